Source: an optimization exercise on an open RTL-to-GDS flow (aim: small area). Production flows keep margins and buffers that such runs may drop. At most, simulation tests tie the RTL to the original design; equivalence was not proved. Order is by start time. A run may have started before the one above it ended, and the first run may already hold edits. Not every run is shown, and edits may drop behaviour that the tests do not exercise. Only the layout flow was run in runs 6 and 22 to 24; the RTL was not checked for function there. The flow treats the clock pin as an ideal source, which a real chip does not have.

**flow/config.mk**
```make
export PLATFORM = sky130hd
export DESIGN_NAME = uart_ip_top
export DESIGN_NICKNAME = uart_ip_top
export VERILOG_FILES = /design/flow/design.v
export SDC_FILE = /design/flow/constraint.sdc
export NUM_CORES = 4
export LEC_CHECK = 0
export CAP_MARGIN = 20
export CORE_MARGIN = 2
export CORE_UTILIZATION = 40
export SLEW_MARGIN = 20
```
**flow/constraint.sdc**
```tcl
create_clock -name core_clock -period 20.0 [get_ports {sys_clk}]
set_input_delay 4.0000 -clock core_clock [delete_from_list [all_inputs] [get_ports {sys_clk}]]
set_output_delay 4.0000 -clock core_clock [all_outputs]
set_load 0.01 [all_outputs]
```
**flow/design.v**
```verilog
 `timescale 1ns/1ps
 module async_fifo #(
     parameter  DEPTH   =   128,
     parameter  WIDTH   =   8
 )
 (
     clk,
     reset,
     r_ce,
     r_en,
     r_dout,
     r_depth,
     r_empty,
     w_ce,
     w_en, 
     w_din,
     w_depth,
     w_full
 );
    localparam  PTR_WIDTH   =   $clog2(DEPTH) + 1;   
    input                       clk;         
    input                       reset;
    input                       r_ce;        
    input                       r_en;
    output  [0:WIDTH - 1]       r_dout;
    output  [0:PTR_WIDTH - 1]   r_depth;
    output  r_empty;
    input                       w_ce;        
    input                       w_en;
    input   [0:WIDTH - 1]       w_din;
    output  [0:PTR_WIDTH - 1]   w_depth;
    output                      w_full;
    reg     [0:PTR_WIDTH - 1]   r_ptr;
    wire    [0:PTR_WIDTH - 1]   r_ptr_g;         
    reg     [0:PTR_WIDTH - 1]   r_ptr_g_s;       
    reg     [0:PTR_WIDTH - 1]   r_ptr_g_ss;      
    reg     [0:PTR_WIDTH - 1]   r_ptr_g_ss_b;    
    reg     [0:PTR_WIDTH - 1]   w_ptr;
    wire    [0:PTR_WIDTH - 1]   w_ptr_g;         
    reg     [0:PTR_WIDTH - 1]   w_ptr_g_s;       
    reg     [0:PTR_WIDTH - 1]   w_ptr_g_ss;      
    reg     [0:PTR_WIDTH - 1]   w_ptr_g_ss_b;    
    wire    [0:PTR_WIDTH - 1]   diff_r;
    wire    [0:PTR_WIDTH - 1]   diff_w;
    reg [0:WIDTH - 1]   mem [0:DEPTH - 1];
    assign  r_ptr_g         =   ((r_ptr >> 1) ^ r_ptr);
    assign  w_ptr_g         =   ((w_ptr >> 1) ^ w_ptr);
    always @(*) begin : grey_to_binary
        integer i;
        for(i = 0; i < PTR_WIDTH; i = i + 1) begin
            if(i == 0) begin
                r_ptr_g_ss_b[i] = r_ptr_g_ss[i];
                w_ptr_g_ss_b[i] = w_ptr_g_ss[i];
            end
            else begin
                r_ptr_g_ss_b[i] = r_ptr_g_ss[i] ^ r_ptr_g_ss_b[i - 1];
                w_ptr_g_ss_b[i] = w_ptr_g_ss[i] ^ w_ptr_g_ss_b[i - 1];
            end
        end
    end
    always @(posedge clk, posedge reset) begin
        if(reset) begin
            r_ptr_g_s <= 0;
            r_ptr_g_ss <= 0;
        end
        else if(w_ce) begin
            r_ptr_g_s <= r_ptr_g;
            r_ptr_g_ss <= r_ptr_g_s;
        end
    end
    always @(posedge clk, posedge reset) begin
        if(reset) begin
            w_ptr_g_s <= 0;
            w_ptr_g_ss <= 0;
        end
        else if(r_ce) begin
            w_ptr_g_s <= w_ptr_g;
            w_ptr_g_ss <= w_ptr_g_s;
        end
    end
    assign  diff_r  =   w_ptr_g_ss_b - r_ptr;
    assign  diff_w  =   w_ptr - r_ptr_g_ss_b;
    assign  r_empty =   (diff_r == 0);
    assign  r_depth =   diff_r;
    assign  w_full  =   (diff_w == DEPTH);
    assign  w_depth =   diff_w;
    assign  r_dout  =   mem[r_ptr[1:PTR_WIDTH - 1]];
    always @(posedge clk, posedge reset) begin
        if(reset) r_ptr <= 0;
        else if(r_ce && r_en)
            r_ptr <= r_ptr + 1;
    end
    always @(posedge clk) begin
        if(w_ce && w_en)
            mem[w_ptr[1:PTR_WIDTH - 1]] <= w_din;
    end
    always @(posedge clk, posedge reset) begin
        if(reset) w_ptr <= 0;
        else if(w_ce && w_en)
            w_ptr <= w_ptr + 1;
    end
 endmodule
 `timescale 1ns/1ps
 module uart_tx_clk_gen #(
     parameter  SYS_CLK_FREQ    =   200_000_000,     
     parameter  BAUD_RATE       =   19200            
 )
 (
     sys_clk, 
     reset,
     bit_clk
 );
    input   sys_clk;         
    input   reset;           
    output  bit_clk;
    localparam  COUNT_VALUE =   SYS_CLK_FREQ / BAUD_RATE;    
    reg                             sample_dff;      
    reg [0:$clog2(COUNT_VALUE) - 1] counter;         
    wire                            find_count;      
    assign  bit_clk =   sample_dff;
    assign  find_count  =   (counter == COUNT_VALUE - 1);
    always @(posedge sys_clk, posedge reset) begin
        if(reset) begin
            counter <= 0;
            sample_dff <= 0;
        end
        else begin
            if(find_count) counter <= 0;
            else counter <= counter + 1;
            sample_dff <= find_count;
        end
    end
 endmodule
 `timescale 1ns/1ps
 module uart_tx_send_logic #(
     parameter  FRAME_WIDTH    =   8    
 )
 (
     sys_clk,
     bit_clk,
     reset,
     uart_tx_en,
     uart_tx_din,  
     uart_tx_dout,  
     uart_tx_done
 );
    input                           sys_clk;         
    input                           bit_clk;         
    input                           reset;           
    input                           uart_tx_en;      
    input   [0:FRAME_WIDTH - 1]     uart_tx_din;     
    output                          uart_tx_dout;    
    output                          uart_tx_done;    
    localparam  IDLE    =   2'b00,  
                INIT    =   2'b01,  
                ACTIVE  =   2'b10,  
                STOP    =   2'b11;  
    reg [0:1]                               state;       
    reg [0:$clog2(FRAME_WIDTH + 1) - 1]     counter;     
    reg [0:FRAME_WIDTH]                     shift_reg;   
    reg [0:FRAME_WIDTH - 1]                 din_temp;    
    reg                                     parity_bit;  
    always @(*) begin : parity_generator
        integer i;
        parity_bit = 0;
        for(i = 0; i < FRAME_WIDTH; i = i + 1)
            parity_bit = (parity_bit ^ din_temp[i]);
    end
    always @(posedge sys_clk, posedge reset) begin
        if(reset) begin
            state <= IDLE;
            counter <= 0;
            shift_reg <= 1;  
            din_temp <= 0;
        end
        else if(bit_clk)
            case(state)
                IDLE : begin
                    if(uart_tx_en) begin
                        shift_reg[FRAME_WIDTH] <= 0;  
                        din_temp <= uart_tx_din;
                        state <= INIT;  
                    end
                end
                INIT : begin
                    shift_reg <= {parity_bit, din_temp};  
                    counter <= 0;
                    state <= ACTIVE;  
                end
                ACTIVE : begin
                    if(counter < FRAME_WIDTH) begin : shift_loop
                        integer i;
                        for(i = 1; i <= FRAME_WIDTH; i = i + 1) 
                            shift_reg[i] <= shift_reg[i - 1];  
                        counter <= counter + 1;
                    end
                    else begin
                        shift_reg[FRAME_WIDTH] <= 1;  
                        counter <= 0;
                        state <= STOP;  
                    end
                end
                STOP : begin   
                    if(counter == 1) state <= IDLE;  
                    else counter <= counter + 1;
                end
            endcase
    end
    assign  uart_tx_dout    =   shift_reg[FRAME_WIDTH];      
    assign  uart_tx_done    =   (state == IDLE);             
 endmodule
 `timescale 1ns/1ps
 module uart_tx_top #(
     parameter  SYS_CLK_FREQ    =   200_000_000,
     parameter  BAUD_RATE       =   19200,       
     parameter  FRAME_WIDTH     =   8
 )
 (
     sys_clk,
     reset,
     uart_tx_en,
     uart_tx_din,
     uart_tx_dout,
     uart_tx_done,
     uart_tx_bit_clk
 );
    input                       sys_clk;
    input                       reset;
    input                       uart_tx_en;
    input   [0:FRAME_WIDTH - 1] uart_tx_din;
    output                      uart_tx_dout;
    output                      uart_tx_done;
    output                      uart_tx_bit_clk;     
    wire                        bit_clk_i;
    assign  uart_tx_bit_clk =   bit_clk_i;
    uart_tx_send_logic #(
        .FRAME_WIDTH    (FRAME_WIDTH)
    )
    uart_tx_send_logic_inst
    (
        .sys_clk        (sys_clk),
        .bit_clk        (bit_clk_i),
        .reset          (reset),
        .uart_tx_en     (uart_tx_en),
        .uart_tx_din    (uart_tx_din),
        .uart_tx_dout   (uart_tx_dout),
        .uart_tx_done   (uart_tx_done)
    );
    uart_tx_clk_gen #(
        .SYS_CLK_FREQ   (SYS_CLK_FREQ),
        .BAUD_RATE      (BAUD_RATE)
    )
    uart_tx_clk_gen_inst
    (
        .sys_clk        (sys_clk),
        .reset          (reset),
        .bit_clk        (bit_clk_i)
    );
 endmodule
 `timescale 1ns/1ps
 module uart_rx_clk_gen #(
     parameter  SYS_CLK_FREQ    =   200_000_000,     
     parameter  BAUD_RATE       =   19200            
 )
 (
     sys_clk, 
     reset,
     sample_clk
 );
    input   sys_clk;         
    input   reset;           
    output  sample_clk;
    localparam  COUNT_VALUE =   SYS_CLK_FREQ / (BAUD_RATE * 16);    
    reg                             sample_dff;      
    reg [0:$clog2(COUNT_VALUE) - 1] counter;         
    wire                            find_count;      
    assign  sample_clk =   sample_dff;
    assign  find_count  =   (counter == COUNT_VALUE - 1);
    always @(posedge sys_clk, posedge reset) begin
        if(reset) begin
            counter <= 0;
            sample_dff <= 0;
        end
        else begin
            if(find_count) counter <= 0;
            else counter <= counter + 1;
            sample_dff <= find_count;
        end
    end
 endmodule
 `timescale 1ns/1ps
 module uart_rx_receive_logic #(
     parameter  FRAME_WIDTH =   8
 )
 (
     sys_clk,
     sample_clk,
     reset,
     uart_rx_din,
     uart_rx_dout,
     uart_rx_done,
     uart_rx_data_error,
     uart_rx_frame_error
 );
    input                       sys_clk;                 
    input                       sample_clk;              
    input                       reset;                   
    input                       uart_rx_din;
    output  [0:FRAME_WIDTH - 1] uart_rx_dout;            
    output                      uart_rx_done;
    output                      uart_rx_data_error;      
    output                      uart_rx_frame_error;     
    localparam  IDLE    =   2'b00,
                INIT    =   2'b01,
                SAMPLE  =   2'b10,
                DONE    =   2'b11;
    reg [0:4]               clk_counter;         
    reg [0:FRAME_WIDTH]     bit_counter;         
    reg [0:FRAME_WIDTH - 1] shift_reg;           
    reg                     parity_check_flag;   
    reg                     frame_check_flag;    
    reg [0:1]               state;               
    reg                     din_delay1;          
    reg                     din_delay2;          
    reg                     din_delay3;          
    wire                    negedge_detect;      
    reg                     parity_cur;          
    always @(*) begin : parity_generator_loop
        integer i;
        parity_cur = 0;
        for(i = 0; i < FRAME_WIDTH; i = i + 1)
            parity_cur = parity_cur ^ shift_reg[i];
    end
    always @(posedge sys_clk, posedge reset) begin
        if(reset) begin
            din_delay1 <= 0;
            din_delay2 <= 0;
            din_delay3 <= 0;
        end
        else if(sample_clk) begin
            din_delay1 <= uart_rx_din;
            din_delay2 <= din_delay1;    
            din_delay3 <= din_delay2;
        end
    end
    assign  negedge_detect  =   (~din_delay2) & din_delay3;
    always @(posedge sys_clk, posedge reset) begin
        if(reset) begin
            clk_counter <= 0;
            bit_counter <= 0;
            shift_reg <= 0;
            parity_check_flag <= 0;
            frame_check_flag <= 0;
            state <= IDLE;
        end
        else if(sample_clk)
            case(state)
                IDLE : 
                    if(negedge_detect) begin
                        clk_counter <= 0;
                        state <= INIT;
                    end
                INIT : begin
                    if(clk_counter == 6) begin
                        clk_counter <= 0;
                        bit_counter <= 0;
                        state <= SAMPLE;
                    end
                    else 
                        clk_counter <= clk_counter + 1;
                end
                SAMPLE : begin : shift_loop
                    integer i;
                    if(clk_counter == 15) begin
                        bit_counter <= bit_counter + 1;
                        clk_counter <= 0;
                        if(bit_counter < FRAME_WIDTH) begin  
                            shift_reg[0] <= uart_rx_din;
                            for(i = 1; i < FRAME_WIDTH; i = i + 1)
                                shift_reg[i] <= shift_reg[i - 1];
                        end
                        else if(bit_counter == FRAME_WIDTH) begin  
                            if(uart_rx_din == parity_cur)
                                parity_check_flag <= 0;
                            else 
                                parity_check_flag <= 1;  
                        end
                        else begin  
                            state <= DONE;
                            if(uart_rx_din == 1)
                                frame_check_flag <= 0;
                            else
                                frame_check_flag <= 1;
                        end
                    end
                    else 
                        clk_counter <= clk_counter + 1;
                end
                DONE : state <= IDLE;
            endcase
    end
    assign  uart_rx_done        =   (state == DONE);
    assign  uart_rx_data_error  =   parity_check_flag;
    assign  uart_rx_frame_error =   frame_check_flag;
    assign  uart_rx_dout        =   shift_reg;
 endmodule  
 `timescale 1ns/1ps
 module uart_rx_top #(
     parameter  SYS_CLK_FREQ    =   200_000_000,
     parameter  BAUD_RATE       =   19200,   
     parameter  FRAME_WIDTH     =   8
 )
 (
     sys_clk,
     reset,
     uart_rx_din,
     uart_rx_dout,
     uart_rx_done,
     uart_rx_data_error,
     uart_rx_frame_error,
     uart_rx_sample_clk
 );
    input                       sys_clk;
    input                       reset;
    input                       uart_rx_din;
    output  [0:FRAME_WIDTH - 1] uart_rx_dout;
    output                      uart_rx_done;
    output                      uart_rx_data_error;
    output                      uart_rx_frame_error;
    output                      uart_rx_sample_clk;  
    wire                        sample_clk_i;
    assign  uart_rx_sample_clk  =   sample_clk_i;   
    uart_rx_receive_logic #(
        .FRAME_WIDTH            (FRAME_WIDTH)
    )
    uart_rx_receive_logic_inst
    (
        .sys_clk                (sys_clk),
        .sample_clk             (sample_clk_i),
        .reset                  (reset),
        .uart_rx_din            (uart_rx_din),
        .uart_rx_dout           (uart_rx_dout),
        .uart_rx_done           (uart_rx_done),
        .uart_rx_data_error     (uart_rx_data_error),
        .uart_rx_frame_error    (uart_rx_frame_error)
    );
    uart_rx_clk_gen #(
        .SYS_CLK_FREQ           (SYS_CLK_FREQ),
        .BAUD_RATE              (BAUD_RATE)
    )
    uart_rx_clk_gen_inst
    (
        .sys_clk                (sys_clk),
        .reset                  (reset),
        .sample_clk             (sample_clk_i)
    );
 endmodule
 `timescale 1ns/1ps
 module uart_ip_top #(
     parameter  FRAME_WIDTH     =   8,
     parameter  FIFO_DEPTH      =   16,
     parameter  BAUD_RATE       =   115_200,
     parameter  SYS_CLK_FREQ    =   50_000_000
 )
 (
     sys_clk,
     reset,
     din,
     ri,
     si,
     tx,
     dout,
     ro, 
     so,
     rx
 );
    input                       sys_clk;     
    input                       reset;       
    input   [0:FRAME_WIDTH - 1] din;
    input                       si;          
    output                      ri;          
    output                      tx;          
    output  [0:FRAME_WIDTH - 1] dout;
    input                       ro;          
    output                      so;          
    input                       rx;          
    wire                        in_buf_full;
    wire                        in_buf_w_en;
    wire    [0:FRAME_WIDTH - 1] in_buf_w_din;
    wire                        in_buf_empty;
    wire                        in_buf_r_en;
    wire    [0:FRAME_WIDTH - 1] in_buf_r_dout;
    wire                        out_buf_full;
    wire                        out_buf_w_en;
    wire    [0:FRAME_WIDTH - 1] out_buf_w_din;
    wire                        out_buf_empty;
    wire                        out_buf_r_en;
    wire    [0:FRAME_WIDTH - 1] out_buf_r_dout;
    wire                        bit_clk;
    wire                        uart_tx_en;
    wire    [0:FRAME_WIDTH - 1] uart_tx_din;
    wire                        uart_tx_dout;
    wire                        uart_tx_done;
    wire                        sample_clk;
    wire                        uart_rx_din;
    wire    [0:FRAME_WIDTH - 1] uart_rx_dout;
    wire                        uart_rx_done;
    wire                        uart_rx_data_error;
    wire                        uart_rx_frame_error;
    async_fifo #(
        .DEPTH              (FIFO_DEPTH),
        .WIDTH              (FRAME_WIDTH)
    )
    in_buf
    (
        .clk                (sys_clk),
        .reset              (reset),
        .r_ce               (bit_clk),
        .r_en               (in_buf_r_en),
        .r_dout             (in_buf_r_dout),
        .r_depth            (),
        .r_empty            (in_buf_empty),
        .w_ce               (1'b1),
        .w_en               (in_buf_w_en),
        .w_din              (in_buf_w_din),
        .w_depth            (),
        .w_full             (in_buf_full)
    );
    uart_tx_top #(
        .SYS_CLK_FREQ       (SYS_CLK_FREQ),
        .BAUD_RATE          (BAUD_RATE),
        .FRAME_WIDTH        (FRAME_WIDTH)
    )
    tx_inst
    (
        .sys_clk            (sys_clk),
        .reset              (reset),
        .uart_tx_en         (uart_tx_en),
        .uart_tx_din        (uart_tx_din),
        .uart_tx_dout       (uart_tx_dout),
        .uart_tx_done       (uart_tx_done),
        .uart_tx_bit_clk    (bit_clk)
    );
    async_fifo #(
        .DEPTH              (FIFO_DEPTH),
        .WIDTH              (FRAME_WIDTH)
    )
    out_buf
    (
        .clk                (sys_clk),
        .reset              (reset),
        .r_ce               (1'b1),
        .r_en               (out_buf_r_en),
        .r_dout             (out_buf_r_dout),
        .r_depth            (),
        .r_empty            (out_buf_empty),
        .w_ce               (sample_clk),
        .w_en               (out_buf_w_en),
        .w_din              (out_buf_w_din),
        .w_depth            (),
        .w_full             (out_buf_full)
    );
    uart_rx_top #(
        .SYS_CLK_FREQ           (SYS_CLK_FREQ),
        .BAUD_RATE              (BAUD_RATE),
        .FRAME_WIDTH            (FRAME_WIDTH)
    )
    rx_inst
    (
        .sys_clk                (sys_clk),
        .reset                  (reset),
        .uart_rx_din            (uart_rx_din),
        .uart_rx_dout           (uart_rx_dout),
        .uart_rx_done           (uart_rx_done),
        .uart_rx_data_error     (uart_rx_data_error),
        .uart_rx_frame_error    (uart_rx_frame_error),
        .uart_rx_sample_clk     (sample_clk)
    );
    assign  ri              =   si & (!in_buf_full);
    assign  in_buf_w_en     =   ri;
    assign  in_buf_w_din    =   (in_buf_w_en) ? din : 0;
    assign  in_buf_r_en     =   uart_tx_done & (!in_buf_empty);
    assign  uart_tx_en      =   uart_tx_done & (!in_buf_empty);
    assign  uart_tx_din     =   in_buf_r_dout;
    assign  tx              =   uart_tx_dout;
    assign  so              =   (!out_buf_empty);
    assign  out_buf_r_en    =   so & ro;
    assign  dout            =   (out_buf_r_en) ? out_buf_r_dout : 0;
    assign  out_buf_w_en    =  uart_rx_done & (!out_buf_full);
    assign  out_buf_w_din   =  (out_buf_w_en) ? uart_rx_dout : 0;
    assign  uart_rx_din     =   rx;
 endmodule      
```
**flow/run.sh**
```bash
#!/bin/bash
# synth_recipe.tcl (not shown) runs the flow's synth.tcl, then flattens the netlist and writes it again
# the make line also repeats each setting of config.mk as NAME=value (left out here)
make -C /OpenROAD-flow-scripts/flow DESIGN_CONFIG=/design/flow/config.mk WORK_HOME=/design/flow/orfs CLKGATE_MAP_FILE= SYNTH_SCRIPT=/design/flow/synth_recipe.tcl finish
```
==> summary.txt, run 1 <==
# TYPE chip_impl_metric gauge
chip_impl_info{name="synthDominantAreaCellType",value="sky130_fd_sc_hd__edfxtp_1"} 1
chip_impl_metric{name="syn_area_per_cell",unit="um2"} 16.82
chip_impl_metric{name="hold-path-cell-count",unit=""} 0
chip_impl_info{name="critical_path.reg2reg.endpoint",value="in_buf.mem[11][4]$_DFFE_PP_"} 1
chip_impl_metric{name="crit_path_max_fanout",unit=""} 18
chip_impl_info{name="worst_path_dominant_cell_family",value="buffers and inverters"} 1
chip_impl_metric{name="yosys.area.top_type_share",unit="%"} 47.16
chip_impl_info{name="critical-path-slowest-cell",value="sky130_fd_sc_hd__clkdlybuf4s50_1"} 1
chip_impl_metric{name="skew",unit="ns"} 0.009867
chip_impl_info{name="hold_end",value="out_buf.w_ptr_g_ss[3]$_DFF_PP0_"} 1
chip_impl_metric{name="core_area",unit="mm2"} 0.04001
chip_impl_info{name="min-delay-start",value="out_buf.w_ptr_g_s[3]$_DFF_PP0_"} 1
chip_impl_info{name="worst_path_most_repeated_cell",value="sky130_fd_sc_hd__clkdlybuf4s50_1"} 1
chip_impl_metric{name="diodes",unit=""} 0
chip_impl_metric{name="postSynthNetCount",unit=""} 1043
chip_impl_metric{name="cts_hold_buffers",unit=""} 0
chip_impl_metric{name="clock_tree.buffer_depth",unit=""} 3
chip_impl_metric{name="slew_headroom",unit="%"} 35.08
chip_impl_metric{name="synth_seq_cells",unit=""} 382
chip_impl_metric{name="cts_inserted_buffers",unit=""} 41
chip_impl_metric{name="detailroute.via_count",unit=""} 7901
chip_impl_info{name="timing.critical_path.from_type",value="primary input"} 1
chip_impl_metric{name="totalWireLength",unit="um"} 27960
chip_impl_metric{name="syn_area",unit="mm2"} 0.01630
chip_impl_metric{name="clkLatencyLatePin",unit="ns"} 0.54
chip_impl_metric{name="first_global_vias",unit=""} 8487
chip_impl_metric{name="first_pass_iters",unit=""} 4
chip_impl_info{name="critPathCaptureType",value="primary output"} 1
chip_impl_metric{name="max_slew.worst_pin.slew",unit="ns"} 0.9649
chip_impl_metric{name="globalRouteOverflowTotal",unit=""} 0
chip_impl_metric{name="wl_per_cell",unit="um"} 17.90
chip_impl_metric{name="hold_violations",unit=""} 0
chip_impl_metric{name="x_dimension_of_the_die",unit="um"} 205.9
chip_impl_metric{name="crit_required",unit="ns"} 16.00
chip_impl_metric{name="fin_crit_sh",unit="%"} 48.18
chip_impl_metric{name="setup_slack",unit="ns"} 10.36
chip_impl_metric{name="drtIter0Drc",unit=""} 496
chip_impl_metric{name="preCtsSetupSlack",unit="ns"} 10.39
chip_impl_metric{name="rows",unit=""} 73
chip_impl_metric{name="min_period",unit="ns"} 9.636
chip_impl_metric{name="final.hold.worst_slack",unit="ns"} 0.3490
chip_impl_metric{name="worst-path-buf-inv",unit=""} 2
chip_impl_info{name="hold_path_class",value="flop to flop"} 1
chip_impl_metric{name="drt.antenna.violating_nets",unit=""} 0
chip_impl_metric{name="floorplan.initialDensity",unit="%"} 40.74
chip_impl_metric{name="synth-edff-count",unit=""} 256
chip_impl_metric{name="initial_antenna_violation_count",unit=""} 0
chip_impl_metric{name="layout-drive-gt1-share",unit="%"} 19.38
chip_impl_metric{name="async_reset_ff_share",unit="%"} 32.98
chip_impl_metric{name="synth_cell_types",unit=""} 54
chip_impl_info{name="rsz0062_at_grt",value="no"} 1
chip_impl_metric{name="max_cap_violations",unit=""} 0
chip_impl_metric{name="grt_start_max_net_pins",unit=""} 82
chip_impl_metric{name="cts_htree_levels",unit=""} 2
chip_impl_info{name="rr_startpoint",value="in_buf.r_ptr_g_ss[0]$_DFF_PP0_"} 1
chip_impl_info{name="timing.critical_path.cells",value="clkdlybuf4s50_1, and2_1, clkdlybuf4s50_1"} 1
chip_impl_info{name="yosysMostFrequentCell",value="sky130_fd_sc_hd__edfxtp_1"} 1
chip_impl_metric{name="final_util",unit="%"} 46.16
chip_impl_info{name="most_used_standard_cells_in_the_synthesized_netlist",value="256 x sky130_fd_sc_hd__edfxtp_1, 125 x sky130_fd_sc_hd__dfrtp_1, 80 x sky130_fd_sc_hd__mux4_2"} 1
chip_impl_info{name="clock_tree_root_buffer_cell",value="sky130_fd_sc_hd__clkbuf_16"} 1
chip_impl_metric{name="timing.final.max_slew_violations",unit=""} 0
chip_impl_metric{name="critical_path.max_stage_delay",unit="ns"} 0.63
chip_impl_metric{name="via_per_inst",unit=""} 5.058
chip_impl_metric{name="die-area",unit="mm2"} 0.04238
chip_impl_metric{name="report.final.setup_viol",unit=""} 0
chip_impl_info{name="synth_area_leaders",value="sky130_fd_sc_hd__edfxtp_1 47%, sky130_fd_sc_hd__dfrtp_1 19%, sky130_fd_sc_hd__mux4_2 11%"} 1
chip_impl_metric{name="io_pins",unit=""} 24
chip_impl_metric{name="global_route_wire_length_before_repair",unit="um"} 46020
chip_impl_metric{name="gp_congestion",unit=""} 0.7559
chip_impl_metric{name="postCtsResizedCells",unit=""} 0
chip_impl_metric{name="final_net_count",unit=""} 1081
chip_impl_metric{name="synth_cells",unit=""} 969
chip_impl_metric{name="post_cts.repair.setup_buffers",unit=""} 0
chip_impl_metric{name="gr-usage-all-layers",unit="%"} 13.87
chip_impl_metric{name="setup.reg_to_reg.worst_slack",unit="ns"} 16.40
chip_impl_metric{name="r2r_cells",unit=""} 11
chip_impl_info{name="synth_flop_cell",value="sky130_fd_sc_hd__edfxtp_1"} 1
chip_impl_info{name="status",value="complete, no violations"} 1
chip_impl_metric{name="worst_setup_hold_path_clk_slew",unit="ns"} 0.06
chip_impl_metric{name="synthesis_to_finish_area_growth",unit="%"} 13.29
chip_impl_metric{name="drc",unit=""} 0
chip_impl_metric{name="synth.yosys.warnings",unit=""} 5
chip_impl_info{name="tritoncts",value="done"} 1
chip_impl_metric{name="place.detailed.hpwl",unit="um"} 18540
chip_impl_metric{name="achievable-frequency",unit="MHz"} 103.8
chip_impl_metric{name="yosysSeqAreaShare",unit="%"} 66.52
chip_impl_info{name="setup.worst_path.class",value="primary input to primary output"} 1
chip_impl_metric{name="die_height",unit="um"} 205.9
chip_impl_metric{name="cts.sink_count",unit=""} 382
chip_impl_metric{name="total_negative_setup_slack",unit="ns"} 0
chip_impl_metric{name="port-buffer-count",unit=""} 23
chip_impl_metric{name="worstPathArrival",unit="ns"} 5.64
stage by stage:
stage | cells | cell area, um2
detailed placement | 1489 | 17090
CTS | 1562 | 18460
floorplan | 969 | 16300
finish | 1562 | 18470
global placement | 1489 | 17090
global route | 1562 | 18470
cell type report:
cell class              count  area, um2
inverters                  45      173.9
clock buffers              48       1115
multi-input cells         507       5136
repair buffers             30      282.8
clock inverters            25      256.5
flip-flops and latches    382      10840
fillers                  3456      21540
well taps                 525      656.9
logic make-up (layout without fill, tap and decap cells):
kind of cell	count (synthesis)	after routing	share of synthesized area [%]
adder cells (fa/ha/maj)	61	61	4.683
multiplexers	130	130	14.52
buffers and inverters	80	148	1.981
AO/OA/AOI/OAI	72	72	2.717
flip-flops	382	382	66.52
AND/OR/NAND/NOR	175	175	5.788
XOR/XNOR	69	69	3.792
worst max-delay path by stage:
stage / startpoint / end / slack (ns) / depth (start not counted)
2_1_floorplan: si / ri / 11.59 / 3
3_3_place_gp: si / ri / 10.43 / 3
3_5_place_dp: si / ri / 10.39 / 3
4_1_cts: si / ri / 10.39 / 3
5_1_grt: si / ri / 10.28 / 3
6_report: si / ri / 10.36 / 3
layout by cell type (no fill, tap or decap), types with 11 or more instances in the layout:
cell type | Yosys | layout
sky130_fd_sc_hd__edfxtp_1 | 256 | 256
sky130_fd_sc_hd__dfrtp_1 | 125 | 123
sky130_fd_sc_hd__mux4_2 | 80 | 80
sky130_fd_sc_hd__ha_1 | 61 | 61
sky130_fd_sc_hd__clkbuf_16 | 0 | 43
sky130_fd_sc_hd__inv_1 | 43 | 42
sky130_fd_sc_hd__xnor2_1 | 41 | 41
sky130_fd_sc_hd__and3_1 | 41 | 41
sky130_fd_sc_hd__o21ai_0 | 39 | 39
sky130_fd_sc_hd__mux2_2 | 36 | 36
sky130_fd_sc_hd__nand2_1 | 34 | 34
sky130_fd_sc_hd__nor2_1 | 32 | 32
sky130_fd_sc_hd__xor2_1 | 27 | 27
sky130_fd_sc_hd__clkdlybuf4s50_1 | 0 | 23
sky130_fd_sc_hd__nand3_1 | 19 | 19
sky130_fd_sc_hd__a21oi_1 | 11 | 11
sky130_fd_sc_hd__and2_1 | 11 | 11
routing by layer:
layer  part of all wire, %  up-vias  track usage [%]
met2                    50       90            23.70
li1                      -     3766                -
met5                     0        -                0
met1                    46     4008            18.19
met4                   1.7        0            3.776
met3                   3.1       37            2.681
Power of run 1 is not shown: the default activity estimate is doubtful for this run.
==> inputs of run 2 (changes only) <==
--- a/flow/config.mk
+++ b/flow/config.mk
@@ -9,3 +9,4 @@
 export CORE_MARGIN = 2
 export CORE_UTILIZATION = 40
+export CTS_BUF_LIST = sky130_fd_sc_hd__clkbuf_4
 export SLEW_MARGIN = 20
==> summary.txt, run 2 <==
# TYPE chip_impl_metric gauge
chip_impl_metric{name="x_dimension_of_the_die",unit="um"} 205.9
chip_impl_metric{name="post_cts.repair.setup_buffers",unit=""} 0
chip_impl_metric{name="crit_required",unit="ns"} 16.00
chip_impl_info{name="synth_area_leaders",value="sky130_fd_sc_hd__edfxtp_1 47%, sky130_fd_sc_hd__dfrtp_1 19%, sky130_fd_sc_hd__mux4_2 11%"} 1
chip_impl_info{name="hold_end",value="out_buf.w_ptr_g_ss[3]$_DFF_PP0_"} 1
chip_impl_metric{name="syn_area_per_cell",unit="um2"} 16.82
chip_impl_metric{name="io_pins",unit=""} 24
chip_impl_metric{name="yosysSeqAreaShare",unit="%"} 66.52
chip_impl_metric{name="core_area",unit="mm2"} 0.04001
chip_impl_metric{name="layout-drive-gt1-share",unit="%"} 26.54
chip_impl_metric{name="postSynthNetCount",unit=""} 1043
chip_impl_info{name="clock_tree_root_buffer_cell",value="sky130_fd_sc_hd__clkbuf_4"} 1
chip_impl_info{name="critical_path.reg2reg.endpoint",value="in_buf.mem[11][6]$_DFFE_PP_"} 1
chip_impl_metric{name="worst_setup_hold_path_clk_slew",unit="ns"} 0.06
chip_impl_metric{name="synth-edff-count",unit=""} 256
chip_impl_metric{name="max_cap_violations",unit=""} 0
chip_impl_metric{name="clock_tree.buffer_depth",unit=""} 3
chip_impl_info{name="synthDominantAreaCellType",value="sky130_fd_sc_hd__edfxtp_1"} 1
chip_impl_metric{name="rows",unit=""} 73
chip_impl_metric{name="synthesis_to_finish_area_growth",unit="%"} 12.74
chip_impl_metric{name="place.detailed.hpwl",unit="um"} 18540
chip_impl_metric{name="postCtsResizedCells",unit=""} 0
chip_impl_metric{name="skew",unit="ns"} 0.04454
chip_impl_metric{name="final.hold.worst_slack",unit="ns"} 0.3459
chip_impl_metric{name="totalWireLength",unit="um"} 28430
chip_impl_metric{name="cts_htree_levels",unit=""} 3
chip_impl_metric{name="fin_crit_sh",unit="%"} 48.13
chip_impl_info{name="synth_flop_cell",value="sky130_fd_sc_hd__edfxtp_1"} 1
chip_impl_metric{name="gr-usage-all-layers",unit="%"} 14.34
chip_impl_metric{name="cts.sink_count",unit=""} 382
chip_impl_metric{name="synth.yosys.warnings",unit=""} 5
chip_impl_metric{name="synth_cells",unit=""} 969
chip_impl_metric{name="crit_path_max_fanout",unit=""} 18
chip_impl_metric{name="global_route_wire_length_before_repair",unit="um"} 47000
chip_impl_metric{name="r2r_cells",unit=""} 11
chip_impl_metric{name="total_negative_setup_slack",unit="ns"} 0
chip_impl_info{name="rsz0062_at_grt",value="no"} 1
chip_impl_metric{name="via_per_inst",unit=""} 4.942
chip_impl_metric{name="hold_violations",unit=""} 0
chip_impl_metric{name="die-area",unit="mm2"} 0.04238
chip_impl_metric{name="detailroute.via_count",unit=""} 8203
chip_impl_metric{name="timing.final.max_slew_violations",unit=""} 0
chip_impl_metric{name="yosys.area.top_type_share",unit="%"} 47.16
chip_impl_metric{name="max_slew.worst_pin.slew",unit="ns"} 0.9699
chip_impl_metric{name="port-buffer-count",unit=""} 23
chip_impl_metric{name="drt.antenna.violating_nets",unit=""} 0
chip_impl_metric{name="setup_slack",unit="ns"} 10.37
chip_impl_metric{name="setup.reg_to_reg.worst_slack",unit="ns"} 16.43
chip_impl_info{name="critPathCaptureType",value="primary output"} 1
chip_impl_metric{name="synth_seq_cells",unit=""} 382
chip_impl_metric{name="final_net_count",unit=""} 1137
chip_impl_metric{name="synth_cell_types",unit=""} 54
chip_impl_metric{name="syn_area",unit="mm2"} 0.01630
chip_impl_info{name="hold_path_class",value="flop to flop"} 1
chip_impl_metric{name="preCtsSetupSlack",unit="ns"} 10.39
chip_impl_metric{name="report.final.setup_viol",unit=""} 0
chip_impl_metric{name="worstPathArrival",unit="ns"} 5.63
chip_impl_metric{name="fill_cells",unit=""} 3558
chip_impl_metric{name="achievable-frequency",unit="MHz"} 103.9
chip_impl_metric{name="drtIter0Drc",unit=""} 490
chip_impl_metric{name="min_period",unit="ns"} 9.626
chip_impl_info{name="tritoncts",value="done"} 1
chip_impl_metric{name="async_reset_ff_share",unit="%"} 32.98
chip_impl_metric{name="hold-path-cell-count",unit=""} 0
chip_impl_info{name="yosysMostFrequentCell",value="sky130_fd_sc_hd__edfxtp_1"} 1
chip_impl_metric{name="clkLatencyLatePin",unit="ns"} 0.77
chip_impl_metric{name="first_pass_iters",unit=""} 5
chip_impl_info{name="most-common-layout-cells",value="256 x sky130_fd_sc_hd__edfxtp_1, 156 x sky130_fd_sc_hd__clkbuf_4, 123 x sky130_fd_sc_hd__dfrtp_1"} 1
chip_impl_metric{name="cts_inserted_buffers",unit=""} 97
chip_impl_metric{name="die_height",unit="um"} 205.9
chip_impl_metric{name="layout.area.seq",unit="mm2"} 0.01084
chip_impl_metric{name="grt_start_max_net_pins",unit=""} 82
chip_impl_metric{name="gp_congestion",unit=""} 0.7559
chip_impl_metric{name="wl_per_cell",unit="um"} 17.12
chip_impl_metric{name="initial_antenna_violation_count",unit=""} 1
chip_impl_info{name="setup.worst_path.class",value="primary input to primary output"} 1
chip_impl_metric{name="drc",unit=""} 0
chip_impl_metric{name="first_global_vias",unit=""} 8974
chip_impl_metric{name="placedCellCount",unit=""} 1489
chip_impl_info{name="most_used_standard_cells_in_the_synthesized_netlist",value="256 x sky130_fd_sc_hd__edfxtp_1, 125 x sky130_fd_sc_hd__dfrtp_1, 80 x sky130_fd_sc_hd__mux4_2"} 1
chip_impl_info{name="rr_startpoint",value="in_buf.r_ptr_g_ss[0]$_DFF_PP0_"} 1
chip_impl_info{name="min-delay-start",value="out_buf.w_ptr_g_s[3]$_DFF_PP0_"} 1
chip_impl_metric{name="final-instance-count-excl-fill",unit=""} 1660
chip_impl_metric{name="multi_input_comb_area",unit="mm2"} 0.005135
chip_impl_info{name="status",value="complete, no violations"} 1
chip_impl_info{name="layout.cells.most_common",value="sky130_fd_sc_hd__edfxtp_1"} 1
chip_impl_info{name="timing.critical_path.from_type",value="primary input"} 1
chip_impl_metric{name="slew_headroom",unit="%"} 34.74
chip_impl_metric{name="globalRouteOverflowTotal",unit=""} 0
chip_impl_metric{name="floorplan.initialDensity",unit="%"} 40.74
chip_impl_metric{name="cts_hold_buffers",unit=""} 0
-- run 2: cell count changes in the layout (fill, tap and decap cells not counted), moves of 2 or more --
cell / before / now
sky130_fd_sc_hd__bufinv_16: 5 / 2
sky130_fd_sc_hd__clkbuf_1: 3 / 0
sky130_fd_sc_hd__clkbuf_16: 43 / 0
sky130_fd_sc_hd__clkbuf_8: 2 / 0
sky130_fd_sc_hd__clkinv_2: 7 / 1
sky130_fd_sc_hd__inv_2: 2 / 4
sky130_fd_sc_hd__clkbuf_4: 0 / 156
sky130_fd_sc_hd__clkinv_4: 2 / 0
-- run 2: per-layer routing --
metal / global-route usage, % / wire, um / up-vias
met4: 6.658 / 627 / 0
met2: 23.64 / 14000 / 124
met1: 18.02 / 12830 / 4095
met3: 3.343 / 961 / 44
met5: 0 / 0 / -
li1: - / - / 3940
-- run 2: area by class of cell --
class | count | share of cell area [%]
flip-flops and latches | 382 | 59.01
multi-input cells | 507 | 27.94
clock buffers | 156 | 6.373
well taps | 525 | 3.575
repair buffers | 30 | 1.539
inverters | 45 | 0.9464
clock inverters | 14 | 0.5992
diodes | 1 | 0.01362
-- run 2: critical path, cell delays in order --
cell and delay (ns):
sky130_fd_sc_hd__clkdlybuf4s50_1 0.53, sky130_fd_sc_hd__and2_1 0.46, sky130_fd_sc_hd__clkdlybuf4s50_1 0.63
-- run 2: cells by family (layout without fill, tap and decap cells) --
family                   Yosys count  count (layout)  synth area share [%]
AND/OR/NAND/NOR                  175             175                 5.788
other                              0               1                     0
multiplexers                     130             130                 14.52
adder cells (fa/ha/maj)           61              61                 4.683
XOR/XNOR                          69              69                 3.792
flip-flops                       382             382                 66.52
buffers and inverters             80             245                 1.981
AO/OA/AOI/OAI                     72              72                 2.717
-- run 2: how the worst max path moves through the flow --
stage | startpoint | to
after CTS | si | ri
after global placement | si | ri
final | si | ri
after floorplan | si | ri
after global routing | si | ri
after detailed placement | si | ri
-- run 2: metrics by stage --
step | util, % | cell area (um2)
after floorplan | - | 16300
after global placement | 42.72 | 17090
after detailed placement | 42.72 | 17090
after CTS | 45.92 | 18370
after global routing | 45.93 | 18380
final | 45.93 | 18380
Power of run 2 is not shown: the default activity estimate is doubtful for this run.
==> inputs of run 3 (changes only) <==
==> flow/design.v (replaced) <==
`timescale 1ns/1ps
module uart_ip_top (
    sys_clk,
    reset,
    din,
    ri,
    si,
    tx,
    dout,
    ro,
    so,
    rx
);
    input           sys_clk;
    input           reset;
    input   [0:7]   din;
    input           si;
    output          ri;
    output          tx;
    output  [0:7]   dout;
    input           ro;
    output          so;
    input           rx;
    reg     [8:0]   tc;
    wire            bit_tick = (tc == 9'd434);
    wire            tc_two   = (tc == 9'd2);
    always @(posedge sys_clk, posedge reset)
        if (reset)          tc <= 9'd0;
        else if (bit_tick)  tc <= 9'd1;
        else                tc <= tc + 9'd1;
    reg     [0:7]   tmem [0:15];
    reg     [4:0]   twp;             
    reg     [4:0]   trp;             
    wire    [4:0]   tdx    = twp ^ trp;
    wire            t_full = (tdx == 5'b10000);
    wire            t_ne   = |tdx;
    assign ri = si & ~t_full;
    always @(posedge sys_clk)
        if (ri) tmem[twp[3:0]] <= din;
    always @(posedge sys_clk, posedge reset)
        if (reset)      twp <= 5'd0;
        else if (ri)    twp <= twp + 5'd1;
    reg     [3:0]   tp;
    reg             e_s, e_ss;       
    wire            t_idle = (tp == 4'd3);
    always @(posedge sys_clk, posedge reset)
        if (reset) begin
            tp   <= 4'd3;
            e_s  <= 1'b0;
            e_ss <= 1'b0;
        end
        else if (bit_tick) begin
            e_s  <= t_ne;
            e_ss <= e_s;
            if (t_idle) begin
                if (e_ss) tp <= 4'd7;
            end
            else tp <= tp + 4'd1;
        end
    always @(posedge sys_clk, posedge reset)
        if (reset)                      trp <= 5'd0;
        else if (tc_two && tp == 4'd7)  trp <= trp + 5'd1;
    reg     [0:7]   dt;
    always @(posedge sys_clk)
        if (bit_tick && t_idle && e_ss) dt <= tmem[trp[3:0]];
    wire            dbit = dt[~tp[2:0]];
    reg             par;
    always @(posedge sys_clk)
        if (bit_tick) par <= tp[3] & (par ^ dbit);
    assign tx = tp[3] ? dbit : (tp[2] ? 1'b0 : ((tp[1] | tp[0]) ? 1'b1 : par));
    reg     [4:0]   rc;
    wire            s_tick = (rc == 5'd27);
    wire            rc_two = (rc == 5'd2);
    always @(posedge sys_clk, posedge reset)
        if (reset)          rc <= 5'd0;
        else if (s_tick)    rc <= 5'd1;
        else                rc <= rc + 5'd1;
    reg             d1, d2, d3;
    always @(posedge sys_clk, posedge reset)
        if (reset) begin
            d1 <= 1'b0;
            d2 <= 1'b0;
            d3 <= 1'b0;
        end
        else if (s_tick) begin
            d1 <= rx;
            d2 <= d1;
            d3 <= d2;
        end
    reg             ridle;
    reg     [7:0]   k;
    wire            r_done = ~ridle & (k == 8'd167);
    always @(posedge sys_clk, posedge reset)
        if (reset) ridle <= 1'b1;
        else if (s_tick) begin
            if (ridle) begin
                if (~d2 & d3) ridle <= 1'b0;
            end
            else if (k == 8'd167) ridle <= 1'b1;
        end
    always @(posedge sys_clk)
        if (s_tick) begin
            if (ridle) k <= 8'd0;
            else       k <= k + 8'd1;
        end
    reg     [0:7]   sr;
    wire            shift = ~ridle && k[3:0] == 4'd6 && k[7:4] >= 4'd1 && k[7:4] <= 4'd8;
    always @(posedge sys_clk)
        if (s_tick && shift) sr <= {rx, sr[0:6]};
    reg     [0:7]   rmem [0:15];
    reg     [4:0]   rwp;             
    reg     [4:0]   rrp;
    reg             f_s, f_ss;       
    reg             wp;              
    wire    [4:0]   rdx    = rwp ^ rrp;
    wire            r_full = (rdx == 5'b10000);
    wire            wgo    = wp & rc_two;
    always @(posedge sys_clk, posedge reset)
        if (reset) begin
            f_s  <= 1'b0;
            f_ss <= 1'b0;
            wp   <= 1'b0;
        end
        else begin
            if (s_tick) begin
                f_s  <= r_full;
                f_ss <= f_s;
            end
            if (s_tick && r_done) wp <= ~f_ss;
            else if (rc_two)      wp <= 1'b0;
        end
    always @(posedge sys_clk)
        if (wgo) rmem[rwp[3:0]] <= sr;
    always @(posedge sys_clk, posedge reset)
        if (reset)      rwp <= 5'd0;
        else if (wgo)   rwp <= rwp + 5'd1;
    assign so = |rdx;
    wire rd = so & ro;
    assign dout = rd ? rmem[rrp[3:0]] : 8'd0;
    always @(posedge sys_clk, posedge reset)
        if (reset)      rrp <= 5'd0;
        else if (rd)    rrp <= rrp + 5'd1;
endmodule
--- a/flow/config.mk
+++ b/flow/config.mk
@@ -9,4 +9,3 @@
 export CORE_MARGIN = 2
 export CORE_UTILIZATION = 40
-export CTS_BUF_LIST = sky130_fd_sc_hd__clkbuf_4
 export SLEW_MARGIN = 20
==> summary.txt, run 3 <==
# TYPE chip_impl_metric gauge
chip_impl_metric{name="slew_headroom",unit="%"} 32.43
chip_impl_metric{name="via_per_inst",unit=""} 5.311
chip_impl_info{name="most-common-layout-cells",value="281 x sky130_fd_sc_hd__edfxtp_1, 57 x sky130_fd_sc_hd__mux4_2, 41 x sky130_fd_sc_hd__dfrtp_1"} 1
chip_impl_metric{name="layout-drive-gt1-share",unit="%"} 16.79
chip_impl_metric{name="critical_path.max_stage_delay",unit="ns"} 0.62
chip_impl_metric{name="totalWireLength",unit="um"} 25300
chip_impl_metric{name="wl_per_cell",unit="um"} 20.50
chip_impl_metric{name="place.detailed.hpwl",unit="um"} 15940
chip_impl_info{name="critPathCaptureType",value="primary output"} 1
chip_impl_info{name="synthDominantAreaCellType",value="sky130_fd_sc_hd__edfxtp_1"} 1
chip_impl_metric{name="fin_crit_sh",unit="%"} 47.83
chip_impl_info{name="critical-path-slowest-cell",value="sky130_fd_sc_hd__clkdlybuf4s50_1"} 1
chip_impl_metric{name="layout.area.seq",unit="mm2"} 0.009622
chip_impl_metric{name="first_global_vias",unit=""} 6862
chip_impl_metric{name="report.final.setup_viol",unit=""} 0
chip_impl_metric{name="clkLatencyLatePin",unit="ns"} 0.53
chip_impl_metric{name="fill_cells",unit=""} 2821
chip_impl_info{name="worst_path_most_repeated_cell",value="sky130_fd_sc_hd__clkdlybuf4s50_1"} 1
chip_impl_metric{name="core_area",unit="mm2"} 0.03270
chip_impl_metric{name="drt.antenna.violating_nets",unit=""} 0
chip_impl_metric{name="multi_input_comb_area",unit="mm2"} 0.003453
chip_impl_metric{name="post_cts.repair.setup_buffers",unit=""} 0
chip_impl_metric{name="crit_path_max_fanout",unit=""} 15
chip_impl_metric{name="drc",unit=""} 0
chip_impl_info{name="worst_path_dominant_cell_family",value="buffers and inverters"} 1
chip_impl_metric{name="cts.sink_count",unit=""} 328
chip_impl_metric{name="diodes",unit=""} 0
chip_impl_metric{name="x_dimension_of_the_die",unit="um"} 186.7
chip_impl_info{name="hold_path_class",value="flop to flop"} 1
chip_impl_metric{name="synth-edff-count",unit=""} 281
chip_impl_metric{name="rows",unit=""} 66
chip_impl_metric{name="clock_tree.buffer_depth",unit=""} 3
chip_impl_metric{name="max_cap_violations",unit=""} 0
chip_impl_metric{name="yosys.area.top_type_share",unit="%"} 63.20
chip_impl_metric{name="initial_antenna_violation_count",unit=""} 0
chip_impl_info{name="synth_flop_cell",value="sky130_fd_sc_hd__edfxtp_1"} 1
chip_impl_info{name="tritoncts",value="done"} 1
chip_impl_metric{name="die-area",unit="mm2"} 0.03486
chip_impl_metric{name="synthesis_to_finish_area_growth",unit="%"} 13.33
chip_impl_metric{name="total_negative_setup_slack",unit="ns"} 0
chip_impl_metric{name="die_height",unit="um"} 186.7
chip_impl_metric{name="syn_area_per_cell",unit="um2"} 18.24
chip_impl_metric{name="crit_cells",unit=""} 3
chip_impl_metric{name="drtIter0Drc",unit=""} 451
chip_impl_metric{name="postCtsResizedCells",unit=""} 0
chip_impl_metric{name="min_period",unit="ns"} 9.565
chip_impl_info{name="setup.worst_path.class",value="primary input to primary output"} 1
chip_impl_info{name="most_used_standard_cells_in_the_synthesized_netlist",value="281 x sky130_fd_sc_hd__edfxtp_1, 57 x sky130_fd_sc_hd__mux4_2, 44 x sky130_fd_sc_hd__dfrtp_1"} 1
chip_impl_metric{name="gp_congestion",unit=""} 0.7663
chip_impl_metric{name="achievable-frequency",unit="MHz"} 104.5
chip_impl_metric{name="detailroute.via_count",unit=""} 6554
chip_impl_info{name="timing.critical_path.from_type",value="primary input"} 1
chip_impl_metric{name="synth.yosys.warnings",unit=""} 1
chip_impl_info{name="rsz0062_at_grt",value="no"} 1
chip_impl_info{name="synth_area_leaders",value="sky130_fd_sc_hd__edfxtp_1 63%, sky130_fd_sc_hd__mux4_2 9.6%, sky130_fd_sc_hd__dfrtp_1 8.2%"} 1
chip_impl_metric{name="synth_cell_types",unit=""} 51
chip_impl_metric{name="synth_cells",unit=""} 732
chip_impl_metric{name="cts_htree_levels",unit=""} 2
chip_impl_metric{name="cts_hold_buffers",unit=""} 0
chip_impl_metric{name="postSynthNetCount",unit=""} 763
chip_impl_metric{name="global_route_wire_length_before_repair",unit="um"} 39610
chip_impl_metric{name="floorplan.initialDensity",unit="%"} 40.83
chip_impl_metric{name="skew",unit="ns"} 0.02300
chip_impl_metric{name="r2r_cells",unit=""} 5
chip_impl_metric{name="io_pins",unit=""} 24
chip_impl_metric{name="hold_violations",unit=""} 0
chip_impl_metric{name="async_reset_ff_share",unit="%"} 14.33
chip_impl_metric{name="synth_seq_cells",unit=""} 328
chip_impl_info{name="timing.critical_path.cells",value="clkdlybuf4s50_1, o21a_1, clkdlybuf4s50_1"} 1
chip_impl_metric{name="syn_area",unit="mm2"} 0.01335
chip_impl_info{name="clock_tree_root_buffer_cell",value="sky130_fd_sc_hd__clkbuf_16"} 1
chip_impl_metric{name="first_pass_iters",unit=""} 4
chip_impl_metric{name="globalRouteOverflowTotal",unit=""} 0
chip_impl_metric{name="hold-path-cell-count",unit=""} 1
chip_impl_metric{name="crit_required",unit="ns"} 16.00
chip_impl_info{name="layout.cells.most_common",value="sky130_fd_sc_hd__edfxtp_1"} 1
chip_impl_metric{name="gr-usage-all-layers",unit="%"} 14.67
chip_impl_metric{name="yosysSeqAreaShare",unit="%"} 72.04
chip_impl_metric{name="max_slew.worst_pin.slew",unit="ns"} 1.012
chip_impl_metric{name="grt_start_max_net_pins",unit=""} 48
chip_impl_info{name="yosysMostFrequentCell",value="sky130_fd_sc_hd__edfxtp_1"} 1
chip_impl_metric{name="cts_inserted_buffers",unit=""} 36
chip_impl_metric{name="port-buffer-count",unit=""} 23
chip_impl_metric{name="final_net_count",unit=""} 797
chip_impl_metric{name="timing.final.max_slew_violations",unit=""} 0
chip_impl_info{name="status",value="complete, no violations"} 1
chip_impl_metric{name="worstPathArrival",unit="ns"} 5.57
chip_impl_metric{name="worst_setup_hold_path_clk_slew",unit="ns"} 0.06
chip_impl_metric{name="worst-path-buf-inv",unit=""} 2
==> run 3: worst paths after layout <==
kind / slack (ns) / start / end
hold reg to reg: 0.46 / f_ss$_DFFE_PP0N_ / wp$_DFFE_PP0P_
setup / recovery: 10.43 / si / ri
min in group asynchronous: 3.96 / reset / rrp[3]$_DFFE_PP0P_
max in group asynchronous: 15.48 / reset / trp[0]$_DFFE_PP0P_
hold / removal: 0.46 / f_ss$_DFFE_PP0N_ / wp$_DFFE_PP0P_
setup reg to reg: 17.25 / trp[0]$_DFFE_PP0P_ / tmem[11][2]$_DFFE_PP_
==> run 3: final cells by class <==
| cell class | count | area share [%] |
|---|---|---|
| multi-input cells | 350 | 22.82 |
| flip-flops and latches | 328 | 63.59 |
| clock buffers | 45 | 6.318 |
| well taps | 442 | 3.655 |
| inverters | 18 | 0.4548 |
| repair buffers | 32 | 1.968 |
| clock inverters | 19 | 1.191 |
==> run 3: logic make-up (layout without fill, tap and decap cells) <==
logic type / after synthesis / count (layout) / share of synthesized area [%]
xor+xnor: 41 / 41 / 2.689
mux: 81 / 81 / 12.59
compound gates: 68 / 68 / 3.449
buf+inv: 54 / 114 / 2.099
simple gates: 142 / 142 / 5.454
fa+ha+maj: 18 / 18 / 1.687
flops: 328 / 328 / 72.04
==> run 3: worst register-to-register path, cell delays in order (launching register included) <==
cell and delay [ns]:
sky130_fd_sc_hd__dfrtp_2 0.34, sky130_fd_sc_hd__buf_4 0.56, sky130_fd_sc_hd__xnor2_1 0.17, sky130_fd_sc_hd__nand4_1 0.23, sky130_fd_sc_hd__o211ai_1 0.22, sky130_fd_sc_hd__nor2b_1 0.84
==> run 3: per-stage QoR <==
stage / util (%) / worst slack, ns / area, um2 / hold WS (ns) / std cells
final: 46.27 / 10.43 / 15130 / 0.4634 / 1234
after global placement: 42.79 / 10.49 / 13990 / 0.4374 / 1170
after detailed placement: 42.79 / 10.46 / 13990 / 0.4527 / 1170
after global routing: 46.27 / 10.39 / 15130 / 0.4876 / 1234
after floorplan: - / 11.65 / 13350 / 0.4229 / 732
after CTS: 46.27 / 10.46 / 15130 / 0.4682 / 1234
==> run 3: layer usage <==
metal | GRT usage (%) | up-vias | share of wire (%)
met4 | 4.426 | 0 | 2.3
met5 | 0 | - | 0
met2 | 24.65 | 138 | 50
met1 | 19.41 | 3416 | 43
li1 | - | 2955 | -
met3 | 2.878 | 45 | 4.5
Power of run 3 is not shown: the default activity estimate is doubtful for this run.
==> inputs of run 4 (changes only) <==
--- a/flow/config.mk
+++ b/flow/config.mk
@@ -9,3 +9,6 @@
 export CORE_MARGIN = 2
 export CORE_UTILIZATION = 40
+export CTS_BUF_LIST = sky130_fd_sc_hd__clkbuf_8
+export CTS_CLUSTER_DIAMETER = 60
+export CTS_CLUSTER_SIZE = 16
 export SLEW_MARGIN = 20
==> summary.txt, run 4 <==
# TYPE chip_impl_metric gauge
chip_impl_metric{name="cts_inserted_buffers",unit=""} 28
chip_impl_metric{name="critical_path.max_stage_delay",unit="ns"} 0.62
chip_impl_metric{name="yosys.area.top_type_share",unit="%"} 63.20
chip_impl_info{name="status",value="complete, no violations"} 1
chip_impl_metric{name="floorplan.initialDensity",unit="%"} 40.83
chip_impl_metric{name="gr-usage-all-layers",unit="%"} 14.41
chip_impl_metric{name="synth_cells",unit=""} 732
chip_impl_info{name="worst_path_dominant_cell_family",value="buffers and inverters"} 1
chip_impl_info{name="timing.critical_path.from_type",value="primary input"} 1
chip_impl_metric{name="syn_area_per_cell",unit="um2"} 18.24
chip_impl_info{name="synth_area_leaders",value="sky130_fd_sc_hd__edfxtp_1 63%, sky130_fd_sc_hd__mux4_2 9.6%, sky130_fd_sc_hd__dfrtp_1 8.2%"} 1
chip_impl_metric{name="crit_path_max_fanout",unit=""} 15
chip_impl_metric{name="cts_hold_buffers",unit=""} 0
chip_impl_metric{name="synth_xor_area_share",unit="%"} 2.690
chip_impl_info{name="most-common-layout-cells",value="281 x sky130_fd_sc_hd__edfxtp_1, 57 x sky130_fd_sc_hd__mux4_2, 41 x sky130_fd_sc_hd__dfrtp_1"} 1
chip_impl_metric{name="postCtsResizedCells",unit=""} 0
chip_impl_metric{name="place.detailed.hpwl",unit="um"} 15940
chip_impl_metric{name="timing.final.max_slew_violations",unit=""} 0
chip_impl_info{name="clock_tree_root_buffer_cell",value="sky130_fd_sc_hd__clkbuf_8"} 1
chip_impl_metric{name="cts_htree_levels",unit=""} 1
chip_impl_metric{name="max_cap_violations",unit=""} 0
chip_impl_info{name="synthDominantAreaCellType",value="sky130_fd_sc_hd__edfxtp_1"} 1
chip_impl_info{name="synth_flop_cell",value="sky130_fd_sc_hd__edfxtp_1"} 1
chip_impl_metric{name="hold_violations",unit=""} 0
chip_impl_metric{name="worstPathArrival",unit="ns"} 5.56
chip_impl_metric{name="post_cts.repair.setup_buffers",unit=""} 0
chip_impl_metric{name="via_per_inst",unit=""} 5.329
chip_impl_metric{name="worst_setup_hold_path_clk_slew",unit="ns"} 0.09
chip_impl_metric{name="post_synthesis_adder_cell_area_fraction",unit="%"} 1.687
chip_impl_info{name="most_used_standard_cells_in_the_synthesized_netlist",value="281 x sky130_fd_sc_hd__edfxtp_1, 57 x sky130_fd_sc_hd__mux4_2, 44 x sky130_fd_sc_hd__dfrtp_1"} 1
chip_impl_metric{name="postSynthNetCount",unit=""} 763
chip_impl_metric{name="clkLatencyLatePin",unit="ns"} 0.58
chip_impl_metric{name="synth-edff-count",unit=""} 281
chip_impl_info{name="rsz0062_at_grt",value="no"} 1
chip_impl_metric{name="synth-compound-area-share",unit="%"} 3.449
chip_impl_metric{name="die_height",unit="um"} 186.7
chip_impl_metric{name="globalRouteOverflowTotal",unit=""} 0
chip_impl_info{name="tritoncts",value="done"} 1
chip_impl_metric{name="worst-path-buf-inv",unit=""} 2
chip_impl_metric{name="port-buffer-count",unit=""} 23
chip_impl_info{name="layout.cells.most_common",value="sky130_fd_sc_hd__edfxtp_1"} 1
chip_impl_metric{name="gp_congestion",unit=""} 0.7663
chip_impl_metric{name="first_global_vias",unit=""} 6740
chip_impl_metric{name="min_period",unit="ns"} 9.562
chip_impl_metric{name="final_net_count",unit=""} 789
chip_impl_metric{name="drc",unit=""} 0
chip_impl_info{name="hold_path_class",value="flop to flop"} 1
chip_impl_metric{name="synthesis_to_finish_area_growth",unit="%"} 9.315
chip_impl_metric{name="layout-drive-gt1-share",unit="%"} 15.87
chip_impl_metric{name="fin_crit_sh",unit="%"} 47.81
chip_impl_metric{name="cts.sink_count",unit=""} 328
chip_impl_metric{name="synth_simple_gate_area_share",unit="%"} 5.454
chip_impl_metric{name="yosysSeqAreaShare",unit="%"} 72.04
chip_impl_metric{name="x_dimension_of_the_die",unit="um"} 186.7
chip_impl_metric{name="clock_tree.buffer_depth",unit=""} 3
chip_impl_metric{name="detailroute.via_count",unit=""} 6491
chip_impl_metric{name="global_route_wire_length_before_repair",unit="um"} 39110
chip_impl_metric{name="skew",unit="ns"} 0.02554
chip_impl_metric{name="totalWireLength",unit="um"} 24980
chip_impl_info{name="combinational_family_with_the_most_area_after_synthesis",value="multiplexers"} 1
chip_impl_info{name="timing.critical_path.cells",value="clkdlybuf4s50_1, o21a_1, clkdlybuf4s50_1"} 1
chip_impl_info{name="critPathCaptureType",value="primary output"} 1
chip_impl_info{name="yosysMostFrequentCell",value="sky130_fd_sc_hd__edfxtp_1"} 1
chip_impl_metric{name="report.final.setup_viol",unit=""} 0
chip_impl_metric{name="drt.antenna.violating_nets",unit=""} 0
chip_impl_metric{name="portion_of_netlist_area_occupied_by_mux_cells",unit="%"} 12.59
chip_impl_metric{name="max_slew.worst_pin.slew",unit="ns"} 1.061
chip_impl_metric{name="crit_required",unit="ns"} 16.00
chip_impl_metric{name="die-area",unit="mm2"} 0.03486
chip_impl_metric{name="rows",unit=""} 66
chip_impl_metric{name="initial_antenna_violation_count",unit=""} 0
chip_impl_info{name="critical-path-slowest-cell",value="sky130_fd_sc_hd__clkdlybuf4s50_1"} 1
chip_impl_metric{name="synth_cell_types",unit=""} 51
chip_impl_metric{name="synth_seq_cells",unit=""} 328
chip_impl_metric{name="async_reset_ff_share",unit="%"} 14.33
chip_impl_metric{name="drtIter0Drc",unit=""} 508
chip_impl_metric{name="syn_area",unit="mm2"} 0.01335
chip_impl_metric{name="achievable-frequency",unit="MHz"} 104.6
chip_impl_metric{name="core_area",unit="mm2"} 0.03270
chip_impl_metric{name="synth.yosys.warnings",unit=""} 1
chip_impl_info{name="setup.worst_path.class",value="primary input to primary output"} 1
chip_impl_metric{name="wl_per_cell",unit="um"} 20.51
chip_impl_metric{name="first_pass_iters",unit=""} 4
chip_impl_metric{name="slew_headroom",unit="%"} 29.12
chip_impl_metric{name="total_negative_setup_slack",unit="ns"} 0
chip_impl_info{name="worst_path_most_repeated_cell",value="sky130_fd_sc_hd__clkdlybuf4s50_1"} 1
chip_impl_metric{name="grt_start_max_net_pins",unit=""} 48
chip_impl_metric{name="io_pins",unit=""} 24
chip_impl_metric{name="final.hold.worst_slack",unit="ns"} 0.4656
-- run 4: cell counts after synthesis --
Identical to the previous run, type by type.
-- run 4: worst paths after layout --
path | cells past startpoint | end | slack [ns] | from
hold / removal | 1 | wp$_DFFE_PP0P_ | 0.47 | f_ss$_DFFE_PP0N_
max in group asynchronous | 2 | rrp[0]$_DFFE_PP0P_ | 15.55 | reset
setup reg to reg | 5 | tmem[11][2]$_DFFE_PP_ | 17.17 | trp[0]$_DFFE_PP0P_
hold reg to reg | 1 | wp$_DFFE_PP0P_ | 0.47 | f_ss$_DFFE_PP0N_
min in group asynchronous | 2 | rwp[2]$_DFFE_PP0P_ | 3.91 | reset
setup / recovery | 3 | ri | 10.44 | si
-- run 4: kinds of logic after synthesis --
logic type               after synthesis
AO/OA/AOI/OAI                         68
XOR/XNOR                              41
adder cells (fa/ha/maj)               18
buffers and inverters                 54
flip-flops                           328
multiplexers                          81
AND/OR/NAND/NOR                      142
-- run 4: through the flow --
stage / util (%) / cells / cell area, um2 / setup slack [ns]
after floorplan: - / 732 / 13350 / 11.65
after global placement: 42.79 / 1170 / 13990 / 10.49
after detailed placement: 42.79 / 1170 / 13990 / 10.46
after CTS: 44.62 / 1217 / 14590 / 10.46
after global routing: 44.62 / 1217 / 14590 / 10.39
final: 44.63 / 1218 / 14600 / 10.44
-- run 4: final cells by class --
type	count	area (um2)
repair buffers	32	297.8
fillers	2846	18110
inverters	18	68.82
clock inverters	18	198.9
flip-flops and latches	328	9622
clock buffers	29	399.1
well taps	442	553.0
diodes	1	2.502
multi-input cells	350	3453
-- run 4: layer usage --
metal | part of all wire, % | vias up | global-route usage, %
met3 | 4.4 | 38 | 2.295
li1 | - | 2918 | -
met5 | 0 | - | 0
met2 | 50 | 139 | 24.29
met1 | 44 | 3396 | 19.60
met4 | 1.9 | 0 | 3.755
Power of run 4 is not shown: the default activity estimate is doubtful for this run.
==> inputs of run 5 (changes only) <==
--- a/flow/config.mk
+++ b/flow/config.mk
@@ -8,7 +8,7 @@
 export CAP_MARGIN = 20
 export CORE_MARGIN = 2
-export CORE_UTILIZATION = 40
-export CTS_BUF_LIST = sky130_fd_sc_hd__clkbuf_8
-export CTS_CLUSTER_DIAMETER = 60
-export CTS_CLUSTER_SIZE = 16
+export CORE_UTILIZATION = 60
+export CTS_BUF_LIST = sky130_fd_sc_hd__clkbuf_16
+export CTS_CLUSTER_DIAMETER = 80
+export CTS_CLUSTER_SIZE = 30
 export SLEW_MARGIN = 20
==> summary.txt, run 5 <==
# TYPE chip_impl_metric gauge
chip_impl_metric{name="postCtsResizedCells",unit=""} 0
chip_impl_metric{name="gp_congestion",unit=""} 0.7877
chip_impl_metric{name="syn_area",unit="mm2"} 0.01335
chip_impl_info{name="tritoncts",value="done"} 1
chip_impl_metric{name="die_height",unit="um"} 153.2
chip_impl_metric{name="drt.antenna.violating_nets",unit=""} 0
chip_impl_metric{name="first_global_vias",unit=""} 6420
chip_impl_metric{name="initial_antenna_violation_count",unit=""} 0
chip_impl_metric{name="yosys.area.top_type_share",unit="%"} 63.20
chip_impl_metric{name="slew_headroom",unit="%"} 41.39
chip_impl_info{name="yosysMostFrequentCell",value="sky130_fd_sc_hd__edfxtp_1"} 1
chip_impl_metric{name="detailed_place.area",unit="mm2"} 0.01380
chip_impl_metric{name="die-area",unit="mm2"} 0.02346
chip_impl_metric{name="total_negative_setup_slack",unit="ns"} 0
chip_impl_info{name="synthDominantAreaCellType",value="sky130_fd_sc_hd__edfxtp_1"} 1
chip_impl_metric{name="synth-edff-count",unit=""} 281
chip_impl_metric{name="layout-drive-gt1-share",unit="%"} 13.96
chip_impl_metric{name="critical_path.max_stage_delay",unit="ns"} 0.62
chip_impl_metric{name="skew",unit="ns"} 0.01695
chip_impl_metric{name="fin_crit_sh",unit="%"} 47.84
chip_impl_metric{name="fill_cells",unit=""} 1467
chip_impl_metric{name="rows",unit=""} 54
chip_impl_metric{name="totalWireLength",unit="um"} 23900
chip_impl_metric{name="global_route_wire_length_before_repair",unit="um"} 37610
chip_impl_metric{name="drtIter0Drc",unit=""} 432
chip_impl_info{name="setup.worst_path.class",value="primary input to primary output"} 1
chip_impl_metric{name="synth_cells",unit=""} 732
chip_impl_metric{name="cts_htree_levels",unit=""} 1
chip_impl_metric{name="postLayoutCellArea",unit="mm2"} 0.01423
chip_impl_metric{name="globalRouteOverflowTotal",unit=""} 0
chip_impl_metric{name="worst_setup_hold_path_clk_slew",unit="ns"} 0.12
chip_impl_metric{name="async_reset_ff_share",unit="%"} 14.33
chip_impl_metric{name="port-buffer-count",unit=""} 23
chip_impl_info{name="synth_flop_cell",value="sky130_fd_sc_hd__edfxtp_1"} 1
chip_impl_metric{name="clkLatencyLatePin",unit="ns"} 0.51
chip_impl_info{name="most-common-layout-cells",value="281 x sky130_fd_sc_hd__edfxtp_1, 57 x sky130_fd_sc_hd__mux4_2, 42 x sky130_fd_sc_hd__dfrtp_1"} 1
chip_impl_metric{name="crit_path_max_fanout",unit=""} 15
chip_impl_metric{name="cts_hold_buffers",unit=""} 0
chip_impl_metric{name="diodes",unit=""} 0
chip_impl_info{name="most_used_standard_cells_in_the_synthesized_netlist",value="281 x sky130_fd_sc_hd__edfxtp_1, 57 x sky130_fd_sc_hd__mux4_2, 44 x sky130_fd_sc_hd__dfrtp_1"} 1
chip_impl_metric{name="timing.final.max_slew_violations",unit=""} 0
chip_impl_info{name="rsz0062_at_grt",value="no"} 1
chip_impl_metric{name="achievable-frequency",unit="MHz"} 104.5
chip_impl_metric{name="first_pass_iters",unit=""} 5
chip_impl_metric{name="max_cap_violations",unit=""} 0
chip_impl_metric{name="core_area",unit="mm2"} 0.02182
chip_impl_info{name="layout.cells.most_common",value="sky130_fd_sc_hd__edfxtp_1"} 1
chip_impl_metric{name="syn_area_per_cell",unit="um2"} 18.24
chip_impl_metric{name="max_slew.worst_pin.slew",unit="ns"} 0.8773
chip_impl_metric{name="grt_start_max_net_pins",unit=""} 48
chip_impl_metric{name="detailroute.via_count",unit=""} 6354
chip_impl_metric{name="synth.yosys.warnings",unit=""} 1
chip_impl_metric{name="x_dimension_of_the_die",unit="um"} 153.2
chip_impl_metric{name="report.final.setup_viol",unit=""} 0
chip_impl_metric{name="post_cts.repair.setup_buffers",unit=""} 0
chip_impl_metric{name="cts_inserted_buffers",unit=""} 15
chip_impl_metric{name="hold_violations",unit=""} 0
chip_impl_metric{name="place.detailed.hpwl",unit="um"} 15200
chip_impl_info{name="status",value="complete, no violations"} 1
chip_impl_info{name="timing.critical_path.cells",value="clkdlybuf4s50_1, o21a_1, clkdlybuf4s50_1"} 1
chip_impl_metric{name="synth_cell_types",unit=""} 51
chip_impl_info{name="worst_path_most_repeated_cell",value="sky130_fd_sc_hd__clkdlybuf4s50_1"} 1
chip_impl_info{name="critPathCaptureType",value="primary output"} 1
chip_impl_metric{name="cts.sink_count",unit=""} 328
chip_impl_metric{name="final_net_count",unit=""} 777
chip_impl_metric{name="gr-usage-all-layers",unit="%"} 21.04
chip_impl_metric{name="via_per_inst",unit=""} 6.157
chip_impl_info{name="synth_area_leaders",value="sky130_fd_sc_hd__edfxtp_1 63%, sky130_fd_sc_hd__mux4_2 9.6%, sky130_fd_sc_hd__dfrtp_1 8.2%"} 1
chip_impl_metric{name="yosysSeqAreaShare",unit="%"} 72.04
chip_impl_info{name="hold_path_class",value="flop to flop"} 1
chip_impl_metric{name="drc",unit=""} 0
chip_impl_metric{name="worstPathArrival",unit="ns"} 5.57
chip_impl_metric{name="io_pins",unit=""} 24
chip_impl_info{name="timing.critical_path.from_type",value="primary input"} 1
chip_impl_metric{name="synth_seq_cells",unit=""} 328
chip_impl_metric{name="wl_per_cell",unit="um"} 23.16
chip_impl_metric{name="clock_tree.buffer_depth",unit=""} 3
chip_impl_metric{name="min_period",unit="ns"} 9.568
chip_impl_info{name="clock_tree_root_buffer_cell",value="sky130_fd_sc_hd__clkbuf_16"} 1
chip_impl_metric{name="floorplan.initialDensity",unit="%"} 61.18
chip_impl_info{name="critical-path-slowest-cell",value="sky130_fd_sc_hd__clkdlybuf4s50_1"} 1
chip_impl_metric{name="synthesis_to_finish_area_growth",unit="%"} 6.597
chip_impl_metric{name="postSynthNetCount",unit=""} 763
chip_impl_metric{name="crit_required",unit="ns"} 16.00
==> run 5: cell counts after synthesis <==
No cell type changed its count.
==> run 5: worst paths after layout <==
| kind | from | end | slack, ns | cells after the start |
|---|---|---|---|---|
| max in group asynchronous | reset | trp[0]$_DFFE_PP0P_ | 15.49 | 2 |
| min in group asynchronous | reset | f_ss$_DFFE_PP0N_ | 3.95 | 2 |
| setup / recovery | si | ri | 10.43 | 3 |
| setup reg to reg | trp[3]$_DFFE_PP0P_ | tmem[2][7]$_DFFE_PP_ | 17.31 | 4 |
| hold reg to reg | f_ss$_DFFE_PP0N_ | wp$_DFFE_PP0P_ | 0.47 | 1 |
| hold / removal | f_ss$_DFFE_PP0N_ | wp$_DFFE_PP0P_ | 0.47 | 1 |
==> run 5: logic make-up (layout without fill, tap and decap cells) <==
logic type                 Yosys count  after routing  synth area share (%)
DFF                                328            328                 72.04
and+or+nand+nor                    142            142                 5.454
buffers and inverters               54             74                 2.099
xor gates and xnor gates            41             41                 2.689
AOI/OAI and AO/OA                   68             68                 3.449
adders and majority gates           18             18                 1.687
muxes                               81             81                 12.59
==> run 5: layout make-up <==
type | instances | area [um2] | area share [%]
clock buffer | 15 | 375.4 | 2.637
clock inverter | 8 | 58.81 | 0.4132
inverter | 18 | 68.82 | 0.4835
multi-input combinational | 350 | 3453 | 24.26
sequential | 328 | 9620 | 67.60
tap | 280 | 350.3 | 2.462
timing repair buffer | 33 | 305.3 | 2.145
==> run 5: worst max-delay path, delay by kind of cell <==
kind | cells | cell delay [ns]
compound gates | 1 | 0.41
buf+inv | 2 | 1.16
==> run 5: stage by stage <==
step	hold slack [ns]	util (%)	instances	setup slack, ns
after floorplan	0.4229	-	732	11.65
after detailed placement	0.4385	63.22	1009	10.48
after global placement	0.4478	63.22	1009	10.53
after global routing	0.5057	65.22	1032	10.37
after CTS	0.4772	65.21	1032	10.46
final	0.4749	65.22	1032	10.43
==> run 5: layer usage <==
| metal | wire length (um) | global-route usage [%] | vias to the layer above |
|---|---|---|---|
| met1 | 10170 | 30.25 | 3291 |
| met4 | 431 | 4.497 | 0 |
| met2 | 12240 | 35.99 | 147 |
| met5 | 0 | 0 | - |
| met3 | 1053 | 1.956 | 24 |
| li1 | - | - | 2892 |
Power of run 5 is not shown: the default activity estimate is doubtful for this run.
==> inputs of run 6 (changes only) <==
--- a/flow/design.v
+++ b/flow/design.v
@@ -23,22 +23,21 @@
     input           rx;
     reg     [8:0]   tc;
-    wire            bit_tick = (tc == 9'd434);
-    wire            tc_two   = (tc == 9'd2);
+    wire            bit_tick = tc[8] & ~tc[7] & tc[6] & ~tc[5] & tc[4] & ~tc[3] & tc[2] & ~tc[0];
+    wire            tc_two   = tc[8] & ~tc[7] & ~tc[5] & tc[4] & ~tc[3] & ~tc[2] & ~tc[1] & tc[0];
     always @(posedge sys_clk, posedge reset)
-        if (reset)          tc <= 9'd0;
-        else if (bit_tick)  tc <= 9'd1;
-        else                tc <= tc + 9'd1;
+        if (reset)  tc <= 9'b001010100;
+        else        tc <= {tc[7:0], tc[8] ^ tc[3] ^ bit_tick};
     reg     [0:7]   tmem [0:15];
-    reg     [4:0]   twp;             
-    reg     [4:0]   trp;             
-    wire    [4:0]   tdx    = twp ^ trp;
-    wire            t_full = (tdx == 5'b10000);
-    wire            t_ne   = |tdx;
+    reg     [4:0]   tcnt;
+    wire            t_full = tcnt[4];
+    wire            t_ne   = |tcnt;
+    integer         ti;
     assign ri = si & ~t_full;
     always @(posedge sys_clk)
-        if (ri) tmem[twp[3:0]] <= din;
-    always @(posedge sys_clk, posedge reset)
-        if (reset)      twp <= 5'd0;
-        else if (ri)    twp <= twp + 5'd1;
+        if (ri) begin
+            tmem[0] <= din;
+            for (ti = 1; ti < 16; ti = ti + 1)
+                tmem[ti] <= tmem[ti - 1];
+        end
     reg     [3:0]   tp;
     reg             e_s, e_ss;       
@@ -58,10 +57,12 @@
             else tp <= tp + 4'd1;
         end
+    wire            t_rd = tc_two && tp == 4'd7;
     always @(posedge sys_clk, posedge reset)
-        if (reset)                      trp <= 5'd0;
-        else if (tc_two && tp == 4'd7)  trp <= trp + 5'd1;
+        if (reset)  tcnt <= 5'd0;
+        else        tcnt <= tcnt + {4'd0, ri} - {4'd0, t_rd};
+    wire    [3:0]   toldest = tcnt[3:0] - 4'd1;
     reg     [0:7]   dt;
     always @(posedge sys_clk)
-        if (bit_tick && t_idle && e_ss) dt <= tmem[trp[3:0]];
+        if (bit_tick && t_idle && e_ss) dt <= tmem[toldest];
     wire            dbit = dt[~tp[2:0]];
     reg             par;
@@ -70,10 +71,9 @@
     assign tx = tp[3] ? dbit : (tp[2] ? 1'b0 : ((tp[1] | tp[0]) ? 1'b1 : par));
     reg     [4:0]   rc;
-    wire            s_tick = (rc == 5'd27);
-    wire            rc_two = (rc == 5'd2);
+    wire            s_tick = (rc == 5'b01011);
+    wire            rc_two = ~rc[4] & rc[3] & rc[2] & ~rc[0];
     always @(posedge sys_clk, posedge reset)
-        if (reset)          rc <= 5'd0;
-        else if (s_tick)    rc <= 5'd1;
-        else                rc <= rc + 5'd1;
+        if (reset)  rc <= 5'b11011;
+        else        rc <= {rc[3:0], rc[4] ^ rc[1] ^ s_tick};
     reg             d1, d2, d3;
     always @(posedge sys_clk, posedge reset)
@@ -108,12 +108,14 @@
     always @(posedge sys_clk)
         if (s_tick && shift) sr <= {rx, sr[0:6]};
-    reg     [0:7]   rmem [0:15];
-    reg     [4:0]   rwp;             
-    reg     [4:0]   rrp;
+    reg     [0:7]   ring [0:15];
+    reg     [3:0]   rpos;
+    reg     [4:0]   cnt;
     reg             f_s, f_ss;       
     reg             wp;              
-    wire    [4:0]   rdx    = rwp ^ rrp;
-    wire            r_full = (rdx == 5'b10000);
+    wire            r_full = cnt[4];
     wire            wgo    = wp & rc_two;
+    wire            rd     = so & ro;
+    wire    [3:0]   wpos   = rpos + cnt[3:0];
+    wire            wr_now = ~ridle & k[7] & k[5] & ~r_full & (wpos == 4'd15);
     always @(posedge sys_clk, posedge reset)
         if (reset) begin
@@ -130,14 +132,20 @@
             else if (rc_two)      wp <= 1'b0;
         end
-    always @(posedge sys_clk)
-        if (wgo) rmem[rwp[3:0]] <= sr;
+    integer         ri_;
+    always @(posedge sys_clk) begin
+        for (ri_ = 1; ri_ < 16; ri_ = ri_ + 1)
+            ring[ri_] <= ring[ri_ - 1];
+        ring[0] <= wr_now ? sr : ring[15];
+    end
     always @(posedge sys_clk, posedge reset)
-        if (reset)      rwp <= 5'd0;
-        else if (wgo)   rwp <= rwp + 5'd1;
-    assign so = |rdx;
-    wire rd = so & ro;
-    assign dout = rd ? rmem[rrp[3:0]] : 8'd0;
-    always @(posedge sys_clk, posedge reset)
-        if (reset)      rrp <= 5'd0;
-        else if (rd)    rrp <= rrp + 5'd1;
+        if (reset) begin
+            rpos <= 4'd0;
+            cnt  <= 5'd0;
+        end
+        else begin
+            rpos <= rpos + {3'd0, rd} + 4'd1;
+            cnt  <= cnt + {4'd0, wgo} - {4'd0, rd};
+        end
+    assign so   = |cnt;
+    assign dout = rd ? ring[rpos] : 8'd0;
 endmodule
==> summary.txt, run 6 <==
# TYPE chip_impl_metric gauge
chip_impl_info{name="most_used_standard_cells_in_the_synthesized_netlist",value="153 x sky130_fd_sc_hd__edfxtp_1, 128 x sky130_fd_sc_hd__dfxtp_1, 50 x sky130_fd_sc_hd__nand2_1"} 1
chip_impl_metric{name="post_cts.repair.setup_buffers",unit=""} 0
chip_impl_metric{name="fill_cells",unit=""} 1452
chip_impl_metric{name="wl_per_cell",unit="um"} 21.01
chip_impl_metric{name="place.detailed.hpwl",unit="um"} 15120
chip_impl_metric{name="synth-edff-count",unit=""} 153
chip_impl_metric{name="first_global_vias",unit=""} 7046
chip_impl_metric{name="die-area",unit="mm2"} 0.02116
chip_impl_info{name="status",value="complete, no violations"} 1
chip_impl_metric{name="final.hold.worst_slack",unit="ns"} 0.3448
chip_impl_info{name="timing.critical_path.cells",value="clkdlybuf4s50_1, and2_1, o21ai_0, a31oi_1, clkdlybuf4s50_1"} 1
chip_impl_metric{name="portion_of_netlist_area_occupied_by_mux_cells",unit="%"} 7.158
chip_impl_metric{name="global_route_wire_length_before_repair",unit="um"} 38460
chip_impl_metric{name="via_per_inst",unit=""} 6.058
chip_impl_metric{name="timing.final.max_slew_violations",unit=""} 0
chip_impl_metric{name="postCtsResizedCells",unit=""} 0
chip_impl_metric{name="worst-path-buf-inv",unit=""} 2
chip_impl_metric{name="yosys.area.top_type_share",unit="%"} 38.26
chip_impl_metric{name="syn_area_per_cell",unit="um2"} 14.26
chip_impl_info{name="most-common-layout-cells",value="153 x sky130_fd_sc_hd__edfxtp_1, 128 x sky130_fd_sc_hd__dfxtp_1, 50 x sky130_fd_sc_hd__nand2_1"} 1
chip_impl_metric{name="worst_setup_hold_path_clk_slew",unit="ns"} 0.11
chip_impl_metric{name="rows",unit=""} 51
chip_impl_metric{name="synth_simple_gate_area_share",unit="%"} 7.064
chip_impl_metric{name="gr-usage-all-layers",unit="%"} 22.61
chip_impl_metric{name="x_dimension_of_the_die",unit="um"} 145.5
chip_impl_metric{name="async_reset_ff_share",unit="%"} 12.73
chip_impl_metric{name="grt_start_max_net_pins",unit=""} 82
chip_impl_metric{name="io_pins",unit=""} 24
chip_impl_metric{name="cts.sink_count",unit=""} 322
chip_impl_metric{name="fin_crit_sh",unit="%"} 49.38
chip_impl_info{name="synthDominantAreaCellType",value="sky130_fd_sc_hd__edfxtp_1"} 1
chip_impl_metric{name="gp_congestion",unit=""} 0.8592
chip_impl_info{name="setup.worst_path.class",value="primary input to primary output"} 1
chip_impl_metric{name="cts_hold_buffers",unit=""} 0
chip_impl_metric{name="core_area",unit="mm2"} 0.01953
chip_impl_metric{name="syn_area",unit="mm2"} 0.01201
chip_impl_info{name="timing.critical_path.from_type",value="primary input"} 1
chip_impl_metric{name="yosysSeqAreaShare",unit="%"} 68.24
chip_impl_metric{name="critical_path.max_stage_delay",unit="ns"} 0.56
chip_impl_metric{name="report.final.setup_viol",unit=""} 0
chip_impl_metric{name="crit_required",unit="ns"} 16.00
chip_impl_metric{name="drc",unit=""} 0
chip_impl_metric{name="synth_cell_types",unit=""} 69
chip_impl_metric{name="cts_htree_levels",unit=""} 1
chip_impl_info{name="rsz0062_at_grt",value="no"} 1
chip_impl_info{name="synth_flop_cell",value="sky130_fd_sc_hd__edfxtp_1"} 1
chip_impl_metric{name="synth-compound-area-share",unit="%"} 9.450
chip_impl_info{name="synth_area_leaders",value="sky130_fd_sc_hd__edfxtp_1 38%, sky130_fd_sc_hd__dfxtp_1 21%, sky130_fd_sc_hd__dfrtp_1 6.5%"} 1
chip_impl_metric{name="layout-drive-gt1-share",unit="%"} 12.02
chip_impl_info{name="yosysMostFrequentCell",value="sky130_fd_sc_hd__edfxtp_1"} 1
chip_impl_metric{name="postSynthNetCount",unit=""} 881
chip_impl_metric{name="clock_tree.buffer_depth",unit=""} 3
chip_impl_metric{name="final_util",unit="%"} 66.15
chip_impl_metric{name="globalRouteOverflowTotal",unit=""} 0
chip_impl_metric{name="min_period",unit="ns"} 9.876
chip_impl_metric{name="drt.antenna.violating_nets",unit=""} 0
chip_impl_metric{name="totalWireLength",unit="um"} 23740
chip_impl_info{name="worst_path_dominant_cell_family",value="buffers and inverters"} 1
chip_impl_metric{name="multi_input_comb_area",unit="mm2"} 0.003480
chip_impl_metric{name="synthesis_to_finish_area_growth",unit="%"} 7.553
chip_impl_metric{name="synth_xor_area_share",unit="%"} 2.094
chip_impl_info{name="clock_tree_root_buffer_cell",value="sky130_fd_sc_hd__clkbuf_16"} 1
chip_impl_metric{name="total_negative_setup_slack",unit="ns"} 0
chip_impl_info{name="combinational_family_with_the_most_area_after_synthesis",value="compound AO/OA/AOI/OAI gates"} 1
chip_impl_metric{name="cts_inserted_buffers",unit=""} 15
chip_impl_metric{name="worstPathArrival",unit="ns"} 5.88
chip_impl_metric{name="final_net_count",unit=""} 895
chip_impl_metric{name="synth_seq_cells",unit=""} 322
chip_impl_metric{name="max_cap_violations",unit=""} 0
chip_impl_metric{name="achievable-frequency",unit="MHz"} 101.3
chip_impl_metric{name="clkLatencyLatePin",unit="ns"} 0.52
chip_impl_metric{name="first_pass_iters",unit=""} 5
chip_impl_info{name="tritoncts",value="done"} 1
chip_impl_metric{name="die_height",unit="um"} 145.5
chip_impl_metric{name="post_synthesis_adder_cell_area_fraction",unit="%"} 2.896
chip_impl_info{name="layout.cells.most_common",value="sky130_fd_sc_hd__edfxtp_1"} 1
chip_impl_info{name="critPathCaptureType",value="primary output"} 1
chip_impl_metric{name="max_slew.worst_pin.slew",unit="ns"} 0.9652
chip_impl_metric{name="diodes",unit=""} 0
chip_impl_metric{name="port-buffer-count",unit=""} 23
chip_impl_metric{name="layout.area.seq",unit="mm2"} 0.008195
chip_impl_metric{name="initial_antenna_violation_count",unit=""} 0
chip_impl_metric{name="skew",unit="ns"} 0.01767
chip_impl_metric{name="floorplan.initialDensity",unit="%"} 61.50
chip_impl_metric{name="crit_path_max_fanout",unit=""} 10
chip_impl_metric{name="detailroute.via_count",unit=""} 6846
chip_impl_info{name="critical-path-slowest-cell",value="sky130_fd_sc_hd__clkdlybuf4s50_1"} 1
chip_impl_metric{name="slew_headroom",unit="%"} 35.65
chip_impl_info{name="worst_path_most_repeated_cell",value="sky130_fd_sc_hd__clkdlybuf4s50_1"} 1
chip_impl_metric{name="synth.yosys.warnings",unit=""} 3
chip_impl_metric{name="hold_violations",unit=""} 0
chip_impl_info{name="hold_path_class",value="flop to flop"} 1
chip_impl_metric{name="synth_cells",unit=""} 842
chip_impl_metric{name="drtIter0Drc",unit=""} 653
==> run 6: changes by cell type after synthesis, moves of 16 or more <==
cell                       delta
sky130_fd_sc_hd__edfxtp_1   -128
sky130_fd_sc_hd__xnor2_1     -17
sky130_fd_sc_hd__dfxtp_1    +128
sky130_fd_sc_hd__mux4_2      -45
sky130_fd_sc_hd__nand2_1     +16
sky130_fd_sc_hd__mux2_2      +26
==> run 6: logic make-up after synthesis <==
kind of cell	Yosys count
xor+xnor	27
fa+ha+maj	26
simple gates	170
flops	322
buf+inv	70
mux	67
compound gates	160
==> run 6: layer usage <==
metal	share of wire [%]	vias up	global-route usage [%]
li1	-	3154	-
met1	44	3447	31.07
met2	50	209	38.58
met3	4.4	36	2.665
met4	2.1	0	6.324
met5	0	-	0
==> run 6: through the flow <==
| stage | setup WS, ns | std cells | instance area, um2 |
|---|---|---|---|
| after floorplan | 6.288 | 842 | 12010 |
| after global placement | 10.23 | 1104 | 12430 |
| after detailed placement | 10.14 | 1104 | 12430 |
| after CTS | 10.12 | 1130 | 12900 |
| after global routing | 10.01 | 1130 | 12920 |
| final | 10.12 | 1130 | 12920 |
==> run 6: final timing paths <==
kind                                     from            endpoint  slack (ns)  cells after the start
setup / recovery                           ro             dout[1]       10.12                      5
max in group asynchronous               reset     tc[4]$_DFF_PP1_       15.72                      3
min in group asynchronous               reset    cnt[2]$_DFF_PP0_        3.91                      3
setup reg to reg            tcnt[1]$_DFF_PP0_     dt[2]$_DFFE_PP_       16.41                      7
hold reg to reg            ring[2][7]$_DFF_P_  ring[3][7]$_DFF_P_        0.34                      0
hold / removal             ring[2][7]$_DFF_P_  ring[3][7]$_DFF_P_        0.34                      0
==> run 6: worst register-to-register path, delay by kind of cell, from the launching register on <==
family,cells,cell delay [ns]
DFF,1,0.88
and+or+nand+nor,3,0.84
xor gates and xnor gates,1,0.64
buffers and inverters,1,0.38
AOI/OAI and AO/OA,1,0.34
adders and majority gates,1,0.31
==> run 6: layout make-up <==
| cell class | count | area share (%) |
|---|---|---|
| clock buffer | 16 | 3.100 |
| sequential | 322 | 63.45 |
| clock inverter | 10 | 0.5328 |
| tap | 265 | 2.567 |
| multi-input combinational | 450 | 26.94 |
| timing repair buffer | 35 | 2.480 |
| inverter | 32 | 0.9300 |
Power of run 6 is not shown: the default activity estimate is doubtful for this run.
==> inputs of run 7 (changes only) <==
--- a/flow/design.v
+++ b/flow/design.v
@@ -61,8 +61,15 @@
         if (reset)  tcnt <= 5'd0;
         else        tcnt <= tcnt + {4'd0, ri} - {4'd0, t_rd};
-    wire    [3:0]   toldest = tcnt[3:0] - 4'd1;
+    wire    [0:7]   tperm [0:15];
+    genvar          tg;
+    generate
+        for (tg = 0; tg < 16; tg = tg + 1) begin : g_tperm
+            assign tperm[tg] = tmem[(tg + 15) % 16];
+        end
+    endgenerate
+    wire    [0:7]   told = tperm[tcnt[3:0]];
     reg     [0:7]   dt;
     always @(posedge sys_clk)
-        if (bit_tick && t_idle && e_ss) dt <= tmem[toldest];
+        if (bit_tick && t_idle && e_ss) dt <= told;
     wire            dbit = dt[~tp[2:0]];
     reg             par;
==> summary.txt, run 7 <==
# TYPE chip_impl_metric gauge
chip_impl_metric{name="postCtsResizedCells",unit=""} 0
chip_impl_metric{name="die-area",unit="mm2"} 0.02091
chip_impl_metric{name="place.detailed.hpwl",unit="um"} 13830
chip_impl_info{name="rsz0062_at_grt",value="no"} 1
chip_impl_metric{name="max_slew.worst_pin.slew",unit="ns"} 1.078
chip_impl_metric{name="synth_cell_types",unit=""} 71
chip_impl_info{name="tritoncts",value="done"} 1
chip_impl_metric{name="r2r_cells",unit=""} 13
chip_impl_metric{name="gr-usage-all-layers",unit="%"} 22.55
chip_impl_metric{name="final_net_count",unit=""} 911
chip_impl_metric{name="postLayoutCellArea",unit="mm2"} 0.01272
chip_impl_metric{name="initial_antenna_violation_count",unit=""} 0
chip_impl_metric{name="drc",unit=""} 0
chip_impl_metric{name="detailroute.via_count",unit=""} 6920
chip_impl_metric{name="synth.yosys.warnings",unit=""} 3
chip_impl_info{name="layout.cells.most_common",value="sky130_fd_sc_hd__edfxtp_1"} 1
chip_impl_info{name="yosysMostFrequentCell",value="sky130_fd_sc_hd__edfxtp_1"} 1
chip_impl_metric{name="cts_hold_buffers",unit=""} 0
chip_impl_info{name="setup.worst_path.class",value="primary input to primary output"} 1
chip_impl_metric{name="gp_congestion",unit=""} 0.8076
chip_impl_metric{name="first_pass_iters",unit=""} 5
chip_impl_metric{name="detailed_place.area",unit="mm2"} 0.01228
chip_impl_metric{name="worst_setup_hold_path_clk_slew",unit="ns"} 0.11
chip_impl_info{name="critPathCaptureType",value="primary output"} 1
chip_impl_metric{name="synth_cells",unit=""} 867
chip_impl_metric{name="setup.reg_to_reg.worst_slack",unit="ns"} 17.20
chip_impl_info{name="critical_path.reg2reg.endpoint",value="tcnt[4]$_DFF_PP0_"} 1
chip_impl_metric{name="skew",unit="ns"} 0.008566
chip_impl_metric{name="rows",unit=""} 51
chip_impl_metric{name="drt.antenna.violating_nets",unit=""} 0
chip_impl_metric{name="hold_violations",unit=""} 0
chip_impl_info{name="most-common-layout-cells",value="153 x sky130_fd_sc_hd__edfxtp_1, 128 x sky130_fd_sc_hd__dfxtp_1, 49 x sky130_fd_sc_hd__nand2_1"} 1
chip_impl_info{name="most_used_standard_cells_in_the_synthesized_netlist",value="153 x sky130_fd_sc_hd__edfxtp_1, 128 x sky130_fd_sc_hd__dfxtp_1, 49 x sky130_fd_sc_hd__nand2_1"} 1
chip_impl_metric{name="port-buffer-count",unit=""} 23
chip_impl_metric{name="final.hold.worst_slack",unit="ns"} 0.3515
chip_impl_metric{name="totalWireLength",unit="um"} 22670
chip_impl_info{name="worstSetupEndpoint",value="dout[0]"} 1
chip_impl_metric{name="clock_tree.buffer_depth",unit=""} 3
chip_impl_metric{name="first_global_vias",unit=""} 6890
chip_impl_metric{name="post_cts.repair.setup_buffers",unit=""} 0
chip_impl_metric{name="postSynthNetCount",unit=""} 906
chip_impl_metric{name="io_pins",unit=""} 24
chip_impl_metric{name="clkLatencyLatePin",unit="ns"} 0.49
chip_impl_metric{name="timing.final.max_slew_violations",unit=""} 0
chip_impl_info{name="synthDominantAreaCellType",value="sky130_fd_sc_hd__edfxtp_1"} 1
chip_impl_info{name="clock_tree_root_buffer_cell",value="sky130_fd_sc_hd__clkbuf_16"} 1
chip_impl_metric{name="cts.sink_count",unit=""} 322
chip_impl_metric{name="worstPathArrival",unit="ns"} 5.81
chip_impl_metric{name="core_area",unit="mm2"} 0.01940
chip_impl_metric{name="report.final.setup_viol",unit=""} 0
chip_impl_metric{name="floorplan.initialDensity",unit="%"} 61.14
chip_impl_metric{name="x_dimension_of_the_die",unit="um"} 144.6
chip_impl_metric{name="global_route_wire_length_before_repair",unit="um"} 36700
chip_impl_metric{name="synth_seq_cells",unit=""} 322
chip_impl_metric{name="hold-path-cell-count",unit=""} 0
chip_impl_info{name="timing.critical_path.from_type",value="primary input"} 1
chip_impl_metric{name="cts_inserted_buffers",unit=""} 14
chip_impl_metric{name="globalRouteOverflowTotal",unit=""} 0
chip_impl_metric{name="syn_area",unit="mm2"} 0.01186
chip_impl_info{name="worst_setup_path_start",value="ro"} 1
chip_impl_info{name="synth_area_leaders",value="sky130_fd_sc_hd__edfxtp_1 39%, sky130_fd_sc_hd__dfxtp_1 22%, sky130_fd_sc_hd__dfrtp_1 6.5%"} 1
chip_impl_metric{name="cts_htree_levels",unit=""} 1
chip_impl_metric{name="max_cap_violations",unit=""} 0
chip_impl_metric{name="async_reset_ff_share",unit="%"} 12.73
chip_impl_metric{name="crit_path_max_fanout",unit=""} 10
chip_impl_metric{name="slew_headroom",unit="%"} 27.53
chip_impl_info{name="synth_flop_cell",value="sky130_fd_sc_hd__edfxtp_1"} 1
chip_impl_metric{name="via_per_inst",unit=""} 6.044
chip_impl_info{name="hold_path_class",value="flop to flop"} 1
chip_impl_metric{name="fin_crit_sh",unit="%"} 49.06
chip_impl_metric{name="yosys.area.top_type_share",unit="%"} 38.74
chip_impl_metric{name="drtIter0Drc",unit=""} 629
chip_impl_metric{name="min_period",unit="ns"} 9.813
chip_impl_metric{name="syn_area_per_cell",unit="um2"} 13.68
chip_impl_metric{name="synthesis_to_finish_area_growth",unit="%"} 7.248
chip_impl_metric{name="diodes",unit=""} 0
chip_impl_metric{name="die_height",unit="um"} 144.6
chip_impl_metric{name="crit_required",unit="ns"} 16.00
chip_impl_metric{name="wl_per_cell",unit="um"} 19.80
chip_impl_metric{name="total_negative_setup_slack",unit="ns"} 0
chip_impl_metric{name="yosysSeqAreaShare",unit="%"} 69.10
chip_impl_metric{name="synth-edff-count",unit=""} 153
chip_impl_info{name="status",value="complete, no violations"} 1
chip_impl_metric{name="grt_start_max_net_pins",unit=""} 82
chip_impl_metric{name="layout-drive-gt1-share",unit="%"} 8.409
chip_impl_info{name="rr_startpoint",value="tp[0]$_DFFE_PP1P_"} 1
chip_impl_metric{name="achievable-frequency",unit="MHz"} 101.9
-- run 7: worst min path at each step --
stage | slack (ns) | endpoint | startpoint
floorplan | 0.32 | ring[2][7]$_DFF_P_ | ring[1][7]$_DFF_P_
global placement | 0.33 | ring[11][7]$_DFF_P_ | ring[10][7]$_DFF_P_
detailed placement | 0.33 | ring[5][5]$_DFF_P_ | ring[4][5]$_DFF_P_
CTS | 0.35 | ring[14][3]$_DFF_P_ | ring[13][3]$_DFF_P_
global route | 0.36 | ring[7][6]$_DFF_P_ | ring[6][6]$_DFF_P_
finish | 0.35 | ring[2][5]$_DFF_P_ | ring[1][5]$_DFF_P_
-- run 7: per-stage QoR --
stage | setup WS, ns | cells | util (%)
2_1_floorplan | 6.288 | 867 | -
3_3_place_gp | 10.24 | 1121 | 63.32
3_5_place_dp | 10.18 | 1121 | 63.32
4_1_cts | 10.17 | 1145 | 65.57
5_1_grt | 10.05 | 1145 | 65.57
6_report | 10.19 | 1145 | 65.57
-- run 7: critical path, stage by stage --
cell and delay [ns]:
sky130_fd_sc_hd__clkdlybuf4s50_1 0.45, sky130_fd_sc_hd__and2_1 0.44, sky130_fd_sc_hd__o21ai_0 0.18, sky130_fd_sc_hd__a21oi_1 0.18, sky130_fd_sc_hd__clkdlybuf4s50_1 0.56
-- run 7: cell families after synthesis --
logic type      Yosys count  synth area share, %
fa+ha+maj                26                2.933
flops                   322                69.10
mux                      42                4.167
buf+inv                  78                3.070
simple gates            192                8.419
xor+xnor                 23                1.699
compound gates          184                10.61
-- run 7: metal layers --
metal | vias up | GRT usage (%) | wire length [um]
met4 | 0 | 7.052 | 532
met3 | 35 | 3.079 | 1198
met1 | 3447 | 31.24 | 10170
met2 | 214 | 37.39 | 10770
li1 | 3224 | - | -
met5 | - | 0 | 0
-- run 7: layout make-up --
cell class                      count  area (um2)
Sequential cell                   322        8197
Fill cell                        1461        6679
Multi-Input combinational cell    467        3314
Clock buffer                       15       375.4
Tap cell                          265       331.6
Timing Repair Buffer               35       320.3
Inverter                           32       120.1
Clock inverter                      9       61.31
Power of run 7 is not shown: the default activity estimate is doubtful for this run.
==> inputs of run 8 (changes only) <==
==> flow/flow/run.sh (new file) <==
#!/bin/bash
# Own layout flow: the standard layout, with two changes.
#  1. Synthesis is ORFS's (synth_recipe.tcl, unchanged), but ABC maps the
#     logic with an area-oriented script (flow/abc_map.script) in place of
#     ORFS's delay-oriented abc_speed.script. Flip-flops are mapped by
#     dfflibmap before ABC runs, so the registers are the standard ones.
#  2. Port buffers use the smallest buffer cell.
# Each tool's output goes to a log file in this folder.
set -euo pipefail
here=$(pwd)
rm -rf "$here/scripts_abc"
cp -r "$FLOW_HOME/scripts" "$here/scripts_abc"
cp "$here/flow/abc_map.script" "$here/scripts_abc/abc_speed.script"
bash standard.sh SCRIPTS_DIR="$here/scripts_abc" synth > "$here/synth.log" 2>&1
bash standard.sh BUFFER_PORTS_ARGS="-buffer_cell sky130_fd_sc_hd__buf_1" > "$here/layout.log" 2>&1
test -s out/final.def
==> flow/flow/abc_map.script (new file) <==
strash
ifraig
scorr
dc2
strash
&get -n
&st
&dch
&nf -R 1000 -p
&put
topo
stime -c
==> flow/standard.sh (new file) <==
#!/bin/bash
# synth_recipe.tcl (not shown) runs the flow's synth.tcl, then flattens the netlist and writes it again
# the make line also repeats each setting of config.mk as NAME=value (left out here)
make -C /OpenROAD-flow-scripts/flow DESIGN_CONFIG=/design/flow/config.mk WORK_HOME=/design/flow/orfs CLKGATE_MAP_FILE= SYNTH_SCRIPT=/design/flow/synth_recipe.tcl "${@:-finish}"
removed: flow/run.sh
==> summary.txt, run 8 <==
# TYPE chip_impl_metric gauge
chip_impl_metric{name="cts_hold_buffers",unit=""} 0
chip_impl_info{name="timing.critical_path.cells",value="buf_1, nor2b_4, buf_16, buf_1"} 1
chip_impl_info{name="min-delay-start",value="ring[7][0]$_DFF_P_"} 1
chip_impl_info{name="worst_path_most_repeated_cell",value="sky130_fd_sc_hd__buf_1"} 1
chip_impl_metric{name="crit_required",unit="ns"} 16.00
chip_impl_metric{name="syn_area",unit="mm2"} 0.01082
chip_impl_metric{name="placedCellCount",unit=""} 942
chip_impl_metric{name="gp_congestion",unit=""} 0.8666
chip_impl_metric{name="global_route_wire_length_before_repair",unit="um"} 34430
chip_impl_metric{name="cts.sink_count",unit=""} 322
chip_impl_info{name="synthDominantAreaCellType",value="sky130_fd_sc_hd__edfxtp_1"} 1
chip_impl_metric{name="globalRouteOverflowTotal",unit=""} 0
chip_impl_metric{name="max_cap_violations",unit=""} 0
chip_impl_metric{name="yosysSeqAreaShare",unit="%"} 75.72
chip_impl_metric{name="syn_area_per_cell",unit="um2"} 15.99
chip_impl_metric{name="worst_setup_hold_path_clk_slew",unit="ns"} 0.11
chip_impl_info{name="timing.critical_path.from_type",value="primary input"} 1
chip_impl_metric{name="drc",unit=""} 0
chip_impl_metric{name="die-area",unit="mm2"} 0.01913
chip_impl_metric{name="gr-usage-all-layers",unit="%"} 22.79
chip_impl_metric{name="cts_inserted_buffers",unit=""} 14
chip_impl_info{name="rr_startpoint",value="tp[0]$_DFFE_PP1P_"} 1
chip_impl_metric{name="yosys.area.top_type_share",unit="%"} 42.45
chip_impl_metric{name="fill_cells",unit=""} 1263
chip_impl_info{name="layout.cells.most_common",value="sky130_fd_sc_hd__edfxtp_1"} 1
chip_impl_info{name="critPathCaptureType",value="primary output"} 1
chip_impl_metric{name="critical_path.max_stage_delay",unit="ns"} 0.58
chip_impl_metric{name="totalWireLength",unit="um"} 22110
chip_impl_metric{name="port-buffer-count",unit=""} 23
chip_impl_metric{name="synth_cell_types",unit=""} 40
chip_impl_metric{name="layout-drive-gt1-share",unit="%"} 6.225
chip_impl_metric{name="async_reset_ff_share",unit="%"} 12.73
chip_impl_metric{name="via_per_inst",unit=""} 6.436
chip_impl_metric{name="final_net_count",unit=""} 770
chip_impl_metric{name="clkLatencyLatePin",unit="ns"} 0.49
chip_impl_metric{name="crit_path_max_fanout",unit=""} 22
chip_impl_metric{name="postCtsResizedCells",unit=""} 0
chip_impl_info{name="critical_path.reg2reg.endpoint",value="tcnt[4]$_DFF_PP0_"} 1
chip_impl_metric{name="max_slew.worst_pin.slew",unit="ns"} 1.016
chip_impl_metric{name="diodes",unit=""} 0
chip_impl_info{name="setup.worst_path.class",value="primary input to primary output"} 1
chip_impl_metric{name="x_dimension_of_the_die",unit="um"} 138.3
chip_impl_metric{name="report.final.setup_viol",unit=""} 0
chip_impl_metric{name="min_period",unit="ns"} 9.045
chip_impl_info{name="most-common-layout-cells",value="153 x sky130_fd_sc_hd__edfxtp_1, 128 x sky130_fd_sc_hd__dfxtp_1, 52 x sky130_fd_sc_hd__a222oi_1"} 1
chip_impl_metric{name="achievable-frequency",unit="MHz"} 110.6
chip_impl_metric{name="io_pins",unit=""} 24
chip_impl_metric{name="first_global_vias",unit=""} 6164
chip_impl_info{name="synth_area_leaders",value="sky130_fd_sc_hd__edfxtp_1 42%, sky130_fd_sc_hd__dfxtp_1 24%, sky130_fd_sc_hd__dfrtp_1 7.2%"} 1
chip_impl_metric{name="initial_antenna_violation_count",unit=""} 0
chip_impl_info{name="critical-path-slowest-cell",value="sky130_fd_sc_hd__nor2b_4"} 1
chip_impl_metric{name="place.detailed.hpwl",unit="um"} 13890
chip_impl_metric{name="hold_violations",unit=""} 0
chip_impl_metric{name="drtIter0Drc",unit=""} 843
chip_impl_info{name="clock_tree_root_buffer_cell",value="sky130_fd_sc_hd__clkbuf_16"} 1
chip_impl_metric{name="final-instance-count-excl-fill",unit=""} 968
chip_impl_metric{name="floorplan.initialDensity",unit="%"} 60.66
chip_impl_info{name="most_used_standard_cells_in_the_synthesized_netlist",value="153 x sky130_fd_sc_hd__edfxtp_1, 128 x sky130_fd_sc_hd__dfxtp_1, 52 x sky130_fd_sc_hd__a222oi_1"} 1
chip_impl_metric{name="cts_htree_levels",unit=""} 1
chip_impl_metric{name="rows",unit=""} 49
chip_impl_info{name="tritoncts",value="done"} 1
chip_impl_metric{name="r2r_cells",unit=""} 13
chip_impl_metric{name="worstPathArrival",unit="ns"} 5.05
chip_impl_metric{name="setup_slack",unit="ns"} 10.95
chip_impl_metric{name="wl_per_cell",unit="um"} 22.84
chip_impl_info{name="rsz0062_at_grt",value="no"} 1
chip_impl_info{name="synth_flop_cell",value="sky130_fd_sc_hd__edfxtp_1"} 1
chip_impl_metric{name="total_negative_setup_slack",unit="ns"} 0
chip_impl_metric{name="setup.reg_to_reg.worst_slack",unit="ns"} 17.07
chip_impl_metric{name="hold-path-cell-count",unit=""} 0
chip_impl_info{name="yosysMostFrequentCell",value="sky130_fd_sc_hd__edfxtp_1"} 1
chip_impl_metric{name="synthesis_to_finish_area_growth",unit="%"} 8.786
chip_impl_metric{name="first_pass_iters",unit=""} 7
chip_impl_metric{name="preCtsSetupSlack",unit="ns"} 10.80
chip_impl_info{name="status",value="complete, no violations"} 1
chip_impl_metric{name="detailroute.via_count",unit=""} 6230
chip_impl_metric{name="fin_crit_sh",unit="%"} 45.23
chip_impl_metric{name="post_cts.repair.setup_buffers",unit=""} 0
chip_impl_metric{name="core_area",unit="mm2"} 0.01784
chip_impl_metric{name="timing.final.max_slew_violations",unit=""} 0
chip_impl_metric{name="clock_tree.buffer_depth",unit=""} 3
chip_impl_info{name="hold_path_class",value="flop to flop"} 1
chip_impl_metric{name="postSynthNetCount",unit=""} 716
chip_impl_metric{name="slew_headroom",unit="%"} 32.01
chip_impl_metric{name="synth-edff-count",unit=""} 153
chip_impl_metric{name="skew",unit="ns"} 0.01446
chip_impl_metric{name="synth_cells",unit=""} 677
chip_impl_metric{name="synth.yosys.warnings",unit=""} 3
chip_impl_metric{name="die_height",unit="um"} 138.3
chip_impl_metric{name="synth_seq_cells",unit=""} 322
chip_impl_info{name="hold_end",value="ring[8][0]$_DFF_P_"} 1
chip_impl_metric{name="drt.antenna.violating_nets",unit=""} 0
chip_impl_metric{name="grt_start_max_net_pins",unit=""} 91
## run 8: cell count changes after synthesis, moves of 24 or more
cell,change
sky130_fd_sc_hd__inv_1,-31
sky130_fd_sc_hd__a222oi_1,+43
sky130_fd_sc_hd__clkinv_1,+25
sky130_fd_sc_hd__o21ai_0,-33
sky130_fd_sc_hd__a21oi_1,-25
sky130_fd_sc_hd__nand2_1,-24
sky130_fd_sc_hd__nand3_1,-26
## run 8: critical path: cells and delay by family
kind / cells / cell delay, ns
AND/OR/NAND/NOR: 1 / 0.58
buffers and inverters: 3 / 0.46
## run 8: cell type report
| class | instances | area, um2 | area share [%] |
|---|---|---|---|
| Inverter | 26 | 97.59 | 0.8289 |
| Sequential cell | 322 | 8195 | 69.61 |
| Clock buffer | 15 | 375.4 | 3.188 |
| Tap cell | 229 | 286.5 | 2.434 |
| Multi-Input combinational cell | 329 | 2549 | 21.65 |
| Clock inverter | 9 | 38.79 | 0.3294 |
| Timing Repair Buffer | 38 | 231.5 | 1.966 |
## run 8: worst max path at each step
stage          startpoint  to  slack [ns]  cells after the start
5_1_grt                si  ri       10.84                      4
2_1_floorplan          si  ri        6.29                      1
3_3_place_gp           si  ri       10.86                      3
4_1_cts                si  ri       10.83                      3
6_report               si  ri       10.95                      4
3_5_place_dp           si  ri       10.80                      3
## run 8: layer usage
metal	vias to the layer above	GRT usage [%]	routed length, um
li1	2801	-	-
met2	259	37.73	10690
met1	3129	31.56	9311
met3	41	3.256	1576
met5	-	0	0
met4	0	7.680	527
## run 8: cell families after synthesis
family | after synthesis | synth area share, %
buffers and inverters | 26 | 0.9017
flip-flops | 322 | 75.72
AO/OA/AOI/OAI | 135 | 10.45
AND/OR/NAND/NOR | 136 | 6.555
adder cells (fa/ha/maj) | 26 | 3.214
XOR/XNOR | 16 | 1.295
multiplexers | 16 | 1.861
## run 8: through the flow
| step | utilization (%) | cell area, um2 | hold slack (ns) |
|---|---|---|---|
| after floorplan | - | 10820 | 0.3269 |
| after global placement | 63.41 | 11310 | 0.3336 |
| after detailed placement | 63.41 | 11310 | 0.3380 |
| after CTS | 65.73 | 11730 | 0.3534 |
| after global routing | 65.99 | 11770 | 0.3602 |
| final | 65.99 | 11770 | 0.3483 |
Power of run 8 is not shown: the default activity estimate is doubtful for this run.
==> inputs of run 9 (changes only) <==
--- a/flow/design.v
+++ b/flow/design.v
@@ -97,5 +97,6 @@
     reg             ridle;
     reg     [7:0]   k;
-    wire            r_done = ~ridle & (k == 8'd167);
+    wire            k_done = ~k[7] & ~k[6] & k[5];
+    wire            r_done = ~ridle & k_done;
     always @(posedge sys_clk, posedge reset)
         if (reset) ridle <= 1'b1;
@@ -104,13 +105,13 @@
                 if (~d2 & d3) ridle <= 1'b0;
             end
-            else if (k == 8'd167) ridle <= 1'b1;
+            else if (k_done) ridle <= 1'b1;
         end
     always @(posedge sys_clk)
         if (s_tick) begin
-            if (ridle) k <= 8'd0;
+            if (ridle) k <= 8'h79;
             else       k <= k + 8'd1;
         end
     reg     [0:7]   sr;
-    wire            shift = ~ridle && k[3:0] == 4'd6 && k[7:4] >= 4'd1 && k[7:4] <= 4'd8;
+    wire            shift = k[7] & (k[3:0] == 4'hf);
     always @(posedge sys_clk)
         if (s_tick && shift) sr <= {rx, sr[0:6]};
@@ -124,5 +125,5 @@
     wire            rd     = so & ro;
     wire    [3:0]   wpos   = rpos + cnt[3:0];
-    wire            wr_now = ~ridle & k[7] & k[5] & ~r_full & (wpos == 4'd15);
+    wire            wr_now = ~ridle & ~k[7] & ~k[6] & ~r_full & (wpos == 4'd15);
     always @(posedge sys_clk, posedge reset)
         if (reset) begin
==> summary.txt, run 9 <==
# TYPE chip_impl_metric gauge
chip_impl_metric{name="floorplan.initialDensity",unit="%"} 61.82
chip_impl_info{name="synth_area_leaders",value="sky130_fd_sc_hd__edfxtp_1 43%, sky130_fd_sc_hd__dfxtp_1 24%, sky130_fd_sc_hd__dfrtp_1 7.2%"} 1
chip_impl_metric{name="io_pins",unit=""} 24
chip_impl_info{name="hold_path_class",value="flop to flop"} 1
chip_impl_metric{name="synth.yosys.warnings",unit=""} 3
chip_impl_metric{name="totalWireLength",unit="um"} 22370
chip_impl_metric{name="max_slew.worst_pin.slew",unit="ns"} 1.022
chip_impl_info{name="timing.critical_path.cells",value="buf_1, nand2_1, a31oi_1, buf_1"} 1
chip_impl_metric{name="global_route_wire_length_before_repair",unit="um"} 33610
chip_impl_metric{name="crit_path_max_fanout",unit=""} 10
chip_impl_metric{name="place.detailed.hpwl",unit="um"} 13800
chip_impl_metric{name="drc",unit=""} 0
chip_impl_metric{name="wl_per_cell",unit="um"} 23.62
chip_impl_metric{name="cts.sink_count",unit=""} 322
chip_impl_metric{name="yosysSeqAreaShare",unit="%"} 76.12
chip_impl_metric{name="crit_required",unit="ns"} 16.00
chip_impl_metric{name="core_area",unit="mm2"} 0.01742
chip_impl_metric{name="first_pass_iters",unit=""} 8
chip_impl_metric{name="syn_area",unit="mm2"} 0.01077
chip_impl_metric{name="grt_util_met1",unit="%"} 31.53
chip_impl_metric{name="clock_tree.buffer_depth",unit=""} 3
chip_impl_metric{name="synth_cell_types",unit=""} 43
chip_impl_metric{name="cts_htree_levels",unit=""} 1
chip_impl_metric{name="hold_violations",unit=""} 0
chip_impl_metric{name="drt.antenna.violating_nets",unit=""} 0
chip_impl_metric{name="post_cts.repair.setup_buffers",unit=""} 0
chip_impl_metric{name="skew",unit="ns"} 0.02498
chip_impl_metric{name="synthesis_to_finish_area_growth",unit="%"} 8.797
chip_impl_info{name="synthDominantAreaCellType",value="sky130_fd_sc_hd__edfxtp_1"} 1
chip_impl_metric{name="syn_area_per_cell",unit="um2"} 16.26
chip_impl_metric{name="die_height",unit="um"} 138.0
chip_impl_metric{name="report.final.setup_viol",unit=""} 0
chip_impl_metric{name="detailroute.via_count",unit=""} 6144
chip_impl_info{name="status",value="complete, no violations"} 1
chip_impl_metric{name="initial_antenna_violation_count",unit=""} 0
chip_impl_metric{name="clkLatencyLatePin",unit="ns"} 0.50
chip_impl_metric{name="async_reset_ff_share",unit="%"} 12.73
chip_impl_metric{name="fin_crit_sh",unit="%"} 44.43
chip_impl_metric{name="worst-path-buf-inv",unit=""} 2
chip_impl_metric{name="synth_cells",unit=""} 662
chip_impl_metric{name="total_negative_setup_slack",unit="ns"} 0
chip_impl_info{name="synth_flop_cell",value="sky130_fd_sc_hd__edfxtp_1"} 1
chip_impl_metric{name="gr-usage-all-layers",unit="%"} 23.70
chip_impl_metric{name="final_net_count",unit=""} 752
chip_impl_metric{name="worstPathArrival",unit="ns"} 4.89
chip_impl_metric{name="gp_congestion",unit=""} 0.8264
chip_impl_metric{name="min_period",unit="ns"} 8.886
chip_impl_metric{name="synth_seq_cells",unit=""} 322
chip_impl_info{name="critPathCaptureType",value="primary output"} 1
chip_impl_info{name="worst_path_most_repeated_cell",value="sky130_fd_sc_hd__buf_1"} 1
chip_impl_metric{name="via_per_inst",unit=""} 6.488
chip_impl_metric{name="synth-edff-count",unit=""} 153
chip_impl_metric{name="rows",unit=""} 48
chip_impl_info{name="rsz0062_at_grt",value="no"} 1
chip_impl_metric{name="global_route.usage.met3",unit="%"} 3.655
chip_impl_info{name="tritoncts",value="done"} 1
chip_impl_metric{name="die-area",unit="mm2"} 0.01903
chip_impl_info{name="most_used_standard_cells_in_the_synthesized_netlist",value="153 x sky130_fd_sc_hd__edfxtp_1, 128 x sky130_fd_sc_hd__dfxtp_1, 56 x sky130_fd_sc_hd__a222oi_1"} 1
chip_impl_metric{name="yosys.area.top_type_share",unit="%"} 42.67
chip_impl_metric{name="first_global_vias",unit=""} 6033
chip_impl_info{name="layout.cells.most_common",value="sky130_fd_sc_hd__edfxtp_1"} 1
chip_impl_info{name="grt_busiest_layer",value="met2"} 1
chip_impl_metric{name="globalRouteOverflowTotal",unit=""} 0
chip_impl_metric{name="drtIter0Drc",unit=""} 818
chip_impl_metric{name="layout-drive-gt1-share",unit="%"} 6.648
chip_impl_metric{name="max_cap_violations",unit=""} 0
chip_impl_metric{name="timing.final.max_slew_violations",unit=""} 0
chip_impl_metric{name="cts_hold_buffers",unit=""} 0
chip_impl_info{name="setup.worst_path.class",value="primary input to primary output"} 1
chip_impl_info{name="worst_path_dominant_cell_family",value="simple AND/OR/NAND/NOR gates"} 1
chip_impl_info{name="critical-path-slowest-cell",value="sky130_fd_sc_hd__nand2_1"} 1
chip_impl_metric{name="global_route_met2_usage",unit="%"} 40.92
chip_impl_info{name="timing.critical_path.from_type",value="primary input"} 1
chip_impl_metric{name="worst_setup_hold_path_clk_slew",unit="ns"} 0.11
chip_impl_metric{name="diodes",unit=""} 0
chip_impl_metric{name="slew_headroom",unit="%"} 31.60
chip_impl_info{name="clock_tree_root_buffer_cell",value="sky130_fd_sc_hd__clkbuf_16"} 1
chip_impl_metric{name="cts_inserted_buffers",unit=""} 15
chip_impl_metric{name="achievable-frequency",unit="MHz"} 112.5
chip_impl_metric{name="postCtsResizedCells",unit=""} 0
chip_impl_metric{name="postSynthNetCount",unit=""} 700
chip_impl_metric{name="x_dimension_of_the_die",unit="um"} 138.0
chip_impl_info{name="yosysMostFrequentCell",value="sky130_fd_sc_hd__edfxtp_1"} 1
chip_impl_info{name="most-common-layout-cells",value="153 x sky130_fd_sc_hd__edfxtp_1, 128 x sky130_fd_sc_hd__dfxtp_1, 56 x sky130_fd_sc_hd__a222oi_1"} 1
chip_impl_metric{name="port-buffer-count",unit=""} 23
chip_impl_metric{name="grt_start_max_net_pins",unit=""} 94
chip_impl_metric{name="critical_path.max_stage_delay",unit="ns"} 0.31
==> run 9: cell count changes in the layout (fill, tap and decap cells not counted), moves of 4 or more <==
cell                       previous run  this run
sky130_fd_sc_hd__inv_1                8         4
sky130_fd_sc_hd__a221oi_1            11         4
sky130_fd_sc_hd__a222oi_1            52        56
sky130_fd_sc_hd__nand3_1             14         9
sky130_fd_sc_hd__o21ai_0              0         4
sky130_fd_sc_hd__a22oi_1             19        31
sky130_fd_sc_hd__nor2_1              34        26
sky130_fd_sc_hd__a22o_1              14         5
==> run 9: kinds of logic after synthesis <==
| group | count (synthesis) | share of synthesized area [%] |
|---|---|---|
| xor+xnor | 17 | 1.383 |
| fa+ha+maj | 25 | 3.114 |
| flops | 322 | 76.12 |
| mux | 16 | 1.883 |
| compound gates | 135 | 10.37 |
| buf+inv | 25 | 0.8716 |
| simple gates | 122 | 6.264 |
==> run 9: layer usage <==
| layer | wire (um) | vias up |
|---|---|---|
| li1 | - | 2751 |
| met1 | 9345 | 3055 |
| met2 | 11030 | 294 |
| met3 | 1413 | 44 |
| met4 | 573 | 0 |
| met5 | 0 | - |
==> run 9: metrics by stage <==
stage	util (%)	instance area (um2)	setup slack [ns]	hold WS (ns)	cells
after floorplan	-	10770	6.288	0.3298	662
after global placement	64.55	11240	11.20	0.3329	922
after detailed placement	64.55	11240	11.11	0.3369	922
after CTS	67.23	11710	11.12	0.3421	947
after global routing	67.26	11710	11.04	0.3539	947
final	67.26	11710	11.11	0.3512	947
==> run 9: final cells by class <==
type	instances	area, um2
inverters	25	93.84
multi-input cells	315	2496
clock buffers	16	400.4
well taps	225	281.5
clock inverters	9	66.31
fillers	1255	5703
flip-flops and latches	322	8195
repair buffers	35	180.2
==> run 9: final timing paths <==
check,endpoint,start,depth (start not counted),slack [ns]
min in group asynchronous,tcnt[4]$_DFF_PP0_,reset,3,3.58
max in group asynchronous,rc[3]$_DFF_PP1_,reset,3,16.06
setup reg to reg,cnt[4]$_DFF_PP0_,cnt[3]$_DFF_PP0_,15,16.75
hold / removal,ring[8][0]$_DFF_P_,ring[7][0]$_DFF_P_,0,0.35
setup / recovery,dout[0],ro,4,11.11
hold reg to reg,ring[8][0]$_DFF_P_,ring[7][0]$_DFF_P_,0,0.35
Power of run 9 is not shown: the default activity estimate is doubtful for this run.
==> inputs of run 10 (changes only) <==
--- a/flow/config.mk
+++ b/flow/config.mk
@@ -9,6 +9,6 @@
 export CORE_MARGIN = 2
 export CORE_UTILIZATION = 60
-export CTS_BUF_LIST = sky130_fd_sc_hd__clkbuf_16
-export CTS_CLUSTER_DIAMETER = 80
-export CTS_CLUSTER_SIZE = 30
+export CTS_BUF_LIST = sky130_fd_sc_hd__clkbuf_8
+export CTS_CLUSTER_DIAMETER = 50
+export CTS_CLUSTER_SIZE = 16
 export SLEW_MARGIN = 20
==> summary.txt, run 10 <==
# TYPE chip_impl_metric gauge
chip_impl_info{name="status",value="complete, no violations"} 1
chip_impl_metric{name="critical_path.max_stage_delay",unit="ns"} 0.31
chip_impl_metric{name="postCtsResizedCells",unit=""} 0
chip_impl_info{name="critical-path-slowest-cell",value="sky130_fd_sc_hd__nand2_1"} 1
chip_impl_metric{name="clkLatencyLatePin",unit="ns"} 0.58
chip_impl_metric{name="wl_per_cell",unit="um"} 23.14
chip_impl_metric{name="worstPathArrival",unit="ns"} 4.88
chip_impl_metric{name="diodes",unit=""} 0
chip_impl_metric{name="drt.antenna.violating_nets",unit=""} 0
chip_impl_metric{name="via_per_inst",unit=""} 6.425
chip_impl_metric{name="x_dimension_of_the_die",unit="um"} 138.0
chip_impl_metric{name="cts_inserted_buffers",unit=""} 28
chip_impl_info{name="rsz0062_at_grt",value="no"} 1
chip_impl_metric{name="totalWireLength",unit="um"} 22540
chip_impl_info{name="hold_path_class",value="flop to flop"} 1
chip_impl_metric{name="report.final.setup_viol",unit=""} 0
chip_impl_metric{name="die-area",unit="mm2"} 0.01903
chip_impl_info{name="clock_tree_root_buffer_cell",value="sky130_fd_sc_hd__clkbuf_8"} 1
chip_impl_metric{name="detailroute.via_count",unit=""} 6258
chip_impl_metric{name="postSynthNetCount",unit=""} 700
chip_impl_metric{name="syn_area_per_cell",unit="um2"} 16.26
chip_impl_metric{name="hold_violations",unit=""} 0
chip_impl_metric{name="drc",unit=""} 0
chip_impl_info{name="yosysMostFrequentCell",value="sky130_fd_sc_hd__edfxtp_1"} 1
chip_impl_metric{name="r2r_cells",unit=""} 15
chip_impl_info{name="timing.critical_path.from_type",value="primary input"} 1
chip_impl_metric{name="worst_setup_hold_path_clk_slew",unit="ns"} 0.10
chip_impl_info{name="critPathCaptureType",value="primary output"} 1
chip_impl_metric{name="drtIter0Drc",unit=""} 848
chip_impl_info{name="critical_path.reg2reg.endpoint",value="cnt[4]$_DFF_PP0_"} 1
chip_impl_metric{name="crit_cells",unit=""} 4
chip_impl_info{name="min-delay-start",value="ring[11][2]$_DFF_P_"} 1
chip_impl_metric{name="total_negative_setup_slack",unit="ns"} 0
chip_impl_metric{name="gp_congestion",unit=""} 0.8264
chip_impl_metric{name="max_slew.worst_pin.slew",unit="ns"} 1.054
chip_impl_metric{name="timing.final.max_slew_violations",unit=""} 0
chip_impl_metric{name="crit_path_max_fanout",unit=""} 10
chip_impl_info{name="synthDominantAreaCellType",value="sky130_fd_sc_hd__edfxtp_1"} 1
chip_impl_metric{name="syn_area",unit="mm2"} 0.01077
chip_impl_metric{name="grt_start_max_net_pins",unit=""} 94
chip_impl_metric{name="clock_tree.buffer_depth",unit=""} 3
chip_impl_info{name="most-common-layout-cells",value="153 x sky130_fd_sc_hd__edfxtp_1, 128 x sky130_fd_sc_hd__dfxtp_1, 56 x sky130_fd_sc_hd__a222oi_1"} 1
chip_impl_metric{name="synth_cell_types",unit=""} 43
chip_impl_metric{name="fin_crit_sh",unit="%"} 44.42
chip_impl_info{name="synth_flop_cell",value="sky130_fd_sc_hd__edfxtp_1"} 1
chip_impl_metric{name="initial_antenna_violation_count",unit=""} 0
chip_impl_metric{name="slew_headroom",unit="%"} 29.47
chip_impl_metric{name="global_route_wire_length_before_repair",unit="um"} 34100
chip_impl_metric{name="floorplan.initialDensity",unit="%"} 61.82
chip_impl_metric{name="gr-usage-all-layers",unit="%"} 24.04
chip_impl_info{name="rr_startpoint",value="cnt[3]$_DFF_PP0_"} 1
chip_impl_metric{name="skew",unit="ns"} 0.01919
chip_impl_metric{name="achievable-frequency",unit="MHz"} 112.6
chip_impl_metric{name="port-buffer-count",unit=""} 23
chip_impl_metric{name="synth-edff-count",unit=""} 153
chip_impl_info{name="worst_path_most_repeated_cell",value="sky130_fd_sc_hd__buf_1"} 1
chip_impl_info{name="setup.worst_path.class",value="primary input to primary output"} 1
chip_impl_metric{name="hold-path-cell-count",unit=""} 0
chip_impl_metric{name="synth.yosys.warnings",unit=""} 3
chip_impl_metric{name="first_pass_iters",unit=""} 6
chip_impl_info{name="worst_setup_path_start",value="ro"} 1
chip_impl_metric{name="cts_htree_levels",unit=""} 1
chip_impl_metric{name="worst-path-buf-inv",unit=""} 2
chip_impl_metric{name="synth_cells",unit=""} 662
chip_impl_info{name="tritoncts",value="done"} 1
chip_impl_metric{name="max_cap_violations",unit=""} 0
chip_impl_metric{name="min_period",unit="ns"} 8.884
chip_impl_metric{name="cts_hold_buffers",unit=""} 0
chip_impl_info{name="synth_area_leaders",value="sky130_fd_sc_hd__edfxtp_1 43%, sky130_fd_sc_hd__dfxtp_1 24%, sky130_fd_sc_hd__dfrtp_1 7.2%"} 1
chip_impl_metric{name="synthesis_to_finish_area_growth",unit="%"} 10.53
chip_impl_metric{name="async_reset_ff_share",unit="%"} 12.73
chip_impl_metric{name="cts.sink_count",unit=""} 322
chip_impl_metric{name="layout-drive-gt1-share",unit="%"} 9.613
chip_impl_metric{name="yosysSeqAreaShare",unit="%"} 76.12
chip_impl_metric{name="setup.reg_to_reg.worst_slack",unit="ns"} 16.75
chip_impl_metric{name="rows",unit=""} 48
chip_impl_info{name="layout.cells.most_common",value="sky130_fd_sc_hd__edfxtp_1"} 1
chip_impl_info{name="worst_path_dominant_cell_family",value="simple AND/OR/NAND/NOR gates"} 1
chip_impl_info{name="most_used_standard_cells_in_the_synthesized_netlist",value="153 x sky130_fd_sc_hd__edfxtp_1, 128 x sky130_fd_sc_hd__dfxtp_1, 56 x sky130_fd_sc_hd__a222oi_1"} 1
chip_impl_metric{name="synth_seq_cells",unit=""} 322
chip_impl_info{name="timing.critical_path.cells",value="buf_1, nand2_1, a31oi_1, buf_1"} 1
chip_impl_metric{name="final_net_count",unit=""} 765
chip_impl_metric{name="crit_required",unit="ns"} 16.00
chip_impl_metric{name="post_cts.repair.setup_buffers",unit=""} 0
chip_impl_metric{name="yosys.area.top_type_share",unit="%"} 42.67
chip_impl_info{name="hold_end",value="ring[12][2]$_DFF_P_"} 1
chip_impl_metric{name="core_area",unit="mm2"} 0.01742
chip_impl_metric{name="die_height",unit="um"} 138.0
chip_impl_metric{name="first_global_vias",unit=""} 6180
chip_impl_metric{name="io_pins",unit=""} 24
chip_impl_metric{name="globalRouteOverflowTotal",unit=""} 0
chip_impl_metric{name="place.detailed.hpwl",unit="um"} 13800
## run 10: how the worst max path moves through the flow
stage                   end  slack, ns
detailed placement  dout[0]      11.11
CTS                 dout[0]      11.11
floorplan                ri       6.29
finish              dout[0]      11.12
global route        dout[3]      11.04
global placement         ri      11.20
## run 10: cell type report
type | instances | area (um2)
Clock buffer | 31 | 426.7
Clock inverter | 21 | 226.5
Fill cell | 1234 | 5517
Inverter | 25 | 93.84
Multi-Input combinational cell | 315 | 2496
Sequential cell | 322 | 8195
Tap cell | 225 | 281.5
Timing Repair Buffer | 35 | 180.2
## run 10: kinds of logic (layout without fill, tap and decap cells)
kind of cell | count (synthesis) | after routing | synth area share, %
AOI/OAI and AO/OA | 135 | 135 | 10.37
and+or+nand+nor | 122 | 122 | 6.264
buffers and inverters | 25 | 112 | 0.8716
muxes | 16 | 16 | 1.883
xor gates and xnor gates | 17 | 17 | 1.383
DFF | 322 | 322 | 76.12
adders and majority gates | 25 | 25 | 3.114
## run 10: metrics by stage
stage / setup WS, ns / area [um2] / std cells / utilization, % / hold WS [ns]
final: 11.12 / 11900 / 974 / 68.33 / 0.3416
after detailed placement: 11.11 / 11240 / 922 / 64.55 / 0.3369
after global placement: 11.20 / 11240 / 922 / 64.55 / 0.3329
after global routing: 11.04 / 11900 / 974 / 68.33 / 0.3522
after floorplan: 6.288 / 10770 / 662 / - / 0.3298
after CTS: 11.11 / 11900 / 974 / 68.30 / 0.3456
## run 10: layer usage
metal | up-vias | track usage (%) | wire length, um
met5 | - | 0 | 0
met4 | 0 | 8.617 | 735
met3 | 69 | 3.911 | 1699
met2 | 288 | 40.57 | 10900
met1 | 3111 | 31.81 | 9202
li1 | 2790 | - | -
Power of run 10 is not shown: the default activity estimate is doubtful for this run.
==> inputs of run 11 (changes only) <==
--- a/flow/config.mk
+++ b/flow/config.mk
@@ -8,7 +8,7 @@
 export CAP_MARGIN = 20
 export CORE_MARGIN = 2
-export CORE_UTILIZATION = 60
-export CTS_BUF_LIST = sky130_fd_sc_hd__clkbuf_8
-export CTS_CLUSTER_DIAMETER = 50
-export CTS_CLUSTER_SIZE = 16
+export CORE_UTILIZATION = 70
+export CTS_BUF_LIST = sky130_fd_sc_hd__clkbuf_16
+export CTS_CLUSTER_DIAMETER = 80
+export CTS_CLUSTER_SIZE = 35
 export SLEW_MARGIN = 20
==> summary.txt, run 11 <==
# TYPE chip_impl_metric gauge
chip_impl_info{name="status",value="complete, no violations"} 1
chip_impl_info{name="synthDominantAreaCellType",value="sky130_fd_sc_hd__edfxtp_1"} 1
chip_impl_metric{name="detailroute.via_count",unit=""} 6145
chip_impl_info{name="tritoncts",value="done"} 1
chip_impl_metric{name="port-buffer-count",unit=""} 23
chip_impl_metric{name="io_pins",unit=""} 24
chip_impl_metric{name="cts_htree_levels",unit=""} 1
chip_impl_metric{name="crit_required",unit="ns"} 16.00
chip_impl_metric{name="synth-edff-count",unit=""} 153
chip_impl_metric{name="die-area",unit="mm2"} 0.01639
chip_impl_metric{name="core_area",unit="mm2"} 0.01509
chip_impl_metric{name="async_reset_ff_share",unit="%"} 12.73
chip_impl_metric{name="cts_hold_buffers",unit=""} 0
chip_impl_metric{name="final-instance-count-excl-fill",unit=""} 905
chip_impl_metric{name="rows",unit=""} 45
chip_impl_metric{name="gr-usage-all-layers",unit="%"} 26.55
chip_impl_metric{name="layout-drive-gt1-share",unit="%"} 5.997
chip_impl_metric{name="gp_congestion",unit=""} 0.8698
chip_impl_metric{name="first_global_vias",unit=""} 6078
chip_impl_metric{name="synth_cells",unit=""} 662
chip_impl_metric{name="syn_area",unit="mm2"} 0.01077
chip_impl_metric{name="placedCellCount",unit=""} 885
chip_impl_metric{name="global_route_wire_length_before_repair",unit="um"} 33170
chip_impl_metric{name="worstPathArrival",unit="ns"} 4.83
chip_impl_info{name="synth_area_leaders",value="sky130_fd_sc_hd__edfxtp_1 43%, sky130_fd_sc_hd__dfxtp_1 24%, sky130_fd_sc_hd__dfrtp_1 7.2%"} 1
chip_impl_metric{name="clock_tree.buffer_depth",unit=""} 3
chip_impl_metric{name="cts.sink_count",unit=""} 322
chip_impl_metric{name="fill_cells",unit=""} 910
chip_impl_info{name="timing.critical_path.from_type",value="primary input"} 1
chip_impl_metric{name="yosys.area.top_type_share",unit="%"} 42.67
chip_impl_info{name="hold_path_class",value="flop to flop"} 1
chip_impl_metric{name="drc",unit=""} 0
chip_impl_metric{name="drt.antenna.violating_nets",unit=""} 0
chip_impl_metric{name="die_height",unit="um"} 128.0
chip_impl_metric{name="post_cts.repair.setup_buffers",unit=""} 0
chip_impl_metric{name="fin_crit_sh",unit="%"} 44.13
chip_impl_metric{name="final.hold.worst_slack",unit="ns"} 0.3574
chip_impl_metric{name="syn_area_per_cell",unit="um2"} 16.26
chip_impl_info{name="most_used_standard_cells_in_the_synthesized_netlist",value="153 x sky130_fd_sc_hd__edfxtp_1, 128 x sky130_fd_sc_hd__dfxtp_1, 56 x sky130_fd_sc_hd__a222oi_1"} 1
chip_impl_metric{name="synthesis_to_finish_area_growth",unit="%"} 7.531
chip_impl_info{name="most-common-layout-cells",value="153 x sky130_fd_sc_hd__edfxtp_1, 128 x sky130_fd_sc_hd__dfxtp_1, 56 x sky130_fd_sc_hd__a222oi_1"} 1
chip_impl_metric{name="final_util",unit="%"} 76.72
chip_impl_metric{name="cts_inserted_buffers",unit=""} 13
chip_impl_info{name="layout.cells.most_common",value="sky130_fd_sc_hd__edfxtp_1"} 1
chip_impl_metric{name="via_per_inst",unit=""} 6.790
chip_impl_metric{name="x_dimension_of_the_die",unit="um"} 128.0
chip_impl_info{name="rsz0062_at_grt",value="no"} 1
chip_impl_info{name="synth_flop_cell",value="sky130_fd_sc_hd__edfxtp_1"} 1
chip_impl_info{name="setup.worst_path.class",value="primary input to primary output"} 1
chip_impl_metric{name="crit_path_max_fanout",unit=""} 10
chip_impl_metric{name="slew_headroom",unit="%"} 34.70
chip_impl_metric{name="postCtsResizedCells",unit=""} 0
chip_impl_metric{name="grt_start_max_net_pins",unit=""} 94
chip_impl_metric{name="timing.final.max_slew_violations",unit=""} 0
chip_impl_metric{name="place.detailed.hpwl",unit="um"} 13440
chip_impl_metric{name="floorplan.initialDensity",unit="%"} 71.35
chip_impl_metric{name="globalRouteOverflowTotal",unit=""} 0
chip_impl_metric{name="first_pass_iters",unit=""} 8
chip_impl_metric{name="synth_seq_cells",unit=""} 322
chip_impl_metric{name="skew",unit="ns"} 0.01955
chip_impl_info{name="clock_tree_root_buffer_cell",value="sky130_fd_sc_hd__clkbuf_16"} 1
chip_impl_metric{name="report.final.setup_viol",unit=""} 0
chip_impl_metric{name="achievable-frequency",unit="MHz"} 113.3
chip_impl_metric{name="synth.yosys.warnings",unit=""} 3
chip_impl_metric{name="synth_cell_types",unit=""} 43
chip_impl_metric{name="hold_violations",unit=""} 0
chip_impl_metric{name="totalWireLength",unit="um"} 21320
chip_impl_metric{name="yosysSeqAreaShare",unit="%"} 76.12
chip_impl_metric{name="final_net_count",unit=""} 750
chip_impl_metric{name="diodes",unit=""} 0
chip_impl_metric{name="min_period",unit="ns"} 8.826
chip_impl_info{name="critPathCaptureType",value="primary output"} 1
chip_impl_metric{name="drtIter0Drc",unit=""} 933
chip_impl_metric{name="max_cap_violations",unit=""} 0
chip_impl_metric{name="postSynthNetCount",unit=""} 700
chip_impl_metric{name="wl_per_cell",unit="um"} 23.55
chip_impl_metric{name="worst_setup_hold_path_clk_slew",unit="ns"} 0.12
chip_impl_metric{name="initial_antenna_violation_count",unit=""} 0
chip_impl_info{name="yosysMostFrequentCell",value="sky130_fd_sc_hd__edfxtp_1"} 1
chip_impl_metric{name="total_negative_setup_slack",unit="ns"} 0
chip_impl_metric{name="clkLatencyLatePin",unit="ns"} 0.50
chip_impl_metric{name="max_slew.worst_pin.slew",unit="ns"} 0.9760
[run 11: cells by family (layout without fill, tap and decap cells)]
group | Yosys count | in the layout | share of synthesized area (%)
AOI/OAI and AO/OA | 135 | 135 | 10.37
xor gates and xnor gates | 17 | 17 | 1.383
adders and majority gates | 25 | 25 | 3.114
buffers and inverters | 25 | 80 | 0.8716
DFF | 322 | 322 | 76.12
muxes | 16 | 16 | 1.883
and+or+nand+nor | 122 | 122 | 6.264
[run 11: worst paths after layout]
check / slack, ns / to / cells after the start / from
worst max-delay path: 11.17 / dout[7] / 4 / ro
worst min-delay path: 0.36 / ring[12][0]$_DFF_P_ / 0 / ring[11][0]$_DFF_P_
worst max register to register: 16.79 / cnt[4]$_DFF_PP0_ / 15 / cnt[3]$_DFF_PP0_
worst min register to register: 0.36 / ring[12][0]$_DFF_P_ / 0 / ring[11][0]$_DFF_P_
max in group asynchronous: 16.05 / rc[1]$_DFF_PP1_ / 3 / reset
min in group asynchronous: 3.57 / e_s$_DFFE_PP0P_ / 3 / reset
[run 11: layer usage]
layer / vias to the layer above / part of all wire [%] / track usage, %
li1: 2738 / - / -
met1: 3033 / 41 / 36.99
met2: 317 / 48 / 43.50
met3: 57 / 8.4 / 3.798
met4: 0 / 2.9 / 9.890
met5: - / 0 / 0
[run 11: critical path, stage by stage]
cell and delay (ns):
sky130_fd_sc_hd__buf_1 0.06, sky130_fd_sc_hd__nand2_1 0.30, sky130_fd_sc_hd__a31oi_1 0.28, sky130_fd_sc_hd__buf_1 0.18
[run 11: layout make-up]
type	count	area (um2)	area share (%)
Clock buffer	13	325.3	2.810
Clock inverter	7	51.30	0.4431
Inverter	25	93.84	0.8105
Multi-Input combinational cell	315	2496	21.56
Sequential cell	322	8195	70.79
Tap cell	188	235.2	2.032
Timing Repair Buffer	35	180.2	1.556
[run 11: stage by stage]
| step | cell area (um2) | setup slack, ns |
|---|---|---|
| final | 11580 | 11.17 |
| after global routing | 11580 | 11.11 |
| after CTS | 11570 | 11.19 |
| after detailed placement | 11200 | 11.19 |
| after global placement | 11200 | 11.22 |
| after floorplan | 10770 | 6.288 |
Power of run 11 is not shown: the default activity estimate is doubtful for this run.
==> inputs of run 12 (changes only) <==
--- a/flow/config.mk
+++ b/flow/config.mk
@@ -9,6 +9,6 @@
 export CORE_MARGIN = 2
 export CORE_UTILIZATION = 70
-export CTS_BUF_LIST = sky130_fd_sc_hd__clkbuf_16
-export CTS_CLUSTER_DIAMETER = 80
-export CTS_CLUSTER_SIZE = 35
+export CTS_BUF_LIST = sky130_fd_sc_hd__clkbuf_8
+export CTS_CLUSTER_DIAMETER = 50
+export CTS_CLUSTER_SIZE = 20
 export SLEW_MARGIN = 20
==> summary.txt, run 12 <==
# TYPE chip_impl_metric gauge
chip_impl_info{name="status",value="complete, no violations"} 1
chip_impl_metric{name="detailroute.via_count",unit=""} 6266
chip_impl_metric{name="max_cap_violations",unit=""} 0
chip_impl_metric{name="cts.sink_count",unit=""} 322
chip_impl_metric{name="syn_area",unit="mm2"} 0.01077
chip_impl_metric{name="hold_violations",unit=""} 0
chip_impl_metric{name="placedCellCount",unit=""} 885
chip_impl_metric{name="fin_crit_sh",unit="%"} 44.13
chip_impl_metric{name="min_period",unit="ns"} 8.826
chip_impl_metric{name="die_height",unit="um"} 128.0
chip_impl_info{name="timing.critical_path.from_type",value="primary input"} 1
chip_impl_metric{name="rows",unit=""} 45
chip_impl_metric{name="yosys.area.top_type_share",unit="%"} 42.67
chip_impl_metric{name="synthesis_to_finish_area_growth",unit="%"} 9.088
chip_impl_metric{name="worstPathArrival",unit="ns"} 4.83
chip_impl_metric{name="final.hold.worst_slack",unit="ns"} 0.3483
chip_impl_info{name="synth_flop_cell",value="sky130_fd_sc_hd__edfxtp_1"} 1
chip_impl_metric{name="clkLatencyLatePin",unit="ns"} 0.58
chip_impl_info{name="layout.cells.most_common",value="sky130_fd_sc_hd__edfxtp_1"} 1
chip_impl_metric{name="worst_setup_hold_path_clk_slew",unit="ns"} 0.11
chip_impl_metric{name="diodes",unit=""} 0
chip_impl_info{name="most-common-layout-cells",value="153 x sky130_fd_sc_hd__edfxtp_1, 128 x sky130_fd_sc_hd__dfxtp_1, 56 x sky130_fd_sc_hd__a222oi_1"} 1
chip_impl_metric{name="port-buffer-count",unit=""} 23
chip_impl_metric{name="synth-compound-area-share",unit="%"} 10.37
chip_impl_metric{name="die-area",unit="mm2"} 0.01639
chip_impl_metric{name="hold-path-cell-count",unit=""} 0
chip_impl_metric{name="floorplan.initialDensity",unit="%"} 71.35
chip_impl_metric{name="r2r_cells",unit=""} 15
chip_impl_metric{name="clock_tree.buffer_depth",unit=""} 3
chip_impl_metric{name="slew_headroom",unit="%"} 33.29
chip_impl_metric{name="final_net_count",unit=""} 761
chip_impl_metric{name="achievable-frequency",unit="MHz"} 113.3
chip_impl_metric{name="synth_xor_area_share",unit="%"} 1.383
chip_impl_metric{name="yosysSeqAreaShare",unit="%"} 76.12
chip_impl_info{name="yosysMostFrequentCell",value="sky130_fd_sc_hd__edfxtp_1"} 1
chip_impl_metric{name="synth_cell_types",unit=""} 43
chip_impl_metric{name="layout-drive-gt1-share",unit="%"} 9.177
chip_impl_info{name="tritoncts",value="done"} 1
chip_impl_metric{name="async_reset_ff_share",unit="%"} 12.73
chip_impl_metric{name="skew",unit="ns"} 0.02170
chip_impl_metric{name="synth.yosys.warnings",unit=""} 3
chip_impl_metric{name="first_global_vias",unit=""} 6193
chip_impl_metric{name="max_slew.worst_pin.slew",unit="ns"} 0.9969
chip_impl_metric{name="drt.antenna.violating_nets",unit=""} 0
chip_impl_metric{name="crit_required",unit="ns"} 16.00
chip_impl_metric{name="globalRouteOverflowTotal",unit=""} 0
chip_impl_metric{name="postSynthNetCount",unit=""} 700
chip_impl_metric{name="io_pins",unit=""} 24
chip_impl_metric{name="drc",unit=""} 0
chip_impl_metric{name="postCtsResizedCells",unit=""} 0
chip_impl_metric{name="synth_seq_cells",unit=""} 322
chip_impl_info{name="hold_path_class",value="flop to flop"} 1
chip_impl_metric{name="total_negative_setup_slack",unit="ns"} 0
chip_impl_metric{name="grt_start_max_net_pins",unit=""} 94
chip_impl_metric{name="initial_antenna_violation_count",unit=""} 0
chip_impl_info{name="critPathCaptureType",value="primary output"} 1
chip_impl_metric{name="gr-usage-all-layers",unit="%"} 26.97
chip_impl_info{name="combinational_family_with_the_most_area_after_synthesis",value="compound AO/OA/AOI/OAI gates"} 1
chip_impl_info{name="synth_area_leaders",value="sky130_fd_sc_hd__edfxtp_1 43%, sky130_fd_sc_hd__dfxtp_1 24%, sky130_fd_sc_hd__dfrtp_1 7.2%"} 1
chip_impl_info{name="clock_tree_root_buffer_cell",value="sky130_fd_sc_hd__clkbuf_8"} 1
chip_impl_metric{name="drtIter0Drc",unit=""} 923
chip_impl_metric{name="post_synthesis_adder_cell_area_fraction",unit="%"} 3.114
chip_impl_metric{name="synth-edff-count",unit=""} 153
chip_impl_metric{name="report.final.setup_viol",unit=""} 0
chip_impl_metric{name="portion_of_netlist_area_occupied_by_mux_cells",unit="%"} 1.883
chip_impl_metric{name="timing.final.max_slew_violations",unit=""} 0
chip_impl_info{name="setup.worst_path.class",value="primary input to primary output"} 1
chip_impl_metric{name="core_area",unit="mm2"} 0.01509
chip_impl_metric{name="synth_simple_gate_area_share",unit="%"} 6.264
chip_impl_info{name="most_used_standard_cells_in_the_synthesized_netlist",value="153 x sky130_fd_sc_hd__edfxtp_1, 128 x sky130_fd_sc_hd__dfxtp_1, 56 x sky130_fd_sc_hd__a222oi_1"} 1
chip_impl_info{name="rsz0062_at_grt",value="no"} 1
chip_impl_metric{name="totalWireLength",unit="um"} 21440
chip_impl_metric{name="gp_congestion",unit=""} 0.8698
chip_impl_metric{name="x_dimension_of_the_die",unit="um"} 128.0
chip_impl_metric{name="detailed_place.area",unit="mm2"} 0.01120
chip_impl_metric{name="global_route_wire_length_before_repair",unit="um"} 33710
chip_impl_metric{name="crit_path_max_fanout",unit=""} 10
chip_impl_metric{name="syn_area_per_cell",unit="um2"} 16.26
chip_impl_metric{name="final-instance-count-excl-fill",unit=""} 929
chip_impl_metric{name="cts_htree_levels",unit=""} 1
chip_impl_metric{name="post_cts.repair.setup_buffers",unit=""} 0
chip_impl_metric{name="cts_inserted_buffers",unit=""} 24
chip_impl_metric{name="place.detailed.hpwl",unit="um"} 13440
chip_impl_metric{name="via_per_inst",unit=""} 6.745
chip_impl_metric{name="postLayoutCellArea",unit="mm2"} 0.01175
chip_impl_metric{name="first_pass_iters",unit=""} 6
chip_impl_metric{name="cts_hold_buffers",unit=""} 0
chip_impl_info{name="synthDominantAreaCellType",value="sky130_fd_sc_hd__edfxtp_1"} 1
chip_impl_metric{name="synth_cells",unit=""} 662
chip_impl_metric{name="wl_per_cell",unit="um"} 23.07
==> run 12: worst max-delay path, stage by stage <==
cell and delay, ns:
sky130_fd_sc_hd__buf_1 0.06, sky130_fd_sc_hd__nand2_1 0.30, sky130_fd_sc_hd__a31oi_1 0.29, sky130_fd_sc_hd__buf_1 0.17
==> run 12: worst paths after layout <==
kind	from	to	slack [ns]
max	ro	dout[6]	11.17
min	ring[11][0]$_DFF_P_	ring[12][0]$_DFF_P_	0.35
max reg2reg	cnt[3]$_DFF_PP0_	cnt[4]$_DFF_PP0_	16.80
min reg2reg	ring[11][0]$_DFF_P_	ring[12][0]$_DFF_P_	0.35
max in group asynchronous	reset	rc[0]$_DFF_PP1_	16.13
min in group asynchronous	reset	tc[0]$_DFF_PP0_	3.49
==> run 12: kinds of logic after synthesis <==
| kind of cell | count (synthesis) |
|---|---|
| adders and majority gates | 25 |
| and+or+nand+nor | 122 |
| DFF | 322 |
| xor gates and xnor gates | 17 |
| AOI/OAI and AO/OA | 135 |
| muxes | 16 |
| buffers and inverters | 25 |
==> run 12: final cells by class <==
cell class / count / area (um2)
well taps: 188 / 235.2
clock inverters: 18 / 186.4
multi-input cells: 315 / 2496
repair buffers: 35 / 180.2
flip-flops and latches: 322 / 8195
fillers: 899 / 3344
inverters: 25 / 93.84
clock buffers: 26 / 357.8
==> run 12: per-layer routing <==
| metal | wire length, um | vias to the layer above | GRT usage (%) |
|---|---|---|---|
| met3 | 1895 | 62 | 4.132 |
| li1 | - | 2785 | - |
| met1 | 8637 | 3077 | 37.85 |
| met4 | 734 | 0 | 10.34 |
| met5 | 0 | - | 0 |
| met2 | 10170 | 342 | 43.57 |
==> run 12: metrics by stage <==
stage	setup WS (ns)	util (%)
6_report	11.17	77.84
5_1_grt	11.10	77.84
4_1_cts	11.20	77.81
3_5_place_dp	11.19	74.20
3_3_place_gp	11.22	74.20
2_1_floorplan	6.288	-
Power of run 12 is not shown: the default activity estimate is doubtful for this run.
==> inputs of run 13 (changes only) <==
==> flow/flow/run.sh (replaced) <==
#!/bin/bash
# Own layout flow: the standard layout (standard.sh), with these changes.
#  1. Synthesis is ORFS's (synth_recipe.tcl, unchanged), but ABC maps the
#     logic with an area-oriented script (flow/abc_map.script) in place of
#     ORFS's delay-oriented abc_speed.script. Flip-flops are mapped by
#     dfflibmap before ABC runs, so the registers are the standard ones.
#  2. Port buffers use the smallest buffer cell.
#  3. Clock tree synthesis without dummy loads.
# Each tool's output goes to a log file in this folder.
set -euo pipefail
here=$(pwd)
rm -rf "$here/scripts_abc"
cp -r "$FLOW_HOME/scripts" "$here/scripts_abc"
cp "$here/flow/abc_map.script" "$here/scripts_abc/abc_speed.script"
bash standard.sh SCRIPTS_DIR="$here/scripts_abc" synth > "$here/synth.log" 2>&1
cts="-sink_clustering_enable -repair_clock_nets -dont_use_dummy_load"
cts="$cts -sink_clustering_size $(cat flow/cts_size) -sink_clustering_max_diameter $(cat flow/cts_diam)"
cts="$cts -buf_list $(cat flow/cts_buf)"
bash standard.sh BUFFER_PORTS_ARGS="-buffer_cell sky130_fd_sc_hd__buf_1" CTS_ARGS="$cts" > "$here/layout.log" 2>&1
test -s out/final.def
==> flow/flow/cts_buf (new file) <==
sky130_fd_sc_hd__clkbuf_16
==> flow/flow/cts_diam (new file) <==
80
==> flow/flow/cts_size (new file) <==
30
==> flow/config.mk (replaced) <==
export PLATFORM = sky130hd
export DESIGN_NAME = uart_ip_top
export DESIGN_NICKNAME = uart_ip_top
export VERILOG_FILES = /design/flow/design.v
export SDC_FILE = /design/flow/constraint.sdc
export NUM_CORES = 4
export LEC_CHECK = 0
export CAP_MARGIN = 0
export CORE_MARGIN = 2
export CORE_UTILIZATION = 60
export SLEW_MARGIN = 0
==> summary.txt, run 13 <==
# TYPE chip_impl_metric gauge
chip_impl_metric{name="via_per_inst",unit=""} 6.490
chip_impl_info{name="clock_tree_root_buffer_cell",value="sky130_fd_sc_hd__clkbuf_16"} 1
chip_impl_metric{name="port-buffer-count",unit=""} 23
chip_impl_metric{name="yosysSeqAreaShare",unit="%"} 76.12
chip_impl_metric{name="worstPathArrival",unit="ns"} 4.90
chip_impl_metric{name="x_dimension_of_the_die",unit="um"} 138.0
chip_impl_metric{name="crit_path_max_fanout",unit=""} 10
chip_impl_metric{name="initial_antenna_violation_count",unit=""} 0
chip_impl_metric{name="final_net_count",unit=""} 752
chip_impl_info{name="tritoncts",value="done"} 1
chip_impl_metric{name="drt.antenna.violating_nets",unit=""} 0
chip_impl_metric{name="io_pins",unit=""} 24
chip_impl_metric{name="async_reset_ff_share",unit="%"} 12.73
chip_impl_info{name="yosysMostFrequentCell",value="sky130_fd_sc_hd__edfxtp_1"} 1
chip_impl_metric{name="synthesis_to_finish_area_growth",unit="%"} 7.914
chip_impl_metric{name="rows",unit=""} 48
chip_impl_metric{name="synth_seq_cells",unit=""} 322
chip_impl_metric{name="yosys.area.top_type_share",unit="%"} 42.67
chip_impl_metric{name="drtIter0Drc",unit=""} 750
chip_impl_metric{name="synth.yosys.warnings",unit=""} 3
chip_impl_metric{name="synth-edff-count",unit=""} 153
chip_impl_metric{name="fill_cells",unit=""} 1255
chip_impl_metric{name="setup.reg_to_reg.worst_slack",unit="ns"} 16.75
chip_impl_metric{name="drc",unit=""} 0
chip_impl_info{name="most-common-layout-cells",value="153 x sky130_fd_sc_hd__edfxtp_1, 128 x sky130_fd_sc_hd__dfxtp_1, 56 x sky130_fd_sc_hd__a222oi_1"} 1
chip_impl_metric{name="diodes",unit=""} 0
chip_impl_info{name="worst_path_most_repeated_cell",value="sky130_fd_sc_hd__buf_1"} 1
chip_impl_info{name="critical_path.reg2reg.endpoint",value="cnt[4]$_DFF_PP0_"} 1
chip_impl_info{name="hold_path_class",value="flop to flop"} 1
chip_impl_info{name="grt_busiest_layer",value="met2"} 1
chip_impl_metric{name="achievable-frequency",unit="MHz"} 112.3
chip_impl_metric{name="clock_tree.buffer_depth",unit=""} 3
chip_impl_metric{name="cts_hold_buffers",unit=""} 0
chip_impl_metric{name="hold_violations",unit=""} 0
chip_impl_metric{name="globalRouteOverflowTotal",unit=""} 0
chip_impl_metric{name="post_cts.repair.setup_buffers",unit=""} 0
chip_impl_metric{name="gr-usage-all-layers",unit="%"} 23.72
chip_impl_info{name="synth_area_leaders",value="sky130_fd_sc_hd__edfxtp_1 43%, sky130_fd_sc_hd__dfxtp_1 24%, sky130_fd_sc_hd__dfrtp_1 7.2%"} 1
chip_impl_metric{name="wl_per_cell",unit="um"} 23.72
chip_impl_metric{name="global_route_met2_usage",unit="%"} 40.87
chip_impl_info{name="timing.critical_path.cells",value="buf_1, nand2_1, a31oi_1, buf_1"} 1
chip_impl_metric{name="critical_path.max_stage_delay",unit="ns"} 0.33
chip_impl_info{name="rsz0062_at_grt",value="no"} 1
chip_impl_info{name="hold_end",value="ring[12][2]$_DFF_P_"} 1
chip_impl_metric{name="hold-path-cell-count",unit=""} 0
chip_impl_info{name="critPathCaptureType",value="primary output"} 1
chip_impl_metric{name="cts.sink_count",unit=""} 322
chip_impl_metric{name="totalWireLength",unit="um"} 22220
chip_impl_metric{name="die_height",unit="um"} 138.0
chip_impl_metric{name="skew",unit="ns"} 0.06087
chip_impl_metric{name="r2r_cells",unit=""} 15
chip_impl_metric{name="slew_headroom",unit="%"} 24.08
chip_impl_info{name="timing.critical_path.from_type",value="primary input"} 1
chip_impl_metric{name="total_negative_setup_slack",unit="ns"} 0
chip_impl_info{name="setup.worst_path.class",value="primary input to primary output"} 1
chip_impl_metric{name="worst_setup_hold_path_clk_slew",unit="ns"} 0.11
chip_impl_metric{name="grt_start_max_net_pins",unit=""} 94
chip_impl_info{name="synth_flop_cell",value="sky130_fd_sc_hd__edfxtp_1"} 1
chip_impl_metric{name="global_route.usage.met3",unit="%"} 3.582
chip_impl_metric{name="synth_cell_types",unit=""} 43
chip_impl_metric{name="gp_congestion",unit=""} 0.8264
chip_impl_metric{name="max_cap_violations",unit=""} 0
chip_impl_metric{name="core_area",unit="mm2"} 0.01742
chip_impl_metric{name="report.final.setup_viol",unit=""} 0
chip_impl_info{name="critical-path-slowest-cell",value="sky130_fd_sc_hd__a31oi_1"} 1
chip_impl_info{name="rr_startpoint",value="cnt[3]$_DFF_PP0_"} 1
chip_impl_metric{name="crit_required",unit="ns"} 16.00
chip_impl_info{name="min-delay-start",value="ring[11][2]$_DFF_P_"} 1
chip_impl_metric{name="detailroute.via_count",unit=""} 6081
chip_impl_metric{name="global_route_wire_length_before_repair",unit="um"} 33620
chip_impl_metric{name="max_slew.worst_pin.slew",unit="ns"} 1.139
chip_impl_info{name="synthDominantAreaCellType",value="sky130_fd_sc_hd__edfxtp_1"} 1
chip_impl_metric{name="clkLatencyLatePin",unit="ns"} 0.51
chip_impl_metric{name="grt_util_met1",unit="%"} 31.56
chip_impl_info{name="worst_setup_path_start",value="ro"} 1
chip_impl_metric{name="first_pass_iters",unit=""} 6
chip_impl_metric{name="first_global_vias",unit=""} 6021
chip_impl_metric{name="min_period",unit="ns"} 8.902
chip_impl_metric{name="place.detailed.hpwl",unit="um"} 13800
chip_impl_metric{name="postCtsResizedCells",unit=""} 0
chip_impl_metric{name="cts_inserted_buffers",unit=""} 15
chip_impl_metric{name="syn_area_per_cell",unit="um2"} 16.26
chip_impl_metric{name="floorplan.initialDensity",unit="%"} 61.82
chip_impl_info{name="layout.cells.most_common",value="sky130_fd_sc_hd__edfxtp_1"} 1
chip_impl_metric{name="synth_cells",unit=""} 662
chip_impl_metric{name="fin_crit_sh",unit="%"} 44.51
chip_impl_metric{name="layout-drive-gt1-share",unit="%"} 5.899
chip_impl_info{name="status",value="complete, no violations"} 1
chip_impl_metric{name="cts_htree_levels",unit=""} 1
chip_impl_info{name="most_used_standard_cells_in_the_synthesized_netlist",value="153 x sky130_fd_sc_hd__edfxtp_1, 128 x sky130_fd_sc_hd__dfxtp_1, 56 x sky130_fd_sc_hd__a222oi_1"} 1
chip_impl_metric{name="syn_area",unit="mm2"} 0.01077
chip_impl_metric{name="timing.final.max_slew_violations",unit=""} 0
chip_impl_metric{name="die-area",unit="mm2"} 0.01903
chip_impl_metric{name="postSynthNetCount",unit=""} 700
[run 13: cell types whose count changed in the layout (fill, tap and decap cells not counted), sizes merged]
cell	previous run	this run
bufinv	2	0
clkbuf	26	15
clkinvlp	1	0
inv	8	0
clkinv	32	25
[run 13: worst max path at each step]
stage	cells past startpoint	endpoint	slack [ns]
after global routing	4	dout[3]	11.04
after detailed placement	4	dout[0]	11.11
after floorplan	1	ri	6.29
after CTS	4	dout[0]	11.11
after global placement	4	ri	11.20
final	4	dout[0]	11.10
[run 13: kinds of logic after synthesis]
group | synth area share [%]
DFF | 76.12
AOI/OAI and AO/OA | 10.37
and+or+nand+nor | 6.264
buffers and inverters | 0.8716
adders and majority gates | 3.114
xor gates and xnor gates | 1.383
muxes | 1.883
[run 13: per-stage QoR]
| step | instance area, um2 | hold WS [ns] | instances | utilization (%) | setup slack (ns) |
|---|---|---|---|---|---|
| after floorplan | 10770 | 0.3298 | 662 | - | 6.288 |
| after global placement | 11240 | 0.3329 | 922 | 64.55 | 11.20 |
| after detailed placement | 11240 | 0.3369 | 922 | 64.55 | 11.11 |
| after CTS | 11620 | 0.3221 | 937 | 66.71 | 11.11 |
| after global routing | 11620 | 0.3342 | 937 | 66.71 | 11.04 |
| final | 11620 | 0.3344 | 937 | 66.71 | 11.10 |
[run 13: layer usage]
layer | up-vias | part of all wire (%)
met5 | - | 0
met4 | 0 | 2.4
met3 | 39 | 6.2
met2 | 258 | 50
met1 | 3053 | 42
li1 | 2731 | -
[run 13: critical path, delay by kind of cell]
kind	cells	cell delay, ns
buf+inv	2	0.26
compound gates	1	0.33
simple gates	1	0.31
[run 13: final cells by class]
| type | count | area, um2 | area share (%) |
|---|---|---|---|
| Sequential cell | 322 | 8195 | 70.54 |
| Multi-Input combinational cell | 315 | 2496 | 21.48 |
| Clock buffer | 15 | 375.4 | 3.231 |
| Tap cell | 225 | 281.5 | 2.423 |
| Timing Repair Buffer | 35 | 176.4 | 1.518 |
| Inverter | 25 | 93.84 | 0.8077 |
Power of run 13 is not shown: the default activity estimate is doubtful for this run.
==> inputs of run 14 (changes only) <==
--- a/flow/config.mk
+++ b/flow/config.mk
@@ -6,6 +6,6 @@
 export NUM_CORES = 4
 export LEC_CHECK = 0
-export CAP_MARGIN = 0
+export CAP_MARGIN = 20
 export CORE_MARGIN = 2
 export CORE_UTILIZATION = 60
-export SLEW_MARGIN = 0
+export SLEW_MARGIN = 20
==> summary.txt, run 14 <==
# TYPE chip_impl_metric gauge
chip_impl_info{name="status",value="complete, no violations"} 1
chip_impl_metric{name="grt_start_max_net_pins",unit=""} 94
chip_impl_metric{name="port-buffer-count",unit=""} 23
chip_impl_metric{name="worst-path-buf-inv",unit=""} 2
chip_impl_metric{name="cts_inserted_buffers",unit=""} 15
chip_impl_info{name="clock_tree_root_buffer_cell",value="sky130_fd_sc_hd__clkbuf_16"} 1
chip_impl_info{name="most_used_standard_cells_in_the_synthesized_netlist",value="153 x sky130_fd_sc_hd__edfxtp_1, 128 x sky130_fd_sc_hd__dfxtp_1, 56 x sky130_fd_sc_hd__a222oi_1"} 1
chip_impl_metric{name="met2_length",unit="um"} 11010
chip_impl_metric{name="via_per_inst",unit=""} 6.507
chip_impl_metric{name="globalRouteOverflowTotal",unit=""} 0
chip_impl_metric{name="io_pins",unit=""} 24
chip_impl_info{name="rr_startpoint",value="cnt[3]$_DFF_PP0_"} 1
chip_impl_metric{name="place.detailed.hpwl",unit="um"} 13800
chip_impl_metric{name="diodes",unit=""} 0
chip_impl_metric{name="wl_per_cell",unit="um"} 23.71
chip_impl_metric{name="postCtsResizedCells",unit=""} 0
chip_impl_info{name="rsz0062_at_grt",value="no"} 1
chip_impl_metric{name="synth_cells",unit=""} 662
chip_impl_info{name="critical_path.reg2reg.endpoint",value="cnt[4]$_DFF_PP0_"} 1
chip_impl_metric{name="post_cts.repair.setup_buffers",unit=""} 0
chip_impl_metric{name="postSynthNetCount",unit=""} 700
chip_impl_metric{name="achievable-frequency",unit="MHz"} 112.3
chip_impl_metric{name="synth_seq_cells",unit=""} 322
chip_impl_metric{name="skew",unit="ns"} 0.06109
chip_impl_metric{name="synth.yosys.warnings",unit=""} 3
chip_impl_metric{name="synth-edff-count",unit=""} 153
chip_impl_metric{name="totalWireLength",unit="um"} 22210
chip_impl_metric{name="total_negative_setup_slack",unit="ns"} 0
chip_impl_metric{name="wl_met1",unit="um"} 9262
chip_impl_info{name="worst_path_most_repeated_cell",value="sky130_fd_sc_hd__buf_1"} 1
chip_impl_metric{name="max_cap_violations",unit=""} 0
chip_impl_metric{name="synth_cell_types",unit=""} 43
chip_impl_metric{name="die-area",unit="mm2"} 0.01903
chip_impl_metric{name="detailroute.via_count",unit=""} 6097
chip_impl_info{name="timing.critical_path.from_type",value="primary input"} 1
chip_impl_metric{name="synthesis_to_finish_area_growth",unit="%"} 7.949
chip_impl_metric{name="core_area",unit="mm2"} 0.01742
chip_impl_metric{name="initial_antenna_violation_count",unit=""} 0
chip_impl_info{name="synth_flop_cell",value="sky130_fd_sc_hd__edfxtp_1"} 1
chip_impl_info{name="critical-path-slowest-cell",value="sky130_fd_sc_hd__a31oi_1"} 1
chip_impl_metric{name="syn_area",unit="mm2"} 0.01077
chip_impl_metric{name="critical_path.max_stage_delay",unit="ns"} 0.33
chip_impl_metric{name="clkLatencyLatePin",unit="ns"} 0.51
chip_impl_metric{name="crit_path_max_fanout",unit=""} 10
chip_impl_metric{name="cts_hold_buffers",unit=""} 0
chip_impl_metric{name="fin_crit_sh",unit="%"} 44.51
chip_impl_metric{name="r2r_cells",unit=""} 15
chip_impl_info{name="hold_end",value="ring[12][2]$_DFF_P_"} 1
chip_impl_info{name="top_layer_used",value="met4"} 1
chip_impl_metric{name="slew_headroom",unit="%"} 31.77
chip_impl_metric{name="report.final.setup_viol",unit=""} 0
chip_impl_info{name="critPathCaptureType",value="primary output"} 1
chip_impl_info{name="worst_path_dominant_cell_family",value="compound AO/OA/AOI/OAI gates"} 1
chip_impl_metric{name="hold_violations",unit=""} 0
chip_impl_metric{name="x_dimension_of_the_die",unit="um"} 138.0
chip_impl_metric{name="cts_htree_levels",unit=""} 1
chip_impl_metric{name="gp_congestion",unit=""} 0.8264
chip_impl_metric{name="drc",unit=""} 0
chip_impl_info{name="hold_path_class",value="flop to flop"} 1
chip_impl_info{name="setup.worst_path.class",value="primary input to primary output"} 1
chip_impl_metric{name="rows",unit=""} 48
chip_impl_metric{name="yosysSeqAreaShare",unit="%"} 76.12
chip_impl_metric{name="first_pass_iters",unit=""} 8
chip_impl_metric{name="yosys.area.top_type_share",unit="%"} 42.67
chip_impl_metric{name="gr-usage-all-layers",unit="%"} 23.72
chip_impl_metric{name="layout-drive-gt1-share",unit="%"} 5.899
chip_impl_metric{name="hold-path-cell-count",unit=""} 0
chip_impl_info{name="yosysMostFrequentCell",value="sky130_fd_sc_hd__edfxtp_1"} 1
chip_impl_info{name="most-common-layout-cells",value="153 x sky130_fd_sc_hd__edfxtp_1, 128 x sky130_fd_sc_hd__dfxtp_1, 56 x sky130_fd_sc_hd__a222oi_1"} 1
chip_impl_metric{name="drt.antenna.violating_nets",unit=""} 0
chip_impl_metric{name="async_reset_ff_share",unit="%"} 12.73
chip_impl_info{name="tritoncts",value="done"} 1
chip_impl_metric{name="global_route_wire_length_before_repair",unit="um"} 33620
chip_impl_metric{name="crit_required",unit="ns"} 16.00
chip_impl_metric{name="clock_tree.buffer_depth",unit=""} 3
chip_impl_metric{name="worst_setup_hold_path_clk_slew",unit="ns"} 0.11
chip_impl_info{name="min-delay-start",value="ring[11][2]$_DFF_P_"} 1
chip_impl_metric{name="syn_area_per_cell",unit="um2"} 16.26
chip_impl_metric{name="met3WireLength",unit="um"} 1383
chip_impl_metric{name="floorplan.initialDensity",unit="%"} 61.82
chip_impl_metric{name="die_height",unit="um"} 138.0
chip_impl_metric{name="final_net_count",unit=""} 752
chip_impl_metric{name="max_slew.worst_pin.slew",unit="ns"} 1.020
chip_impl_info{name="layout.cells.most_common",value="sky130_fd_sc_hd__edfxtp_1"} 1
chip_impl_metric{name="timing.final.max_slew_violations",unit=""} 0
chip_impl_metric{name="min_period",unit="ns"} 8.902
chip_impl_metric{name="worstPathArrival",unit="ns"} 4.90
chip_impl_metric{name="cts.sink_count",unit=""} 322
chip_impl_metric{name="setup.reg_to_reg.worst_slack",unit="ns"} 16.75
chip_impl_metric{name="drtIter0Drc",unit=""} 749
chip_impl_metric{name="first_global_vias",unit=""} 6021
chip_impl_info{name="synth_area_leaders",value="sky130_fd_sc_hd__edfxtp_1 43%, sky130_fd_sc_hd__dfxtp_1 24%, sky130_fd_sc_hd__dfrtp_1 7.2%"} 1
chip_impl_info{name="synthDominantAreaCellType",value="sky130_fd_sc_hd__edfxtp_1"} 1
chip_impl_info{name="timing.critical_path.cells",value="buf_1, nand2_1, a31oi_1, buf_1"} 1
chip_impl_metric{name="fill_cells",unit=""} 1254
run 14: worst max-delay path by stage:
stage | cells after the start | startpoint | end
final | 4 | ro | dout[0]
after global routing | 4 | ro | dout[3]
after CTS | 4 | ro | dout[0]
after detailed placement | 4 | ro | dout[0]
after global placement | 4 | si | ri
after floorplan | 1 | si | ri
run 14: logic make-up after synthesis:
family                   count (synthesis)  synth area share (%)
AND/OR/NAND/NOR                        122                 6.264
flip-flops                             322                 76.12
buffers and inverters                   25                0.8716
adder cells (fa/ha/maj)                 25                 3.114
AO/OA/AOI/OAI                          135                 10.37
XOR/XNOR                                17                 1.383
multiplexers                            16                 1.883
run 14: cell type report:
class	count	area, um2	share of cell area, %
sequential	322	8195	70.51
inverter	25	93.84	0.8074
tap	225	281.5	2.422
multi-input combinational	315	2496	21.48
clock buffer	15	375.4	3.230
timing repair buffer	35	180.2	1.550
run 14: layer usage:
metal | up-vias | track usage (%)
met4 | 0 | 6.803
li1 | 2734 | -
met1 | 3057 | 31.56
met5 | - | 0
met2 | 265 | 40.87
met3 | 41 | 3.582
run 14: stage by stage:
| stage | hold slack [ns] | area (um2) | utilization (%) | cells | setup slack [ns] |
|---|---|---|---|---|---|
| 2_1_floorplan | 0.3298 | 10770 | - | 662 | 6.288 |
| 3_3_place_gp | 0.3329 | 11240 | 64.55 | 922 | 11.20 |
| 3_5_place_dp | 0.3369 | 11240 | 64.55 | 922 | 11.11 |
| 4_1_cts | 0.3221 | 11620 | 66.71 | 937 | 11.11 |
| 5_1_grt | 0.3342 | 11620 | 66.73 | 937 | 11.04 |
| 6_report | 0.3338 | 11620 | 66.73 | 937 | 11.10 |
Power of run 14 is not shown: the default activity estimate is doubtful for this run.
==> inputs of run 15 (changes only) <==
==> flow/flow/cts_size (replaced) <==
36
==> summary.txt, run 15 <==
# TYPE chip_impl_metric gauge
chip_impl_info{name="status",value="complete, no violations"} 1
chip_impl_metric{name="via_per_inst",unit=""} 6.493
chip_impl_metric{name="drc",unit=""} 0
chip_impl_info{name="timing.critical_path.from_type",value="primary input"} 1
chip_impl_metric{name="syn_area_per_cell",unit="um2"} 16.26
chip_impl_metric{name="max_cap_violations",unit=""} 0
chip_impl_metric{name="synthesis_to_finish_area_growth",unit="%"} 7.717
chip_impl_metric{name="grt_start_max_net_pins",unit=""} 94
chip_impl_metric{name="postCtsResizedCells",unit=""} 0
chip_impl_metric{name="crit_path_max_fanout",unit=""} 10
chip_impl_metric{name="synth-compound-area-share",unit="%"} 10.37
chip_impl_metric{name="syn_area",unit="mm2"} 0.01077
chip_impl_metric{name="rows",unit=""} 48
chip_impl_metric{name="fin_crit_sh",unit="%"} 44.40
chip_impl_metric{name="initial_antenna_violation_count",unit=""} 0
chip_impl_info{name="rsz0062_at_grt",value="no"} 1
chip_impl_metric{name="slew_headroom",unit="%"} 32.12
chip_impl_metric{name="diodes",unit=""} 0
chip_impl_metric{name="synth-edff-count",unit=""} 153
chip_impl_metric{name="core_area",unit="mm2"} 0.01742
chip_impl_metric{name="max_slew.worst_pin.slew",unit="ns"} 1.014
chip_impl_info{name="clock_tree_root_buffer_cell",value="sky130_fd_sc_hd__clkbuf_16"} 1
chip_impl_metric{name="synth_seq_cells",unit=""} 322
chip_impl_metric{name="async_reset_ff_share",unit="%"} 12.73
chip_impl_metric{name="worstPathArrival",unit="ns"} 4.88
chip_impl_metric{name="first_global_vias",unit=""} 6003
chip_impl_metric{name="layout-drive-gt1-share",unit="%"} 5.767
chip_impl_metric{name="clock_tree.buffer_depth",unit=""} 3
chip_impl_info{name="hold_path_class",value="flop to flop"} 1
chip_impl_metric{name="yosysSeqAreaShare",unit="%"} 76.12
chip_impl_metric{name="synth.yosys.warnings",unit=""} 3
chip_impl_metric{name="final_net_count",unit=""} 751
chip_impl_info{name="combinational_family_with_the_most_area_after_synthesis",value="compound AO/OA/AOI/OAI gates"} 1
chip_impl_info{name="synthDominantAreaCellType",value="sky130_fd_sc_hd__edfxtp_1"} 1
chip_impl_metric{name="postSynthNetCount",unit=""} 700
chip_impl_metric{name="drt.antenna.violating_nets",unit=""} 0
chip_impl_info{name="yosysMostFrequentCell",value="sky130_fd_sc_hd__edfxtp_1"} 1
chip_impl_metric{name="first_pass_iters",unit=""} 8
chip_impl_metric{name="yosys.area.top_type_share",unit="%"} 42.67
chip_impl_metric{name="skew",unit="ns"} 0.04071
chip_impl_metric{name="post_cts.repair.setup_buffers",unit=""} 0
chip_impl_info{name="setup.worst_path.class",value="primary input to primary output"} 1
chip_impl_metric{name="synth_cells",unit=""} 662
chip_impl_metric{name="setup.reg_to_reg.worst_slack",unit="ns"} 16.75
chip_impl_metric{name="worst_setup_hold_path_clk_slew",unit="ns"} 0.12
chip_impl_metric{name="floorplan.initialDensity",unit="%"} 61.82
chip_impl_info{name="synth_area_leaders",value="sky130_fd_sc_hd__edfxtp_1 43%, sky130_fd_sc_hd__dfxtp_1 24%, sky130_fd_sc_hd__dfrtp_1 7.2%"} 1
chip_impl_metric{name="die_height",unit="um"} 138.0
chip_impl_metric{name="wl_per_cell",unit="um"} 23.59
chip_impl_metric{name="synth_cell_types",unit=""} 43
chip_impl_metric{name="portion_of_netlist_area_occupied_by_mux_cells",unit="%"} 1.883
chip_impl_metric{name="port-buffer-count",unit=""} 23
chip_impl_info{name="tritoncts",value="done"} 1
chip_impl_metric{name="clkLatencyLatePin",unit="ns"} 0.50
chip_impl_metric{name="report.final.setup_viol",unit=""} 0
chip_impl_metric{name="die-area",unit="mm2"} 0.01903
chip_impl_metric{name="crit_required",unit="ns"} 16.00
chip_impl_metric{name="gr-usage-all-layers",unit="%"} 23.42
chip_impl_metric{name="x_dimension_of_the_die",unit="um"} 138.0
chip_impl_metric{name="post_synthesis_adder_cell_area_fraction",unit="%"} 3.114
chip_impl_metric{name="timing.final.max_slew_violations",unit=""} 0
chip_impl_info{name="most_used_standard_cells_in_the_synthesized_netlist",value="153 x sky130_fd_sc_hd__edfxtp_1, 128 x sky130_fd_sc_hd__dfxtp_1, 56 x sky130_fd_sc_hd__a222oi_1"} 1
chip_impl_metric{name="min_period",unit="ns"} 8.881
chip_impl_metric{name="cts_inserted_buffers",unit=""} 14
chip_impl_metric{name="synth_xor_area_share",unit="%"} 1.383
chip_impl_metric{name="synth_simple_gate_area_share",unit="%"} 6.264
chip_impl_metric{name="achievable-frequency",unit="MHz"} 112.6
chip_impl_metric{name="detailroute.via_count",unit=""} 6077
chip_impl_metric{name="cts.sink_count",unit=""} 322
chip_impl_info{name="synth_flop_cell",value="sky130_fd_sc_hd__edfxtp_1"} 1
chip_impl_metric{name="cts_hold_buffers",unit=""} 0
chip_impl_metric{name="gp_congestion",unit=""} 0.8264
chip_impl_metric{name="total_negative_setup_slack",unit="ns"} 0
chip_impl_metric{name="hold_violations",unit=""} 0
chip_impl_info{name="most-common-layout-cells",value="153 x sky130_fd_sc_hd__edfxtp_1, 128 x sky130_fd_sc_hd__dfxtp_1, 56 x sky130_fd_sc_hd__a222oi_1"} 1
chip_impl_metric{name="place.detailed.hpwl",unit="um"} 13800
chip_impl_metric{name="cts_htree_levels",unit=""} 1
chip_impl_metric{name="drtIter0Drc",unit=""} 890
chip_impl_metric{name="totalWireLength",unit="um"} 22080
chip_impl_metric{name="io_pins",unit=""} 24
chip_impl_info{name="critPathCaptureType",value="primary output"} 1
chip_impl_metric{name="global_route_wire_length_before_repair",unit="um"} 33330
chip_impl_metric{name="globalRouteOverflowTotal",unit=""} 0
chip_impl_info{name="layout.cells.most_common",value="sky130_fd_sc_hd__edfxtp_1"} 1
-- run 15: cell counts after synthesis --
Identical to the previous run, type by type.
-- run 15: worst paths after layout --
check                                         from                  to  depth (start not counted)
max in group asynchronous                    reset   ridle$_DFFE_PP1N_                          3
worst max-delay path                            ro             dout[0]                          4
worst min register to register  ring[7][0]$_DFF_P_  ring[8][0]$_DFF_P_                          0
worst min-delay path            ring[7][0]$_DFF_P_  ring[8][0]$_DFF_P_                          0
worst max register to register    cnt[3]$_DFF_PP0_    cnt[4]$_DFF_PP0_                         15
min in group asynchronous                    reset     tc[7]$_DFF_PP0_                          3
-- run 15: final cells by class --
class	instances	area, um2
Sequential cell	322	8195
Fill cell	1257	5819
Multi-Input combinational cell	315	2496
Clock buffer	14	350.3
Tap cell	225	281.5
Timing Repair Buffer	35	180.2
Inverter	25	93.84
-- run 15: through the flow --
stage | util, % | worst slack [ns] | hold WS, ns | cells | instance area [um2]
6_report | 66.59 | 11.12 | 0.3106 | 936 | 11600
5_1_grt | 66.59 | 11.04 | 0.3123 | 936 | 11600
4_1_cts | 66.57 | 11.11 | 0.3064 | 936 | 11590
3_5_place_dp | 64.55 | 11.11 | 0.3369 | 922 | 11240
3_3_place_gp | 64.55 | 11.20 | 0.3329 | 922 | 11240
2_1_floorplan | - | 6.288 | 0.3298 | 662 | 10770
-- run 15: routing by layer --
metal	part of all wire [%]	GRT usage (%)	routed length, um	vias up
met5	0	0	0	-
met4	1.9	5.726	413	0
met3	6.4	3.180	1418	39
met2	50	40.59	10940	272
met1	42	31.61	9303	3026
li1	-	-	-	2740
-- run 15: worst max-delay path: stages --
cell	delay, ns
sky130_fd_sc_hd__buf_1	0.08
sky130_fd_sc_hd__nand2_1	0.31
sky130_fd_sc_hd__a31oi_1	0.31
sky130_fd_sc_hd__buf_1	0.18
-- run 15: kinds of logic (layout without fill, tap and decap cells) --
logic type      after synthesis  in the layout
xor+xnor                     17             17
buf+inv                      25             74
compound gates              135            135
flops                       322            322
mux                          16             16
fa+ha+maj                    25             25
simple gates                122            122
Power of run 15 is not shown: the default activity estimate is doubtful for this run.
==> inputs of run 16 (changes only) <==
--- a/flow/flow/run.sh
+++ b/flow/flow/run.sh
@@ -5,4 +5,6 @@
 #     ORFS's delay-oriented abc_speed.script. Flip-flops are mapped by
 #     dfflibmap before ABC runs, so the registers are the standard ones.
+#     Adders are left to ABC as plain logic (no ADDER_MAP_FILE cells and no
+#     Kogge-Stone carry map), which ABC maps smaller for this design.
 #  2. Port buffers use the smallest buffer cell.
 #  3. Clock tree synthesis without dummy loads.
@@ -13,5 +15,5 @@
 cp -r "$FLOW_HOME/scripts" "$here/scripts_abc"
 cp "$here/flow/abc_map.script" "$here/scripts_abc/abc_speed.script"
-bash standard.sh SCRIPTS_DIR="$here/scripts_abc" synth > "$here/synth.log" 2>&1
+bash standard.sh SCRIPTS_DIR="$here/scripts_abc" ADDER_MAP_FILE= SYNTH_OPERATIONS_ARGS=-nofsm synth > "$here/synth.log" 2>&1
 cts="-sink_clustering_enable -repair_clock_nets -dont_use_dummy_load"
 cts="$cts -sink_clustering_size $(cat flow/cts_size) -sink_clustering_max_diameter $(cat flow/cts_diam)"
==> flow/flow/abc_map.script (replaced) <==
strash
ifraig
scorr
dc2
strash
&get -n
&st
&dch
&nf -R 1000 -p -C 32 -F 8 -A 8
&put
topo
stime -c
==> flow/flow/cts_size (replaced) <==
30
--- a/flow/config.mk
+++ b/flow/config.mk
@@ -9,3 +9,6 @@
 export CORE_MARGIN = 2
 export CORE_UTILIZATION = 60
+export CTS_BUF_LIST = sky130_fd_sc_hd__clkbuf_16
+export CTS_CLUSTER_DIAMETER = 80
+export CTS_CLUSTER_SIZE = 30
 export SLEW_MARGIN = 20
==> summary.txt, run 16 <==
# TYPE chip_impl_metric gauge
chip_impl_info{name="rsz0062_at_grt",value="no"} 1
chip_impl_metric{name="core_area",unit="mm2"} 0.01718
chip_impl_info{name="most-common-layout-cells",value="153 x sky130_fd_sc_hd__edfxtp_1, 128 x sky130_fd_sc_hd__dfxtp_1, 57 x sky130_fd_sc_hd__a222oi_1"} 1
chip_impl_metric{name="layout.area.seq",unit="mm2"} 0.008195
chip_impl_metric{name="place.detailed.hpwl",unit="um"} 13600
chip_impl_metric{name="gr-usage-all-layers",unit="%"} 24.31
chip_impl_metric{name="postSynthNetCount",unit=""} 657
chip_impl_info{name="layout.cells.most_common",value="sky130_fd_sc_hd__edfxtp_1"} 1
chip_impl_metric{name="cts_hold_buffers",unit=""} 0
chip_impl_info{name="worst_path_most_repeated_cell",value="sky130_fd_sc_hd__buf_1"} 1
chip_impl_info{name="synth_flop_cell",value="sky130_fd_sc_hd__edfxtp_1"} 1
chip_impl_metric{name="floorplan.initialDensity",unit="%"} 61.02
chip_impl_info{name="synthDominantAreaCellType",value="sky130_fd_sc_hd__edfxtp_1"} 1
chip_impl_info{name="critical-path-slowest-cell",value="sky130_fd_sc_hd__buf_4"} 1
chip_impl_info{name="timing.critical_path.from_type",value="primary input"} 1
chip_impl_metric{name="worstPathArrival",unit="ns"} 5.03
chip_impl_metric{name="yosysSeqAreaShare",unit="%"} 78.19
chip_impl_info{name="status",value="complete, no violations"} 1
chip_impl_info{name="yosysMostFrequentCell",value="sky130_fd_sc_hd__edfxtp_1"} 1
chip_impl_metric{name="synth_cell_types",unit=""} 41
chip_impl_metric{name="min_period",unit="ns"} 9.026
chip_impl_metric{name="critical_path.max_stage_delay",unit="ns"} 0.60
chip_impl_metric{name="layout-drive-gt1-share",unit="%"} 6.600
chip_impl_metric{name="synth_seq_cells",unit=""} 322
chip_impl_info{name="tritoncts",value="done"} 1
chip_impl_metric{name="report.final.setup_viol",unit=""} 0
chip_impl_metric{name="syn_area",unit="mm2"} 0.01048
chip_impl_metric{name="final_net_count",unit=""} 712
chip_impl_metric{name="io_pins",unit=""} 24
chip_impl_metric{name="cts_inserted_buffers",unit=""} 15
chip_impl_metric{name="first_pass_iters",unit=""} 7
chip_impl_metric{name="grt_start_max_net_pins",unit=""} 71
chip_impl_metric{name="drt.antenna.violating_nets",unit=""} 0
chip_impl_metric{name="worst_setup_hold_path_clk_slew",unit="ns"} 0.11
chip_impl_metric{name="skew",unit="ns"} 0.04228
chip_impl_metric{name="fin_crit_sh",unit="%"} 45.13
chip_impl_info{name="clock_tree_root_buffer_cell",value="sky130_fd_sc_hd__clkbuf_16"} 1
chip_impl_metric{name="synthesis_to_finish_area_growth",unit="%"} 8.440
chip_impl_info{name="hold_path_class",value="flop to flop"} 1
chip_impl_metric{name="die_height",unit="um"} 136.2
chip_impl_metric{name="detailroute.via_count",unit=""} 6025
chip_impl_metric{name="totalWireLength",unit="um"} 21850
chip_impl_metric{name="drc",unit=""} 0
chip_impl_metric{name="clkLatencyLatePin",unit="ns"} 0.50
chip_impl_metric{name="synth-edff-count",unit=""} 153
chip_impl_metric{name="crit_required",unit="ns"} 16.00
chip_impl_metric{name="synth.yosys.warnings",unit=""} 3
chip_impl_metric{name="global_route_wire_length_before_repair",unit="um"} 33870
chip_impl_metric{name="max_slew.worst_pin.slew",unit="ns"} 1.082
chip_impl_metric{name="clock_tree.buffer_depth",unit=""} 3
chip_impl_metric{name="cts_htree_levels",unit=""} 1
chip_impl_metric{name="post_cts.repair.setup_buffers",unit=""} 0
chip_impl_metric{name="crit_path_max_fanout",unit=""} 62
chip_impl_info{name="synth_area_leaders",value="sky130_fd_sc_hd__edfxtp_1 44%, sky130_fd_sc_hd__dfxtp_1 24%, sky130_fd_sc_hd__dfrtp_1 7.4%"} 1
chip_impl_metric{name="fill_cells",unit=""} 1255
chip_impl_metric{name="synth_cells",unit=""} 644
chip_impl_metric{name="achievable-frequency",unit="MHz"} 110.8
chip_impl_metric{name="yosys.area.top_type_share",unit="%"} 43.83
chip_impl_metric{name="drtIter0Drc",unit=""} 820
chip_impl_metric{name="max_cap_violations",unit=""} 0
chip_impl_metric{name="rows",unit=""} 48
chip_impl_metric{name="port-buffer-count",unit=""} 23
chip_impl_metric{name="timing.final.max_slew_violations",unit=""} 0
chip_impl_metric{name="die-area",unit="mm2"} 0.01854
chip_impl_metric{name="slew_headroom",unit="%"} 27.62
chip_impl_info{name="setup.worst_path.class",value="primary input to primary output"} 1
chip_impl_metric{name="multi_input_comb_area",unit="mm2"} 0.002300
chip_impl_metric{name="total_negative_setup_slack",unit="ns"} 0
chip_impl_metric{name="diodes",unit=""} 0
chip_impl_metric{name="gp_congestion",unit=""} 0.8504
chip_impl_metric{name="async_reset_ff_share",unit="%"} 12.73
chip_impl_info{name="timing.critical_path.cells",value="buf_1, nor2b_4, buf_4, buf_1"} 1
chip_impl_info{name="most_used_standard_cells_in_the_synthesized_netlist",value="153 x sky130_fd_sc_hd__edfxtp_1, 128 x sky130_fd_sc_hd__dfxtp_1, 57 x sky130_fd_sc_hd__a222oi_1"} 1
chip_impl_metric{name="hold_violations",unit=""} 0
chip_impl_metric{name="syn_area_per_cell",unit="um2"} 16.28
chip_impl_metric{name="globalRouteOverflowTotal",unit=""} 0
chip_impl_metric{name="wl_per_cell",unit="um"} 23.70
chip_impl_metric{name="initial_antenna_violation_count",unit=""} 0
chip_impl_info{name="critPathCaptureType",value="primary output"} 1
chip_impl_metric{name="cts.sink_count",unit=""} 322
chip_impl_metric{name="x_dimension_of_the_die",unit="um"} 136.2
chip_impl_metric{name="via_per_inst",unit=""} 6.535
chip_impl_metric{name="postCtsResizedCells",unit=""} 0
chip_impl_metric{name="first_global_vias",unit=""} 5981
[run 16: worst paths after layout]
kind	from	end	slack [ns]	cells past startpoint
setup / recovery	si	ri	10.97	4
hold / removal	ring[10][0]$_DFF_P_	ring[11][0]$_DFF_P_	0.33	0
setup reg to reg	cnt[1]$_DFF_PP0_	cnt[4]$_DFF_PP0_	17.29	9
hold reg to reg	ring[10][0]$_DFF_P_	ring[11][0]$_DFF_P_	0.33	0
max in group asynchronous	reset	tp[1]$_DFFE_PP1P_	16.01	3
min in group asynchronous	reset	d3$_DFFE_PP0N_	3.57	3
[run 16: layout make-up]
type	count	share of cell area (%)
Clock buffer	15	3.303
Inverter	4	0.1321
Multi-Input combinational cell	318	20.23
Sequential cell	322	72.10
Tap cell	225	2.477
Timing Repair Buffer	38	1.750
[run 16: metal layers]
metal / vias up / wire, um / global-route usage [%]
met5: - / 0 / 0
met4: 0 / 635 / 9.259
met3: 46 / 1378 / 2.871
met2: 266 / 10420 / 39.06
met1: 3020 / 9409 / 34.53
li1: 2693 / - / -
[run 16: critical path: cells and delay by family]
family | cells | cell delay [ns]
buffers and inverters | 3 | 0.89
and+or+nand+nor | 1 | 0.13
[run 16: cells by family after synthesis]
kind of cell / share of synthesized area [%]
compound gates: 10.53
xor+xnor: 2.173
flops: 78.19
simple gates: 7.246
mux: 1.719
buf+inv: 0.1432
[run 16: metrics by stage]
stage               setup WS, ns  util [%]  hold slack [ns]  instances  area [um2]
finish                     10.97     66.17           0.3286        922       11370
global route               10.88     66.17           0.3280        922       11370
CTS                        10.95     66.17           0.3380        922       11370
detailed placement         10.95     63.99           0.3383        907       10990
global placement           10.99     63.99           0.3334        907       10990
floorplan                  6.249         -           0.3298        644       10480
Power of run 16 is not shown: the default activity estimate is doubtful for this run.
==> inputs of run 17 (changes only) <==
==> flow/flow/cts_diam (replaced) <==
100
==> summary.txt, run 17 <==
# TYPE chip_impl_metric gauge
chip_impl_metric{name="wl_met1",unit="um"} 9407
chip_impl_metric{name="crit_path_max_fanout",unit=""} 62
chip_impl_metric{name="syn_area_per_cell",unit="um2"} 16.28
chip_impl_metric{name="syn_area",unit="mm2"} 0.01048
chip_impl_metric{name="cts.sink_count",unit=""} 322
chip_impl_metric{name="synth.yosys.warnings",unit=""} 3
chip_impl_metric{name="cts_hold_buffers",unit=""} 0
chip_impl_metric{name="met2_length",unit="um"} 10430
chip_impl_metric{name="postCtsResizedCells",unit=""} 0
chip_impl_metric{name="drc",unit=""} 0
chip_impl_metric{name="layout-drive-gt1-share",unit="%"} 6.466
chip_impl_metric{name="async_reset_ff_share",unit="%"} 12.73
chip_impl_metric{name="drt.antenna.violating_nets",unit=""} 0
chip_impl_metric{name="first_global_vias",unit=""} 5996
chip_impl_metric{name="yosys.area.top_type_share",unit="%"} 43.83
chip_impl_info{name="timing.critical_path.from_type",value="primary input"} 1
chip_impl_metric{name="report.final.setup_viol",unit=""} 0
chip_impl_metric{name="synthesis_to_finish_area_growth",unit="%"} 8.201
chip_impl_metric{name="total_negative_setup_slack",unit="ns"} 0
chip_impl_metric{name="skew",unit="ns"} 0.02733
chip_impl_metric{name="initial_antenna_violation_count",unit=""} 0
chip_impl_metric{name="clkLatencyLatePin",unit="ns"} 0.49
chip_impl_info{name="min-delay-start",value="ring[12][6]$_DFF_P_"} 1
chip_impl_metric{name="postSynthNetCount",unit=""} 657
chip_impl_info{name="top_layer_used",value="met4"} 1
chip_impl_metric{name="synth_cell_types",unit=""} 41
chip_impl_metric{name="via_per_inst",unit=""} 6.559
chip_impl_metric{name="totalWireLength",unit="um"} 21700
chip_impl_info{name="rr_startpoint",value="cnt[1]$_DFF_PP0_"} 1
chip_impl_info{name="rsz0062_at_grt",value="no"} 1
chip_impl_metric{name="drtIter0Drc",unit=""} 908
chip_impl_metric{name="r2r_cells",unit=""} 9
chip_impl_metric{name="die-area",unit="mm2"} 0.01854
chip_impl_metric{name="x_dimension_of_the_die",unit="um"} 136.2
chip_impl_metric{name="global_route_wire_length_before_repair",unit="um"} 33800
chip_impl_metric{name="synth_seq_cells",unit=""} 322
chip_impl_metric{name="max_slew.worst_pin.slew",unit="ns"} 1.030
chip_impl_info{name="setup.worst_path.class",value="primary input to primary output"} 1
chip_impl_metric{name="fill_cells",unit=""} 1256
chip_impl_metric{name="hold_violations",unit=""} 0
chip_impl_info{name="critPathCaptureType",value="primary output"} 1
chip_impl_info{name="critical-path-slowest-cell",value="sky130_fd_sc_hd__buf_4"} 1
chip_impl_metric{name="final_net_count",unit=""} 711
chip_impl_info{name="timing.critical_path.cells",value="buf_1, nor2b_4, buf_4, buf_1"} 1
chip_impl_metric{name="min_period",unit="ns"} 9.024
chip_impl_metric{name="floorplan.initialDensity",unit="%"} 61.02
chip_impl_metric{name="cts_inserted_buffers",unit=""} 14
chip_impl_metric{name="multi_input_comb_area",unit="mm2"} 0.002300
chip_impl_metric{name="critical_path.max_stage_delay",unit="ns"} 0.60
chip_impl_metric{name="timing.final.max_slew_violations",unit=""} 0
chip_impl_info{name="clock_tree_root_buffer_cell",value="sky130_fd_sc_hd__clkbuf_16"} 1
chip_impl_metric{name="gr-usage-all-layers",unit="%"} 24.22
chip_impl_metric{name="hold-path-cell-count",unit=""} 0
chip_impl_metric{name="cts_htree_levels",unit=""} 1
chip_impl_metric{name="worst_setup_hold_path_clk_slew",unit="ns"} 0.11
chip_impl_info{name="yosysMostFrequentCell",value="sky130_fd_sc_hd__edfxtp_1"} 1
chip_impl_metric{name="grt_start_max_net_pins",unit=""} 71
chip_impl_metric{name="max_cap_violations",unit=""} 0
chip_impl_metric{name="rows",unit=""} 48
chip_impl_metric{name="first_pass_iters",unit=""} 6
chip_impl_info{name="status",value="complete, no violations"} 1
chip_impl_info{name="synth_area_leaders",value="sky130_fd_sc_hd__edfxtp_1 44%, sky130_fd_sc_hd__dfxtp_1 24%, sky130_fd_sc_hd__dfrtp_1 7.4%"} 1
chip_impl_metric{name="place.detailed.hpwl",unit="um"} 13600
chip_impl_metric{name="gp_congestion",unit=""} 0.8504
chip_impl_info{name="hold_path_class",value="flop to flop"} 1
chip_impl_metric{name="achievable-frequency",unit="MHz"} 110.8
chip_impl_metric{name="port-buffer-count",unit=""} 23
chip_impl_info{name="tritoncts",value="done"} 1
chip_impl_metric{name="die_height",unit="um"} 136.2
chip_impl_metric{name="crit_required",unit="ns"} 16.00
chip_impl_metric{name="globalRouteOverflowTotal",unit=""} 0
chip_impl_metric{name="detailroute.via_count",unit=""} 6041
chip_impl_metric{name="clock_tree.buffer_depth",unit=""} 3
chip_impl_info{name="synthDominantAreaCellType",value="sky130_fd_sc_hd__edfxtp_1"} 1
chip_impl_metric{name="final.hold.worst_slack",unit="ns"} 0.3339
chip_impl_info{name="critical_path.reg2reg.endpoint",value="cnt[4]$_DFF_PP0_"} 1
chip_impl_metric{name="synth-edff-count",unit=""} 153
chip_impl_info{name="hold_end",value="ring[13][6]$_DFF_P_"} 1
chip_impl_metric{name="diodes",unit=""} 0
chip_impl_info{name="synth_flop_cell",value="sky130_fd_sc_hd__edfxtp_1"} 1
chip_impl_metric{name="slew_headroom",unit="%"} 30.95
chip_impl_metric{name="post_cts.repair.setup_buffers",unit=""} 0
chip_impl_metric{name="setup.reg_to_reg.worst_slack",unit="ns"} 17.33
chip_impl_metric{name="yosysSeqAreaShare",unit="%"} 78.19
chip_impl_info{name="most_used_standard_cells_in_the_synthesized_netlist",value="153 x sky130_fd_sc_hd__edfxtp_1, 128 x sky130_fd_sc_hd__dfxtp_1, 57 x sky130_fd_sc_hd__a222oi_1"} 1
chip_impl_metric{name="synth_cells",unit=""} 644
chip_impl_info{name="most-common-layout-cells",value="153 x sky130_fd_sc_hd__edfxtp_1, 128 x sky130_fd_sc_hd__dfxtp_1, 57 x sky130_fd_sc_hd__a222oi_1"} 1
chip_impl_metric{name="layout.area.seq",unit="mm2"} 0.008195
chip_impl_metric{name="wl_per_cell",unit="um"} 23.56
chip_impl_metric{name="worstPathArrival",unit="ns"} 5.02
chip_impl_metric{name="met3WireLength",unit="um"} 1221
chip_impl_metric{name="fin_crit_sh",unit="%"} 45.12
chip_impl_info{name="layout.cells.most_common",value="sky130_fd_sc_hd__edfxtp_1"} 1
chip_impl_metric{name="io_pins",unit=""} 24
chip_impl_info{name="worst_path_most_repeated_cell",value="sky130_fd_sc_hd__buf_1"} 1
chip_impl_metric{name="core_area",unit="mm2"} 0.01718
## run 17: worst max-delay path, delay by kind of cell
kind	cells	cell delay (ns)
AND/OR/NAND/NOR	1	0.13
buffers and inverters	3	0.89
## run 17: logic make-up (layout without fill, tap and decap cells)
| family | count (synthesis) | in the layout | share of synthesized area [%] |
|---|---|---|---|
| mux | 15 | 15 | 1.719 |
| buf+inv | 4 | 56 | 0.1432 |
| simple gates | 144 | 144 | 7.246 |
| flops | 322 | 322 | 78.19 |
| compound gates | 133 | 133 | 10.53 |
| xor+xnor | 26 | 26 | 2.173 |
## run 17: how the worst max path moves through the flow
stage | end | slack [ns] | startpoint | cells after the start
2_1_floorplan | ri | 6.25 | si | 1
3_3_place_gp | ri | 10.99 | si | 4
3_5_place_dp | ri | 10.95 | si | 4
4_1_cts | ri | 10.95 | si | 4
5_1_grt | ri | 10.88 | si | 4
6_report | ri | 10.98 | si | 4
## run 17: per-stage QoR
stage | cell area [um2] | worst slack [ns] | util (%) | instances
CTS | 11340 | 10.95 | 66.03 | 921
finish | 11340 | 10.98 | 66.03 | 921
global route | 11340 | 10.88 | 66.03 | 921
floorplan | 10480 | 6.249 | - | 644
global placement | 10990 | 10.99 | 63.99 | 907
detailed placement | 10990 | 10.95 | 63.99 | 907
## run 17: layer usage
| metal | up-vias | track usage [%] |
|---|---|---|
| met3 | 49 | 2.796 |
| met2 | 244 | 38.86 |
| met5 | - | 0 |
| met1 | 3051 | 34.60 |
| li1 | 2697 | - |
| met4 | 0 | 8.970 |
## run 17: layout make-up
type	instances	share of cell area [%]
Tap cell	225	2.482
Timing Repair Buffer	38	1.754
Sequential cell	322	72.26
Clock buffer	14	3.089
Multi-Input combinational cell	318	20.28
Inverter	4	0.1324
Power of run 17 is not shown: the default activity estimate is doubtful for this run.
==> inputs of run 18 (changes only) <==
==> flow/flow/cts_diam (replaced) <==
60
==> flow/flow/cts_size (replaced) <==
34
--- a/flow/config.mk
+++ b/flow/config.mk
@@ -8,7 +8,4 @@
 export CAP_MARGIN = 20
 export CORE_MARGIN = 2
-export CORE_UTILIZATION = 60
-export CTS_BUF_LIST = sky130_fd_sc_hd__clkbuf_16
-export CTS_CLUSTER_DIAMETER = 80
-export CTS_CLUSTER_SIZE = 30
+export CORE_UTILIZATION = 70
 export SLEW_MARGIN = 20
==> summary.txt, run 18 <==
# TYPE chip_impl_metric gauge
chip_impl_info{name="status",value="complete, no violations"} 1
chip_impl_metric{name="clkLatencyLatePin",unit="ns"} 0.50
chip_impl_metric{name="wl_per_cell",unit="um"} 23.78
chip_impl_metric{name="crit_required",unit="ns"} 16.00
chip_impl_metric{name="final.hold.worst_slack",unit="ns"} 0.3165
chip_impl_metric{name="drt.antenna.violating_nets",unit=""} 0
chip_impl_metric{name="timing.final.max_slew_violations",unit=""} 0
chip_impl_metric{name="global_route_wire_length_before_repair",unit="um"} 33060
chip_impl_metric{name="diodes",unit=""} 0
chip_impl_metric{name="cts_htree_levels",unit=""} 1
chip_impl_metric{name="worstPathArrival",unit="ns"} 4.92
chip_impl_info{name="hold_end",value="ring[2][5]$_DFF_P_"} 1
chip_impl_info{name="critical_path.reg2reg.endpoint",value="cnt[4]$_DFF_PP0_"} 1
chip_impl_metric{name="globalRouteOverflowTotal",unit=""} 0
chip_impl_metric{name="placedCellCount",unit=""} 869
chip_impl_metric{name="synth-edff-count",unit=""} 153
chip_impl_metric{name="report.final.setup_viol",unit=""} 0
chip_impl_metric{name="hold-path-cell-count",unit=""} 0
chip_impl_info{name="synth_area_leaders",value="sky130_fd_sc_hd__edfxtp_1 44%, sky130_fd_sc_hd__dfxtp_1 24%, sky130_fd_sc_hd__dfrtp_1 7.4%"} 1
chip_impl_metric{name="first_global_vias",unit=""} 6096
chip_impl_info{name="most_used_standard_cells_in_the_synthesized_netlist",value="153 x sky130_fd_sc_hd__edfxtp_1, 128 x sky130_fd_sc_hd__dfxtp_1, 57 x sky130_fd_sc_hd__a222oi_1"} 1
chip_impl_info{name="synthDominantAreaCellType",value="sky130_fd_sc_hd__edfxtp_1"} 1
chip_impl_metric{name="drtIter0Drc",unit=""} 861
chip_impl_metric{name="io_pins",unit=""} 24
chip_impl_metric{name="crit_path_max_fanout",unit=""} 12
chip_impl_metric{name="drc",unit=""} 0
chip_impl_metric{name="max_cap_violations",unit=""} 0
chip_impl_metric{name="detailroute.via_count",unit=""} 6076
chip_impl_metric{name="grt_start_max_net_pins",unit=""} 95
chip_impl_metric{name="worst_setup_hold_path_clk_slew",unit="ns"} 0.12
chip_impl_metric{name="layout-drive-gt1-share",unit="%"} 6.571
chip_impl_metric{name="die_height",unit="um"} 126.4
chip_impl_metric{name="synth_seq_cells",unit=""} 322
chip_impl_metric{name="gr-usage-all-layers",unit="%"} 26.62
chip_impl_metric{name="core_area",unit="mm2"} 0.01459
chip_impl_metric{name="syn_area_per_cell",unit="um2"} 16.28
chip_impl_metric{name="postSynthNetCount",unit=""} 657
chip_impl_metric{name="yosysSeqAreaShare",unit="%"} 78.19
chip_impl_info{name="hold_path_class",value="flop to flop"} 1
chip_impl_metric{name="post_cts.repair.setup_buffers",unit=""} 0
chip_impl_info{name="min-delay-start",value="ring[1][5]$_DFF_P_"} 1
chip_impl_metric{name="cts_inserted_buffers",unit=""} 15
chip_impl_metric{name="port-buffer-count",unit=""} 23
chip_impl_metric{name="hold_violations",unit=""} 0
chip_impl_metric{name="totalWireLength",unit="um"} 21020
chip_impl_info{name="clock_tree_root_buffer_cell",value="sky130_fd_sc_hd__clkbuf_16"} 1
chip_impl_metric{name="synth.yosys.warnings",unit=""} 3
chip_impl_metric{name="slew_headroom",unit="%"} 30.08
chip_impl_info{name="yosysMostFrequentCell",value="sky130_fd_sc_hd__edfxtp_1"} 1
chip_impl_metric{name="die-area",unit="mm2"} 0.01597
chip_impl_metric{name="initial_antenna_violation_count",unit=""} 0
chip_impl_metric{name="final-instance-count-excl-fill",unit=""} 884
chip_impl_metric{name="rows",unit=""} 44
chip_impl_metric{name="via_per_inst",unit=""} 6.873
chip_impl_metric{name="fill_cells",unit=""} 831
chip_impl_info{name="rr_startpoint",value="cnt[1]$_DFF_PP0_"} 1
chip_impl_info{name="layout.cells.most_common",value="sky130_fd_sc_hd__edfxtp_1"} 1
chip_impl_metric{name="skew",unit="ns"} 0.03783
chip_impl_metric{name="r2r_cells",unit=""} 9
chip_impl_metric{name="cts_hold_buffers",unit=""} 0
chip_impl_metric{name="async_reset_ff_share",unit="%"} 12.73
chip_impl_metric{name="yosys.area.top_type_share",unit="%"} 43.83
chip_impl_metric{name="place.detailed.hpwl",unit="um"} 13130
chip_impl_metric{name="x_dimension_of_the_die",unit="um"} 126.4
chip_impl_metric{name="fin_crit_sh",unit="%"} 44.62
chip_impl_metric{name="min_period",unit="ns"} 8.925
chip_impl_metric{name="total_negative_setup_slack",unit="ns"} 0
chip_impl_info{name="rsz0062_at_grt",value="no"} 1
chip_impl_metric{name="floorplan.initialDensity",unit="%"} 71.84
chip_impl_info{name="setup.worst_path.class",value="primary input to primary output"} 1
chip_impl_metric{name="cts.sink_count",unit=""} 322
chip_impl_info{name="timing.critical_path.from_type",value="primary input"} 1
chip_impl_info{name="most-common-layout-cells",value="153 x sky130_fd_sc_hd__edfxtp_1, 128 x sky130_fd_sc_hd__dfxtp_1, 57 x sky130_fd_sc_hd__a222oi_1"} 1
chip_impl_metric{name="clock_tree.buffer_depth",unit=""} 3
chip_impl_metric{name="postCtsResizedCells",unit=""} 0
chip_impl_info{name="synth_flop_cell",value="sky130_fd_sc_hd__edfxtp_1"} 1
chip_impl_metric{name="achievable-frequency",unit="MHz"} 112.0
chip_impl_metric{name="gp_congestion",unit=""} 0.8690
chip_impl_metric{name="max_slew.worst_pin.slew",unit="ns"} 1.045
chip_impl_metric{name="synth_cell_types",unit=""} 41
chip_impl_info{name="tritoncts",value="done"} 1
chip_impl_metric{name="synthesis_to_finish_area_growth",unit="%"} 8.058
chip_impl_metric{name="setup.reg_to_reg.worst_slack",unit="ns"} 17.38
chip_impl_metric{name="synth_cells",unit=""} 644
chip_impl_info{name="critPathCaptureType",value="primary output"} 1
chip_impl_metric{name="first_pass_iters",unit=""} 6
chip_impl_metric{name="syn_area",unit="mm2"} 0.01048
chip_impl_metric{name="final_net_count",unit=""} 715
==> run 18: cell counts after synthesis <==
Identical to the previous run, type by type.
==> run 18: critical path: stages <==
cell,delay (ns)
sky130_fd_sc_hd__buf_1,0.07
sky130_fd_sc_hd__nand2_1,0.34
sky130_fd_sc_hd__a31oi_1,0.34
sky130_fd_sc_hd__buf_1,0.18
==> run 18: worst max-delay path by stage <==
stage	start	endpoint	slack (ns)	cells after the start
6_report	ro	dout[0]	11.08	4
5_1_grt	ro	dout[0]	11.01	4
4_1_cts	ro	dout[0]	11.10	4
3_5_place_dp	ro	dout[0]	11.10	4
3_3_place_gp	si	ri	11.14	4
2_1_floorplan	si	ri	6.25	1
==> run 18: cells by family after synthesis <==
| family | after synthesis | synth area share, % |
|---|---|---|
| flops | 322 | 78.19 |
| simple gates | 144 | 7.246 |
| compound gates | 133 | 10.53 |
| xor+xnor | 26 | 2.173 |
| mux | 15 | 1.719 |
| buf+inv | 4 | 0.1432 |
==> run 18: layout make-up <==
| class | count | area [um2] | area share (%) |
|---|---|---|---|
| sequential | 322 | 8195 | 72.36 |
| multi-input combinational | 318 | 2285 | 20.17 |
| clock buffer | 15 | 375.4 | 3.314 |
| tap | 184 | 230.2 | 2.033 |
| timing repair buffer | 41 | 225.2 | 1.989 |
| inverter | 4 | 15.01 | 0.1326 |
==> run 18: metal layers <==
metal | track usage, % | share of wire [%] | vias up
met5 | 0 | 0 | -
met3 | 3.121 | 7.9 | 64
li1 | - | - | 2701
met4 | 10.41 | 3.3 | 0
met1 | 36.68 | 39 | 2971
met2 | 44.39 | 49 | 340
==> run 18: metrics by stage <==
stage | util (%) | area (um2) | worst slack, ns
floorplan | - | 10480 | 6.249
global placement | 75.03 | 10950 | 11.14
detailed placement | 75.03 | 10950 | 11.10
CTS | 77.61 | 11320 | 11.10
global route | 77.63 | 11330 | 11.01
finish | 77.63 | 11330 | 11.08
Power of run 18 is not shown: the default activity estimate is doubtful for this run.
==> inputs of run 19 (changes only) <==
==> flow/flow/cts_diam (replaced) <==
150
==> flow/flow/cts_size (replaced) <==
30
--- a/flow/config.mk
+++ b/flow/config.mk
@@ -8,4 +8,4 @@
 export CAP_MARGIN = 20
 export CORE_MARGIN = 2
-export CORE_UTILIZATION = 70
+export CORE_UTILIZATION = 60
 export SLEW_MARGIN = 20
==> summary.txt, run 19 <==
# TYPE chip_impl_metric gauge
chip_impl_info{name="timing.critical_path.from_type",value="primary input"} 1
chip_impl_metric{name="postSynthNetCount",unit=""} 657
chip_impl_metric{name="synth-edff-count",unit=""} 153
chip_impl_info{name="layout.cells.most_common",value="sky130_fd_sc_hd__edfxtp_1"} 1
chip_impl_metric{name="global_route_wire_length_before_repair",unit="um"} 33780
chip_impl_metric{name="worst_setup_hold_path_clk_slew",unit="ns"} 0.10
chip_impl_metric{name="synth.yosys.warnings",unit=""} 3
chip_impl_metric{name="totalWireLength",unit="um"} 21750
chip_impl_metric{name="slew_headroom",unit="%"} 30.71
chip_impl_info{name="status",value="complete, no violations"} 1
chip_impl_metric{name="cts.sink_count",unit=""} 322
chip_impl_metric{name="gp_congestion",unit=""} 0.8504
chip_impl_metric{name="final_net_count",unit=""} 711
chip_impl_metric{name="port-buffer-count",unit=""} 23
chip_impl_metric{name="postCtsResizedCells",unit=""} 0
chip_impl_info{name="worst_path_most_repeated_cell",value="sky130_fd_sc_hd__buf_1"} 1
chip_impl_metric{name="drc",unit=""} 0
chip_impl_metric{name="min_period",unit="ns"} 9.021
chip_impl_info{name="synthDominantAreaCellType",value="sky130_fd_sc_hd__edfxtp_1"} 1
chip_impl_metric{name="floorplan.initialDensity",unit="%"} 61.02
chip_impl_metric{name="x_dimension_of_the_die",unit="um"} 136.2
chip_impl_info{name="synth_flop_cell",value="sky130_fd_sc_hd__edfxtp_1"} 1
chip_impl_metric{name="fin_crit_sh",unit="%"} 45.11
chip_impl_metric{name="post_cts.repair.setup_buffers",unit=""} 0
chip_impl_metric{name="clkLatencyLatePin",unit="ns"} 0.49
chip_impl_metric{name="cts_hold_buffers",unit=""} 0
chip_impl_metric{name="globalRouteOverflowTotal",unit=""} 0
chip_impl_metric{name="achievable-frequency",unit="MHz"} 110.9
chip_impl_info{name="rsz0062_at_grt",value="no"} 1
chip_impl_metric{name="diodes",unit=""} 0
chip_impl_metric{name="timing.final.max_slew_violations",unit=""} 0
chip_impl_info{name="synth_area_leaders",value="sky130_fd_sc_hd__edfxtp_1 44%, sky130_fd_sc_hd__dfxtp_1 24%, sky130_fd_sc_hd__dfrtp_1 7.4%"} 1
chip_impl_info{name="setup.worst_path.class",value="primary input to primary output"} 1
chip_impl_metric{name="io_pins",unit=""} 24
chip_impl_metric{name="skew",unit="ns"} 0.03160
chip_impl_metric{name="critical_path.max_stage_delay",unit="ns"} 0.59
chip_impl_info{name="hold_path_class",value="flop to flop"} 1
chip_impl_info{name="most-common-layout-cells",value="153 x sky130_fd_sc_hd__edfxtp_1, 128 x sky130_fd_sc_hd__dfxtp_1, 57 x sky130_fd_sc_hd__a222oi_1"} 1
chip_impl_metric{name="first_pass_iters",unit=""} 6
chip_impl_metric{name="rows",unit=""} 48
chip_impl_metric{name="crit_required",unit="ns"} 16.00
chip_impl_metric{name="layout-drive-gt1-share",unit="%"} 6.466
chip_impl_info{name="critPathCaptureType",value="primary output"} 1
chip_impl_metric{name="drt.antenna.violating_nets",unit=""} 0
chip_impl_metric{name="max_cap_violations",unit=""} 0
chip_impl_metric{name="detailroute.via_count",unit=""} 6069
chip_impl_metric{name="clock_tree.buffer_depth",unit=""} 3
chip_impl_info{name="critical-path-slowest-cell",value="sky130_fd_sc_hd__buf_4"} 1
chip_impl_metric{name="grt_start_max_net_pins",unit=""} 71
chip_impl_metric{name="async_reset_ff_share",unit="%"} 12.73
chip_impl_metric{name="total_negative_setup_slack",unit="ns"} 0
chip_impl_metric{name="yosys.area.top_type_share",unit="%"} 43.83
chip_impl_metric{name="synthesis_to_finish_area_growth",unit="%"} 8.201
chip_impl_metric{name="synth_seq_cells",unit=""} 322
chip_impl_metric{name="crit_path_max_fanout",unit=""} 62
chip_impl_metric{name="max_slew.worst_pin.slew",unit="ns"} 1.036
chip_impl_info{name="tritoncts",value="done"} 1
chip_impl_metric{name="die_height",unit="um"} 136.2
chip_impl_metric{name="synth_cells",unit=""} 644
chip_impl_metric{name="worstPathArrival",unit="ns"} 5.02
chip_impl_metric{name="gr-usage-all-layers",unit="%"} 24.25
chip_impl_metric{name="die-area",unit="mm2"} 0.01854
chip_impl_info{name="yosysMostFrequentCell",value="sky130_fd_sc_hd__edfxtp_1"} 1
chip_impl_metric{name="hold_violations",unit=""} 0
chip_impl_metric{name="report.final.setup_viol",unit=""} 0
chip_impl_info{name="most_used_standard_cells_in_the_synthesized_netlist",value="153 x sky130_fd_sc_hd__edfxtp_1, 128 x sky130_fd_sc_hd__dfxtp_1, 57 x sky130_fd_sc_hd__a222oi_1"} 1
chip_impl_metric{name="first_global_vias",unit=""} 5992
chip_impl_metric{name="yosysSeqAreaShare",unit="%"} 78.19
chip_impl_metric{name="syn_area_per_cell",unit="um2"} 16.28
chip_impl_metric{name="wl_per_cell",unit="um"} 23.62
chip_impl_metric{name="via_per_inst",unit=""} 6.590
chip_impl_metric{name="synth_cell_types",unit=""} 41
chip_impl_metric{name="place.detailed.hpwl",unit="um"} 13600
chip_impl_metric{name="cts_htree_levels",unit=""} 1
chip_impl_metric{name="cts_inserted_buffers",unit=""} 14
chip_impl_metric{name="core_area",unit="mm2"} 0.01718
chip_impl_metric{name="initial_antenna_violation_count",unit=""} 0
chip_impl_metric{name="syn_area",unit="mm2"} 0.01048
chip_impl_metric{name="drtIter0Drc",unit=""} 840
chip_impl_info{name="clock_tree_root_buffer_cell",value="sky130_fd_sc_hd__clkbuf_16"} 1
chip_impl_info{name="timing.critical_path.cells",value="buf_1, nor2b_4, buf_4, buf_1"} 1
## run 19: final cells by class
cell class	instances	area, um2
fill	1258	5836
multi-input combinational	318	2300
timing repair buffer	38	198.9
sequential	322	8195
inverter	4	15.01
clock buffer	14	350.3
tap	225	281.5
## run 19: kinds of logic after synthesis
family | share of synthesized area, %
DFF | 78.19
and+or+nand+nor | 7.246
AOI/OAI and AO/OA | 10.53
xor gates and xnor gates | 2.173
muxes | 1.719
buffers and inverters | 0.1432
## run 19: routing by layer
layer / wire, um / share of wire [%] / track usage [%] / up-vias
met2: 10370 / 48 / 38.36 / 266
met4: 626 / 2.9 / 10.01 / 0
met3: 1357 / 6.2 / 3.020 / 43
met5: 0 / 0 / 0 / -
met1: 9397 / 43 / 34.57 / 3061
li1: - / - / - / 2699
## run 19: critical path: cells and delay by family
family | cells | cell delay (ns)
simple gates | 1 | 0.13
buf+inv | 3 | 0.88
## run 19: metrics by stage
| step | cell area [um2] | hold slack, ns | util, % | std cells | worst slack, ns |
|---|---|---|---|---|---|
| finish | 11340 | 0.3562 | 66.03 | 921 | 10.98 |
| global route | 11340 | 0.3569 | 66.03 | 921 | 10.88 |
| CTS | 11340 | 0.3508 | 66.03 | 921 | 10.95 |
| detailed placement | 10990 | 0.3383 | 63.99 | 907 | 10.95 |
| global placement | 10990 | 0.3334 | 63.99 | 907 | 10.99 |
| floorplan | 10480 | 0.3298 | - | 644 | 6.249 |
## run 19: worst paths after layout
kind | start | to | slack [ns] | cells after the start
min in group asynchronous | reset | d2$_DFFE_PP0N_ | 3.60 | 3
max in group asynchronous | reset | tc[6]$_DFF_PP1_ | 16.01 | 3
worst min register to register | ring[0][5]$_DFF_P_ | ring[1][5]$_DFF_P_ | 0.36 | 0
worst max-delay path | si | ri | 10.98 | 4
worst max register to register | cnt[1]$_DFF_PP0_ | cnt[4]$_DFF_PP0_ | 17.32 | 9
worst min-delay path | ring[0][5]$_DFF_P_ | ring[1][5]$_DFF_P_ | 0.36 | 0
Power of run 19 is not shown: the default activity estimate is doubtful for this run.
==> inputs of run 20 (changes only) <==
==> flow/flow/cts_diam (replaced) <==
100
--- a/flow/config.mk
+++ b/flow/config.mk
@@ -8,4 +8,5 @@
 export CAP_MARGIN = 20
 export CORE_MARGIN = 2
-export CORE_UTILIZATION = 60
+export CORE_UTILIZATION = 50
+export GPL_TIMING_DRIVEN = 0
 export SLEW_MARGIN = 20
==> summary.txt, run 20 <==
# TYPE chip_impl_metric gauge
chip_impl_metric{name="fin_crit_sh",unit="%"} 47.90
chip_impl_metric{name="totalWireLength",unit="um"} 21760
chip_impl_metric{name="floorplan.initialDensity",unit="%"} 51.30
chip_impl_info{name="yosysMostFrequentCell",value="sky130_fd_sc_hd__edfxtp_1"} 1
chip_impl_metric{name="post_synthesis_adder_cell_area_fraction",unit="%"} 0
chip_impl_info{name="clock_tree_root_buffer_cell",value="sky130_fd_sc_hd__clkbuf_16"} 1
chip_impl_metric{name="global_route_wire_length_before_repair",unit="um"} 33990
chip_impl_metric{name="wl_per_cell",unit="um"} 22.60
chip_impl_info{name="rsz0062_at_grt",value="no"} 1
chip_impl_metric{name="synth-edff-count",unit=""} 153
chip_impl_metric{name="portion_of_netlist_area_occupied_by_mux_cells",unit="%"} 1.719
chip_impl_info{name="critical-path-slowest-cell",value="sky130_fd_sc_hd__nor2b_4"} 1
chip_impl_metric{name="via_per_inst",unit=""} 6.262
chip_impl_info{name="timing.critical_path.from_type",value="primary input"} 1
chip_impl_metric{name="max_slew.worst_pin.slew",unit="ns"} 1.066
chip_impl_metric{name="synth_seq_cells",unit=""} 322
chip_impl_metric{name="place.detailed.hpwl",unit="um"} 13790
chip_impl_metric{name="timing.final.max_slew_violations",unit=""} 0
chip_impl_info{name="combinational_family_with_the_most_area_after_synthesis",value="compound AO/OA/AOI/OAI gates"} 1
chip_impl_metric{name="layout-drive-gt1-share",unit="%"} 7.792
chip_impl_metric{name="worst_setup_hold_path_clk_slew",unit="ns"} 0.11
chip_impl_metric{name="initial_antenna_violation_count",unit=""} 0
chip_impl_metric{name="drc",unit=""} 0
chip_impl_metric{name="synthesis_to_finish_area_growth",unit="%"} 9.609
chip_impl_metric{name="hold_violations",unit=""} 0
chip_impl_metric{name="async_reset_ff_share",unit="%"} 12.73
chip_impl_metric{name="total_negative_setup_slack",unit="ns"} 0
chip_impl_metric{name="crit_required",unit="ns"} 16.00
chip_impl_metric{name="cts_htree_levels",unit=""} 1
chip_impl_metric{name="synth_xor_area_share",unit="%"} 2.173
chip_impl_metric{name="drtIter0Drc",unit=""} 783
chip_impl_metric{name="final_util",unit="%"} 56.23
chip_impl_metric{name="yosys.area.top_type_share",unit="%"} 43.83
chip_impl_metric{name="crit_path_max_fanout",unit=""} 29
chip_impl_info{name="critPathCaptureType",value="primary output"} 1
chip_impl_info{name="tritoncts",value="done"} 1
chip_impl_metric{name="synth-compound-area-share",unit="%"} 10.53
chip_impl_metric{name="achievable-frequency",unit="MHz"} 104.4
chip_impl_info{name="synth_area_leaders",value="sky130_fd_sc_hd__edfxtp_1 44%, sky130_fd_sc_hd__dfxtp_1 24%, sky130_fd_sc_hd__dfrtp_1 7.4%"} 1
chip_impl_metric{name="gp_congestion",unit=""} 0.8404
chip_impl_metric{name="synth_simple_gate_area_share",unit="%"} 7.246
chip_impl_metric{name="max_cap_violations",unit=""} 0
chip_impl_metric{name="critical_path.max_stage_delay",unit="ns"} 0.64
chip_impl_metric{name="syn_area",unit="mm2"} 0.01048
chip_impl_metric{name="io_pins",unit=""} 24
chip_impl_metric{name="diodes",unit=""} 0
chip_impl_info{name="hold_path_class",value="flop to flop"} 1
chip_impl_metric{name="synth.yosys.warnings",unit=""} 3
chip_impl_metric{name="report.final.setup_viol",unit=""} 0
chip_impl_metric{name="x_dimension_of_the_die",unit="um"} 148.8
chip_impl_metric{name="final_net_count",unit=""} 708
chip_impl_metric{name="skew",unit="ns"} 0.02375
chip_impl_info{name="setup.worst_path.class",value="primary input to primary output"} 1
chip_impl_metric{name="first_global_vias",unit=""} 6053
chip_impl_info{name="most_used_standard_cells_in_the_synthesized_netlist",value="153 x sky130_fd_sc_hd__edfxtp_1, 128 x sky130_fd_sc_hd__dfxtp_1, 57 x sky130_fd_sc_hd__a222oi_1"} 1
chip_impl_metric{name="clkLatencyLatePin",unit="ns"} 0.50
chip_impl_metric{name="cts_hold_buffers",unit=""} 0
chip_impl_metric{name="postSynthNetCount",unit=""} 657
chip_impl_metric{name="rows",unit=""} 52
chip_impl_info{name="synthDominantAreaCellType",value="sky130_fd_sc_hd__edfxtp_1"} 1
chip_impl_metric{name="synth_cells",unit=""} 644
chip_impl_metric{name="fill_cells",unit=""} 1631
chip_impl_metric{name="die-area",unit="mm2"} 0.02214
chip_impl_info{name="timing.critical_path.cells",value="buf_1, nor2b_4, buf_12, buf_16, buf_16, buf_1"} 1
chip_impl_metric{name="postCtsResizedCells",unit=""} 0
chip_impl_metric{name="drt.antenna.violating_nets",unit=""} 0
chip_impl_info{name="synth_flop_cell",value="sky130_fd_sc_hd__edfxtp_1"} 1
chip_impl_metric{name="core_area",unit="mm2"} 0.02043
chip_impl_metric{name="globalRouteOverflowTotal",unit=""} 0
chip_impl_metric{name="port-buffer-count",unit=""} 23
chip_impl_metric{name="syn_area_per_cell",unit="um2"} 16.28
chip_impl_metric{name="clock_tree.buffer_depth",unit=""} 3
chip_impl_metric{name="cts.sink_count",unit=""} 322
chip_impl_metric{name="grt_start_max_net_pins",unit=""} 42
chip_impl_metric{name="synth_cell_types",unit=""} 41
chip_impl_metric{name="min_period",unit="ns"} 9.580
chip_impl_metric{name="gr-usage-all-layers",unit="%"} 20.04
chip_impl_metric{name="first_pass_iters",unit=""} 9
chip_impl_metric{name="yosysSeqAreaShare",unit="%"} 78.19
chip_impl_metric{name="post_cts.repair.setup_buffers",unit=""} 0
chip_impl_metric{name="worstPathArrival",unit="ns"} 5.58
chip_impl_metric{name="cts_inserted_buffers",unit=""} 14
chip_impl_metric{name="die_height",unit="um"} 148.8
chip_impl_info{name="layout.cells.most_common",value="sky130_fd_sc_hd__edfxtp_1"} 1
chip_impl_metric{name="slew_headroom",unit="%"} 28.68
chip_impl_info{name="status",value="complete, no violations"} 1
chip_impl_metric{name="detailroute.via_count",unit=""} 6030
chip_impl_info{name="most-common-layout-cells",value="153 x sky130_fd_sc_hd__edfxtp_1, 128 x sky130_fd_sc_hd__dfxtp_1, 57 x sky130_fd_sc_hd__a222oi_1"} 1
==> run 20: cell families (layout without fill, tap and decap cells) <==
family | Yosys count | after routing
buffers and inverters | 4 | 53
AOI/OAI and AO/OA | 133 | 133
and+or+nand+nor | 144 | 144
DFF | 322 | 322
xor gates and xnor gates | 26 | 26
muxes | 15 | 15
==> run 20: metal layers <==
layer	share of wire (%)	up-vias	global-route usage, %
met5	0	-	0
li1	-	2683	-
met3	6.8	55	2.844
met2	48	264	33.15
met4	3.8	0	8.429
met1	41	3028	26.89
==> run 20: layout make-up <==
type                            count  area [um2]  area share [%]
Clock buffer                       14       350.3           3.049
Inverter                            4       16.27          0.1416
Multi-Input combinational cell    318        2357           20.52
Sequential cell                   322        8195           71.34
Tap cell                          270       337.8           2.941
Timing Repair Buffer               35       231.5           2.015
==> run 20: final timing paths <==
kind                                    startpoint            endpoint  slack [ns]  cells after the start
worst max-delay path                            si                  ri       10.42                      6
worst min-delay path            ring[7][0]$_DFF_P_  ring[8][0]$_DFF_P_        0.34                      0
worst max register to register    cnt[1]$_DFF_PP0_    cnt[4]$_DFF_PP0_       17.29                      9
worst min register to register  ring[7][0]$_DFF_P_  ring[8][0]$_DFF_P_        0.34                      0
max in group asynchronous                    reset   tcnt[3]$_DFF_PP0_       16.00                      2
min in group asynchronous                    reset     tc[5]$_DFF_PP0_        3.56                      2
==> run 20: worst max-delay path: cells and delay by family <==
| kind | cells | cell delay [ns] |
|---|---|---|
| buffers and inverters | 5 | 0.91 |
| AND/OR/NAND/NOR | 1 | 0.64 |
==> run 20: per-stage QoR <==
stage | hold WS, ns | cell area, um2 | cells | setup WS (ns)
finish | 0.3424 | 11490 | 963 | 10.42
global placement | 0.3320 | 10910 | 937 | 4.071
floorplan | 0.3298 | 10480 | 644 | 6.249
CTS | 0.3370 | 11490 | 963 | 10.40
global route | 0.3523 | 11490 | 963 | 10.25
detailed placement | 0.3369 | 11140 | 949 | 10.39
Power of run 20 is not shown: the default activity estimate is doubtful for this run.
==> inputs of run 21 (changes only) <==
--- a/flow/config.mk
+++ b/flow/config.mk
@@ -8,5 +8,5 @@
 export CAP_MARGIN = 20
 export CORE_MARGIN = 2
-export CORE_UTILIZATION = 50
+export CORE_UTILIZATION = 60
 export GPL_TIMING_DRIVEN = 0
 export SLEW_MARGIN = 20
==> summary.txt, run 21 <==
# TYPE chip_impl_metric gauge
chip_impl_metric{name="synth-edff-count",unit=""} 153
chip_impl_metric{name="clkLatencyLatePin",unit="ns"} 0.50
chip_impl_metric{name="x_dimension_of_the_die",unit="um"} 136.2
chip_impl_metric{name="skew",unit="ns"} 0.02741
chip_impl_metric{name="globalRouteOverflowTotal",unit=""} 0
chip_impl_info{name="rsz0062_at_grt",value="no"} 1
chip_impl_info{name="timing.critical_path.from_type",value="primary input"} 1
chip_impl_metric{name="postCtsResizedCells",unit=""} 0
chip_impl_metric{name="fin_crit_sh",unit="%"} 45.27
chip_impl_metric{name="post_synthesis_adder_cell_area_fraction",unit="%"} 0
chip_impl_metric{name="crit_required",unit="ns"} 16.00
chip_impl_metric{name="synthesis_to_finish_area_growth",unit="%"} 9.670
chip_impl_metric{name="final_util",unit="%"} 66.92
chip_impl_info{name="critical-path-slowest-cell",value="sky130_fd_sc_hd__a31oi_1"} 1
chip_impl_info{name="worst_path_most_repeated_cell",value="sky130_fd_sc_hd__buf_1"} 1
chip_impl_metric{name="first_pass_iters",unit=""} 7
chip_impl_metric{name="cts_htree_levels",unit=""} 1
chip_impl_metric{name="gr-usage-all-layers",unit="%"} 24.02
chip_impl_info{name="timing.critical_path.cells",value="buf_1, nand2_1, a31oi_1, buf_1"} 1
chip_impl_metric{name="yosysSeqAreaShare",unit="%"} 78.19
chip_impl_metric{name="final_net_count",unit=""} 709
chip_impl_metric{name="rows",unit=""} 48
chip_impl_info{name="clock_tree_root_buffer_cell",value="sky130_fd_sc_hd__clkbuf_16"} 1
chip_impl_metric{name="max_slew.worst_pin.slew",unit="ns"} 1.068
chip_impl_metric{name="initial_antenna_violation_count",unit=""} 0
chip_impl_info{name="status",value="complete, no violations"} 1
chip_impl_metric{name="syn_area",unit="mm2"} 0.01048
chip_impl_metric{name="min_period",unit="ns"} 9.053
chip_impl_metric{name="synth_xor_area_share",unit="%"} 2.173
chip_impl_metric{name="fill_cells",unit=""} 1206
chip_impl_metric{name="wl_per_cell",unit="um"} 23.63
chip_impl_metric{name="io_pins",unit=""} 24
chip_impl_metric{name="crit_path_max_fanout",unit=""} 12
chip_impl_metric{name="layout-drive-gt1-share",unit="%"} 7.925
chip_impl_metric{name="worst_setup_hold_path_clk_slew",unit="ns"} 0.12
chip_impl_metric{name="syn_area_per_cell",unit="um2"} 16.28
chip_impl_metric{name="postSynthNetCount",unit=""} 657
chip_impl_metric{name="first_global_vias",unit=""} 5991
chip_impl_metric{name="drt.antenna.violating_nets",unit=""} 0
chip_impl_info{name="layout.cells.most_common",value="sky130_fd_sc_hd__edfxtp_1"} 1
chip_impl_metric{name="grt_start_max_net_pins",unit=""} 41
chip_impl_metric{name="synth_seq_cells",unit=""} 322
chip_impl_metric{name="synth_cells",unit=""} 644
chip_impl_info{name="most-common-layout-cells",value="153 x sky130_fd_sc_hd__edfxtp_1, 128 x sky130_fd_sc_hd__dfxtp_1, 57 x sky130_fd_sc_hd__a222oi_1"} 1
chip_impl_metric{name="synth_simple_gate_area_share",unit="%"} 7.246
chip_impl_metric{name="synth.yosys.warnings",unit=""} 3
chip_impl_metric{name="clock_tree.buffer_depth",unit=""} 3
chip_impl_info{name="combinational_family_with_the_most_area_after_synthesis",value="compound AO/OA/AOI/OAI gates"} 1
chip_impl_metric{name="slew_headroom",unit="%"} 28.55
chip_impl_metric{name="synth-compound-area-share",unit="%"} 10.53
chip_impl_info{name="worst_path_dominant_cell_family",value="compound AO/OA/AOI/OAI gates"} 1
chip_impl_metric{name="achievable-frequency",unit="MHz"} 110.5
chip_impl_metric{name="drc",unit=""} 0
chip_impl_metric{name="max_cap_violations",unit=""} 0
chip_impl_info{name="synth_area_leaders",value="sky130_fd_sc_hd__edfxtp_1 44%, sky130_fd_sc_hd__dfxtp_1 24%, sky130_fd_sc_hd__dfrtp_1 7.4%"} 1
chip_impl_metric{name="place.detailed.hpwl",unit="um"} 13970
chip_impl_metric{name="die-area",unit="mm2"} 0.01854
chip_impl_info{name="hold_path_class",value="flop to flop"} 1
chip_impl_metric{name="total_negative_setup_slack",unit="ns"} 0
chip_impl_metric{name="synth_cell_types",unit=""} 41
chip_impl_metric{name="core_area",unit="mm2"} 0.01718
chip_impl_metric{name="gp_congestion",unit=""} 0.8283
chip_impl_info{name="synthDominantAreaCellType",value="sky130_fd_sc_hd__edfxtp_1"} 1
chip_impl_metric{name="detailroute.via_count",unit=""} 6031
chip_impl_metric{name="global_route_wire_length_before_repair",unit="um"} 33510
chip_impl_metric{name="cts_hold_buffers",unit=""} 0
chip_impl_metric{name="critical_path.max_stage_delay",unit="ns"} 0.44
chip_impl_metric{name="async_reset_ff_share",unit="%"} 12.73
chip_impl_metric{name="worstPathArrival",unit="ns"} 5.05
chip_impl_info{name="setup.worst_path.class",value="primary input to primary output"} 1
chip_impl_metric{name="portion_of_netlist_area_occupied_by_mux_cells",unit="%"} 1.719
chip_impl_metric{name="port-buffer-count",unit=""} 23
chip_impl_metric{name="worst-path-buf-inv",unit=""} 2
chip_impl_info{name="critPathCaptureType",value="primary output"} 1
chip_impl_info{name="synth_flop_cell",value="sky130_fd_sc_hd__edfxtp_1"} 1
chip_impl_metric{name="diodes",unit=""} 0
chip_impl_metric{name="floorplan.initialDensity",unit="%"} 61.02
chip_impl_metric{name="cts_inserted_buffers",unit=""} 14
chip_impl_info{name="tritoncts",value="done"} 1
chip_impl_metric{name="totalWireLength",unit="um"} 21710
chip_impl_info{name="yosysMostFrequentCell",value="sky130_fd_sc_hd__edfxtp_1"} 1
chip_impl_metric{name="post_cts.repair.setup_buffers",unit=""} 0
chip_impl_info{name="most_used_standard_cells_in_the_synthesized_netlist",value="153 x sky130_fd_sc_hd__edfxtp_1, 128 x sky130_fd_sc_hd__dfxtp_1, 57 x sky130_fd_sc_hd__a222oi_1"} 1
chip_impl_metric{name="yosys.area.top_type_share",unit="%"} 43.83
chip_impl_metric{name="die_height",unit="um"} 136.2
chip_impl_metric{name="drtIter0Drc",unit=""} 801
chip_impl_metric{name="timing.final.max_slew_violations",unit=""} 0
chip_impl_metric{name="cts.sink_count",unit=""} 322
chip_impl_metric{name="via_per_inst",unit=""} 6.563
chip_impl_metric{name="report.final.setup_viol",unit=""} 0
chip_impl_metric{name="hold_violations",unit=""} 0
[run 21: cells by family after synthesis]
logic type	after synthesis
and+or+nand+nor	144
DFF	322
xor gates and xnor gates	26
buffers and inverters	4
AOI/OAI and AO/OA	133
muxes	15
[run 21: path summary, 6_finish.rpt]
kind / start / endpoint / slack (ns) / cells after the start
max: ro / dout[1] / 10.95 / 4
min: ring[0][1]$_DFF_P_ / ring[1][1]$_DFF_P_ / 0.33 / 0
max reg2reg: cnt[1]$_DFF_PP0_ / cnt[4]$_DFF_PP0_ / 17.37 / 9
min reg2reg: ring[0][1]$_DFF_P_ / ring[1][1]$_DFF_P_ / 0.33 / 0
max in group asynchronous: reset / tc[4]$_DFF_PP1_ / 16.19 / 3
min in group asynchronous: reset / d1$_DFFE_PP0N_ / 3.32 / 2
[run 21: cell type report]
cell class / count / area [um2] / share of cell area (%)
flip-flops and latches: 322 / 8195 / 71.30
clock buffers: 14 / 350.3 / 3.048
repair buffers: 36 / 294.0 / 2.558
multi-input cells: 318 / 2357 / 20.51
well taps: 225 / 281.5 / 2.449
inverters: 4 / 16.27 / 0.1415
[run 21: metal layers]
| metal | vias to the layer above | global-route usage [%] | share of wire [%] |
|---|---|---|---|
| li1 | 2696 | - | - |
| met4 | 0 | 9.144 | 2.9 |
| met5 | - | 0 | 0 |
| met1 | 3040 | 31.69 | 41 |
| met2 | 244 | 39.73 | 50 |
| met3 | 51 | 4.773 | 6.9 |
[run 21: metrics by stage]
step	hold WS (ns)	worst slack, ns	area [um2]	cells
final	0.3349	10.95	11490	919
after global routing	0.3534	10.83	11490	919
after detailed placement	0.3374	10.90	11140	905
after floorplan	0.3298	6.249	10480	644
after CTS	0.3471	10.94	11490	919
after global placement	0.3347	4.229	10850	892
[run 21: worst register-to-register path, stage by stage, from the launching register on]
cell and delay, ns:
sky130_fd_sc_hd__dfrtp_1 0.48, sky130_fd_sc_hd__nor3_1 0.28, sky130_fd_sc_hd__nand2_1 0.10, sky130_fd_sc_hd__nand2_1 0.48, sky130_fd_sc_hd__a21oi_1 0.17, sky130_fd_sc_hd__nand2b_1 0.23
sky130_fd_sc_hd__a31oi_1 0.32, sky130_fd_sc_hd__nor2_1 0.12, sky130_fd_sc_hd__a32oi_1 0.24, sky130_fd_sc_hd__xnor2_1 0.14
Power of run 21 is not shown: the default activity estimate is doubtful for this run.
==> inputs of run 22 (changes only) <==
--- a/flow/design.v
+++ b/flow/design.v
@@ -22,10 +22,11 @@
     output          so;
     input           rx;
-    reg     [8:0]   tc;
+    reg     [8:0]   tq;
+    wire    [8:0]   tc = tq ^ 9'b001010100;
     wire            bit_tick = tc[8] & ~tc[7] & tc[6] & ~tc[5] & tc[4] & ~tc[3] & tc[2] & ~tc[0];
     wire            tc_two   = tc[8] & ~tc[7] & ~tc[5] & tc[4] & ~tc[3] & ~tc[2] & ~tc[1] & tc[0];
     always @(posedge sys_clk, posedge reset)
-        if (reset)  tc <= 9'b001010100;
-        else        tc <= {tc[7:0], tc[8] ^ tc[3] ^ bit_tick};
+        if (reset)  tq <= 9'd0;
+        else        tq <= {tc[7:0], tc[8] ^ tc[3] ^ bit_tick} ^ 9'b001010100;
     reg     [0:7]   tmem [0:15];
     reg     [4:0]   tcnt;
@@ -40,10 +41,11 @@
                 tmem[ti] <= tmem[ti - 1];
         end
-    reg     [3:0]   tp;
+    reg     [3:0]   tpq;
+    wire    [3:0]   tp = tpq ^ 4'b0011;
     reg             e_s, e_ss;       
     wire            t_idle = (tp == 4'd3);
     always @(posedge sys_clk, posedge reset)
         if (reset) begin
-            tp   <= 4'd3;
+            tpq  <= 4'd0;
             e_s  <= 1'b0;
             e_ss <= 1'b0;
@@ -53,7 +55,7 @@
             e_ss <= e_s;
             if (t_idle) begin
-                if (e_ss) tp <= 4'd7;
+                if (e_ss) tpq <= 4'd7 ^ 4'b0011;
             end
-            else tp <= tp + 4'd1;
+            else tpq <= (tp + 4'd1) ^ 4'b0011;
         end
     wire            t_rd = tc_two && tp == 4'd7;
@@ -77,10 +79,11 @@
         if (bit_tick) par <= tp[3] & (par ^ dbit);
     assign tx = tp[3] ? dbit : (tp[2] ? 1'b0 : ((tp[1] | tp[0]) ? 1'b1 : par));
-    reg     [4:0]   rc;
+    reg     [4:0]   rq;
+    wire    [4:0]   rc = rq ^ 5'b11011;
     wire            s_tick = (rc == 5'b01011);
     wire            rc_two = ~rc[4] & rc[3] & rc[2] & ~rc[0];
     always @(posedge sys_clk, posedge reset)
-        if (reset)  rc <= 5'b11011;
-        else        rc <= {rc[3:0], rc[4] ^ rc[1] ^ s_tick};
+        if (reset)  rq <= 5'd0;
+        else        rq <= {rc[3:0], rc[4] ^ rc[1] ^ s_tick} ^ 5'b11011;
     reg             d1, d2, d3;
     always @(posedge sys_clk, posedge reset)
@@ -95,15 +98,16 @@
             d3 <= d2;
         end
-    reg             ridle;
+    reg             rbusy;           
+    wire            ridle = ~rbusy;
     reg     [7:0]   k;
     wire            k_done = ~k[7] & ~k[6] & k[5];
     wire            r_done = ~ridle & k_done;
     always @(posedge sys_clk, posedge reset)
-        if (reset) ridle <= 1'b1;
+        if (reset) rbusy <= 1'b0;
         else if (s_tick) begin
             if (ridle) begin
-                if (~d2 & d3) ridle <= 1'b0;
+                if (~d2 & d3) rbusy <= 1'b1;
             end
-            else if (k_done) ridle <= 1'b1;
+            else if (k_done) rbusy <= 1'b0;
         end
     always @(posedge sys_clk)
==> flow/flow/cts_size (replaced) <==
32
--- a/flow/config.mk
+++ b/flow/config.mk
@@ -9,4 +9,3 @@
 export CORE_MARGIN = 2
 export CORE_UTILIZATION = 60
-export GPL_TIMING_DRIVEN = 0
 export SLEW_MARGIN = 20
==> summary.txt, run 22 <==
# TYPE chip_impl_metric gauge
chip_impl_info{name="worst_path_most_repeated_cell",value="sky130_fd_sc_hd__buf_1"} 1
chip_impl_metric{name="syn_area",unit="mm2"} 0.01047
chip_impl_info{name="top_layer_used",value="met4"} 1
chip_impl_metric{name="io_pins",unit=""} 24
chip_impl_info{name="synth_area_leaders",value="sky130_fd_sc_hd__edfxtp_1 44%, sky130_fd_sc_hd__dfxtp_1 24%, sky130_fd_sc_hd__dfrtp_1 9.8%"} 1
chip_impl_metric{name="postLayoutCellArea",unit="mm2"} 0.01134
chip_impl_metric{name="layout-drive-gt1-share",unit="%"} 5.405
chip_impl_metric{name="drc",unit=""} 0
chip_impl_metric{name="critical_path.max_stage_delay",unit="ns"} 0.35
chip_impl_metric{name="final.hold.worst_slack",unit="ns"} 0.3382
chip_impl_metric{name="gr-usage-all-layers",unit="%"} 23.85
chip_impl_info{name="min-delay-start",value="ring[8][1]$_DFF_P_"} 1
chip_impl_info{name="synthDominantAreaCellType",value="sky130_fd_sc_hd__edfxtp_1"} 1
chip_impl_metric{name="clkLatencyLatePin",unit="ns"} 0.50
chip_impl_metric{name="fin_crit_sh",unit="%"} 45.05
chip_impl_metric{name="fill_cells",unit=""} 1231
chip_impl_metric{name="initial_antenna_violation_count",unit=""} 0
chip_impl_metric{name="worstPathArrival",unit="ns"} 5.01
chip_impl_info{name="worst_setup_path_start",value="ro"} 1
chip_impl_metric{name="synth_seq_cells",unit=""} 322
chip_impl_info{name="rsz0062_at_grt",value="no"} 1
chip_impl_metric{name="synth.yosys.warnings",unit=""} 3
chip_impl_metric{name="grt_start_max_net_pins",unit=""} 76
chip_impl_metric{name="postSynthNetCount",unit=""} 662
chip_impl_metric{name="met2_length",unit="um"} 10690
chip_impl_metric{name="achievable-frequency",unit="MHz"} 111.0
chip_impl_metric{name="synth_cells",unit=""} 649
chip_impl_metric{name="met3WireLength",unit="um"} 1804
chip_impl_metric{name="post_cts.repair.setup_buffers",unit=""} 0
chip_impl_metric{name="synth-edff-count",unit=""} 153
chip_impl_info{name="setup.worst_path.class",value="primary input to primary output"} 1
chip_impl_metric{name="diodes",unit=""} 0
chip_impl_metric{name="gp_congestion",unit=""} 0.8154
chip_impl_metric{name="core_area",unit="mm2"} 0.01718
chip_impl_metric{name="async_reset_ff_share",unit="%"} 12.73
chip_impl_metric{name="cts_hold_buffers",unit=""} 0
chip_impl_metric{name="place.detailed.hpwl",unit="um"} 13760
chip_impl_info{name="status",value="complete, no violations"} 1
chip_impl_metric{name="min_period",unit="ns"} 9.011
chip_impl_metric{name="cts.sink_count",unit=""} 322
chip_impl_info{name="critical-path-slowest-cell",value="sky130_fd_sc_hd__nand2_1"} 1
chip_impl_metric{name="port-buffer-count",unit=""} 23
chip_impl_metric{name="die-area",unit="mm2"} 0.01852
chip_impl_metric{name="worst_setup_hold_path_clk_slew",unit="ns"} 0.12
chip_impl_metric{name="drtIter0Drc",unit=""} 1022
chip_impl_metric{name="syn_area_per_cell",unit="um2"} 16.13
chip_impl_info{name="timing.critical_path.from_type",value="primary input"} 1
chip_impl_metric{name="first_pass_iters",unit=""} 6
chip_impl_metric{name="slew_headroom",unit="%"} 31.53
chip_impl_metric{name="report.final.setup_viol",unit=""} 0
chip_impl_metric{name="crit_required",unit="ns"} 16.00
chip_impl_metric{name="cts_htree_levels",unit=""} 1
chip_impl_info{name="synth_flop_cell",value="sky130_fd_sc_hd__edfxtp_1"} 1
chip_impl_metric{name="max_cap_violations",unit=""} 0
chip_impl_metric{name="hold_violations",unit=""} 0
chip_impl_metric{name="synthesis_to_finish_area_growth",unit="%"} 8.367
chip_impl_info{name="most-common-layout-cells",value="153 x sky130_fd_sc_hd__edfxtp_1, 128 x sky130_fd_sc_hd__dfxtp_1, 52 x sky130_fd_sc_hd__a222oi_1"} 1
chip_impl_metric{name="via_per_inst",unit=""} 6.518
chip_impl_metric{name="final_util",unit="%"} 66.04
chip_impl_metric{name="clock_tree.buffer_depth",unit=""} 3
chip_impl_metric{name="total_negative_setup_slack",unit="ns"} 0
chip_impl_metric{name="globalRouteOverflowTotal",unit=""} 0
chip_impl_metric{name="yosys.area.top_type_share",unit="%"} 43.89
chip_impl_metric{name="timing.final.max_slew_violations",unit=""} 0
chip_impl_metric{name="max_slew.worst_pin.slew",unit="ns"} 1.023
chip_impl_info{name="rr_startpoint",value="tpq[0]$_DFFE_PP0P_"} 1
chip_impl_metric{name="detailed_place.area",unit="mm2"} 0.01099
chip_impl_metric{name="final_net_count",unit=""} 718
chip_impl_metric{name="x_dimension_of_the_die",unit="um"} 136.1
chip_impl_metric{name="global_route_wire_length_before_repair",unit="um"} 33480
chip_impl_info{name="timing.critical_path.cells",value="buf_1, nand2_1, a41oi_1, buf_1"} 1
chip_impl_info{name="layout.cells.most_common",value="sky130_fd_sc_hd__edfxtp_1"} 1
chip_impl_metric{name="synth_cell_types",unit=""} 36
chip_impl_metric{name="totalWireLength",unit="um"} 21760
chip_impl_metric{name="die_height",unit="um"} 136.1
chip_impl_info{name="yosysMostFrequentCell",value="sky130_fd_sc_hd__edfxtp_1"} 1
chip_impl_metric{name="detailroute.via_count",unit=""} 6049
chip_impl_metric{name="floorplan.initialDensity",unit="%"} 60.94
chip_impl_info{name="most_used_standard_cells_in_the_synthesized_netlist",value="153 x sky130_fd_sc_hd__edfxtp_1, 128 x sky130_fd_sc_hd__dfxtp_1, 52 x sky130_fd_sc_hd__a222oi_1"} 1
chip_impl_metric{name="rows",unit=""} 48
chip_impl_metric{name="wl_per_cell",unit="um"} 23.45
chip_impl_info{name="clock_tree_root_buffer_cell",value="sky130_fd_sc_hd__clkbuf_16"} 1
chip_impl_metric{name="first_global_vias",unit=""} 5982
chip_impl_metric{name="yosysSeqAreaShare",unit="%"} 78.17
chip_impl_metric{name="skew",unit="ns"} 0.07613
chip_impl_info{name="tritoncts",value="done"} 1
chip_impl_metric{name="cts_inserted_buffers",unit=""} 14
chip_impl_info{name="hold_path_class",value="flop to flop"} 1
chip_impl_info{name="critPathCaptureType",value="primary output"} 1
chip_impl_metric{name="crit_path_max_fanout",unit=""} 11
chip_impl_metric{name="layout.area.seq",unit="mm2"} 0.008183
chip_impl_metric{name="drt.antenna.violating_nets",unit=""} 0
chip_impl_metric{name="multi_input_comb_area",unit="mm2"} 0.002262
chip_impl_metric{name="wl_met1",unit="um"} 8705
chip_impl_metric{name="postCtsResizedCells",unit=""} 0
==> run 22: stage by stage <==
stage	cells	worst slack [ns]
3_3_place_gp	914	11.00
6_report	928	10.99
3_5_place_dp	914	10.99
2_1_floorplan	649	6.249
5_1_grt	928	10.86
4_1_cts	928	10.98
==> run 22: layer usage <==
metal,GRT usage [%],vias up
li1,-,2694
met3,4.400,50
met4,6.771,0
met2,40.09,295
met5,0,-
met1,32.18,3010
==> run 22: critical path: cells and delay by family <==
family	cells	cell delay [ns]
buffers and inverters	2	0.31
AND/OR/NAND/NOR	1	0.35
AO/OA/AOI/OAI	1	0.34
==> run 22: area by class of cell <==
class,instances,area share (%)
Inverter,14,0.4633
Tap cell,225,2.482
Clock buffer,14,3.088
Timing Repair Buffer,40,1.886
Multi-Input combinational cell,313,19.94
Sequential cell,322,72.14
==> run 22: kinds of logic after synthesis <==
group,share of synthesized area (%)
xor+xnor,2.175
buf+inv,0.5020
simple gates,6.251
compound gates,10.96
flops,78.17
mux,1.936
==> run 22: final timing paths <==
check	endpoint	slack, ns	cells after the start
worst max-delay path	dout[4]	10.99	4
worst min-delay path	ring[9][1]$_DFF_P_	0.34	0
worst max register to register	tcnt[4]$_DFF_PP0_	17.43	9
max in group asynchronous	cnt[4]$_DFF_PP0_	16.06	3
min in group asynchronous	tq[8]$_DFF_PP0_	3.57	3
worst min register to register	ring[9][1]$_DFF_P_	0.34	0
Power of run 22 is not shown: the default activity estimate is doubtful for this run.
==> inputs of run 23 (changes only) <==
==> flow/flow/cts_size (replaced) <==
30
==> summary.txt, run 23 <==
# TYPE chip_impl_metric gauge
chip_impl_info{name="status",value="complete, no violations"} 1
chip_impl_metric{name="core_area",unit="mm2"} 0.01718
chip_impl_info{name="most_used_standard_cells_in_the_synthesized_netlist",value="153 x sky130_fd_sc_hd__edfxtp_1, 128 x sky130_fd_sc_hd__dfxtp_1, 52 x sky130_fd_sc_hd__a222oi_1"} 1
chip_impl_info{name="rsz0062_at_grt",value="no"} 1
chip_impl_info{name="hold_path_class",value="flop to flop"} 1
chip_impl_metric{name="detailroute.via_count",unit=""} 5963
chip_impl_metric{name="gr-usage-all-layers",unit="%"} 23.79
chip_impl_metric{name="worstPathArrival",unit="ns"} 5.02
chip_impl_metric{name="cts_inserted_buffers",unit=""} 14
chip_impl_info{name="clock_tree_root_buffer_cell",value="sky130_fd_sc_hd__clkbuf_16"} 1
chip_impl_info{name="synthDominantAreaCellType",value="sky130_fd_sc_hd__edfxtp_1"} 1
chip_impl_info{name="layout.cells.most_common",value="sky130_fd_sc_hd__edfxtp_1"} 1
chip_impl_metric{name="die-area",unit="mm2"} 0.01852
chip_impl_metric{name="global_route_wire_length_before_repair",unit="um"} 33350
chip_impl_metric{name="synth.yosys.warnings",unit=""} 3
chip_impl_metric{name="preCtsSetupSlack",unit="ns"} 10.99
chip_impl_info{name="worst_path_most_repeated_cell",value="sky130_fd_sc_hd__buf_1"} 1
chip_impl_metric{name="achievable-frequency",unit="MHz"} 110.8
chip_impl_metric{name="min_period",unit="ns"} 9.022
chip_impl_info{name="most-common-layout-cells",value="153 x sky130_fd_sc_hd__edfxtp_1, 128 x sky130_fd_sc_hd__dfxtp_1, 52 x sky130_fd_sc_hd__a222oi_1"} 1
chip_impl_metric{name="skew",unit="ns"} 0.02058
chip_impl_info{name="tritoncts",value="done"} 1
chip_impl_metric{name="final-instance-count-excl-fill",unit=""} 928
chip_impl_metric{name="syn_area",unit="mm2"} 0.01047
chip_impl_metric{name="rows",unit=""} 48
chip_impl_metric{name="crit_path_max_fanout",unit=""} 11
chip_impl_info{name="setup.worst_path.class",value="primary input to primary output"} 1
chip_impl_metric{name="totalWireLength",unit="um"} 21630
chip_impl_metric{name="via_per_inst",unit=""} 6.426
chip_impl_metric{name="critical_path.max_stage_delay",unit="ns"} 0.36
chip_impl_metric{name="hold_violations",unit=""} 0
chip_impl_metric{name="clkLatencyLatePin",unit="ns"} 0.48
chip_impl_metric{name="worst_setup_hold_path_clk_slew",unit="ns"} 0.12
chip_impl_info{name="critPathCaptureType",value="primary output"} 1
chip_impl_metric{name="synth_cells",unit=""} 649
chip_impl_metric{name="cts.sink_count",unit=""} 322
chip_impl_metric{name="setup.reg_to_reg.worst_slack",unit="ns"} 17.45
chip_impl_metric{name="total_negative_setup_slack",unit="ns"} 0
chip_impl_metric{name="gp_congestion",unit=""} 0.8154
chip_impl_metric{name="post_cts.repair.setup_buffers",unit=""} 0
chip_impl_info{name="yosysMostFrequentCell",value="sky130_fd_sc_hd__edfxtp_1"} 1
chip_impl_metric{name="placedCellCount",unit=""} 914
chip_impl_metric{name="die_height",unit="um"} 136.1
chip_impl_metric{name="layout-drive-gt1-share",unit="%"} 5.405
chip_impl_metric{name="crit_required",unit="ns"} 16.00
chip_impl_metric{name="grt_start_max_net_pins",unit=""} 76
chip_impl_metric{name="syn_area_per_cell",unit="um2"} 16.13
chip_impl_metric{name="final_net_count",unit=""} 718
chip_impl_metric{name="synth_seq_cells",unit=""} 322
chip_impl_info{name="timing.critical_path.cells",value="buf_1, nand2_1, a41oi_1, buf_1"} 1
chip_impl_metric{name="floorplan.initialDensity",unit="%"} 60.94
chip_impl_info{name="synth_area_leaders",value="sky130_fd_sc_hd__edfxtp_1 44%, sky130_fd_sc_hd__dfxtp_1 24%, sky130_fd_sc_hd__dfrtp_1 9.8%"} 1
chip_impl_metric{name="yosysSeqAreaShare",unit="%"} 78.17
chip_impl_metric{name="initial_antenna_violation_count",unit=""} 0
chip_impl_metric{name="wl_per_cell",unit="um"} 23.31
chip_impl_metric{name="drt.antenna.violating_nets",unit=""} 0
chip_impl_metric{name="drc",unit=""} 0
chip_impl_metric{name="setup_slack",unit="ns"} 10.98
chip_impl_metric{name="final.hold.worst_slack",unit="ns"} 0.3526
chip_impl_metric{name="fin_crit_sh",unit="%"} 45.11
chip_impl_metric{name="port-buffer-count",unit=""} 23
chip_impl_info{name="worst_path_dominant_cell_family",value="simple AND/OR/NAND/NOR gates"} 1
chip_impl_metric{name="postSynthNetCount",unit=""} 662
chip_impl_info{name="timing.critical_path.from_type",value="primary input"} 1
chip_impl_info{name="synth_flop_cell",value="sky130_fd_sc_hd__edfxtp_1"} 1
chip_impl_metric{name="clock_tree.buffer_depth",unit=""} 3
chip_impl_metric{name="globalRouteOverflowTotal",unit=""} 0
chip_impl_metric{name="place.detailed.hpwl",unit="um"} 13760
chip_impl_metric{name="synth-edff-count",unit=""} 153
chip_impl_metric{name="postCtsResizedCells",unit=""} 0
chip_impl_metric{name="io_pins",unit=""} 24
chip_impl_metric{name="synthesis_to_finish_area_growth",unit="%"} 8.367
chip_impl_metric{name="report.final.setup_viol",unit=""} 0
chip_impl_metric{name="slew_headroom",unit="%"} 32.88
chip_impl_metric{name="yosys.area.top_type_share",unit="%"} 43.89
chip_impl_metric{name="cts_htree_levels",unit=""} 1
chip_impl_metric{name="cts_hold_buffers",unit=""} 0
chip_impl_metric{name="drtIter0Drc",unit=""} 1127
chip_impl_metric{name="diodes",unit=""} 0
chip_impl_metric{name="first_pass_iters",unit=""} 6
chip_impl_metric{name="x_dimension_of_the_die",unit="um"} 136.1
chip_impl_metric{name="synth_cell_types",unit=""} 36
chip_impl_metric{name="max_cap_violations",unit=""} 0
chip_impl_metric{name="timing.final.max_slew_violations",unit=""} 0
chip_impl_metric{name="max_slew.worst_pin.slew",unit="ns"} 1.003
chip_impl_info{name="critical-path-slowest-cell",value="sky130_fd_sc_hd__nand2_1"} 1
chip_impl_metric{name="first_global_vias",unit=""} 5970
chip_impl_metric{name="worst-path-buf-inv",unit=""} 2
chip_impl_metric{name="async_reset_ff_share",unit="%"} 12.73
-- run 23: worst paths after layout --
| kind | from | endpoint | cells after the start |
|---|---|---|---|
| max in group asynchronous | reset | tq[3]$_DFF_PP0_ | 3 |
| worst max register to register | cnt[2]$_DFF_PP0_ | cnt[4]$_DFF_PP0_ | 8 |
| worst min register to register | ring[8][1]$_DFF_P_ | ring[9][1]$_DFF_P_ | 0 |
| min in group asynchronous | reset | tq[8]$_DFF_PP0_ | 3 |
| worst min-delay path | ring[8][1]$_DFF_P_ | ring[9][1]$_DFF_P_ | 0 |
| worst max-delay path | ro | dout[4] | 4 |
-- run 23: routing by layer --
metal  GRT usage (%)  wire (um)  up-vias
met2           40.23      10610      283
met3           4.400       1784       37
met5               0          0        -
li1                -          -     2690
met1           32.07       8852     2953
met4           6.308        386        0
-- run 23: cell families after synthesis --
logic type / synth area share [%]
AO/OA/AOI/OAI: 10.96
multiplexers: 1.936
flip-flops: 78.17
buffers and inverters: 0.5020
AND/OR/NAND/NOR: 6.251
XOR/XNOR: 2.175
-- run 23: through the flow --
stage / cell area, um2 / util (%)
2_1_floorplan: 10470 / -
5_1_grt: 11340 / 66.04
6_report: 11340 / 66.04
3_3_place_gp: 10990 / 64.00
4_1_cts: 11340 / 66.04
3_5_place_dp: 10990 / 64.00
-- run 23: area by class of cell --
class	instances	area, um2
clock buffers	14	350.3
fillers	1241	5833
inverters	14	52.55
multi-input cells	313	2262
flip-flops and latches	322	8183
well taps	225	281.5
repair buffers	40	214.0
Power of run 23 is not shown: the default activity estimate is doubtful for this run.
==> inputs of run 24 (changes only) <==
==> flow/flow/cts_buf (replaced) <==
{sky130_fd_sc_hd__clkbuf_8 sky130_fd_sc_hd__clkbuf_16}
==> summary.txt, run 24 <==
# TYPE chip_impl_metric gauge
chip_impl_metric{name="cts_hold_buffers",unit=""} 0
chip_impl_metric{name="first_global_vias",unit=""} 5970
chip_impl_metric{name="rows",unit=""} 48
chip_impl_info{name="yosysMostFrequentCell",value="sky130_fd_sc_hd__edfxtp_1"} 1
chip_impl_metric{name="setup_slack",unit="ns"} 10.98
chip_impl_info{name="critical_path.reg2reg.endpoint",value="cnt[4]$_DFF_PP0_"} 1
chip_impl_metric{name="postSynthNetCount",unit=""} 662
chip_impl_info{name="tritoncts",value="done"} 1
chip_impl_metric{name="totalWireLength",unit="um"} 21630
chip_impl_metric{name="drtIter0Drc",unit=""} 1127
chip_impl_info{name="rsz0062_at_grt",value="no"} 1
chip_impl_metric{name="max_cap_violations",unit=""} 0
chip_impl_metric{name="max_slew.worst_pin.slew",unit="ns"} 1.003
chip_impl_metric{name="x_dimension_of_the_die",unit="um"} 136.1
chip_impl_metric{name="async_reset_ff_share",unit="%"} 12.73
chip_impl_metric{name="post_cts.repair.setup_buffers",unit=""} 0
chip_impl_metric{name="clock_tree.buffer_depth",unit=""} 3
chip_impl_metric{name="initial_antenna_violation_count",unit=""} 0
chip_impl_metric{name="setup.reg_to_reg.worst_slack",unit="ns"} 17.45
chip_impl_metric{name="layout.area.seq",unit="mm2"} 0.008183
chip_impl_metric{name="fin_crit_sh",unit="%"} 45.11
chip_impl_metric{name="die-area",unit="mm2"} 0.01852
chip_impl_metric{name="floorplan.initialDensity",unit="%"} 60.94
chip_impl_metric{name="synth.yosys.warnings",unit=""} 3
chip_impl_metric{name="cts_inserted_buffers",unit=""} 14
chip_impl_info{name="worstSetupEndpoint",value="dout[4]"} 1
chip_impl_metric{name="io_pins",unit=""} 24
chip_impl_info{name="layout.cells.most_common",value="sky130_fd_sc_hd__edfxtp_1"} 1
chip_impl_metric{name="synth_seq_cells",unit=""} 322
chip_impl_metric{name="cts.sink_count",unit=""} 322
chip_impl_metric{name="syn_area",unit="mm2"} 0.01047
chip_impl_metric{name="synth_cells",unit=""} 649
chip_impl_metric{name="cts_htree_levels",unit=""} 1
chip_impl_metric{name="synthesis_to_finish_area_growth",unit="%"} 8.367
chip_impl_metric{name="drt.antenna.violating_nets",unit=""} 0
chip_impl_info{name="worst_setup_path_start",value="ro"} 1
chip_impl_metric{name="final.hold.worst_slack",unit="ns"} 0.3526
chip_impl_metric{name="gp_congestion",unit=""} 0.8154
chip_impl_metric{name="multi_input_comb_area",unit="mm2"} 0.002262
chip_impl_metric{name="die_height",unit="um"} 136.1
chip_impl_info{name="hold_path_class",value="flop to flop"} 1
chip_impl_info{name="rr_startpoint",value="cnt[2]$_DFF_PP0_"} 1
chip_impl_metric{name="postCtsResizedCells",unit=""} 0
chip_impl_metric{name="synth-edff-count",unit=""} 153
chip_impl_metric{name="clkLatencyLatePin",unit="ns"} 0.48
chip_impl_info{name="critPathCaptureType",value="primary output"} 1
chip_impl_info{name="status",value="complete, no violations"} 1
chip_impl_metric{name="grt_start_max_net_pins",unit=""} 76
chip_impl_info{name="synth_area_leaders",value="sky130_fd_sc_hd__edfxtp_1 44%, sky130_fd_sc_hd__dfxtp_1 24%, sky130_fd_sc_hd__dfrtp_1 9.8%"} 1
chip_impl_metric{name="place.detailed.hpwl",unit="um"} 13760
chip_impl_info{name="setup.worst_path.class",value="primary input to primary output"} 1
chip_impl_metric{name="slew_headroom",unit="%"} 32.88
chip_impl_metric{name="timing.final.max_slew_violations",unit=""} 0
chip_impl_info{name="synthDominantAreaCellType",value="sky130_fd_sc_hd__edfxtp_1"} 1
chip_impl_metric{name="yosysSeqAreaShare",unit="%"} 78.17
chip_impl_metric{name="total_negative_setup_slack",unit="ns"} 0
chip_impl_metric{name="layout-drive-gt1-share",unit="%"} 5.405
chip_impl_metric{name="worstPathArrival",unit="ns"} 5.02
chip_impl_info{name="most-common-layout-cells",value="153 x sky130_fd_sc_hd__edfxtp_1, 128 x sky130_fd_sc_hd__dfxtp_1, 52 x sky130_fd_sc_hd__a222oi_1"} 1
chip_impl_metric{name="syn_area_per_cell",unit="um2"} 16.13
chip_impl_info{name="synth_flop_cell",value="sky130_fd_sc_hd__edfxtp_1"} 1
chip_impl_metric{name="placedCellCount",unit=""} 914
chip_impl_metric{name="globalRouteOverflowTotal",unit=""} 0
chip_impl_metric{name="min_period",unit="ns"} 9.022
chip_impl_info{name="timing.critical_path.from_type",value="primary input"} 1
chip_impl_metric{name="gr-usage-all-layers",unit="%"} 23.79
chip_impl_metric{name="crit_required",unit="ns"} 16.00
chip_impl_metric{name="final_net_count",unit=""} 718
chip_impl_metric{name="worst_setup_hold_path_clk_slew",unit="ns"} 0.12
chip_impl_metric{name="report.final.setup_viol",unit=""} 0
chip_impl_metric{name="final-instance-count-excl-fill",unit=""} 928
chip_impl_metric{name="global_route_wire_length_before_repair",unit="um"} 33350
chip_impl_metric{name="fill_cells",unit=""} 1241
chip_impl_info{name="most_used_standard_cells_in_the_synthesized_netlist",value="153 x sky130_fd_sc_hd__edfxtp_1, 128 x sky130_fd_sc_hd__dfxtp_1, 52 x sky130_fd_sc_hd__a222oi_1"} 1
chip_impl_metric{name="via_per_inst",unit=""} 6.426
chip_impl_metric{name="core_area",unit="mm2"} 0.01718
chip_impl_metric{name="detailroute.via_count",unit=""} 5963
chip_impl_metric{name="skew",unit="ns"} 0.02058
chip_impl_metric{name="wl_per_cell",unit="um"} 23.31
chip_impl_metric{name="port-buffer-count",unit=""} 23
chip_impl_metric{name="yosys.area.top_type_share",unit="%"} 43.89
chip_impl_metric{name="hold_violations",unit=""} 0
chip_impl_metric{name="drc",unit=""} 0
chip_impl_metric{name="first_pass_iters",unit=""} 6
chip_impl_metric{name="diodes",unit=""} 0
chip_impl_info{name="clock_tree_root_buffer_cell",value="sky130_fd_sc_hd__clkbuf_16"} 1
chip_impl_metric{name="preCtsSetupSlack",unit="ns"} 10.99
chip_impl_metric{name="synth_cell_types",unit=""} 36
chip_impl_metric{name="r2r_cells",unit=""} 8
chip_impl_metric{name="achievable-frequency",unit="MHz"} 110.8
chip_impl_metric{name="crit_path_max_fanout",unit=""} 11
## run 24: cell counts in the layout (fill, tap and decap cells not counted)
No cell type changed its count.
## run 24: cells by family after synthesis
logic type	count (synthesis)	share of synthesized area, %
AOI/OAI and AO/OA	141	10.96
xor gates and xnor gates	26	2.175
buffers and inverters	14	0.5020
DFF	322	78.17
muxes	16	1.936
and+or+nand+nor	130	6.251
## run 24: how the worst min path moves through the flow
stage                        start                   to  slack (ns)  depth (start not counted)
2_1_floorplan   ring[9][3]$_DFF_P_  ring[10][3]$_DFF_P_        0.33                          0
3_3_place_gp    ring[5][7]$_DFF_P_   ring[6][7]$_DFF_P_        0.33                          0
3_5_place_dp    ring[1][4]$_DFF_P_   ring[2][4]$_DFF_P_        0.34                          0
4_1_cts        ring[12][2]$_DFF_P_  ring[13][2]$_DFF_P_        0.36                          0
5_1_grt         ring[5][4]$_DFF_P_   ring[6][4]$_DFF_P_        0.36                          0
6_report        ring[8][1]$_DFF_P_   ring[9][1]$_DFF_P_        0.35                          0
## run 24: metal layers
| layer | vias to the layer above | global-route usage (%) | share of wire [%] |
|---|---|---|---|
| li1 | 2690 | - | - |
| met2 | 283 | 40.23 | 49 |
| met1 | 2953 | 32.07 | 41 |
| met3 | 37 | 4.400 | 8.2 |
| met4 | 0 | 6.308 | 1.8 |
| met5 | - | 0 | 0 |
## run 24: layout make-up
type / count / share of cell area [%]
Sequential cell: 322 / 72.14
Multi-Input combinational cell: 313 / 19.94
Tap cell: 225 / 2.482
Timing Repair Buffer: 40 / 1.886
Clock buffer: 14 / 3.088
Inverter: 14 / 0.4633
## run 24: critical path: stages
cell and delay, ns:
sky130_fd_sc_hd__buf_1 0.12, sky130_fd_sc_hd__nand2_1 0.36, sky130_fd_sc_hd__a41oi_1 0.35, sky130_fd_sc_hd__buf_1 0.19
## run 24: metrics by stage
stage	cell area (um2)	util, %
final	11340	66.04
after detailed placement	10990	64.00
after global placement	10990	64.00
after CTS	11340	66.04
after floorplan	10470	-
after global routing	11340	66.04
Power of run 24 is not shown: the default activity estimate is doubtful for this run.
==> inputs of run 25 (changes only) <==
--- a/flow/design.v
+++ b/flow/design.v
@@ -31,14 +31,16 @@
     reg     [0:7]   tmem [0:15];
     reg     [4:0]   tcnt;
+    reg     [3:0]   twpos;
     wire            t_full = tcnt[4];
     wire            t_ne   = |tcnt;
+    wire    [3:0]   twnext = twpos + 4'd1;
     integer         ti;
     assign ri = si & ~t_full;
     always @(posedge sys_clk)
-        if (ri) begin
-            tmem[0] <= din;
-            for (ti = 1; ti < 16; ti = ti + 1)
-                tmem[ti] <= tmem[ti - 1];
-        end
+        for (ti = 0; ti < 16; ti = ti + 1)
+            tmem[ti] <= ~((ri && twnext == ti) ? ((ti % 2) ? din : ~din) : tmem[(ti + 15) % 16]);
+    always @(posedge sys_clk, posedge reset)
+        if (reset)  twpos <= 4'd0;
+        else        twpos <= twnext + {3'd0, ri};
     reg     [3:0]   tpq;
     wire    [3:0]   tp = tpq ^ 4'b0011;
@@ -63,15 +65,7 @@
         if (reset)  tcnt <= 5'd0;
         else        tcnt <= tcnt + {4'd0, ri} - {4'd0, t_rd};
-    wire    [0:7]   tperm [0:15];
-    genvar          tg;
-    generate
-        for (tg = 0; tg < 16; tg = tg + 1) begin : g_tperm
-            assign tperm[tg] = tmem[(tg + 15) % 16];
-        end
-    endgenerate
-    wire    [0:7]   told = tperm[tcnt[3:0]];
     reg     [0:7]   dt;
     always @(posedge sys_clk)
-        if (bit_tick && t_idle && e_ss) dt <= told;
+        if (t_idle && twpos == tcnt[3:0]) dt <= tmem[0];
     wire            dbit = dt[~tp[2:0]];
     reg             par;
==> flow/flow/cts_buf (replaced) <==
sky130_fd_sc_hd__clkbuf_16
--- a/flow/config.mk
+++ b/flow/config.mk
@@ -9,3 +9,6 @@
 export CORE_MARGIN = 2
 export CORE_UTILIZATION = 60
+export CTS_BUF_LIST = sky130_fd_sc_hd__clkbuf_16
+export CTS_CLUSTER_DIAMETER = 80
+export CTS_CLUSTER_SIZE = 30
 export SLEW_MARGIN = 20
==> summary.txt, run 25 <==
# TYPE chip_impl_metric gauge
chip_impl_info{name="status",value="complete, no violations"} 1
chip_impl_metric{name="wl_per_cell",unit="um"} 18.99
chip_impl_metric{name="floorplan.initialDensity",unit="%"} 61.13
chip_impl_info{name="hold_path_class",value="flop to flop"} 1
chip_impl_metric{name="total_negative_setup_slack",unit="ns"} 0
chip_impl_metric{name="yosysSeqAreaShare",unit="%"} 69.56
chip_impl_metric{name="global_route_wire_length_before_repair",unit="um"} 32490
chip_impl_info{name="rsz0062_at_grt",value="no"} 1
chip_impl_metric{name="critical_path.max_stage_delay",unit="ns"} 0.37
chip_impl_metric{name="gp_congestion",unit=""} 0.8522
chip_impl_info{name="timing.critical_path.cells",value="buf_1, nand2_1, a31oi_1, buf_1"} 1
chip_impl_metric{name="first_global_vias",unit=""} 6284
chip_impl_metric{name="achievable-frequency",unit="MHz"} 110.8
chip_impl_metric{name="clkLatencyLatePin",unit="ns"} 0.49
chip_impl_metric{name="synth-edff-count",unit=""} 25
chip_impl_info{name="layout.cells.most_common",value="sky130_fd_sc_hd__dfxtp_1"} 1
chip_impl_metric{name="hold_violations",unit=""} 0
chip_impl_info{name="setup.worst_path.class",value="primary input to primary output"} 1
chip_impl_metric{name="max_slew.worst_pin.slew",unit="ns"} 1.056
chip_impl_metric{name="synth_cell_types",unit=""} 38
chip_impl_metric{name="fin_crit_sh",unit="%"} 45.13
chip_impl_metric{name="syn_area",unit="mm2"} 0.01007
chip_impl_metric{name="skew",unit="ns"} 0.03511
chip_impl_metric{name="detailroute.via_count",unit=""} 6157
chip_impl_metric{name="place.detailed.hpwl",unit="um"} 13120
chip_impl_metric{name="synthesis_to_finish_area_growth",unit="%"} 8.477
chip_impl_metric{name="cts_inserted_buffers",unit=""} 14
chip_impl_metric{name="diodes",unit=""} 0
chip_impl_metric{name="gr-usage-all-layers",unit="%"} 22.94
chip_impl_metric{name="drc",unit=""} 0
chip_impl_metric{name="layout.area.seq",unit="mm2"} 0.007002
chip_impl_info{name="worst_path_most_repeated_cell",value="sky130_fd_sc_hd__buf_1"} 1
chip_impl_metric{name="globalRouteOverflowTotal",unit=""} 0
chip_impl_metric{name="fill_cells",unit=""} 1258
chip_impl_info{name="synthDominantAreaCellType",value="sky130_fd_sc_hd__dfxtp_1"} 1
chip_impl_metric{name="syn_area_per_cell",unit="um2"} 12.76
chip_impl_metric{name="report.final.setup_viol",unit=""} 0
chip_impl_metric{name="crit_path_max_fanout",unit=""} 11
chip_impl_metric{name="post_cts.repair.setup_buffers",unit=""} 0
chip_impl_metric{name="worst_setup_hold_path_clk_slew",unit="ns"} 0.11
chip_impl_metric{name="crit_required",unit="ns"} 16.00
chip_impl_metric{name="first_pass_iters",unit=""} 5
chip_impl_metric{name="synth_seq_cells",unit=""} 326
chip_impl_metric{name="timing.final.max_slew_violations",unit=""} 0
chip_impl_metric{name="final_util",unit="%"} 66.31
chip_impl_metric{name="detailed_place.area",unit="mm2"} 0.01056
chip_impl_metric{name="clock_tree.buffer_depth",unit=""} 3
chip_impl_metric{name="totalWireLength",unit="um"} 20130
chip_impl_metric{name="die-area",unit="mm2"} 0.01783
chip_impl_info{name="synth_area_leaders",value="sky130_fd_sc_hd__dfxtp_1 51%, sky130_fd_sc_hd__dfrtp_1 11%, sky130_fd_sc_hd__edfxtp_1 7.5%"} 1
chip_impl_info{name="timing.critical_path.from_type",value="primary input"} 1
chip_impl_metric{name="drt.antenna.violating_nets",unit=""} 0
chip_impl_metric{name="postCtsResizedCells",unit=""} 0
chip_impl_info{name="yosysMostFrequentCell",value="sky130_fd_sc_hd__dfxtp_1"} 1
chip_impl_metric{name="via_per_inst",unit=""} 5.808
chip_impl_metric{name="layout-drive-gt1-share",unit="%"} 4.048
chip_impl_metric{name="drtIter0Drc",unit=""} 608
chip_impl_metric{name="postLayoutCellArea",unit="mm2"} 0.01092
chip_impl_metric{name="postSynthNetCount",unit=""} 802
chip_impl_info{name="tritoncts",value="done"} 1
chip_impl_metric{name="max_cap_violations",unit=""} 0
chip_impl_metric{name="cts_htree_levels",unit=""} 1
chip_impl_metric{name="multi_input_comb_area",unit="mm2"} 0.003044
chip_impl_metric{name="io_pins",unit=""} 24
chip_impl_metric{name="x_dimension_of_the_die",unit="um"} 133.5
chip_impl_metric{name="synth_cells",unit=""} 789
chip_impl_metric{name="initial_antenna_violation_count",unit=""} 0
chip_impl_metric{name="port-buffer-count",unit=""} 23
chip_impl_metric{name="core_area",unit="mm2"} 0.01647
chip_impl_metric{name="cts.sink_count",unit=""} 326
chip_impl_metric{name="synth.yosys.warnings",unit=""} 3
chip_impl_metric{name="die_height",unit="um"} 133.5
chip_impl_metric{name="cts_hold_buffers",unit=""} 0
chip_impl_metric{name="slew_headroom",unit="%"} 29.35
chip_impl_metric{name="rows",unit=""} 47
chip_impl_metric{name="grt_start_max_net_pins",unit=""} 46
chip_impl_info{name="critical-path-slowest-cell",value="sky130_fd_sc_hd__nand2_1"} 1
chip_impl_metric{name="yosys.area.top_type_share",unit="%"} 50.91
chip_impl_metric{name="async_reset_ff_share",unit="%"} 13.80
chip_impl_metric{name="worstPathArrival",unit="ns"} 5.03
chip_impl_info{name="clock_tree_root_buffer_cell",value="sky130_fd_sc_hd__clkbuf_16"} 1
chip_impl_info{name="synth_flop_cell",value="sky130_fd_sc_hd__dfxtp_1"} 1
chip_impl_metric{name="final_net_count",unit=""} 855
chip_impl_info{name="most-common-layout-cells",value="256 x sky130_fd_sc_hd__dfxtp_1, 71 x sky130_fd_sc_hd__nand2_1, 65 x sky130_fd_sc_hd__mux2i_1"} 1
chip_impl_info{name="critPathCaptureType",value="primary output"} 1
chip_impl_info{name="most_used_standard_cells_in_the_synthesized_netlist",value="256 x sky130_fd_sc_hd__dfxtp_1, 71 x sky130_fd_sc_hd__nand2_1, 65 x sky130_fd_sc_hd__mux2i_1"} 1
chip_impl_metric{name="min_period",unit="ns"} 9.027
[run 25: cell count changes in the layout (fill, tap and decap cells not counted), moves of 8 or more]
cell                       previous run  this run
sky130_fd_sc_hd__nand2_1             29        71
sky130_fd_sc_hd__edfxtp_1           153        25
sky130_fd_sc_hd__a21oi_1             11        25
sky130_fd_sc_hd__mux2i_1              0        65
sky130_fd_sc_hd__a222oi_1            52        28
sky130_fd_sc_hd__o21ai_0             11        59
sky130_fd_sc_hd__a22oi_1             30        19
sky130_fd_sc_hd__dfxtp_1            128       256
sky130_fd_sc_hd__nor2_1              31        39
sky130_fd_sc_hd__xor2_1              10        19
[run 25: cell families after synthesis]
group / synth area share (%)
fa+ha+maj: 0.09944
buf+inv: 0.5593
simple gates: 8.353
flops: 69.56
compound gates: 9.820
xor+xnor: 3.132
mux: 8.477
[run 25: metrics by stage]
step	worst slack [ns]	cells	hold WS, ns
finish	10.97	1060	0.3352
global route	10.94	1060	0.3469
CTS	10.98	1060	0.3410
detailed placement	11.03	1046	0.3345
global placement	11.10	1046	0.3334
floorplan	11.52	789	0.3298
[run 25: worst max-delay path, delay by kind of cell]
family                 cells  cell delay (ns)
buffers and inverters      2             0.31
and+or+nand+nor            1             0.37
AOI/OAI and AO/OA          1             0.34
[run 25: final timing paths]
kind	slack, ns	cells past startpoint	end	from
worst min-delay path	0.34	0	ring[13][3]$_DFF_P_	ring[12][3]$_DFF_P_
min in group asynchronous	3.67	2	cnt[1]$_DFF_PP0_	reset
worst max register to register	17.29	4	tmem[7][1]$_DFF_P_	twpos[1]$_DFF_PP0_
max in group asynchronous	15.72	2	twpos[1]$_DFF_PP0_	reset
worst min register to register	0.34	0	ring[13][3]$_DFF_P_	ring[12][3]$_DFF_P_
worst max-delay path	10.97	4	dout[4]	ro
[run 25: final cells by class]
class / instances / share of cell area [%]
flip-flops and latches: 326 / 64.12
multi-input cells: 448 / 27.88
clock buffers: 14 / 3.208
well taps: 220 / 2.521
repair buffers: 37 / 1.753
inverters: 15 / 0.5156
[run 25: layer usage]
metal  vias to the layer above  share of wire [%]  GRT usage [%]
li1                       2955                  -              -
met1                      2997                 43          29.14
met2                       162                 50          40.78
met3                        43                4.0          2.854
met4                         0                2.9          7.742
met5                         -                  0              0
Power of run 25 is not shown: the default activity estimate is doubtful for this run.
==> inputs of run 26 (changes only) <==
--- a/flow/config.mk
+++ b/flow/config.mk
@@ -9,6 +9,3 @@
 export CORE_MARGIN = 2
 export CORE_UTILIZATION = 60
-export CTS_BUF_LIST = sky130_fd_sc_hd__clkbuf_16
-export CTS_CLUSTER_DIAMETER = 80
-export CTS_CLUSTER_SIZE = 30
 export SLEW_MARGIN = 20
==> summary.txt, run 26 <==
# TYPE chip_impl_metric gauge
chip_impl_info{name="status",value="complete, no violations"} 1
chip_impl_metric{name="port-buffer-count",unit=""} 23
chip_impl_metric{name="synthesis_to_finish_area_growth",unit="%"} 8.477
chip_impl_metric{name="final_net_count",unit=""} 855
chip_impl_info{name="setup.worst_path.class",value="primary input to primary output"} 1
chip_impl_metric{name="grt_start_max_net_pins",unit=""} 46
chip_impl_metric{name="achievable-frequency",unit="MHz"} 110.8
chip_impl_metric{name="min_period",unit="ns"} 9.027
chip_impl_metric{name="die_height",unit="um"} 133.5
chip_impl_metric{name="drc",unit=""} 0
chip_impl_info{name="min-delay-start",value="ring[12][3]$_DFF_P_"} 1
chip_impl_info{name="yosysMostFrequentCell",value="sky130_fd_sc_hd__dfxtp_1"} 1
chip_impl_metric{name="total_negative_setup_slack",unit="ns"} 0
chip_impl_metric{name="core_area",unit="mm2"} 0.01647
chip_impl_metric{name="detailed_place.area",unit="mm2"} 0.01056
chip_impl_metric{name="first_global_vias",unit=""} 6284
chip_impl_metric{name="setup_slack",unit="ns"} 10.97
chip_impl_metric{name="first_pass_iters",unit=""} 5
chip_impl_metric{name="postCtsResizedCells",unit=""} 0
chip_impl_metric{name="clock_tree.buffer_depth",unit=""} 3
chip_impl_metric{name="drt.antenna.violating_nets",unit=""} 0
chip_impl_info{name="synth_area_leaders",value="sky130_fd_sc_hd__dfxtp_1 51%, sky130_fd_sc_hd__dfrtp_1 11%, sky130_fd_sc_hd__edfxtp_1 7.5%"} 1
chip_impl_info{name="most_used_standard_cells_in_the_synthesized_netlist",value="256 x sky130_fd_sc_hd__dfxtp_1, 71 x sky130_fd_sc_hd__nand2_1, 65 x sky130_fd_sc_hd__mux2i_1"} 1
chip_impl_metric{name="post_cts.repair.setup_buffers",unit=""} 0
chip_impl_info{name="layout.cells.most_common",value="sky130_fd_sc_hd__dfxtp_1"} 1
chip_impl_metric{name="cts_htree_levels",unit=""} 1
chip_impl_metric{name="diodes",unit=""} 0
chip_impl_metric{name="fill_cells",unit=""} 1258
chip_impl_metric{name="worst_setup_hold_path_clk_slew",unit="ns"} 0.11
chip_impl_metric{name="postLayoutCellArea",unit="mm2"} 0.01092
chip_impl_metric{name="io_pins",unit=""} 24
chip_impl_metric{name="synth_cell_types",unit=""} 38
chip_impl_info{name="clock_tree_root_buffer_cell",value="sky130_fd_sc_hd__clkbuf_16"} 1
chip_impl_metric{name="crit_path_max_fanout",unit=""} 11
chip_impl_metric{name="multi_input_comb_area",unit="mm2"} 0.003044
chip_impl_metric{name="clkLatencyLatePin",unit="ns"} 0.49
chip_impl_info{name="grt_busiest_layer",value="met2"} 1
chip_impl_metric{name="synth.yosys.warnings",unit=""} 3
chip_impl_metric{name="report.final.setup_viol",unit=""} 0
chip_impl_metric{name="yosysSeqAreaShare",unit="%"} 69.56
chip_impl_metric{name="crit_required",unit="ns"} 16.00
chip_impl_metric{name="max_cap_violations",unit=""} 0
chip_impl_info{name="synthDominantAreaCellType",value="sky130_fd_sc_hd__dfxtp_1"} 1
chip_impl_metric{name="global_route_met2_usage",unit="%"} 40.78
chip_impl_metric{name="skew",unit="ns"} 0.03511
chip_impl_metric{name="floorplan.initialDensity",unit="%"} 61.13
chip_impl_info{name="tritoncts",value="done"} 1
chip_impl_metric{name="wl_per_cell",unit="um"} 18.99
chip_impl_metric{name="setup.reg_to_reg.worst_slack",unit="ns"} 17.29
chip_impl_metric{name="global_route_wire_length_before_repair",unit="um"} 32490
chip_impl_metric{name="grt_util_met1",unit="%"} 29.14
chip_impl_metric{name="global_route.usage.met3",unit="%"} 2.854
chip_impl_metric{name="slew_headroom",unit="%"} 29.35
chip_impl_info{name="critPathCaptureType",value="primary output"} 1
chip_impl_metric{name="layout-drive-gt1-share",unit="%"} 4.048
chip_impl_metric{name="cts_hold_buffers",unit=""} 0
chip_impl_info{name="rsz0062_at_grt",value="no"} 1
chip_impl_metric{name="syn_area_per_cell",unit="um2"} 12.76
chip_impl_metric{name="layout.area.seq",unit="mm2"} 0.007002
chip_impl_metric{name="die-area",unit="mm2"} 0.01783
chip_impl_info{name="critical_path.reg2reg.endpoint",value="tmem[7][1]$_DFF_P_"} 1
chip_impl_metric{name="rows",unit=""} 47
chip_impl_metric{name="drtIter0Drc",unit=""} 608
chip_impl_metric{name="cts_inserted_buffers",unit=""} 14
chip_impl_info{name="timing.critical_path.from_type",value="primary input"} 1
chip_impl_metric{name="initial_antenna_violation_count",unit=""} 0
chip_impl_metric{name="synth_seq_cells",unit=""} 326
chip_impl_metric{name="worstPathArrival",unit="ns"} 5.03
chip_impl_metric{name="gp_congestion",unit=""} 0.8522
chip_impl_metric{name="hold-path-cell-count",unit=""} 0
chip_impl_metric{name="globalRouteOverflowTotal",unit=""} 0
chip_impl_metric{name="x_dimension_of_the_die",unit="um"} 133.5
chip_impl_metric{name="synth-edff-count",unit=""} 25
chip_impl_metric{name="r2r_cells",unit=""} 4
chip_impl_metric{name="detailroute.via_count",unit=""} 6157
chip_impl_metric{name="timing.final.max_slew_violations",unit=""} 0
chip_impl_metric{name="gr-usage-all-layers",unit="%"} 22.94
chip_impl_metric{name="place.detailed.hpwl",unit="um"} 13120
chip_impl_metric{name="syn_area",unit="mm2"} 0.01007
chip_impl_metric{name="yosys.area.top_type_share",unit="%"} 50.91
chip_impl_metric{name="synth_cells",unit=""} 789
chip_impl_metric{name="hold_violations",unit=""} 0
chip_impl_metric{name="max_slew.worst_pin.slew",unit="ns"} 1.056
chip_impl_info{name="hold_end",value="ring[13][3]$_DFF_P_"} 1
chip_impl_metric{name="fin_crit_sh",unit="%"} 45.13
chip_impl_metric{name="final_util",unit="%"} 66.31
chip_impl_metric{name="async_reset_ff_share",unit="%"} 13.80
chip_impl_metric{name="cts.sink_count",unit=""} 326
chip_impl_info{name="most-common-layout-cells",value="256 x sky130_fd_sc_hd__dfxtp_1, 71 x sky130_fd_sc_hd__nand2_1, 65 x sky130_fd_sc_hd__mux2i_1"} 1
chip_impl_info{name="synth_flop_cell",value="sky130_fd_sc_hd__dfxtp_1"} 1
chip_impl_info{name="hold_path_class",value="flop to flop"} 1
chip_impl_metric{name="preCtsSetupSlack",unit="ns"} 11.03
chip_impl_metric{name="postSynthNetCount",unit=""} 802
chip_impl_metric{name="via_per_inst",unit=""} 5.808
chip_impl_metric{name="totalWireLength",unit="um"} 20130
chip_impl_info{name="rr_startpoint",value="twpos[1]$_DFF_PP0_"} 1
## run 26: cell counts after synthesis
No cell type changed its count.
## run 26: through the flow
| step | instances | hold WS (ns) |
|---|---|---|
| 2_1_floorplan | 789 | 0.3298 |
| 3_3_place_gp | 1046 | 0.3334 |
| 3_5_place_dp | 1046 | 0.3345 |
| 4_1_cts | 1060 | 0.3410 |
| 5_1_grt | 1060 | 0.3469 |
| 6_report | 1060 | 0.3352 |
## run 26: kinds of logic (layout without fill, tap and decap cells)
group                    after synthesis  in the layout  synth area share (%)
flip-flops                           326            326                 69.56
AND/OR/NAND/NOR                      179            179                 8.353
AO/OA/AOI/OAI                        151            151                 9.820
multiplexers                          81             81                 8.477
XOR/XNOR                              36             36                 3.132
buffers and inverters                 15             66                0.5593
adder cells (fa/ha/maj)                1              1               0.09944
## run 26: worst max path at each step
stage	startpoint	to	slack [ns]	depth (start not counted)
final	ro	dout[4]	10.97	4
after global routing	ro	dout[4]	10.94	4
after CTS	ro	dout[4]	10.98	4
after detailed placement	ro	dout[2]	11.03	4
after global placement	ro	dout[7]	11.10	4
after floorplan	ro	dout[7]	11.52	2
## run 26: final cells by class
| type | count | area share, % |
|---|---|---|
| clock buffers | 14 | 3.208 |
| inverters | 15 | 0.5156 |
| repair buffers | 37 | 1.753 |
| well taps | 220 | 2.521 |
| multi-input cells | 448 | 27.88 |
| flip-flops and latches | 326 | 64.12 |
## run 26: critical path, cell delays in order
cell and delay, ns:
sky130_fd_sc_hd__buf_1 0.13, sky130_fd_sc_hd__nand2_1 0.37, sky130_fd_sc_hd__a31oi_1 0.34, sky130_fd_sc_hd__buf_1 0.18
## run 26: metal layers
metal / up-vias / part of all wire [%]
li1: 2955 / -
met1: 2997 / 43
met2: 162 / 50
met3: 43 / 4.0
met4: 0 / 2.9
met5: - / 0
Power of run 26 is not shown: the default activity estimate is doubtful for this run.
==> inputs of run 27 (changes only) <==
--- a/flow/config.mk
+++ b/flow/config.mk
@@ -9,3 +9,4 @@
 export CORE_MARGIN = 2
 export CORE_UTILIZATION = 60
+export GPL_TIMING_DRIVEN = 0
 export SLEW_MARGIN = 20
==> summary.txt, run 27 <==
# TYPE chip_impl_metric gauge
chip_impl_info{name="clock_tree_root_buffer_cell",value="sky130_fd_sc_hd__clkbuf_16"} 1
chip_impl_metric{name="detailroute.via_count",unit=""} 6128
chip_impl_metric{name="first_pass_iters",unit=""} 5
chip_impl_info{name="most-common-layout-cells",value="256 x sky130_fd_sc_hd__dfxtp_1, 71 x sky130_fd_sc_hd__nand2_1, 65 x sky130_fd_sc_hd__mux2i_1"} 1
chip_impl_metric{name="postLayoutCellArea",unit="mm2"} 0.01091
chip_impl_metric{name="cts_inserted_buffers",unit=""} 14
chip_impl_metric{name="postSynthNetCount",unit=""} 802
chip_impl_info{name="critPathCaptureType",value="primary output"} 1
chip_impl_metric{name="crit_required",unit="ns"} 16.00
chip_impl_metric{name="drtIter0Drc",unit=""} 573
chip_impl_metric{name="worstPathArrival",unit="ns"} 5.25
chip_impl_info{name="synth_flop_cell",value="sky130_fd_sc_hd__dfxtp_1"} 1
chip_impl_metric{name="synth.yosys.warnings",unit=""} 3
chip_impl_metric{name="fin_crit_sh",unit="%"} 46.25
chip_impl_info{name="critical-path-slowest-cell",value="sky130_fd_sc_hd__a31oi_1"} 1
chip_impl_metric{name="first_global_vias",unit=""} 6030
chip_impl_metric{name="max_slew.worst_pin.slew",unit="ns"} 1.000
chip_impl_metric{name="timing.final.max_slew_violations",unit=""} 0
chip_impl_metric{name="worst_setup_hold_path_clk_slew",unit="ns"} 0.10
chip_impl_metric{name="slew_headroom",unit="%"} 33.06
chip_impl_info{name="rsz0062_at_grt",value="no"} 1
chip_impl_info{name="hold_end",value="ring[8][3]$_DFF_P_"} 1
chip_impl_metric{name="post_cts.repair.setup_buffers",unit=""} 0
chip_impl_metric{name="synthesis_to_finish_area_growth",unit="%"} 8.415
chip_impl_info{name="synth_area_leaders",value="sky130_fd_sc_hd__dfxtp_1 51%, sky130_fd_sc_hd__dfrtp_1 11%, sky130_fd_sc_hd__edfxtp_1 7.5%"} 1
chip_impl_metric{name="synth-edff-count",unit=""} 25
chip_impl_metric{name="totalWireLength",unit="um"} 20240
chip_impl_metric{name="via_per_inst",unit=""} 5.825
chip_impl_metric{name="initial_antenna_violation_count",unit=""} 0
chip_impl_info{name="status",value="complete, no violations"} 1
chip_impl_info{name="hold_path_class",value="flop to flop"} 1
chip_impl_metric{name="min_period",unit="ns"} 9.249
chip_impl_metric{name="port-buffer-count",unit=""} 23
chip_impl_info{name="tritoncts",value="done"} 1
chip_impl_metric{name="r2r_cells",unit=""} 9
chip_impl_metric{name="met2_length",unit="um"} 10390
chip_impl_metric{name="setup.reg_to_reg.worst_slack",unit="ns"} 17.33
chip_impl_metric{name="synth_cell_types",unit=""} 38
chip_impl_metric{name="gp_congestion",unit=""} 0.8147
chip_impl_metric{name="io_pins",unit=""} 24
chip_impl_metric{name="report.final.setup_viol",unit=""} 0
chip_impl_metric{name="cts_hold_buffers",unit=""} 0
chip_impl_info{name="min-delay-start",value="ring[7][3]$_DFF_P_"} 1
chip_impl_metric{name="final.hold.worst_slack",unit="ns"} 0.3467
chip_impl_metric{name="clock_tree.buffer_depth",unit=""} 3
chip_impl_metric{name="hold_violations",unit=""} 0
chip_impl_metric{name="async_reset_ff_share",unit="%"} 13.80
chip_impl_metric{name="fill_cells",unit=""} 1270
chip_impl_metric{name="cts.sink_count",unit=""} 326
chip_impl_metric{name="detailed_place.area",unit="mm2"} 0.01056
chip_impl_metric{name="wl_per_cell",unit="um"} 19.24
chip_impl_metric{name="x_dimension_of_the_die",unit="um"} 133.5
chip_impl_metric{name="placedCellCount",unit=""} 1038
chip_impl_metric{name="layout-drive-gt1-share",unit="%"} 4.688
chip_impl_metric{name="die_height",unit="um"} 133.5
chip_impl_metric{name="core_area",unit="mm2"} 0.01647
chip_impl_metric{name="diodes",unit=""} 0
chip_impl_info{name="rr_startpoint",value="tq[7]$_DFF_PP0_"} 1
chip_impl_metric{name="global_route_wire_length_before_repair",unit="um"} 32370
chip_impl_info{name="yosysMostFrequentCell",value="sky130_fd_sc_hd__dfxtp_1"} 1
chip_impl_metric{name="gr-usage-all-layers",unit="%"} 23.01
chip_impl_metric{name="critical_path.max_stage_delay",unit="ns"} 0.49
chip_impl_metric{name="clkLatencyLatePin",unit="ns"} 0.48
chip_impl_metric{name="achievable-frequency",unit="MHz"} 108.1
chip_impl_metric{name="globalRouteOverflowTotal",unit=""} 0
chip_impl_metric{name="synth_seq_cells",unit=""} 326
chip_impl_metric{name="drt.antenna.violating_nets",unit=""} 0
chip_impl_info{name="timing.critical_path.cells",value="buf_1, nand2_1, a31oi_1, buf_1"} 1
chip_impl_info{name="top_layer_used",value="met4"} 1
chip_impl_info{name="setup.worst_path.class",value="primary input to primary output"} 1
chip_impl_info{name="synthDominantAreaCellType",value="sky130_fd_sc_hd__dfxtp_1"} 1
chip_impl_info{name="critical_path.reg2reg.endpoint",value="tcnt[4]$_DFF_PP0_"} 1
chip_impl_metric{name="yosysSeqAreaShare",unit="%"} 69.56
chip_impl_metric{name="final-instance-count-excl-fill",unit=""} 1052
chip_impl_metric{name="wl_met1",unit="um"} 8347
chip_impl_metric{name="die-area",unit="mm2"} 0.01783
chip_impl_metric{name="hold-path-cell-count",unit=""} 0
chip_impl_metric{name="total_negative_setup_slack",unit="ns"} 0
chip_impl_info{name="most_used_standard_cells_in_the_synthesized_netlist",value="256 x sky130_fd_sc_hd__dfxtp_1, 71 x sky130_fd_sc_hd__nand2_1, 65 x sky130_fd_sc_hd__mux2i_1"} 1
chip_impl_metric{name="yosys.area.top_type_share",unit="%"} 50.91
chip_impl_metric{name="postCtsResizedCells",unit=""} 0
chip_impl_info{name="worst_path_most_repeated_cell",value="sky130_fd_sc_hd__buf_1"} 1
chip_impl_metric{name="met3WireLength",unit="um"} 980
chip_impl_metric{name="syn_area_per_cell",unit="um2"} 12.76
chip_impl_metric{name="max_cap_violations",unit=""} 0
chip_impl_metric{name="grt_start_max_net_pins",unit=""} 44
chip_impl_metric{name="crit_path_max_fanout",unit=""} 11
chip_impl_metric{name="cts_htree_levels",unit=""} 1
chip_impl_metric{name="syn_area",unit="mm2"} 0.01007
chip_impl_metric{name="place.detailed.hpwl",unit="um"} 13240
chip_impl_info{name="timing.critical_path.from_type",value="primary input"} 1
chip_impl_info{name="worst_setup_path_start",value="ro"} 1
chip_impl_info{name="layout.cells.most_common",value="sky130_fd_sc_hd__dfxtp_1"} 1
chip_impl_metric{name="floorplan.initialDensity",unit="%"} 61.13
chip_impl_metric{name="skew",unit="ns"} 0.01883
chip_impl_metric{name="rows",unit=""} 47
chip_impl_metric{name="final_net_count",unit=""} 847
chip_impl_metric{name="drc",unit=""} 0
chip_impl_metric{name="synth_cells",unit=""} 789
## run 27: final cells by class
cell class / instances / area [um2] / share of cell area (%)
clock buffers: 14 / 350.3 / 3.210
flip-flops and latches: 326 / 7002 / 64.16
multi-input cells: 448 / 3094 / 28.35
inverters: 15 / 57.56 / 0.5274
well taps: 220 / 275.3 / 2.522
repair buffers: 29 / 133.9 / 1.227
## run 27: worst max path at each step
stage / end / slack [ns] / cells after the start
finish: dout[0] / 10.75 / 4
CTS: dout[0] / 10.82 / 4
floorplan: dout[7] / 11.52 / 2
global placement: dout[0] / 10.90 / 4
global route: dout[0] / 10.71 / 4
detailed placement: dout[0] / 10.82 / 4
## run 27: per-stage QoR
step                      setup slack [ns]  util, %
after floorplan                      11.52        -
after global placement               10.90    63.33
after detailed placement             10.82    64.15
after CTS                            10.82    66.28
after global routing                 10.71    66.28
final                                10.75    66.28
## run 27: cell families after synthesis
group	synth area share (%)
compound gates	9.820
mux	8.477
xor+xnor	3.132
simple gates	8.353
buf+inv	0.5593
fa+ha+maj	0.09944
flops	69.56
## run 27: worst max-delay path: cells and delay by family
kind,cells,cell delay (ns)
AOI/OAI and AO/OA,1,0.49
and+or+nand+nor,1,0.42
buffers and inverters,2,0.35
## run 27: metal layers
layer	vias up	global-route usage (%)
met5	-	0
met4	0	6.501
met3	45	3.501
met2	174	41.24
met1	2971	29.07
li1	2938	-
Power of run 27 is not shown: the default activity estimate is doubtful for this run.
==> inputs of run 28 (changes only) <==
--- a/flow/config.mk
+++ b/flow/config.mk
@@ -6,7 +6,6 @@
 export NUM_CORES = 4
 export LEC_CHECK = 0
-export CAP_MARGIN = 20
+export CAP_MARGIN = 0
 export CORE_MARGIN = 2
 export CORE_UTILIZATION = 60
-export GPL_TIMING_DRIVEN = 0
-export SLEW_MARGIN = 20
+export SLEW_MARGIN = 0
==> summary.txt, run 28 <==
# TYPE chip_impl_metric gauge
chip_impl_metric{name="hold_violations",unit=""} 0
chip_impl_metric{name="max_slew.worst_pin.slew",unit="ns"} 1.027
chip_impl_info{name="combinational_family_with_the_most_area_after_synthesis",value="compound AO/OA/AOI/OAI gates"} 1
chip_impl_metric{name="synth_simple_gate_area_share",unit="%"} 8.353
chip_impl_metric{name="grt_start_max_net_pins",unit=""} 46
chip_impl_metric{name="postLayoutCellArea",unit="mm2"} 0.01091
chip_impl_metric{name="yosysSeqAreaShare",unit="%"} 69.56
chip_impl_metric{name="syn_area_per_cell",unit="um2"} 12.76
chip_impl_metric{name="drt.antenna.violating_nets",unit=""} 0
chip_impl_metric{name="worstPathArrival",unit="ns"} 4.98
chip_impl_info{name="tritoncts",value="done"} 1
chip_impl_metric{name="via_per_inst",unit=""} 5.841
chip_impl_metric{name="post_cts.repair.setup_buffers",unit=""} 0
chip_impl_metric{name="total_negative_setup_slack",unit="ns"} 0
chip_impl_metric{name="wl_per_cell",unit="um"} 18.89
chip_impl_metric{name="io_pins",unit=""} 24
chip_impl_metric{name="final-instance-count-excl-fill",unit=""} 1061
chip_impl_metric{name="placedCellCount",unit=""} 1046
chip_impl_metric{name="cts_htree_levels",unit=""} 1
chip_impl_info{name="clock_tree_root_buffer_cell",value="sky130_fd_sc_hd__clkbuf_16"} 1
chip_impl_metric{name="first_pass_iters",unit=""} 5
chip_impl_metric{name="diodes",unit=""} 0
chip_impl_metric{name="synth-compound-area-share",unit="%"} 9.820
chip_impl_metric{name="final.hold.worst_slack",unit="ns"} 0.3385
chip_impl_metric{name="port-buffer-count",unit=""} 23
chip_impl_info{name="layout.cells.most_common",value="sky130_fd_sc_hd__dfxtp_1"} 1
chip_impl_metric{name="initial_antenna_violation_count",unit=""} 0
chip_impl_metric{name="crit_path_max_fanout",unit=""} 11
chip_impl_metric{name="place.detailed.hpwl",unit="um"} 13080
chip_impl_metric{name="report.final.setup_viol",unit=""} 0
chip_impl_metric{name="synth_xor_area_share",unit="%"} 3.132
chip_impl_metric{name="achievable-frequency",unit="MHz"} 111.4
chip_impl_metric{name="detailed_place.area",unit="mm2"} 0.01055
chip_impl_metric{name="postSynthNetCount",unit=""} 802
chip_impl_metric{name="die-area",unit="mm2"} 0.01783
chip_impl_metric{name="drc",unit=""} 0
chip_impl_metric{name="gp_congestion",unit=""} 0.8522
chip_impl_metric{name="first_global_vias",unit=""} 6236
chip_impl_metric{name="yosys.area.top_type_share",unit="%"} 50.91
chip_impl_metric{name="postCtsResizedCells",unit=""} 0
chip_impl_metric{name="syn_area",unit="mm2"} 0.01007
chip_impl_metric{name="crit_required",unit="ns"} 16.00
chip_impl_metric{name="die_height",unit="um"} 133.5
chip_impl_metric{name="slew_headroom",unit="%"} 30.97
chip_impl_metric{name="synth_cells",unit=""} 789
chip_impl_metric{name="cts.sink_count",unit=""} 326
chip_impl_metric{name="fill_cells",unit=""} 1267
chip_impl_metric{name="gr-usage-all-layers",unit="%"} 22.87
chip_impl_info{name="most-common-layout-cells",value="256 x sky130_fd_sc_hd__dfxtp_1, 71 x sky130_fd_sc_hd__nand2_1, 65 x sky130_fd_sc_hd__mux2i_1"} 1
chip_impl_info{name="synth_flop_cell",value="sky130_fd_sc_hd__dfxtp_1"} 1
chip_impl_metric{name="synth.yosys.warnings",unit=""} 3
chip_impl_info{name="synth_area_leaders",value="sky130_fd_sc_hd__dfxtp_1 51%, sky130_fd_sc_hd__dfrtp_1 11%, sky130_fd_sc_hd__edfxtp_1 7.5%"} 1
chip_impl_info{name="critPathCaptureType",value="primary output"} 1
chip_impl_metric{name="synth-edff-count",unit=""} 25
chip_impl_metric{name="max_cap_violations",unit=""} 0
chip_impl_metric{name="rows",unit=""} 47
chip_impl_metric{name="drtIter0Drc",unit=""} 554
chip_impl_metric{name="worst_setup_hold_path_clk_slew",unit="ns"} 0.11
chip_impl_info{name="timing.critical_path.from_type",value="primary input"} 1
chip_impl_metric{name="detailroute.via_count",unit=""} 6197
chip_impl_metric{name="synth_seq_cells",unit=""} 326
chip_impl_metric{name="totalWireLength",unit="um"} 20040
chip_impl_metric{name="floorplan.initialDensity",unit="%"} 61.13
chip_impl_metric{name="globalRouteOverflowTotal",unit=""} 0
chip_impl_metric{name="portion_of_netlist_area_occupied_by_mux_cells",unit="%"} 8.477
chip_impl_metric{name="cts_hold_buffers",unit=""} 0
chip_impl_metric{name="clock_tree.buffer_depth",unit=""} 3
chip_impl_metric{name="synth_cell_types",unit=""} 38
chip_impl_metric{name="global_route_wire_length_before_repair",unit="um"} 32260
chip_impl_info{name="rsz0062_at_grt",value="no"} 1
chip_impl_metric{name="clkLatencyLatePin",unit="ns"} 0.50
chip_impl_info{name="yosysMostFrequentCell",value="sky130_fd_sc_hd__dfxtp_1"} 1
chip_impl_metric{name="post_synthesis_adder_cell_area_fraction",unit="%"} 0.09944
chip_impl_metric{name="min_period",unit="ns"} 8.979
chip_impl_metric{name="x_dimension_of_the_die",unit="um"} 133.5
chip_impl_metric{name="cts_inserted_buffers",unit=""} 14
chip_impl_metric{name="skew",unit="ns"} 0.03156
chip_impl_metric{name="layout-drive-gt1-share",unit="%"} 4.162
chip_impl_info{name="hold_path_class",value="flop to flop"} 1
chip_impl_metric{name="timing.final.max_slew_violations",unit=""} 0
chip_impl_info{name="synthDominantAreaCellType",value="sky130_fd_sc_hd__dfxtp_1"} 1
chip_impl_metric{name="async_reset_ff_share",unit="%"} 13.80
chip_impl_metric{name="synthesis_to_finish_area_growth",unit="%"} 8.378
chip_impl_metric{name="final_net_count",unit=""} 856
chip_impl_metric{name="core_area",unit="mm2"} 0.01647
chip_impl_info{name="status",value="complete, no violations"} 1
chip_impl_metric{name="fin_crit_sh",unit="%"} 44.90
chip_impl_info{name="setup.worst_path.class",value="primary input to primary output"} 1
chip_impl_info{name="most_used_standard_cells_in_the_synthesized_netlist",value="256 x sky130_fd_sc_hd__dfxtp_1, 71 x sky130_fd_sc_hd__nand2_1, 65 x sky130_fd_sc_hd__mux2i_1"} 1
-- run 28: worst paths after layout --
kind                                    start            endpoint  slack, ns  cells after the start
setup / recovery                           ro             dout[2]      11.02                      4
hold / removal             ring[7][0]$_DFF_P_  ring[8][0]$_DFF_P_       0.34                      0
setup reg to reg           twpos[1]$_DFF_PP0_  tmem[7][1]$_DFF_P_      17.31                      4
hold reg to reg            ring[7][0]$_DFF_P_  ring[8][0]$_DFF_P_       0.34                      0
max in group asynchronous               reset  twpos[1]$_DFF_PP0_      15.73                      2
min in group asynchronous               reset   rpos[3]$_DFF_PP0_       3.68                      2
-- run 28: per-stage QoR --
| stage | worst slack [ns] | util [%] |
|---|---|---|
| after floorplan | 11.52 | - |
| final | 11.02 | 66.25 |
| after CTS | 11.03 | 66.21 |
| after global routing | 10.95 | 66.25 |
| after detailed placement | 11.03 | 64.08 |
| after global placement | 11.10 | 64.08 |
-- run 28: logic make-up (layout without fill, tap and decap cells) --
family          Yosys count  count (layout)
xor+xnor                 36              36
mux                      81              81
flops                   326             326
compound gates          151             151
simple gates            179             179
fa+ha+maj                 1               1
buf+inv                  15              67
-- run 28: layout make-up --
| cell class | instances | area [um2] | area share, % |
|---|---|---|---|
| sequential | 326 | 7002 | 64.18 |
| multi-input combinational | 448 | 3027 | 27.74 |
| clock buffer | 14 | 350.3 | 3.211 |
| tap | 220 | 275.3 | 2.523 |
| timing repair buffer | 38 | 198.9 | 1.824 |
| inverter | 15 | 56.30 | 0.5161 |
-- run 28: metal layers --
| metal | part of all wire [%] | vias up | global-route usage, % |
|---|---|---|---|
| met3 | 4.8 | 57 | 3.234 |
| met4 | 3.6 | 0 | 8.452 |
| met1 | 42 | 3010 | 29.02 |
| li1 | - | 2950 | - |
| met5 | 0 | - | 0 |
| met2 | 49 | 180 | 40.06 |
-- run 28: critical path, stage by stage --
cell and delay (ns):
sky130_fd_sc_hd__buf_1 0.13, sky130_fd_sc_hd__nand2_1 0.36, sky130_fd_sc_hd__a31oi_1 0.30, sky130_fd_sc_hd__buf_1 0.18
Power of run 28 is not shown: the default activity estimate is doubtful for this run.
==> inputs of run 29 (changes only) <==
--- a/flow/flow/run.sh
+++ b/flow/flow/run.sh
@@ -2,5 +2,5 @@
 # Own layout flow: the standard layout (standard.sh), with these changes.
 #  1. Synthesis is ORFS's (synth_recipe.tcl, unchanged), but ABC maps the
-#     logic with an area-oriented script (flow/abc_map.script) in place of
+#     logic with an area-only script (flow/abc_map.script, ABC amap) in place of
 #     ORFS's delay-oriented abc_speed.script. Flip-flops are mapped by
 #     dfflibmap before ABC runs, so the registers are the standard ones.
==> flow/flow/abc_map.script (replaced) <==
strash
ifraig
scorr
dc2
strash
dch
amap -F 4 -A 8
topo
stime -c
--- a/flow/config.mk
+++ b/flow/config.mk
@@ -6,6 +6,6 @@
 export NUM_CORES = 4
 export LEC_CHECK = 0
-export CAP_MARGIN = 0
+export CAP_MARGIN = 20
 export CORE_MARGIN = 2
 export CORE_UTILIZATION = 60
-export SLEW_MARGIN = 0
+export SLEW_MARGIN = 20
==> summary.txt, run 29 <==
# TYPE chip_impl_metric gauge
chip_impl_info{name="status",value="complete, no violations"} 1
chip_impl_metric{name="io_pins",unit=""} 24
chip_impl_metric{name="port-buffer-count",unit=""} 23
chip_impl_info{name="critical-path-slowest-cell",value="sky130_fd_sc_hd__a31oi_1"} 1
chip_impl_metric{name="achievable-frequency",unit="MHz"} 112.6
chip_impl_metric{name="clkLatencyLatePin",unit="ns"} 0.50
chip_impl_metric{name="drc",unit=""} 0
chip_impl_metric{name="die_height",unit="um"} 131.1
chip_impl_metric{name="die-area",unit="mm2"} 0.01718
chip_impl_metric{name="postCtsResizedCells",unit=""} 0
chip_impl_metric{name="setup.reg_to_reg.worst_slack",unit="ns"} 17.18
chip_impl_metric{name="hold-path-cell-count",unit=""} 0
chip_impl_info{name="layout.cells.most_common",value="sky130_fd_sc_hd__dfxtp_1"} 1
chip_impl_metric{name="fill_cells",unit=""} 1204
chip_impl_metric{name="gp_congestion",unit=""} 0.8669
chip_impl_metric{name="clock_tree.buffer_depth",unit=""} 3
chip_impl_metric{name="totalWireLength",unit="um"} 21410
chip_impl_info{name="setup.worst_path.class",value="primary input to primary output"} 1
chip_impl_metric{name="critical_path.max_stage_delay",unit="ns"} 0.32
chip_impl_metric{name="cts_hold_buffers",unit=""} 0
chip_impl_metric{name="placedCellCount",unit=""} 1039
chip_impl_metric{name="first_pass_iters",unit=""} 6
chip_impl_metric{name="skew",unit="ns"} 0.02896
chip_impl_metric{name="syn_area_per_cell",unit="um2"} 12.17
chip_impl_metric{name="post_cts.repair.setup_buffers",unit=""} 0
chip_impl_metric{name="globalRouteOverflowTotal",unit=""} 0
chip_impl_metric{name="worstPathArrival",unit="ns"} 4.88
chip_impl_metric{name="grt_start_max_net_pins",unit=""} 46
chip_impl_metric{name="global_route.usage.met3",unit="%"} 3.369
chip_impl_metric{name="yosys.area.top_type_share",unit="%"} 52.89
chip_impl_metric{name="yosysSeqAreaShare",unit="%"} 72.26
chip_impl_metric{name="detailroute.via_count",unit=""} 6542
chip_impl_info{name="synth_area_leaders",value="sky130_fd_sc_hd__dfxtp_1 53%, sky130_fd_sc_hd__dfrtp_1 12%, sky130_fd_sc_hd__o22ai_1 9.0%"} 1
chip_impl_metric{name="cts.sink_count",unit=""} 326
chip_impl_info{name="min-delay-start",value="ring[4][0]$_DFF_P_"} 1
chip_impl_metric{name="multi_input_comb_area",unit="mm2"} 0.002432
chip_impl_metric{name="drtIter0Drc",unit=""} 590
chip_impl_info{name="critPathCaptureType",value="primary output"} 1
chip_impl_metric{name="synth.yosys.warnings",unit=""} 3
chip_impl_metric{name="final-instance-count-excl-fill",unit=""} 1053
chip_impl_metric{name="place.detailed.hpwl",unit="um"} 13920
chip_impl_metric{name="synth_seq_cells",unit=""} 326
chip_impl_metric{name="final_net_count",unit=""} 852
chip_impl_info{name="most_used_standard_cells_in_the_synthesized_netlist",value="256 x sky130_fd_sc_hd__dfxtp_1, 139 x sky130_fd_sc_hd__o22ai_1, 68 x sky130_fd_sc_hd__clkinv_1"} 1
chip_impl_info{name="timing.critical_path.cells",value="buf_1, nand2_1, a31oi_1, buf_1"} 1
chip_impl_info{name="rr_startpoint",value="twpos[0]$_DFF_PP0_"} 1
chip_impl_metric{name="fin_crit_sh",unit="%"} 44.41
chip_impl_metric{name="max_cap_violations",unit=""} 0
chip_impl_info{name="rsz0062_at_grt",value="no"} 1
chip_impl_metric{name="rows",unit=""} 46
chip_impl_metric{name="crit_path_max_fanout",unit=""} 12
chip_impl_info{name="clock_tree_root_buffer_cell",value="sky130_fd_sc_hd__clkbuf_16"} 1
chip_impl_metric{name="layout-drive-gt1-share",unit="%"} 2.151
chip_impl_metric{name="layout.area.seq",unit="mm2"} 0.007002
chip_impl_metric{name="min_period",unit="ns"} 8.883
chip_impl_metric{name="synthesis_to_finish_area_growth",unit="%"} 7.605
chip_impl_metric{name="synth_cells",unit=""} 796
chip_impl_info{name="most-common-layout-cells",value="256 x sky130_fd_sc_hd__dfxtp_1, 139 x sky130_fd_sc_hd__o22ai_1, 68 x sky130_fd_sc_hd__clkinv_1"} 1
chip_impl_metric{name="timing.final.max_slew_violations",unit=""} 0
chip_impl_metric{name="initial_antenna_violation_count",unit=""} 0
chip_impl_info{name="timing.critical_path.from_type",value="primary input"} 1
chip_impl_metric{name="first_global_vias",unit=""} 6385
chip_impl_metric{name="floorplan.initialDensity",unit="%"} 61.22
chip_impl_info{name="hold_path_class",value="flop to flop"} 1
chip_impl_metric{name="async_reset_ff_share",unit="%"} 13.80
chip_impl_info{name="synth_flop_cell",value="sky130_fd_sc_hd__dfxtp_1"} 1
chip_impl_metric{name="slew_headroom",unit="%"} 32.78
chip_impl_metric{name="cts_htree_levels",unit=""} 1
chip_impl_metric{name="crit_required",unit="ns"} 16.00
chip_impl_info{name="critical_path.reg2reg.endpoint",value="tmem[1][2]$_DFF_P_"} 1
chip_impl_info{name="hold_end",value="ring[5][0]$_DFF_P_"} 1
chip_impl_metric{name="gr-usage-all-layers",unit="%"} 25.56
chip_impl_metric{name="diodes",unit=""} 0
chip_impl_metric{name="synth-edff-count",unit=""} 25
chip_impl_metric{name="total_negative_setup_slack",unit="ns"} 0
chip_impl_info{name="tritoncts",value="done"} 1
chip_impl_metric{name="via_per_inst",unit=""} 6.213
chip_impl_metric{name="global_route_met2_usage",unit="%"} 44.13
chip_impl_metric{name="syn_area",unit="mm2"} 0.009689
chip_impl_metric{name="hold_violations",unit=""} 0
chip_impl_metric{name="worst_setup_hold_path_clk_slew",unit="ns"} 0.11
chip_impl_info{name="synthDominantAreaCellType",value="sky130_fd_sc_hd__dfxtp_1"} 1
chip_impl_metric{name="r2r_cells",unit=""} 8
chip_impl_metric{name="core_area",unit="mm2"} 0.01583
chip_impl_metric{name="grt_util_met1",unit="%"} 34.32
chip_impl_info{name="yosysMostFrequentCell",value="sky130_fd_sc_hd__dfxtp_1"} 1
chip_impl_metric{name="x_dimension_of_the_die",unit="um"} 131.1
chip_impl_info{name="worst_path_most_repeated_cell",value="sky130_fd_sc_hd__buf_1"} 1
chip_impl_metric{name="drt.antenna.violating_nets",unit=""} 0
chip_impl_metric{name="global_route_wire_length_before_repair",unit="um"} 33730
chip_impl_metric{name="report.final.setup_viol",unit=""} 0
chip_impl_metric{name="max_slew.worst_pin.slew",unit="ns"} 1.001
chip_impl_metric{name="cts_inserted_buffers",unit=""} 14
chip_impl_metric{name="synth_cell_types",unit=""} 36
chip_impl_info{name="grt_busiest_layer",value="met2"} 1
chip_impl_metric{name="wl_per_cell",unit="um"} 20.33
chip_impl_metric{name="postSynthNetCount",unit=""} 809
## run 29: cell types whose count changed after synthesis, sizes merged, moves of 7 or more
cell    before  now
nor2        39   62
o22a         0   13
mux2        14    0
nand2b       9    1
xnor2       17    0
o21ai       59   23
clkinv      15   68
mux2i       65    0
xor2        19    0
o22ai        1  139
nor2b        7    0
a21oi       25   12
nand2       71   34
## run 29: worst max-delay path, delay by kind of cell
kind / cells / cell delay [ns]
AOI/OAI and AO/OA: 1 / 0.32
and+or+nand+nor: 1 / 0.31
buffers and inverters: 2 / 0.24
## run 29: final cells by class
class / instances / area share, %
clock buffers: 14 / 3.360
repair buffers: 27 / 1.116
inverters: 68 / 2.448
flip-flops and latches: 326 / 67.16
multi-input cells: 402 / 23.33
well taps: 216 / 2.592
## run 29: cell families (layout without fill, tap and decap cells)
kind of cell	after synthesis	after routing	synth area share (%)
flops	326	326	72.26
simple gates	132	132	5.876
compound gates	270	270	19.23
buf+inv	68	109	2.634
## run 29: through the flow
stage | cell area [um2] | util (%) | setup slack, ns | hold slack (ns)
after floorplan | 9689 | - | 11.54 | 0.3298
after global placement | 10080 | 63.66 | 11.14 | 0.3328
after detailed placement | 10080 | 63.66 | 11.12 | 0.3367
after global routing | 10430 | 65.87 | 11.04 | 0.3438
final | 10430 | 65.87 | 11.12 | 0.3366
after CTS | 10430 | 65.87 | 11.12 | 0.3290
## run 29: how the worst max path moves through the flow
stage / start / to / slack, ns / depth (start not counted)
after floorplan: ro / dout[1] / 11.54 / 2
after global placement: ro / dout[7] / 11.14 / 4
after detailed placement: ro / dout[7] / 11.12 / 4
after CTS: ro / dout[7] / 11.12 / 4
after global routing: ro / dout[7] / 11.04 / 4
final: ro / dout[0] / 11.12 / 4
## run 29: per-layer routing
layer	share of wire (%)	wire, um	vias to the layer above
li1	-	-	3080
met1	44	9393	3188
met2	48	10340	237
met3	5.5	1180	37
met4	2.3	491	0
met5	0	0	-
Power of run 29 is not shown: the default activity estimate is doubtful for this run.
==> inputs of run 30 (changes only) <==
--- a/flow/design.v
+++ b/flow/design.v
@@ -30,17 +30,18 @@
         else        tq <= {tc[7:0], tc[8] ^ tc[3] ^ bit_tick} ^ 9'b001010100;
     reg     [0:7]   tmem [0:15];
-    reg     [4:0]   tcnt;
     reg     [3:0]   twpos;
-    wire            t_full = tcnt[4];
-    wire            t_ne   = |tcnt;
-    wire    [3:0]   twnext = twpos + 4'd1;
+    reg     [3:0]   trpos;
+    reg             tlastw;
+    wire            t_eq   = (twpos == trpos);
+    wire            t_full = t_eq & tlastw;
+    wire            t_ne   = ~t_eq | tlastw;
     integer         ti;
     assign ri = si & ~t_full;
     always @(posedge sys_clk)
         for (ti = 0; ti < 16; ti = ti + 1)
-            tmem[ti] <= ~((ri && twnext == ti) ? ((ti % 2) ? din : ~din) : tmem[(ti + 15) % 16]);
+            tmem[ti] <= ~((ri && twpos == ti) ? ((ti % 2) ? ~din : din) : tmem[(ti + 15) % 16]);
     always @(posedge sys_clk, posedge reset)
         if (reset)  twpos <= 4'd0;
-        else        twpos <= twnext + {3'd0, ri};
+        else        twpos <= twpos + {3'd0, ri} + 4'd1;
     reg     [3:0]   tpq;
     wire    [3:0]   tp = tpq ^ 4'b0011;
@@ -63,9 +64,15 @@
     wire            t_rd = tc_two && tp == 4'd7;
     always @(posedge sys_clk, posedge reset)
-        if (reset)  tcnt <= 5'd0;
-        else        tcnt <= tcnt + {4'd0, ri} - {4'd0, t_rd};
+        if (reset) begin
+            trpos  <= 4'd0;
+            tlastw <= 1'b0;
+        end
+        else begin
+            trpos <= trpos + {3'd0, t_rd} + 4'd1;
+            if (ri != t_rd) tlastw <= ri;
+        end
     reg     [0:7]   dt;
     always @(posedge sys_clk)
-        if (t_idle && twpos == tcnt[3:0]) dt <= tmem[0];
+        if (t_idle && trpos == 4'd0) dt <= tmem[15];
     wire            dbit = dt[~tp[2:0]];
     reg             par;
@@ -116,11 +123,12 @@
     reg     [0:7]   ring [0:15];
     reg     [3:0]   rpos;
-    reg     [4:0]   cnt;
+    reg     [3:0]   wpos;
+    reg             rlastw;
     reg             f_s, f_ss;       
     reg             wp;              
-    wire            r_full = cnt[4];
+    wire            r_eq   = (rpos == wpos);
+    wire            r_full = r_eq & rlastw;
     wire            wgo    = wp & rc_two;
     wire            rd     = so & ro;
-    wire    [3:0]   wpos   = rpos + cnt[3:0];
     wire            wr_now = ~ridle & ~k[7] & ~k[6] & ~r_full & (wpos == 4'd15);
     always @(posedge sys_clk, posedge reset)
@@ -146,12 +154,14 @@
     always @(posedge sys_clk, posedge reset)
         if (reset) begin
-            rpos <= 4'd0;
-            cnt  <= 5'd0;
+            rpos   <= 4'd0;
+            wpos   <= 4'd0;
+            rlastw <= 1'b0;
         end
         else begin
             rpos <= rpos + {3'd0, rd} + 4'd1;
-            cnt  <= cnt + {4'd0, wgo} - {4'd0, rd};
+            wpos <= wpos + {3'd0, wgo} + 4'd1;
+            if (wgo != rd) rlastw <= wgo;
         end
-    assign so   = |cnt;
+    assign so   = ~r_eq | rlastw;
     assign dout = rd ? ring[rpos] : 8'd0;
 endmodule
==> summary.txt, run 30 <==
# TYPE chip_impl_metric gauge
chip_impl_info{name="status",value="complete, no violations"} 1
chip_impl_metric{name="hold_violations",unit=""} 0
chip_impl_metric{name="syn_area_per_cell",unit="um2"} 12.22
chip_impl_metric{name="rows",unit=""} 46
chip_impl_metric{name="min_period",unit="ns"} 8.867
chip_impl_metric{name="diodes",unit=""} 0
chip_impl_metric{name="postLayoutCellArea",unit="mm2"} 0.01034
chip_impl_metric{name="first_pass_iters",unit=""} 5
chip_impl_metric{name="post_cts.repair.setup_buffers",unit=""} 0
chip_impl_metric{name="gp_congestion",unit=""} 0.8233
chip_impl_metric{name="first_global_vias",unit=""} 6300
chip_impl_metric{name="place.detailed.hpwl",unit="um"} 13830
chip_impl_metric{name="via_per_inst",unit=""} 6.086
chip_impl_metric{name="die_height",unit="um"} 130.5
chip_impl_metric{name="setup_slack",unit="ns"} 11.13
chip_impl_metric{name="cts_htree_levels",unit=""} 1
chip_impl_info{name="min-delay-start",value="ring[10][4]$_DFF_P_"} 1
chip_impl_metric{name="worst_setup_hold_path_clk_slew",unit="ns"} 0.10
chip_impl_metric{name="yosys.area.top_type_share",unit="%"} 53.35
chip_impl_metric{name="postCtsResizedCells",unit=""} 0
chip_impl_info{name="critPathCaptureType",value="primary output"} 1
chip_impl_metric{name="clkLatencyLatePin",unit="ns"} 0.49
chip_impl_metric{name="io_pins",unit=""} 24
chip_impl_metric{name="postSynthNetCount",unit=""} 799
chip_impl_metric{name="wl_per_cell",unit="um"} 20.48
chip_impl_info{name="most_used_standard_cells_in_the_synthesized_netlist",value="256 x sky130_fd_sc_hd__dfxtp_1, 144 x sky130_fd_sc_hd__o22ai_1, 75 x sky130_fd_sc_hd__clkinv_1"} 1
chip_impl_metric{name="layout-drive-gt1-share",unit="%"} 2.177
chip_impl_metric{name="drt.antenna.violating_nets",unit=""} 0
chip_impl_metric{name="total_negative_setup_slack",unit="ns"} 0
chip_impl_metric{name="core_area",unit="mm2"} 0.01577
chip_impl_metric{name="achievable-frequency",unit="MHz"} 112.8
chip_impl_metric{name="crit_required",unit="ns"} 16.00
chip_impl_metric{name="global_route_met2_usage",unit="%"} 43.72
chip_impl_metric{name="async_reset_ff_share",unit="%"} 13.80
chip_impl_metric{name="drc",unit=""} 0
chip_impl_metric{name="fin_crit_sh",unit="%"} 44.33
chip_impl_metric{name="detailroute.via_count",unit=""} 6348
chip_impl_metric{name="totalWireLength",unit="um"} 21360
chip_impl_metric{name="port-buffer-count",unit=""} 23
chip_impl_metric{name="worstPathArrival",unit="ns"} 4.87
chip_impl_metric{name="max_cap_violations",unit=""} 0
chip_impl_info{name="setup.worst_path.class",value="primary input to primary output"} 1
chip_impl_metric{name="cts.sink_count",unit=""} 326
chip_impl_info{name="layout.cells.most_common",value="sky130_fd_sc_hd__dfxtp_1"} 1
chip_impl_metric{name="skew",unit="ns"} 0.01812
chip_impl_metric{name="syn_area",unit="mm2"} 0.009607
chip_impl_info{name="hold_path_class",value="flop to flop"} 1
chip_impl_metric{name="preCtsSetupSlack",unit="ns"} 11.11
chip_impl_metric{name="timing.final.max_slew_violations",unit=""} 0
chip_impl_info{name="synth_flop_cell",value="sky130_fd_sc_hd__dfxtp_1"} 1
chip_impl_info{name="tritoncts",value="done"} 1
chip_impl_metric{name="final_util",unit="%"} 65.59
chip_impl_info{name="synthDominantAreaCellType",value="sky130_fd_sc_hd__dfxtp_1"} 1
chip_impl_metric{name="clock_tree.buffer_depth",unit=""} 3
chip_impl_metric{name="floorplan.initialDensity",unit="%"} 60.92
chip_impl_metric{name="globalRouteOverflowTotal",unit=""} 0
chip_impl_info{name="worst_setup_path_start",value="ro"} 1
chip_impl_metric{name="synthesis_to_finish_area_growth",unit="%"} 7.672
chip_impl_metric{name="x_dimension_of_the_die",unit="um"} 130.5
chip_impl_metric{name="synth-edff-count",unit=""} 25
chip_impl_info{name="rsz0062_at_grt",value="no"} 1
chip_impl_metric{name="detailed_place.area",unit="mm2"} 0.009993
chip_impl_metric{name="cts_inserted_buffers",unit=""} 14
chip_impl_metric{name="gr-usage-all-layers",unit="%"} 25.34
chip_impl_metric{name="synth_seq_cells",unit=""} 326
chip_impl_metric{name="yosysSeqAreaShare",unit="%"} 72.88
chip_impl_info{name="timing.critical_path.from_type",value="primary input"} 1
chip_impl_metric{name="slew_headroom",unit="%"} 29.67
chip_impl_metric{name="global_route.usage.met3",unit="%"} 3.868
chip_impl_metric{name="max_slew.worst_pin.slew",unit="ns"} 1.051
chip_impl_metric{name="report.final.setup_viol",unit=""} 0
chip_impl_metric{name="synth_cells",unit=""} 786
chip_impl_metric{name="grt_util_met1",unit="%"} 32.18
chip_impl_info{name="synth_area_leaders",value="sky130_fd_sc_hd__dfxtp_1 53%, sky130_fd_sc_hd__dfrtp_1 12%, sky130_fd_sc_hd__o22ai_1 9.4%"} 1
chip_impl_metric{name="final_net_count",unit=""} 842
chip_impl_metric{name="crit_path_max_fanout",unit=""} 11
chip_impl_info{name="most-common-layout-cells",value="256 x sky130_fd_sc_hd__dfxtp_1, 144 x sky130_fd_sc_hd__o22ai_1, 75 x sky130_fd_sc_hd__clkinv_1"} 1
chip_impl_metric{name="grt_start_max_net_pins",unit=""} 39
chip_impl_info{name="yosysMostFrequentCell",value="sky130_fd_sc_hd__dfxtp_1"} 1
chip_impl_metric{name="cts_hold_buffers",unit=""} 0
chip_impl_metric{name="synth_cell_types",unit=""} 36
chip_impl_metric{name="global_route_wire_length_before_repair",unit="um"} 33060
chip_impl_metric{name="drtIter0Drc",unit=""} 537
chip_impl_info{name="grt_busiest_layer",value="met2"} 1
chip_impl_metric{name="die-area",unit="mm2"} 0.01704
chip_impl_metric{name="initial_antenna_violation_count",unit=""} 0
chip_impl_info{name="rr_startpoint",value="twpos[0]$_DFF_PP0_"} 1
chip_impl_metric{name="synth.yosys.warnings",unit=""} 3
chip_impl_info{name="clock_tree_root_buffer_cell",value="sky130_fd_sc_hd__clkbuf_16"} 1
==> run 30: cell types whose count changed after synthesis, moves of 3 or more <==
cell                       change
sky130_fd_sc_hd__o21a_1        -4
sky130_fd_sc_hd__clkinv_1      +7
sky130_fd_sc_hd__a22o_1        +7
sky130_fd_sc_hd__nor2_1        +3
sky130_fd_sc_hd__nand2_1       -3
sky130_fd_sc_hd__o22ai_1       +5
sky130_fd_sc_hd__a222oi_1      -3
sky130_fd_sc_hd__o21ai_0       -7
sky130_fd_sc_hd__a22oi_1      -10
==> run 30: metrics by stage <==
step	std cells	hold WS, ns
detailed placement	1029	0.3360
finish	1043	0.3489
CTS	1043	0.3354
floorplan	786	0.3298
global route	1043	0.3386
global placement	1029	0.3337
==> run 30: worst paths after layout <==
check,end,cells after the start,slack [ns]
max,dout[0],4,11.13
min,ring[11][4]$_DFF_P_,0,0.35
max reg2reg,tmem[14][5]$_DFF_P_,9,17.13
min reg2reg,ring[11][4]$_DFF_P_,0,0.35
max in group asynchronous,tlastw$_DFFE_PP0P_,3,15.91
min in group asynchronous,d2$_DFFE_PP0P_,2,3.38
==> run 30: layer usage <==
metal / part of all wire, % / vias up
met4: 4.3 / 0
met1: 42 / 3052
met3: 4.7 / 76
met2: 49 / 197
li1: - / 3023
met5: 0 / -
==> run 30: critical path, cell delays in order <==
cell	delay (ns)
sky130_fd_sc_hd__buf_1	0.07
sky130_fd_sc_hd__nand2_1	0.30
sky130_fd_sc_hd__a31oi_1	0.32
sky130_fd_sc_hd__buf_1	0.18
==> run 30: area by class of cell <==
type / count / area, um2
inverter: 75 / 281.5
sequential: 326 / 7002
multi-input combinational: 385 / 2323
clock buffer: 14 / 350.3
timing repair buffer: 27 / 116.4
tap: 216 / 270.3
fill: 1221 / 5426
==> run 30: logic make-up after synthesis <==
logic type	after synthesis	share of synthesized area (%)
compound gates	255	18.35
buf+inv	75	2.930
flops	326	72.88
simple gates	130	5.835
Power of run 30 is not shown: the default activity estimate is doubtful for this run.
==> inputs of run 31 (changes only) <==
==> flow/flow/cts_buf (replaced) <==
sky130_fd_sc_hd__clkbuf_8
==> flow/flow/cts_size (replaced) <==
16
==> summary.txt, run 31 <==
# TYPE chip_impl_metric gauge
chip_impl_info{name="synth_flop_cell",value="sky130_fd_sc_hd__dfxtp_1"} 1
chip_impl_metric{name="worst-path-buf-inv",unit=""} 2
chip_impl_metric{name="setup.reg_to_reg.worst_slack",unit="ns"} 17.16
chip_impl_metric{name="hold_violations",unit=""} 0
chip_impl_metric{name="via_per_inst",unit=""} 6.130
chip_impl_metric{name="synth-edff-count",unit=""} 25
chip_impl_info{name="clock_tree_root_buffer_cell",value="sky130_fd_sc_hd__clkbuf_8"} 1
chip_impl_metric{name="clock_tree.buffer_depth",unit=""} 3
chip_impl_metric{name="layout-drive-gt1-share",unit="%"} 3.345
chip_impl_info{name="most_used_standard_cells_in_the_synthesized_netlist",value="256 x sky130_fd_sc_hd__dfxtp_1, 144 x sky130_fd_sc_hd__o22ai_1, 75 x sky130_fd_sc_hd__clkinv_1"} 1
chip_impl_metric{name="cts_htree_levels",unit=""} 1
chip_impl_metric{name="max_slew.worst_pin.slew",unit="ns"} 1.085
chip_impl_info{name="worst_path_dominant_cell_family",value="compound AO/OA/AOI/OAI gates"} 1
chip_impl_info{name="critical-path-slowest-cell",value="sky130_fd_sc_hd__a31oi_1"} 1
chip_impl_info{name="tritoncts",value="done"} 1
chip_impl_metric{name="first_pass_iters",unit=""} 6
chip_impl_metric{name="initial_antenna_violation_count",unit=""} 0
chip_impl_metric{name="detailroute.via_count",unit=""} 6455
chip_impl_metric{name="report.final.setup_viol",unit=""} 0
chip_impl_info{name="timing.critical_path.cells",value="buf_1, nand2_1, a31oi_1, buf_1"} 1
chip_impl_metric{name="fin_crit_sh",unit="%"} 44.32
chip_impl_metric{name="synth_cell_types",unit=""} 36
chip_impl_metric{name="core_area",unit="mm2"} 0.01577
chip_impl_metric{name="wl_per_cell",unit="um"} 20.32
chip_impl_metric{name="die-area",unit="mm2"} 0.01704
chip_impl_info{name="setup.worst_path.class",value="primary input to primary output"} 1
chip_impl_metric{name="gr-usage-all-layers",unit="%"} 25.69
chip_impl_info{name="critPathCaptureType",value="primary output"} 1
chip_impl_info{name="rr_startpoint",value="twpos[0]$_DFF_PP0_"} 1
chip_impl_metric{name="total_negative_setup_slack",unit="ns"} 0
chip_impl_metric{name="cts_hold_buffers",unit=""} 0
chip_impl_metric{name="worstPathArrival",unit="ns"} 4.86
chip_impl_metric{name="drc",unit=""} 0
chip_impl_metric{name="floorplan.initialDensity",unit="%"} 60.92
chip_impl_metric{name="crit_required",unit="ns"} 16.00
chip_impl_metric{name="syn_area_per_cell",unit="um2"} 12.22
chip_impl_metric{name="synth_cells",unit=""} 786
chip_impl_info{name="hold_end",value="ring[11][4]$_DFF_P_"} 1
chip_impl_info{name="timing.critical_path.from_type",value="primary input"} 1
chip_impl_metric{name="synth_seq_cells",unit=""} 326
chip_impl_info{name="status",value="complete, no violations"} 1
chip_impl_metric{name="postCtsResizedCells",unit=""} 0
chip_impl_info{name="min-delay-start",value="ring[10][4]$_DFF_P_"} 1
chip_impl_metric{name="max_cap_violations",unit=""} 0
chip_impl_info{name="synthDominantAreaCellType",value="sky130_fd_sc_hd__dfxtp_1"} 1
chip_impl_metric{name="synth.yosys.warnings",unit=""} 3
chip_impl_metric{name="final_net_count",unit=""} 852
chip_impl_metric{name="x_dimension_of_the_die",unit="um"} 130.5
chip_impl_metric{name="post_cts.repair.setup_buffers",unit=""} 0
chip_impl_metric{name="hold-path-cell-count",unit=""} 0
chip_impl_metric{name="postSynthNetCount",unit=""} 799
chip_impl_metric{name="critical_path.max_stage_delay",unit="ns"} 0.32
chip_impl_metric{name="crit_path_max_fanout",unit=""} 11
chip_impl_info{name="critical_path.reg2reg.endpoint",value="tmem[2][6]$_DFF_P_"} 1
chip_impl_metric{name="die_height",unit="um"} 130.5
chip_impl_metric{name="fill_cells",unit=""} 1229
chip_impl_metric{name="async_reset_ff_share",unit="%"} 13.80
chip_impl_metric{name="syn_area",unit="mm2"} 0.009607
chip_impl_info{name="worst_path_most_repeated_cell",value="sky130_fd_sc_hd__buf_1"} 1
chip_impl_metric{name="layout.area.seq",unit="mm2"} 0.007002
chip_impl_metric{name="port-buffer-count",unit=""} 23
chip_impl_metric{name="io_pins",unit=""} 24
chip_impl_metric{name="grt_start_max_net_pins",unit=""} 39
chip_impl_info{name="hold_path_class",value="flop to flop"} 1
chip_impl_metric{name="drt.antenna.violating_nets",unit=""} 0
chip_impl_metric{name="slew_headroom",unit="%"} 27.37
chip_impl_metric{name="diodes",unit=""} 0
chip_impl_metric{name="global_route_wire_length_before_repair",unit="um"} 33390
chip_impl_metric{name="synthesis_to_finish_area_growth",unit="%"} 7.463
chip_impl_metric{name="gp_congestion",unit=""} 0.8233
chip_impl_metric{name="achievable-frequency",unit="MHz"} 112.8
chip_impl_metric{name="worst_setup_hold_path_clk_slew",unit="ns"} 0.09
chip_impl_info{name="synth_area_leaders",value="sky130_fd_sc_hd__dfxtp_1 53%, sky130_fd_sc_hd__dfrtp_1 12%, sky130_fd_sc_hd__o22ai_1 9.4%"} 1
chip_impl_metric{name="timing.final.max_slew_violations",unit=""} 0
chip_impl_metric{name="cts.sink_count",unit=""} 326
chip_impl_metric{name="yosys.area.top_type_share",unit="%"} 53.35
chip_impl_metric{name="clkLatencyLatePin",unit="ns"} 0.55
chip_impl_metric{name="totalWireLength",unit="um"} 21390
chip_impl_info{name="rsz0062_at_grt",value="no"} 1
chip_impl_metric{name="yosysSeqAreaShare",unit="%"} 72.88
chip_impl_info{name="most-common-layout-cells",value="256 x sky130_fd_sc_hd__dfxtp_1, 144 x sky130_fd_sc_hd__o22ai_1, 75 x sky130_fd_sc_hd__clkinv_1"} 1
chip_impl_metric{name="skew",unit="ns"} 0.03671
chip_impl_info{name="layout.cells.most_common",value="sky130_fd_sc_hd__dfxtp_1"} 1
chip_impl_metric{name="min_period",unit="ns"} 8.865
chip_impl_metric{name="r2r_cells",unit=""} 9
chip_impl_metric{name="rows",unit=""} 46
chip_impl_info{name="yosysMostFrequentCell",value="sky130_fd_sc_hd__dfxtp_1"} 1
chip_impl_metric{name="drtIter0Drc",unit=""} 476
chip_impl_metric{name="first_global_vias",unit=""} 6418
chip_impl_metric{name="place.detailed.hpwl",unit="um"} 13830
chip_impl_metric{name="multi_input_comb_area",unit="mm2"} 0.002323
chip_impl_metric{name="cts_inserted_buffers",unit=""} 24
chip_impl_metric{name="globalRouteOverflowTotal",unit=""} 0
-- run 31: how the worst max path moves through the flow --
stage | start | end | depth (start not counted)
6_report | ro | dout[0] | 4
5_1_grt | ro | dout[0] | 4
4_1_cts | ro | dout[0] | 4
3_5_place_dp | ro | dout[0] | 4
3_3_place_gp | ro | dout[0] | 4
2_1_floorplan | ro | dout[1] | 2
-- run 31: per-layer routing --
layer | up-vias | wire (um) | global-route usage (%)
met3 | 79 | 1120 | 4.316
met5 | - | 0 | 0
met4 | 0 | 864 | 10.58
met2 | 226 | 10450 | 44.61
met1 | 3114 | 8959 | 32.09
li1 | 3036 | - | -
-- run 31: area by class of cell --
type                       count  area share [%]
clock buffer                  24           3.200
timing repair buffer          27           1.127
inverter                      75           2.727
multi-input combinational    385           22.51
sequential                   326           67.82
tap                          216           2.618
-- run 31: stage by stage --
step	cells	worst slack [ns]	cell area, um2	hold slack (ns)	util [%]
after global placement	1029	11.12	9993	0.3337	63.37
after detailed placement	1029	11.11	9993	0.3360	63.37
final	1053	11.14	10320	0.3335	65.46
after floorplan	786	11.56	9607	0.3298	-
after global routing	1053	11.03	10320	0.3429	65.46
after CTS	1053	11.10	10320	0.3421	65.46
-- run 31: kinds of logic (layout without fill, tap and decap cells) --
| family | Yosys count | count (layout) | synth area share, % |
|---|---|---|---|
| AOI/OAI and AO/OA | 255 | 255 | 18.35 |
| DFF | 326 | 326 | 72.88 |
| and+or+nand+nor | 130 | 130 | 5.835 |
| buffers and inverters | 75 | 126 | 2.930 |
Power of run 31 is not shown: the default activity estimate is doubtful for this run.
==> inputs of run 32 (changes only) <==
==> flow/flow/cts_buf (replaced) <==
sky130_fd_sc_hd__clkbuf_16
==> flow/flow/cts_size (replaced) <==
34
==> summary.txt, run 32 <==
# TYPE chip_impl_metric gauge
chip_impl_metric{name="fin_crit_sh",unit="%"} 44.34
chip_impl_metric{name="via_per_inst",unit=""} 6.101
chip_impl_metric{name="synth_cells",unit=""} 786
chip_impl_metric{name="achievable-frequency",unit="MHz"} 112.8
chip_impl_metric{name="postSynthNetCount",unit=""} 799
chip_impl_metric{name="cts_inserted_buffers",unit=""} 13
chip_impl_metric{name="io_pins",unit=""} 24
chip_impl_metric{name="total_negative_setup_slack",unit="ns"} 0
chip_impl_metric{name="report.final.setup_viol",unit=""} 0
chip_impl_info{name="critPathCaptureType",value="primary output"} 1
chip_impl_metric{name="clock_tree.buffer_depth",unit=""} 3
chip_impl_metric{name="globalRouteOverflowTotal",unit=""} 0
chip_impl_metric{name="slew_headroom",unit="%"} 30.46
chip_impl_metric{name="wl_per_cell",unit="um"} 20.34
chip_impl_info{name="layout.cells.most_common",value="sky130_fd_sc_hd__dfxtp_1"} 1
chip_impl_metric{name="totalWireLength",unit="um"} 21190
chip_impl_metric{name="floorplan.initialDensity",unit="%"} 60.92
chip_impl_metric{name="min_period",unit="ns"} 8.869
chip_impl_metric{name="synthesis_to_finish_area_growth",unit="%"} 7.410
chip_impl_metric{name="die_height",unit="um"} 130.5
chip_impl_metric{name="hold_violations",unit=""} 0
chip_impl_info{name="rsz0062_at_grt",value="no"} 1
chip_impl_metric{name="syn_area_per_cell",unit="um2"} 12.22
chip_impl_metric{name="postCtsResizedCells",unit=""} 0
chip_impl_metric{name="worstPathArrival",unit="ns"} 4.87
chip_impl_metric{name="global_route_met2_usage",unit="%"} 44.36
chip_impl_metric{name="crit_required",unit="ns"} 16.00
chip_impl_metric{name="rows",unit=""} 46
chip_impl_info{name="worstSetupEndpoint",value="dout[0]"} 1
chip_impl_metric{name="syn_area",unit="mm2"} 0.009607
chip_impl_info{name="tritoncts",value="done"} 1
chip_impl_info{name="combinational_family_with_the_most_area_after_synthesis",value="compound AO/OA/AOI/OAI gates"} 1
chip_impl_metric{name="worst_setup_hold_path_clk_slew",unit="ns"} 0.12
chip_impl_info{name="synthDominantAreaCellType",value="sky130_fd_sc_hd__dfxtp_1"} 1
chip_impl_metric{name="final-instance-count-excl-fill",unit=""} 1042
chip_impl_metric{name="place.detailed.hpwl",unit="um"} 13830
chip_impl_metric{name="synth_simple_gate_area_share",unit="%"} 5.835
chip_impl_metric{name="cts_hold_buffers",unit=""} 0
chip_impl_info{name="most_used_standard_cells_in_the_synthesized_netlist",value="256 x sky130_fd_sc_hd__dfxtp_1, 144 x sky130_fd_sc_hd__o22ai_1, 75 x sky130_fd_sc_hd__clkinv_1"} 1
chip_impl_metric{name="synth_seq_cells",unit=""} 326
chip_impl_metric{name="grt_start_max_net_pins",unit=""} 39
chip_impl_metric{name="gp_congestion",unit=""} 0.8233
chip_impl_metric{name="synth-compound-area-share",unit="%"} 18.35
chip_impl_metric{name="placedCellCount",unit=""} 1029
chip_impl_metric{name="cts_htree_levels",unit=""} 1
chip_impl_metric{name="x_dimension_of_the_die",unit="um"} 130.5
chip_impl_info{name="status",value="complete, no violations"} 1
chip_impl_metric{name="port-buffer-count",unit=""} 23
chip_impl_metric{name="yosysSeqAreaShare",unit="%"} 72.88
chip_impl_info{name="grt_busiest_layer",value="met2"} 1
chip_impl_metric{name="first_global_vias",unit=""} 6270
chip_impl_metric{name="drtIter0Drc",unit=""} 530
chip_impl_metric{name="core_area",unit="mm2"} 0.01577
chip_impl_metric{name="crit_path_max_fanout",unit=""} 11
chip_impl_metric{name="drt.antenna.violating_nets",unit=""} 0
chip_impl_metric{name="synth.yosys.warnings",unit=""} 3
chip_impl_info{name="synth_area_leaders",value="sky130_fd_sc_hd__dfxtp_1 53%, sky130_fd_sc_hd__dfrtp_1 12%, sky130_fd_sc_hd__o22ai_1 9.4%"} 1
chip_impl_metric{name="synth-edff-count",unit=""} 25
chip_impl_metric{name="die-area",unit="mm2"} 0.01704
chip_impl_metric{name="yosys.area.top_type_share",unit="%"} 53.35
chip_impl_info{name="timing.critical_path.from_type",value="primary input"} 1
chip_impl_metric{name="max_slew.worst_pin.slew",unit="ns"} 1.039
chip_impl_info{name="synth_flop_cell",value="sky130_fd_sc_hd__dfxtp_1"} 1
chip_impl_info{name="hold_path_class",value="flop to flop"} 1
chip_impl_info{name="rr_startpoint",value="twpos[0]$_DFF_PP0_"} 1
chip_impl_metric{name="skew",unit="ns"} 0.04173
chip_impl_metric{name="grt_util_met1",unit="%"} 31.79
chip_impl_metric{name="global_route_wire_length_before_repair",unit="um"} 32900
chip_impl_metric{name="gr-usage-all-layers",unit="%"} 25.21
chip_impl_metric{name="detailroute.via_count",unit=""} 6357
chip_impl_info{name="worst_setup_path_start",value="ro"} 1
chip_impl_metric{name="preCtsSetupSlack",unit="ns"} 11.11
chip_impl_metric{name="final_util",unit="%"} 65.43
chip_impl_metric{name="post_synthesis_adder_cell_area_fraction",unit="%"} 0
chip_impl_metric{name="cts.sink_count",unit=""} 326
chip_impl_metric{name="final_net_count",unit=""} 841
chip_impl_metric{name="synth_xor_area_share",unit="%"} 0
chip_impl_metric{name="r2r_cells",unit=""} 9
chip_impl_info{name="setup.worst_path.class",value="primary input to primary output"} 1
chip_impl_info{name="most-common-layout-cells",value="256 x sky130_fd_sc_hd__dfxtp_1, 144 x sky130_fd_sc_hd__o22ai_1, 75 x sky130_fd_sc_hd__clkinv_1"} 1
chip_impl_metric{name="layout-drive-gt1-share",unit="%"} 2.058
chip_impl_metric{name="drc",unit=""} 0
chip_impl_metric{name="first_pass_iters",unit=""} 5
chip_impl_metric{name="timing.final.max_slew_violations",unit=""} 0
chip_impl_info{name="critical_path.reg2reg.endpoint",value="tmem[2][3]$_DFF_P_"} 1
chip_impl_metric{name="portion_of_netlist_area_occupied_by_mux_cells",unit="%"} 0
chip_impl_info{name="clock_tree_root_buffer_cell",value="sky130_fd_sc_hd__clkbuf_16"} 1
chip_impl_info{name="yosysMostFrequentCell",value="sky130_fd_sc_hd__dfxtp_1"} 1
chip_impl_metric{name="setup_slack",unit="ns"} 11.13
chip_impl_metric{name="synth_cell_types",unit=""} 36
chip_impl_metric{name="async_reset_ff_share",unit="%"} 13.80
chip_impl_metric{name="diodes",unit=""} 0
chip_impl_metric{name="setup.reg_to_reg.worst_slack",unit="ns"} 17.19
chip_impl_metric{name="global_route.usage.met3",unit="%"} 3.542
chip_impl_metric{name="initial_antenna_violation_count",unit=""} 0
chip_impl_metric{name="max_cap_violations",unit=""} 0
chip_impl_metric{name="post_cts.repair.setup_buffers",unit=""} 0
chip_impl_metric{name="clkLatencyLatePin",unit="ns"} 0.49
[run 32: cell counts after synthesis]
Identical to the previous run, type by type.
[run 32: metal layers]
layer,wire [um],vias up,part of all wire (%)
met3,1097,63,5.2
met5,0,-,0
met1,8800,3058,42
met2,10550,205,50
met4,745,0,3.5
li1,-,3031,-
[run 32: layout make-up]
class                      instances  area [um2]
clock buffer                      13       325.3
fill                            1232        5451
inverter                          75       281.5
multi-input combinational        385        2323
sequential                       326        7002
tap                              216       270.3
timing repair buffer              27       116.4
[run 32: worst min-delay path by stage]
stage / from / to / cells after the start
2_1_floorplan: ring[9][1]$_DFF_P_ / ring[10][1]$_DFF_P_ / 0
3_3_place_gp: ring[2][6]$_DFF_P_ / ring[3][6]$_DFF_P_ / 0
3_5_place_dp: ring[3][0]$_DFF_P_ / ring[4][0]$_DFF_P_ / 0
4_1_cts: ring[3][0]$_DFF_P_ / ring[4][0]$_DFF_P_ / 0
5_1_grt: ring[10][4]$_DFF_P_ / ring[11][4]$_DFF_P_ / 0
6_report: ring[2][4]$_DFF_P_ / ring[3][4]$_DFF_P_ / 0
[run 32: critical path: stages]
cell and delay [ns]:
sky130_fd_sc_hd__buf_1 0.07, sky130_fd_sc_hd__nand2_1 0.30, sky130_fd_sc_hd__a31oi_1 0.32, sky130_fd_sc_hd__buf_1 0.18
[run 32: cell families after synthesis]
| logic type | Yosys count |
|---|---|
| AO/OA/AOI/OAI | 255 |
| AND/OR/NAND/NOR | 130 |
| buffers and inverters | 75 |
| flip-flops | 326 |
[run 32: per-stage QoR]
step,area (um2),hold slack (ns)
after floorplan,9607,0.3298
after CTS,10320,0.3578
final,10320,0.3530
after detailed placement,9993,0.3360
after global placement,9993,0.3337
after global routing,10320,0.3586
Power of run 32 is not shown: the default activity estimate is doubtful for this run.
==> inputs of run 33 (changes only) <==
==> flow/flow/cts_buf (replaced) <==
sky130_fd_sc_hd__clkbuf_8
==> flow/flow/cts_size (replaced) <==
18
==> summary.txt, run 33 <==
# TYPE chip_impl_metric gauge
chip_impl_metric{name="x_dimension_of_the_die",unit="um"} 130.5
chip_impl_metric{name="grt_start_max_net_pins",unit=""} 39
chip_impl_metric{name="synth_cell_types",unit=""} 36
chip_impl_info{name="rsz0062_at_grt",value="no"} 1
chip_impl_metric{name="max_cap_violations",unit=""} 0
chip_impl_metric{name="cts_hold_buffers",unit=""} 0
chip_impl_metric{name="final_net_count",unit=""} 850
chip_impl_metric{name="die_height",unit="um"} 130.5
chip_impl_metric{name="syn_area_per_cell",unit="um2"} 12.22
chip_impl_metric{name="critical_path.max_stage_delay",unit="ns"} 0.31
chip_impl_metric{name="place.detailed.hpwl",unit="um"} 13830
chip_impl_metric{name="yosysSeqAreaShare",unit="%"} 72.88
chip_impl_info{name="worst_path_most_repeated_cell",value="sky130_fd_sc_hd__buf_1"} 1
chip_impl_metric{name="crit_path_max_fanout",unit=""} 11
chip_impl_info{name="layout.cells.most_common",value="sky130_fd_sc_hd__dfxtp_1"} 1
chip_impl_metric{name="min_period",unit="ns"} 8.856
chip_impl_metric{name="max_slew.worst_pin.slew",unit="ns"} 1.069
chip_impl_metric{name="slew_headroom",unit="%"} 28.44
chip_impl_info{name="hold_path_class",value="flop to flop"} 1
chip_impl_metric{name="core_area",unit="mm2"} 0.01577
chip_impl_metric{name="drtIter0Drc",unit=""} 517
chip_impl_metric{name="postSynthNetCount",unit=""} 799
chip_impl_metric{name="synthesis_to_finish_area_growth",unit="%"} 7.176
chip_impl_metric{name="crit_required",unit="ns"} 16.00
chip_impl_metric{name="total_negative_setup_slack",unit="ns"} 0
chip_impl_metric{name="port-buffer-count",unit=""} 23
chip_impl_info{name="critPathCaptureType",value="primary output"} 1
chip_impl_info{name="synth_flop_cell",value="sky130_fd_sc_hd__dfxtp_1"} 1
chip_impl_metric{name="postCtsResizedCells",unit=""} 0
chip_impl_metric{name="global_route_wire_length_before_repair",unit="um"} 33230
chip_impl_info{name="synthDominantAreaCellType",value="sky130_fd_sc_hd__dfxtp_1"} 1
chip_impl_metric{name="syn_area",unit="mm2"} 0.009607
chip_impl_metric{name="floorplan.initialDensity",unit="%"} 60.92
chip_impl_metric{name="cts_htree_levels",unit=""} 1
chip_impl_info{name="most_used_standard_cells_in_the_synthesized_netlist",value="256 x sky130_fd_sc_hd__dfxtp_1, 144 x sky130_fd_sc_hd__o22ai_1, 75 x sky130_fd_sc_hd__clkinv_1"} 1
chip_impl_metric{name="setup.reg_to_reg.worst_slack",unit="ns"} 17.11
chip_impl_metric{name="synth-edff-count",unit=""} 25
chip_impl_metric{name="synth_seq_cells",unit=""} 326
chip_impl_metric{name="worst_setup_hold_path_clk_slew",unit="ns"} 0.10
chip_impl_metric{name="report.final.setup_viol",unit=""} 0
chip_impl_metric{name="layout-drive-gt1-share",unit="%"} 3.114
chip_impl_info{name="synth_area_leaders",value="sky130_fd_sc_hd__dfxtp_1 53%, sky130_fd_sc_hd__dfrtp_1 12%, sky130_fd_sc_hd__o22ai_1 9.4%"} 1
chip_impl_metric{name="async_reset_ff_share",unit="%"} 13.80
chip_impl_metric{name="worstPathArrival",unit="ns"} 4.86
chip_impl_metric{name="skew",unit="ns"} 0.06742
chip_impl_info{name="setup.worst_path.class",value="primary input to primary output"} 1
chip_impl_info{name="timing.critical_path.cells",value="buf_1, nand2_1, a31oi_1, buf_1"} 1
chip_impl_metric{name="timing.final.max_slew_violations",unit=""} 0
chip_impl_metric{name="postLayoutCellArea",unit="mm2"} 0.01030
chip_impl_metric{name="io_pins",unit=""} 24
chip_impl_info{name="most-common-layout-cells",value="256 x sky130_fd_sc_hd__dfxtp_1, 144 x sky130_fd_sc_hd__o22ai_1, 75 x sky130_fd_sc_hd__clkinv_1"} 1
chip_impl_info{name="tritoncts",value="done"} 1
chip_impl_metric{name="post_cts.repair.setup_buffers",unit=""} 0
chip_impl_metric{name="first_global_vias",unit=""} 6333
chip_impl_metric{name="clock_tree.buffer_depth",unit=""} 3
chip_impl_metric{name="cts_inserted_buffers",unit=""} 22
chip_impl_metric{name="detailroute.via_count",unit=""} 6413
chip_impl_info{name="clock_tree_root_buffer_cell",value="sky130_fd_sc_hd__clkbuf_8"} 1
chip_impl_metric{name="detailed_place.area",unit="mm2"} 0.009993
chip_impl_info{name="status",value="complete, no violations"} 1
chip_impl_metric{name="via_per_inst",unit=""} 6.102
chip_impl_metric{name="initial_antenna_violation_count",unit=""} 0
chip_impl_metric{name="cts.sink_count",unit=""} 326
chip_impl_info{name="critical-path-slowest-cell",value="sky130_fd_sc_hd__a31oi_1"} 1
chip_impl_metric{name="wl_per_cell",unit="um"} 20.38
chip_impl_metric{name="clkLatencyLatePin",unit="ns"} 0.55
chip_impl_metric{name="first_pass_iters",unit=""} 5
chip_impl_info{name="yosysMostFrequentCell",value="sky130_fd_sc_hd__dfxtp_1"} 1
chip_impl_metric{name="globalRouteOverflowTotal",unit=""} 0
chip_impl_metric{name="gr-usage-all-layers",unit="%"} 25.48
chip_impl_metric{name="drc",unit=""} 0
chip_impl_metric{name="gp_congestion",unit=""} 0.8233
chip_impl_metric{name="totalWireLength",unit="um"} 21420
chip_impl_metric{name="fin_crit_sh",unit="%"} 44.28
chip_impl_info{name="timing.critical_path.from_type",value="primary input"} 1
chip_impl_metric{name="fill_cells",unit=""} 1235
chip_impl_metric{name="rows",unit=""} 46
chip_impl_metric{name="yosys.area.top_type_share",unit="%"} 53.35
chip_impl_metric{name="drt.antenna.violating_nets",unit=""} 0
chip_impl_metric{name="die-area",unit="mm2"} 0.01704
chip_impl_metric{name="hold_violations",unit=""} 0
chip_impl_metric{name="diodes",unit=""} 0
chip_impl_metric{name="achievable-frequency",unit="MHz"} 112.9
chip_impl_metric{name="synth_cells",unit=""} 786
chip_impl_metric{name="synth.yosys.warnings",unit=""} 3
run 33: cell types whose count changed in the layout (fill, tap and decap cells not counted):
cell and change:
sky130_fd_sc_hd__clkbuf_8 +22, sky130_fd_sc_hd__clkbuf_16 -13
run 33: kinds of logic (layout without fill, tap and decap cells):
family                 count (synthesis)  after routing  share of synthesized area, %
AO/OA/AOI/OAI                        255            255                         18.35
buffers and inverters                 75            124                         2.930
flip-flops                           326            326                         72.88
AND/OR/NAND/NOR                      130            130                         5.835
run 33: stage by stage:
step | utilization (%) | setup slack (ns) | hold slack (ns) | instances
5_1_grt | 65.29 | 11.03 | 0.3511 | 1051
3_3_place_gp | 63.37 | 11.12 | 0.3337 | 1029
2_1_floorplan | - | 11.56 | 0.3298 | 786
3_5_place_dp | 63.37 | 11.11 | 0.3360 | 1029
6_report | 65.29 | 11.14 | 0.3447 | 1051
4_1_cts | 65.29 | 11.10 | 0.3534 | 1051
run 33: worst max-delay path, delay by kind of cell:
kind | cells | cell delay, ns
compound gates | 1 | 0.31
simple gates | 1 | 0.29
buf+inv | 2 | 0.25
run 33: final timing paths:
check | startpoint | endpoint | depth (start not counted)
hold reg to reg | ring[10][4]$_DFF_P_ | ring[11][4]$_DFF_P_ | 0
setup / recovery | ro | dout[0] | 4
min in group asynchronous | reset | rbusy$_DFFE_PP0P_ | 2
setup reg to reg | twpos[0]$_DFF_PP0_ | tmem[0][1]$_DFF_P_ | 9
max in group asynchronous | reset | wpos[1]$_DFF_PP0_ | 3
hold / removal | ring[10][4]$_DFF_P_ | ring[11][4]$_DFF_P_ | 0
run 33: per-layer routing:
layer | part of all wire (%) | track usage [%]
met5 | 0 | 0
met4 | 3.5 | 9.574
met3 | 5.5 | 4.275
met2 | 49 | 44.67
met1 | 42 | 31.88
run 33: cell type report:
type | count | area, um2 | share of cell area [%]
clock buffers | 22 | 302.8 | 2.941
inverters | 75 | 281.5 | 2.734
well taps | 216 | 270.3 | 2.625
multi-input cells | 385 | 2323 | 22.57
repair buffers | 27 | 116.4 | 1.130
flip-flops and latches | 326 | 7002 | 68.00
Power of run 33 is not shown: the default activity estimate is doubtful for this run.
==> inputs of run 34 (changes only) <==
==> flow/flow/cts_size (replaced) <==
20
==> summary.txt, run 34 <==
# TYPE chip_impl_metric gauge
chip_impl_info{name="status",value="complete, no violations"} 1
chip_impl_metric{name="die_height",unit="um"} 130.5
chip_impl_metric{name="worstPathArrival",unit="ns"} 4.85
chip_impl_metric{name="fin_crit_sh",unit="%"} 44.27
chip_impl_info{name="most_used_standard_cells_in_the_synthesized_netlist",value="256 x sky130_fd_sc_hd__dfxtp_1, 144 x sky130_fd_sc_hd__o22ai_1, 75 x sky130_fd_sc_hd__clkinv_1"} 1
chip_impl_metric{name="floorplan.initialDensity",unit="%"} 60.92
chip_impl_info{name="synthDominantAreaCellType",value="sky130_fd_sc_hd__dfxtp_1"} 1
chip_impl_metric{name="postLayoutCellArea",unit="mm2"} 0.01027
chip_impl_metric{name="drt.antenna.violating_nets",unit=""} 0
chip_impl_metric{name="diodes",unit=""} 0
chip_impl_metric{name="initial_antenna_violation_count",unit=""} 0
chip_impl_info{name="worst_path_most_repeated_cell",value="sky130_fd_sc_hd__buf_1"} 1
chip_impl_metric{name="synth_cells",unit=""} 786
chip_impl_metric{name="cts.sink_count",unit=""} 326
chip_impl_info{name="worst_path_dominant_cell_family",value="compound AO/OA/AOI/OAI gates"} 1
chip_impl_metric{name="cts_inserted_buffers",unit=""} 20
chip_impl_metric{name="gp_congestion",unit=""} 0.8233
chip_impl_metric{name="worst_setup_hold_path_clk_slew",unit="ns"} 0.11
chip_impl_metric{name="globalRouteOverflowTotal",unit=""} 0
chip_impl_metric{name="post_cts.repair.setup_buffers",unit=""} 0
chip_impl_info{name="layout.cells.most_common",value="sky130_fd_sc_hd__dfxtp_1"} 1
chip_impl_metric{name="syn_area",unit="mm2"} 0.009607
chip_impl_metric{name="timing.final.max_slew_violations",unit=""} 0
chip_impl_metric{name="clkLatencyLatePin",unit="ns"} 0.54
chip_impl_info{name="setup.worst_path.class",value="primary input to primary output"} 1
chip_impl_info{name="clock_tree_root_buffer_cell",value="sky130_fd_sc_hd__clkbuf_8"} 1
chip_impl_info{name="yosysMostFrequentCell",value="sky130_fd_sc_hd__dfxtp_1"} 1
chip_impl_metric{name="async_reset_ff_share",unit="%"} 13.80
chip_impl_info{name="tritoncts",value="done"} 1
chip_impl_info{name="timing.critical_path.from_type",value="primary input"} 1
chip_impl_metric{name="synthesis_to_finish_area_growth",unit="%"} 6.890
chip_impl_metric{name="core_area",unit="mm2"} 0.01577
chip_impl_metric{name="layout-drive-gt1-share",unit="%"} 2.881
chip_impl_metric{name="synth.yosys.warnings",unit=""} 3
chip_impl_metric{name="max_slew.worst_pin.slew",unit="ns"} 1.078
chip_impl_metric{name="crit_required",unit="ns"} 16.00
chip_impl_metric{name="report.final.setup_viol",unit=""} 0
chip_impl_metric{name="totalWireLength",unit="um"} 21240
chip_impl_metric{name="port-buffer-count",unit=""} 23
chip_impl_metric{name="gr-usage-all-layers",unit="%"} 25.48
chip_impl_metric{name="grt_start_max_net_pins",unit=""} 39
chip_impl_metric{name="slew_headroom",unit="%"} 27.85
chip_impl_info{name="synth_area_leaders",value="sky130_fd_sc_hd__dfxtp_1 53%, sky130_fd_sc_hd__dfrtp_1 12%, sky130_fd_sc_hd__o22ai_1 9.4%"} 1
chip_impl_metric{name="yosys.area.top_type_share",unit="%"} 53.35
chip_impl_metric{name="cts_htree_levels",unit=""} 1
chip_impl_metric{name="postCtsResizedCells",unit=""} 0
chip_impl_metric{name="first_pass_iters",unit=""} 5
chip_impl_metric{name="place.detailed.hpwl",unit="um"} 13830
chip_impl_info{name="timing.critical_path.cells",value="buf_1, nand2_1, a31oi_1, buf_1"} 1
chip_impl_metric{name="yosysSeqAreaShare",unit="%"} 72.88
chip_impl_metric{name="io_pins",unit=""} 24
chip_impl_metric{name="postSynthNetCount",unit=""} 799
chip_impl_info{name="rsz0062_at_grt",value="no"} 1
chip_impl_info{name="synth_flop_cell",value="sky130_fd_sc_hd__dfxtp_1"} 1
chip_impl_metric{name="final_net_count",unit=""} 848
chip_impl_metric{name="synth_cell_types",unit=""} 36
chip_impl_metric{name="syn_area_per_cell",unit="um2"} 12.22
chip_impl_info{name="hold_path_class",value="flop to flop"} 1
chip_impl_metric{name="drc",unit=""} 0
chip_impl_metric{name="via_per_inst",unit=""} 6.127
chip_impl_metric{name="global_route_wire_length_before_repair",unit="um"} 33180
chip_impl_metric{name="synth_seq_cells",unit=""} 326
chip_impl_metric{name="max_cap_violations",unit=""} 0
chip_impl_metric{name="fill_cells",unit=""} 1245
chip_impl_metric{name="skew",unit="ns"} 0.06452
chip_impl_metric{name="rows",unit=""} 46
chip_impl_metric{name="wl_per_cell",unit="um"} 20.25
chip_impl_metric{name="min_period",unit="ns"} 8.855
chip_impl_info{name="most-common-layout-cells",value="256 x sky130_fd_sc_hd__dfxtp_1, 144 x sky130_fd_sc_hd__o22ai_1, 75 x sky130_fd_sc_hd__clkinv_1"} 1
chip_impl_metric{name="first_global_vias",unit=""} 6359
chip_impl_metric{name="detailed_place.area",unit="mm2"} 0.009993
chip_impl_metric{name="synth-edff-count",unit=""} 25
chip_impl_metric{name="x_dimension_of_the_die",unit="um"} 130.5
chip_impl_metric{name="total_negative_setup_slack",unit="ns"} 0
chip_impl_metric{name="critical_path.max_stage_delay",unit="ns"} 0.31
chip_impl_info{name="critical-path-slowest-cell",value="sky130_fd_sc_hd__a31oi_1"} 1
chip_impl_info{name="critPathCaptureType",value="primary output"} 1
chip_impl_metric{name="hold_violations",unit=""} 0
chip_impl_metric{name="clock_tree.buffer_depth",unit=""} 3
chip_impl_metric{name="cts_hold_buffers",unit=""} 0
chip_impl_metric{name="die-area",unit="mm2"} 0.01704
chip_impl_metric{name="detailroute.via_count",unit=""} 6427
chip_impl_metric{name="drtIter0Drc",unit=""} 599
chip_impl_metric{name="worst-path-buf-inv",unit=""} 2
chip_impl_metric{name="crit_path_max_fanout",unit=""} 11
chip_impl_metric{name="achievable-frequency",unit="MHz"} 112.9
-- run 34: cell counts after synthesis --
Identical to the previous run, type by type.
-- run 34: worst paths after layout --
| kind | from | to | slack (ns) | cells past startpoint |
|---|---|---|---|---|
| min in group asynchronous | reset | d1$_DFFE_PP0P_ | 3.31 | 2 |
| hold / removal | ring[2][4]$_DFF_P_ | ring[3][4]$_DFF_P_ | 0.35 | 0 |
| hold reg to reg | ring[2][4]$_DFF_P_ | ring[3][4]$_DFF_P_ | 0.35 | 0 |
| max in group asynchronous | reset | trpos[0]$_DFF_PP0_ | 15.90 | 3 |
| setup reg to reg | twpos[0]$_DFF_PP0_ | tmem[2][6]$_DFF_P_ | 17.17 | 9 |
| setup / recovery | ro | dout[0] | 11.15 | 4 |
-- run 34: worst reg2reg max path: stages (launching register included) --
cell                       delay, ns
sky130_fd_sc_hd__dfrtp_1        0.43
sky130_fd_sc_hd__clkinv_1       0.11
sky130_fd_sc_hd__o22ai_1        0.07
sky130_fd_sc_hd__or4_1          0.55
sky130_fd_sc_hd__o21ai_0        0.41
sky130_fd_sc_hd__clkinv_1       0.27
sky130_fd_sc_hd__nand3_1        0.33
sky130_fd_sc_hd__nor2_1         0.22
sky130_fd_sc_hd__clkinv_1       0.19
sky130_fd_sc_hd__o22ai_1        0.10
-- run 34: layout make-up --
class | instances | area (um2) | area share [%]
Multi-Input combinational cell | 385 | 2323 | 22.63
Timing Repair Buffer | 27 | 116.4 | 1.133
Tap cell | 216 | 270.3 | 2.632
Inverter | 75 | 281.5 | 2.742
Sequential cell | 326 | 7002 | 68.19
Clock buffer | 20 | 275.3 | 2.681
-- run 34: cell families (layout without fill, tap and decap cells) --
family / count (synthesis) / in the layout / share of synthesized area (%)
and+or+nand+nor: 130 / 130 / 5.835
DFF: 326 / 326 / 72.88
AOI/OAI and AO/OA: 255 / 255 / 18.35
buffers and inverters: 75 / 122 / 2.930
-- run 34: stage by stage --
step	setup WS [ns]	util, %	hold WS [ns]	instances
after floorplan	11.56	-	0.3298	786
after global placement	11.12	63.37	0.3337	1029
after detailed placement	11.11	63.37	0.3360	1029
after CTS	11.10	65.11	0.3384	1049
after global routing	11.03	65.11	0.3568	1049
final	11.15	65.11	0.3458	1049
-- run 34: metal layers --
metal | global-route usage (%) | up-vias | wire [um]
li1 | - | 3040 | -
met1 | 31.97 | 3096 | 8780
met2 | 44.55 | 224 | 10580
met3 | 4.316 | 67 | 1187
met4 | 9.512 | 0 | 699
met5 | 0 | - | 0
Power of run 34 is not shown: the default activity estimate is doubtful for this run.
==> inputs of run 35 (changes only) <==
==> flow/flow/cts_diam (replaced) <==
60
==> summary.txt, run 35 <==
# TYPE chip_impl_metric gauge
chip_impl_info{name="hold_path_class",value="flop to flop"} 1
chip_impl_metric{name="drtIter0Drc",unit=""} 497
chip_impl_metric{name="wl_per_cell",unit="um"} 20.40
chip_impl_info{name="worstSetupEndpoint",value="dout[0]"} 1
chip_impl_metric{name="hold_violations",unit=""} 0
chip_impl_metric{name="x_dimension_of_the_die",unit="um"} 130.5
chip_impl_info{name="critPathCaptureType",value="primary output"} 1
chip_impl_metric{name="worstPathArrival",unit="ns"} 4.85
chip_impl_metric{name="first_pass_iters",unit=""} 5
chip_impl_info{name="layout.cells.most_common",value="sky130_fd_sc_hd__dfxtp_1"} 1
chip_impl_metric{name="yosysSeqAreaShare",unit="%"} 72.88
chip_impl_metric{name="via_per_inst",unit=""} 6.109
chip_impl_metric{name="report.final.setup_viol",unit=""} 0
chip_impl_metric{name="synthesis_to_finish_area_growth",unit="%"} 6.890
chip_impl_metric{name="cts_htree_levels",unit=""} 1
chip_impl_metric{name="port-buffer-count",unit=""} 23
chip_impl_info{name="rsz0062_at_grt",value="no"} 1
chip_impl_metric{name="drt.antenna.violating_nets",unit=""} 0
chip_impl_metric{name="yosys.area.top_type_share",unit="%"} 53.35
chip_impl_info{name="timing.critical_path.from_type",value="primary input"} 1
chip_impl_metric{name="rows",unit=""} 46
chip_impl_metric{name="global_route_wire_length_before_repair",unit="um"} 33180
chip_impl_metric{name="postLayoutCellArea",unit="mm2"} 0.01027
chip_impl_metric{name="worst_setup_hold_path_clk_slew",unit="ns"} 0.11
chip_impl_metric{name="globalRouteOverflowTotal",unit=""} 0
chip_impl_metric{name="clkLatencyLatePin",unit="ns"} 0.56
chip_impl_metric{name="cts_hold_buffers",unit=""} 0
chip_impl_metric{name="die_height",unit="um"} 130.5
chip_impl_metric{name="first_global_vias",unit=""} 6302
chip_impl_info{name="min-delay-start",value="ring[11][5]$_DFF_P_"} 1
chip_impl_metric{name="postCtsResizedCells",unit=""} 0
chip_impl_metric{name="drc",unit=""} 0
chip_impl_metric{name="diodes",unit=""} 0
chip_impl_info{name="most-common-layout-cells",value="256 x sky130_fd_sc_hd__dfxtp_1, 144 x sky130_fd_sc_hd__o22ai_1, 75 x sky130_fd_sc_hd__clkinv_1"} 1
chip_impl_metric{name="floorplan.initialDensity",unit="%"} 60.92
chip_impl_metric{name="initial_antenna_violation_count",unit=""} 0
chip_impl_metric{name="fin_crit_sh",unit="%"} 44.26
chip_impl_metric{name="preCtsSetupSlack",unit="ns"} 11.11
chip_impl_metric{name="gr-usage-all-layers",unit="%"} 25.48
chip_impl_metric{name="synth_cell_types",unit=""} 36
chip_impl_metric{name="postSynthNetCount",unit=""} 799
chip_impl_metric{name="die-area",unit="mm2"} 0.01704
chip_impl_metric{name="synth.yosys.warnings",unit=""} 3
chip_impl_metric{name="skew",unit="ns"} 0.03369
chip_impl_metric{name="setup_slack",unit="ns"} 11.15
chip_impl_metric{name="syn_area",unit="mm2"} 0.009607
chip_impl_info{name="setup.worst_path.class",value="primary input to primary output"} 1
chip_impl_metric{name="layout-drive-gt1-share",unit="%"} 2.881
chip_impl_info{name="clock_tree_root_buffer_cell",value="sky130_fd_sc_hd__clkbuf_8"} 1
chip_impl_metric{name="gp_congestion",unit=""} 0.8233
chip_impl_metric{name="cts.sink_count",unit=""} 326
chip_impl_metric{name="crit_path_max_fanout",unit=""} 11
chip_impl_metric{name="min_period",unit="ns"} 8.852
chip_impl_info{name="synthDominantAreaCellType",value="sky130_fd_sc_hd__dfxtp_1"} 1
chip_impl_metric{name="total_negative_setup_slack",unit="ns"} 0
chip_impl_metric{name="achievable-frequency",unit="MHz"} 113.0
chip_impl_info{name="rr_startpoint",value="twpos[0]$_DFF_PP0_"} 1
chip_impl_info{name="worst_setup_path_start",value="ro"} 1
chip_impl_metric{name="grt_start_max_net_pins",unit=""} 39
chip_impl_metric{name="synth-edff-count",unit=""} 25
chip_impl_metric{name="syn_area_per_cell",unit="um2"} 12.22
chip_impl_metric{name="synth_seq_cells",unit=""} 326
chip_impl_metric{name="totalWireLength",unit="um"} 21400
chip_impl_metric{name="max_slew.worst_pin.slew",unit="ns"} 1.081
chip_impl_metric{name="max_cap_violations",unit=""} 0
chip_impl_metric{name="slew_headroom",unit="%"} 27.64
chip_impl_info{name="synth_flop_cell",value="sky130_fd_sc_hd__dfxtp_1"} 1
chip_impl_metric{name="async_reset_ff_share",unit="%"} 13.80
chip_impl_metric{name="io_pins",unit=""} 24
chip_impl_info{name="yosysMostFrequentCell",value="sky130_fd_sc_hd__dfxtp_1"} 1
chip_impl_metric{name="crit_required",unit="ns"} 16.00
chip_impl_metric{name="setup.reg_to_reg.worst_slack",unit="ns"} 17.20
chip_impl_metric{name="post_cts.repair.setup_buffers",unit=""} 0
chip_impl_metric{name="cts_inserted_buffers",unit=""} 20
chip_impl_info{name="status",value="complete, no violations"} 1
chip_impl_metric{name="clock_tree.buffer_depth",unit=""} 3
chip_impl_metric{name="core_area",unit="mm2"} 0.01577
chip_impl_metric{name="r2r_cells",unit=""} 9
chip_impl_metric{name="final.hold.worst_slack",unit="ns"} 0.3501
chip_impl_info{name="critical_path.reg2reg.endpoint",value="tmem[0][3]$_DFF_P_"} 1
chip_impl_metric{name="detailroute.via_count",unit=""} 6408
chip_impl_metric{name="detailed_place.area",unit="mm2"} 0.009993
chip_impl_info{name="synth_area_leaders",value="sky130_fd_sc_hd__dfxtp_1 53%, sky130_fd_sc_hd__dfrtp_1 12%, sky130_fd_sc_hd__o22ai_1 9.4%"} 1
chip_impl_metric{name="synth_cells",unit=""} 786
chip_impl_info{name="tritoncts",value="done"} 1
chip_impl_metric{name="final_net_count",unit=""} 848
chip_impl_info{name="most_used_standard_cells_in_the_synthesized_netlist",value="256 x sky130_fd_sc_hd__dfxtp_1, 144 x sky130_fd_sc_hd__o22ai_1, 75 x sky130_fd_sc_hd__clkinv_1"} 1
chip_impl_metric{name="timing.final.max_slew_violations",unit=""} 0
chip_impl_metric{name="place.detailed.hpwl",unit="um"} 13830
[run 35: cell counts in the layout (fill, tap and decap cells not counted)]
Identical to the previous run, type by type.
[run 35: metal layers]
layer	track usage, %	wire, um
met1	32.00	8864
met2	44.09	10490
met3	4.153	1138
met4	10.64	910
met5	0	0
[run 35: worst min path at each step]
stage	end	slack, ns	cells after the start
2_1_floorplan	ring[10][1]$_DFF_P_	0.33	0
3_3_place_gp	ring[3][6]$_DFF_P_	0.33	0
3_5_place_dp	ring[4][0]$_DFF_P_	0.34	0
4_1_cts	ring[12][5]$_DFF_P_	0.35	0
5_1_grt	ring[11][4]$_DFF_P_	0.35	0
6_report	ring[12][5]$_DFF_P_	0.35	0
[run 35: logic make-up (layout without fill, tap and decap cells)]
kind of cell           count (synthesis)  in the layout  share of synthesized area (%)
flip-flops                           326            326                          72.88
AO/OA/AOI/OAI                        255            255                          18.35
AND/OR/NAND/NOR                      130            130                          5.835
buffers and inverters                 75            122                          2.930
[run 35: layout make-up]
cell class	instances	area, um2
well taps	216	270.3
repair buffers	27	116.4
fillers	1233	5502
inverters	75	281.5
flip-flops and latches	326	7002
multi-input cells	385	2323
clock buffers	20	275.3
[run 35: worst max-delay path: stages]
cell	delay, ns
sky130_fd_sc_hd__buf_1	0.07
sky130_fd_sc_hd__nand2_1	0.29
sky130_fd_sc_hd__a31oi_1	0.31
sky130_fd_sc_hd__buf_1	0.18
[run 35: stage by stage]
step                cells  util [%]
floorplan             786         -
global placement     1029     63.37
detailed placement   1029     63.37
CTS                  1049     65.11
global route         1049     65.11
finish               1049     65.11
Power of run 35 is not shown: the default activity estimate is doubtful for this run.
==> inputs of run 36 (changes only) <==
==> flow/flow/cts_diam (replaced) <==
100
--- a/flow/config.mk
+++ b/flow/config.mk
@@ -8,4 +8,4 @@
 export CAP_MARGIN = 20
 export CORE_MARGIN = 2
-export CORE_UTILIZATION = 60
+export CORE_UTILIZATION = 70
 export SLEW_MARGIN = 20
==> summary.txt, run 36 <==
# TYPE chip_impl_metric gauge
chip_impl_info{name="tritoncts",value="done"} 1
chip_impl_info{name="critPathCaptureType",value="primary output"} 1
chip_impl_metric{name="die_height",unit="um"} 121.2
chip_impl_metric{name="timing.final.max_slew_violations",unit=""} 0
chip_impl_info{name="layout.cells.most_common",value="sky130_fd_sc_hd__dfxtp_1"} 1
chip_impl_info{name="hold_end",value="ring[11][4]$_DFF_P_"} 1
chip_impl_info{name="rsz0062_at_grt",value="no"} 1
chip_impl_metric{name="global_route_wire_length_before_repair",unit="um"} 33620
chip_impl_info{name="hold_path_class",value="flop to flop"} 1
chip_impl_info{name="setup.worst_path.class",value="primary input to primary output"} 1
chip_impl_metric{name="wl_met1",unit="um"} 9014
chip_impl_metric{name="skew",unit="ns"} 0.05911
chip_impl_metric{name="drc",unit=""} 0
chip_impl_metric{name="diodes",unit=""} 0
chip_impl_metric{name="achievable-frequency",unit="MHz"} 112.5
chip_impl_metric{name="gr-usage-all-layers",unit="%"} 29.62
chip_impl_metric{name="fin_crit_sh",unit="%"} 44.46
chip_impl_metric{name="synth_xor_area_share",unit="%"} 0
chip_impl_metric{name="synth_simple_gate_area_share",unit="%"} 5.835
chip_impl_metric{name="io_pins",unit=""} 24
chip_impl_info{name="status",value="complete, no violations"} 1
chip_impl_metric{name="clkLatencyLatePin",unit="ns"} 0.52
chip_impl_metric{name="total_negative_setup_slack",unit="ns"} 0
chip_impl_metric{name="place.detailed.hpwl",unit="um"} 13870
chip_impl_metric{name="final.hold.worst_slack",unit="ns"} 0.3408
chip_impl_metric{name="x_dimension_of_the_die",unit="um"} 121.2
chip_impl_metric{name="synth_seq_cells",unit=""} 326
chip_impl_metric{name="report.final.setup_viol",unit=""} 0
chip_impl_metric{name="cts_hold_buffers",unit=""} 0
chip_impl_metric{name="yosysSeqAreaShare",unit="%"} 72.88
chip_impl_metric{name="synth-edff-count",unit=""} 25
chip_impl_info{name="synthDominantAreaCellType",value="sky130_fd_sc_hd__dfxtp_1"} 1
chip_impl_metric{name="synth-compound-area-share",unit="%"} 18.35
chip_impl_metric{name="synth_cells",unit=""} 786
chip_impl_info{name="synth_flop_cell",value="sky130_fd_sc_hd__dfxtp_1"} 1
chip_impl_metric{name="async_reset_ff_share",unit="%"} 13.80
chip_impl_metric{name="max_cap_violations",unit=""} 0
chip_impl_metric{name="worstPathArrival",unit="ns"} 4.89
chip_impl_metric{name="first_global_vias",unit=""} 6454
chip_impl_info{name="clock_tree_root_buffer_cell",value="sky130_fd_sc_hd__clkbuf_8"} 1
chip_impl_metric{name="met2_length",unit="um"} 10400
chip_impl_metric{name="portion_of_netlist_area_occupied_by_mux_cells",unit="%"} 0
chip_impl_metric{name="postSynthNetCount",unit=""} 799
chip_impl_metric{name="hold-path-cell-count",unit=""} 0
chip_impl_metric{name="min_period",unit="ns"} 8.892
chip_impl_metric{name="worst_setup_hold_path_clk_slew",unit="ns"} 0.11
chip_impl_metric{name="setup.reg_to_reg.worst_slack",unit="ns"} 17.24
chip_impl_metric{name="drt.antenna.violating_nets",unit=""} 0
chip_impl_metric{name="cts_htree_levels",unit=""} 1
chip_impl_info{name="top_layer_used",value="met4"} 1
chip_impl_metric{name="r2r_cells",unit=""} 9
chip_impl_metric{name="grt_start_max_net_pins",unit=""} 46
chip_impl_metric{name="cts_inserted_buffers",unit=""} 20
chip_impl_info{name="rr_startpoint",value="twpos[1]$_DFF_PP0_"} 1
chip_impl_metric{name="layout.area.seq",unit="mm2"} 0.007002
chip_impl_metric{name="via_per_inst",unit=""} 6.409
chip_impl_metric{name="synth.yosys.warnings",unit=""} 3
chip_impl_metric{name="totalWireLength",unit="um"} 21140
chip_impl_info{name="most-common-layout-cells",value="256 x sky130_fd_sc_hd__dfxtp_1, 144 x sky130_fd_sc_hd__o22ai_1, 75 x sky130_fd_sc_hd__clkinv_1"} 1
chip_impl_metric{name="hold_violations",unit=""} 0
chip_impl_metric{name="multi_input_comb_area",unit="mm2"} 0.002330
chip_impl_metric{name="cts.sink_count",unit=""} 326
chip_impl_metric{name="gp_congestion",unit=""} 0.8382
chip_impl_metric{name="die-area",unit="mm2"} 0.01468
chip_impl_metric{name="max_slew.worst_pin.slew",unit="ns"} 0.9618
chip_impl_metric{name="first_pass_iters",unit=""} 5
chip_impl_metric{name="floorplan.initialDensity",unit="%"} 71.97
chip_impl_metric{name="syn_area",unit="mm2"} 0.009607
chip_impl_metric{name="drtIter0Drc",unit=""} 617
chip_impl_metric{name="crit_required",unit="ns"} 16.00
chip_impl_info{name="timing.critical_path.from_type",value="primary input"} 1
chip_impl_metric{name="port-buffer-count",unit=""} 23
chip_impl_info{name="most_used_standard_cells_in_the_synthesized_netlist",value="256 x sky130_fd_sc_hd__dfxtp_1, 144 x sky130_fd_sc_hd__o22ai_1, 75 x sky130_fd_sc_hd__clkinv_1"} 1
chip_impl_info{name="combinational_family_with_the_most_area_after_synthesis",value="compound AO/OA/AOI/OAI gates"} 1
chip_impl_metric{name="final_net_count",unit=""} 848
chip_impl_metric{name="wl_per_cell",unit="um"} 20.95
chip_impl_metric{name="detailroute.via_count",unit=""} 6467
chip_impl_info{name="yosysMostFrequentCell",value="sky130_fd_sc_hd__dfxtp_1"} 1
chip_impl_metric{name="post_cts.repair.setup_buffers",unit=""} 0
chip_impl_metric{name="synthesis_to_finish_area_growth",unit="%"} 6.408
chip_impl_metric{name="clock_tree.buffer_depth",unit=""} 3
chip_impl_metric{name="postCtsResizedCells",unit=""} 0
chip_impl_metric{name="initial_antenna_violation_count",unit=""} 0
chip_impl_metric{name="globalRouteOverflowTotal",unit=""} 0
chip_impl_metric{name="post_synthesis_adder_cell_area_fraction",unit="%"} 0
chip_impl_metric{name="synth_cell_types",unit=""} 36
chip_impl_info{name="critical_path.reg2reg.endpoint",value="tmem[2][3]$_DFF_P_"} 1
chip_impl_metric{name="yosys.area.top_type_share",unit="%"} 53.35
chip_impl_metric{name="core_area",unit="mm2"} 0.01335
chip_impl_metric{name="fill_cells",unit=""} 878
chip_impl_metric{name="layout-drive-gt1-share",unit="%"} 3.001
chip_impl_metric{name="crit_path_max_fanout",unit=""} 11
chip_impl_metric{name="syn_area_per_cell",unit="um2"} 12.22
chip_impl_info{name="synth_area_leaders",value="sky130_fd_sc_hd__dfxtp_1 53%, sky130_fd_sc_hd__dfrtp_1 12%, sky130_fd_sc_hd__o22ai_1 9.4%"} 1
chip_impl_info{name="min-delay-start",value="ring[10][4]$_DFF_P_"} 1
chip_impl_metric{name="met3WireLength",unit="um"} 1046
chip_impl_metric{name="slew_headroom",unit="%"} 35.64
chip_impl_metric{name="rows",unit=""} 42
-- run 36: cell counts after synthesis --
Identical to the previous run, type by type.
-- run 36: critical path, stage by stage --
cell,delay [ns]
sky130_fd_sc_hd__buf_1,0.06
sky130_fd_sc_hd__nand2_1,0.31
sky130_fd_sc_hd__a41oi_1,0.32
sky130_fd_sc_hd__buf_1,0.19
-- run 36: final cells by class --
cell class              instances  share of cell area, %
flip-flops and latches        326                  68.49
multi-input cells             385                  22.79
inverters                      75                  2.754
clock buffers                  20                  2.693
well taps                     176                  2.154
repair buffers                 27                  1.114
-- run 36: cells by family after synthesis --
| logic type | after synthesis |
|---|---|
| flip-flops | 326 |
| buffers and inverters | 75 |
| AO/OA/AOI/OAI | 255 |
| AND/OR/NAND/NOR | 130 |
-- run 36: routing by layer --
metal / vias up / GRT usage [%]
met4: 0 / 11.85
li1: 3040 / -
met5: - / 0
met1: 3151 / 39.04
met2: 219 / 49.72
met3: 57 / 4.417
-- run 36: worst max path at each step --
stage	depth (start not counted)	slack, ns	from	end
floorplan	2	11.56	ro	dout[1]
global placement	4	11.16	ro	dout[1]
CTS	4	11.11	ro	dout[1]
detailed placement	4	11.11	ro	dout[1]
finish	4	11.11	ro	dout[1]
global route	4	11.04	ro	dout[1]
-- run 36: stage by stage --
step | std cells | utilization [%] | cell area (um2) | worst slack, ns
3_5_place_dp | 988 | 74.44 | 9936 | 11.11
4_1_cts | 1008 | 76.50 | 10210 | 11.11
6_report | 1009 | 76.58 | 10220 | 11.11
5_1_grt | 1009 | 76.58 | 10220 | 11.04
2_1_floorplan | 786 | - | 9607 | 11.56
3_3_place_gp | 988 | 74.44 | 9936 | 11.16
Power of run 36 is not shown: the default activity estimate is doubtful for this run.
==> inputs of run 37 (changes only) <==
--- a/flow/config.mk
+++ b/flow/config.mk
@@ -8,4 +8,4 @@
 export CAP_MARGIN = 20
 export CORE_MARGIN = 2
-export CORE_UTILIZATION = 70
+export CORE_UTILIZATION = 50
 export SLEW_MARGIN = 20
==> summary.txt, run 37 <==
# TYPE chip_impl_metric gauge
chip_impl_info{name="synth_flop_cell",value="sky130_fd_sc_hd__dfxtp_1"} 1
chip_impl_metric{name="post_synthesis_adder_cell_area_fraction",unit="%"} 0
chip_impl_metric{name="x_dimension_of_the_die",unit="um"} 142.6
chip_impl_metric{name="port-buffer-count",unit=""} 23
chip_impl_metric{name="cts.sink_count",unit=""} 326
chip_impl_metric{name="io_pins",unit=""} 24
chip_impl_metric{name="syn_area",unit="mm2"} 0.009607
chip_impl_metric{name="max_cap_violations",unit=""} 0
chip_impl_metric{name="wl_met1",unit="um"} 9237
chip_impl_metric{name="place.detailed.hpwl",unit="um"} 14120
chip_impl_metric{name="drt.antenna.violating_nets",unit=""} 0
chip_impl_metric{name="via_per_inst",unit=""} 5.874
chip_impl_info{name="worst_path_most_repeated_cell",value="sky130_fd_sc_hd__buf_1"} 1
chip_impl_info{name="tritoncts",value="done"} 1
chip_impl_info{name="critPathCaptureType",value="primary output"} 1
chip_impl_metric{name="wl_per_cell",unit="um"} 20.22
chip_impl_info{name="layout.cells.most_common",value="sky130_fd_sc_hd__dfxtp_1"} 1
chip_impl_metric{name="achievable-frequency",unit="MHz"} 111.8
chip_impl_info{name="critical-path-slowest-cell",value="sky130_fd_sc_hd__a31oi_1"} 1
chip_impl_metric{name="portion_of_netlist_area_occupied_by_mux_cells",unit="%"} 0
chip_impl_metric{name="worst_setup_hold_path_clk_slew",unit="ns"} 0.12
chip_impl_metric{name="synth_simple_gate_area_share",unit="%"} 5.835
chip_impl_metric{name="yosys.area.top_type_share",unit="%"} 53.35
chip_impl_metric{name="final_net_count",unit=""} 848
chip_impl_metric{name="cts_htree_levels",unit=""} 1
chip_impl_info{name="status",value="complete, no violations"} 1
chip_impl_metric{name="r2r_cells",unit=""} 9
chip_impl_info{name="yosysMostFrequentCell",value="sky130_fd_sc_hd__dfxtp_1"} 1
chip_impl_metric{name="fill_cells",unit=""} 1590
chip_impl_metric{name="synth-edff-count",unit=""} 25
chip_impl_metric{name="clkLatencyLatePin",unit="ns"} 0.54
chip_impl_metric{name="cts_hold_buffers",unit=""} 0
chip_impl_metric{name="synth-compound-area-share",unit="%"} 18.35
chip_impl_metric{name="grt_start_max_net_pins",unit=""} 46
chip_impl_metric{name="worst-path-buf-inv",unit=""} 2
chip_impl_metric{name="floorplan.initialDensity",unit="%"} 51.19
chip_impl_metric{name="report.final.setup_viol",unit=""} 0
chip_impl_metric{name="min_period",unit="ns"} 8.947
chip_impl_metric{name="die_height",unit="um"} 142.6
chip_impl_metric{name="synthesis_to_finish_area_growth",unit="%"} 7.228
chip_impl_metric{name="crit_path_max_fanout",unit=""} 11
chip_impl_info{name="setup.worst_path.class",value="primary input to primary output"} 1
chip_impl_metric{name="critical_path.max_stage_delay",unit="ns"} 0.34
chip_impl_metric{name="crit_required",unit="ns"} 16.00
chip_impl_metric{name="layout-drive-gt1-share",unit="%"} 3.121
chip_impl_metric{name="die-area",unit="mm2"} 0.02034
chip_impl_metric{name="postSynthNetCount",unit=""} 799
chip_impl_metric{name="detailroute.via_count",unit=""} 6268
chip_impl_info{name="most_used_standard_cells_in_the_synthesized_netlist",value="256 x sky130_fd_sc_hd__dfxtp_1, 144 x sky130_fd_sc_hd__o22ai_1, 75 x sky130_fd_sc_hd__clkinv_1"} 1
chip_impl_metric{name="synth_cells",unit=""} 786
chip_impl_info{name="clock_tree_root_buffer_cell",value="sky130_fd_sc_hd__clkbuf_8"} 1
chip_impl_metric{name="synth_xor_area_share",unit="%"} 0
chip_impl_metric{name="hold-path-cell-count",unit=""} 0
chip_impl_metric{name="synth_seq_cells",unit=""} 326
chip_impl_metric{name="gr-usage-all-layers",unit="%"} 21.77
chip_impl_info{name="rsz0062_at_grt",value="no"} 1
chip_impl_metric{name="setup.reg_to_reg.worst_slack",unit="ns"} 17.19
chip_impl_metric{name="multi_input_comb_area",unit="mm2"} 0.002333
chip_impl_info{name="synth_area_leaders",value="sky130_fd_sc_hd__dfxtp_1 53%, sky130_fd_sc_hd__dfrtp_1 12%, sky130_fd_sc_hd__o22ai_1 9.4%"} 1
chip_impl_metric{name="async_reset_ff_share",unit="%"} 13.80
chip_impl_metric{name="core_area",unit="mm2"} 0.01877
chip_impl_metric{name="post_cts.repair.setup_buffers",unit=""} 0
chip_impl_info{name="worst_path_dominant_cell_family",value="compound AO/OA/AOI/OAI gates"} 1
chip_impl_info{name="synthDominantAreaCellType",value="sky130_fd_sc_hd__dfxtp_1"} 1
chip_impl_metric{name="totalWireLength",unit="um"} 21580
chip_impl_metric{name="yosysSeqAreaShare",unit="%"} 72.88
chip_impl_metric{name="total_negative_setup_slack",unit="ns"} 0
chip_impl_metric{name="globalRouteOverflowTotal",unit=""} 0
chip_impl_metric{name="cts_inserted_buffers",unit=""} 20
chip_impl_metric{name="hold_violations",unit=""} 0
chip_impl_metric{name="synth.yosys.warnings",unit=""} 3
chip_impl_metric{name="postCtsResizedCells",unit=""} 0
chip_impl_metric{name="fin_crit_sh",unit="%"} 44.73
chip_impl_info{name="combinational_family_with_the_most_area_after_synthesis",value="compound AO/OA/AOI/OAI gates"} 1
chip_impl_metric{name="first_pass_iters",unit=""} 5
chip_impl_metric{name="global_route_wire_length_before_repair",unit="um"} 34390
chip_impl_metric{name="clock_tree.buffer_depth",unit=""} 3
chip_impl_metric{name="initial_antenna_violation_count",unit=""} 0
chip_impl_metric{name="drtIter0Drc",unit=""} 484
chip_impl_metric{name="gp_congestion",unit=""} 0.8273
chip_impl_metric{name="first_global_vias",unit=""} 6465
chip_impl_metric{name="worstPathArrival",unit="ns"} 4.95
chip_impl_metric{name="skew",unit="ns"} 0.07051
chip_impl_metric{name="max_slew.worst_pin.slew",unit="ns"} 1.072
chip_impl_metric{name="rows",unit=""} 50
chip_impl_info{name="timing.critical_path.from_type",value="primary input"} 1
chip_impl_metric{name="met2_length",unit="um"} 10740
chip_impl_info{name="top_layer_used",value="met4"} 1
chip_impl_metric{name="layout.area.seq",unit="mm2"} 0.007002
chip_impl_metric{name="syn_area_per_cell",unit="um2"} 12.22
chip_impl_metric{name="diodes",unit=""} 0
chip_impl_metric{name="drc",unit=""} 0
chip_impl_info{name="hold_path_class",value="flop to flop"} 1
chip_impl_metric{name="synth_cell_types",unit=""} 36
chip_impl_metric{name="crit_cells",unit=""} 4
chip_impl_metric{name="slew_headroom",unit="%"} 28.24
chip_impl_metric{name="timing.final.max_slew_violations",unit=""} 0
chip_impl_info{name="most-common-layout-cells",value="256 x sky130_fd_sc_hd__dfxtp_1, 144 x sky130_fd_sc_hd__o22ai_1, 75 x sky130_fd_sc_hd__clkinv_1"} 1
chip_impl_info{name="timing.critical_path.cells",value="buf_1, nand2_1, a31oi_1, buf_1"} 1
chip_impl_metric{name="met3WireLength",unit="um"} 1092
## run 37: kinds of logic (layout without fill, tap and decap cells)
family,count (synthesis),count (layout)
DFF,326,326
and+or+nand+nor,130,130
AOI/OAI and AO/OA,255,255
buffers and inverters,75,122
## run 37: metrics by stage
stage	std cells	hold WS (ns)	util [%]	worst slack, ns	area, um2
after detailed placement	1047	0.3369	53.39	11.07	10020
after CTS	1067	0.3570	54.86	11.07	10300
final	1067	0.3533	54.89	11.05	10300
after global placement	1047	0.3334	53.37	11.13	10020
after global routing	1067	0.3625	54.89	11.02	10300
after floorplan	786	0.3298	-	11.56	9607
## run 37: final timing paths
path / endpoint / from
max: dout[2] / ro
min: ring[11][4]$_DFF_P_ / ring[10][4]$_DFF_P_
max reg2reg: tmem[3][1]$_DFF_P_ / twpos[0]$_DFF_PP0_
min reg2reg: ring[11][4]$_DFF_P_ / ring[10][4]$_DFF_P_
max in group asynchronous: twpos[3]$_DFF_PP0_ / reset
min in group asynchronous: rq[0]$_DFF_PP0_ / reset
## run 37: metal layers
metal	vias up	global-route usage, %
met2	166	38.11
met1	3008	27.33
met5	-	0
met4	0	6.983
li1	3049	-
met3	45	4.091
## run 37: final cells by class
| type | instances | area share (%) |
|---|---|---|
| Clock buffer | 20 | 2.672 |
| Inverter | 75 | 2.733 |
| Multi-Input combinational cell | 385 | 22.65 |
| Sequential cell | 326 | 67.97 |
| Tap cell | 234 | 2.842 |
| Timing Repair Buffer | 27 | 1.130 |
Power of run 37 is not shown: the default activity estimate is doubtful for this run.
==> inputs of run 38 (changes only) <==
==> flow/flow/run.sh (replaced) <==
#!/bin/bash
# Own layout flow: the standard layout (standard.sh), with these changes.
#  1. Synthesis is ORFS's (synth_recipe.tcl, unchanged), but ABC maps the
#     logic with an area-only script (flow/abc_map.script, ABC amap) in
#     place of ORFS's delay-oriented abc_speed.script. Flip-flops are mapped
#     by dfflibmap before ABC runs, so the registers are the standard ones.
#     Adders are left to ABC as plain logic (no ADDER_MAP_FILE cells and no
#     Kogge-Stone carry map), which ABC maps smaller for this design.
#  2. Port buffers use the smallest buffer cell.
#  3. Clock tree: clkbuf_8 buffers, clusters of up to 20 registers within
#     100 um, and no dummy loads.
# Each tool's output goes to a log file in this folder (synth.log,
# layout.log; ORFS's per-step logs are under orfs/logs).
set -euo pipefail
here=$(pwd)
rm -rf "$here/scripts_abc"
cp -r "$FLOW_HOME/scripts" "$here/scripts_abc"
cp "$here/flow/abc_map.script" "$here/scripts_abc/abc_speed.script"
bash standard.sh SCRIPTS_DIR="$here/scripts_abc" ADDER_MAP_FILE= SYNTH_OPERATIONS_ARGS=-nofsm synth > "$here/synth.log" 2>&1
cts="-sink_clustering_enable -repair_clock_nets -dont_use_dummy_load"
cts="$cts -sink_clustering_size 20 -sink_clustering_max_diameter 100"
cts="$cts -buf_list sky130_fd_sc_hd__clkbuf_8"
bash standard.sh BUFFER_PORTS_ARGS="-buffer_cell sky130_fd_sc_hd__buf_1" CTS_ARGS="$cts" > "$here/layout.log" 2>&1
test -s out/final.def
--- a/flow/config.mk
+++ b/flow/config.mk
@@ -8,4 +8,4 @@
 export CAP_MARGIN = 20
 export CORE_MARGIN = 2
-export CORE_UTILIZATION = 50
+export CORE_UTILIZATION = 60
 export SLEW_MARGIN = 20
removed: flow/flow/cts_buf
removed: flow/flow/cts_diam
removed: flow/flow/cts_size
==> summary.txt, run 38 <==
# TYPE chip_impl_metric gauge
chip_impl_info{name="status",value="complete, no violations"} 1
chip_impl_info{name="clock_tree_root_buffer_cell",value="sky130_fd_sc_hd__clkbuf_8"} 1
chip_impl_info{name="min-delay-start",value="ring[2][4]$_DFF_P_"} 1
chip_impl_metric{name="final_net_count",unit=""} 848
chip_impl_metric{name="syn_area_per_cell",unit="um2"} 12.22
chip_impl_metric{name="fin_crit_sh",unit="%"} 44.27
chip_impl_metric{name="synth-edff-count",unit=""} 25
chip_impl_metric{name="max_cap_violations",unit=""} 0
chip_impl_metric{name="layout-drive-gt1-share",unit="%"} 2.881
chip_impl_info{name="most_used_standard_cells_in_the_synthesized_netlist",value="256 x sky130_fd_sc_hd__dfxtp_1, 144 x sky130_fd_sc_hd__o22ai_1, 75 x sky130_fd_sc_hd__clkinv_1"} 1
chip_impl_metric{name="wl_per_cell",unit="um"} 20.25
chip_impl_metric{name="floorplan.initialDensity",unit="%"} 60.92
chip_impl_metric{name="die-area",unit="mm2"} 0.01704
chip_impl_metric{name="yosysSeqAreaShare",unit="%"} 72.88
chip_impl_metric{name="syn_area",unit="mm2"} 0.009607
chip_impl_metric{name="timing.final.max_slew_violations",unit=""} 0
chip_impl_metric{name="achievable-frequency",unit="MHz"} 112.9
chip_impl_metric{name="first_global_vias",unit=""} 6359
chip_impl_info{name="rsz0062_at_grt",value="no"} 1
chip_impl_info{name="yosysMostFrequentCell",value="sky130_fd_sc_hd__dfxtp_1"} 1
chip_impl_metric{name="cts_inserted_buffers",unit=""} 20
chip_impl_info{name="setup.worst_path.class",value="primary input to primary output"} 1
chip_impl_metric{name="die_height",unit="um"} 130.5
chip_impl_metric{name="port-buffer-count",unit=""} 23
chip_impl_metric{name="crit_path_max_fanout",unit=""} 11
chip_impl_info{name="tritoncts",value="done"} 1
chip_impl_metric{name="drtIter0Drc",unit=""} 599
chip_impl_metric{name="slew_headroom",unit="%"} 27.85
chip_impl_metric{name="synthesis_to_finish_area_growth",unit="%"} 6.890
chip_impl_info{name="worst_path_most_repeated_cell",value="sky130_fd_sc_hd__buf_1"} 1
chip_impl_info{name="worst_path_dominant_cell_family",value="compound AO/OA/AOI/OAI gates"} 1
chip_impl_metric{name="synth_cells",unit=""} 786
chip_impl_metric{name="io_pins",unit=""} 24
chip_impl_info{name="timing.critical_path.from_type",value="primary input"} 1
chip_impl_metric{name="worst_setup_hold_path_clk_slew",unit="ns"} 0.11
chip_impl_info{name="rr_startpoint",value="twpos[0]$_DFF_PP0_"} 1
chip_impl_info{name="most-common-layout-cells",value="256 x sky130_fd_sc_hd__dfxtp_1, 144 x sky130_fd_sc_hd__o22ai_1, 75 x sky130_fd_sc_hd__clkinv_1"} 1
chip_impl_metric{name="postCtsResizedCells",unit=""} 0
chip_impl_metric{name="report.final.setup_viol",unit=""} 0
chip_impl_metric{name="crit_required",unit="ns"} 16.00
chip_impl_metric{name="rows",unit=""} 46
chip_impl_metric{name="detailroute.via_count",unit=""} 6427
chip_impl_metric{name="fill_cells",unit=""} 1245
chip_impl_metric{name="gr-usage-all-layers",unit="%"} 25.48
chip_impl_info{name="synth_flop_cell",value="sky130_fd_sc_hd__dfxtp_1"} 1
chip_impl_metric{name="globalRouteOverflowTotal",unit=""} 0
chip_impl_info{name="hold_path_class",value="flop to flop"} 1
chip_impl_info{name="timing.critical_path.cells",value="buf_1, nand2_1, a31oi_1, buf_1"} 1
chip_impl_metric{name="setup.reg_to_reg.worst_slack",unit="ns"} 17.17
chip_impl_metric{name="cts_htree_levels",unit=""} 1
chip_impl_metric{name="skew",unit="ns"} 0.06452
chip_impl_metric{name="diodes",unit=""} 0
chip_impl_metric{name="post_cts.repair.setup_buffers",unit=""} 0
chip_impl_metric{name="critical_path.max_stage_delay",unit="ns"} 0.31
chip_impl_metric{name="via_per_inst",unit=""} 6.127
chip_impl_metric{name="max_slew.worst_pin.slew",unit="ns"} 1.078
chip_impl_metric{name="yosys.area.top_type_share",unit="%"} 53.35
chip_impl_metric{name="async_reset_ff_share",unit="%"} 13.80
chip_impl_info{name="synthDominantAreaCellType",value="sky130_fd_sc_hd__dfxtp_1"} 1
chip_impl_metric{name="first_pass_iters",unit=""} 5
chip_impl_metric{name="global_route_wire_length_before_repair",unit="um"} 33180
chip_impl_metric{name="core_area",unit="mm2"} 0.01577
chip_impl_metric{name="worst-path-buf-inv",unit=""} 2
chip_impl_metric{name="worstPathArrival",unit="ns"} 4.85
chip_impl_metric{name="drc",unit=""} 0
chip_impl_metric{name="hold_violations",unit=""} 0
chip_impl_metric{name="clock_tree.buffer_depth",unit=""} 3
chip_impl_metric{name="cts.sink_count",unit=""} 326
chip_impl_info{name="synth_area_leaders",value="sky130_fd_sc_hd__dfxtp_1 53%, sky130_fd_sc_hd__dfrtp_1 12%, sky130_fd_sc_hd__o22ai_1 9.4%"} 1
chip_impl_metric{name="cts_hold_buffers",unit=""} 0
chip_impl_info{name="worst_setup_path_start",value="ro"} 1
chip_impl_metric{name="drt.antenna.violating_nets",unit=""} 0
chip_impl_metric{name="x_dimension_of_the_die",unit="um"} 130.5
chip_impl_metric{name="place.detailed.hpwl",unit="um"} 13830
chip_impl_metric{name="synth_seq_cells",unit=""} 326
chip_impl_metric{name="totalWireLength",unit="um"} 21240
chip_impl_metric{name="postSynthNetCount",unit=""} 799
chip_impl_metric{name="grt_start_max_net_pins",unit=""} 39
chip_impl_metric{name="initial_antenna_violation_count",unit=""} 0
chip_impl_metric{name="synth_cell_types",unit=""} 36
chip_impl_metric{name="total_negative_setup_slack",unit="ns"} 0
chip_impl_info{name="layout.cells.most_common",value="sky130_fd_sc_hd__dfxtp_1"} 1
chip_impl_info{name="critPathCaptureType",value="primary output"} 1
chip_impl_metric{name="min_period",unit="ns"} 8.855
chip_impl_metric{name="synth.yosys.warnings",unit=""} 3
chip_impl_metric{name="gp_congestion",unit=""} 0.8233
chip_impl_metric{name="clkLatencyLatePin",unit="ns"} 0.54
chip_impl_info{name="critical-path-slowest-cell",value="sky130_fd_sc_hd__a31oi_1"} 1
## run 38: cell types whose count changed in the layout (fill, tap and decap cells not counted)
| cell | previous run | this run |
|---|---|---|
| sky130_fd_sc_hd__nor3_2 | 2 | 0 |
| sky130_fd_sc_hd__nor3_1 | 5 | 7 |
## run 38: cell families after synthesis
family | Yosys count | synth area share [%]
simple gates | 130 | 5.835
compound gates | 255 | 18.35
flops | 326 | 72.88
buf+inv | 75 | 2.930
## run 38: worst register-to-register path, stage by stage (launching register included)
cell,delay [ns]
sky130_fd_sc_hd__dfrtp_1,0.43
sky130_fd_sc_hd__clkinv_1,0.11
sky130_fd_sc_hd__o22ai_1,0.07
sky130_fd_sc_hd__or4_1,0.55
sky130_fd_sc_hd__o21ai_0,0.41
sky130_fd_sc_hd__clkinv_1,0.27
sky130_fd_sc_hd__nand3_1,0.33
sky130_fd_sc_hd__nor2_1,0.22
sky130_fd_sc_hd__clkinv_1,0.19
sky130_fd_sc_hd__o22ai_1,0.10
## run 38: final timing paths
kind	depth (start not counted)	to
worst max-delay path	4	dout[0]
worst min-delay path	0	ring[3][4]$_DFF_P_
worst max register to register	9	tmem[2][6]$_DFF_P_
worst min register to register	0	ring[3][4]$_DFF_P_
max in group asynchronous	3	trpos[0]$_DFF_PP0_
min in group asynchronous	2	d1$_DFFE_PP0P_
## run 38: cell type report
cell class / instances / area, um2 / share of cell area [%]
Clock buffer: 20 / 275.3 / 2.681
Timing Repair Buffer: 27 / 116.4 / 1.133
Sequential cell: 326 / 7002 / 68.19
Inverter: 75 / 281.5 / 2.742
Tap cell: 216 / 270.3 / 2.632
Multi-Input combinational cell: 385 / 2323 / 22.63
## run 38: per-stage QoR
| step | hold slack (ns) | area [um2] | util, % | setup WS, ns | instances |
|---|---|---|---|---|---|
| 6_report | 0.3458 | 10270 | 65.11 | 11.15 | 1049 |
| 5_1_grt | 0.3568 | 10270 | 65.11 | 11.03 | 1049 |
| 4_1_cts | 0.3384 | 10270 | 65.11 | 11.10 | 1049 |
| 3_5_place_dp | 0.3360 | 9993 | 63.37 | 11.11 | 1029 |
| 3_3_place_gp | 0.3337 | 9993 | 63.37 | 11.12 | 1029 |
| 2_1_floorplan | 0.3298 | 9607 | - | 11.56 | 786 |
## run 38: layer usage
layer	global-route usage, %	part of all wire [%]	vias to the layer above
met4	9.512	3.3	0
met1	31.97	41	3096
li1	-	-	3040
met5	0	0	-
met2	44.55	50	224
met3	4.316	5.6	67
Power of run 38 is not shown: the default activity estimate is doubtful for this run.
==> inputs of run 39 (changes only) <==
==> flow/flow/run.sh (replaced) <==
#!/bin/bash
# Own layout flow: the standard layout (standard.sh), with these changes.
#  1. Synthesis is ORFS's (synth_recipe.tcl, unchanged), but ABC maps the
#     logic with an area-only script (flow/abc_map.script, ABC amap) in place of
#     ORFS's delay-oriented abc_speed.script. Flip-flops are mapped by
#     dfflibmap before ABC runs, so the registers are the standard ones.
#     Adders are left to ABC as plain logic (no ADDER_MAP_FILE cells and no
#     Kogge-Stone carry map), which ABC maps smaller for this design.
#  2. Port buffers use the smallest buffer cell.
#  3. Clock tree synthesis without dummy loads.
# Each tool's output goes to a log file in this folder.
set -euo pipefail
here=$(pwd)
rm -rf "$here/scripts_abc"
cp -r "$FLOW_HOME/scripts" "$here/scripts_abc"
cp "$here/flow/abc_map.script" "$here/scripts_abc/abc_speed.script"
bash standard.sh SCRIPTS_DIR="$here/scripts_abc" ADDER_MAP_FILE= SYNTH_OPERATIONS_ARGS=-nofsm synth > "$here/synth.log" 2>&1
cts="-sink_clustering_enable -repair_clock_nets -dont_use_dummy_load"
cts="$cts -sink_clustering_size $(cat flow/cts_size) -sink_clustering_max_diameter $(cat flow/cts_diam)"
cts="$cts -buf_list $(cat flow/cts_buf)"
bash standard.sh BUFFER_PORTS_ARGS="-buffer_cell sky130_fd_sc_hd__buf_1" CTS_ARGS="$cts" > "$here/layout.log" 2>&1
test -s out/final.def
==> flow/flow/cts_buf (new file) <==
sky130_fd_sc_hd__clkbuf_4
==> flow/flow/cts_diam (new file) <==
100
==> flow/flow/cts_size (new file) <==
10
==> summary.txt, run 39 <==
# TYPE chip_impl_metric gauge
chip_impl_info{name="status",value="complete, no violations"} 1
chip_impl_metric{name="cts_inserted_buffers",unit=""} 38
chip_impl_metric{name="drc",unit=""} 0
chip_impl_metric{name="detailroute.via_count",unit=""} 6511
chip_impl_info{name="yosysMostFrequentCell",value="sky130_fd_sc_hd__dfxtp_1"} 1
chip_impl_metric{name="total_negative_setup_slack",unit="ns"} 0
chip_impl_metric{name="grt_start_max_net_pins",unit=""} 39
chip_impl_metric{name="report.final.setup_viol",unit=""} 0
chip_impl_metric{name="postCtsResizedCells",unit=""} 0
chip_impl_metric{name="synth.yosys.warnings",unit=""} 3
chip_impl_metric{name="layout.area.seq",unit="mm2"} 0.007002
chip_impl_metric{name="first_global_vias",unit=""} 6487
chip_impl_info{name="most_used_standard_cells_in_the_synthesized_netlist",value="256 x sky130_fd_sc_hd__dfxtp_1, 144 x sky130_fd_sc_hd__o22ai_1, 75 x sky130_fd_sc_hd__clkinv_1"} 1
chip_impl_metric{name="place.detailed.hpwl",unit="um"} 13830
chip_impl_metric{name="max_slew.worst_pin.slew",unit="ns"} 1.102
chip_impl_metric{name="placedCellCount",unit=""} 1029
chip_impl_metric{name="yosys.area.top_type_share",unit="%"} 53.35
chip_impl_metric{name="port-buffer-count",unit=""} 23
chip_impl_metric{name="synth_cell_types",unit=""} 36
chip_impl_metric{name="min_period",unit="ns"} 8.860
chip_impl_metric{name="syn_area_per_cell",unit="um2"} 12.22
chip_impl_metric{name="achievable-frequency",unit="MHz"} 112.9
chip_impl_metric{name="post_cts.repair.setup_buffers",unit=""} 0
chip_impl_info{name="synthDominantAreaCellType",value="sky130_fd_sc_hd__dfxtp_1"} 1
chip_impl_metric{name="skew",unit="ns"} 0.04805
chip_impl_metric{name="global_route_wire_length_before_repair",unit="um"} 33700
chip_impl_metric{name="core_area",unit="mm2"} 0.01577
chip_impl_info{name="rsz0062_at_grt",value="no"} 1
chip_impl_metric{name="first_pass_iters",unit=""} 5
chip_impl_metric{name="synth_cells",unit=""} 786
chip_impl_info{name="hold_path_class",value="flop to flop"} 1
chip_impl_metric{name="via_per_inst",unit=""} 6.096
chip_impl_metric{name="timing.final.max_slew_violations",unit=""} 0
chip_impl_metric{name="final-instance-count-excl-fill",unit=""} 1068
chip_impl_metric{name="fin_crit_sh",unit="%"} 44.30
chip_impl_info{name="timing.critical_path.from_type",value="primary input"} 1
chip_impl_info{name="layout.cells.most_common",value="sky130_fd_sc_hd__dfxtp_1"} 1
chip_impl_metric{name="async_reset_ff_share",unit="%"} 13.80
chip_impl_metric{name="gp_congestion",unit=""} 0.8233
chip_impl_metric{name="synthesis_to_finish_area_growth",unit="%"} 7.020
chip_impl_metric{name="crit_required",unit="ns"} 16.00
chip_impl_info{name="tritoncts",value="done"} 1
chip_impl_metric{name="worst_setup_hold_path_clk_slew",unit="ns"} 0.10
chip_impl_metric{name="layout-drive-gt1-share",unit="%"} 4.935
chip_impl_metric{name="wl_per_cell",unit="um"} 20.26
chip_impl_info{name="critPathCaptureType",value="primary output"} 1
chip_impl_info{name="setup.worst_path.class",value="primary input to primary output"} 1
chip_impl_metric{name="synth_seq_cells",unit=""} 326
chip_impl_metric{name="final.hold.worst_slack",unit="ns"} 0.3393
chip_impl_metric{name="multi_input_comb_area",unit="mm2"} 0.002323
chip_impl_metric{name="totalWireLength",unit="um"} 21630
chip_impl_metric{name="clock_tree.buffer_depth",unit=""} 3
chip_impl_metric{name="postSynthNetCount",unit=""} 799
chip_impl_metric{name="slew_headroom",unit="%"} 26.28
chip_impl_metric{name="drtIter0Drc",unit=""} 443
chip_impl_metric{name="die-area",unit="mm2"} 0.01704
chip_impl_metric{name="gr-usage-all-layers",unit="%"} 26.14
chip_impl_metric{name="syn_area",unit="mm2"} 0.009607
chip_impl_metric{name="max_cap_violations",unit=""} 0
chip_impl_metric{name="globalRouteOverflowTotal",unit=""} 0
chip_impl_metric{name="cts_htree_levels",unit=""} 2
chip_impl_metric{name="floorplan.initialDensity",unit="%"} 60.92
chip_impl_metric{name="synth-edff-count",unit=""} 25
chip_impl_metric{name="worstPathArrival",unit="ns"} 4.86
chip_impl_metric{name="crit_path_max_fanout",unit=""} 11
chip_impl_info{name="most-common-layout-cells",value="256 x sky130_fd_sc_hd__dfxtp_1, 144 x sky130_fd_sc_hd__o22ai_1, 75 x sky130_fd_sc_hd__clkinv_1"} 1
chip_impl_info{name="synth_flop_cell",value="sky130_fd_sc_hd__dfxtp_1"} 1
chip_impl_metric{name="io_pins",unit=""} 24
chip_impl_metric{name="initial_antenna_violation_count",unit=""} 1
chip_impl_metric{name="clkLatencyLatePin",unit="ns"} 0.65
chip_impl_info{name="clock_tree_root_buffer_cell",value="sky130_fd_sc_hd__clkbuf_4"} 1
chip_impl_metric{name="final_net_count",unit=""} 866
chip_impl_metric{name="hold_violations",unit=""} 0
chip_impl_metric{name="die_height",unit="um"} 130.5
chip_impl_metric{name="cts_hold_buffers",unit=""} 0
chip_impl_info{name="synth_area_leaders",value="sky130_fd_sc_hd__dfxtp_1 53%, sky130_fd_sc_hd__dfrtp_1 12%, sky130_fd_sc_hd__o22ai_1 9.4%"} 1
chip_impl_metric{name="yosysSeqAreaShare",unit="%"} 72.88
chip_impl_metric{name="cts.sink_count",unit=""} 326
chip_impl_metric{name="x_dimension_of_the_die",unit="um"} 130.5
chip_impl_metric{name="fill_cells",unit=""} 1253
chip_impl_metric{name="rows",unit=""} 46
chip_impl_metric{name="drt.antenna.violating_nets",unit=""} 0
run 39: cell count changes in the layout (fill, tap and decap cells not counted):
| cell | delta |
|---|---|
| sky130_fd_sc_hd__clkbuf_4 | +38 |
| sky130_fd_sc_hd__clkbuf_8 | -20 |
| sky130_fd_sc_hd__diode_2 | +1 |
run 39: through the flow:
stage	setup WS (ns)	cell area, um2	util (%)
floorplan	11.56	9607	-
detailed placement	11.11	9993	63.37
CTS	11.10	10280	65.18
global route	11.03	10280	65.19
global placement	11.12	9993	63.37
finish	11.14	10280	65.19
run 39: kinds of logic (layout without fill, tap and decap cells):
| group | Yosys count | after routing | synth area share (%) |
|---|---|---|---|
| AO/OA/AOI/OAI | 255 | 255 | 18.35 |
| buffers and inverters | 75 | 140 | 2.930 |
| flip-flops | 326 | 326 | 72.88 |
| other | 0 | 1 | 0 |
| AND/OR/NAND/NOR | 130 | 130 | 5.835 |
run 39: layout make-up:
| class | count | share of cell area, % |
|---|---|---|
| diodes | 1 | 0.02434 |
| clock buffers | 38 | 2.775 |
| inverters | 75 | 2.738 |
| multi-input cells | 385 | 22.60 |
| flip-flops and latches | 326 | 68.10 |
| well taps | 216 | 2.629 |
| repair buffers | 27 | 1.132 |
run 39: routing by layer:
metal	vias to the layer above	GRT usage, %	share of wire (%)
li1	3084	-	-
met1	3114	31.87	41
met2	233	44.94	49
met3	80	5.375	6.3
met4	0	12.02	4.0
met5	-	0	0
run 39: path summary, 6_finish.rpt:
check	from	cells after the start	endpoint	slack [ns]
hold / removal	ring[12][0]$_DFF_P_	0	ring[13][0]$_DFF_P_	0.34
min in group asynchronous	reset	2	d1$_DFFE_PP0P_	3.24
hold reg to reg	ring[12][0]$_DFF_P_	0	ring[13][0]$_DFF_P_	0.34
setup / recovery	ro	4	dout[0]	11.14
max in group asynchronous	reset	3	twpos[1]$_DFF_PP0_	16.02
setup reg to reg	twpos[0]$_DFF_PP0_	9	tmem[14][2]$_DFF_P_	17.21
run 39: worst max-delay path: stages:
cell	delay, ns
sky130_fd_sc_hd__buf_1	0.07
sky130_fd_sc_hd__nand2_1	0.29
sky130_fd_sc_hd__a31oi_1	0.32
sky130_fd_sc_hd__buf_1	0.18
Power of run 39 is not shown: the default activity estimate is doubtful for this run.
==> inputs of run 40 (changes only) <==
==> flow/flow/cts_size (replaced) <==
12
==> summary.txt, run 40 <==
# TYPE chip_impl_metric gauge
chip_impl_info{name="status",value="complete, no violations"} 1
chip_impl_metric{name="fin_crit_sh",unit="%"} 44.38
chip_impl_metric{name="first_pass_iters",unit=""} 6
chip_impl_metric{name="final_net_count",unit=""} 859
chip_impl_info{name="rsz0062_at_grt",value="no"} 1
chip_impl_metric{name="cts_inserted_buffers",unit=""} 31
chip_impl_metric{name="fill_cells",unit=""} 1252
chip_impl_metric{name="cts_htree_levels",unit=""} 1
chip_impl_metric{name="yosys.area.top_type_share",unit="%"} 53.35
chip_impl_info{name="tritoncts",value="done"} 1
chip_impl_metric{name="worstPathArrival",unit="ns"} 4.88
chip_impl_metric{name="syn_area",unit="mm2"} 0.009607
chip_impl_metric{name="report.final.setup_viol",unit=""} 0
chip_impl_metric{name="layout-drive-gt1-share",unit="%"} 4.147
chip_impl_metric{name="worst_setup_hold_path_clk_slew",unit="ns"} 0.12
chip_impl_metric{name="postSynthNetCount",unit=""} 799
chip_impl_metric{name="timing.final.max_slew_violations",unit=""} 0
chip_impl_metric{name="cts_hold_buffers",unit=""} 0
chip_impl_metric{name="drtIter0Drc",unit=""} 547
chip_impl_metric{name="synth_cell_types",unit=""} 36
chip_impl_info{name="setup.worst_path.class",value="primary input to primary output"} 1
chip_impl_info{name="timing.critical_path.from_type",value="primary input"} 1
chip_impl_metric{name="synth_seq_cells",unit=""} 326
chip_impl_metric{name="hold_violations",unit=""} 0
chip_impl_info{name="yosysMostFrequentCell",value="sky130_fd_sc_hd__dfxtp_1"} 1
chip_impl_info{name="most_used_standard_cells_in_the_synthesized_netlist",value="256 x sky130_fd_sc_hd__dfxtp_1, 144 x sky130_fd_sc_hd__o22ai_1, 75 x sky130_fd_sc_hd__clkinv_1"} 1
chip_impl_metric{name="grt_start_max_net_pins",unit=""} 39
chip_impl_metric{name="place.detailed.hpwl",unit="um"} 13830
chip_impl_metric{name="via_per_inst",unit=""} 6.031
chip_impl_metric{name="totalWireLength",unit="um"} 21510
chip_impl_info{name="synth_flop_cell",value="sky130_fd_sc_hd__dfxtp_1"} 1
chip_impl_metric{name="yosysSeqAreaShare",unit="%"} 72.88
chip_impl_metric{name="die_height",unit="um"} 130.5
chip_impl_metric{name="wl_per_cell",unit="um"} 20.28
chip_impl_metric{name="async_reset_ff_share",unit="%"} 13.80
chip_impl_info{name="clock_tree_root_buffer_cell",value="sky130_fd_sc_hd__clkbuf_4"} 1
chip_impl_metric{name="synth_cells",unit=""} 786
chip_impl_metric{name="floorplan.initialDensity",unit="%"} 60.92
chip_impl_metric{name="preCtsSetupSlack",unit="ns"} 11.11
chip_impl_metric{name="global_route_wire_length_before_repair",unit="um"} 33440
chip_impl_metric{name="crit_required",unit="ns"} 16.00
chip_impl_metric{name="crit_path_max_fanout",unit=""} 11
chip_impl_metric{name="io_pins",unit=""} 24
chip_impl_metric{name="cts.sink_count",unit=""} 326
chip_impl_metric{name="synthesis_to_finish_area_growth",unit="%"} 6.473
chip_impl_metric{name="post_cts.repair.setup_buffers",unit=""} 0
chip_impl_metric{name="die-area",unit="mm2"} 0.01704
chip_impl_metric{name="initial_antenna_violation_count",unit=""} 1
chip_impl_metric{name="achievable-frequency",unit="MHz"} 112.7
chip_impl_metric{name="gp_congestion",unit=""} 0.8233
chip_impl_metric{name="port-buffer-count",unit=""} 23
chip_impl_metric{name="drc",unit=""} 0
chip_impl_info{name="hold_path_class",value="flop to flop"} 1
chip_impl_metric{name="x_dimension_of_the_die",unit="um"} 130.5
chip_impl_metric{name="drt.antenna.violating_nets",unit=""} 0
chip_impl_info{name="layout.cells.most_common",value="sky130_fd_sc_hd__dfxtp_1"} 1
chip_impl_metric{name="syn_area_per_cell",unit="um2"} 12.22
chip_impl_metric{name="slew_headroom",unit="%"} 27.19
chip_impl_metric{name="globalRouteOverflowTotal",unit=""} 0
chip_impl_metric{name="synth-edff-count",unit=""} 25
chip_impl_info{name="synthDominantAreaCellType",value="sky130_fd_sc_hd__dfxtp_1"} 1
chip_impl_metric{name="total_negative_setup_slack",unit="ns"} 0
chip_impl_info{name="most-common-layout-cells",value="256 x sky130_fd_sc_hd__dfxtp_1, 144 x sky130_fd_sc_hd__o22ai_1, 75 x sky130_fd_sc_hd__clkinv_1"} 1
chip_impl_metric{name="max_cap_violations",unit=""} 0
chip_impl_info{name="critPathCaptureType",value="primary output"} 1
chip_impl_metric{name="synth.yosys.warnings",unit=""} 3
chip_impl_metric{name="gr-usage-all-layers",unit="%"} 25.76
chip_impl_info{name="synth_area_leaders",value="sky130_fd_sc_hd__dfxtp_1 53%, sky130_fd_sc_hd__dfrtp_1 12%, sky130_fd_sc_hd__o22ai_1 9.4%"} 1
chip_impl_metric{name="max_slew.worst_pin.slew",unit="ns"} 1.088
chip_impl_metric{name="skew",unit="ns"} 0.07563
chip_impl_metric{name="first_global_vias",unit=""} 6405
chip_impl_metric{name="min_period",unit="ns"} 8.877
chip_impl_metric{name="core_area",unit="mm2"} 0.01577
chip_impl_metric{name="postCtsResizedCells",unit=""} 0
chip_impl_metric{name="setup_slack",unit="ns"} 11.12
chip_impl_metric{name="detailroute.via_count",unit=""} 6399
chip_impl_metric{name="rows",unit=""} 46
chip_impl_metric{name="clock_tree.buffer_depth",unit=""} 3
chip_impl_metric{name="clkLatencyLatePin",unit="ns"} 0.70
[run 40: cell counts after synthesis]
No cell type changed its count.
[run 40: final timing paths]
check,startpoint,depth (start not counted),slack [ns],end
worst max-delay path,ro,4,11.12,dout[0]
worst min-delay path,ring[10][4]$_DFF_P_,0,0.34,ring[11][4]$_DFF_P_
worst max register to register,trpos[0]$_DFF_PP0_,9,17.19,tmem[6][5]$_DFF_P_
worst min register to register,ring[10][4]$_DFF_P_,0,0.34,ring[11][4]$_DFF_P_
max in group asynchronous,reset,3,16.04,trpos[1]$_DFF_PP0_
min in group asynchronous,reset,2,3.17,rbusy$_DFFE_PP0P_
[run 40: through the flow]
step / area [um2] / std cells / hold slack (ns) / util [%]
after detailed placement: 9993 / 1029 / 0.3360 / 63.37
final: 10230 / 1061 / 0.3383 / 64.86
after floorplan: 9607 / 786 / 0.3298 / -
after global routing: 10230 / 1061 / 0.3442 / 64.86
after CTS: 10230 / 1060 / 0.3425 / 64.84
after global placement: 9993 / 1029 / 0.3337 / 63.37
[run 40: cells by family after synthesis]
group,after synthesis,share of synthesized area [%]
compound gates,255,18.35
buf+inv,75,2.930
flops,326,72.88
simple gates,130,5.835
[run 40: per-layer routing]
| metal | GRT usage, % | share of wire (%) |
|---|---|---|
| met3 | 4.316 | 5.0 |
| met5 | 0 | 0 |
| met4 | 11.01 | 3.4 |
| met2 | 44.55 | 49 |
| met1 | 32.17 | 42 |
[run 40: cell type report]
cell class | instances | area (um2) | share of cell area, %
antenna | 1 | 2.502 | 0.02446
clock buffer | 31 | 232.7 | 2.275
inverter | 75 | 281.5 | 2.752
multi-input combinational | 385 | 2323 | 22.72
sequential | 326 | 7002 | 68.45
tap | 216 | 270.3 | 2.642
timing repair buffer | 27 | 116.4 | 1.138
[run 40: critical path, cell delays in order]
cell	delay, ns
sky130_fd_sc_hd__buf_1	0.07
sky130_fd_sc_hd__nand2_1	0.30
sky130_fd_sc_hd__a31oi_1	0.32
sky130_fd_sc_hd__buf_1	0.18
Power of run 40 is not shown: the default activity estimate is doubtful for this run.
==> inputs of run 41 (changes only) <==
==> flow/flow/run.sh (replaced) <==
#!/bin/bash
# Own layout flow: the standard layout (standard.sh), with these changes.
#  1. Synthesis is ORFS's (synth_recipe.tcl, unchanged), but ABC maps the
#     logic with an area-only script (flow/abc_map.script, ABC amap) in
#     place of ORFS's delay-oriented abc_speed.script. Flip-flops are mapped
#     by dfflibmap before ABC runs, so the registers are the standard ones.
#     Adders are left to ABC as plain logic (no ADDER_MAP_FILE cells and no
#     Kogge-Stone carry map), which ABC maps smaller for this design.
#  2. Port buffers use the smallest buffer cell.
#  3. Clock tree: clkbuf_8 buffers, clusters of up to 20 registers within
#     100 um, and no dummy loads.
# Each tool's output goes to a log file in this folder (synth.log,
# layout.log; ORFS's per-step logs are under orfs/logs).
set -euo pipefail
here=$(pwd)
rm -rf "$here/scripts_abc"
cp -r "$FLOW_HOME/scripts" "$here/scripts_abc"
cp "$here/flow/abc_map.script" "$here/scripts_abc/abc_speed.script"
bash standard.sh SCRIPTS_DIR="$here/scripts_abc" ADDER_MAP_FILE= SYNTH_OPERATIONS_ARGS=-nofsm synth > "$here/synth.log" 2>&1
cts="-sink_clustering_enable -repair_clock_nets -dont_use_dummy_load"
cts="$cts -sink_clustering_size 11 -sink_clustering_max_diameter 100"
cts="$cts -buf_list sky130_fd_sc_hd__clkbuf_4"
bash standard.sh BUFFER_PORTS_ARGS="-buffer_cell sky130_fd_sc_hd__buf_1" CTS_ARGS="$cts" > "$here/layout.log" 2>&1
test -s out/final.def
removed: flow/flow/cts_buf
removed: flow/flow/cts_diam
removed: flow/flow/cts_size
==> summary.txt, run 41 <==
# TYPE chip_impl_metric gauge
chip_impl_info{name="status",value="complete, no violations"} 1
chip_impl_metric{name="skew",unit="ns"} 0.03650
chip_impl_metric{name="first_pass_iters",unit=""} 6
chip_impl_info{name="synth_area_leaders",value="sky130_fd_sc_hd__dfxtp_1 53%, sky130_fd_sc_hd__dfrtp_1 12%, sky130_fd_sc_hd__o22ai_1 9.4%"} 1
chip_impl_metric{name="slew_headroom",unit="%"} 29.05
chip_impl_info{name="synthDominantAreaCellType",value="sky130_fd_sc_hd__dfxtp_1"} 1
chip_impl_metric{name="placedCellCount",unit=""} 1029
chip_impl_info{name="layout.cells.most_common",value="sky130_fd_sc_hd__dfxtp_1"} 1
chip_impl_info{name="most-common-layout-cells",value="256 x sky130_fd_sc_hd__dfxtp_1, 144 x sky130_fd_sc_hd__o22ai_1, 75 x sky130_fd_sc_hd__clkinv_1"} 1
chip_impl_metric{name="post_cts.repair.setup_buffers",unit=""} 0
chip_impl_metric{name="via_per_inst",unit=""} 6.065
chip_impl_info{name="rsz0062_at_grt",value="no"} 1
chip_impl_info{name="yosysMostFrequentCell",value="sky130_fd_sc_hd__dfxtp_1"} 1
chip_impl_metric{name="report.final.setup_viol",unit=""} 0
chip_impl_metric{name="fin_crit_sh",unit="%"} 44.30
chip_impl_metric{name="cts_hold_buffers",unit=""} 0
chip_impl_metric{name="core_area",unit="mm2"} 0.01577
chip_impl_metric{name="drtIter0Drc",unit=""} 572
chip_impl_metric{name="met2_length",unit="um"} 10610
chip_impl_info{name="setup.worst_path.class",value="primary input to primary output"} 1
chip_impl_metric{name="timing.final.max_slew_violations",unit=""} 0
chip_impl_metric{name="met3WireLength",unit="um"} 1311
chip_impl_metric{name="synth_cell_types",unit=""} 36
chip_impl_metric{name="total_negative_setup_slack",unit="ns"} 0
chip_impl_metric{name="final.hold.worst_slack",unit="ns"} 0.3522
chip_impl_info{name="top_layer_used",value="met4"} 1
chip_impl_info{name="rr_startpoint",value="twpos[3]$_DFF_PP0_"} 1
chip_impl_metric{name="io_pins",unit=""} 24
chip_impl_metric{name="max_slew.worst_pin.slew",unit="ns"} 1.060
chip_impl_metric{name="wl_per_cell",unit="um"} 20.31
chip_impl_metric{name="postCtsResizedCells",unit=""} 0
chip_impl_metric{name="cts_htree_levels",unit=""} 2
chip_impl_info{name="min-delay-start",value="ring[13][7]$_DFF_P_"} 1
chip_impl_metric{name="totalWireLength",unit="um"} 21610
chip_impl_info{name="critPathCaptureType",value="primary output"} 1
chip_impl_metric{name="place.detailed.hpwl",unit="um"} 13830
chip_impl_metric{name="worst_setup_hold_path_clk_slew",unit="ns"} 0.12
chip_impl_metric{name="postSynthNetCount",unit=""} 799
chip_impl_metric{name="min_period",unit="ns"} 8.861
chip_impl_metric{name="cts_inserted_buffers",unit=""} 35
chip_impl_metric{name="yosys.area.top_type_share",unit="%"} 53.35
chip_impl_metric{name="max_cap_violations",unit=""} 0
chip_impl_metric{name="gr-usage-all-layers",unit="%"} 26.24
chip_impl_metric{name="clkLatencyLatePin",unit="ns"} 0.62
chip_impl_info{name="synth_flop_cell",value="sky130_fd_sc_hd__dfxtp_1"} 1
chip_impl_metric{name="wl_met1",unit="um"} 8882
chip_impl_metric{name="syn_area_per_cell",unit="um2"} 12.22
chip_impl_metric{name="die_height",unit="um"} 130.5
chip_impl_metric{name="die-area",unit="mm2"} 0.01704
chip_impl_metric{name="achievable-frequency",unit="MHz"} 112.9
chip_impl_metric{name="synth.yosys.warnings",unit=""} 3
chip_impl_metric{name="drt.antenna.violating_nets",unit=""} 0
chip_impl_metric{name="critical_path.max_stage_delay",unit="ns"} 0.32
chip_impl_metric{name="first_global_vias",unit=""} 6529
chip_impl_metric{name="port-buffer-count",unit=""} 23
chip_impl_metric{name="synthesis_to_finish_area_growth",unit="%"} 6.760
chip_impl_metric{name="preCtsSetupSlack",unit="ns"} 11.11
chip_impl_metric{name="syn_area",unit="mm2"} 0.009607
chip_impl_info{name="timing.critical_path.cells",value="buf_1, nand2_1, a31oi_1, buf_1"} 1
chip_impl_info{name="clock_tree_root_buffer_cell",value="sky130_fd_sc_hd__clkbuf_4"} 1
chip_impl_metric{name="diodes",unit=""} 0
chip_impl_info{name="worst_path_dominant_cell_family",value="compound AO/OA/AOI/OAI gates"} 1
chip_impl_metric{name="yosysSeqAreaShare",unit="%"} 72.88
chip_impl_metric{name="rows",unit=""} 46
chip_impl_metric{name="crit_path_max_fanout",unit=""} 11
chip_impl_metric{name="globalRouteOverflowTotal",unit=""} 0
chip_impl_info{name="worst_path_most_repeated_cell",value="sky130_fd_sc_hd__buf_1"} 1
chip_impl_metric{name="synth_seq_cells",unit=""} 326
chip_impl_metric{name="gp_congestion",unit=""} 0.8233
chip_impl_metric{name="final-instance-count-excl-fill",unit=""} 1064
chip_impl_info{name="hold_path_class",value="flop to flop"} 1
chip_impl_metric{name="cts.sink_count",unit=""} 326
chip_impl_metric{name="detailroute.via_count",unit=""} 6453
chip_impl_info{name="critical-path-slowest-cell",value="sky130_fd_sc_hd__a31oi_1"} 1
chip_impl_metric{name="fill_cells",unit=""} 1245
chip_impl_info{name="worst_setup_path_start",value="ro"} 1
chip_impl_metric{name="worstPathArrival",unit="ns"} 4.86
chip_impl_metric{name="x_dimension_of_the_die",unit="um"} 130.5
chip_impl_metric{name="layout-drive-gt1-share",unit="%"} 4.599
chip_impl_info{name="most_used_standard_cells_in_the_synthesized_netlist",value="256 x sky130_fd_sc_hd__dfxtp_1, 144 x sky130_fd_sc_hd__o22ai_1, 75 x sky130_fd_sc_hd__clkinv_1"} 1
chip_impl_metric{name="synth-edff-count",unit=""} 25
chip_impl_metric{name="final_net_count",unit=""} 863
chip_impl_metric{name="setup_slack",unit="ns"} 11.14
chip_impl_metric{name="grt_start_max_net_pins",unit=""} 39
chip_impl_metric{name="worst-path-buf-inv",unit=""} 2
chip_impl_metric{name="clock_tree.buffer_depth",unit=""} 3
chip_impl_info{name="timing.critical_path.from_type",value="primary input"} 1
chip_impl_info{name="tritoncts",value="done"} 1
chip_impl_metric{name="async_reset_ff_share",unit="%"} 13.80
chip_impl_metric{name="floorplan.initialDensity",unit="%"} 60.92
chip_impl_metric{name="drc",unit=""} 0
chip_impl_metric{name="initial_antenna_violation_count",unit=""} 0
chip_impl_metric{name="global_route_wire_length_before_repair",unit="um"} 33830
chip_impl_metric{name="crit_required",unit="ns"} 16.00
chip_impl_metric{name="hold_violations",unit=""} 0
chip_impl_metric{name="synth_cells",unit=""} 786
## run 41: cell counts after synthesis
Identical to the previous run, type by type.
## run 41: final timing paths
| check | endpoint | slack (ns) | cells past startpoint |
|---|---|---|---|
| max in group asynchronous | twpos[2]$_DFF_PP0_ | 16.01 | 3 |
| hold / removal | ring[14][7]$_DFF_P_ | 0.35 | 0 |
| setup reg to reg | tmem[2][6]$_DFF_P_ | 17.20 | 9 |
| setup / recovery | dout[0] | 11.14 | 4 |
| min in group asynchronous | rbusy$_DFFE_PP0P_ | 3.23 | 2 |
| hold reg to reg | ring[14][7]$_DFF_P_ | 0.35 | 0 |
## run 41: cells by family (layout without fill, tap and decap cells)
logic type	count (synthesis)	after routing	synth area share, %
flops	326	326	72.88
compound gates	255	255	18.35
buf+inv	75	137	2.930
simple gates	130	130	5.835
## run 41: layout make-up
class                   count  area (um2)  area share, %
repair buffers             27       116.4          1.135
inverters                  75       281.5          2.745
flip-flops and latches    326        7002          68.27
multi-input cells         385        2323          22.65
well taps                 216       270.3          2.635
clock buffers              35       262.8          2.562
## run 41: per-stage QoR
step	utilization [%]	cell area, um2
3_5_place_dp	63.37	9993
2_1_floorplan	-	9607
5_1_grt	65.03	10260
4_1_cts	65.03	10260
3_3_place_gp	63.37	9993
6_report	65.03	10260
## run 41: routing by layer
layer  vias up  GRT usage, %
li1       3077             -
met1      3079         32.06
met5         -             0
met2       224         45.22
met3        73         5.293
met4         0         11.83
Power of run 41 is not shown: the default activity estimate is doubtful for this run.
==> inputs of run 42 (changes only) <==
==> flow/flow/abc_map.script (replaced) <==
strash
ifraig
scorr
dc2
strash
dch
amap -F 4 -A 8
strash
dch
amap -F 4 -A 8
topo
stime -c
==> summary.txt, run 42 <==
# TYPE chip_impl_metric gauge
chip_impl_info{name="status",value="complete, no violations"} 1
chip_impl_metric{name="global_route_wire_length_before_repair",unit="um"} 33530
chip_impl_metric{name="port-buffer-count",unit=""} 23
chip_impl_metric{name="cts.sink_count",unit=""} 326
chip_impl_metric{name="totalWireLength",unit="um"} 21670
chip_impl_metric{name="detailroute.via_count",unit=""} 6505
chip_impl_metric{name="synth.yosys.warnings",unit=""} 3
chip_impl_metric{name="fill_cells",unit=""} 1263
chip_impl_metric{name="postSynthNetCount",unit=""} 800
chip_impl_info{name="synth_area_leaders",value="sky130_fd_sc_hd__dfxtp_1 53%, sky130_fd_sc_hd__dfrtp_1 12%, sky130_fd_sc_hd__o22ai_1 9.3%"} 1
chip_impl_metric{name="total_negative_setup_slack",unit="ns"} 0
chip_impl_metric{name="cts_inserted_buffers",unit=""} 35
chip_impl_metric{name="clock_tree.buffer_depth",unit=""} 3
chip_impl_metric{name="initial_antenna_violation_count",unit=""} 1
chip_impl_metric{name="cts_hold_buffers",unit=""} 0
chip_impl_info{name="hold_path_class",value="flop to flop"} 1
chip_impl_metric{name="fin_crit_sh",unit="%"} 44.45
chip_impl_metric{name="hold_violations",unit=""} 0
chip_impl_info{name="critPathCaptureType",value="primary output"} 1
chip_impl_metric{name="crit_path_max_fanout",unit=""} 11
chip_impl_metric{name="clkLatencyLatePin",unit="ns"} 0.64
chip_impl_metric{name="floorplan.initialDensity",unit="%"} 60.87
chip_impl_metric{name="synthesis_to_finish_area_growth",unit="%"} 6.791
chip_impl_metric{name="via_per_inst",unit=""} 6.102
chip_impl_metric{name="yosys.area.top_type_share",unit="%"} 53.39
chip_impl_info{name="rsz0062_at_grt",value="no"} 1
chip_impl_metric{name="grt_start_max_net_pins",unit=""} 46
chip_impl_metric{name="final_util",unit="%"} 65.00
chip_impl_metric{name="cts_htree_levels",unit=""} 2
chip_impl_metric{name="synth_seq_cells",unit=""} 326
chip_impl_metric{name="first_global_vias",unit=""} 6443
chip_impl_metric{name="first_pass_iters",unit=""} 5
chip_impl_metric{name="gr-usage-all-layers",unit="%"} 25.84
chip_impl_info{name="most_used_standard_cells_in_the_synthesized_netlist",value="256 x sky130_fd_sc_hd__dfxtp_1, 143 x sky130_fd_sc_hd__o22ai_1, 76 x sky130_fd_sc_hd__clkinv_1"} 1
chip_impl_metric{name="achievable-frequency",unit="MHz"} 112.5
chip_impl_metric{name="drtIter0Drc",unit=""} 413
chip_impl_metric{name="core_area",unit="mm2"} 0.01577
chip_impl_metric{name="setup_slack",unit="ns"} 11.11
chip_impl_metric{name="die-area",unit="mm2"} 0.01703
chip_impl_metric{name="postLayoutCellArea",unit="mm2"} 0.01025
chip_impl_metric{name="layout-drive-gt1-share",unit="%"} 4.594
chip_impl_metric{name="timing.final.max_slew_violations",unit=""} 0
chip_impl_metric{name="wl_per_cell",unit="um"} 20.32
chip_impl_info{name="clock_tree_root_buffer_cell",value="sky130_fd_sc_hd__clkbuf_4"} 1
chip_impl_metric{name="drt.antenna.violating_nets",unit=""} 0
chip_impl_metric{name="gp_congestion",unit=""} 0.7782
chip_impl_metric{name="min_period",unit="ns"} 8.889
chip_impl_info{name="timing.critical_path.from_type",value="primary input"} 1
chip_impl_info{name="tritoncts",value="done"} 1
chip_impl_metric{name="postCtsResizedCells",unit=""} 0
chip_impl_info{name="synthDominantAreaCellType",value="sky130_fd_sc_hd__dfxtp_1"} 1
chip_impl_info{name="setup.worst_path.class",value="primary input to primary output"} 1
chip_impl_metric{name="report.final.setup_viol",unit=""} 0
chip_impl_metric{name="globalRouteOverflowTotal",unit=""} 0
chip_impl_metric{name="slew_headroom",unit="%"} 31.28
chip_impl_metric{name="preCtsSetupSlack",unit="ns"} 11.11
chip_impl_info{name="most-common-layout-cells",value="256 x sky130_fd_sc_hd__dfxtp_1, 143 x sky130_fd_sc_hd__o22ai_1, 76 x sky130_fd_sc_hd__clkinv_1"} 1
chip_impl_metric{name="yosysSeqAreaShare",unit="%"} 72.94
chip_impl_metric{name="syn_area_per_cell",unit="um2"} 12.20
chip_impl_metric{name="die_height",unit="um"} 130.5
chip_impl_metric{name="worst_setup_hold_path_clk_slew",unit="ns"} 0.11
chip_impl_metric{name="x_dimension_of_the_die",unit="um"} 130.5
chip_impl_metric{name="synth-edff-count",unit=""} 25
chip_impl_metric{name="final_net_count",unit=""} 864
chip_impl_metric{name="worstPathArrival",unit="ns"} 4.89
chip_impl_metric{name="rows",unit=""} 46
chip_impl_metric{name="max_cap_violations",unit=""} 0
chip_impl_metric{name="syn_area",unit="mm2"} 0.009599
chip_impl_info{name="yosysMostFrequentCell",value="sky130_fd_sc_hd__dfxtp_1"} 1
chip_impl_metric{name="detailed_place.area",unit="mm2"} 0.009986
chip_impl_metric{name="synth_cells",unit=""} 787
chip_impl_metric{name="post_cts.repair.setup_buffers",unit=""} 0
chip_impl_metric{name="io_pins",unit=""} 24
chip_impl_metric{name="crit_required",unit="ns"} 16.00
chip_impl_metric{name="synth_cell_types",unit=""} 33
chip_impl_metric{name="async_reset_ff_share",unit="%"} 13.80
chip_impl_info{name="synth_flop_cell",value="sky130_fd_sc_hd__dfxtp_1"} 1
chip_impl_metric{name="drc",unit=""} 0
chip_impl_info{name="layout.cells.most_common",value="sky130_fd_sc_hd__dfxtp_1"} 1
chip_impl_metric{name="max_slew.worst_pin.slew",unit="ns"} 1.023
chip_impl_metric{name="place.detailed.hpwl",unit="um"} 13790
chip_impl_metric{name="skew",unit="ns"} 0.05660
-- run 42: cell types whose count changed in the layout (fill, tap and decap cells not counted), moves of 2 or more --
cell,previous run,this run
sky130_fd_sc_hd__o221ai_1,1,3
sky130_fd_sc_hd__a21oi_1,13,16
sky130_fd_sc_hd__a31oi_1,6,3
sky130_fd_sc_hd__nor3_1,7,9
sky130_fd_sc_hd__or4_1,3,1
sky130_fd_sc_hd__a22o_1,13,10
-- run 42: area by class of cell --
cell class	instances	area, um2	share of cell area (%)
Inverter	76	285.3	2.783
Tap cell	216	270.3	2.636
Antenna cell	1	2.502	0.02441
Multi-Input combinational cell	385	2312	22.56
Timing Repair Buffer	27	116.4	1.135
Sequential cell	326	7002	68.30
Clock buffer	35	262.8	2.563
-- run 42: critical path, stage by stage --
cell	delay, ns
sky130_fd_sc_hd__buf_1	0.06
sky130_fd_sc_hd__nand2_1	0.32
sky130_fd_sc_hd__a41oi_1	0.31
sky130_fd_sc_hd__buf_1	0.18
-- run 42: worst paths after layout --
kind                                      from                  end  slack [ns]  cells after the start
hold reg to reg            ring[13][1]$_DFF_P_  ring[14][1]$_DFF_P_        0.32                      0
setup reg to reg            twpos[3]$_DFF_PP0_  tmem[10][0]$_DFF_P_       17.25                     10
setup / recovery                            ro              dout[1]       11.11                      4
max in group asynchronous                reset   twpos[2]$_DFF_PP0_       16.10                      3
min in group asynchronous                reset      rq[2]$_DFF_PP0_        3.48                      3
hold / removal             ring[13][1]$_DFF_P_  ring[14][1]$_DFF_P_        0.32                      0
-- run 42: stage by stage --
stage / instances / hold WS (ns)
after floorplan: 787 / 0.3298
after global placement: 1030 / 0.3340
after detailed placement: 1030 / 0.3370
after CTS: 1065 / 0.3176
after global routing: 1066 / 0.3148
final: 1066 / 0.3181
-- run 42: layer usage --
layer / vias to the layer above / global-route usage (%) / part of all wire (%)
met5: - / 0 / 0
met2: 208 / 44.24 / 48
met1: 3166 / 32.71 / 43
met4: 0 / 10.83 / 3.2
li1: 3072 / - / -
met3: 59 / 4.397 / 5.2
-- run 42: cell families after synthesis --
group                  share of synthesized area, %
AND/OR/NAND/NOR                               5.722
AO/OA/AOI/OAI                                 18.37
flip-flops                                    72.94
buffers and inverters                         2.972
Power of run 42 is not shown: the default activity estimate is doubtful for this run.
==> inputs of run 43 (changes only) <==
--- a/flow/flow/run.sh
+++ b/flow/flow/run.sh
@@ -19,6 +19,6 @@
 bash standard.sh SCRIPTS_DIR="$here/scripts_abc" ADDER_MAP_FILE= SYNTH_OPERATIONS_ARGS=-nofsm synth > "$here/synth.log" 2>&1
 cts="-sink_clustering_enable -repair_clock_nets -dont_use_dummy_load"
-cts="$cts -sink_clustering_size 11 -sink_clustering_max_diameter 100"
-cts="$cts -buf_list sky130_fd_sc_hd__clkbuf_4"
+cts="$cts -sink_clustering_size 20 -sink_clustering_max_diameter 100"
+cts="$cts -buf_list sky130_fd_sc_hd__clkbuf_8"
 bash standard.sh BUFFER_PORTS_ARGS="-buffer_cell sky130_fd_sc_hd__buf_1" CTS_ARGS="$cts" > "$here/layout.log" 2>&1
 test -s out/final.def
==> summary.txt, run 43 <==
# TYPE chip_impl_metric gauge
chip_impl_metric{name="grt_start_max_net_pins",unit=""} 46
chip_impl_metric{name="total_negative_setup_slack",unit="ns"} 0
chip_impl_metric{name="min_period",unit="ns"} 8.893
chip_impl_metric{name="place.detailed.hpwl",unit="um"} 13790
chip_impl_info{name="synth_area_leaders",value="sky130_fd_sc_hd__dfxtp_1 53%, sky130_fd_sc_hd__dfrtp_1 12%, sky130_fd_sc_hd__o22ai_1 9.3%"} 1
chip_impl_metric{name="gp_congestion",unit=""} 0.7782
chip_impl_metric{name="postCtsResizedCells",unit=""} 0
chip_impl_metric{name="synth.yosys.warnings",unit=""} 3
chip_impl_metric{name="postSynthNetCount",unit=""} 800
chip_impl_metric{name="detailroute.via_count",unit=""} 6407
chip_impl_metric{name="drtIter0Drc",unit=""} 477
chip_impl_metric{name="syn_area_per_cell",unit="um2"} 12.20
chip_impl_info{name="status",value="complete, no violations"} 1
chip_impl_metric{name="first_pass_iters",unit=""} 5
chip_impl_metric{name="multi_input_comb_area",unit="mm2"} 0.002312
chip_impl_metric{name="yosys.area.top_type_share",unit="%"} 53.39
chip_impl_metric{name="synth_cells",unit=""} 787
chip_impl_metric{name="final_net_count",unit=""} 849
chip_impl_metric{name="synthesis_to_finish_area_growth",unit="%"} 6.895
chip_impl_metric{name="cts_inserted_buffers",unit=""} 20
chip_impl_metric{name="timing.final.max_slew_violations",unit=""} 0
chip_impl_metric{name="yosysSeqAreaShare",unit="%"} 72.94
chip_impl_metric{name="worstPathArrival",unit="ns"} 4.89
chip_impl_metric{name="post_cts.repair.setup_buffers",unit=""} 0
chip_impl_metric{name="layout-drive-gt1-share",unit="%"} 2.878
chip_impl_metric{name="port-buffer-count",unit=""} 23
chip_impl_metric{name="layout.area.seq",unit="mm2"} 0.007002
chip_impl_metric{name="max_slew.worst_pin.slew",unit="ns"} 1.028
chip_impl_metric{name="cts_hold_buffers",unit=""} 0
chip_impl_metric{name="placedCellCount",unit=""} 1030
chip_impl_metric{name="globalRouteOverflowTotal",unit=""} 0
chip_impl_metric{name="first_global_vias",unit=""} 6325
chip_impl_metric{name="totalWireLength",unit="um"} 21410
chip_impl_metric{name="critical_path.max_stage_delay",unit="ns"} 0.33
chip_impl_info{name="tritoncts",value="done"} 1
chip_impl_info{name="yosysMostFrequentCell",value="sky130_fd_sc_hd__dfxtp_1"} 1
chip_impl_info{name="critPathCaptureType",value="primary output"} 1
chip_impl_metric{name="x_dimension_of_the_die",unit="um"} 130.5
chip_impl_info{name="most_used_standard_cells_in_the_synthesized_netlist",value="256 x sky130_fd_sc_hd__dfxtp_1, 143 x sky130_fd_sc_hd__o22ai_1, 76 x sky130_fd_sc_hd__clkinv_1"} 1
chip_impl_metric{name="synth-edff-count",unit=""} 25
chip_impl_metric{name="initial_antenna_violation_count",unit=""} 0
chip_impl_metric{name="async_reset_ff_share",unit="%"} 13.80
chip_impl_metric{name="final-instance-count-excl-fill",unit=""} 1050
chip_impl_metric{name="hold_violations",unit=""} 0
chip_impl_metric{name="core_area",unit="mm2"} 0.01577
chip_impl_info{name="timing.critical_path.from_type",value="primary input"} 1
chip_impl_metric{name="die_height",unit="um"} 130.5
chip_impl_info{name="timing.critical_path.cells",value="buf_1, nand2_1, a41oi_1, buf_1"} 1
chip_impl_metric{name="crit_required",unit="ns"} 16.00
chip_impl_metric{name="gr-usage-all-layers",unit="%"} 25.37
chip_impl_metric{name="drt.antenna.violating_nets",unit=""} 0
chip_impl_metric{name="skew",unit="ns"} 0.05988
chip_impl_info{name="layout.cells.most_common",value="sky130_fd_sc_hd__dfxtp_1"} 1
chip_impl_metric{name="synth_seq_cells",unit=""} 326
chip_impl_metric{name="worst_setup_hold_path_clk_slew",unit="ns"} 0.12
chip_impl_info{name="synth_flop_cell",value="sky130_fd_sc_hd__dfxtp_1"} 1
chip_impl_metric{name="syn_area",unit="mm2"} 0.009599
chip_impl_metric{name="crit_path_max_fanout",unit=""} 11
chip_impl_info{name="rsz0062_at_grt",value="no"} 1
chip_impl_metric{name="via_per_inst",unit=""} 6.102
chip_impl_metric{name="floorplan.initialDensity",unit="%"} 60.87
chip_impl_metric{name="diodes",unit=""} 0
chip_impl_metric{name="slew_headroom",unit="%"} 30.94
chip_impl_metric{name="cts.sink_count",unit=""} 326
chip_impl_metric{name="rows",unit=""} 46
chip_impl_metric{name="report.final.setup_viol",unit=""} 0
chip_impl_metric{name="global_route_wire_length_before_repair",unit="um"} 33200
chip_impl_metric{name="wl_per_cell",unit="um"} 20.39
chip_impl_metric{name="fin_crit_sh",unit="%"} 44.47
chip_impl_metric{name="synth_cell_types",unit=""} 33
chip_impl_info{name="clock_tree_root_buffer_cell",value="sky130_fd_sc_hd__clkbuf_8"} 1
chip_impl_metric{name="clkLatencyLatePin",unit="ns"} 0.53
chip_impl_info{name="critical-path-slowest-cell",value="sky130_fd_sc_hd__nand2_1"} 1
chip_impl_metric{name="achievable-frequency",unit="MHz"} 112.4
chip_impl_info{name="setup.worst_path.class",value="primary input to primary output"} 1
chip_impl_info{name="synthDominantAreaCellType",value="sky130_fd_sc_hd__dfxtp_1"} 1
chip_impl_metric{name="final.hold.worst_slack",unit="ns"} 0.3472
chip_impl_metric{name="cts_htree_levels",unit=""} 1
chip_impl_metric{name="clock_tree.buffer_depth",unit=""} 3
chip_impl_metric{name="max_cap_violations",unit=""} 0
chip_impl_metric{name="die-area",unit="mm2"} 0.01703
chip_impl_metric{name="io_pins",unit=""} 24
chip_impl_metric{name="drc",unit=""} 0
chip_impl_info{name="worst_path_most_repeated_cell",value="sky130_fd_sc_hd__buf_1"} 1
chip_impl_info{name="hold_path_class",value="flop to flop"} 1
chip_impl_metric{name="fill_cells",unit=""} 1260
chip_impl_info{name="most-common-layout-cells",value="256 x sky130_fd_sc_hd__dfxtp_1, 143 x sky130_fd_sc_hd__o22ai_1, 76 x sky130_fd_sc_hd__clkinv_1"} 1
## run 43: cell counts after synthesis
Identical to the previous run, type by type.
## run 43: cell type report
class,count,area share [%]
clock buffers,20,2.683
inverters,76,2.780
well taps,216,2.634
multi-input cells,385,22.53
flip-flops and latches,326,68.24
repair buffers,27,1.134
## run 43: cells by family (layout without fill, tap and decap cells)
family / count (synthesis) / after routing / synth area share, %
flops: 326 / 326 / 72.94
compound gates: 256 / 256 / 18.37
simple gates: 129 / 129 / 5.722
buf+inv: 76 / 123 / 2.972
## run 43: path summary, 6_finish.rpt
kind | start | end | slack, ns | depth (start not counted)
max in group asynchronous | reset | tq[5]$_DFF_PP0_ | 16.05 | 3
min in group asynchronous | reset | f_ss$_DFFE_PP0P_ | 3.56 | 3
setup reg to reg | twpos[1]$_DFF_PP0_ | tmem[1][6]$_DFF_P_ | 17.15 | 10
setup / recovery | ro | dout[1] | 11.11 | 4
hold / removal | ring[11][0]$_DFF_P_ | ring[12][0]$_DFF_P_ | 0.35 | 0
hold reg to reg | ring[11][0]$_DFF_P_ | ring[12][0]$_DFF_P_ | 0.35 | 0
## run 43: per-stage QoR
| stage | setup slack (ns) | cell area (um2) | util [%] |
|---|---|---|---|
| 2_1_floorplan | 11.55 | 9599 | - |
| 3_3_place_gp | 11.13 | 9986 | 63.32 |
| 3_5_place_dp | 11.11 | 9986 | 63.32 |
| 4_1_cts | 11.11 | 10260 | 65.07 |
| 5_1_grt | 11.07 | 10260 | 65.07 |
| 6_report | 11.11 | 10260 | 65.07 |
## run 43: worst max-delay path: cells and delay by family
kind / cells / cell delay, ns
buffers and inverters: 2 / 0.24
AND/OR/NAND/NOR: 1 / 0.33
AO/OA/AOI/OAI: 1 / 0.31
## run 43: routing by layer
layer | vias to the layer above | wire length [um] | GRT usage, %
met4 | 0 | 570 | 8.761
met3 | 50 | 1019 | 3.502
met1 | 3122 | 9296 | 32.74
met5 | - | 0 | 0
li1 | 3038 | - | -
met2 | 197 | 10520 | 44.27
Power of run 43 is not shown: the default activity estimate is doubtful for this run.

==> static timing again, ports no longer ideal <==
No port has a modelled driver above. Below, the same layouts with a new extraction and two added sets of constraints.
Step 1, drivers: a clkbuf_16 drives sys_clk and a buf_2 each remaining input, both assumed.
Step 2 times the ports against the registers' clock, not the clock port: input delays grow and output delays shrink by t, the midpoint of the rising clock arrivals with the driver on.
Slacks: ideal ports / drivers / drivers and shift; pairs: ideal ports / drivers.
| run | t (ns) | setup slack, ns | clock arrival spread, ns |
|---|---|---|---|
| run 1 | 0.581 | 10.364 / 10.341 / 10.341 | 0.010 / 0.011 |
| run 2 | 0.794 | 10.374 / 10.351 / 10.351 | 0.056 / 0.055 |
| run 3 | 0.562 | 10.435 / 10.405 / 10.405 | 0.025 / 0.025 |
| run 4 | 0.615 | 10.438 / 10.409 / 10.409 | 0.033 / 0.033 |
| run 5 | 0.540 | 10.432 / 10.411 / 10.411 | 0.022 / 0.021 |
| run 6 | 0.548 | 10.124 / 10.097 / 10.097 | 0.025 / 0.025 |
| run 7 | 0.534 | 10.187 / 10.163 / 10.163 | 0.010 / 0.010 |
| run 8 | 0.524 | 10.955 / 10.931 / 10.931 | 0.016 / 0.016 |
| run 9 | 0.536 | 11.114 / 11.087 / 11.087 | 0.025 / 0.025 |
| run 10 | 0.613 | 11.116 / 11.089 / 11.089 | 0.019 / 0.019 |
| run 11 | 0.531 | 11.174 / 11.148 / 11.148 | 0.019 / 0.020 |
| run 12 | 0.602 | 11.174 / 11.147 / 11.147 | 0.027 / 0.026 |
| run 13 | 0.524 | 11.098 / 11.071 / 11.071 | 0.061 / 0.061 |
| run 14 | 0.526 | 11.098 / 11.071 / 11.071 | 0.061 / 0.061 |
| run 15 | 0.518 | 11.119 / 11.093 / 11.093 | 0.041 / 0.041 |
| run 16 | 0.524 | 10.974 / 10.951 / 10.951 | 0.048 / 0.047 |
| run 17 | 0.522 | 10.976 / 10.954 / 10.954 | 0.027 / 0.027 |
| run 18 | 0.521 | 11.075 / 11.053 / 11.053 | 0.038 / 0.038 |
| run 19 | 0.517 | 10.979 / 10.956 / 10.956 | 0.031 / 0.032 |
| run 20 | 0.536 | 10.420 / 10.396 / 10.396 | 0.025 / 0.025 |
| run 21 | 0.521 | 10.947 / 10.922 / 10.922 | 0.035 / 0.036 |
| run 22 | 0.502 | 10.989 / 10.967 / 10.967 | 0.081 / 0.081 |
| run 23 | 0.513 | 10.978 / 10.956 / 10.956 | 0.026 / 0.026 |
| run 24 | 0.513 | 10.978 / 10.956 / 10.956 | 0.026 / 0.026 |
| run 25 | 0.522 | 10.974 / 10.947 / 10.947 | 0.035 / 0.035 |
| run 26 | 0.522 | 10.974 / 10.947 / 10.947 | 0.035 / 0.035 |
| run 27 | 0.514 | 10.751 / 10.725 / 10.725 | 0.022 / 0.023 |
| run 28 | 0.525 | 11.021 / 10.997 / 10.997 | 0.031 / 0.032 |
| run 29 | 0.524 | 11.117 / 11.093 / 11.093 | 0.035 / 0.035 |
| run 30 | 0.524 | 11.133 / 11.111 / 11.111 | 0.024 / 0.024 |
| run 31 | 0.572 | 11.135 / 11.113 / 11.113 | 0.037 / 0.036 |
| run 32 | 0.512 | 11.131 / 11.109 / 11.109 | 0.041 / 0.042 |
| run 33 | 0.556 | 11.144 / 11.121 / 11.121 | 0.068 / 0.068 |
| run 34 | 0.545 | 11.145 / 11.123 / 11.123 | 0.064 / 0.064 |
| run 35 | 0.577 | 11.148 / 11.125 / 11.125 | 0.043 / 0.043 |
| run 36 | 0.542 | 11.108 / 11.082 / 11.082 | 0.076 / 0.076 |
| run 37 | 0.543 | 11.053 / 11.031 / 11.031 | 0.072 / 0.072 |
| run 38 | 0.545 | 11.145 / 11.123 / 11.123 | 0.064 / 0.064 |
| run 39 | 0.659 | 11.141 / 11.118 / 11.118 | 0.049 / 0.048 |
| run 40 | 0.700 | 11.123 / 11.101 / 11.101 | 0.076 / 0.076 |
| run 41 | 0.641 | 11.139 / 11.117 / 11.117 | 0.036 / 0.037 |
| run 42 | 0.653 | 11.111 / 11.085 / 11.085 | 0.056 / 0.057 |
| run 43 | 0.549 | 11.107 / 11.081 / 11.081 | 0.071 / 0.072 |
After both steps setup and hold are still met in every run listed. For run 3, which loses most, drivers alone change the setup slack by -0.030 ns; drivers and shift together by -0.030 ns.
